This is an optimization exercise on Yosys and OpenROAD, whose aim is small area, a short achievable clock period and few clock cycles, not a production implementation. Where RTL was checked, it was by simulation tests only, not by an equivalence proof against the original. The runs stand in the order in which they began. Some may have run side by side, so a run need not build on the results above it, and the first need not be the original design. Not every run is shown, and edits may drop behaviour that the tests do not exercise. The RTL of runs 2 to 4, 7 to 11, 13, 16 to 22, 25 to 27, 30 to 32, 34 to 36, 38 and 39 was laid out without a check of its function.

--- flow/run.sh ---
#!/bin/bash
# synth_recipe.tcl (not shown) runs the flow's synth.tcl, then flattens the netlist and writes it again
# the make line also repeats each setting of config.mk as NAME=value (left out here)
make -C /OpenROAD-flow-scripts/flow DESIGN_CONFIG=/design/flow/config.mk WORK_HOME=/design/flow/orfs CLKGATE_MAP_FILE= SYNTH_SCRIPT=/design/flow/synth_recipe.tcl finish
--- flow/config.mk ---
export PLATFORM = sky130hd
export DESIGN_NAME = Cfu
export DESIGN_NICKNAME = Cfu
export VERILOG_FILES = /design/flow/design.v
export SDC_FILE = /design/flow/constraint.sdc
export NUM_CORES = 4
export LEC_CHECK = 0
export CAP_MARGIN = 20
export CORE_MARGIN = 2
export CORE_UTILIZATION = 40
export SLEW_MARGIN = 20
--- flow/constraint.sdc ---
create_clock -name core_clock -period 13.5 [get_ports {clk}]
set_input_delay 2.7000 -clock core_clock [delete_from_list [all_inputs] [get_ports {clk}]]
set_output_delay 2.7000 -clock core_clock [all_outputs]
set_load 0.01 [all_outputs]
--- flow/design.v ---
module PE (
	in_a,
	in_b,
	out_c
);
input	[15:0] in_a;  
input	[15:0] in_b;  
output	[9:0] out_c;
wire    [7:0] psum_l0[3:0];  
wire    [8:0] psum_l1[1:0];
assign psum_l0[0] = in_a[ 3: 0] * in_b[ 3: 0];   
assign psum_l0[1] = in_a[ 7: 4] * in_b[ 7: 4];
assign psum_l0[2] = in_a[11: 8] * in_b[11: 8];
assign psum_l0[3] = in_a[15:12] * in_b[15:12];
assign psum_l1[0] = psum_l0[0] + psum_l0[1];     
assign psum_l1[1] = psum_l0[2] + psum_l0[3];
assign out_c = psum_l1[0] + psum_l1[1];          
endmodule
module Bitblade (
	mode,
	in_a,
	in_b,
    out_c
);
input	mode;
input   [63:0] in_a;
input   [63:0] in_b;
output  [17:0] out_c;
wire    [15:0] pe_in_a[3:0];
wire    [15:0] pe_in_b[3:0];
wire    [ 9:0] pe_out_c[3:0];
wire	[31:0] aw, ax, ay, az;
wire	[31:0] bw, bx, by, bz;
assign aw = {in_a[60+4-1:60], in_a[52+4-1:52], in_a[44+4-1:44], in_a[36+4-1:36]};
assign ax = {in_a[56+4-1:56], in_a[48+4-1:48], in_a[40+4-1:40], in_a[32+4-1:32]};
assign ay = {in_a[28+4-1:28], in_a[20+4-1:20], in_a[12+4-1:12], in_a[ 4+4-1: 4]};
assign az = {in_a[24+4-1:24], in_a[16+4-1:16], in_a[ 8+4-1: 8], in_a[ 0+4-1: 0]};
assign bw = {in_b[60+4-1:60], in_b[52+4-1:52], in_b[44+4-1:44], in_b[36+4-1:36]};
assign bx = {in_b[56+4-1:56], in_b[48+4-1:48], in_b[40+4-1:40], in_b[32+4-1:32]};
assign by = {in_b[28+4-1:28], in_b[20+4-1:20], in_b[12+4-1:12], in_b[ 4+4-1: 4]};
assign bz = {in_b[24+4-1:24], in_b[16+4-1:16], in_b[ 8+4-1: 8], in_b[ 0+4-1: 0]};
assign pe_in_a[0] = (mode) ? aw : ay;
assign pe_in_a[1] = (mode) ? ax : az;
assign pe_in_a[2] = ay;
assign pe_in_a[3] = az;
assign pe_in_b[0] = (mode) ? bw : by;
assign pe_in_b[1] = (mode) ? bx : by;
assign pe_in_b[2] = (mode) ? by : bz;
assign pe_in_b[3] = bz;
PE pe0( .in_a(pe_in_a[0]), .in_b(pe_in_b[0]), .out_c(pe_out_c[0]));
PE pe1( .in_a(pe_in_a[1]), .in_b(pe_in_b[1]), .out_c(pe_out_c[1]));
PE pe2( .in_a(pe_in_a[2]), .in_b(pe_in_b[2]), .out_c(pe_out_c[2]));
PE pe3( .in_a(pe_in_a[3]), .in_b(pe_in_b[3]), .out_c(pe_out_c[3]));
assign out_c = (pe_out_c[0] << (mode ? 0 : 8)) + (pe_out_c[1] << (mode ? 0 : 4)) + (pe_out_c[2] << (mode ? 0 : 4)) + (pe_out_c[3] << (mode ? 0 : 0));
endmodule
module Cfu (
  input               cmd_valid,
  output              cmd_ready,
  input      [9:0]    cmd_payload_function_id,
  input      [31:0]   cmd_payload_inputs_0,
  input      [31:0]   cmd_payload_inputs_1,
  output reg          rsp_valid,
  input               rsp_ready,
  output reg [31:0]   rsp_payload_outputs_0,
  input               reset,
  input               clk
);
wire  [2:0] opcode;
wire  is_setting_mode, is_resetting_acc, is_accumlating, is_loading_upper;
reg         mode;  
reg   [31:0] upper_bitblade_in_a;
reg   [31:0] upper_bitblade_in_b;
wire  [63:0] bitblade_in_a;
wire  [63:0] bitblade_in_b;
wire  [31:0] bitblade_out_c;
assign opcode = cmd_payload_function_id[2:0];
assign is_setting_mode =  (cmd_valid) && (opcode == 0);
assign is_resetting_acc = (cmd_valid) && (opcode == 1);
assign is_loading_upper = (cmd_valid) && (opcode == 2);
assign is_accumlating =   (cmd_valid) && (opcode == 3);
always @(posedge clk) begin
  if (reset)
    mode <= 0;  
  else if (is_setting_mode)
    mode <= cmd_payload_function_id[3];
end
assign cmd_ready = ~rsp_valid;
always @(posedge clk) begin
  if (reset)          rsp_valid <= 1'b0;
  else if (rsp_valid) rsp_valid <= ~rsp_ready;   
  else if (cmd_valid) rsp_valid <= 1'b1;         
end
always @(posedge clk) begin
  if (reset)
    rsp_payload_outputs_0 <= 32'b0;
  else if (is_resetting_acc)
    rsp_payload_outputs_0 <= 32'b0;
  else if (is_accumlating)
    rsp_payload_outputs_0 <= rsp_payload_outputs_0 + bitblade_out_c;
end
always @(posedge clk) begin
  if (reset)                  upper_bitblade_in_a <= 0;
  else if (is_loading_upper)  upper_bitblade_in_a <= cmd_payload_inputs_0;
end
always @(posedge clk) begin
  if (reset)                  upper_bitblade_in_b <= 0;
  else if (is_loading_upper)  upper_bitblade_in_b <= cmd_payload_inputs_1;
end
assign bitblade_in_a = {upper_bitblade_in_a, cmd_payload_inputs_0};
assign bitblade_in_b = {upper_bitblade_in_b, cmd_payload_inputs_1};
Bitblade bitblade(
  .mode(mode),
  .in_a(bitblade_in_a),
  .in_b(bitblade_in_b),
  .out_c(bitblade_out_c)
);
endmodule
==> impl_metrics.ini, run 1 <==
[sta]
fmax_mhz = 75.5
finalHoldViolCount = 0
setup_slack_ns = 0.258
maxSlewViolCount = 0
worst_pin_slew_ns = 1.07
setup_violations = 0
fin_worst_skew_ns = 0.00993
relSlewSlack_pct = 28.4
fin_crit_ns = 13.24
min_period_over_period_pct = 98.1

[yosys]
syn_inst = 1831
synth_warnings = 4
netlist_area_um2 = 16100
ys_seq_elements = 98
synthTopCellsByArea = fa_1 28%, ha_1 16%, dfxtp_1 12%
synth-async-reset-ratio_pct = 0
synth_nets = 2338
ys_types = 58
netlist.area_leader.share_pct = 27.7
synth_top_area_cell = fa_1
synth-seq-area-share_pct = 12.2
synth_flop_cell = dfxtp_1
syn_avg_cell_area_um2 = 8.79
synth_edf_count = 0

[clocking]
insertion_delay_ns = 0.40
clock-sinks = 98
cts_hold_buf = 0
cts_root_buf = clkbuf_16
cts_max_path_buffers = 2
h-tree-depth = 3
cts-buffers-inserted = 9
cts_tree = done
path_clk_slew_ns = 0.08

[global_route]
grt_pass1_vias = 14309
grt_pass1_wl_um = 78100
grt_overflow_total = 0
grt_usage_pct = 24.1
grt_max_degree = 81
grt_antenna_before_repair = 0

[finish]
utilization_pct = 50.7
nNetsFinal = 2609
fillCellCount = 3726
syn_to_final_growth_pct = 25.1
drive_above_1_share_pct = 17.0
antenna_cells = 0

[floorplan]
num_rows = 73
core_um2 = 39700
die_y_um = 205
die_area_um2 = 41800
start_util_pct = 40.5
design.portCount = 112
die_w_um = 205

[critical_path]
startpoint_type = primary input
max_stage_delay_ns = 0.60
worst-setup-path-type = primary input to register
cp_data_required_time_ns = 13.83
slowest_stage = fa_1
crit_fanout = 8
critPathArrivalTime_ns = 13.57
crit_top_cell = fa_1
end_kind = register

[detailed_routing]
postRouteAntennaNets = 0
dr.pass1.iters = 5
drcViolationCount = 0
wl_um = 48700
drtIter0Drc = 977
dr_total_vias = 13986
wl_per_cell_um = 18.5
viasPerCell = 5.31

[place]
hpwlAfterDp_um = 40300
dp_slack_ns = -0.665
io_buffers = 105
gp_congestion = 0.913

[status]
status = complete, no violations

[min_path]
hold_class = register to register

[job]
max-cap-violations = 0
critical path: cells and delay by family:
| kind | cells | cell delay [ns] |
|---|---|---|
| xor+xnor | 1 | 0.17 |
| compound gates | 11 | 1.90 |
| fa+ha+maj | 15 | 7.25 |
| buf+inv | 10 | 1.45 |
| simple gates | 1 | 0.08 |
metrics by stage:
stage / cells / TNS (ns) / hold slack (ns) / cell area [um^2]
after floorplan: 1831 / 0 / 0.474 / 16100
after global placement: 2602 / -6.81 / 0.468 / 19100
after global routing: 2632 / -0.202 / 0.507 / 20100
after detailed placement: 2602 / -8.24 / 0.470 / 19100
after CTS: 2618 / 0 / 0.483 / 19500
final: 2632 / 0 / 0.484 / 20100
per-layer routing:
layer | share of wire, % | vias to the layer above | track usage (%)
met5 | 0 | - | 0
met1 | 45 | 6811 | 32.7
met2 | 47 | 415 | 39.7
met3 | 5.1 | 66 | 3.53
li1 | - | 6694 | -
met4 | 2.4 | 0 | 7.45
area by class of cell:
class | count | area [um^2] | area share, %
Tap cell | 525 | 657 | 3.26
Timing Repair Buffer | 335 | 2870 | 14.3
Inverter | 310 | 1160 | 5.78
Clock buffer | 12 | 267 | 1.32
Multi-Input combinational cell | 1348 | 13200 | 65.3
Clock inverter | 4 | 57.6 | 0.286
Sequential cell | 98 | 1970 | 9.77
registers in the layout, summed over array words and instances, names as in the netlist:
signal / cells
rsp_payload_outputs_0: 32
upper_bitblade_in_a: 32
upper_bitblade_in_b: 32
mode: 1
rsp_valid: 1
cell families (layout without fill, tap and decap cells):
family | count (synthesis) | after routing | share of synthesized area, %
multiplexers | 23 | 23 | 1.48
AO/OA/AOI/OAI | 367 | 367 | 16.6
flip-flops | 98 | 98 | 12.2
XOR/XNOR | 38 | 38 | 2.16
adder cells (fa/ha/maj) | 429 | 429 | 43.8
buffers and inverters | 385 | 661 | 9.06
AND/OR/NAND/NOR | 491 | 491 | 14.7
final timing paths:
check / slack, ns / cells after the start / endpoint / from
min: 0.48 / 2 / rsp_payload_outputs_0[4]$_SDFFE_PP0P_ / rsp_payload_outputs_0[4]$_SDFFE_PP0P_
max reg2reg: 1.37 / 38 / rsp_payload_outputs_0[24]$_SDFFE_PP0P_ / mode$_SDFFE_PP0P_
min reg2reg: 0.48 / 2 / rsp_payload_outputs_0[4]$_SDFFE_PP0P_ / rsp_payload_outputs_0[4]$_SDFFE_PP0P_
max: 0.26 / 38 / rsp_payload_outputs_0[20]$_SDFFE_PP0P_ / cmd_payload_inputs_1[15]
layout by cell type, fill, tap and decap left out, drive strengths merged, types with 7 or more instances in the layout:
cell / count
buf: 230
and2: 49
nand2b: 11
ha: 206
nor2b: 78
xor2: 16
a211oi: 8
o211ai: 9
a32oi: 40
dfxtp: 98
nand4: 8
xnor2: 21
o21ai: 38
nand3: 16
fa: 223
a21oi: 126
o31ai: 10
clkdlybuf4s50: 53
a32o: 89
o21a: 9
or3: 7
dlymetal6s2s: 38
or4: 10
mux2i: 17
a21o: 8
nor3: 13
nand2: 240
inv: 311
dlygate4sd2: 10
clkbuf: 15
nor2: 41
o21bai: 7
Yosys cell counts (13+ instances only):
| master | n |
|---|---|
| o21ai_0 | 35 |
| inv_1 | 310 |
| xnor2_1 | 21 |
| a32o_1 | 89 |
| mux2i_1 | 17 |
| nor2b_1 | 78 |
| nand2_1 | 240 |
| dfxtp_1 | 98 |
| nor3_1 | 13 |
| xor2_1 | 16 |
| a32oi_1 | 40 |
| fa_1 | 223 |
| nand3_1 | 16 |
| and2_1 | 49 |
| a21oi_1 | 125 |
| clkbuf_1 | 65 |
| ha_1 | 206 |
| nor2_1 | 41 |
timing repair:
action	in CTS	in global routing
endpoints found under the setup margin	11	20
pin swaps	4	80
gates resized for setup	26	145
buffers inserted	0	14
Testbench counts, summed over its fixed seeds: cycles 4,224.
Power of run 1 is left out: the tool's default activity adds up to more than one toggle a clock period on the data nets, which glitch-free logic cannot reach.
==> run 2: changes to the inputs <==
==> flow/design.v (replaced) <==
module FA (
  input  a,
  input  b,
  input  ci,
  output s,
  output co
);
assign s  = a ^ b ^ ci;
assign co = (a & b) | (ci & (a ^ b));
endmodule
module Bitblade (
  input         sel8,    
  input         op3,     
  input  [31:0] in_a,
  input  [31:0] in_b,
  input  [31:0] acc,     
  input         ldu,     
  input  [10:0] p_g,     
  input  [31:0] acc_m,   
  output [10:0] psum,    
  output [31:0] rsp
);
wire [31:0] a8 = in_a & {32{sel8}};
wire [31:0] b8 = in_b & {32{sel8}};
wire p1;
assign p1 = ~(in_a[0] & in_b[0]);
wire p2;
assign p2 = ~(in_a[0] & in_b[4] & sel8);
wire p3;
assign p3 = ~(in_a[4] & in_b[0] & sel8);
wire p4;
assign p4 = ~(in_a[0] & in_b[1]);
wire p5;
assign p5 = ~(in_a[0] & in_b[5] & sel8);
wire p6;
assign p6 = ~(in_a[4] & in_b[1] & sel8);
wire p7;
assign p7 = ~(in_a[0] & in_b[2]);
wire p8;
assign p8 = ~(in_a[0] & in_b[6] & sel8);
wire p9;
assign p9 = ~(in_a[4] & in_b[2] & sel8);
wire p10;
assign p10 = ~(in_a[0] & in_b[3]);
wire p11;
assign p11 = ~(in_a[0] & in_b[7] & sel8);
wire p12;
assign p12 = ~(in_a[4] & in_b[3] & sel8);
wire p13;
assign p13 = ~(in_a[1] & in_b[0]);
wire p14;
assign p14 = ~(in_a[1] & in_b[4] & sel8);
wire p15;
assign p15 = ~(in_a[5] & in_b[0] & sel8);
wire p16;
assign p16 = ~(in_a[1] & in_b[1]);
wire p17;
assign p17 = ~(in_a[1] & in_b[5] & sel8);
wire p18;
assign p18 = ~(in_a[5] & in_b[1] & sel8);
wire p19;
assign p19 = ~(in_a[1] & in_b[2]);
wire p20;
assign p20 = ~(in_a[1] & in_b[6] & sel8);
wire p21;
assign p21 = ~(in_a[5] & in_b[2] & sel8);
wire p22;
assign p22 = ~(in_a[1] & in_b[3]);
wire p23;
assign p23 = ~(in_a[1] & in_b[7] & sel8);
wire p24;
assign p24 = ~(in_a[5] & in_b[3] & sel8);
wire p25;
assign p25 = ~(in_a[2] & in_b[0]);
wire p26;
assign p26 = ~(in_a[2] & in_b[4] & sel8);
wire p27;
assign p27 = ~(in_a[6] & in_b[0] & sel8);
wire p28;
assign p28 = ~(in_a[2] & in_b[1]);
wire p29;
assign p29 = ~(in_a[2] & in_b[5] & sel8);
wire p30;
assign p30 = ~(in_a[6] & in_b[1] & sel8);
wire p31;
assign p31 = ~(in_a[2] & in_b[2]);
wire p32;
assign p32 = ~(in_a[2] & in_b[6] & sel8);
wire p33;
assign p33 = ~(in_a[6] & in_b[2] & sel8);
wire p34;
assign p34 = ~(in_a[2] & in_b[3]);
wire p35;
assign p35 = ~(in_a[2] & in_b[7] & sel8);
wire p36;
assign p36 = ~(in_a[6] & in_b[3] & sel8);
wire p37;
assign p37 = ~(in_a[3] & in_b[0]);
wire p38;
assign p38 = ~(in_a[3] & in_b[4] & sel8);
wire p39;
assign p39 = ~(in_a[7] & in_b[0] & sel8);
wire p40;
assign p40 = ~(in_a[3] & in_b[1]);
wire p41;
assign p41 = ~(in_a[3] & in_b[5] & sel8);
wire p42;
assign p42 = ~(in_a[7] & in_b[1] & sel8);
wire p43;
assign p43 = ~(in_a[3] & in_b[2]);
wire p44;
assign p44 = ~(in_a[3] & in_b[6] & sel8);
wire p45;
assign p45 = ~(in_a[7] & in_b[2] & sel8);
wire p46;
assign p46 = ~(in_a[3] & in_b[3]);
wire p47;
assign p47 = ~(in_a[3] & in_b[7] & sel8);
wire p48;
assign p48 = ~(in_a[7] & in_b[3] & sel8);
wire p49;
assign p49 = ~(in_a[8] & in_b[8]);
wire p50;
assign p50 = ~(in_a[8] & in_b[12] & sel8);
wire p51;
assign p51 = ~(in_a[12] & in_b[8] & sel8);
wire p52;
assign p52 = ~(in_a[8] & in_b[9]);
wire p53;
assign p53 = ~(in_a[8] & in_b[13] & sel8);
wire p54;
assign p54 = ~(in_a[12] & in_b[9] & sel8);
wire p55;
assign p55 = ~(in_a[8] & in_b[10]);
wire p56;
assign p56 = ~(in_a[8] & in_b[14] & sel8);
wire p57;
assign p57 = ~(in_a[12] & in_b[10] & sel8);
wire p58;
assign p58 = ~(in_a[8] & in_b[11]);
wire p59;
assign p59 = ~(in_a[8] & in_b[15] & sel8);
wire p60;
assign p60 = ~(in_a[12] & in_b[11] & sel8);
wire p61;
assign p61 = ~(in_a[9] & in_b[8]);
wire p62;
assign p62 = ~(in_a[9] & in_b[12] & sel8);
wire p63;
assign p63 = ~(in_a[13] & in_b[8] & sel8);
wire p64;
assign p64 = ~(in_a[9] & in_b[9]);
wire p65;
assign p65 = ~(in_a[9] & in_b[13] & sel8);
wire p66;
assign p66 = ~(in_a[13] & in_b[9] & sel8);
wire p67;
assign p67 = ~(in_a[9] & in_b[10]);
wire p68;
assign p68 = ~(in_a[9] & in_b[14] & sel8);
wire p69;
assign p69 = ~(in_a[13] & in_b[10] & sel8);
wire p70;
assign p70 = ~(in_a[9] & in_b[11]);
wire p71;
assign p71 = ~(in_a[9] & in_b[15] & sel8);
wire p72;
assign p72 = ~(in_a[13] & in_b[11] & sel8);
wire p73;
assign p73 = ~(in_a[10] & in_b[8]);
wire p74;
assign p74 = ~(in_a[10] & in_b[12] & sel8);
wire p75;
assign p75 = ~(in_a[14] & in_b[8] & sel8);
wire p76;
assign p76 = ~(in_a[10] & in_b[9]);
wire p77;
assign p77 = ~(in_a[10] & in_b[13] & sel8);
wire p78;
assign p78 = ~(in_a[14] & in_b[9] & sel8);
wire p79;
assign p79 = ~(in_a[10] & in_b[10]);
wire p80;
assign p80 = ~(in_a[10] & in_b[14] & sel8);
wire p81;
assign p81 = ~(in_a[14] & in_b[10] & sel8);
wire p82;
assign p82 = ~(in_a[10] & in_b[11]);
wire p83;
assign p83 = ~(in_a[10] & in_b[15] & sel8);
wire p84;
assign p84 = ~(in_a[14] & in_b[11] & sel8);
wire p85;
assign p85 = ~(in_a[11] & in_b[8]);
wire p86;
assign p86 = ~(in_a[11] & in_b[12] & sel8);
wire p87;
assign p87 = ~(in_a[15] & in_b[8] & sel8);
wire p88;
assign p88 = ~(in_a[11] & in_b[9]);
wire p89;
assign p89 = ~(in_a[11] & in_b[13] & sel8);
wire p90;
assign p90 = ~(in_a[15] & in_b[9] & sel8);
wire p91;
assign p91 = ~(in_a[11] & in_b[10]);
wire p92;
assign p92 = ~(in_a[11] & in_b[14] & sel8);
wire p93;
assign p93 = ~(in_a[15] & in_b[10] & sel8);
wire p94;
assign p94 = ~(in_a[11] & in_b[11]);
wire p95;
assign p95 = ~(in_a[11] & in_b[15] & sel8);
wire p96;
assign p96 = ~(in_a[15] & in_b[11] & sel8);
wire p97;
assign p97 = ~(in_a[16] & in_b[16]);
wire p98;
assign p98 = ~(in_a[16] & in_b[20] & sel8);
wire p99;
assign p99 = ~(in_a[20] & in_b[16] & sel8);
wire p100;
assign p100 = ~(in_a[16] & in_b[17]);
wire p101;
assign p101 = ~(in_a[16] & in_b[21] & sel8);
wire p102;
assign p102 = ~(in_a[20] & in_b[17] & sel8);
wire p103;
assign p103 = ~(in_a[16] & in_b[18]);
wire p104;
assign p104 = ~(in_a[16] & in_b[22] & sel8);
wire p105;
assign p105 = ~(in_a[20] & in_b[18] & sel8);
wire p106;
assign p106 = ~(in_a[16] & in_b[19]);
wire p107;
assign p107 = ~(in_a[16] & in_b[23] & sel8);
wire p108;
assign p108 = ~(in_a[20] & in_b[19] & sel8);
wire p109;
assign p109 = ~(in_a[17] & in_b[16]);
wire p110;
assign p110 = ~(in_a[17] & in_b[20] & sel8);
wire p111;
assign p111 = ~(in_a[21] & in_b[16] & sel8);
wire p112;
assign p112 = ~(in_a[17] & in_b[17]);
wire p113;
assign p113 = ~(in_a[17] & in_b[21] & sel8);
wire p114;
assign p114 = ~(in_a[21] & in_b[17] & sel8);
wire p115;
assign p115 = ~(in_a[17] & in_b[18]);
wire p116;
assign p116 = ~(in_a[17] & in_b[22] & sel8);
wire p117;
assign p117 = ~(in_a[21] & in_b[18] & sel8);
wire p118;
assign p118 = ~(in_a[17] & in_b[19]);
wire p119;
assign p119 = ~(in_a[17] & in_b[23] & sel8);
wire p120;
assign p120 = ~(in_a[21] & in_b[19] & sel8);
wire p121;
assign p121 = ~(in_a[18] & in_b[16]);
wire p122;
assign p122 = ~(in_a[18] & in_b[20] & sel8);
wire p123;
assign p123 = ~(in_a[22] & in_b[16] & sel8);
wire p124;
assign p124 = ~(in_a[18] & in_b[17]);
wire p125;
assign p125 = ~(in_a[18] & in_b[21] & sel8);
wire p126;
assign p126 = ~(in_a[22] & in_b[17] & sel8);
wire p127;
assign p127 = ~(in_a[18] & in_b[18]);
wire p128;
assign p128 = ~(in_a[18] & in_b[22] & sel8);
wire p129;
assign p129 = ~(in_a[22] & in_b[18] & sel8);
wire p130;
assign p130 = ~(in_a[18] & in_b[19]);
wire p131;
assign p131 = ~(in_a[18] & in_b[23] & sel8);
wire p132;
assign p132 = ~(in_a[22] & in_b[19] & sel8);
wire p133;
assign p133 = ~(in_a[19] & in_b[16]);
wire p134;
assign p134 = ~(in_a[19] & in_b[20] & sel8);
wire p135;
assign p135 = ~(in_a[23] & in_b[16] & sel8);
wire p136;
assign p136 = ~(in_a[19] & in_b[17]);
wire p137;
assign p137 = ~(in_a[19] & in_b[21] & sel8);
wire p138;
assign p138 = ~(in_a[23] & in_b[17] & sel8);
wire p139;
assign p139 = ~(in_a[19] & in_b[18]);
wire p140;
assign p140 = ~(in_a[19] & in_b[22] & sel8);
wire p141;
assign p141 = ~(in_a[23] & in_b[18] & sel8);
wire p142;
assign p142 = ~(in_a[19] & in_b[19]);
wire p143;
assign p143 = ~(in_a[19] & in_b[23] & sel8);
wire p144;
assign p144 = ~(in_a[23] & in_b[19] & sel8);
wire p145;
assign p145 = ~(in_a[24] & in_b[24]);
wire p146;
assign p146 = ~(in_a[24] & in_b[28] & sel8);
wire p147;
assign p147 = ~(in_a[28] & in_b[24] & sel8);
wire p148;
assign p148 = ~(in_a[24] & in_b[25]);
wire p149;
assign p149 = ~(in_a[24] & in_b[29] & sel8);
wire p150;
assign p150 = ~(in_a[28] & in_b[25] & sel8);
wire p151;
assign p151 = ~(in_a[24] & in_b[26]);
wire p152;
assign p152 = ~(in_a[24] & in_b[30] & sel8);
wire p153;
assign p153 = ~(in_a[28] & in_b[26] & sel8);
wire p154;
assign p154 = ~(in_a[24] & in_b[27]);
wire p155;
assign p155 = ~(in_a[24] & in_b[31] & sel8);
wire p156;
assign p156 = ~(in_a[28] & in_b[27] & sel8);
wire p157;
assign p157 = ~(in_a[25] & in_b[24]);
wire p158;
assign p158 = ~(in_a[25] & in_b[28] & sel8);
wire p159;
assign p159 = ~(in_a[29] & in_b[24] & sel8);
wire p160;
assign p160 = ~(in_a[25] & in_b[25]);
wire p161;
assign p161 = ~(in_a[25] & in_b[29] & sel8);
wire p162;
assign p162 = ~(in_a[29] & in_b[25] & sel8);
wire p163;
assign p163 = ~(in_a[25] & in_b[26]);
wire p164;
assign p164 = ~(in_a[25] & in_b[30] & sel8);
wire p165;
assign p165 = ~(in_a[29] & in_b[26] & sel8);
wire p166;
assign p166 = ~(in_a[25] & in_b[27]);
wire p167;
assign p167 = ~(in_a[25] & in_b[31] & sel8);
wire p168;
assign p168 = ~(in_a[29] & in_b[27] & sel8);
wire p169;
assign p169 = ~(in_a[26] & in_b[24]);
wire p170;
assign p170 = ~(in_a[26] & in_b[28] & sel8);
wire p171;
assign p171 = ~(in_a[30] & in_b[24] & sel8);
wire p172;
assign p172 = ~(in_a[26] & in_b[25]);
wire p173;
assign p173 = ~(in_a[26] & in_b[29] & sel8);
wire p174;
assign p174 = ~(in_a[30] & in_b[25] & sel8);
wire p175;
assign p175 = ~(in_a[26] & in_b[26]);
wire p176;
assign p176 = ~(in_a[26] & in_b[30] & sel8);
wire p177;
assign p177 = ~(in_a[30] & in_b[26] & sel8);
wire p178;
assign p178 = ~(in_a[26] & in_b[27]);
wire p179;
assign p179 = ~(in_a[26] & in_b[31] & sel8);
wire p180;
assign p180 = ~(in_a[30] & in_b[27] & sel8);
wire p181;
assign p181 = ~(in_a[27] & in_b[24]);
wire p182;
assign p182 = ~(in_a[27] & in_b[28] & sel8);
wire p183;
assign p183 = ~(in_a[31] & in_b[24] & sel8);
wire p184;
assign p184 = ~(in_a[27] & in_b[25]);
wire p185;
assign p185 = ~(in_a[27] & in_b[29] & sel8);
wire p186;
assign p186 = ~(in_a[31] & in_b[25] & sel8);
wire p187;
assign p187 = ~(in_a[27] & in_b[26]);
wire p188;
assign p188 = ~(in_a[27] & in_b[30] & sel8);
wire p189;
assign p189 = ~(in_a[31] & in_b[26] & sel8);
wire p190;
assign p190 = ~(in_a[27] & in_b[27]);
wire p191;
assign p191 = ~(in_a[27] & in_b[31] & sel8);
wire p192;
assign p192 = ~(in_a[31] & in_b[27] & sel8);
wire p193;
assign p193 = ~(in_a[4] & in_b[4]);
wire p194;
assign p194 = ~(in_a[4] & in_b[5]);
wire p195;
assign p195 = ~(in_a[4] & in_b[6]);
wire p196;
assign p196 = ~(in_a[4] & in_b[7]);
wire p197;
assign p197 = ~(in_a[5] & in_b[4]);
wire p198;
assign p198 = ~(in_a[5] & in_b[5]);
wire p199;
assign p199 = ~(in_a[5] & in_b[6]);
wire p200;
assign p200 = ~(in_a[5] & in_b[7]);
wire p201;
assign p201 = ~(in_a[6] & in_b[4]);
wire p202;
assign p202 = ~(in_a[6] & in_b[5]);
wire p203;
assign p203 = ~(in_a[6] & in_b[6]);
wire p204;
assign p204 = ~(in_a[6] & in_b[7]);
wire p205;
assign p205 = ~(in_a[7] & in_b[4]);
wire p206;
assign p206 = ~(in_a[7] & in_b[5]);
wire p207;
assign p207 = ~(in_a[7] & in_b[6]);
wire p208;
assign p208 = ~(in_a[7] & in_b[7]);
wire p209;
assign p209 = ~(in_a[12] & in_b[12]);
wire p210;
assign p210 = ~(in_a[12] & in_b[13]);
wire p211;
assign p211 = ~(in_a[12] & in_b[14]);
wire p212;
assign p212 = ~(in_a[12] & in_b[15]);
wire p213;
assign p213 = ~(in_a[13] & in_b[12]);
wire p214;
assign p214 = ~(in_a[13] & in_b[13]);
wire p215;
assign p215 = ~(in_a[13] & in_b[14]);
wire p216;
assign p216 = ~(in_a[13] & in_b[15]);
wire p217;
assign p217 = ~(in_a[14] & in_b[12]);
wire p218;
assign p218 = ~(in_a[14] & in_b[13]);
wire p219;
assign p219 = ~(in_a[14] & in_b[14]);
wire p220;
assign p220 = ~(in_a[14] & in_b[15]);
wire p221;
assign p221 = ~(in_a[15] & in_b[12]);
wire p222;
assign p222 = ~(in_a[15] & in_b[13]);
wire p223;
assign p223 = ~(in_a[15] & in_b[14]);
wire p224;
assign p224 = ~(in_a[15] & in_b[15]);
wire p225;
assign p225 = ~(in_a[20] & in_b[20]);
wire p226;
assign p226 = ~(in_a[20] & in_b[21]);
wire p227;
assign p227 = ~(in_a[20] & in_b[22]);
wire p228;
assign p228 = ~(in_a[20] & in_b[23]);
wire p229;
assign p229 = ~(in_a[21] & in_b[20]);
wire p230;
assign p230 = ~(in_a[21] & in_b[21]);
wire p231;
assign p231 = ~(in_a[21] & in_b[22]);
wire p232;
assign p232 = ~(in_a[21] & in_b[23]);
wire p233;
assign p233 = ~(in_a[22] & in_b[20]);
wire p234;
assign p234 = ~(in_a[22] & in_b[21]);
wire p235;
assign p235 = ~(in_a[22] & in_b[22]);
wire p236;
assign p236 = ~(in_a[22] & in_b[23]);
wire p237;
assign p237 = ~(in_a[23] & in_b[20]);
wire p238;
assign p238 = ~(in_a[23] & in_b[21]);
wire p239;
assign p239 = ~(in_a[23] & in_b[22]);
wire p240;
assign p240 = ~(in_a[23] & in_b[23]);
wire p241;
assign p241 = ~(in_a[28] & in_b[28]);
wire p242;
assign p242 = ~(in_a[28] & in_b[29]);
wire p243;
assign p243 = ~(in_a[28] & in_b[30]);
wire p244;
assign p244 = ~(in_a[28] & in_b[31]);
wire p245;
assign p245 = ~(in_a[29] & in_b[28]);
wire p246;
assign p246 = ~(in_a[29] & in_b[29]);
wire p247;
assign p247 = ~(in_a[29] & in_b[30]);
wire p248;
assign p248 = ~(in_a[29] & in_b[31]);
wire p249;
assign p249 = ~(in_a[30] & in_b[28]);
wire p250;
assign p250 = ~(in_a[30] & in_b[29]);
wire p251;
assign p251 = ~(in_a[30] & in_b[30]);
wire p252;
assign p252 = ~(in_a[30] & in_b[31]);
wire p253;
assign p253 = ~(in_a[31] & in_b[28]);
wire p254;
assign p254 = ~(in_a[31] & in_b[29]);
wire p255;
assign p255 = ~(in_a[31] & in_b[30]);
wire p256;
assign p256 = ~(in_a[31] & in_b[31]);
wire s257;
wire c258;
FA fa258 (.a(p193), .b(p209), .ci(p225), .s(s257), .co(c258));
wire s259;
wire c260;
FA fa260 (.a(p194), .b(p197), .ci(p210), .s(s259), .co(c260));
wire s261;
wire c262;
FA fa262 (.a(p213), .b(p226), .ci(p229), .s(s261), .co(c262));
wire s263;
wire c264;
FA fa264 (.a(p242), .b(p245), .ci(c258), .s(s263), .co(c264));
wire s265;
wire c266;
assign s265 = ~(s259 ^ s261);
assign c266 = s259 | s261;
wire s267;
wire c268;
FA fa268 (.a(p195), .b(p198), .ci(p201), .s(s267), .co(c268));
wire s269;
wire c270;
FA fa270 (.a(p211), .b(p214), .ci(p217), .s(s269), .co(c270));
wire s271;
wire c272;
FA fa272 (.a(p227), .b(p230), .ci(p233), .s(s271), .co(c272));
wire s273;
wire c274;
FA fa274 (.a(p243), .b(p246), .ci(p249), .s(s273), .co(c274));
wire s275;
wire c276;
FA fa276 (.a(c260), .b(c262), .ci(s267), .s(s275), .co(c276));
wire s277;
wire c278;
FA fa278 (.a(s269), .b(s271), .ci(s273), .s(s277), .co(c278));
wire s279;
wire c280;
FA fa280 (.a(c266), .b(c264), .ci(s275), .s(s279), .co(c280));
wire s281;
wire c282;
FA fa282 (.a(p196), .b(p199), .ci(p202), .s(s281), .co(c282));
wire s283;
wire c284;
FA fa284 (.a(p205), .b(p212), .ci(p215), .s(s283), .co(c284));
wire s285;
wire c286;
FA fa286 (.a(p218), .b(p221), .ci(p228), .s(s285), .co(c286));
wire s287;
wire c288;
FA fa288 (.a(p231), .b(p234), .ci(p237), .s(s287), .co(c288));
wire s289;
wire c290;
FA fa290 (.a(p244), .b(p247), .ci(p250), .s(s289), .co(c290));
wire s291;
wire c292;
FA fa292 (.a(p253), .b(c268), .ci(c270), .s(s291), .co(c292));
wire s293;
wire c294;
FA fa294 (.a(c272), .b(c274), .ci(s281), .s(s293), .co(c294));
wire s295;
wire c296;
FA fa296 (.a(s283), .b(s285), .ci(s287), .s(s295), .co(c296));
wire s297;
wire c298;
FA fa298 (.a(s289), .b(c276), .ci(c278), .s(s297), .co(c298));
wire s299;
wire c300;
FA fa300 (.a(s291), .b(s293), .ci(s295), .s(s299), .co(c300));
wire s301;
wire c302;
FA fa302 (.a(c280), .b(s297), .ci(s299), .s(s301), .co(c302));
wire s303;
wire c304;
FA fa304 (.a(p200), .b(p203), .ci(p206), .s(s303), .co(c304));
wire s305;
wire c306;
FA fa306 (.a(p216), .b(p219), .ci(p222), .s(s305), .co(c306));
wire s307;
wire c308;
FA fa308 (.a(p232), .b(p235), .ci(p238), .s(s307), .co(c308));
wire s309;
wire c310;
FA fa310 (.a(p248), .b(p251), .ci(p254), .s(s309), .co(c310));
wire s311;
wire c312;
FA fa312 (.a(c282), .b(c284), .ci(c286), .s(s311), .co(c312));
wire s313;
wire c314;
FA fa314 (.a(c288), .b(c290), .ci(s303), .s(s313), .co(c314));
wire s315;
wire c316;
FA fa316 (.a(s305), .b(s307), .ci(s309), .s(s315), .co(c316));
wire s317;
wire c318;
FA fa318 (.a(c292), .b(c294), .ci(c296), .s(s317), .co(c318));
wire s319;
wire c320;
FA fa320 (.a(s311), .b(s313), .ci(s315), .s(s319), .co(c320));
wire s321;
wire c322;
FA fa322 (.a(c298), .b(s317), .ci(c300), .s(s321), .co(c322));
wire s323;
wire c324;
FA fa324 (.a(s319), .b(c302), .ci(s321), .s(s323), .co(c324));
wire s325;
wire c326;
FA fa326 (.a(p204), .b(p207), .ci(p220), .s(s325), .co(c326));
wire s327;
wire c328;
FA fa328 (.a(p223), .b(p236), .ci(p239), .s(s327), .co(c328));
wire s329;
wire c330;
FA fa330 (.a(p252), .b(p255), .ci(c304), .s(s329), .co(c330));
wire s331;
wire c332;
FA fa332 (.a(c306), .b(c308), .ci(c310), .s(s331), .co(c332));
wire s333;
wire c334;
FA fa334 (.a(s325), .b(s327), .ci(c312), .s(s333), .co(c334));
wire s335;
wire c336;
FA fa336 (.a(c314), .b(s329), .ci(c316), .s(s335), .co(c336));
wire s337;
wire c338;
FA fa338 (.a(s331), .b(s333), .ci(c318), .s(s337), .co(c338));
wire s339;
wire c340;
FA fa340 (.a(s335), .b(c320), .ci(s337), .s(s339), .co(c340));
wire s341;
wire c342;
FA fa342 (.a(c322), .b(s339), .ci(c324), .s(s341), .co(c342));
wire s343;
wire c344;
FA fa344 (.a(p208), .b(p224), .ci(p240), .s(s343), .co(c344));
wire s345;
wire c346;
FA fa346 (.a(p256), .b(c326), .ci(c328), .s(s345), .co(c346));
wire s347;
wire c348;
FA fa348 (.a(s343), .b(c330), .ci(c332), .s(s347), .co(c348));
wire s349;
wire c350;
FA fa350 (.a(s345), .b(c334), .ci(c336), .s(s349), .co(c350));
wire s351;
wire c352;
FA fa352 (.a(s347), .b(c338), .ci(s349), .s(s351), .co(c352));
wire s353;
wire c354;
assign s353 = ~(c340 ^ s351);
assign c354 = c340 | s351;
wire s355;
wire c356;
FA fa356 (.a(c344), .b(c346), .ci(c348), .s(s355), .co(c356));
wire s357;
wire c358;
FA fa358 (.a(c350), .b(s355), .ci(c352), .s(s357), .co(c358));
wire h359;
assign h359 = p241 | ~sel8;
wire h360;
assign h360 = p241 | sel8;
wire h361;
assign h361 = s257 | ~sel8;
wire h362;
assign h362 = s257 | sel8;
wire h363;
assign h363 = s265 | ~sel8;
wire h364;
assign h364 = s265 | sel8;
wire h365;
assign h365 = s263 | ~sel8;
wire h366;
assign h366 = s263 | sel8;
wire h367;
assign h367 = s277 | ~sel8;
wire h368;
assign h368 = s277 | sel8;
wire h369;
assign h369 = s279 | ~sel8;
wire h370;
assign h370 = s279 | sel8;
wire h371;
assign h371 = s301 | ~sel8;
wire h372;
assign h372 = s301 | sel8;
wire h373;
assign h373 = s323 | ~sel8;
wire h374;
assign h374 = s323 | sel8;
wire h375;
assign h375 = s341 | ~sel8;
wire h376;
assign h376 = s341 | sel8;
wire h377;
assign h377 = s353 | ~sel8;
wire h378;
assign h378 = s353 | sel8;
wire h379;
assign h379 = c342 | ~sel8;
wire h380;
assign h380 = c342 | sel8;
wire h381;
assign h381 = c354 | ~sel8;
wire h382;
assign h382 = c354 | sel8;
wire h383;
assign h383 = s357 | ~sel8;
wire h384;
assign h384 = s357 | sel8;
wire h385;
assign h385 = c356 | ~sel8;
wire h386;
assign h386 = c356 | sel8;
wire h387;
assign h387 = c358 | ~sel8;
wire h388;
assign h388 = c358 | sel8;
wire ag389;
assign ag389 = ~(acc[0] & ~ldu);
wire ag390;
assign ag390 = ~(acc[1] & ~ldu);
wire ag391;
assign ag391 = ~(acc[2] & ~ldu);
wire ag392;
assign ag392 = ~(acc[3] & ~ldu);
wire ag393;
assign ag393 = ~(acc[4] & ~ldu);
wire ag394;
assign ag394 = ~(acc[5] & ~ldu);
wire ag395;
assign ag395 = ~(acc[6] & ~ldu);
wire ag396;
assign ag396 = ~(acc[7] & ~ldu);
wire ag397;
assign ag397 = ~(acc[8] & ~ldu);
wire ag398;
assign ag398 = ~(acc[9] & ~ldu);
wire ag399;
assign ag399 = ~(acc[10] & ~ldu);
wire s400;
wire c401;
FA fa401 (.a(p1), .b(p49), .ci(p97), .s(s400), .co(c401));
wire s402;
wire c403;
FA fa403 (.a(p145), .b(h360), .ci(ag389), .s(s402), .co(c403));
wire s404;
wire c405;
FA fa405 (.a(~p_g[0]), .b(s400), .ci(h362), .s(s404), .co(c405));
wire s406;
wire c407;
FA fa407 (.a(p4), .b(p13), .ci(p52), .s(s406), .co(c407));
wire s408;
wire c409;
FA fa409 (.a(p61), .b(p100), .ci(p109), .s(s408), .co(c409));
wire s410;
wire c411;
FA fa411 (.a(p148), .b(p157), .ci(ag390), .s(s410), .co(c411));
wire s412;
wire c413;
FA fa413 (.a(~p_g[1]), .b(c401), .ci(s406), .s(s412), .co(c413));
wire s414;
wire c415;
FA fa415 (.a(s408), .b(c403), .ci(s410), .s(s414), .co(c415));
wire s416;
wire c417;
FA fa417 (.a(h364), .b(s412), .ci(h366), .s(s416), .co(c417));
wire s418;
wire c419;
assign s418 = ~(c405 ^ s414);
assign c419 = c405 | s414;
wire s420;
wire c421;
FA fa421 (.a(p7), .b(p16), .ci(p25), .s(s420), .co(c421));
wire s422;
wire c423;
FA fa423 (.a(p55), .b(p64), .ci(p73), .s(s422), .co(c423));
wire s424;
wire c425;
FA fa425 (.a(p103), .b(p112), .ci(p121), .s(s424), .co(c425));
wire s426;
wire c427;
FA fa427 (.a(p151), .b(p160), .ci(p169), .s(s426), .co(c427));
wire s428;
wire c429;
FA fa429 (.a(ag391), .b(~p_g[2]), .ci(c407), .s(s428), .co(c429));
wire s430;
wire c431;
FA fa431 (.a(c409), .b(s420), .ci(s422), .s(s430), .co(c431));
wire s432;
wire c433;
FA fa433 (.a(s424), .b(s426), .ci(c411), .s(s432), .co(c433));
wire s434;
wire c435;
FA fa435 (.a(c413), .b(s428), .ci(s430), .s(s434), .co(c435));
wire s436;
wire c437;
FA fa437 (.a(c415), .b(s432), .ci(h368), .s(s436), .co(c437));
wire s438;
wire c439;
FA fa439 (.a(c419), .b(c417), .ci(s434), .s(s438), .co(c439));
wire s440;
wire c441;
assign s440 = ~(h370 ^ s436);
assign c441 = h370 | s436;
wire s442;
wire c443;
FA fa443 (.a(p10), .b(p19), .ci(p28), .s(s442), .co(c443));
wire s444;
wire c445;
FA fa445 (.a(p37), .b(p58), .ci(p67), .s(s444), .co(c445));
wire s446;
wire c447;
FA fa447 (.a(p76), .b(p85), .ci(p106), .s(s446), .co(c447));
wire s448;
wire c449;
FA fa449 (.a(p115), .b(p124), .ci(p133), .s(s448), .co(c449));
wire s450;
wire c451;
FA fa451 (.a(p154), .b(p163), .ci(p172), .s(s450), .co(c451));
wire s452;
wire c453;
FA fa453 (.a(p181), .b(ag392), .ci(~p_g[3]), .s(s452), .co(c453));
wire s454;
wire c455;
FA fa455 (.a(c421), .b(c423), .ci(c425), .s(s454), .co(c455));
wire s456;
wire c457;
FA fa457 (.a(c427), .b(s442), .ci(s444), .s(s456), .co(c457));
wire s458;
wire c459;
FA fa459 (.a(s446), .b(s448), .ci(s450), .s(s458), .co(c459));
wire s460;
wire c461;
FA fa461 (.a(s452), .b(c429), .ci(c431), .s(s460), .co(c461));
wire s462;
wire c463;
FA fa463 (.a(s454), .b(c433), .ci(s456), .s(s462), .co(c463));
wire s464;
wire c465;
FA fa465 (.a(s458), .b(c435), .ci(s460), .s(s464), .co(c465));
wire s466;
wire c467;
FA fa467 (.a(s462), .b(c437), .ci(c441), .s(s466), .co(c467));
wire s468;
wire c469;
FA fa469 (.a(c439), .b(s464), .ci(h372), .s(s468), .co(c469));
wire s470;
wire c471;
FA fa471 (.a(p22), .b(p31), .ci(p40), .s(s470), .co(c471));
wire s472;
wire c473;
FA fa473 (.a(p70), .b(p79), .ci(p88), .s(s472), .co(c473));
wire s474;
wire c475;
FA fa475 (.a(p118), .b(p127), .ci(p136), .s(s474), .co(c475));
wire s476;
wire c477;
FA fa477 (.a(p166), .b(p175), .ci(p184), .s(s476), .co(c477));
wire s478;
wire c479;
FA fa479 (.a(p2), .b(p3), .ci(p50), .s(s478), .co(c479));
wire s480;
wire c481;
FA fa481 (.a(p51), .b(p98), .ci(p99), .s(s480), .co(c481));
wire s482;
wire c483;
FA fa483 (.a(p146), .b(p147), .ci(ag393), .s(s482), .co(c483));
wire s484;
wire c485;
FA fa485 (.a(~p_g[4]), .b(c443), .ci(c445), .s(s484), .co(c485));
wire s486;
wire c487;
FA fa487 (.a(c447), .b(c449), .ci(c451), .s(s486), .co(c487));
wire s488;
wire c489;
FA fa489 (.a(s470), .b(s472), .ci(s474), .s(s488), .co(c489));
wire s490;
wire c491;
FA fa491 (.a(s476), .b(s478), .ci(s480), .s(s490), .co(c491));
wire s492;
wire c493;
FA fa493 (.a(c453), .b(s482), .ci(c455), .s(s492), .co(c493));
wire s494;
wire c495;
FA fa495 (.a(c457), .b(c459), .ci(s484), .s(s494), .co(c495));
wire s496;
wire c497;
FA fa497 (.a(s486), .b(s488), .ci(s490), .s(s496), .co(c497));
wire s498;
wire c499;
FA fa499 (.a(c461), .b(s492), .ci(c463), .s(s498), .co(c499));
wire s500;
wire c501;
FA fa501 (.a(s494), .b(s496), .ci(c465), .s(s500), .co(c501));
wire s502;
wire c503;
FA fa503 (.a(s498), .b(c467), .ci(s500), .s(s502), .co(c503));
wire s504;
wire c505;
assign s504 = ~(c469 ^ h374);
assign c505 = c469 | h374;
wire s506;
wire c507;
FA fa507 (.a(p34), .b(p43), .ci(p82), .s(s506), .co(c507));
wire s508;
wire c509;
FA fa509 (.a(p91), .b(p130), .ci(p139), .s(s508), .co(c509));
wire s510;
wire c511;
FA fa511 (.a(p178), .b(p187), .ci(p5), .s(s510), .co(c511));
wire s512;
wire c513;
FA fa513 (.a(p6), .b(p14), .ci(p15), .s(s512), .co(c513));
wire s514;
wire c515;
FA fa515 (.a(p53), .b(p54), .ci(p62), .s(s514), .co(c515));
wire s516;
wire c517;
FA fa517 (.a(p63), .b(p101), .ci(p102), .s(s516), .co(c517));
wire s518;
wire c519;
FA fa519 (.a(p110), .b(p111), .ci(p149), .s(s518), .co(c519));
wire s520;
wire c521;
FA fa521 (.a(p150), .b(p158), .ci(p159), .s(s520), .co(c521));
wire s522;
wire c523;
FA fa523 (.a(ag394), .b(~p_g[5]), .ci(c471), .s(s522), .co(c523));
wire s524;
wire c525;
FA fa525 (.a(c473), .b(c475), .ci(c477), .s(s524), .co(c525));
wire s526;
wire c527;
FA fa527 (.a(c479), .b(c481), .ci(s506), .s(s526), .co(c527));
wire s528;
wire c529;
FA fa529 (.a(s508), .b(s510), .ci(s512), .s(s528), .co(c529));
wire s530;
wire c531;
FA fa531 (.a(s514), .b(s516), .ci(s518), .s(s530), .co(c531));
wire s532;
wire c533;
FA fa533 (.a(s520), .b(c483), .ci(c485), .s(s532), .co(c533));
wire s534;
wire c535;
FA fa535 (.a(c487), .b(s522), .ci(c489), .s(s534), .co(c535));
wire s536;
wire c537;
FA fa537 (.a(s524), .b(c491), .ci(s526), .s(s536), .co(c537));
wire s538;
wire c539;
FA fa539 (.a(s528), .b(s530), .ci(c493), .s(s538), .co(c539));
wire s540;
wire c541;
FA fa541 (.a(s532), .b(c495), .ci(s534), .s(s540), .co(c541));
wire s542;
wire c543;
FA fa543 (.a(c497), .b(s536), .ci(s538), .s(s542), .co(c543));
wire s544;
wire c545;
FA fa545 (.a(c499), .b(s540), .ci(s542), .s(s544), .co(c545));
wire s546;
wire c547;
FA fa547 (.a(c501), .b(s544), .ci(c503), .s(s546), .co(c547));
wire s548;
wire c549;
assign s548 = ~(c505 ^ h376);
assign c549 = c505 | h376;
wire s550;
wire c551;
FA fa551 (.a(p46), .b(p94), .ci(p142), .s(s550), .co(c551));
wire s552;
wire c553;
FA fa553 (.a(p190), .b(p8), .ci(p9), .s(s552), .co(c553));
wire s554;
wire c555;
FA fa555 (.a(p17), .b(p18), .ci(p26), .s(s554), .co(c555));
wire s556;
wire c557;
FA fa557 (.a(p27), .b(p56), .ci(p57), .s(s556), .co(c557));
wire s558;
wire c559;
FA fa559 (.a(p65), .b(p66), .ci(p74), .s(s558), .co(c559));
wire s560;
wire c561;
FA fa561 (.a(p75), .b(p104), .ci(p105), .s(s560), .co(c561));
wire s562;
wire c563;
FA fa563 (.a(p113), .b(p114), .ci(p122), .s(s562), .co(c563));
wire s564;
wire c565;
FA fa565 (.a(p123), .b(p152), .ci(p153), .s(s564), .co(c565));
wire s566;
wire c567;
FA fa567 (.a(p161), .b(p162), .ci(p170), .s(s566), .co(c567));
wire s568;
wire c569;
FA fa569 (.a(p171), .b(ag395), .ci(~p_g[6]), .s(s568), .co(c569));
wire s570;
wire c571;
FA fa571 (.a(c507), .b(c509), .ci(c511), .s(s570), .co(c571));
wire s572;
wire c573;
FA fa573 (.a(c513), .b(c515), .ci(c517), .s(s572), .co(c573));
wire s574;
wire c575;
FA fa575 (.a(c519), .b(c521), .ci(s550), .s(s574), .co(c575));
wire s576;
wire c577;
FA fa577 (.a(s552), .b(s554), .ci(s556), .s(s576), .co(c577));
wire s578;
wire c579;
FA fa579 (.a(s558), .b(s560), .ci(s562), .s(s578), .co(c579));
wire s580;
wire c581;
FA fa581 (.a(s564), .b(s566), .ci(s568), .s(s580), .co(c581));
wire s582;
wire c583;
FA fa583 (.a(c523), .b(c525), .ci(c527), .s(s582), .co(c583));
wire s584;
wire c585;
FA fa585 (.a(c529), .b(s570), .ci(c531), .s(s584), .co(c585));
wire s586;
wire c587;
FA fa587 (.a(s572), .b(s574), .ci(s576), .s(s586), .co(c587));
wire s588;
wire c589;
FA fa589 (.a(s578), .b(s580), .ci(c533), .s(s588), .co(c589));
wire s590;
wire c591;
FA fa591 (.a(c535), .b(s582), .ci(c537), .s(s590), .co(c591));
wire s592;
wire c593;
FA fa593 (.a(s584), .b(s586), .ci(c539), .s(s592), .co(c593));
wire s594;
wire c595;
FA fa595 (.a(s588), .b(c541), .ci(s590), .s(s594), .co(c595));
wire s596;
wire c597;
FA fa597 (.a(s592), .b(c543), .ci(s594), .s(s596), .co(c597));
wire s598;
wire c599;
FA fa599 (.a(c545), .b(h378), .ci(s596), .s(s598), .co(c599));
wire s600;
wire c601;
FA fa601 (.a(h380), .b(c547), .ci(c549), .s(s600), .co(c601));
wire s602;
wire c603;
FA fa603 (.a(p11), .b(p12), .ci(p20), .s(s602), .co(c603));
wire s604;
wire c605;
FA fa605 (.a(p21), .b(p29), .ci(p30), .s(s604), .co(c605));
wire s606;
wire c607;
FA fa607 (.a(p38), .b(p39), .ci(p59), .s(s606), .co(c607));
wire s608;
wire c609;
FA fa609 (.a(p60), .b(p68), .ci(p69), .s(s608), .co(c609));
wire s610;
wire c611;
FA fa611 (.a(p77), .b(p78), .ci(p86), .s(s610), .co(c611));
wire s612;
wire c613;
FA fa613 (.a(p87), .b(p107), .ci(p108), .s(s612), .co(c613));
wire s614;
wire c615;
FA fa615 (.a(p116), .b(p117), .ci(p125), .s(s614), .co(c615));
wire s616;
wire c617;
FA fa617 (.a(p126), .b(p134), .ci(p135), .s(s616), .co(c617));
wire s618;
wire c619;
FA fa619 (.a(p155), .b(p156), .ci(p164), .s(s618), .co(c619));
wire s620;
wire c621;
FA fa621 (.a(p165), .b(p173), .ci(p174), .s(s620), .co(c621));
wire s622;
wire c623;
FA fa623 (.a(p182), .b(p183), .ci(ag396), .s(s622), .co(c623));
wire s624;
wire c625;
FA fa625 (.a(~p_g[7]), .b(c551), .ci(c553), .s(s624), .co(c625));
wire s626;
wire c627;
FA fa627 (.a(c555), .b(c557), .ci(c559), .s(s626), .co(c627));
wire s628;
wire c629;
FA fa629 (.a(c561), .b(c563), .ci(c565), .s(s628), .co(c629));
wire s630;
wire c631;
FA fa631 (.a(c567), .b(s602), .ci(s604), .s(s630), .co(c631));
wire s632;
wire c633;
FA fa633 (.a(s606), .b(s608), .ci(s610), .s(s632), .co(c633));
wire s634;
wire c635;
FA fa635 (.a(s612), .b(s614), .ci(s616), .s(s634), .co(c635));
wire s636;
wire c637;
FA fa637 (.a(s618), .b(s620), .ci(c569), .s(s636), .co(c637));
wire s638;
wire c639;
FA fa639 (.a(s622), .b(c571), .ci(c573), .s(s638), .co(c639));
wire s640;
wire c641;
FA fa641 (.a(c575), .b(s624), .ci(c577), .s(s640), .co(c641));
wire s642;
wire c643;
FA fa643 (.a(c579), .b(s626), .ci(s628), .s(s642), .co(c643));
wire s644;
wire c645;
FA fa645 (.a(s630), .b(s632), .ci(s634), .s(s644), .co(c645));
wire s646;
wire c647;
FA fa647 (.a(c581), .b(s636), .ci(c583), .s(s646), .co(c647));
wire s648;
wire c649;
FA fa649 (.a(c585), .b(s638), .ci(c587), .s(s648), .co(c649));
wire s650;
wire c651;
FA fa651 (.a(s640), .b(s642), .ci(s644), .s(s650), .co(c651));
wire s652;
wire c653;
FA fa653 (.a(c589), .b(s646), .ci(c591), .s(s652), .co(c653));
wire s654;
wire c655;
FA fa655 (.a(s648), .b(c593), .ci(s650), .s(s654), .co(c655));
wire s656;
wire c657;
FA fa657 (.a(c595), .b(s652), .ci(s654), .s(s656), .co(c657));
wire s658;
wire c659;
FA fa659 (.a(h382), .b(c597), .ci(h384), .s(s658), .co(c659));
wire s660;
wire c661;
FA fa661 (.a(s656), .b(c599), .ci(s658), .s(s660), .co(c661));
wire s662;
wire c663;
FA fa663 (.a(p23), .b(p24), .ci(p32), .s(s662), .co(c663));
wire s664;
wire c665;
FA fa665 (.a(p33), .b(p41), .ci(p42), .s(s664), .co(c665));
wire s666;
wire c667;
FA fa667 (.a(p71), .b(p72), .ci(p80), .s(s666), .co(c667));
wire s668;
wire c669;
FA fa669 (.a(p81), .b(p89), .ci(p90), .s(s668), .co(c669));
wire s670;
wire c671;
FA fa671 (.a(p119), .b(p120), .ci(p128), .s(s670), .co(c671));
wire s672;
wire c673;
FA fa673 (.a(p129), .b(p137), .ci(p138), .s(s672), .co(c673));
wire s674;
wire c675;
FA fa675 (.a(p167), .b(p168), .ci(p176), .s(s674), .co(c675));
wire s676;
wire c677;
FA fa677 (.a(p177), .b(p185), .ci(p186), .s(s676), .co(c677));
wire s678;
wire c679;
FA fa679 (.a(h359), .b(ag397), .ci(~p_g[8]), .s(s678), .co(c679));
wire s680;
wire c681;
FA fa681 (.a(c603), .b(c605), .ci(c607), .s(s680), .co(c681));
wire s682;
wire c683;
FA fa683 (.a(c609), .b(c611), .ci(c613), .s(s682), .co(c683));
wire s684;
wire c685;
FA fa685 (.a(c615), .b(c617), .ci(c619), .s(s684), .co(c685));
wire s686;
wire c687;
FA fa687 (.a(c621), .b(s662), .ci(s664), .s(s686), .co(c687));
wire s688;
wire c689;
FA fa689 (.a(s666), .b(s668), .ci(s670), .s(s688), .co(c689));
wire s690;
wire c691;
FA fa691 (.a(s672), .b(s674), .ci(s676), .s(s690), .co(c691));
wire s692;
wire c693;
FA fa693 (.a(c623), .b(h361), .ci(s678), .s(s692), .co(c693));
wire s694;
wire c695;
FA fa695 (.a(c625), .b(c627), .ci(c629), .s(s694), .co(c695));
wire s696;
wire c697;
FA fa697 (.a(c631), .b(c633), .ci(c635), .s(s696), .co(c697));
wire s698;
wire c699;
FA fa699 (.a(s680), .b(s682), .ci(s684), .s(s698), .co(c699));
wire s700;
wire c701;
FA fa701 (.a(c637), .b(s686), .ci(s688), .s(s700), .co(c701));
wire s702;
wire c703;
FA fa703 (.a(s690), .b(s692), .ci(c639), .s(s702), .co(c703));
wire s704;
wire c705;
FA fa705 (.a(c641), .b(c643), .ci(s694), .s(s704), .co(c705));
wire s706;
wire c707;
FA fa707 (.a(c645), .b(s696), .ci(s698), .s(s706), .co(c707));
wire s708;
wire c709;
FA fa709 (.a(s700), .b(c647), .ci(h386), .s(s708), .co(c709));
wire s710;
wire c711;
FA fa711 (.a(s702), .b(c649), .ci(s704), .s(s710), .co(c711));
wire s712;
wire c713;
FA fa713 (.a(c651), .b(s706), .ci(c653), .s(s712), .co(c713));
wire s714;
wire c715;
FA fa715 (.a(s708), .b(s710), .ci(c655), .s(s714), .co(c715));
wire s716;
wire c717;
FA fa717 (.a(s712), .b(h388), .ci(c657), .s(s716), .co(c717));
wire s718;
wire c719;
FA fa719 (.a(s714), .b(c659), .ci(s716), .s(s718), .co(c719));
wire s720;
wire c721;
FA fa721 (.a(p35), .b(p36), .ci(p44), .s(s720), .co(c721));
wire s722;
wire c723;
FA fa723 (.a(p45), .b(p83), .ci(p84), .s(s722), .co(c723));
wire s724;
wire c725;
FA fa725 (.a(p92), .b(p93), .ci(p131), .s(s724), .co(c725));
wire s726;
wire c727;
FA fa727 (.a(p132), .b(p140), .ci(p141), .s(s726), .co(c727));
wire s728;
wire c729;
FA fa729 (.a(p179), .b(p180), .ci(p188), .s(s728), .co(c729));
wire s730;
wire c731;
FA fa731 (.a(p189), .b(ag398), .ci(~p_g[9]), .s(s730), .co(c731));
wire s732;
wire c733;
FA fa733 (.a(c663), .b(c665), .ci(c667), .s(s732), .co(c733));
wire s734;
wire c735;
FA fa735 (.a(c669), .b(c671), .ci(c673), .s(s734), .co(c735));
wire s736;
wire c737;
FA fa737 (.a(c675), .b(c677), .ci(s720), .s(s736), .co(c737));
wire s738;
wire c739;
FA fa739 (.a(s722), .b(s724), .ci(s726), .s(s738), .co(c739));
wire s740;
wire c741;
FA fa741 (.a(s728), .b(c679), .ci(s730), .s(s740), .co(c741));
wire s742;
wire c743;
FA fa743 (.a(c681), .b(c683), .ci(c685), .s(s742), .co(c743));
wire s744;
wire c745;
FA fa745 (.a(h363), .b(c687), .ci(c689), .s(s744), .co(c745));
wire s746;
wire c747;
FA fa747 (.a(c691), .b(s732), .ci(s734), .s(s746), .co(c747));
wire s748;
wire c749;
FA fa749 (.a(h365), .b(s736), .ci(s738), .s(s748), .co(c749));
wire s750;
wire c751;
FA fa751 (.a(c693), .b(s740), .ci(c695), .s(s750), .co(c751));
wire s752;
wire c753;
FA fa753 (.a(c697), .b(c699), .ci(s742), .s(s752), .co(c753));
wire s754;
wire c755;
FA fa755 (.a(c701), .b(s744), .ci(s746), .s(s754), .co(c755));
wire s756;
wire c757;
FA fa757 (.a(s748), .b(c703), .ci(s750), .s(s756), .co(c757));
wire s758;
wire c759;
FA fa759 (.a(c705), .b(c707), .ci(s752), .s(s758), .co(c759));
wire s760;
wire c761;
FA fa761 (.a(s754), .b(c709), .ci(s756), .s(s760), .co(c761));
wire s762;
wire c763;
FA fa763 (.a(c711), .b(s758), .ci(c713), .s(s762), .co(c763));
wire s764;
wire c765;
FA fa765 (.a(s760), .b(c715), .ci(s762), .s(s764), .co(c765));
wire s766;
wire c767;
assign s766 = ~(c717 ^ s764);
assign c767 = c717 | s764;
wire s768;
wire c769;
FA fa769 (.a(p47), .b(p48), .ci(p95), .s(s768), .co(c769));
wire s770;
wire c771;
FA fa771 (.a(p96), .b(p143), .ci(p144), .s(s770), .co(c771));
wire s772;
wire c773;
FA fa773 (.a(p191), .b(p192), .ci(ag399), .s(s772), .co(c773));
wire s774;
wire c775;
FA fa775 (.a(~p_g[10]), .b(c721), .ci(c723), .s(s774), .co(c775));
wire s776;
wire c777;
FA fa777 (.a(c725), .b(c727), .ci(c729), .s(s776), .co(c777));
wire s778;
wire c779;
FA fa779 (.a(s768), .b(s770), .ci(c731), .s(s778), .co(c779));
wire s780;
wire c781;
FA fa781 (.a(s772), .b(c733), .ci(c735), .s(s780), .co(c781));
wire s782;
wire c783;
FA fa783 (.a(c737), .b(c739), .ci(s774), .s(s782), .co(c783));
wire s784;
wire c785;
FA fa785 (.a(s776), .b(c741), .ci(s778), .s(s784), .co(c785));
wire s786;
wire c787;
FA fa787 (.a(h367), .b(c743), .ci(c745), .s(s786), .co(c787));
wire s788;
wire c789;
FA fa789 (.a(c747), .b(s780), .ci(c749), .s(s788), .co(c789));
wire s790;
wire c791;
FA fa791 (.a(s782), .b(h369), .ci(s784), .s(s790), .co(c791));
wire s792;
wire c793;
FA fa793 (.a(c751), .b(c753), .ci(s786), .s(s792), .co(c793));
wire s794;
wire c795;
FA fa795 (.a(c755), .b(s788), .ci(s790), .s(s794), .co(c795));
wire s796;
wire c797;
FA fa797 (.a(c757), .b(c759), .ci(s792), .s(s796), .co(c797));
wire s798;
wire c799;
FA fa799 (.a(s794), .b(c761), .ci(s796), .s(s798), .co(c799));
wire s800;
wire c801;
FA fa801 (.a(c763), .b(s798), .ci(c765), .s(s800), .co(c801));
wire s802;
wire c803;
FA fa803 (.a(~acc[11]), .b(c769), .ci(c771), .s(s802), .co(c803));
wire s804;
wire c805;
FA fa805 (.a(c773), .b(c775), .ci(c777), .s(s804), .co(c805));
wire s806;
wire c807;
FA fa807 (.a(s802), .b(c779), .ci(c781), .s(s806), .co(c807));
wire s808;
wire c809;
FA fa809 (.a(c783), .b(s804), .ci(c785), .s(s808), .co(c809));
wire s810;
wire c811;
FA fa811 (.a(c787), .b(s806), .ci(c789), .s(s810), .co(c811));
wire s812;
wire c813;
FA fa813 (.a(c791), .b(s808), .ci(h371), .s(s812), .co(c813));
wire s814;
wire c815;
FA fa815 (.a(c793), .b(s810), .ci(c795), .s(s814), .co(c815));
wire s816;
wire c817;
FA fa817 (.a(s812), .b(c797), .ci(s814), .s(s816), .co(c817));
wire s818;
wire c819;
assign s818 = ~(c799 ^ s816);
assign c819 = c799 | s816;
wire s820;
wire c821;
FA fa821 (.a(~acc[12]), .b(c803), .ci(c805), .s(s820), .co(c821));
wire s822;
wire c823;
FA fa823 (.a(c807), .b(s820), .ci(c809), .s(s822), .co(c823));
wire s824;
wire c825;
FA fa825 (.a(c811), .b(s822), .ci(c813), .s(s824), .co(c825));
wire s826;
wire c827;
FA fa827 (.a(h373), .b(c815), .ci(s824), .s(s826), .co(c827));
wire s828;
wire c829;
assign s828 = ~(c817 ^ s826);
assign c829 = c817 | s826;
wire s830;
wire c831;
FA fa831 (.a(~acc[13]), .b(c821), .ci(c823), .s(s830), .co(c831));
wire s832;
wire c833;
FA fa833 (.a(s830), .b(c825), .ci(h375), .s(s832), .co(c833));
wire s834;
wire c835;
assign s834 = ~(c827 ^ s832);
assign c835 = c827 | s832;
wire s836;
wire c837;
FA fa837 (.a(~acc[14]), .b(c831), .ci(h377), .s(s836), .co(c837));
wire s838;
wire c839;
FA fa839 (.a(h379), .b(s836), .ci(c833), .s(s838), .co(c839));
wire s840;
wire c841;
FA fa841 (.a(~acc[15]), .b(h381), .ci(h383), .s(s840), .co(c841));
wire s842;
wire c843;
assign s842 = ~(c837 ^ s840);
assign c843 = c837 | s840;
wire s844;
wire c845;
FA fa845 (.a(~acc[16]), .b(h385), .ci(h387), .s(s844), .co(c845));
wire s846;
wire c847;
assign s846 = ~(c841 ^ s844);
assign c847 = c841 | s844;
wire s848;
wire c849;
assign s848 = ~(~acc[17] ^ c845);
assign c849 = ~acc[17] | c845;
wire g850;
assign g850 = ~(s402 | s404);
wire q851;
assign q851 = s402 ^ s404;
wire g852;
assign g852 = ~(s418 | s416);
wire q853;
assign q853 = s418 ^ s416;
wire g854;
assign g854 = ~(s440 | s438);
wire q855;
assign q855 = s440 ^ s438;
wire g856;
assign g856 = ~(s466 | s468);
wire q857;
assign q857 = s466 ^ s468;
wire g858;
assign g858 = ~(s502 | s504);
wire q859;
assign q859 = s502 ^ s504;
wire g860;
assign g860 = ~(s546 | s548);
wire q861;
assign q861 = s546 ^ s548;
wire g862;
assign g862 = ~(s598 | s600);
wire q863;
assign q863 = s598 ^ s600;
wire g864;
assign g864 = ~(c601 | s660);
wire q865;
assign q865 = c601 ^ s660;
wire g866;
assign g866 = ~(c661 | s718);
wire q867;
assign q867 = c661 ^ s718;
wire g868;
assign g868 = ~(c719 | s766);
wire q869;
assign q869 = c719 ^ s766;
wire g870;
assign g870 = ~(c767 | s800);
wire q871;
assign q871 = c767 ^ s800;
wire g872;
assign g872 = ~(s818 | c801);
wire q873;
assign q873 = s818 ^ c801;
wire g874;
assign g874 = ~(c819 | s828);
wire q875;
assign q875 = c819 ^ s828;
wire g876;
assign g876 = ~(c829 | s834);
wire q877;
assign q877 = c829 ^ s834;
wire g878;
assign g878 = ~(c835 | s838);
wire q879;
assign q879 = c835 ^ s838;
wire g880;
assign g880 = ~(s842 | c839);
wire q881;
assign q881 = s842 ^ c839;
wire g882;
assign g882 = ~(s846 | c843);
wire q883;
assign q883 = s846 ^ c843;
wire g884;
assign g884 = ~(s848 | c847);
wire q885;
assign q885 = s848 ^ c847;
wire g886;
assign g886 = ~(~acc[18] | c849);
wire q887;
assign q887 = ~acc[18] ^ c849;
wire q888;
assign q888 = ~(~acc[19]);
wire q889;
assign q889 = ~(~acc[20]);
wire q890;
assign q890 = ~(~acc[21]);
wire q891;
assign q891 = ~(~acc[22]);
wire q892;
assign q892 = ~(~acc[23]);
wire q893;
assign q893 = ~(~acc[24]);
wire q894;
assign q894 = ~(~acc[25]);
wire q895;
assign q895 = ~(~acc[26]);
wire q896;
assign q896 = ~(~acc[27]);
wire q897;
assign q897 = ~(~acc[28]);
wire q898;
assign q898 = ~(~acc[29]);
wire q899;
assign q899 = ~(~acc[30]);
wire q900;
assign q900 = ~(~acc[31]);
wire [31:0] r0 = {~(~acc[31]), ~(~acc[30]), ~(~acc[29]), ~(~acc[28]), ~(~acc[27]), ~(~acc[26]), ~(~acc[25]), ~(~acc[24]), ~(~acc[23]), ~(~acc[22]), ~(~acc[21]), ~(~acc[20]), ~(~acc[19]), ~(~acc[18]), ~(s848), ~(s846), ~(s842), ~(c835), ~(c829), ~(c819), ~(s818), ~(c767), ~(c719), ~(c661), ~(c601), ~(s598), ~(s546), ~(s502), ~(s466), ~(s440), ~(s418), ~(s402)};
wire [31:0] r1 = {~(1'b1), ~(1'b1), ~(1'b1), ~(1'b1), ~(1'b1), ~(1'b1), ~(1'b1), ~(1'b1), ~(1'b1), ~(1'b1), ~(1'b1), ~(1'b1), ~(1'b1), ~(c849), ~(c847), ~(c843), ~(c839), ~(s838), ~(s834), ~(s828), ~(c801), ~(s800), ~(s766), ~(s718), ~(s660), ~(s600), ~(s548), ~(s504), ~(s468), ~(s438), ~(s416), ~(s404)};
wire [31:0] sum = r0 + r1;
wire [31:0] rspv = op3 ? sum : acc_m;
assign psum = sum[10:0];
assign rsp = rspv;
endmodule
module Cfu (
  input               cmd_valid,
  output              cmd_ready,
  input      [9:0]    cmd_payload_function_id,
  input      [31:0]   cmd_payload_inputs_0,
  input      [31:0]   cmd_payload_inputs_1,
  output              rsp_valid,
  input               rsp_ready,
  output     [31:0]   rsp_payload_outputs_0,
  input               reset,
  input               clk
);
wire [2:0] opcode = cmd_payload_function_id[2:0];
wire ld_upper = opcode[1] & ~opcode[0];
reg         mode;
reg  [31:0] acc;
reg  [10:0] ups;       
reg         pending;   
reg         nib;       
wire hold = cmd_valid && opcode == 3'd2 && !mode && !nib;
wire go   = cmd_valid && !hold;
wire op0  = go && opcode == 3'd0;
wire op1  = go && opcode == 3'd1;
wire op2  = go && opcode == 3'd2;
wire op3  = go && opcode == 3'd3;
wire [10:0] psum;
Bitblade bitblade (
  .sel8(~mode & ~nib),
  .op3(op3),
  .in_a(cmd_payload_inputs_0),
  .in_b(cmd_payload_inputs_1),
  .acc(acc),
  .ldu(ld_upper),
  .p_g(ups & {11{mode & ~ld_upper}}),
  .acc_m(acc & {32{~op1}}),
  .psum(psum),
  .rsp(rsp_payload_outputs_0)
);
assign cmd_ready = !hold;
assign rsp_valid = go | pending;
always @(posedge clk) begin
  if (reset) begin
    mode    <= 1'b0;
    acc     <= 32'd0;
    ups     <= 11'd0;
    pending <= 1'b0;
    nib     <= 1'b0;
  end else begin
    if (op0) mode <= cmd_payload_function_id[3];
    acc <= rsp_payload_outputs_0;
    if (op2) ups <= psum;
    pending <= rsp_valid & ~rsp_ready;
    nib <= hold;
  end
end
endmodule
--- a/flow/config.mk
+++ b/flow/config.mk
@@ -8,4 +8,7 @@
 export CAP_MARGIN = 20
 export CORE_MARGIN = 2
 export CORE_UTILIZATION = 40
+export SETUP_SLACK_MARGIN = 1.5
 export SLEW_MARGIN = 20
+export SYNTH_HIERARCHICAL = 1
+export SYNTH_MINIMUM_KEEP_SIZE = 0
==> run 2 against run 1 <==
Against the previous run: global-route usage decreased by 1.0 points; clock skew increased by 0.0064 ns; design area decreased by 37%; core utilization decreased by 5.1 points; via count decreased by 37%; die area decreased by 30%; non-clock buffer count decreased by 209; sequential share of layout area decreased by 2.5 points; fmax increased by 13%; critical path type is now primary input to output port; setup slack improved by 1.5 ns.
==> impl_metrics.ini, run 2 <==
[critical_path]
end_kind = output port
crit_fanout = 8
crit_chain = buf_2 > nand3_1 > fa_1 > fa_1 > fa_1 > fa_1 > fa_1 > fa_1 > fa_1 > fa_1 > inv_1 > ha_4 > nand4_1 > o211a_1 > nor4_1 > a21bo_2 > buf_4 > a2111o_1 > nand3_1 > clkdlybuf4s15_2
slowest_stage = fa_1
startpoint_type = primary input
ff2ff_setup_slack_ns = 5.88
crit_top_cell = fa_1
cp_data_required_time_ns = 10.80
max_stage_delay_ns = 0.65
critPathArrivalTime_ns = 9.06
worst-setup-path-type = primary input to output port

[finish]
nNetsFinal = 1591
drive_above_1_share_pct = 15.4
largest_reg_flops = 32
syn_to_final_growth_pct = 12.7
final_cell_mix = 246 x fa_1, 168 x nand2_1, 148 x nand3_1
reg_top3 = acc x32, ups x11
final_common_cell = fa_1
instances_no_fill = 1596
antenna_cells = 0
regMostFlops = acc

[global_route]
grt_overflow_total = 0
grt_pass1_vias = 9222
grt_antenna_before_repair = 0
grt_pass1_wl_um = 51300
grt_max_degree = 108
grt_usage_pct = 23.1

[yosys]
synth_nets = 1566
netlist_area_um2 = 11200
yosysMostFrequentCell = fa_1
synth_edf_count = 0
synth_common_cells = 264 x fa_1, 168 x nand2_1, 148 x nand3_1
synth_flop_cell = dfxtp_1
syn_inst = 1192
syn_avg_cell_area_um2 = 9.40
synth-seq-area-share_pct = 8.22
ys_types = 75
synth-async-reset-ratio_pct = 0
ys_seq_elements = 46
netlist.area_leader.share_pct = 47.2
synth_top_area_cell = fa_1
synthTopCellsByArea = fa_1 47%, dfxtp_1 8.2%, nand3_1 6.6%
synth_warnings = 7

[floorplan]
core_um2 = 27700
start_util_pct = 40.5
num_rows = 61
die_y_um = 171
design.portCount = 112
die_area_um2 = 29400
die_w_um = 171

[sta]
fin_crit_ns = 11.76
maxSlewViolCount = 0
worst_pin_slew_ns = 0.994
finalHoldViolCount = 0
rsz0062_at_grt = false
setup_violations = 0
fmax_mhz = 85.0
min_period_over_period_pct = 87.1
tns_ns = 0
setup_slack_ns = 1.74
fin_worst_skew_ns = 0.0164
relSlewSlack_pct = 33.7

[detailed_routing]
dr_total_vias = 8815
drcViolationCount = 0
drtIter0Drc = 671
wl_per_cell_um = 20.2
viasPerCell = 5.52
wl_um = 32300
postRouteAntennaNets = 0
dr.pass1.iters = 5

[place]
dp_slack_ns = 0.615
dp_cells = 1573
gp_congestion = 0.905
hpwlAfterDp_um = 26500
io_buffers = 105

[min_path]
hold_class = register to register

[clocking]
path_clk_slew_ns = 0.06
insertion_delay_ns = 0.30
cts-buffers-inserted = 5
clock-sinks = 46
cts_hold_buf = 0
cts_tree = done
h-tree-depth = 2
cts_max_path_buffers = 2
cts_root_buf = clkbuf_16

[status]
status = complete, no violations

[job]
max-cap-violations = 0
## run 2: changes by cell type in the layout (fill, tap and decap cells not counted), moves of 35 or more
cell	previous run	this run
nand3_1	16	148
dfxtp_1	97	46
a21oi_1	112	20
inv_1	309	73
nand2_1	239	168
and2_1	48	3
clkdlybuf4s50_1	53	18
ha_1	200	22
buf_4	225	20
nand2b_1	7	50
a32o_1	83	0
## run 2: what timing repair did
item	in CTS	in global routing
pin swaps	10	14
endpoints found under the hold margin	0	0
setup buffers	8	7
resized for setup	212	146
endpoints found under the setup margin	25	23
## run 2: final timing paths
path,start,to,depth (start not counted)
hold reg to reg,pending$_SDFF_PP0_,pending$_SDFF_PP0_,1
setup reg to reg,mode$_SDFFE_PP0P_,acc[26]$_SDFF_PP0_,21
setup / recovery,cmd_payload_inputs_0[12],rsp_payload_outputs_0[26],20
hold / removal,pending$_SDFF_PP0_,pending$_SDFF_PP0_,1
## run 2: layer usage
metal  vias up  GRT usage [%]  part of all wire (%)
met5         -              0                     0
met4         0           5.97                   2.9
met3        46           3.91                   6.6
met2       331           38.5                    48
met1      4533           31.3                    42
li1       3905              -                     -
## run 2: worst max-delay path, delay by kind of cell
kind | cells | cell delay [ns]
buffers and inverters | 4 | 0.67
AND/OR/NAND/NOR | 4 | 0.59
adder cells (fa/ha/maj) | 9 | 4.27
AO/OA/AOI/OAI | 3 | 0.82
## run 2: layout make-up
cell class	count	area (um^2)
fill	2698	15100
multi-input combinational	963	9860
sequential	46	921
timing repair buffer	126	895
tap	378	473
inverter	75	282
clock buffer	6	139
clock inverter	2	60.1
## run 2: Yosys stat by module, one instance, submodules excluded
module | times used | flip-flops and latches | area (um^2)
Bitblade | 1 | 0 | 4120
Cfu | 1 | 46 | 1830
FA | 263 | 0 | 20.0
## run 2: logic make-up (layout without fill, tap and decap cells)
logic type / after synthesis / count (layout) / synth area share (%)
compound gates: 98 / 98 / 6.89
mux: 26 / 26 / 2.47
flops: 46 / 46 / 8.22
simple gates: 532 / 532 / 24.4
xor+xnor: 11 / 11 / 0.860
buf+inv: 183 / 209 / 6.45
fa+ha+maj: 296 / 296 / 50.7
## run 2: metrics by stage
stage / area, um^2 / utilization [%] / hold slack (ns)
after floorplan: 11200 / - / 0.433
after global placement: 12300 / 44.5 / 0.439
after detailed placement: 12300 / 44.5 / 0.448
after CTS: 12800 / 46.3 / 0.464
after global routing: 12600 / 45.6 / 0.483
final: 12600 / 45.6 / 0.458
Power of run 2 is left out for the same reason.
==> run 3: changes to the inputs <==
==> flow/flow/run.sh (new file) <==
#!/bin/bash
# Standard layout, with the port buffers made from sky130_fd_sc_hd__buf_2 cells instead of
# the delay cells the flow picks by default.  make's output goes to
# standard.log; each tool's own log is under orfs/logs/.
set -euo pipefail
export BUFFER_PORTS_ARGS="-buffer_cell sky130_fd_sc_hd__buf_2"
bash standard.sh > standard.log 2>&1
==> flow/standard.sh (new file) <==
#!/bin/bash
# synth_recipe.tcl (not shown) runs the flow's synth.tcl, then flattens the netlist and writes it again
# the make line also repeats each setting of config.mk as NAME=value (left out here)
make -C /OpenROAD-flow-scripts/flow DESIGN_CONFIG=/design/flow/config.mk WORK_HOME=/design/flow/orfs CLKGATE_MAP_FILE= SYNTH_SCRIPT=/design/flow/synth_recipe.tcl "${@:-finish}"
--- a/flow/config.mk
+++ b/flow/config.mk
@@ -8,7 +8,7 @@
 export CAP_MARGIN = 20
 export CORE_MARGIN = 2
 export CORE_UTILIZATION = 40
-export SETUP_SLACK_MARGIN = 1.5
+export SETUP_SLACK_MARGIN = 2.5
 export SLEW_MARGIN = 20
 export SYNTH_HIERARCHICAL = 1
 export SYNTH_MINIMUM_KEEP_SIZE = 0
removed: flow/run.sh
==> run 3 against run 2 <==
Against the previous run: sequential share of layout area fell by 0.79 points; non-clock buffer count increased by 32; still clean on timing, DRC and antenna; setup slack improved by 0.47 ns; first-iteration DRC count grew 6.0%; largest cell class unchanged; synthesized cell count unchanged; core utilization increased by 5.5 points; flip-flop and latch count stayed put.
==> impl_metrics.ini, run 3 <==
[critical_path]
r2r_start = mode$_SDFFE_PP0P_
critPathLaunch = cmd_payload_inputs_0[2]
critPathArrivalTime_ns = 8.59
cp_data_required_time_ns = 10.80
crit_fanout = 8
startpoint_type = primary input
end_kind = output port
worst-setup-path-type = primary input to output port
ff2ff_setup_slack_ns = 5.94
ff2ff_path_depth = 24
rr_endpoint = acc[18]$_SDFF_PP0_

[finish]
nNetsFinal = 1623
antenna_cells = 0
largest_reg_flops = 32
regMostFlops = acc
drive_above_1_share_pct = 35.2
final_common_cell = nand2_1
final_cell_mix = 150 x nand2_1, 148 x fa_1, 116 x fa_2
reg_top3 = acc x32, ups x11
utilization_pct = 51.1
syn_to_final_growth_pct = 26.4

[place]
io_buffers = 105
hpwlAfterDp_um = 26600
gp_congestion = 0.939

[sta]
finalHoldViolCount = 0
tns_ns = 0
fmax_mhz = 88.6
worst_pin_slew_ns = 1.03
fin_worst_skew_ns = 0.00729
setup_violations = 0
min_period_over_period_pct = 83.6
relSlewSlack_pct = 31.6
maxSlewViolCount = 0
rsz0062_at_grt = true
fin_crit_ns = 11.29

[global_route]
grt_usage_pct = 24.3
grt_pass1_vias = 9662
grt_max_degree = 124
grt_antenna_before_repair = 0
grt_pass1_wl_um = 54000
grt_overflow_total = 0

[yosys]
netlist.area_leader.share_pct = 47.2
ys_types = 75
synth_common_cells = 264 x fa_1, 168 x nand2_1, 148 x nand3_1
synth_edf_count = 0
synth_top_family_by_area = adder cells
ys_seq_elements = 46
synthTopCellsByArea = fa_1 47%, dfxtp_1 8.2%, nand3_1 6.6%
synth_nets = 1566
synth_fa_ha_area_share_pct = 50.7
synth-seq-area-share_pct = 8.22
synth_flop_cell = dfxtp_1
synth-simple-area-share_pct = 24.4
netlist_area_um2 = 11200
synth_top_area_cell = fa_1
synth_xor_area_share_pct = 0.860
syn_avg_cell_area_um2 = 9.40
synthMuxAreaShare_pct = 2.47
synth-async-reset-ratio_pct = 0
synth_compound_area_share_pct = 6.89
syn_inst = 1192
synth_warnings = 7
yosysMostFrequentCell = fa_1

[floorplan]
start_util_pct = 40.5
num_rows = 61
die_y_um = 171
design.portCount = 112
die_w_um = 171
core_um2 = 27700
die_area_um2 = 29400

[clocking]
cts_root_buf = clkbuf_16
path_clk_slew_ns = 0.07
cts_max_path_buffers = 2
h-tree-depth = 2
clock-sinks = 46
cts_tree = done
cts-buffers-inserted = 5
insertion_delay_ns = 0.30

[detailed_routing]
dr.pass1.iters = 5
wl_um = 33700
postRouteAntennaNets = 0
dr_total_vias = 8995
drcViolationCount = 0
wl_per_cell_um = 20.7
drtIter0Drc = 711
viasPerCell = 5.53

[status]
status = complete, no violations

[min_path]
min_to = pending$_SDFF_PP0_
min_from = pending$_SDFF_PP0_
hold_depth = 1
hold_class = register to register

[job]
max-cap-violations = 0
[run 3: per-layer routing]
metal,track usage [%],up-vias,part of all wire [%]
met4,6.78,0,2.8
met3,2.74,56,6.7
met5,0,-,0
met2,40.4,350,48
met1,33.7,4614,42
li1,-,3975,-
[run 3: cell families (layout without fill, tap and decap cells)]
family | after synthesis | after routing
muxes | 26 | 26
AOI/OAI and AO/OA | 98 | 98
buffers and inverters | 183 | 241
xor gates and xnor gates | 11 | 11
DFF | 46 | 46
and+or+nand+nor | 532 | 532
adders and majority gates | 296 | 296
[run 3: worst max-delay path by stage]
| stage | endpoint | slack, ns | depth (start not counted) |
|---|---|---|---|
| final | rsp_payload_outputs_0[19] | 2.21 | 18 |
| after global routing | rsp_payload_outputs_0[19] | 2.06 | 20 |
| after CTS | rsp_payload_outputs_0[19] | 2.21 | 19 |
| after detailed placement | rsp_payload_outputs_0[28] | 1.50 | 21 |
| after global placement | rsp_payload_outputs_0[28] | 1.53 | 21 |
| after floorplan | rsp_payload_outputs_0[28] | 2.47 | 21 |
[run 3: final cells by class]
| cell class | count | area, um^2 |
|---|---|---|
| clock buffers | 6 | 139 |
| well taps | 378 | 473 |
| clock inverters | 2 | 12.5 |
| multi-input cells | 963 | 10700 |
| flip-flops and latches | 46 | 921 |
| fillers | 2541 | 13500 |
| repair buffers | 158 | 1640 |
| inverters | 75 | 284 |
[run 3: through the flow]
step,hold WS [ns],instance area (um^2),worst slack [ns],instances
after floorplan,0.433,11400,2.47,1192
after global placement,0.439,11900,1.53,1570
after detailed placement,0.447,11900,1.50,1570
after CTS,0.464,13700,2.21,1609
after global routing,0.490,14200,2.06,1628
final,0.458,14200,2.21,1628
[run 3: timing repair]
action	4_1_cts	5_1_grt
endpoints found under the setup margin	26	25
gates resized for setup	382	64
pin swaps	92	52
setup buffers	31	19
hold buffers	0	0
[run 3: worst max-delay path, stage by stage]
cell and delay (ns):
buf_6 0.12, nand3_2 0.09, fa_2 0.54, fa_2 0.57, fa_2 0.45, fa_2 0.58
fa_2 0.46, fa_2 0.37, fa_1 0.46, fa_1 0.51, inv_2 0.05, ha_4 0.31
nand4_1 0.24, a2111oi_4 0.38, buf_4 0.20, o31ai_4 0.06, o311ai_2 0.29, buf_2 0.19
[run 3: per-module statistics from Yosys, one instance, submodules excluded]
module,flip-flops and latches,copies in the design
Bitblade,0,1
Cfu,46,1
FA,0,263
Power of run 3 is left out for the same reason.
==> run 4: changes to the inputs <==
--- a/flow/config.mk
+++ b/flow/config.mk
@@ -8,7 +8,7 @@
 export CAP_MARGIN = 20
 export CORE_MARGIN = 2
 export CORE_UTILIZATION = 40
-export SETUP_SLACK_MARGIN = 2.5
+export SETUP_SLACK_MARGIN = 1.5
 export SLEW_MARGIN = 20
 export SYNTH_HIERARCHICAL = 1
 export SYNTH_MINIMUM_KEEP_SIZE = 0
==> run 4 against run 3 <==
Against the previous run: flip-flop and latch count stayed put; largest cell class unchanged; setup slack lost 0.47 ns; wire length is 4.7% lower; register-to-register slack about the same; critical path depth grew 3.
==> impl_metrics.ini, run 4 <==
[detailed_routing]
wl_per_cell_um = 20.3
dr_total_vias = 8714
dr.pass1.iters = 5
drtIter0Drc = 767
drcViolationCount = 0
wl_um = 32100
postRouteAntennaNets = 0
viasPerCell = 5.52

[yosys]
yosysMostFrequentCell = fa_1
syn_avg_cell_area_um2 = 9.40
synthTopCellsByArea = fa_1 47%, dfxtp_1 8.2%, nand3_1 6.6%
synth_common_cells = 264 x fa_1, 168 x nand2_1, 148 x nand3_1
synth-seq-area-share_pct = 8.22
synth_top_area_cell = fa_1
ys_types = 75
netlist_area_um2 = 11200
synth_warnings = 7
syn_inst = 1192
synth_flop_cell = dfxtp_1
synth_edf_count = 0
synth_nets = 1566
synth-async-reset-ratio_pct = 0
netlist.area_leader.share_pct = 47.2
ys_seq_elements = 46

[finish]
largest_reg_flops = 32
final_cell_mix = 263 x fa_1, 168 x nand2_1, 148 x nand3_1
instances_no_fill = 1579
nNetsFinal = 1574
drive_above_1_share_pct = 15.2
syn_to_final_growth_pct = 8.16
antenna_cells = 0
regMostFlops = acc
reg_top3 = acc x32, ups x11
final_common_cell = fa_1

[clocking]
path_clk_slew_ns = 0.06
cts_root_buf = clkbuf_16
cts_tree = done
cts-buffers-inserted = 5
h-tree-depth = 2
insertion_delay_ns = 0.30
cts_hold_buf = 0
cts_max_path_buffers = 2
clock-sinks = 46

[floorplan]
core_um2 = 27700
die_area_um2 = 29400
design.portCount = 112
die_y_um = 171
start_util_pct = 40.5
num_rows = 61
die_w_um = 171

[place]
hpwlAfterDp_um = 26400
io_buffers = 105
dp_cells = 1568
gp_congestion = 0.888

[critical_path]
worst-setup-path-type = primary input to output port
cp_data_required_time_ns = 10.80
end_kind = output port
startpoint_type = primary input
crit_fanout = 8
critPathArrivalTime_ns = 9.06

[min_path]
hold_class = register to register

[sta]
finalHoldViolCount = 0
maxSlewViolCount = 0
rsz0062_at_grt = true
setup_violations = 0
relSlewSlack_pct = 33.6
fin_worst_skew_ns = 0.00869
fmax_mhz = 85.0
worst_pin_slew_ns = 0.997
fin_crit_ns = 11.76
tns_ns = 0
min_period_over_period_pct = 87.1

[status]
status = complete, no violations

[global_route]
grt_pass1_wl_um = 51400
grt_max_degree = 162
grt_overflow_total = 0
grt_pass1_vias = 9072
grt_antenna_before_repair = 0
grt_usage_pct = 23.2

[job]
max-cap-violations = 0
-- run 4: cell counts after synthesis --
No cell type changed its count.
-- run 4: what timing repair did --
action | CTS | global route
buffers inserted | 0 | 3
pin swaps | 0 | 3
resized for setup | 2 | 28
setup endpoints to repair | 9 | 17
hold endpoints to repair | 0 | 0
-- run 4: area by class of cell --
| cell class | count | area [um^2] |
|---|---|---|
| inverters | 75 | 285 |
| well taps | 378 | 473 |
| clock inverters | 3 | 40.0 |
| flip-flops and latches | 46 | 921 |
| clock buffers | 5 | 125 |
| repair buffers | 109 | 573 |
| multi-input cells | 963 | 9700 |
| fillers | 2697 | 15600 |
-- run 4: worst paths after layout --
| path | startpoint | end | slack (ns) | cells after the start |
|---|---|---|---|---|
| worst max-delay path | cmd_payload_inputs_1[4] | rsp_payload_outputs_0[23] | 1.74 | 21 |
| worst min-delay path | pending$_SDFF_PP0_ | pending$_SDFF_PP0_ | 0.46 | 1 |
| worst max register to register | mode$_SDFFE_PP0P_ | acc[29]$_SDFF_PP0_ | 5.95 | 21 |
| worst min register to register | pending$_SDFF_PP0_ | pending$_SDFF_PP0_ | 0.46 | 1 |
-- run 4: through the flow --
step	setup WS, ns	utilization, %	instance area, um^2	hold slack (ns)
floorplan	2.17	-	11200	0.433
global placement	1.35	42.6	11800	0.439
detailed placement	1.27	42.6	11800	0.446
CTS	1.55	43.2	12000	0.462
global route	1.50	43.8	12100	0.481
finish	1.74	43.8	12100	0.459
-- run 4: worst max-delay path, stage by stage --
cell and delay (ns):
buf_2 0.22, nand2_1 0.13, fa_1 0.53, fa_1 0.58
fa_1 0.44, fa_1 0.53, nand2b_1 0.20, fa_1 0.40
fa_1 0.40, fa_1 0.41, fa_1 0.49, inv_1 0.04
ha_2 0.38, nand2_1 0.07, or3_4 0.37, a2111oi_4 0.32
buf_4 0.19, nor3_4 0.06, nor3b_2 0.17, a211oi_2 0.24
buf_2 0.17
-- run 4: Yosys stat by module, one instance, submodules excluded --
| module | flip-flops and latches | cell area, um^2 | times used | cells inside |
|---|---|---|---|---|
| Bitblade | 0 | 4120 | 1 | 747 |
| FA | 0 | 20.0 | 263 | 1 |
| Cfu | 46 | 1830 | 1 | 182 |
-- run 4: logic make-up after synthesis --
family | Yosys count | synth area share [%]
flops | 46 | 8.22
buf+inv | 183 | 6.45
compound gates | 98 | 6.89
fa+ha+maj | 296 | 50.7
mux | 26 | 2.47
simple gates | 532 | 24.4
xor+xnor | 11 | 0.860
-- run 4: routing by layer --
layer  up-vias  track usage (%)  share of wire (%)
met5         -                0                  0
met4         0             4.42                2.2
li1       3878                -                  -
met2       333             39.3                 49
met1      4454             31.5                 40
met3        49             4.28                8.1
Power of run 4 is left out for the same reason.
## Run 5: large edit since run 4, in outline
flow/design.v: 1624 -> 2035 lines; modules unchanged: 2
  INV: new, 3 lines
  NAND2: new, 3 lines, not shown
  NOR2: new, 3 lines, not shown
  XOR2: new, 3 lines
  XNOR2: new, 3 lines, not shown
  A21OI: new, 3 lines, not shown
  O21AI: new, 3 lines, not shown
  Bitblade: edited, 1558 -> 1948 lines, shown in part
==> module INV as of run 5 <==
module INV (input a, output y);
assign y = ~a;
endmodule
==> module XOR2 as of run 5 <==
module XOR2 (input a, input b, output y);
assign y = a ^ b;
endmodule
==> module Bitblade, changes in run 5, first 4 of 405 lines <==
@@ -1549,10 +1549,400 @@
 assign q899 = ~(~acc[30]);
 wire q900;
 assign q900 = ~(~acc[31]);
--- a/flow/config.mk
+++ b/flow/config.mk
@@ -8,7 +8,7 @@
 export CAP_MARGIN = 20
 export CORE_MARGIN = 2
 export CORE_UTILIZATION = 40
-export SETUP_SLACK_MARGIN = 1.5
+export SETUP_SLACK_MARGIN = 1.0
 export SLEW_MARGIN = 20
 export SYNTH_HIERARCHICAL = 1
 export SYNTH_MINIMUM_KEEP_SIZE = 0
==> run 5 against run 4 <==
Against the previous run: still clean on timing, DRC and antenna; non-clock buffer count down 1; setup slack improved by 0.025 ns; design area decreased by 4.5%; global-route usage is 0.45 points lower; via count fell by 5.1%; sequential share of layout area rose by 0.35 points; die area is 2.4% lower; flip-flop and latch count stayed put; final cell count down 3.2%; wire length fell by 4.7%; clock-buffer cell count unchanged; critical path depth up 2; critical endpoint is now rsp_payload_outputs_0[31]; largest cell class unchanged.
==> impl_metrics.ini, run 5 <==
[yosys]
ys_seq_elements = 46
syn_inst = 1183
synth_common_cells = 263 x fa_1, 186 x nand2_1, 131 x nand3_1
synth-seq-area-share_pct = 8.42
yosysMostFrequentCell = fa_1
synthTopCellsByArea = fa_1 48%, dfxtp_1 8.4%, nand2_1 6.4%
synth_edf_count = 0
synth_flop_cell = dfxtp_1
synth_top_area_cell = fa_1
synth-async-reset-ratio_pct = 0
syn_avg_cell_area_um2 = 9.24
netlist.area_leader.share_pct = 48.2
netlist_area_um2 = 10900
synth_nets = 1538
synth_warnings = 7
ys_types = 40

[clocking]
cts_root_buf = clkbuf_16
cts_max_path_buffers = 2
cts-buffers-inserted = 5
h-tree-depth = 2
clock-sinks = 46
cts_setup_buffers = 0
cts_resized = 0
cts_hold_buf = 0
insertion_delay_ns = 0.30
cts_tree = done
path_clk_slew_ns = 0.06

[finish]
nNetsFinal = 1542
largest_reg_flops = 32
ff_latch_area_um2 = 921
fillCellCount = 2709
instances_no_fill = 1529
regMostFlops = acc
drive_above_1_share_pct = 15.6
multi_input_area_um2 = 9270
reg_top3 = acc x32, ups x11
final_cell_mix = 263 x fa_1, 186 x nand2_1, 131 x nand3_1
syn_to_final_growth_pct = 5.93
antenna_cells = 0
final_common_cell = fa_1
final_area_um2 = 11600

[detailed_routing]
dr_total_vias = 8270
drcViolationCount = 0
drtIter0Drc = 499
postRouteAntennaNets = 0
wl_um = 30600
viasPerCell = 5.41
wl_per_cell_um = 20.0
dr.pass1.iters = 5

[critical_path]
r2r_start = mode$_SDFFE_PP0P_
startpoint_type = primary input
worst-setup-path-type = primary input to output port
ff2ff_path_depth = 22
end_kind = output port
critPathArrivalTime_ns = 9.04
rr_endpoint = acc[31]$_SDFF_PP0_
cp_data_required_time_ns = 10.80
crit_fanout = 17
ff2ff_setup_slack_ns = 5.61

[min_path]
hold_depth = 1
min_from = pending$_SDFF_PP0_
hold_class = register to register
min_to = pending$_SDFF_PP0_

[floorplan]
num_rows = 60
die_y_um = 169
die_area_um2 = 28700
core_um2 = 26900
die_w_um = 169
start_util_pct = 40.7
design.portCount = 112

[sta]
relSlewSlack_pct = 33.0
fin_worst_skew_ns = 0.00764
rsz0062_at_grt = false
min_period_over_period_pct = 86.9
fmax_mhz = 85.2
finalHoldViolCount = 0
tns_ns = 0
setup_violations = 0
timing.hold.ws_ns = 0.460
worst_pin_slew_ns = 1.00
maxSlewViolCount = 0
fin_crit_ns = 11.74

[place]
hpwlAfterDp_um = 26200
postPlaceCellArea_um2 = 11400
dp_cells = 1521
gp_congestion = 0.931
io_buffers = 105

[global_route]
grt_pass1_vias = 8835
grt_overflow_total = 0
grt_max_degree = 64
grt_usage_pct = 22.8
grt_pass1_wl_um = 49800
grt_antenna_before_repair = 0

[job]
max-cap-violations = 0

[status]
status = complete, no violations
==> run 5: changes by cell type in the layout (fill, tap and decap cells not counted), moves of 17 or more <==
cell,before,now
o21ai_1,4,28
a21oi_1,21,0
nand2_1,168,186
xor2_1,4,31
nor2_1,22,51
nand3_1,148,131
a21oi_2,2,36
==> run 5: kinds of logic (layout without fill, tap and decap cells) <==
family / Yosys count / in the layout / share of synthesized area [%]
XOR/XNOR: 40 / 40 / 3.20
flip-flops: 46 / 46 / 8.42
adder cells (fa/ha/maj): 277 / 277 / 49.8
multiplexers: 31 / 31 / 3.06
buffers and inverters: 181 / 186 / 6.81
AO/OA/AOI/OAI: 86 / 86 / 5.40
AND/OR/NAND/NOR: 522 / 522 / 23.3
==> run 5: cell type report <==
class,count,area share [%]
clock buffers,5,1.08
clock inverters,3,0.216
inverters,70,2.27
multi-input cells,956,80.1
flip-flops and latches,46,7.95
well taps,341,3.68
repair buffers,108,4.73
==> run 5: Yosys stat by module (local to each module, per instance) <==
module	cells inside	copies in the design	flops+latches	cell area (um^2)
XOR2	1	30	0	8.76
O21AI	1	28	0	5.00
NOR2	1	37	0	3.75
A21OI	1	36	0	8.76
INV	1	6	0	3.75
FA	1	263	0	20.0
Cfu	182	1	46	1830
NAND2	1	46	0	3.75
Bitblade	548	1	0	2730
XNOR2	1	7	0	8.76
==> run 5: worst max path at each step <==
stage	from	endpoint	slack (ns)	cells after the start
6_report	cmd_payload_function_id[0]	rsp_payload_outputs_0[31]	1.76	23
2_1_floorplan	cmd_payload_inputs_0[4]	rsp_payload_outputs_0[30]	2.26	22
5_1_grt	cmd_payload_function_id[0]	rsp_payload_outputs_0[21]	1.37	21
3_5_place_dp	cmd_payload_function_id[0]	rsp_payload_outputs_0[29]	1.80	23
4_1_cts	cmd_payload_function_id[0]	rsp_payload_outputs_0[29]	1.80	23
3_3_place_gp	cmd_payload_function_id[0]	rsp_payload_outputs_0[31]	1.82	23
==> run 5: stage by stage <==
step / utilization, % / setup WS (ns)
after floorplan: - / 2.26
after global placement: 42.5 / 1.82
after detailed placement: 42.5 / 1.80
after CTS: 43.1 / 1.80
after global routing: 43.1 / 1.37
final: 43.1 / 1.76
==> run 5: worst max-delay path, cell delays in order <==
cell and delay [ns]:
buf_2 0.10, nand2b_1 0.42, inv_1 0.29, nand2b_1 0.24, fa_1 0.44, fa_1 0.47
fa_1 0.40, fa_1 0.40, fa_1 0.51, fa_1 0.41, fa_1 0.51, fa_1 0.46
nand2_1 0.14, nand2_1 0.11, nor2_1 0.25, nand2_1 0.12, nor2_1 0.17, a21oi_2 0.08
nor2b_1 0.13, buf_4 0.22, nor2_1 0.06, a31oi_1 0.20, buf_2 0.17
==> run 5: per-layer routing <==
layer | routed length [um] | track usage, % | vias up
li1 | - | - | 3707
met5 | 0 | 0 | -
met2 | 14400 | 37.1 | 321
met3 | 2370 | 4.22 | 40
met1 | 13100 | 32.1 | 4202
met4 | 677 | 4.57 | 0
Testbench counts for the RTL of run 5, summed over its fixed seeds: cycles 2,112.
Power of run 5 is left out for the same reason.
==> run 6: changes to the inputs <==
--- a/flow/config.mk
+++ b/flow/config.mk
@@ -8,7 +8,7 @@
 export CAP_MARGIN = 20
 export CORE_MARGIN = 2
 export CORE_UTILIZATION = 40
-export SETUP_SLACK_MARGIN = 1.0
+export SETUP_SLACK_MARGIN = 1.5
 export SLEW_MARGIN = 20
 export SYNTH_HIERARCHICAL = 1
 export SYNTH_MINIMUM_KEEP_SIZE = 0
==> run 6 against run 5 <==
Against the previous run: clock-buffer cell count did not move; setup slack improved by 0.22 ns; non-clock buffer count stayed put; highest routed layer unchanged.
==> impl_metrics.ini, run 6 <==
[status]
status = complete, no violations

[finish]
antenna_cells = 0
regMostFlops = acc
nNetsFinal = 1542
fillCellCount = 2708
utilization_pct = 43.1
drive_above_1_share_pct = 15.7
largest_reg_flops = 32
final_common_cell = fa_1
syn_to_final_growth_pct = 5.95
final_cell_mix = 263 x fa_1, 186 x nand2_1, 131 x nand3_1
reg_top3 = acc x32, ups x11

[yosys]
synth_nets = 1538
synth_flop_cell = dfxtp_1
synthTopCellsByArea = fa_1 48%, dfxtp_1 8.4%, nand2_1 6.4%
synth-seq-area-share_pct = 8.42
synth_warnings = 7
netlist.area_leader.share_pct = 48.2
synth_common_cells = 263 x fa_1, 186 x nand2_1, 131 x nand3_1
netlist_area_um2 = 10900
syn_avg_cell_area_um2 = 9.24
ys_seq_elements = 46
ys_types = 40
synth_edf_count = 0
yosysMostFrequentCell = fa_1
syn_inst = 1183
synth-async-reset-ratio_pct = 0
synth_top_area_cell = fa_1

[job]
max-cap-violations = 0

[sta]
fin_worst_skew_ns = 0.00835
min_period_over_period_pct = 85.3
fmax_mhz = 86.8
tns_ns = 0
relSlewSlack_pct = 32.7
setup_slack_ns = 1.98
rsz0062_at_grt = false
finalHoldViolCount = 0
worst_pin_slew_ns = 1.01
maxSlewViolCount = 0
fin_crit_ns = 11.52
setup_violations = 0

[clocking]
clock-sinks = 46
cts_root_buf = clkbuf_16
cts_hold_buf = 0
path_clk_slew_ns = 0.06
cts_tree = done
h-tree-depth = 2
cts-buffers-inserted = 5
insertion_delay_ns = 0.30
cts_max_path_buffers = 2

[critical_path]
critPathArrivalTime_ns = 8.82
ff2ff_path_depth = 22
crit_top_cell = fa_1
crit_fanout = 17
end_kind = output port
cp_data_required_time_ns = 10.80
crit_chain = buf_2 > nand2b_2 > inv_1 > nand2b_1 > fa_1 > fa_1 > fa_1 > fa_1 > fa_1 > fa_1 > fa_1 > fa_1 > nand2_1 > nand2_1 > nor2_1 > nand2_1 > nor2_1 > a21oi_2 > nor2b_1 > buf_4 > nor2_1 > a31oi_1 > buf_2
rr_endpoint = acc[29]$_SDFF_PP0_
ff2ff_setup_slack_ns = 5.62
r2r_start = mode$_SDFFE_PP0P_
slowest_stage = fa_1
max_stage_delay_ns = 0.51
startpoint_type = primary input
cp-endpoint = rsp_payload_outputs_0[31]
critPathLaunch = cmd_payload_function_id[0]
worst-setup-path-type = primary input to output port

[detailed_routing]
dr.pass1.iters = 8
drcViolationCount = 0
dr_total_vias = 8215
postRouteAntennaNets = 0
drtIter0Drc = 487
viasPerCell = 5.37
wl_per_cell_um = 20.0
wl_um = 30600

[floorplan]
die_w_um = 169
design.portCount = 112
die_area_um2 = 28700
core_um2 = 26900
num_rows = 60
start_util_pct = 40.7
die_y_um = 169

[place]
dp_slack_ns = 1.80
gp_congestion = 0.931
hpwlAfterDp_um = 26200
io_buffers = 105

[global_route]
grt_pass1_vias = 8835
grt_antenna_before_repair = 0
grtUsageMet1_pct = 32.1
gr-usage-met3_pct = 4.22
use_met2_pct = 37.1
grt_max_degree = 64
grt_usage_pct = 22.8
grt_overflow_total = 0
gr-max-usage-layer = met2
grt_pass1_wl_um = 49800

[min_path]
hold_class = register to register
==> run 6: changes by cell type in the layout (fill, tap and decap cells not counted) <==
| cell | delta |
|---|---|
| nand2b_1 | -1 |
| nand2b_2 | +1 |
==> run 6: critical path: cells and delay by family <==
| family | cells | cell delay (ns) |
|---|---|---|
| compound gates | 2 | 0.27 |
| fa+ha+maj | 8 | 3.57 |
| simple gates | 9 | 1.45 |
| buf+inv | 4 | 0.80 |
==> run 6: modules after synthesis (local to each module, per instance) <==
module | copies in the design | flip-flops and latches | cells inside
XOR2 | 30 | 0 | 1
FA | 263 | 0 | 1
Cfu | 1 | 46 | 182
A21OI | 36 | 0 | 1
NOR2 | 37 | 0 | 1
NAND2 | 46 | 0 | 1
XNOR2 | 7 | 0 | 1
O21AI | 28 | 0 | 1
INV | 6 | 0 | 1
Bitblade | 1 | 0 | 548
==> run 6: layout make-up <==
cell class,count,area (um^2),share of cell area (%)
clock inverters,3,25.0,0.216
flip-flops and latches,46,921,7.95
multi-input cells,956,9280,80.1
clock buffers,5,125,1.08
inverters,70,263,2.27
repair buffers,108,548,4.73
well taps,341,427,3.68
==> run 6: what timing repair did <==
action	4_1_cts	5_1_grt
endpoints found under the setup margin	0	12
setup buffers	0	0
resized for setup	0	1
endpoints found under the hold margin	0	0
==> run 6: worst min path at each step <==
stage | slack, ns | startpoint | endpoint | cells after the start
2_1_floorplan | 0.43 | pending$_SDFF_PP0_ | pending$_SDFF_PP0_ | 1
3_3_place_gp | 0.44 | pending$_SDFF_PP0_ | pending$_SDFF_PP0_ | 1
3_5_place_dp | 0.45 | pending$_SDFF_PP0_ | pending$_SDFF_PP0_ | 1
4_1_cts | 0.47 | pending$_SDFF_PP0_ | pending$_SDFF_PP0_ | 1
5_1_grt | 0.50 | pending$_SDFF_PP0_ | pending$_SDFF_PP0_ | 1
6_report | 0.46 | pending$_SDFF_PP0_ | pending$_SDFF_PP0_ | 1
==> run 6: stage by stage <==
| stage | hold WS (ns) | instances | instance area (um^2) |
|---|---|---|---|
| after global routing | 0.499 | 1529 | 11600 |
| after floorplan | 0.433 | 1183 | 10900 |
| final | 0.460 | 1529 | 11600 |
| after CTS | 0.466 | 1529 | 11600 |
| after global placement | 0.439 | 1521 | 11400 |
| after detailed placement | 0.450 | 1521 | 11400 |
==> run 6: per-layer routing <==
metal,vias to the layer above,routed length (um)
li1,3710,-
met1,4174,13000
met2,293,14400
met3,38,2420
met4,0,676
met5,-,0
==> run 6: cells by family (layout without fill, tap and decap cells) <==
| family | count (synthesis) | in the layout | share of synthesized area [%] |
|---|---|---|---|
| simple gates | 522 | 522 | 23.3 |
| buf+inv | 181 | 186 | 6.81 |
| fa+ha+maj | 277 | 277 | 49.8 |
| compound gates | 86 | 86 | 5.40 |
| flops | 46 | 46 | 8.42 |
| xor+xnor | 40 | 40 | 3.20 |
| mux | 31 | 31 | 3.06 |
Power of run 6 is left out for the same reason.
==> run 7: changes to the inputs <==
--- a/flow/design.v
+++ b/flow/design.v
@@ -2002,31 +2002,33 @@
 wire op1  = go && opcode == 3'd1;
 wire op2  = go && opcode == 3'd2;
 wire op3  = go && opcode == 3'd3;
+wire use_sum = op3 && !reset;
+wire clr     = op1 || reset;
 wire [10:0] psum;
 Bitblade bitblade (
   .sel8(~mode & ~nib),
-  .op3(op3),
+  .op3(use_sum),
   .in_a(cmd_payload_inputs_0),
   .in_b(cmd_payload_inputs_1),
   .acc(acc),
   .ldu(ld_upper),
   .p_g(ups & {11{mode & ~ld_upper}}),
-  .acc_m(acc & {32{~op1}}),
+  .acc_m(acc & {32{~clr}}),
   .psum(psum),
   .rsp(rsp_payload_outputs_0)
 );
 assign cmd_ready = !hold;
 assign rsp_valid = go | pending;
+always @(posedge clk)
+  acc <= rsp_payload_outputs_0;
 always @(posedge clk) begin
   if (reset) begin
     mode    <= 1'b0;
-    acc     <= 32'd0;
     ups     <= 11'd0;
     pending <= 1'b0;
     nib     <= 1'b0;
   end else begin
     if (op0) mode <= cmd_payload_function_id[3];
-    acc <= rsp_payload_outputs_0;
     if (op2) ups <= psum;
     pending <= rsp_valid & ~rsp_ready;
     nib <= hold;
==> run 7 against run 6 <==
Against the previous run: register-to-register slack better by 0.08 ns; wire length is 1.3% lower; final cell count is 2.3% lower; critical path depth is 1 lower; global-route usage is 0.17 points lower; sequential share of layout area is 0.11 points higher; non-clock buffer count is 1 higher; via count is 1.7% lower; hold slack better by 0.012 ns; core utilization is 0.48 points higher.
==> impl_metrics.ini, run 7 <==
[critical_path]
end_kind = output port
startpoint_type = primary input
worst-setup-path-type = primary input to output port
cp_data_required_time_ns = 10.80
critPathArrivalTime_ns = 8.81
crit_fanout = 17

[job]
max-cap-violations = 0

[sta]
fin_crit_ns = 11.51
worst_pin_slew_ns = 1.02
setup_violations = 0
rsz0062_at_grt = false
maxSlewViolCount = 0
finalHoldViolCount = 0
fmax_mhz = 86.8
min_period_over_period_pct = 85.3
tns_ns = 0
relSlewSlack_pct = 31.9
fin_worst_skew_ns = 0.00443

[clocking]
cts_hold_buf = 0
path_clk_slew_ns = 0.07
cts-buffers-inserted = 5
insertion_delay_ns = 0.29
cts_max_path_buffers = 2
cts_tree = done
cts_root_buf = clkbuf_16
h-tree-depth = 2
cts_setup_buffers = 0
clock-sinks = 46

[finish]
final_area_um2 = 11400
fillCellCount = 2607
final_cell_mix = 263 x fa_1, 186 x nand2_1, 132 x nand3_1
drive_above_1_share_pct = 16.5
antenna_cells = 0
multi_input_area_um2 = 9090
ff_latch_area_um2 = 921
nNetsFinal = 1513
syn_to_final_growth_pct = 6.56
reg_top3 = acc x32, ups x11
regMostFlops = acc
final_common_cell = fa_1
largest_reg_flops = 32

[yosys]
ys_types = 41
synth-async-reset-ratio_pct = 0
netlist_area_um2 = 10700
synth_edf_count = 0
synth_warnings = 7
syn_inst = 1150
synth-seq-area-share_pct = 8.59
synth_flop_cell = dfxtp_1
ys_seq_elements = 46
synth_nets = 1505
synth_top_area_cell = fa_1
yosysMostFrequentCell = fa_1
syn_avg_cell_area_um2 = 9.32
netlist.area_leader.share_pct = 49.1
synth_common_cells = 263 x fa_1, 186 x nand2_1, 132 x nand3_1
synthTopCellsByArea = fa_1 49%, dfxtp_1 8.6%, nand2_1 6.5%

[detailed_routing]
wl_per_cell_um = 20.2
drcViolationCount = 0
postRouteAntennaNets = 0
wl_um = 30200
dr_total_vias = 8074
drtIter0Drc = 456
dr.pass1.iters = 5
viasPerCell = 5.40

[floorplan]
die_y_um = 168
design.portCount = 112
core_um2 = 26200
num_rows = 59
start_util_pct = 40.9
die_area_um2 = 28100
die_w_um = 168

[global_route]
grt_usage_pct = 22.6
grt_antenna_before_repair = 0
grt_pass1_vias = 8509
grt_pass1_wl_um = 48400
grt_max_degree = 65
grt_overflow_total = 0

[place]
postPlaceCellArea_um2 = 11200
io_buffers = 105
hpwlAfterDp_um = 26000
gp_congestion = 0.917

[min_path]
hold_class = register to register

[status]
status = complete, no violations
==> run 7: per-module statistics from Yosys (local to each module, per instance), excerpt <==
module,times used,flops+latches
XNOR2,7,0
NAND2,46,0
XOR2,30,0
O21AI,28,0
Cfu,1,46
NOR2,37,0
FA,263,0
Bitblade,1,0
A21OI,36,0
==> run 7: area by class of cell <==
class | instances | area share, %
tap | 335 | 3.67
sequential | 46 | 8.06
inverter | 71 | 2.33
multi-input combinational | 925 | 79.6
clock inverter | 3 | 0.383
clock buffer | 5 | 1.10
timing repair buffer | 109 | 4.86
==> run 7: worst max-delay path, stage by stage <==
cell      delay, ns
buf_2          0.12
nand2b_2       0.31
inv_2          0.25
nand2b_1       0.18
fa_1           0.44
fa_1           0.45
fa_1           0.40
fa_1           0.40
fa_1           0.51
fa_1           0.41
fa_1           0.51
fa_1           0.46
nor2_1         0.22
a21oi_2        0.07
o21ai_1        0.26
a21oi_2        0.07
o21ai_1        0.17
a21oi_2        0.07
nor2b_4        0.36
nor2_1         0.07
a31oi_1        0.21
buf_2          0.17
==> run 7: kinds of logic after synthesis <==
logic type	Yosys count	synth area share, %
fa+ha+maj	277	50.8
xor+xnor	40	3.27
compound gates	87	5.64
simple gates	490	21.8
mux	31	3.12
buf+inv	179	6.78
flops	46	8.59
==> run 7: metal layers <==
layer	track usage, %	part of all wire (%)
met1	32.0	44
met2	36.8	47
met3	3.57	6.6
met4	5.37	2.5
met5	0	0
==> run 7: final timing paths <==
check,start,end,slack [ns],cells after the start
max reg2reg,mode$_SDFFE_PP0P_,acc[30]$_DFF_P_,5.70,20
min,ups[9]$_SDFFE_PP0P_,ups[9]$_SDFFE_PP0P_,0.47,2
max,cmd_payload_function_id[0],rsp_payload_outputs_0[30],1.99,22
min reg2reg,ups[9]$_SDFFE_PP0P_,ups[9]$_SDFFE_PP0P_,0.47,2
==> run 7: metrics by stage <==
step           hold slack (ns)  utilization, %  cells  worst slack (ns)
6_report                 0.472            43.6   1494              1.99
5_1_grt                  0.502            43.6   1494              1.60
4_1_cts                  0.475            43.6   1494              1.73
3_5_place_dp             0.466            42.9   1486              1.44
3_3_place_gp             0.455            42.9   1486              1.44
2_1_floorplan            0.444               -   1150              2.26
==> run 7: what timing repair did <==
item                                    CTS  global route
endpoints found under the setup margin    8             8
pin swaps                                 0             0
resized for setup                         1             1
Power of run 7 is left out for the same reason.
==> run 8: too many edits to list; what changed since run 7 <==
flow/design.v: 2037 -> 2037 lines; modules unchanged: 9
  Bitblade: edited, 1948 -> 1948 lines, shown in part
==> module Bitblade, changes in run 8, first 26 of 703 lines <==
@@ -766,10 +766,10 @@
 FA fa401 (.a(p1), .b(p49), .ci(p97), .s(s400), .co(c401));
 wire s402;
 wire c403;
-FA fa403 (.a(p145), .b(h360), .ci(ag389), .s(s402), .co(c403));
+FA fa403 (.a(p145), .b(h360), .ci(s400), .s(s402), .co(c403));
 wire s404;
 wire c405;
-FA fa405 (.a(~p_g[0]), .b(s400), .ci(h362), .s(s404), .co(c405));
+FA fa405 (.a(h362), .b(ag389), .ci(~p_g[0]), .s(s404), .co(c405));
 wire s406;
 wire c407;
 FA fa407 (.a(p4), .b(p13), .ci(p52), .s(s406), .co(c407));
@@ -778,20 +778,20 @@
 FA fa409 (.a(p61), .b(p100), .ci(p109), .s(s408), .co(c409));
 wire s410;
 wire c411;
-FA fa411 (.a(p148), .b(p157), .ci(ag390), .s(s410), .co(c411));
+FA fa411 (.a(p148), .b(p157), .ci(c401), .s(s410), .co(c411));
 wire s412;
 wire c413;
-FA fa413 (.a(~p_g[1]), .b(c401), .ci(s406), .s(s412), .co(c413));
+FA fa413 (.a(s406), .b(s408), .ci(ag390), .s(s412), .co(c413));
 wire s414;
 wire c415;
-FA fa415 (.a(s408), .b(c403), .ci(s410), .s(s414), .co(c415));
==> run 8 against run 7 <==
Against the previous run: largest cell class unchanged; clock skew rose by 0.0030 ns; still clean on timing, DRC and antenna; core utilization rose by 0.18 points; critical path type unchanged; synthesized cell count did not move; wire length fell by 2.2%; fmax fell by 1.1%.
==> impl_metrics.ini, run 8 <==
[status]
status = complete, no violations

[critical_path]
end_kind = output port
cp_data_required_time_ns = 10.80
cp_num_buf_inv = 4
slowest_stage = fa_1
crit_fanout = 16
startpoint_type = primary input
cp.depth = 24
critPathLaunch = cmd_payload_inputs_0[5]
ff2ff_path_depth = 25
crit_top_cell = fa_1
crit_chain = buf_2 > nand2_1 > fa_1 > fa_1 > fa_1 > fa_1 > or2_2 > fa_1 > fa_1 > fa_1 > fa_1 > fa_1 > nand2_1 > nand2_1 > nor2_1 > nand2_1 > nor2_1 > a21oi_2 > nor2b_4 > buf_12 > buf_4 > nor2_1 > a31oi_1 > buf_2
r2r_start = mode$_SDFFE_PP0P_
cp-endpoint = rsp_payload_outputs_0[24]
rr_endpoint = acc[24]$_DFF_P_
critPathArrivalTime_ns = 8.94
worst-setup-path-type = primary input to output port
max_stage_delay_ns = 0.50
ff2ff_setup_slack_ns = 5.73
cp_top_family = adder cells

[clocking]
cts_tree = done
cts_max_path_buffers = 2
cts_hold_buf = 0
clock-sinks = 46
cts_root_buf = clkbuf_16
path_clk_slew_ns = 0.06
cts-buffers-inserted = 5
h-tree-depth = 2
insertion_delay_ns = 0.30

[detailed_routing]
wl_um = 29500
postRouteAntennaNets = 0
dr_total_vias = 8090
viasPerCell = 5.40
drtIter0Drc = 487
wl_per_cell_um = 19.7
drcViolationCount = 0
dr.pass1.iters = 5

[yosys]
ys_seq_elements = 46
synth_common_cells = 263 x fa_1, 186 x nand2_1, 132 x nand3_1
synth_warnings = 7
ys_types = 41
synth-async-reset-ratio_pct = 0
synthTopCellsByArea = fa_1 49%, dfxtp_1 8.6%, nand2_1 6.5%
synth_edf_count = 0
netlist.area_leader.share_pct = 49.1
synth_nets = 1505
syn_inst = 1150
yosysMostFrequentCell = fa_1
synth_flop_cell = dfxtp_1
synth_top_area_cell = fa_1
synth-seq-area-share_pct = 8.59
netlist_area_um2 = 10700
syn_avg_cell_area_um2 = 9.32

[sta]
fmax_mhz = 85.9
rsz0062_at_grt = false
min_period_over_period_pct = 86.2
relSlewSlack_pct = 42.0
fin_crit_ns = 11.64
setup_violations = 0
worst_pin_slew_ns = 0.869
tns_ns = 0
maxSlewViolCount = 0
timing.hold.ws_ns = 0.472
fin_worst_skew_ns = 0.00746
finalHoldViolCount = 0

[global_route]
grt_antenna_before_repair = 0
grt_pass1_vias = 8626
grt_usage_pct = 22.4
grt_pass1_wl_um = 47900
grt_overflow_total = 0
grt_max_degree = 104

[floorplan]
start_util_pct = 40.9
die_y_um = 168
design.portCount = 112
die_w_um = 168
num_rows = 59
core_um2 = 26200
die_area_um2 = 28100

[finish]
syn_to_final_growth_pct = 6.98
fillCellCount = 2594
reg_top3 = acc x32, ups x11
final_common_cell = fa_1
final_cell_mix = 263 x fa_1, 186 x nand2_1, 132 x nand3_1
largest_reg_flops = 32
nNetsFinal = 1517
regMostFlops = acc
drive_above_1_share_pct = 16.9

[job]
max-cap-violations = 0

[min_path]
hold_class = register to register

[place]
hpwlAfterDp_um = 25700
gp_congestion = 0.911
io_buffers = 105
[run 8: worst min-delay path by stage]
stage,startpoint,to,cells after the start
global placement,ups[10]$_SDFFE_PP0P_,ups[10]$_SDFFE_PP0P_,2
detailed placement,ups[2]$_SDFFE_PP0P_,ups[2]$_SDFFE_PP0P_,2
CTS,ups[2]$_SDFFE_PP0P_,ups[2]$_SDFFE_PP0P_,2
floorplan,ups[10]$_SDFFE_PP0P_,ups[10]$_SDFFE_PP0P_,2
global route,ups[7]$_SDFFE_PP0P_,ups[7]$_SDFFE_PP0P_,2
finish,ups[2]$_SDFFE_PP0P_,ups[2]$_SDFFE_PP0P_,2
[run 8: logic make-up after synthesis]
group	Yosys count	share of synthesized area, %
compound gates	87	5.64
simple gates	490	21.9
mux	31	3.12
xor+xnor	40	3.27
fa+ha+maj	277	50.7
buf+inv	179	6.78
flops	46	8.59
[run 8: timing repair]
item	in CTS	in global routing
resized for setup	1	2
buffers inserted	0	3
endpoints found under the setup margin	9	10
[run 8: layer usage]
metal / track usage, % / wire (um) / share of wire (%) / vias up
li1: - / - / - / 3635
met1: 30.7 / 12500 / 42 / 4123
met2: 37.5 / 14300 / 49 / 293
met3: 3.57 / 2000 / 6.8 / 39
met4: 5.33 / 688 / 2.3 / 0
met5: 0 / 0 / 0 / -
[run 8: metrics by stage]
stage	utilization [%]	instance area (um^2)	setup slack [ns]	cells
CTS	43.6	11400	1.54	1495
detailed placement	42.9	11300	1.24	1487
global placement	42.9	11300	1.32	1487
floorplan	-	10700	2.08	1150
finish	43.8	11500	1.86	1499
global route	43.8	11500	1.54	1498
[run 8: final cells by class]
type                    count  area [um^2]  share of cell area [%]
repair buffers            112          591                    5.15
clock inverters             3         45.0                   0.393
inverters                  72          270                    2.36
well taps                 335          419                    3.65
flip-flops and latches     46          921                    8.03
multi-input cells         925         9090                    79.3
clock buffers               5          125                    1.09
diodes                      1         2.50                  0.0218
[run 8: modules after synthesis, one instance, submodules excluded, excerpt]
module,cell area [um^2],cells,times used
O21AI,5.00,1,28
Cfu,1610,149,1
INV,3.75,1,6
XNOR2,8.76,1,7
A21OI,8.76,1,36
NOR2,3.75,1,37
[run 8: worst min-delay path, delay by kind of cell, from the launching register on]
| kind | cells | cell delay, ns |
|---|---|---|
| flip-flops | 1 | 0.31 |
| AND/OR/NAND/NOR | 1 | 0.06 |
| multiplexers | 1 | 0.05 |
Power of run 8 is left out for the same reason.
## Run 9: large edit since run 8, in outline
flow/design.v: 2037 -> 1989 lines; modules unchanged: 9
  Bitblade: edited, 1948 -> 1900 lines, shown in part
==> module Bitblade, changes in run 9, first 28 of 378 lines <==
@@ -1682,267 +1682,219 @@
 wire k966;
 NAND2 u966 (.a(k917), .b(k914), .y(k966));
 wire k967;
-A21OI u967 (.a(k920), .b(k916), .c(k919), .y(k967));
+INV u967 (.a(k901), .y(k967));
 wire k968;
-NAND2 u968 (.a(k920), .b(k917), .y(k968));
+INV u968 (.a(k902), .y(k968));
 wire k969;
-A21OI u969 (.a(k923), .b(k919), .c(k922), .y(k969));
+O21AI u969 (.a(k960), .b(k967), .c(k959), .y(k969));
 wire k970;
-NAND2 u970 (.a(k923), .b(k920), .y(k970));
+O21AI u970 (.a(k962), .b(k958), .c(k961), .y(k970));
 wire k971;
-A21OI u971 (.a(k926), .b(k922), .c(k925), .y(k971));
+O21AI u971 (.a(k964), .b(k959), .c(k963), .y(k971));
 wire k972;
-NAND2 u972 (.a(k926), .b(k923), .y(k972));
+NOR2 u972 (.a(k964), .b(k960), .y(k972));
 wire k973;
-A21OI u973 (.a(k929), .b(k925), .c(k928), .y(k973));
+O21AI u973 (.a(k966), .b(k961), .c(k965), .y(k973));
 wire k974;
-NAND2 u974 (.a(k929), .b(k926), .y(k974));
+NOR2 u974 (.a(k966), .b(k962), .y(k974));
 wire k975;
==> run 9 against run 8 <==
Against the previous run: clock skew grew 0.0041 ns; synthesized area decreased by 1.2%; critical endpoint is now rsp_payload_outputs_0[29]; core utilization down 0.39 points; clock-buffer cell count did not move; fmax increased by 0.38%; register-to-register slack gained 0.76 ns; highest routed layer is now met5.
==> impl_metrics.ini, run 9 <==
[critical_path]
crit_fanout = 17
rr_endpoint = acc[29]$_DFF_P_
r2r_start = mode$_SDFFE_PP0P_
cp_data_required_time_ns = 10.80
ff2ff_setup_slack_ns = 6.49
worst-setup-path-type = primary input to output port
critPathArrivalTime_ns = 8.89
ff2ff_path_depth = 19
end_kind = output port
critPathLaunch = cmd_payload_inputs_0[13]
startpoint_type = primary input

[place]
gp_congestion = 0.913
hpwlAfterDp_um = 24200
io_buffers = 105

[yosys]
syn_inst = 1126
synth_common_cells = 263 x fa_1, 181 x nand2_1, 132 x nand3_1
synth_flop_cell = dfxtp_1
yosysMostFrequentCell = fa_1
synth_top_area_cell = fa_1
synth_edf_count = 0
synth-async-reset-ratio_pct = 0
ys_seq_elements = 46
synthTopCellsByArea = fa_1 50%, dfxtp_1 8.7%, nand2_1 6.4%
netlist_area_um2 = 10600
synth-seq-area-share_pct = 8.70
synth_nets = 1481
netlist.area_leader.share_pct = 49.7
syn_avg_cell_area_um2 = 9.40
synth_warnings = 7
ys_types = 40

[finish]
multi_input_area_um2 = 8960
final_common_cell = fa_1
antenna_cells = 0
syn_to_final_growth_pct = 6.74
regMostFlops = acc
largest_reg_flops = 32
final_cell_mix = 263 x fa_1, 181 x nand2_1, 132 x nand3_1
drive_above_1_share_pct = 16.3
nNetsFinal = 1490
fillCellCount = 2574
ff_latch_area_um2 = 921
reg_top3 = acc x32, ups x11

[min_path]
min_from = ups[8]$_SDFFE_PP0P_
hold_depth = 2
min_to = ups[8]$_SDFFE_PP0P_
hold_class = register to register

[sta]
relSlewSlack_pct = 48.3
fin_worst_skew_ns = 0.0115
min_period_over_period_pct = 85.9
rsz0062_at_grt = false
fmax_mhz = 86.2
finalHoldViolCount = 0
tns_ns = 0
maxSlewViolCount = 0
setup_violations = 0
fin_crit_ns = 11.59
worst_pin_slew_ns = 0.774

[job]
max-cap-violations = 0

[floorplan]
die_w_um = 167
die_area_um2 = 27800
core_um2 = 26100
design.portCount = 112
start_util_pct = 40.6
num_rows = 59
die_y_um = 167

[detailed_routing]
postRouteAntennaNets = 0
viasPerCell = 5.36
dr.pass1.iters = 5
drcViolationCount = 0
wl_per_cell_um = 18.9
drtIter0Drc = 536
wl_um = 27800
dr_total_vias = 7891

[status]
status = complete, no violations

[clocking]
cts_tree = done
path_clk_slew_ns = 0.07
h-tree-depth = 2
clock-sinks = 46
insertion_delay_ns = 0.30
cts_setup_buffers = 0
cts-buffers-inserted = 5
cts_root_buf = clkbuf_16
cts_max_path_buffers = 2
cts_hold_buf = 0

[global_route]
grt_pass1_wl_um = 46300
grt_max_degree = 161
grt_pass1_vias = 8614
grt_overflow_total = 0
grt_antenna_before_repair = 2
grt_usage_pct = 21.3
==> run 9: worst max-delay path, stage by stage <==
cell	delay, ns
buf_2	0.21
nand2_1	0.12
fa_1	0.47
fa_1	0.44
fa_1	0.40
fa_1	0.43
or2_2	0.34
fa_1	0.49
fa_1	0.39
fa_1	0.45
fa_1	0.39
fa_1	0.49
nand2_1	0.14
nand2_1	0.11
o21ai_1	0.28
a21oi_2	0.08
o21ai_1	0.21
and2_4	0.28
nor2_1	0.06
a31oi_1	0.22
buf_2	0.18
==> run 9: stage by stage <==
stage / cells / hold WS (ns) / setup WS (ns) / util, % / instance area (um^2)
global route: 1471 / 0.496 / 1.55 / 43.4 / 11300
detailed placement: 1463 / 0.462 / 1.64 / 42.7 / 11100
CTS: 1471 / 0.471 / 1.63 / 43.4 / 11300
floorplan: 1126 / 0.444 / 2.12 / - / 10600
finish: 1471 / 0.470 / 1.91 / 43.4 / 11300
global placement: 1463 / 0.455 / 1.72 / 42.7 / 11100
==> run 9: modules after synthesis, one instance, submodules excluded, a selection <==
module	flip-flops and latches	copies in the design	cells	area, um^2
Cfu	46	1	149	1610
Bitblade	0	1	547	2720
NOR2	0	31	1	3.75
XOR2	0	29	1	8.76
FA	0	263	1	20.0
A21OI	0	30	1	8.76
==> run 9: worst max path at each step <==
stage | cells past startpoint | to | slack (ns)
after CTS | 21 | rsp_payload_outputs_0[29] | 1.63
final | 21 | rsp_payload_outputs_0[29] | 1.91
after detailed placement | 21 | rsp_payload_outputs_0[29] | 1.64
after floorplan | 22 | rsp_payload_outputs_0[30] | 2.12
after global placement | 21 | rsp_payload_outputs_0[29] | 1.72
after global routing | 21 | rsp_payload_outputs_0[29] | 1.55
==> run 9: kinds of logic after synthesis <==
family / share of synthesized area, %
xor+xnor: 3.31
flops: 8.70
mux: 3.16
buf+inv: 6.85
fa+ha+maj: 51.4
compound gates: 4.93
simple gates: 21.7
==> run 9: repair_timing <==
item / in CTS / in global routing
setup endpoints to repair: 0 / 9
gates resized for setup: 0 / 2
endpoints found under the hold margin: 0 / 0
==> run 9: layout make-up <==
class / count / area share [%]
clock buffer: 5 / 1.11
clock inverter: 3 / 0.399
inverter: 73 / 2.42
multi-input combinational: 901 / 79.3
sequential: 46 / 8.15
tap: 335 / 3.71
timing repair buffer: 108 / 4.96
==> run 9: per-layer routing <==
metal | up-vias | track usage (%) | routed length [um]
met5 | - | 0 | 31
met4 | 4 | 6.71 | 947
met3 | 59 | 3.68 | 1870
met2 | 276 | 34.7 | 13200
met1 | 4018 | 29.3 | 11800
li1 | 3534 | - | -
Power of run 9 is left out for the same reason.
==> run 10: too many edits to list; what changed since run 9 <==
flow/design.v: 1989 -> 1978 lines; modules unchanged: 9
  Bitblade: edited, 1900 -> 1889 lines, not shown
==> run 10 against run 9 <==
Against the previous run: fmax is essentially flat; design area shrank 1.9%; wire length grew 0.71%; critical path depth shrank 1; global-route usage grew 0.59 points; via count shrank 2.7%; still clean on timing, DRC and antenna; critical path type unchanged; clock skew shrank 0.0063 ns; critical endpoint is now rsp_payload_outputs_0[17]; non-clock buffer count is the same.
==> impl_metrics.ini, run 10 <==
[yosys]
netlist_area_um2 = 10400
synthTopCellsByArea = fa_1 50%, dfxtp_1 8.9%, nand2_1 6.4%
synth-async-reset-ratio_pct = 0
ys_types = 40
ys_seq_elements = 46
synth_common_cells = 258 x fa_1, 178 x nand2_1, 125 x nand3_1
syn_inst = 1105
synth_nets = 1450
yosysMostFrequentCell = fa_1
synth_warnings = 7
syn_avg_cell_area_um2 = 9.39
synth_flop_cell = dfxtp_1
netlist.area_leader.share_pct = 49.8
synth-seq-area-share_pct = 8.87
synth_edf_count = 0
synth_top_area_cell = fa_1

[global_route]
grt_max_degree = 161
grt_pass1_wl_um = 45000
grt_usage_pct = 21.9
grt_overflow_total = 0
grt_antenna_before_repair = 0
grt_pass1_vias = 8135

[floorplan]
die_w_um = 165
core_um2 = 25300
num_rows = 58
start_util_pct = 41.0
die_area_um2 = 27300
design.portCount = 112
die_y_um = 165

[sta]
min_period_over_period_pct = 86.0
setup_violations = 0
fmax_mhz = 86.2
tns_ns = 0
fin_crit_ns = 11.60
rsz0062_at_grt = false
worst_pin_slew_ns = 0.751
maxSlewViolCount = 0
relSlewSlack_pct = 49.8
fin_worst_skew_ns = 0.00524
finalHoldViolCount = 0
timing.hold.ws_ns = 0.471

[critical_path]
crit_fanout = 8
ff2ff_setup_slack_ns = 6.50
critPathArrivalTime_ns = 8.90
worst-setup-path-type = primary input to output port
startpoint_type = primary input
end_kind = output port
cp_data_required_time_ns = 10.80

[clocking]
cts_resized = 0
cts_setup_buffers = 0
h-tree-depth = 2
cts_hold_buf = 0
cts_tree = done
path_clk_slew_ns = 0.06
insertion_delay_ns = 0.29
clock-sinks = 46
cts_max_path_buffers = 2
cts_root_buf = clkbuf_16
cts-buffers-inserted = 5

[place]
io_buffers = 105
postPlaceCellArea_um2 = 10900
hpwlAfterDp_um = 23900
gp_congestion = 0.871

[finish]
final_cell_mix = 258 x fa_1, 178 x nand2_1, 125 x nand3_1
nNetsFinal = 1459
regMostFlops = acc
antenna_cells = 0
fillCellCount = 2436
ff_latch_area_um2 = 921
multi_input_area_um2 = 8760
reg_top3 = acc x32, ups x11
syn_to_final_growth_pct = 6.79
final_area_um2 = 11100
final_common_cell = fa_1
largest_reg_flops = 32
drive_above_1_share_pct = 16.6

[status]
status = complete, no violations

[detailed_routing]
viasPerCell = 5.31
dr.pass1.iters = 5
wl_per_cell_um = 19.4
wl_um = 28000
dr_total_vias = 7674
postRouteAntennaNets = 0
drcViolationCount = 0
drtIter0Drc = 454

[job]
max-cap-violations = 0

[min_path]
hold_class = register to register
run 10: changes by cell type in the layout (fill, tap and decap cells not counted), sizes merged, moves of 3 or more:
cell / previous run / this run
fa: 263 / 258
inv: 73 / 69
nand3: 133 / 126
xor2: 30 / 27
nand2: 181 / 178
a31oi: 9 / 16
ha: 14 / 9
run 10: path summary, 6_finish.rpt:
kind                                          startpoint                   endpoint  cells past startpoint
worst max register to register         mode$_SDFFE_PP0P_            acc[31]$_DFF_P_                     19
worst min register to register       ups[5]$_SDFFE_PP0P_        ups[5]$_SDFFE_PP0P_                      2
worst max-delay path            cmd_payload_inputs_0[13]  rsp_payload_outputs_0[17]                     20
worst min-delay path                 ups[5]$_SDFFE_PP0P_        ups[5]$_SDFFE_PP0P_                      2
run 10: Yosys stat by module (local to each module, per instance):
module | cells | area (um^2)
NOR2 | 1 | 3.75
Cfu | 149 | 1610
NAND2 | 1 | 3.75
Bitblade | 517 | 2580
FA | 1 | 20.0
XNOR2 | 1 | 8.76
O21AI | 1 | 5.00
A21OI | 1 | 8.76
INV | 1 | 3.75
XOR2 | 1 | 8.76
run 10: metrics by stage:
stage | std cells | setup WS (ns) | utilization, %
finish | 1444 | 1.90 | 43.8
global route | 1444 | 1.54 | 43.8
CTS | 1444 | 1.74 | 43.8
detailed placement | 1437 | 1.75 | 43.1
global placement | 1437 | 1.79 | 43.1
floorplan | 1105 | 2.31 | -
run 10: area by class of cell:
type / instances / area share [%]
well taps: 330 / 3.72
repair buffers: 108 / 5.06
clock inverters: 1 / 0.271
clock buffers: 6 / 1.25
multi-input cells: 884 / 79.1
flip-flops and latches: 46 / 8.31
inverters: 69 / 2.34
run 10: cells by family after synthesis:
group,share of synthesized area (%)
AND/OR/NAND/NOR,21.8
adder cells (fa/ha/maj),50.8
buffers and inverters,6.85
AO/OA/AOI/OAI,5.27
flip-flops,8.87
XOR/XNOR,3.21
multiplexers,3.22
run 10: worst max-delay path: stages:
cell,delay [ns]
buf_2,0.25
nand2_1,0.11
fa_1,0.47
fa_1,0.57
fa_1,0.44
fa_1,0.55
or2_2,0.34
fa_1,0.39
fa_1,0.43
fa_1,0.54
nor2_1,0.19
nand2_1,0.08
o21ai_1,0.47
a21oi_2,0.20
o21ai_1,0.39
inv_1,0.07
o21ai_1,0.20
xor2_1,0.10
mux2_2,0.27
buf_2,0.14
run 10: per-layer routing:
metal | up-vias | share of wire, % | track usage (%) | wire length (um)
li1 | 3480 | - | - | -
met5 | - | 0 | 0 | 0
met2 | 239 | 49 | 36.6 | 13600
met1 | 3938 | 43 | 30.8 | 12100
met3 | 17 | 6.9 | 3.87 | 1940
met4 | 0 | 1.2 | 2.96 | 335
Power of run 10 is left out for the same reason.
==> run 11: changes to the inputs <==
--- a/flow/config.mk
+++ b/flow/config.mk
@@ -8,6 +8,7 @@
 export CAP_MARGIN = 20
 export CORE_MARGIN = 2
 export CORE_UTILIZATION = 40
+export PLACE_DENSITY = 0.75
 export SETUP_SLACK_MARGIN = 1.5
 export SLEW_MARGIN = 20
 export SYNTH_HIERARCHICAL = 1
==> run 11 against run 10 <==
Against the previous run: synthesized area is the same; design area is essentially flat; die area is the same.
==> impl_metrics.ini, run 11 <==
[detailed_routing]
viasPerCell = 5.49
dr_total_vias = 7940
wl_um = 27800
drcViolationCount = 0
wl_per_cell_um = 19.2
postRouteAntennaNets = 0
drtIter0Drc = 689
dr.pass1.iters = 9

[critical_path]
crit_fanout = 17
cp_num_buf_inv = 3
startpoint_type = primary input
ff2ff_setup_slack_ns = 6.18
cp.depth = 21
r2r_start = mode$_SDFFE_PP0P_
critPathArrivalTime_ns = 8.94
ff2ff_path_depth = 19
rr_endpoint = acc[30]$_DFF_P_
crit_top_cell = fa_1
max_stage_delay_ns = 0.59
slowest_stage = fa_1
cp_top_family = adder cells
cp_data_required_time_ns = 10.80
crit_chain = buf_2 > nand2_1 > fa_1 > fa_1 > fa_1 > fa_1 > or2_2 > fa_1 > fa_1 > fa_1 > nor2_1 > nand2_1 > o21ai_1 > a21oi_2 > inv_1 > a21oi_2 > o21ai_1 > and2_2 > nor2_1 > a31oi_1 > buf_2
end_kind = output port
worst-setup-path-type = primary input to output port

[yosys]
synth_compound_area_share_pct = 5.27
synth_nets = 1450
synth_top_area_cell = fa_1
synth-async-reset-ratio_pct = 0
netlist.area_leader.share_pct = 49.8
netlist_area_um2 = 10400
synth_xor_area_share_pct = 3.21
ys_types = 40
synth_top_family_by_area = adder cells
synth_edf_count = 0
synthTopCellsByArea = fa_1 50%, dfxtp_1 8.9%, nand2_1 6.4%
synth-simple-area-share_pct = 21.8
synth-seq-area-share_pct = 8.87
synth_flop_cell = dfxtp_1
ys_seq_elements = 46
synth_warnings = 7
yosysMostFrequentCell = fa_1
synth_fa_ha_area_share_pct = 50.8
synthMuxAreaShare_pct = 3.22
syn_inst = 1105
synth_common_cells = 258 x fa_1, 178 x nand2_1, 125 x nand3_1
syn_avg_cell_area_um2 = 9.39

[sta]
min_period_over_period_pct = 86.2
fin_crit_ns = 11.64
tns_ns = 0
finalHoldViolCount = 0
relSlewSlack_pct = 29.7
fmax_mhz = 85.9
worst_pin_slew_ns = 1.05
fin_worst_skew_ns = 0.00986
maxSlewViolCount = 0
rsz0062_at_grt = false
setup_violations = 0

[global_route]
grt_pass1_wl_um = 45400
grt_overflow_total = 0
grt_max_degree = 115
grt_antenna_before_repair = 0
grt_usage_pct = 21.9
grt_pass1_vias = 8620

[min_path]
min_from = ups[10]$_SDFFE_PP0P_
hold_class = register to register
hold_depth = 2
min_to = ups[10]$_SDFFE_PP0P_

[finish]
nNetsFinal = 1460
largest_reg_flops = 32
ff_latch_area_um2 = 921
final_cell_mix = 258 x fa_1, 178 x nand2_1, 125 x nand3_1
syn_to_final_growth_pct = 6.77
reg_top3 = acc x32, ups x11
final_common_cell = fa_1
multi_input_area_um2 = 8760
drive_above_1_share_pct = 16.8
fillCellCount = 2443
regMostFlops = acc

[job]
max-cap-violations = 0

[clocking]
cts_setup_buffers = 0
cts-buffers-inserted = 5
clock-sinks = 46
insertion_delay_ns = 0.29
path_clk_slew_ns = 0.07
cts_max_path_buffers = 2
cts_root_buf = clkbuf_16
h-tree-depth = 2
cts_tree = done

[floorplan]
die_area_um2 = 27300
num_rows = 58
core_um2 = 25300
die_y_um = 165
design.portCount = 112
start_util_pct = 41.0
die_w_um = 165

[place]
io_buffers = 105
gp_congestion = 0.921
hpwlAfterDp_um = 23500

[status]
status = complete, no violations
==> run 11: cell types whose count changed in the layout (fill, tap and decap cells not counted), sizes merged <==
cell,change
diode,+1
clkinvlp,+2
clkbuf,-1
buf,+1
==> run 11: how the worst max path moves through the flow <==
stage | from | to | slack [ns]
finish | cmd_payload_inputs_1[4] | rsp_payload_outputs_0[30] | 1.86
global route | cmd_payload_inputs_1[4] | rsp_payload_outputs_0[30] | 1.54
CTS | cmd_payload_inputs_1[4] | rsp_payload_outputs_0[30] | 1.72
detailed placement | cmd_payload_inputs_1[4] | rsp_payload_outputs_0[30] | 1.73
global placement | cmd_payload_inputs_1[4] | rsp_payload_outputs_0[25] | 1.78
floorplan | cmd_payload_inputs_1[7] | rsp_payload_outputs_0[30] | 2.31
==> run 11: metal layers <==
layer | track usage, % | part of all wire [%] | routed length, um
met1 | 28.2 | 38 | 10700
met2 | 36.4 | 48 | 13400
met3 | 5.27 | 9.4 | 2600
met4 | 7.11 | 3.9 | 1080
met5 | 0 | 0 | 0
==> run 11: modules after synthesis (local to each module, per instance) <==
module / times used / cells
A21OI: 29 / 1
Bitblade: 1 / 517
Cfu: 1 / 149
FA: 258 / 1
INV: 28 / 1
NAND2: 37 / 1
NOR2: 32 / 1
O21AI: 20 / 1
XNOR2: 9 / 1
XOR2: 26 / 1
==> run 11: what timing repair did <==
item / 4_1_cts / 5_1_grt
hold buffers: 0 / 0
setup endpoints to repair: 0 / 9
resized for setup: 0 / 1
==> run 11: worst reg2reg max path: cells and delay by family (launching register included) <==
kind | cells | cell delay (ns)
DFF | 1 | 0.46
and+or+nand+nor | 5 | 1.19
AOI/OAI and AO/OA | 5 | 0.78
buffers and inverters | 1 | 0.76
adders and majority gates | 8 | 4.02
==> run 11: kinds of logic (layout without fill, tap and decap cells) <==
logic type | count (synthesis) | in the layout
and+or+nand+nor | 469 | 469
adders and majority gates | 267 | 267
buffers and inverters | 175 | 186
AOI/OAI and AO/OA | 79 | 79
DFF | 46 | 46
xor gates and xnor gates | 38 | 38
muxes | 31 | 31
other | 0 | 1
==> run 11: through the flow <==
stage / setup WS [ns] / util (%) / hold slack (ns) / cells / cell area, um^2
final: 1.86 / 43.8 / 0.476 / 1447 / 11100
after global routing: 1.54 / 43.8 / 0.497 / 1446 / 11100
after CTS: 1.72 / 43.8 / 0.478 / 1446 / 11100
after detailed placement: 1.73 / 43.1 / 0.467 / 1438 / 10900
after global placement: 1.78 / 43.1 / 0.454 / 1438 / 10900
after floorplan: 2.31 / - / 0.444 / 1105 / 10400
==> run 11: layout make-up <==
| type | count | area share [%] |
|---|---|---|
| clock buffer | 5 | 1.13 |
| antenna | 1 | 0.0226 |
| multi-input combinational | 884 | 79.1 |
| inverter | 69 | 2.34 |
| tap | 330 | 3.73 |
| sequential | 46 | 8.31 |
| clock inverter | 3 | 0.406 |
| timing repair buffer | 109 | 5.01 |
Power of run 11 is left out for the same reason.
==> run 12: changes to the inputs <==
--- a/flow/design.v
+++ b/flow/design.v
@@ -29,6 +29,15 @@
 module O21AI (input a, input b, input c, output y);
 assign y = ~((a | b) & c);
 endmodule
+module HAN (
+  input  a,
+  input  b,
+  output s,
+  output co
+);
+assign s  = ~(a ^ b);
+assign co = a | b;
+endmodule
 module Bitblade (
   input         sel8,    
   input         op3,     
@@ -37,7 +46,7 @@
   input  [31:0] acc,     
   input         ldu,     
   input  [10:0] p_g,     
-  input  [31:0] acc_m,   
+  input         keep,    
   output [10:0] psum,    
   output [31:0] rsp
 );
@@ -313,8 +322,7 @@
 FA fa136 (.a(p114), .b(p117), .ci(c130), .s(s135), .co(c136));
 wire s137;
 wire c138;
-assign s137 = ~(s131 ^ s133);
-assign c138 = s131 | s133;
+HAN ha138 (.a(s131), .b(s133), .s(s137), .co(c138));
 wire s139;
 wire c140;
 FA fa140 (.a(p67), .b(p70), .ci(p73), .s(s139), .co(c140));
@@ -446,8 +454,7 @@
 FA fa224 (.a(s219), .b(c210), .ci(s221), .s(s223), .co(c224));
 wire s225;
 wire c226;
-assign s225 = ~(c212 ^ s223);
-assign c226 = c212 | s223;
+HAN ha226 (.a(c212), .b(s223), .s(s225), .co(c226));
 wire s227;
 wire c228;
 FA fa228 (.a(c216), .b(c218), .ci(c220), .s(s227), .co(c228));
@@ -821,8 +828,7 @@
 FA fa417 (.a(h236), .b(h238), .ci(c405), .s(s416), .co(c417));
 wire s418;
 wire c419;
-assign s418 = ~(s412 ^ s414);
-assign c419 = s412 | s414;
+HAN ha419 (.a(s412), .b(s414), .s(s418), .co(c419));
 wire s420;
 wire c421;
 FA fa421 (.a(p3), .b(p6), .ci(p9), .s(s420), .co(c421));
@@ -855,8 +861,7 @@
 FA fa439 (.a(c417), .b(h242), .ci(s434), .s(s438), .co(c439));
 wire s440;
 wire c441;
-assign s440 = ~(c419 ^ s436);
-assign c441 = c419 | s436;
+HAN ha441 (.a(c419), .b(s436), .s(s440), .co(c441));
 wire s442;
 wire c443;
 FA fa443 (.a(p4), .b(p7), .ci(p10), .s(s442), .co(c443));
@@ -1327,8 +1332,7 @@
 FA fa753 (.a(s748), .b(c705), .ci(s750), .s(s752), .co(c753));
 wire s754;
 wire c755;
-assign s754 = ~(c707 ^ s752);
-assign c755 = c707 | s752;
+HAN ha755 (.a(c707), .b(s752), .s(s754), .co(c755));
 wire s756;
 wire c757;
 FA fa757 (.a(p382), .b(p383), .ci(p384), .s(s756), .co(c757));
@@ -1430,19 +1434,16 @@
 FA fa821 (.a(~acc[15]), .b(h253), .ci(h255), .s(s820), .co(c821));
 wire s822;
 wire c823;
-assign s822 = ~(c817 ^ s820);
-assign c823 = c817 | s820;
+HAN ha823 (.a(c817), .b(s820), .s(s822), .co(c823));
 wire s824;
 wire c825;
 FA fa825 (.a(~acc[16]), .b(h257), .ci(h259), .s(s824), .co(c825));
 wire s826;
 wire c827;
-assign s826 = ~(c821 ^ s824);
-assign c827 = c821 | s824;
+HAN ha827 (.a(c821), .b(s824), .s(s826), .co(c827));
 wire s828;
 wire c829;
-assign s828 = ~(~acc[17] ^ c825);
-assign c829 = ~acc[17] | c825;
+HAN ha829 (.a(~acc[17]), .b(c825), .s(s828), .co(c829));
 wire g830;
 assign g830 = ~(s402 | s404);
 wire q831;
@@ -1914,7 +1915,7 @@
 wire [18:0] lo = {k1062, k1061, k1060, k1059, k1058, k1057, k1056, k1055, k1054, k1053, k1052, k1051, k1050, k1049, k1048, k1047, k1046, k1045, S1044};
 wire [12:0] inc = acc[31:19] + 1'b1;
 wire [31:0] sum = {ck1063 ? inc : acc[31:19], lo};
-wire [31:0] rspv = {(op3 & ck1063) ? inc : acc_m[31:19], op3 ? lo : acc_m[18:0]};
+wire [31:0] rspv = {(op3 & ck1063) ? inc : acc[31:19] & {13{keep | op3}}, lo & {19{op3}} | acc[18:0] & {19{keep}}};
 assign psum = sum[10:0];
 assign rsp = rspv;
 endmodule
@@ -1954,7 +1955,7 @@
   .acc(acc),
   .ldu(ld_upper),
   .p_g(ups & {11{mode & ~ld_upper}}),
-  .acc_m(acc & {32{~clr}}),
+  .keep(~use_sum & ~clr),
   .psum(psum),
   .rsp(rsp_payload_outputs_0)
 );
--- a/flow/config.mk
+++ b/flow/config.mk
@@ -8,7 +8,6 @@
 export CAP_MARGIN = 20
 export CORE_MARGIN = 2
 export CORE_UTILIZATION = 40
-export PLACE_DENSITY = 0.75
 export SETUP_SLACK_MARGIN = 1.5
 export SLEW_MARGIN = 20
 export SYNTH_HIERARCHICAL = 1
==> run 12 against run 11 <==
Against the previous run: wire length down 1.8%; first-iteration DRC count fell by 16%; register-to-register slack improved by 0.15 ns; highest routed layer unchanged; clock skew decreased by 0.0030 ns; still clean on timing, DRC and antenna; flip-flop and latch count did not move; die area decreased by 2.5%.
==> impl_metrics.ini, run 12 <==
[detailed_routing]
postRouteAntennaNets = 0
drcViolationCount = 0
route.met2.wl_um = 13100
top_layer_used = met4
dr_total_vias = 7432
drtIter0Drc = 576
viasPerCell = 5.29
met1Wirelength_um = 11900
dr.pass1.iters = 5
wl_um = 27300
met3WireLength_um = 1820
wl_per_cell_um = 19.4

[critical_path]
end_kind = output port
crit_top_cell = fa_1
cp_top_family = adder cells
critPathLaunch = cmd_payload_inputs_0[4]
slowest_stage = fa_1
crit_fanout = 8
cp_num_buf_inv = 2
cp_data_required_time_ns = 10.80
critPathArrivalTime_ns = 8.91
startpoint_type = primary input
crit_chain = buf_2 > nand2_1 > fa_1 > fa_1 > fa_1 > fa_1 > fa_1 > fa_1 > or2_2 > fa_1 > fa_1 > nor2_1 > a21oi_2 > o21ai_1 > a21oi_2 > o21ai_2 > and4_1 > and2b_1 > nand4_1 > mux2i_2 > buf_2
r2r_start = mode$_SDFFE_PP0P_
worst-setup-path-type = primary input to output port
max_stage_delay_ns = 0.51

[clocking]
path_clk_slew_ns = 0.06
h-tree-depth = 2
clock-sinks = 46
cts_tree = done
cts_max_path_buffers = 2
insertion_delay_ns = 0.29
cts_root_buf = clkbuf_16
cts-buffers-inserted = 5

[global_route]
grt_usage_pct = 22.2
grt_pass1_wl_um = 44800
grt_max_degree = 161
grt_overflow_total = 0
grt_antenna_before_repair = 1
grt_pass1_vias = 8136

[yosys]
netlist_area_um2 = 10100
synth_warnings = 7
synth-async-reset-ratio_pct = 0
ys_types = 42
yosysMostFrequentCell = fa_1
synth-seq-area-share_pct = 9.11
synth_common_cells = 258 x fa_1, 178 x nand2_1, 130 x nand3_1
synth_nets = 1406
synthTopCellsByArea = fa_1 51%, dfxtp_1 9.1%, nand2_1 6.6%
netlist.area_leader.share_pct = 51.1
syn_avg_cell_area_um2 = 9.53
synth_top_area_cell = fa_1
synth_edf_count = 0
synth_flop_cell = dfxtp_1
syn_inst = 1061
ys_seq_elements = 46

[finish]
final_common_cell = fa_1
regMostFlops = acc
drive_above_1_share_pct = 16.1
largest_reg_flops = 32
final_cell_mix = 258 x fa_1, 178 x nand2_1, 130 x nand3_1
syn_to_final_growth_pct = 7.15
reg_top3 = acc x32, ups x11
nNetsFinal = 1418

[floorplan]
design.portCount = 112
die_w_um = 163
die_area_um2 = 26600
die_y_um = 163
num_rows = 58
start_util_pct = 40.5
core_um2 = 25000

[sta]
maxSlewViolCount = 0
setup_violations = 0
worst_pin_slew_ns = 0.790
min_period_over_period_pct = 86.0
rsz0062_at_grt = false
finalHoldViolCount = 0
relSlewSlack_pct = 47.3
fmax_mhz = 86.1
fin_worst_skew_ns = 0.00691
tns_ns = 0
fin_crit_ns = 11.61

[min_path]
hold_class = register to register
min_from = acc[31]$_DFF_P_

[job]
max-cap-violations = 0

[place]
io_buffers = 105
gp_congestion = 0.921
hpwlAfterDp_um = 23500

[status]
status = complete, no violations
-- run 12: cell types whose count changed in the layout (fill, tap and decap cells not counted), sizes merged, moves of 4 or more --
cell   delta
or2       +4
and2     -33
nand3     +4
a31oi     -9
or3       -4
nor2      -8
or4       -4
mux2     -19
mux2i     +8
inv       +5
o21ai     -5
a22o     +19
-- run 12: cell families (layout without fill, tap and decap cells) --
kind of cell               Yosys count  after routing  synth area share [%]
muxes                               20             20                  1.98
AOI/OAI and AO/OA                   84             84                  6.16
and+or+nand+nor                    433            433                  20.3
other                                0              2                     0
xor gates and xnor gates            35             35                  3.03
DFF                                 46             46                  9.11
adders and majority gates          267            267                  52.2
buffers and inverters              176            189                  7.19
-- run 12: worst register-to-register path, stage by stage, from the launching register on --
cell and delay (ns):
dfxtp_1 0.47, nor2_4 0.19, buf_12 0.42, nand3_1 0.35
fa_1 0.61, fa_1 0.45, fa_1 0.59, fa_1 0.47
fa_1 0.49, fa_1 0.42, fa_1 0.52, fa_1 0.46
nor2_1 0.22, a21oi_2 0.06, o21ai_1 0.21, a21oi_2 0.08
o21ai_2 0.22, and4_1 0.25, and2b_1 0.22, nand4_1 0.15
mux2i_2 0.23
-- run 12: layout make-up --
class                   count  area (um^2)
well taps                 330          413
inverters                  73          274
repair buffers            108          564
flip-flops and latches     46          921
clock buffers               5          125
fillers                  2490        14100
clock inverters             3         25.0
multi-input cells         839         8510
diodes                      2         5.00
-- run 12: per-layer routing --
layer,vias to the layer above,track usage (%)
met4,0,4.22
met2,281,37.0
met1,3774,31.2
met5,-,0
li1,3351,-
met3,26,3.16
-- run 12: what timing repair did --
item                                    CTS  global route
pin swaps                                 0             1
cloned                                    0             0
gates resized for setup                   1             8
setup buffers                             0             0
endpoints found under the setup margin    1             8
hold buffers                              0             0
-- run 12: worst paths after layout --
check | endpoint | slack (ns) | cells past startpoint
worst max-delay path | rsp_payload_outputs_0[27] | 1.89 | 21
worst max register to register | acc[27]$_DFF_P_ | 6.33 | 20
worst min-delay path | acc[31]$_DFF_P_ | 0.46 | 1
worst min register to register | acc[31]$_DFF_P_ | 0.46 | 1
-- run 12: stage by stage --
step | util [%] | setup slack [ns] | hold WS [ns] | instances | area, um^2
finish | 43.4 | 1.89 | 0.460 | 1406 | 10800
global route | 43.4 | 1.51 | 0.492 | 1404 | 10800
CTS | 43.2 | 1.62 | 0.464 | 1403 | 10800
detailed placement | 42.6 | 1.48 | 0.453 | 1395 | 10600
global placement | 42.6 | 1.58 | 0.445 | 1395 | 10600
floorplan | - | 2.30 | 0.444 | 1061 | 10100
-- run 12: modules after synthesis, one instance, submodules excluded --
| module | flip-flops and latches | times used |
|---|---|---|
| Cfu | 46 | 1 |
| A21OI | 0 | 29 |
| HAN | 0 | 8 |
| FA | 0 | 258 |
| NOR2 | 0 | 32 |
| NAND2 | 0 | 37 |
| Bitblade | 0 | 1 |
| INV | 0 | 28 |
| XNOR2 | 0 | 9 |
| O21AI | 0 | 20 |
| XOR2 | 0 | 26 |
Testbench counts for the RTL of run 12, summed over its fixed seeds: cycles 2,112.
Power of run 12 is left out for the same reason.
--- run 13: outline of the changes from run 12 ---
flow/design.v: 1979 -> 1953 lines; modules unchanged: 10
  Bitblade: edited, 1881 -> 1855 lines, not shown
==> run 13 against run 12 <==
Against the previous run: critical path type unchanged; first-iteration DRC count is 8.0% lower; flip-flop and latch count stayed put; synthesized cell count is 1.2% lower; fmax is 0.62% lower; critical endpoint unchanged; via count is 0.43% higher; setup slack worse by 0.072 ns; die area is 0.51% lower.
==> impl_metrics.ini, run 13 <==
[critical_path]
startpoint_type = primary input
end_kind = output port
worst-setup-path-type = primary input to output port
critPathArrivalTime_ns = 8.99
ff2ff_setup_slack_ns = 6.24
crit_fanout = 8
cp_data_required_time_ns = 10.80

[yosys]
synth-async-reset-ratio_pct = 0
synth_top_area_cell = fa_1
synth-simple-area-share_pct = 20.4
synthTopCellsByArea = fa_1 51%, dfxtp_1 9.2%, nand2_1 6.8%
synth_common_cells = 258 x fa_1, 181 x nand2_1, 130 x nand3_1
ys_types = 42
synth-seq-area-share_pct = 9.16
synth_compound_area_share_pct = 6.16
netlist.area_leader.share_pct = 51.3
synth_nets = 1393
syn_inst = 1048
synth_edf_count = 0
synth_warnings = 7
synth_xor_area_share_pct = 3.05
syn_avg_cell_area_um2 = 9.60
synthMuxAreaShare_pct = 1.99
synth_flop_cell = dfxtp_1
yosysMostFrequentCell = fa_1
synth_fa_ha_area_share_pct = 52.5
synth_top_family_by_area = adder cells
netlist_area_um2 = 10100
ys_seq_elements = 46

[clocking]
cts_root_buf = clkbuf_16
insertion_delay_ns = 0.29
cts_tree = done
cts_max_path_buffers = 2
cts_hold_buf = 0
path_clk_slew_ns = 0.06
cts-buffers-inserted = 5
clock-sinks = 46
h-tree-depth = 2

[sta]
maxSlewViolCount = 0
finalHoldViolCount = 0
relSlewSlack_pct = 32.7
tns_ns = 0
fin_worst_skew_ns = 0.00827
min_period_over_period_pct = 86.6
worst_pin_slew_ns = 1.01
rsz0062_at_grt = true
setup_violations = 0
fmax_mhz = 85.6
fin_crit_ns = 11.69

[global_route]
grt_overflow_total = 0
grt_max_degree = 161
grt_antenna_before_repair = 0
grt_pass1_wl_um = 44500
grt_pass1_vias = 7984
grt_usage_pct = 22.1

[detailed_routing]
dr_total_vias = 7464
wl_per_cell_um = 19.7
wl_um = 27400
drtIter0Drc = 530
viasPerCell = 5.36
dr.pass1.iters = 6
drcViolationCount = 0
postRouteAntennaNets = 0

[floorplan]
die_area_um2 = 26400
design.portCount = 112
die_y_um = 163
die_w_um = 163
start_util_pct = 40.3
core_um2 = 25000
num_rows = 58

[finish]
largest_reg_flops = 32
utilization_pct = 43.3
nNetsFinal = 1406
final_common_cell = fa_1
reg_top3 = acc x32, ups x11
regMostFlops = acc
syn_to_final_growth_pct = 7.46
final_cell_mix = 258 x fa_1, 181 x nand2_1, 130 x nand3_1
drive_above_1_share_pct = 15.8

[place]
hpwlAfterDp_um = 23300
gp_congestion = 0.912
io_buffers = 105

[job]
max-cap-violations = 0

[min_path]
hold_class = register to register

[status]
status = complete, no violations
## run 13: cell types whose count changed in the layout (fill, tap and decap cells not counted), moves of 2 or more
cell / change
nor2_2: -3
o21ai_1: +2
buf_4: +2
bufinv_16: +2
nand2_1: +3
inv_1: -13
## run 13: layout make-up
class                      instances  area (um^2)
clock inverter                     2         60.1
fill                            2470        14200
antenna                            1         2.50
inverter                          60          225
tap                              330          413
sequential                        46          921
timing repair buffer             109          568
clock buffer                       6          139
multi-input combinational        839         8480
## run 13: cell families (layout without fill, tap and decap cells)
kind of cell | count (synthesis) | after routing
AND/OR/NAND/NOR | 433 | 433
adder cells (fa/ha/maj) | 267 | 267
buffers and inverters | 163 | 177
AO/OA/AOI/OAI | 84 | 84
flip-flops | 46 | 46
XOR/XNOR | 35 | 35
multiplexers | 20 | 20
other | 0 | 1
## run 13: worst paths after layout
check / to / depth (start not counted) / startpoint
min: ups[10]$_SDFFE_PP0P_ / 2 / ups[10]$_SDFFE_PP0P_
max: rsp_payload_outputs_0[27] / 24 / cmd_payload_inputs_1[5]
min reg2reg: ups[10]$_SDFFE_PP0P_ / 2 / ups[10]$_SDFFE_PP0P_
max reg2reg: acc[26]$_DFF_P_ / 20 / mode$_SDFFE_PP0P_
## run 13: worst max-delay path, cell delays in order
cell and delay (ns):
buf_2 0.22, nand2_1 0.12, fa_1 0.48, fa_1 0.59, fa_1 0.52, or2_2 0.34
fa_1 0.42, fa_1 0.45, fa_1 0.43, fa_1 0.54, inv_1 0.07, nand2_1 0.09
o21ai_1 0.08, a21oi_2 0.21, inv_1 0.08, a21oi_2 0.25, inv_1 0.09, a21oi_2 0.19
o21ai_2 0.12, and4_1 0.21, and2b_1 0.22, nand4_1 0.12, mux2i_1 0.26, buf_2 0.17
## run 13: repair_timing
item / CTS / global route
endpoints found under the hold margin: 0 / 0
buffers inserted: 0 / 2
resized for setup: 0 / 3
endpoints found under the setup margin: 0 / 8
## run 13: layer usage
layer	global-route usage, %	share of wire (%)
met1	31.2	43
met2	36.4	48
met3	3.67	7.5
met4	4.22	2.1
met5	0	0
## run 13: modules after synthesis, one instance, submodules excluded
module    cells  times used  flops+latches  cell area, um^2
NOR2          1          29              0             3.75
Cfu         111           1             46             1390
XOR2          1          26              0             8.76
NAND2         1          40              0             3.75
A21OI         1          28              0             8.76
Bitblade    471           1              0             2310
XNOR2         1           9              0             8.76
HAN           5           8              0             27.5
INV           1          15              0             3.75
FA            1         258              0             20.0
O21AI         1          21              0             5.00
## run 13: stage by stage
step | hold WS (ns) | instances | instance area, um^2 | setup WS (ns)
3_5_place_dp | 0.465 | 1382 | 10600 | 1.57
5_1_grt | 0.489 | 1392 | 10800 | 1.45
3_3_place_gp | 0.445 | 1382 | 10600 | 1.66
6_report | 0.474 | 1393 | 10800 | 1.81
4_1_cts | 0.476 | 1390 | 10800 | 1.57
2_1_floorplan | 0.444 | 1048 | 10100 | 2.28
Power of run 13 is left out for the same reason.
==> run 14: changes to the inputs <==
==> flow/design.v: back to that of run 12 <==
--- a/flow/config.mk
+++ b/flow/config.mk
@@ -8,7 +8,7 @@
 export CAP_MARGIN = 20
 export CORE_MARGIN = 2
 export CORE_UTILIZATION = 40
-export SETUP_SLACK_MARGIN = 1.5
+export SETUP_SLACK_MARGIN = 2.0
 export SLEW_MARGIN = 20
 export SYNTH_HIERARCHICAL = 1
 export SYNTH_MINIMUM_KEEP_SIZE = 0
==> run 14 against run 13 <==
Against the previous run: clock skew shrank 0.0022 ns; flip-flop and latch count unchanged; non-clock buffer count is 10 higher; critical path depth shrank 3; largest cell class unchanged; global-route usage increased by 0.18 points.
==> impl_metrics.ini, run 14 <==
[yosys]
ys_types = 42
syn_inst = 1061
synth_compound_area_share_pct = 6.16
synth-simple-area-share_pct = 20.3
netlist_area_um2 = 10100
synth_common_cells = 258 x fa_1, 178 x nand2_1, 130 x nand3_1
synth_nets = 1406
synth_top_area_cell = fa_1
synth_flop_cell = dfxtp_1
synth_xor_area_share_pct = 3.03
synth_top_family_by_area = adder cells
synthMuxAreaShare_pct = 1.98
synth-async-reset-ratio_pct = 0
netlist.area_leader.share_pct = 51.1
yosysMostFrequentCell = fa_1
synth_edf_count = 0
ys_seq_elements = 46
synth-seq-area-share_pct = 9.11
synth_fa_ha_area_share_pct = 52.2
synthTopCellsByArea = fa_1 51%, dfxtp_1 9.1%, nand2_1 6.6%
syn_avg_cell_area_um2 = 9.53
synth_warnings = 7

[critical_path]
critPathArrivalTime_ns = 8.63
worst-setup-path-type = primary input to output port
startpoint_type = primary input
rr_endpoint = acc[27]$_DFF_P_
end_kind = output port
cp_data_required_time_ns = 10.80
crit_fanout = 8
ff2ff_path_depth = 21
ff2ff_setup_slack_ns = 6.35
r2r_start = mode$_SDFFE_PP0P_

[sta]
fin_crit_ns = 11.33
worst_pin_slew_ns = 0.793
setup_violations = 0
maxSlewViolCount = 0
rsz0062_at_grt = false
relSlewSlack_pct = 47.1
tns_ns = 0
fin_worst_skew_ns = 0.00605
min_period_over_period_pct = 83.9
fmax_mhz = 88.3
finalHoldViolCount = 0

[floorplan]
start_util_pct = 40.5
die_y_um = 163
die_w_um = 163
num_rows = 58
core_um2 = 25000
die_area_um2 = 26600
design.portCount = 112

[min_path]
min_to = acc[31]$_DFF_P_
hold_depth = 1
min_from = acc[31]$_DFF_P_
hold_class = register to register

[place]
io_buffers = 105
gp_congestion = 0.921
hpwlAfterDp_um = 23500

[finish]
reg_top3 = acc x32, ups x11
final_cell_mix = 229 x fa_1, 172 x nand2_1, 125 x nand3_1
syn_to_final_growth_pct = 11.1
largest_reg_flops = 32
final_common_cell = fa_1
nNetsFinal = 1429
drive_above_1_share_pct = 21.6
antenna_cells = 0
regMostFlops = acc

[detailed_routing]
dr_total_vias = 7462
drcViolationCount = 0
wl_per_cell_um = 19.5
viasPerCell = 5.27
postRouteAntennaNets = 0
drtIter0Drc = 518
wl_um = 27500
dr.pass1.iters = 6

[clocking]
cts_tree = done
insertion_delay_ns = 0.29
cts_hold_buf = 0
cts_root_buf = clkbuf_16
cts_max_path_buffers = 2
h-tree-depth = 2
clock-sinks = 46
path_clk_slew_ns = 0.06
cts-buffers-inserted = 5

[job]
max-cap-violations = 0

[global_route]
grt_pass1_vias = 8174
grt_max_degree = 161
grt_pass1_wl_um = 45000
grt_usage_pct = 22.3
grt_overflow_total = 0
grt_antenna_before_repair = 0

[status]
status = complete, no violations
## run 14: changes by cell type after synthesis, sizes merged
cell,delta
a21oi,+1
inv,+13
nand2,-3
nor2,+3
o21ai,-1
## run 14: layer usage
| layer | vias to the layer above | share of wire, % | track usage, % | wire (um) |
|---|---|---|---|---|
| li1 | 3368 | - | - | - |
| met4 | 0 | 2.1 | 4.22 | 568 |
| met1 | 3783 | 43 | 31.1 | 11700 |
| met3 | 30 | 7.2 | 3.59 | 1980 |
| met2 | 281 | 48 | 37.1 | 13300 |
| met5 | - | 0 | 0 | 0 |
## run 14: how the worst max path moves through the flow
stage / startpoint / end / slack (ns) / depth (start not counted)
after floorplan: cmd_payload_inputs_1[7] / rsp_payload_outputs_0[26] / 2.30 / 21
after global placement: cmd_payload_inputs_1[4] / rsp_payload_outputs_0[26] / 1.58 / 22
after detailed placement: cmd_payload_inputs_0[4] / rsp_payload_outputs_0[26] / 1.48 / 22
after CTS: cmd_payload_inputs_1[5] / rsp_payload_outputs_0[26] / 1.99 / 24
after global routing: cmd_payload_inputs_1[13] / rsp_payload_outputs_0[27] / 1.98 / 21
final: cmd_payload_inputs_0[9] / rsp_payload_outputs_0[27] / 2.17 / 21
## run 14: repair_timing
item	in CTS	in global routing
gates cloned	0	0
buffers inserted	4	7
resized for setup	31	95
pin swaps	4	18
setup endpoints to repair	11	13
## run 14: Yosys stat by module (local to each module, per instance), a selection
module,flops+latches,area [um^2],copies in the design
XOR2,0,8.76,26
FA,0,20.0,258
O21AI,0,5.00,20
NOR2,0,3.75,32
HAN,0,27.5,8
XNOR2,0,8.76,9
Cfu,46,1390,1
INV,0,3.75,28
NAND2,0,3.75,37
## run 14: final cells by class
cell class	count	area (um^2)
clock buffer	5	125
clock inverter	3	25.0
fill	2444	13700
inverter	73	274
multi-input combinational	839	8690
sequential	46	921
tap	330	413
timing repair buffer	119	790
## run 14: cell families (layout without fill, tap and decap cells)
family                     count (synthesis)  count (layout)
AOI/OAI and AO/OA                         84              84
buffers and inverters                    176             200
adders and majority gates                267             267
and+or+nand+nor                          433             433
muxes                                     20              20
xor gates and xnor gates                  35              35
DFF                                       46              46
## run 14: critical path: stages
cell and delay (ns):
buf_4 0.16, nand2_1 0.10, fa_1 0.48, fa_2 0.50, fa_1 0.46, fa_1 0.39, fa_1 0.41, fa_1 0.39
fa_1 0.46, fa_1 0.40, fa_2 0.59, nand2_2 0.10, a21oi_4 0.18, o21ai_2 0.08, a21oi_2 0.15, o21ai_2 0.11
and4_1 0.20, and2b_2 0.23, nand4_1 0.12, mux2i_2 0.24, buf_2 0.16
## run 14: per-stage QoR
stage               setup WS (ns)  utilization, %  std cells  hold WS (ns)  instance area (um^2)
floorplan                    2.30               -       1061         0.444                 10100
global placement             1.58            42.6       1395         0.445                 10600
detailed placement           1.48            42.6       1395         0.453                 10600
CTS                          1.99            43.7       1407         0.464                 10900
global route                 1.98            45.0       1415         0.492                 11200
finish                       2.17            45.0       1415         0.460                 11200
Testbench counts for the RTL of run 14, summed over its fixed seeds: cycles 2,112.
Power of run 14 is left out for the same reason.
==> run 15: changes to the inputs <==
--- a/flow/config.mk
+++ b/flow/config.mk
@@ -7,8 +7,9 @@
 export LEC_CHECK = 0
 export CAP_MARGIN = 20
 export CORE_MARGIN = 2
-export CORE_UTILIZATION = 40
-export SETUP_SLACK_MARGIN = 2.0
+export CORE_UTILIZATION = 60
+export PLACE_DENSITY = 0.75
+export SETUP_SLACK_MARGIN = 1.5
 export SLEW_MARGIN = 20
 export SYNTH_HIERARCHICAL = 1
 export SYNTH_MINIMUM_KEEP_SIZE = 0
==> run 15 against run 14 <==
Against the previous run: final cell count down 8.6%; design area is 5.3% lower; core utilization is 19 points higher; global-route usage rose by 9.0 points; die area fell by 33%; synthesized cell count unchanged; register-to-register slack worse by 0.73 ns; setup slack worse by 0.31 ns; critical endpoint is now rsp_payload_outputs_0[26]; flip-flop and latch count did not move; via count rose by 3.8%; clock-buffer cell count is 1 higher; clock skew rose by 0.0022 ns; still clean on timing, DRC and antenna.
==> impl_metrics.ini, run 15 <==
[critical_path]
cp_top_family = adder cells
slowest_stage = fa_1
ff2ff_setup_slack_ns = 5.62
crit_top_cell = fa_1
end_kind = output port
cp-endpoint = rsp_payload_outputs_0[26]
r2r_start = mode$_SDFFE_PP0P_
ff2ff_path_depth = 20
worst-setup-path-type = primary input to output port
startpoint_type = primary input
cp.depth = 22
cp_num_buf_inv = 3
crit_fanout = 8
critPathArrivalTime_ns = 8.94
cp_data_required_time_ns = 10.80
rr_endpoint = acc[26]$_DFF_P_
crit_chain = buf_2 > nand2_1 > fa_1 > fa_1 > fa_1 > fa_1 > or2_2 > fa_1 > fa_1 > fa_1 > nor2_1 > nand2_1 > o21ai_2 > a21oi_2 > inv_1 > a21oi_2 > o21ai_2 > nand2_2 > nor3_4 > and3_1 > mux2i_1 > buf_2
critPathLaunch = cmd_payload_inputs_0[4]
max_stage_delay_ns = 0.60

[floorplan]
die_area_um2 = 17900
die_y_um = 134
num_rows = 47
core_um2 = 16500
start_util_pct = 61.2
die_w_um = 134
design.portCount = 112

[global_route]
grt_antenna_before_repair = 0
grt_max_degree = 76
grt_overflow_total = 0
grt_usage_pct = 31.2
grt_pass1_wl_um = 42700
grt_pass1_vias = 8181

[detailed_routing]
viasPerCell = 5.99
drcViolationCount = 0
dr.pass1.iters = 5
wl_per_cell_um = 19.8
dr_total_vias = 7749
met1Wirelength_um = 10100
wl_um = 25600
met3WireLength_um = 2540
postRouteAntennaNets = 0
top_layer_used = met4
drtIter0Drc = 612
route.met2.wl_um = 12000

[finish]
syn_to_final_growth_pct = 5.28
reg_top3 = acc x32, ups x11
final_cell_mix = 258 x fa_1, 178 x nand2_1, 130 x nand3_1
fillCellCount = 1363
nNetsFinal = 1418
multi_input_area_um2 = 8480
drive_above_1_share_pct = 15.5
largest_reg_flops = 32
final_common_cell = fa_1
regMostFlops = acc
ff_latch_area_um2 = 921
antenna_cells = 0

[yosys]
yosysMostFrequentCell = fa_1
synth-async-reset-ratio_pct = 0
synth_common_cells = 258 x fa_1, 178 x nand2_1, 130 x nand3_1
synth-simple-area-share_pct = 20.3
synth-seq-area-share_pct = 9.11
synth_compound_area_share_pct = 6.16
synth_nets = 1406
netlist_area_um2 = 10100
synth_edf_count = 0
synth_top_area_cell = fa_1
synthMuxAreaShare_pct = 1.98
syn_inst = 1061
ys_seq_elements = 46
ys_types = 42
netlist.area_leader.share_pct = 51.1
syn_avg_cell_area_um2 = 9.53
synthTopCellsByArea = fa_1 51%, dfxtp_1 9.1%, nand2_1 6.6%
synth_top_family_by_area = adder cells
synth_fa_ha_area_share_pct = 52.2
synth_warnings = 7
synth_flop_cell = dfxtp_1
synth_xor_area_share_pct = 3.03

[sta]
min_period_over_period_pct = 86.2
worst_pin_slew_ns = 1.02
relSlewSlack_pct = 32.1
maxSlewViolCount = 0
finalHoldViolCount = 0
fin_crit_ns = 11.64
rsz0062_at_grt = false
tns_ns = 0
fmax_mhz = 85.9
fin_worst_skew_ns = 0.00828
setup_violations = 0

[clocking]
cts_max_path_buffers = 2
clock-sinks = 46
h-tree-depth = 2
path_clk_slew_ns = 0.06
cts_tree = done
cts_hold_buf = 0
insertion_delay_ns = 0.29
cts-buffers-inserted = 5
cts_root_buf = clkbuf_16

[place]
hpwlAfterDp_um = 22000
gp_congestion = 0.953
io_buffers = 105

[status]
status = complete, no violations

[min_path]
min_from = ups[10]$_SDFFE_PP0P_
hold_class = register to register

[job]
max-cap-violations = 0
-- run 15: worst min path at each step --
stage	end	slack (ns)	cells after the start
3_3_place_gp	acc[31]$_DFF_P_	0.44	1
5_1_grt	ups[10]$_SDFFE_PP0P_	0.49	2
2_1_floorplan	ups[10]$_SDFFE_PP0P_	0.44	2
4_1_cts	ups[10]$_SDFFE_PP0P_	0.47	2
6_report	ups[10]$_SDFFE_PP0P_	0.47	2
3_5_place_dp	ups[4]$_SDFFE_PP0P_	0.46	2
-- run 15: layout make-up --
type	count	share of cell area, %
clock buffers	6	1.21
clock inverters	2	0.129
inverters	73	2.57
multi-input cells	839	79.7
flip-flops and latches	46	8.65
well taps	220	2.59
repair buffers	108	5.15
-- run 15: per-module statistics from Yosys (local to each module, per instance) --
| module | times used | cell area, um^2 |
|---|---|---|
| HAN | 8 | 27.5 |
| O21AI | 20 | 5.00 |
| FA | 258 | 20.0 |
| XNOR2 | 9 | 8.76 |
| XOR2 | 26 | 8.76 |
| INV | 28 | 3.75 |
| NAND2 | 37 | 3.75 |
| Bitblade | 1 | 2310 |
| NOR2 | 32 | 3.75 |
| Cfu | 1 | 1390 |
| A21OI | 29 | 8.76 |
-- run 15: what timing repair did --
action                     4_1_cts  5_1_grt
buffers inserted                 0        0
setup endpoints to repair        0        8
resized for setup                0        4
-- run 15: worst reg2reg max path, cell delays in order (launching register included) --
cell     delay [ns]
dfxtp_1        0.45
nor2_4         0.79
buf_4          0.71
nand3_1        0.23
fa_1           0.54
fa_1           0.60
fa_1           0.44
fa_1           0.54
fa_1           0.46
fa_1           0.41
fa_1           0.51
fa_1           0.46
nor2_1         0.24
a21oi_2        0.07
o21ai_1        0.22
a21oi_2        0.08
o21ai_2        0.21
nand2_2        0.14
nor3_4         0.29
and3_1         0.21
mux2i_1        0.21
-- run 15: per-stage QoR --
stage / util [%] / setup WS [ns] / hold WS (ns) / area (um^2) / std cells
6_report: 64.4 / 1.86 / 0.470 / 10600 / 1294
5_1_grt: 64.4 / 1.54 / 0.495 / 10600 / 1294
4_1_cts: 64.3 / 1.54 / 0.472 / 10600 / 1294
3_5_place_dp: 63.5 / 1.52 / 0.459 / 10500 / 1286
3_3_place_gp: 63.5 / 1.66 / 0.441 / 10500 / 1286
2_1_floorplan: - / 2.30 / 0.444 / 10100 / 1061
-- run 15: layer usage --
| metal | vias up | GRT usage, % |
|---|---|---|
| li1 | 3349 | - |
| met1 | 3895 | 44.2 |
| met2 | 430 | 49.1 |
| met3 | 75 | 6.01 |
| met4 | 0 | 10.9 |
| met5 | - | 0 |
-- run 15: logic make-up after synthesis --
family,Yosys count
adders and majority gates,267
buffers and inverters,176
DFF,46
muxes,20
AOI/OAI and AO/OA,84
xor gates and xnor gates,35
and+or+nand+nor,433
Power of run 15 is left out for the same reason.
--- run 16: outline of the changes from run 15 ---
flow/design.v: 1979 -> 1994 lines; modules unchanged: 10
  HAP: new, 9 lines
  MUX2: new, 3 lines
  Bitblade: edited, 1881 -> 1884 lines, not shown
==> module HAP as of run 16 <==
module HAP (
  input  a,
  input  b,
  output s,
  output co
);
assign s  = a ^ b;
assign co = a & b;
endmodule
==> module MUX2 as of run 16 <==
module MUX2 (input a, input b, input c, output y);
assign y = c ? a : b;
endmodule
--- a/flow/config.mk
+++ b/flow/config.mk
@@ -7,8 +7,7 @@
 export LEC_CHECK = 0
 export CAP_MARGIN = 20
 export CORE_MARGIN = 2
-export CORE_UTILIZATION = 60
-export PLACE_DENSITY = 0.75
+export CORE_UTILIZATION = 40
 export SETUP_SLACK_MARGIN = 1.5
 export SLEW_MARGIN = 20
 export SYNTH_HIERARCHICAL = 1
==> run 16 against run 15 <==
Against the previous run: design area grew 4.8%; critical path depth is 5 lower; final cell count increased by 9.7%; flip-flop and latch count stayed put; non-clock buffer count is the same; synthesized cell count down 0.28%; critical endpoint is now rsp_payload_outputs_0[20]; largest cell class unchanged.
==> impl_metrics.ini, run 16 <==
[sta]
setup_violations = 0
rsz0062_at_grt = false
worst_pin_slew_ns = 1.01
relSlewSlack_pct = 32.8
fin_worst_skew_ns = 0.00716
fin_crit_ns = 11.70
min_period_over_period_pct = 86.7
fmax_mhz = 85.4
maxSlewViolCount = 0
finalHoldViolCount = 0
tns_ns = 0

[clocking]
cts_max_path_buffers = 2
insertion_delay_ns = 0.30
cts_hold_buf = 0
cts_resized = 0
cts_root_buf = clkbuf_16
cts-buffers-inserted = 5
cts_tree = done
h-tree-depth = 2
path_clk_slew_ns = 0.08
cts_setup_buffers = 0
clock-sinks = 46

[min_path]
hold_depth = 2
hold_class = register to register

[yosys]
ys_seq_elements = 46
syn_inst = 1058
synth_flop_cell = dfxtp_1
synth-seq-area-share_pct = 8.79
synth_common_cells = 258 x fa_1, 131 x nand2_1, 126 x nand3_1
synth_edf_count = 0
ys_types = 47
synth_top_area_cell = fa_1
synth-async-reset-ratio_pct = 0
synth_warnings = 7
synthTopCellsByArea = fa_1 49%, dfxtp_1 8.8%, nand3_1 6.0%
netlist.area_leader.share_pct = 49.3
syn_avg_cell_area_um2 = 9.90
yosysMostFrequentCell = fa_1
synth_nets = 1403
netlist_area_um2 = 10500

[detailed_routing]
top_layer_used = met4
postRouteAntennaNets = 0
met3WireLength_um = 2100
drtIter0Drc = 572
dr_total_vias = 7779
route.met2.wl_um = 13800
dr.pass1.iters = 6
wl_per_cell_um = 20.3
met1Wirelength_um = 11900
drcViolationCount = 0
viasPerCell = 5.48
wl_um = 28700

[critical_path]
critPathArrivalTime_ns = 9.00
startpoint_type = primary input
crit_fanout = 13
cp_data_required_time_ns = 10.80
ff2ff_path_depth = 17
end_kind = output port
worst-setup-path-type = primary input to output port

[global_route]
grt_usage_pct = 21.7
grt_antenna_before_repair = 0
grt_overflow_total = 0
grt_pass1_vias = 8292
grt_max_degree = 161
grt_pass1_wl_um = 46400

[finish]
drive_above_1_share_pct = 15.5
syn_to_final_growth_pct = 6.50
ff_latch_area_um2 = 921
final_cell_mix = 258 x fa_1, 131 x nand2_1, 126 x nand3_1
regMostFlops = acc
final_common_cell = fa_1
multi_input_area_um2 = 8880
reg_top3 = acc x32, ups x11
antenna_cells = 0
nNetsFinal = 1428
largest_reg_flops = 32
fillCellCount = 2502

[floorplan]
core_um2 = 25900
die_w_um = 166
die_y_um = 166
start_util_pct = 40.4
num_rows = 59
design.portCount = 112
die_area_um2 = 27500

[place]
io_buffers = 105
gp_congestion = 0.914
hpwlAfterDp_um = 24000

[job]
max-cap-violations = 0

[status]
status = complete, no violations
run 16: changes by cell type after synthesis, moves of 13 or more:
cell      before  now
and2_1         1   72
buf_4         11   26
clkbuf_1      74   47
inv_1         73   59
mux2_4         0   13
nand2_1      178  131
or2_2         14    0
run 16: cell families after synthesis:
group / after synthesis / share of synthesized area [%]
AOI/OAI and AO/OA: 91 / 6.39
xor gates and xnor gates: 35 / 2.93
adders and majority gates: 267 / 50.4
buffers and inverters: 149 / 6.53
DFF: 46 / 8.79
muxes: 32 / 3.69
and+or+nand+nor: 438 / 21.3
run 16: area by class of cell:
cell class	instances	share of cell area, %
repair buffers	108	5.02
flip-flops and latches	46	8.25
well taps	335	3.76
clock inverters	3	0.236
inverters	59	1.98
multi-input cells	863	79.6
clock buffers	5	1.12
run 16: final timing paths:
check	startpoint	endpoint	slack (ns)
worst min register to register	ups[4]$_SDFFE_PP0P_	ups[4]$_SDFFE_PP0P_	0.47
worst max register to register	mode$_SDFFE_PP0P_	acc[20]$_DFF_P_	6.12
worst max-delay path	cmd_payload_inputs_1[11]	rsp_payload_outputs_0[20]	1.80
worst min-delay path	ups[4]$_SDFFE_PP0P_	ups[4]$_SDFFE_PP0P_	0.47
run 16: per-stage QoR:
stage               util, %  hold slack (ns)  setup slack (ns)  instances  area [um^2]
floorplan                 -            0.444              1.95       1058        10500
global placement       42.5            0.455              1.80       1411        11000
detailed placement     42.5            0.463              1.80       1411        11000
CTS                    43.1            0.476              1.77       1419        11200
global route           43.1            0.498              1.55       1419        11200
finish                 43.1            0.470              1.80       1419        11200
run 16: per-module statistics from Yosys, one instance, submodules excluded, excerpt:
module    flops+latches  cells inside
Bitblade              0           476
HAN                   0             5
FA                    0             1
MUX2                  0             1
HAP                   0             1
A21OI                 0             1
XNOR2                 0             1
XOR2                  0             1
INV                   0             1
NAND2                 0             1
run 16: worst max-delay path: stages:
cell     delay [ns]
buf_2          0.24
nand3_1        0.15
fa_1           0.61
fa_1           0.46
fa_1           0.51
fa_1           0.54
fa_1           0.46
fa_1           0.41
fa_1           0.52
fa_1           0.46
nor2_1         0.22
a21oi_2        0.07
o21ai_1        0.26
a21oi_2        0.09
o21ai_2        0.80
mux2_4         0.36
buf_2          0.14
run 16: per-layer routing:
metal,global-route usage (%),vias to the layer above
met1,30.1,3985
met3,3.50,56
met5,0,-
li1,-,3428
met2,35.5,310
met4,5.94,0
Power of run 16 is left out for the same reason.
==> run 17: changes to the inputs <==
--- a/flow/design.v
+++ b/flow/design.v
@@ -193,133 +193,133 @@
 wire p64;
 assign p64 = ~(in_a[27] & in_b[27]);
 wire p65;
-assign p65 = in_a[4] & in_b[4];
+assign p65 = ~(in_a[4] & in_b[4]);
 wire p66;
-assign p66 = in_a[4] & in_b[5];
+assign p66 = ~(in_a[4] & in_b[5]);
 wire p67;
-assign p67 = in_a[4] & in_b[6];
+assign p67 = ~(in_a[4] & in_b[6]);
 wire p68;
-assign p68 = in_a[4] & in_b[7];
+assign p68 = ~(in_a[4] & in_b[7]);
 wire p69;
-assign p69 = in_a[5] & in_b[4];
+assign p69 = ~(in_a[5] & in_b[4]);
 wire p70;
-assign p70 = in_a[5] & in_b[5];
+assign p70 = ~(in_a[5] & in_b[5]);
 wire p71;
-assign p71 = in_a[5] & in_b[6];
+assign p71 = ~(in_a[5] & in_b[6]);
 wire p72;
-assign p72 = in_a[5] & in_b[7];
+assign p72 = ~(in_a[5] & in_b[7]);
 wire p73;
-assign p73 = in_a[6] & in_b[4];
+assign p73 = ~(in_a[6] & in_b[4]);
 wire p74;
-assign p74 = in_a[6] & in_b[5];
+assign p74 = ~(in_a[6] & in_b[5]);
 wire p75;
-assign p75 = in_a[6] & in_b[6];
+assign p75 = ~(in_a[6] & in_b[6]);
 wire p76;
-assign p76 = in_a[6] & in_b[7];
+assign p76 = ~(in_a[6] & in_b[7]);
 wire p77;
-assign p77 = in_a[7] & in_b[4];
+assign p77 = ~(in_a[7] & in_b[4]);
 wire p78;
-assign p78 = in_a[7] & in_b[5];
+assign p78 = ~(in_a[7] & in_b[5]);
 wire p79;
-assign p79 = in_a[7] & in_b[6];
+assign p79 = ~(in_a[7] & in_b[6]);
 wire p80;
-assign p80 = in_a[7] & in_b[7];
+assign p80 = ~(in_a[7] & in_b[7]);
 wire p81;
-assign p81 = in_a[12] & in_b[12];
+assign p81 = ~(in_a[12] & in_b[12]);
 wire p82;
-assign p82 = in_a[12] & in_b[13];
+assign p82 = ~(in_a[12] & in_b[13]);
 wire p83;
-assign p83 = in_a[12] & in_b[14];
+assign p83 = ~(in_a[12] & in_b[14]);
 wire p84;
-assign p84 = in_a[12] & in_b[15];
+assign p84 = ~(in_a[12] & in_b[15]);
 wire p85;
-assign p85 = in_a[13] & in_b[12];
+assign p85 = ~(in_a[13] & in_b[12]);
 wire p86;
-assign p86 = in_a[13] & in_b[13];
+assign p86 = ~(in_a[13] & in_b[13]);
 wire p87;
-assign p87 = in_a[13] & in_b[14];
+assign p87 = ~(in_a[13] & in_b[14]);
 wire p88;
-assign p88 = in_a[13] & in_b[15];
+assign p88 = ~(in_a[13] & in_b[15]);
 wire p89;
-assign p89 = in_a[14] & in_b[12];
+assign p89 = ~(in_a[14] & in_b[12]);
 wire p90;
-assign p90 = in_a[14] & in_b[13];
+assign p90 = ~(in_a[14] & in_b[13]);
 wire p91;
-assign p91 = in_a[14] & in_b[14];
+assign p91 = ~(in_a[14] & in_b[14]);
 wire p92;
-assign p92 = in_a[14] & in_b[15];
+assign p92 = ~(in_a[14] & in_b[15]);
 wire p93;
-assign p93 = in_a[15] & in_b[12];
+assign p93 = ~(in_a[15] & in_b[12]);
 wire p94;
-assign p94 = in_a[15] & in_b[13];
+assign p94 = ~(in_a[15] & in_b[13]);
 wire p95;
-assign p95 = in_a[15] & in_b[14];
+assign p95 = ~(in_a[15] & in_b[14]);
 wire p96;
-assign p96 = in_a[15] & in_b[15];
+assign p96 = ~(in_a[15] & in_b[15]);
 wire p97;
-assign p97 = in_a[20] & in_b[20];
+assign p97 = ~(in_a[20] & in_b[20]);
 wire p98;
-assign p98 = in_a[20] & in_b[21];
+assign p98 = ~(in_a[20] & in_b[21]);
 wire p99;
-assign p99 = in_a[20] & in_b[22];
+assign p99 = ~(in_a[20] & in_b[22]);
 wire p100;
-assign p100 = in_a[20] & in_b[23];
+assign p100 = ~(in_a[20] & in_b[23]);
 wire p101;
-assign p101 = in_a[21] & in_b[20];
+assign p101 = ~(in_a[21] & in_b[20]);
 wire p102;
-assign p102 = in_a[21] & in_b[21];
+assign p102 = ~(in_a[21] & in_b[21]);
 wire p103;
-assign p103 = in_a[21] & in_b[22];
+assign p103 = ~(in_a[21] & in_b[22]);
 wire p104;
-assign p104 = in_a[21] & in_b[23];
+assign p104 = ~(in_a[21] & in_b[23]);
 wire p105;
-assign p105 = in_a[22] & in_b[20];
+assign p105 = ~(in_a[22] & in_b[20]);
 wire p106;
-assign p106 = in_a[22] & in_b[21];
+assign p106 = ~(in_a[22] & in_b[21]);
 wire p107;
-assign p107 = in_a[22] & in_b[22];
+assign p107 = ~(in_a[22] & in_b[22]);
 wire p108;
-assign p108 = in_a[22] & in_b[23];
+assign p108 = ~(in_a[22] & in_b[23]);
 wire p109;
-assign p109 = in_a[23] & in_b[20];
+assign p109 = ~(in_a[23] & in_b[20]);
 wire p110;
-assign p110 = in_a[23] & in_b[21];
+assign p110 = ~(in_a[23] & in_b[21]);
 wire p111;
-assign p111 = in_a[23] & in_b[22];
+assign p111 = ~(in_a[23] & in_b[22]);
 wire p112;
-assign p112 = in_a[23] & in_b[23];
+assign p112 = ~(in_a[23] & in_b[23]);
 wire p113;
-assign p113 = in_a[28] & in_b[28];
+assign p113 = ~(in_a[28] & in_b[28]);
 wire p114;
-assign p114 = in_a[28] & in_b[29];
+assign p114 = ~(in_a[28] & in_b[29]);
 wire p115;
-assign p115 = in_a[28] & in_b[30];
+assign p115 = ~(in_a[28] & in_b[30]);
 wire p116;
-assign p116 = in_a[28] & in_b[31];
+assign p116 = ~(in_a[28] & in_b[31]);
 wire p117;
-assign p117 = in_a[29] & in_b[28];
+assign p117 = ~(in_a[29] & in_b[28]);
 wire p118;
-assign p118 = in_a[29] & in_b[29];
+assign p118 = ~(in_a[29] & in_b[29]);
 wire p119;
-assign p119 = in_a[29] & in_b[30];
+assign p119 = ~(in_a[29] & in_b[30]);
 wire p120;
-assign p120 = in_a[29] & in_b[31];
+assign p120 = ~(in_a[29] & in_b[31]);
 wire p121;
-assign p121 = in_a[30] & in_b[28];
+assign p121 = ~(in_a[30] & in_b[28]);
 wire p122;
-assign p122 = in_a[30] & in_b[29];
+assign p122 = ~(in_a[30] & in_b[29]);
 wire p123;
-assign p123 = in_a[30] & in_b[30];
+assign p123 = ~(in_a[30] & in_b[30]);
 wire p124;
-assign p124 = in_a[30] & in_b[31];
+assign p124 = ~(in_a[30] & in_b[31]);
 wire p125;
-assign p125 = in_a[31] & in_b[28];
+assign p125 = ~(in_a[31] & in_b[28]);
 wire p126;
-assign p126 = in_a[31] & in_b[29];
+assign p126 = ~(in_a[31] & in_b[29]);
 wire p127;
-assign p127 = in_a[31] & in_b[30];
+assign p127 = ~(in_a[31] & in_b[30]);
 wire p128;
-assign p128 = in_a[31] & in_b[31];
+assign p128 = ~(in_a[31] & in_b[31]);
 wire s129;
 wire c130;
 FA fa130 (.a(p65), .b(p81), .ci(p97), .s(s129), .co(c130));
@@ -334,7 +334,7 @@
 FA fa136 (.a(p114), .b(p117), .ci(c130), .s(s135), .co(c136));
 wire s137;
 wire c138;
-HAP ha138 (.a(s131), .b(s133), .s(s137), .co(c138));
+HAN ha138 (.a(s131), .b(s133), .s(s137), .co(c138));
 wire s139;
 wire c140;
 FA fa140 (.a(p67), .b(p70), .ci(p73), .s(s139), .co(c140));
@@ -442,13 +442,13 @@
 FA fa208 (.a(c186), .b(s201), .ci(c188), .s(s207), .co(c208));
 wire s209;
 wire c210;
-FA fa210 (.a(s203), .b(c190), .ci(s205), .s(s209), .co(c210));
+FA fa210 (.a(s203), .b(s205), .ci(c190), .s(s209), .co(c210));
 wire s211;
 wire c212;
-FA fa212 (.a(c192), .b(s207), .ci(c194), .s(s211), .co(c212));
+FA fa212 (.a(s207), .b(c192), .ci(s209), .s(s211), .co(c212));
 wire s213;
 wire c214;
-FA fa214 (.a(s209), .b(c196), .ci(s211), .s(s213), .co(c214));
+FA fa214 (.a(c194), .b(s211), .ci(c196), .s(s213), .co(c214));
 wire s215;
 wire c216;
 FA fa216 (.a(p80), .b(p96), .ci(p112), .s(s215), .co(c216));
@@ -466,7 +466,7 @@
 FA fa224 (.a(s219), .b(c210), .ci(s221), .s(s223), .co(c224));
 wire s225;
 wire c226;
-HAP ha226 (.a(c212), .b(s223), .s(s225), .co(c226));
+HAN ha226 (.a(c212), .b(s223), .s(s225), .co(c226));
 wire s227;
 wire c228;
 FA fa228 (.a(c216), .b(c218), .ci(c220), .s(s227), .co(c228));
@@ -474,65 +474,65 @@
 wire c230;
 FA fa230 (.a(c222), .b(s227), .ci(c224), .s(s229), .co(c230));
 wire h231;
-assign h231 = ~(p113 & sel8);
+assign h231 = p113 | ~sel8;
 wire h232;
-assign h232 = ~(p113 & ~sel8);
+assign h232 = p113 | sel8;
 wire h233;
-assign h233 = ~(s129 & sel8);
+assign h233 = s129 | ~sel8;
 wire h234;
-assign h234 = ~(s129 & ~sel8);
+assign h234 = s129 | sel8;
 wire h235;
-assign h235 = ~(s137 & sel8);
+assign h235 = s137 | ~sel8;
 wire h236;
-assign h236 = ~(s137 & ~sel8);
+assign h236 = s137 | sel8;
 wire h237;
-assign h237 = ~(s135 & sel8);
+assign h237 = s135 | ~sel8;
 wire h238;
-assign h238 = ~(s135 & ~sel8);
+assign h238 = s135 | sel8;
 wire h239;
-assign h239 = ~(s149 & sel8);
+assign h239 = s149 | ~sel8;
 wire h240;
-assign h240 = ~(s149 & ~sel8);
+assign h240 = s149 | sel8;
 wire h241;
-assign h241 = ~(s151 & sel8);
+assign h241 = s151 | ~sel8;
 wire h242;
-assign h242 = ~(s151 & ~sel8);
+assign h242 = s151 | sel8;
 wire h243;
-assign h243 = ~(s173 & sel8);
+assign h243 = s173 | ~sel8;
 wire h244;
-assign h244 = ~(s173 & ~sel8);
+assign h244 = s173 | sel8;
 wire h245;
-assign h245 = ~(s195 & sel8);
+assign h245 = s195 | ~sel8;
 wire h246;
-assign h246 = ~(s195 & ~sel8);
+assign h246 = s195 | sel8;
 wire h247;
-assign h247 = ~(s213 & sel8);
+assign h247 = s213 | ~sel8;
 wire h248;
-assign h248 = ~(s213 & ~sel8);
+assign h248 = s213 | sel8;
 wire h249;
-assign h249 = ~(s225 & sel8);
+assign h249 = s225 | ~sel8;
 wire h250;
-assign h250 = ~(s225 & ~sel8);
+assign h250 = s225 | sel8;
 wire h251;
-assign h251 = ~(c214 & sel8);
+assign h251 = c214 | ~sel8;
 wire h252;
-assign h252 = ~(c214 & ~sel8);
+assign h252 = c214 | sel8;
 wire h253;
-assign h253 = ~(c226 & sel8);
+assign h253 = c226 | ~sel8;
 wire h254;
-assign h254 = ~(c226 & ~sel8);
+assign h254 = c226 | sel8;
 wire h255;
-assign h255 = ~(s229 & sel8);
+assign h255 = s229 | ~sel8;
 wire h256;
-assign h256 = ~(s229 & ~sel8);
+assign h256 = s229 | sel8;
 wire h257;
-assign h257 = ~(c228 & sel8);
+assign h257 = c228 | ~sel8;
 wire h258;
-assign h258 = ~(c228 & ~sel8);
+assign h258 = c228 | sel8;
 wire h259;
-assign h259 = ~(c230 & sel8);
+assign h259 = c230 | ~sel8;
 wire h260;
-assign h260 = ~(c230 & ~sel8);
+assign h260 = c230 | sel8;
 wire m261;
 assign m261 = ~(in_a[28] & in_b[24] & sel8 | p_g[4]);
 wire m262;
@@ -870,7 +870,7 @@
 FA fa437 (.a(h240), .b(s432), .ci(c415), .s(s436), .co(c437));
 wire s438;
 wire c439;
-FA fa439 (.a(c417), .b(s434), .ci(h242), .s(s438), .co(c439));
+FA fa439 (.a(c417), .b(h242), .ci(s434), .s(s438), .co(c439));
 wire s440;
 wire c441;
 HAN ha441 (.a(c419), .b(s436), .s(s440), .co(c441));
@@ -966,7 +966,7 @@
 FA fa501 (.a(s496), .b(c465), .ci(s498), .s(s500), .co(c501));
 wire s502;
 wire c503;
-FA fa503 (.a(c467), .b(c469), .ci(s500), .s(s502), .co(c503));
+FA fa503 (.a(c467), .b(c469), .ci(h246), .s(s502), .co(c503));
 wire s504;
 wire c505;
 FA fa505 (.a(p12), .b(p15), .ci(p28), .s(s504), .co(c505));
@@ -1029,7 +1029,7 @@
 FA fa543 (.a(s538), .b(c501), .ci(s540), .s(s542), .co(c543));
 wire s544;
 wire c545;
-FA fa545 (.a(c503), .b(s542), .ci(h248), .s(s544), .co(c545));
+FA fa545 (.a(c503), .b(h248), .ci(s542), .s(s544), .co(c545));
 wire s546;
 wire c547;
 FA fa547 (.a(p16), .b(p32), .ci(p48), .s(s546), .co(c547));
@@ -1104,7 +1104,7 @@
 FA fa593 (.a(s588), .b(h250), .ci(s590), .s(s592), .co(c593));
 wire s594;
 wire c595;
-FA fa595 (.a(c543), .b(h252), .ci(s592), .s(s594), .co(c595));
+FA fa595 (.a(h252), .b(c543), .ci(s592), .s(s594), .co(c595));
 wire s596;
 wire c597;
 FA fa597 (.a(p313), .b(p314), .ci(p315), .s(s596), .co(c597));
@@ -1260,10 +1260,10 @@
 FA fa697 (.a(c637), .b(s686), .ci(s688), .s(s696), .co(c697));
 wire s698;
 wire c699;
-FA fa699 (.a(s690), .b(c639), .ci(s692), .s(s698), .co(c699));
+FA fa699 (.a(s690), .b(c639), .ci(h258), .s(s698), .co(c699));
 wire s700;
 wire c701;
-FA fa701 (.a(h258), .b(c641), .ci(s694), .s(s700), .co(c701));
+FA fa701 (.a(s692), .b(c641), .ci(s694), .s(s700), .co(c701));
 wire s702;
 wire c703;
 FA fa703 (.a(c643), .b(s696), .ci(c645), .s(s702), .co(c703));
@@ -1311,7 +1311,7 @@
 FA fa731 (.a(c671), .b(c673), .ci(c675), .s(s730), .co(c731));
 wire s732;
 wire c733;
-FA fa733 (.a(c677), .b(c679), .ci(h235), .s(s732), .co(c733));
+FA fa733 (.a(h235), .b(c677), .ci(c679), .s(s732), .co(c733));
 wire s734;
 wire c735;
 FA fa735 (.a(c681), .b(s720), .ci(s722), .s(s734), .co(c735));
@@ -1368,7 +1368,7 @@
 FA fa769 (.a(c725), .b(c727), .ci(s760), .s(s768), .co(c769));
 wire s770;
 wire c771;
-FA fa771 (.a(s762), .b(c729), .ci(h239), .s(s770), .co(c771));
+FA fa771 (.a(s762), .b(h239), .ci(c729), .s(s770), .co(c771));
 wire s772;
 wire c773;
 FA fa773 (.a(s764), .b(c731), .ci(c733), .s(s772), .co(c773));
@@ -1473,9 +1473,9 @@
 wire q837;
 assign q837 = s466 ^ s468;
 wire g838;
-assign g838 = ~(h246 | s502);
+assign g838 = ~(s500 | s502);
 wire q839;
-assign q839 = h246 ^ s502;
+assign q839 = s500 ^ s502;
 wire q840;
 assign q840 = ~(s544);
 wire g841;
@@ -1579,11 +1579,11 @@
 wire k890;
 XOR2 u890 (.a(s466), .b(s468), .y(k890));
 wire k891;
-NOR2 u891 (.a(h246), .b(s502), .y(k891));
+NOR2 u891 (.a(s500), .b(s502), .y(k891));
 wire k892;
-NAND2 u892 (.a(h246), .b(s502), .y(k892));
+NAND2 u892 (.a(s500), .b(s502), .y(k892));
 wire k893;
-XOR2 u893 (.a(h246), .b(s502), .y(k893));
+XOR2 u893 (.a(s500), .b(s502), .y(k893));
 wire k894;
 INV u894 (.a(s544), .y(k894));
 wire k895;
==> run 17 against run 16 <==
Against the previous run: still clean on timing, DRC and antenna; fmax increased by 1.5%; setup slack improved by 0.17 ns; clock-buffer cell count unchanged; sequential share of layout area increased by 0.056 points; synthesized cell count increased by 2.8%; critical path depth increased by 1; synthesized area increased by 0.19%; register-to-register slack got worse by 0.07 ns; flip-flop and latch count unchanged; critical path type unchanged.
==> impl_metrics.ini, run 17 <==
[status]
status = complete, no violations

[critical_path]
critPathArrivalTime_ns = 8.84
slowest_stage = o21ai_4
cp_num_buf_inv = 2
max_stage_delay_ns = 0.55
cp_data_required_time_ns = 10.80
startpoint_type = primary input
worst-setup-path-type = primary input to output port
cp_top_family = adder cells
end_kind = output port
crit_fanout = 13
crit_top_cell = fa_1
crit_chain = buf_2 > nand2_1 > fa_1 > fa_1 > fa_1 > fa_1 > fa_1 > fa_1 > or2_2 > fa_1 > fa_1 > nor2_1 > a21oi_2 > o21ai_1 > a21oi_2 > o21ai_4 > mux2_4 > buf_2

[place]
io_buffers = 105
gp_congestion = 0.882
hpwlAfterDp_um = 23900
dp_slack_ns = 1.68

[finish]
final_cell_mix = 258 x fa_1, 173 x nand2_1, 126 x nand3_1
reg_top3 = acc x32, ups x11
drive_above_1_share_pct = 17.1
regMostFlops = acc
nNetsFinal = 1430
final_common_cell = fa_1
syn_to_final_growth_pct = 5.58
largest_reg_flops = 32

[sta]
setup_slack_ns = 1.96
maxSlewViolCount = 0
worst_pin_slew_ns = 0.787
min_period_over_period_pct = 85.5
setup_violations = 0
fin_crit_ns = 11.54
finalHoldViolCount = 0
rsz0062_at_grt = false
relSlewSlack_pct = 47.5
fmax_mhz = 86.7
fin_worst_skew_ns = 0.0126
tns_ns = 0

[yosys]
syn_inst = 1088
synth_top_area_cell = fa_1
synth-seq-area-share_pct = 8.77
netlist.area_leader.share_pct = 49.2
synth_common_cells = 258 x fa_1, 173 x nand2_1, 126 x nand3_1
yosysMostFrequentCell = fa_1
synth_flop_cell = dfxtp_1
ys_seq_elements = 46
ys_types = 47
synth_nets = 1433
netlist_area_um2 = 10500
synthTopCellsByArea = fa_1 49%, dfxtp_1 8.8%, nand2_1 6.2%
synth_edf_count = 0
synth-async-reset-ratio_pct = 0
syn_avg_cell_area_um2 = 9.65
synth_warnings = 7

[detailed_routing]
dr_total_vias = 7674
wl_per_cell_um = 19.7
drcViolationCount = 0
drtIter0Drc = 678
viasPerCell = 5.40
dr.pass1.iters = 5
wl_um = 28000
postRouteAntennaNets = 0

[global_route]
grtUsageMet1_pct = 30.0
grt_overflow_total = 0
use_met2_pct = 36.0
grt_max_degree = 145
grt_antenna_before_repair = 0
gr-usage-met3_pct = 4.03
grt_usage_pct = 21.5
grt_pass1_wl_um = 46400
grt_pass1_vias = 8420
gr-max-usage-layer = met2

[clocking]
cts_resized = 0
cts-buffers-inserted = 5
clock-sinks = 46
cts_setup_buffers = 0
h-tree-depth = 2
cts_tree = done
cts_max_path_buffers = 2
path_clk_slew_ns = 0.08
cts_root_buf = clkbuf_16
cts_hold_buf = 0
insertion_delay_ns = 0.29

[floorplan]
die_area_um2 = 27600
design.portCount = 112
die_y_um = 166
core_um2 = 25900
num_rows = 59
start_util_pct = 40.5
die_w_um = 166

[job]
max-cap-violations = 0

[min_path]
hold_class = register to register
==> run 17: cell count changes after synthesis, sizes merged, moves of 3 or more <==
| cell | previous run | this run |
|---|---|---|
| and2 | 72 | 13 |
| buf | 43 | 46 |
| clkbuf | 47 | 72 |
| inv | 59 | 64 |
| mux2i | 18 | 14 |
| nand2 | 131 | 173 |
| or2 | 1 | 15 |
==> run 17: layer usage <==
metal | share of wire, % | routed length (um) | vias up
li1 | - | - | 3431
met2 | 48 | 13400 | 327
met5 | 0 | 0 | -
met3 | 8.1 | 2260 | 26
met1 | 43 | 12000 | 3890
met4 | 1.3 | 360 | 0
==> run 17: cells by family after synthesis <==
logic type / share of synthesized area [%]
buffers and inverters: 7.70
flip-flops: 8.77
adder cells (fa/ha/maj): 50.3
AND/OR/NAND/NOR: 20.2
XOR/XNOR: 2.92
AO/OA/AOI/OAI: 6.62
multiplexers: 3.52
==> run 17: layout make-up <==
type / instances / area [um^2]
repair buffers: 108 / 561
diodes: 1 / 2.50
clock inverters: 3 / 26.3
multi-input cells: 860 / 8790
flip-flops and latches: 46 / 921
fillers: 2546 / 14800
well taps: 335 / 419
inverters: 64 / 240
clock buffers: 5 / 125
==> run 17: worst min-delay path, cell delays in order (launching register included) <==
cell and delay [ns]:
dfxtp_1 0.31, nand2b_1 0.06, mux2i_1 0.06
==> run 17: final timing paths <==
check	cells after the start	to	slack (ns)	start
max	18	rsp_payload_outputs_0[22]	1.96	cmd_payload_inputs_0[4]
min	2	ups[4]$_SDFFE_PP0P_	0.47	ups[4]$_SDFFE_PP0P_
max reg2reg	17	acc[22]$_DFF_P_	6.05	mode$_SDFFE_PP0P_
min reg2reg	2	ups[4]$_SDFFE_PP0P_	0.47	ups[4]$_SDFFE_PP0P_
==> run 17: per-module statistics from Yosys, one instance, submodules excluded, excerpt <==
module	cell area, um^2	flops+latches	cells inside
Cfu	1390	46	111
FA	20.0	0	1
MUX2	15.0	0	1
A21OI	8.76	0	1
O21AI	5.00	0	1
NOR2	3.75	0	1
INV	3.75	0	1
NAND2	3.75	0	1
==> run 17: through the flow <==
| step | util, % | hold slack [ns] | instances | cell area, um^2 |
|---|---|---|---|---|
| after global placement | 42.1 | 0.455 | 1413 | 10900 |
| final | 42.8 | 0.473 | 1422 | 11100 |
| after CTS | 42.7 | 0.475 | 1421 | 11100 |
| after global routing | 42.8 | 0.496 | 1421 | 11100 |
| after detailed placement | 42.1 | 0.458 | 1413 | 10900 |
| after floorplan | - | 0.444 | 1088 | 10500 |
Power of run 17 is left out for the same reason.
==> run 18: changes to the inputs <==
--- a/flow/design.v
+++ b/flow/design.v
@@ -29,14 +29,8 @@
 module O21AI (input a, input b, input c, output y);
 assign y = ~((a | b) & c);
 endmodule
-module HAN (
-  input  a,
-  input  b,
-  output s,
-  output co
-);
-assign s  = ~(a ^ b);
-assign co = a | b;
+module OR2 (input a, input b, output y);
+assign y = a | b;
 endmodule
 module HAP (
   input  a,
@@ -334,7 +328,8 @@
 FA fa136 (.a(p114), .b(p117), .ci(c130), .s(s135), .co(c136));
 wire s137;
 wire c138;
-HAN ha138 (.a(s131), .b(s133), .s(s137), .co(c138));
+XNOR2 hx138 (.a(s131), .b(s133), .y(s137));
+OR2 ho138 (.a(s131), .b(s133), .y(c138));
 wire s139;
 wire c140;
 FA fa140 (.a(p67), .b(p70), .ci(p73), .s(s139), .co(c140));
@@ -466,7 +461,8 @@
 FA fa224 (.a(s219), .b(c210), .ci(s221), .s(s223), .co(c224));
 wire s225;
 wire c226;
-HAN ha226 (.a(c212), .b(s223), .s(s225), .co(c226));
+XNOR2 hx226 (.a(c212), .b(s223), .y(s225));
+OR2 ho226 (.a(c212), .b(s223), .y(c226));
 wire s227;
 wire c228;
 FA fa228 (.a(c216), .b(c218), .ci(c220), .s(s227), .co(c228));
@@ -840,7 +836,8 @@
 FA fa417 (.a(h236), .b(h238), .ci(c405), .s(s416), .co(c417));
 wire s418;
 wire c419;
-HAN ha419 (.a(s412), .b(s414), .s(s418), .co(c419));
+XNOR2 hx419 (.a(s412), .b(s414), .y(s418));
+OR2 ho419 (.a(s412), .b(s414), .y(c419));
 wire s420;
 wire c421;
 FA fa421 (.a(p3), .b(p6), .ci(p9), .s(s420), .co(c421));
@@ -873,7 +870,8 @@
 FA fa439 (.a(c417), .b(h242), .ci(s434), .s(s438), .co(c439));
 wire s440;
 wire c441;
-HAN ha441 (.a(c419), .b(s436), .s(s440), .co(c441));
+XNOR2 hx441 (.a(c419), .b(s436), .y(s440));
+OR2 ho441 (.a(c419), .b(s436), .y(c441));
 wire s442;
 wire c443;
 FA fa443 (.a(p4), .b(p7), .ci(p10), .s(s442), .co(c443));
@@ -1344,7 +1342,8 @@
 FA fa753 (.a(s748), .b(c705), .ci(s750), .s(s752), .co(c753));
 wire s754;
 wire c755;
-HAN ha755 (.a(c707), .b(s752), .s(s754), .co(c755));
+XNOR2 hx755 (.a(c707), .b(s752), .y(s754));
+OR2 ho755 (.a(c707), .b(s752), .y(c755));
 wire s756;
 wire c757;
 FA fa757 (.a(p382), .b(p383), .ci(p384), .s(s756), .co(c757));
@@ -1446,16 +1445,19 @@
 FA fa821 (.a(~acc[15]), .b(h253), .ci(h255), .s(s820), .co(c821));
 wire s822;
 wire c823;
-HAN ha823 (.a(c817), .b(s820), .s(s822), .co(c823));
+XNOR2 hx823 (.a(c817), .b(s820), .y(s822));
+OR2 ho823 (.a(c817), .b(s820), .y(c823));
 wire s824;
 wire c825;
 FA fa825 (.a(~acc[16]), .b(h257), .ci(h259), .s(s824), .co(c825));
 wire s826;
 wire c827;
-HAN ha827 (.a(c821), .b(s824), .s(s826), .co(c827));
+XNOR2 hx827 (.a(c821), .b(s824), .y(s826));
+OR2 ho827 (.a(c821), .b(s824), .y(c827));
 wire s828;
 wire c829;
-HAN ha829 (.a(~acc[17]), .b(c825), .s(s828), .co(c829));
+XNOR2 hx829 (.a(~acc[17]), .b(c825), .y(s828));
+OR2 ho829 (.a(~acc[17]), .b(c825), .y(c829));
 wire g830;
 assign g830 = ~(s402 | s404);
 wire q831;
@@ -1904,32 +1906,36 @@
 wire [12:0] hi1 = op3 ? inc : acc[31:19] & {13{keep}};
 wire [12:0] hi0 = acc[31:19] & {13{keep | op3}};
 wire k1051;
-MUX2 u1051 (.a(hi1[0]), .b(hi0[0]), .c(ck1050), .y(k1051));
+O21AI u1051 (.a(k1023), .b(k1007), .c(k1022), .y(k1051));
 wire k1052;
-MUX2 u1052 (.a(hi1[1]), .b(hi0[1]), .c(ck1050), .y(k1052));
+O21AI u1052 (.a(k1023), .b(k1007), .c(k1022), .y(k1052));
 wire k1053;
-MUX2 u1053 (.a(hi1[2]), .b(hi0[2]), .c(ck1050), .y(k1053));
+MUX2 u1053 (.a(hi1[0]), .b(hi0[0]), .c(k1030), .y(k1053));
 wire k1054;
-MUX2 u1054 (.a(hi1[3]), .b(hi0[3]), .c(ck1050), .y(k1054));
+MUX2 u1054 (.a(hi1[1]), .b(hi0[1]), .c(k1030), .y(k1054));
 wire k1055;
-MUX2 u1055 (.a(hi1[4]), .b(hi0[4]), .c(ck1050), .y(k1055));
+MUX2 u1055 (.a(hi1[2]), .b(hi0[2]), .c(k1030), .y(k1055));
 wire k1056;
-MUX2 u1056 (.a(hi1[5]), .b(hi0[5]), .c(ck1050), .y(k1056));
+MUX2 u1056 (.a(hi1[3]), .b(hi0[3]), .c(k1030), .y(k1056));
 wire k1057;
-MUX2 u1057 (.a(hi1[6]), .b(hi0[6]), .c(ck1050), .y(k1057));
+MUX2 u1057 (.a(hi1[4]), .b(hi0[4]), .c(k1030), .y(k1057));
 wire k1058;
-MUX2 u1058 (.a(hi1[7]), .b(hi0[7]), .c(ck1050), .y(k1058));
+MUX2 u1058 (.a(hi1[5]), .b(hi0[5]), .c(k1051), .y(k1058));
 wire k1059;
-MUX2 u1059 (.a(hi1[8]), .b(hi0[8]), .c(ck1050), .y(k1059));
+MUX2 u1059 (.a(hi1[6]), .b(hi0[6]), .c(k1051), .y(k1059));
 wire k1060;
-MUX2 u1060 (.a(hi1[9]), .b(hi0[9]), .c(ck1050), .y(k1060));
+MUX2 u1060 (.a(hi1[7]), .b(hi0[7]), .c(k1051), .y(k1060));
 wire k1061;
-MUX2 u1061 (.a(hi1[10]), .b(hi0[10]), .c(ck1050), .y(k1061));
+MUX2 u1061 (.a(hi1[8]), .b(hi0[8]), .c(k1051), .y(k1061));
 wire k1062;
-MUX2 u1062 (.a(hi1[11]), .b(hi0[11]), .c(ck1050), .y(k1062));
+MUX2 u1062 (.a(hi1[9]), .b(hi0[9]), .c(k1052), .y(k1062));
 wire k1063;
-MUX2 u1063 (.a(hi1[12]), .b(hi0[12]), .c(ck1050), .y(k1063));
-wire [12:0] hi = {k1063, k1062, k1061, k1060, k1059, k1058, k1057, k1056, k1055, k1054, k1053, k1052, k1051};
+MUX2 u1063 (.a(hi1[10]), .b(hi0[10]), .c(k1052), .y(k1063));
+wire k1064;
+MUX2 u1064 (.a(hi1[11]), .b(hi0[11]), .c(k1052), .y(k1064));
+wire k1065;
+MUX2 u1065 (.a(hi1[12]), .b(hi0[12]), .c(k1052), .y(k1065));
+wire [12:0] hi = {k1065, k1064, k1063, k1062, k1061, k1060, k1059, k1058, k1057, k1056, k1055, k1054, k1053};
 wire [31:0] rspv = {hi, lo & {19{op3}} | acc[18:0] & {19{keep}}};
 assign psum = sum[10:0];
 assign rsp = rspv;
==> run 18 against run 17 <==
Against the previous run: still clean; critical path depth up 3; flip-flop and latch count unchanged; clock skew down 0.0062 ns; design area down 0.51%; synthesized area down 0.86%; critical endpoint is now rsp_payload_outputs_0[21]; highest routed layer unchanged.
==> impl_metrics.ini, run 18 <==
[place]
io_buffers = 105
postPlaceCellArea_um2 = 10800
hpwlAfterDp_um = 23700
dp_slack_ns = 1.94
gp_congestion = 0.902
dp_cells = 1391

[yosys]
synth-async-reset-ratio_pct = 0
syn_avg_cell_area_um2 = 9.76
netlist.area_leader.share_pct = 49.6
synth_warnings = 7
synth_nets = 1403
synth_flop_cell = dfxtp_1
netlist_area_um2 = 10400
synth_top_area_cell = fa_1
ys_types = 47
synthTopCellsByArea = fa_1 50%, dfxtp_1 8.8%, nand2_1 6.2%
yosysMostFrequentCell = fa_1
syn_inst = 1066
ys_seq_elements = 46
synth_edf_count = 0
synth-seq-area-share_pct = 8.85
synth_common_cells = 258 x fa_1, 173 x nand2_1, 126 x nand3_1

[finish]
nNetsFinal = 1400
final_area_um2 = 11000
regMostFlops = acc
largest_reg_flops = 32
drive_above_1_share_pct = 17.4
final_cell_mix = 258 x fa_1, 173 x nand2_1, 126 x nand3_1
fillCellCount = 2531
instances_no_fill = 1399
reg_top3 = acc x32, ups x11
antenna_cells = 0
final_common_cell = fa_1
syn_to_final_growth_pct = 5.95

[global_route]
grt_pass1_vias = 7985
grt_max_degree = 141
grt_pass1_wl_um = 44700
grt_overflow_total = 0
grt_usage_pct = 21.8
grt_antenna_before_repair = 0

[clocking]
cts_setup_buffers = 0
insertion_delay_ns = 0.30
cts_max_path_buffers = 2
clock-sinks = 46
path_clk_slew_ns = 0.06
h-tree-depth = 2
cts_resized = 0
cts_tree = done
cts_hold_buf = 0
cts_root_buf = clkbuf_16
cts-buffers-inserted = 5

[sta]
fmax_mhz = 86.6
worst_pin_slew_ns = 0.757
fin_crit_ns = 11.55
maxSlewViolCount = 0
min_period_over_period_pct = 85.6
finalHoldViolCount = 0
relSlewSlack_pct = 49.5
setup_violations = 0
fin_worst_skew_ns = 0.00646
tns_ns = 0
setup_slack_ns = 1.95
rsz0062_at_grt = false

[critical_path]
cp_num_buf_inv = 5
max_stage_delay_ns = 0.57
cp_data_required_time_ns = 10.80
rr_endpoint = acc[19]$_DFF_P_
crit_fanout = 8
crit_chain = buf_2 > nand2_1 > fa_1 > fa_1 > fa_1 > fa_1 > or2_2 > fa_1 > fa_1 > fa_1 > inv_1 > nand2_1 > nor2_1 > a21oi_2 > inv_1 > a21oi_2 > inv_1 > a21oi_2 > o21ai_1 > mux2_4 > buf_2
end_kind = output port
worst-setup-path-type = primary input to output port
ff2ff_path_depth = 18
cp_top_family = adder cells
critPathLaunch = cmd_payload_inputs_1[4]
r2r_start = mode$_SDFFE_PP0P_
ff2ff_setup_slack_ns = 6.01
critPathArrivalTime_ns = 8.85
cp.depth = 21
crit_top_cell = fa_1
slowest_stage = fa_1
startpoint_type = primary input

[floorplan]
num_rows = 59
die_w_um = 165
die_area_um2 = 27300
start_util_pct = 40.4
die_y_um = 165
core_um2 = 25800
design.portCount = 112

[status]
status = complete, no violations

[job]
max-cap-violations = 0

[detailed_routing]
dr_total_vias = 7607
drtIter0Drc = 549
dr.pass1.iters = 5
drcViolationCount = 0
postRouteAntennaNets = 0
viasPerCell = 5.44
wl_um = 28000
wl_per_cell_um = 20.0

[min_path]
min_to = ups[4]$_SDFFE_PP0P_
hold_class = register to register
hold_depth = 2
min_from = ups[4]$_SDFFE_PP0P_
## run 18: changes by cell type in the layout (fill, tap and decap cells not counted), moves of 2 or more
cell and delta:
inv_6 -3, bufinv_16 +2, inv_1 -32, or2_1 +8, ha_1 -8, o21ai_1 +3
xnor2_1 +8
## run 18: stage by stage
step | hold WS (ns) | utilization [%]
floorplan | 0.444 | -
global placement | 0.454 | 42.0
detailed placement | 0.465 | 42.0
CTS | 0.476 | 42.8
global route | 0.491 | 42.8
finish | 0.471 | 42.8
## run 18: per-module statistics from Yosys (local to each module, per instance), a selection
| module | cell area [um^2] | cells inside | flops+latches | copies in the design |
|---|---|---|---|---|
| NAND2 | 3.75 | 1 | 0 | 40 |
| MUX2 | 15.0 | 1 | 0 | 13 |
| FA | 20.0 | 1 | 0 | 258 |
| O21AI | 5.00 | 1 | 0 | 23 |
| XOR2 | 8.76 | 1 | 0 | 26 |
| Bitblade | 2550 | 498 | 0 | 1 |
| OR2 | 6.26 | 1 | 0 | 8 |
| INV | 3.75 | 1 | 0 | 15 |
| NOR2 | 3.75 | 1 | 0 | 29 |
| Cfu | 1390 | 111 | 46 | 1 |
| A21OI | 8.76 | 1 | 0 | 28 |
## run 18: kinds of logic (layout without fill, tap and decap cells)
logic type / after synthesis / after routing / synth area share, %
buffers and inverters: 150 / 148 / 6.61
muxes: 30 / 30 / 3.55
and+or+nand+nor: 442 / 442 / 20.8
AOI/OAI and AO/OA: 96 / 96 / 6.77
xor gates and xnor gates: 43 / 43 / 3.62
adders and majority gates: 259 / 259 / 49.8
DFF: 46 / 46 / 8.85
## run 18: how the worst max path moves through the flow
stage and end:
2_1_floorplan rsp_payload_outputs_0[19], 3_3_place_gp rsp_payload_outputs_0[20], 3_5_place_dp rsp_payload_outputs_0[19], 4_1_cts rsp_payload_outputs_0[19], 5_1_grt rsp_payload_outputs_0[19], 6_report rsp_payload_outputs_0[21]
## run 18: layer usage
metal / track usage (%) / vias to the layer above / wire length, um
li1: - / 3380 / -
met1: 30.7 / 3883 / 12000
met2: 35.8 / 327 / 13500
met3: 4.37 / 17 / 2270
met4: 2.90 / 0 / 267
met5: 0 / - / 0
## run 18: tightest hold or removal path: cells and delay by family, from the launching register on
| kind | cells | cell delay, ns |
|---|---|---|
| DFF | 1 | 0.31 |
| and+or+nand+nor | 1 | 0.06 |
| muxes | 1 | 0.06 |
## run 18: layout make-up
cell class | count | area (um^2) | share of cell area [%]
multi-input combinational | 870 | 8810 | 79.9
sequential | 46 | 921 | 8.35
timing repair buffer | 108 | 561 | 5.08
tap | 335 | 419 | 3.80
clock buffer | 6 | 139 | 1.26
inverter | 32 | 120 | 1.09
clock inverter | 2 | 60.1 | 0.545
Power of run 18 is left out for the same reason.
==> run 19: changes to the inputs <==
--- a/flow/design.v
+++ b/flow/design.v
@@ -1903,40 +1903,7 @@
 wire [18:0] lo = {k1049, k1048, k1047, k1046, k1045, k1044, k1043, k1042, k1041, k1040, k1039, k1038, k1037, k1036, k1035, k1034, k1033, k1032, S1031};
 wire [12:0] inc = acc[31:19] + 1'b1;
 wire [31:0] sum = {ck1050 ? inc : acc[31:19], lo};
-wire [12:0] hi1 = op3 ? inc : acc[31:19] & {13{keep}};
-wire [12:0] hi0 = acc[31:19] & {13{keep | op3}};
-wire k1051;
-O21AI u1051 (.a(k1023), .b(k1007), .c(k1022), .y(k1051));
-wire k1052;
-O21AI u1052 (.a(k1023), .b(k1007), .c(k1022), .y(k1052));
-wire k1053;
-MUX2 u1053 (.a(hi1[0]), .b(hi0[0]), .c(k1030), .y(k1053));
-wire k1054;
-MUX2 u1054 (.a(hi1[1]), .b(hi0[1]), .c(k1030), .y(k1054));
-wire k1055;
-MUX2 u1055 (.a(hi1[2]), .b(hi0[2]), .c(k1030), .y(k1055));
-wire k1056;
-MUX2 u1056 (.a(hi1[3]), .b(hi0[3]), .c(k1030), .y(k1056));
-wire k1057;
-MUX2 u1057 (.a(hi1[4]), .b(hi0[4]), .c(k1030), .y(k1057));
-wire k1058;
-MUX2 u1058 (.a(hi1[5]), .b(hi0[5]), .c(k1051), .y(k1058));
-wire k1059;
-MUX2 u1059 (.a(hi1[6]), .b(hi0[6]), .c(k1051), .y(k1059));
-wire k1060;
-MUX2 u1060 (.a(hi1[7]), .b(hi0[7]), .c(k1051), .y(k1060));
-wire k1061;
-MUX2 u1061 (.a(hi1[8]), .b(hi0[8]), .c(k1051), .y(k1061));
-wire k1062;
-MUX2 u1062 (.a(hi1[9]), .b(hi0[9]), .c(k1052), .y(k1062));
-wire k1063;
-MUX2 u1063 (.a(hi1[10]), .b(hi0[10]), .c(k1052), .y(k1063));
-wire k1064;
-MUX2 u1064 (.a(hi1[11]), .b(hi0[11]), .c(k1052), .y(k1064));
-wire k1065;
-MUX2 u1065 (.a(hi1[12]), .b(hi0[12]), .c(k1052), .y(k1065));
-wire [12:0] hi = {k1065, k1064, k1063, k1062, k1061, k1060, k1059, k1058, k1057, k1056, k1055, k1054, k1053};
-wire [31:0] rspv = {hi, lo & {19{op3}} | acc[18:0] & {19{keep}}};
+wire [31:0] rspv = {(op3 & ck1050) ? inc : acc[31:19] & {13{keep | op3}}, lo & {19{op3}} | acc[18:0] & {19{keep}}};
 assign psum = sum[10:0];
 assign rsp = rspv;
 endmodule
==> run 19 against run 18 <==
Against the previous run: still clean; global-route usage up 0.31 points; synthesized area down 4.3%; clock skew up 0.0031 ns; die area down 4.2%; wire length down 2.6%; largest cell class unchanged.
==> impl_metrics.ini, run 19 <==
[status]
status = complete, no violations

[clocking]
cts_hold_buf = 0
insertion_delay_ns = 0.29
cts_tree = done
cts_max_path_buffers = 2
path_clk_slew_ns = 0.06
cts_root_buf = clkbuf_16
h-tree-depth = 2
clock-sinks = 46
cts-buffers-inserted = 5

[sta]
fmax_mhz = 85.8
fin_crit_ns = 11.66
min_period_over_period_pct = 86.3
rsz0062_at_grt = false
finalHoldViolCount = 0
fin_worst_skew_ns = 0.00955
maxSlewViolCount = 0
worst_pin_slew_ns = 0.805
relSlewSlack_pct = 46.3
setup_violations = 0
tns_ns = 0

[yosys]
ys_types = 42
synth-seq-area-share_pct = 9.25
ys_seq_elements = 46
synth-async-reset-ratio_pct = 0
synth_common_cells = 258 x fa_1, 181 x nand2_1, 130 x nand3_1
synth_warnings = 7
syn_inst = 1024
synthTopCellsByArea = fa_1 52%, dfxtp_1 9.2%, nand2_1 6.8%
synth_flop_cell = dfxtp_1
yosysMostFrequentCell = fa_1
synth_top_area_cell = fa_1
synth_edf_count = 0
netlist_area_um2 = 9960
syn_avg_cell_area_um2 = 9.72
netlist.area_leader.share_pct = 51.9
synth_nets = 1361

[detailed_routing]
wl_um = 27300
dr.pass1.iters = 5
drcViolationCount = 0
viasPerCell = 5.38
postRouteAntennaNets = 0
dr_total_vias = 7339
wl_per_cell_um = 20.0
drtIter0Drc = 560

[finish]
nNetsFinal = 1375
reg_top3 = acc x32, ups x11
utilization_pct = 43.8
final_area_um2 = 10700
syn_to_final_growth_pct = 7.39
regMostFlops = acc
final_common_cell = fa_1
largest_reg_flops = 32
final_cell_mix = 258 x fa_1, 181 x nand2_1, 130 x nand3_1
drive_above_1_share_pct = 16.2
instances_no_fill = 1363

[place]
postPlaceCellArea_um2 = 10500
hpwlAfterDp_um = 23400
io_buffers = 105
gp_congestion = 0.907
dp_cells = 1353

[floorplan]
die_area_um2 = 26200
die_y_um = 162
start_util_pct = 40.8
design.portCount = 112
die_w_um = 162
num_rows = 57
core_um2 = 24400

[critical_path]
ff2ff_setup_slack_ns = 6.28
critPathArrivalTime_ns = 8.96
worst-setup-path-type = primary input to output port
startpoint_type = primary input
cp_data_required_time_ns = 10.80
crit_fanout = 8
end_kind = output port

[min_path]
hold_class = register to register

[job]
max-cap-violations = 0

[global_route]
grt_usage_pct = 22.1
grt_pass1_wl_um = 43900
grt_pass1_vias = 7804
grt_antenna_before_repair = 0
grt_overflow_total = 0
grt_max_degree = 161
-- run 19: cell types whose count changed in the layout (fill, tap and decap cells not counted), moves of 4 or more --
cell	previous run	this run
and2_1	11	1
a21oi_1	4	0
nand2_1	173	181
mux2i_1	14	20
nand3_1	126	130
inv_1	32	28
mux2_4	13	0
-- run 19: final timing paths --
check,from,endpoint,cells after the start
setup / recovery,cmd_payload_inputs_1[29],rsp_payload_outputs_0[27],20
hold / removal,acc[31]$_DFF_P_,acc[31]$_DFF_P_,1
setup reg to reg,mode$_SDFFE_PP0P_,acc[27]$_DFF_P_,21
hold reg to reg,acc[31]$_DFF_P_,acc[31]$_DFF_P_,1
-- run 19: what timing repair did --
action,CTS,global route
setup endpoints to repair,0,8
gates resized for setup,0,5
buffers inserted,0,2
-- run 19: layout make-up --
cell class                      instances  area, um^2
Clock buffer                            6         139
Clock inverter                          1        30.0
Inverter                               28         105
Antenna cell                            1        2.50
Multi-Input combinational cell        847        8520
Tap cell                              324         405
Sequential cell                        46         921
Fill cell                            2421       13700
Timing Repair Buffer                  110         576
-- run 19: metrics by stage --
| stage | hold slack, ns | setup slack [ns] |
|---|---|---|
| floorplan | 0.444 | 2.28 |
| global placement | 0.443 | 1.72 |
| detailed placement | 0.448 | 1.65 |
| CTS | 0.458 | 1.63 |
| global route | 0.465 | 1.52 |
| finish | 0.457 | 1.84 |
-- run 19: logic make-up (layout without fill, tap and decap cells) --
logic type / after synthesis / in the layout / synth area share [%]
mux: 20 / 20 / 2.01
xor+xnor: 43 / 43 / 3.78
other cells: 0 / 1 / 0
buf+inv: 131 / 145 / 5.60
compound gates: 84 / 84 / 6.22
flops: 46 / 46 / 9.25
fa+ha+maj: 259 / 259 / 52.0
simple gates: 441 / 441 / 21.1
-- run 19: modules after synthesis (local to each module, per instance) --
module	area [um^2]	cells inside	times used
A21OI	8.76	1	28
Bitblade	2310	471	1
Cfu	1390	111	1
FA	20.0	1	258
INV	3.75	1	15
NAND2	3.75	1	40
NOR2	3.75	1	29
O21AI	5.00	1	21
OR2	6.26	1	8
XNOR2	8.76	1	17
XOR2	8.76	1	26
-- run 19: layer usage --
layer	share of wire [%]	up-vias	track usage, %	wire (um)
met5	0	-	0	0
met4	2.3	0	4.83	635
met3	7.2	34	4.11	1970
met2	47	275	36.0	12900
met1	43	3754	31.0	11800
li1	-	3276	-	-
-- run 19: worst max-delay path: stages --
cell and delay, ns:
buf_2 0.22, nand3_1 0.15, fa_1 0.52, fa_1 0.52, fa_1 0.52, fa_1 0.56
fa_1 0.45, fa_1 0.43, fa_1 0.53, fa_1 0.46, nor2_1 0.23, a21oi_2 0.07
o21ai_1 0.26, a21oi_2 0.09, o21ai_2 0.22, and4_1 0.24, and2b_1 0.21, nand4_1 0.13
mux2i_1 0.23, buf_2 0.17
Power of run 19 is left out for the same reason.
## Run 20: large edit since run 19, in outline
flow/design.v: 1967 -> 1994 lines; modules unchanged: 12
  Bitblade: edited, 1863 -> 1890 lines, shown in part
==> module Bitblade, changes in run 20, first 29 of 387 lines <==
@@ -1627,237 +1627,264 @@
 wire k936;
 NAND2 u936 (.a(k889), .b(k886), .y(k936));
 wire k937;
-A21OI u937 (.a(k892), .b(k888), .c(k891), .y(k937));
+INV u937 (.a(k879), .y(k937));
 wire k938;
-NAND2 u938 (.a(k892), .b(k889), .y(k938));
+INV u938 (.a(k880), .y(k938));
 wire k939;
-NAND2 u939 (.a(k894), .b(k891), .y(k939));
+O21AI u939 (.a(k934), .b(k937), .c(k933), .y(k939));
 wire k940;
-NAND2 u940 (.a(k894), .b(k892), .y(k940));
+O21AI u940 (.a(k936), .b(k932), .c(k935), .y(k940));
 wire k941;
-INV u941 (.a(k879), .y(k941));
+A21OI u941 (.a(k892), .b(k940), .c(k891), .y(k941));
 wire k942;
-INV u942 (.a(k880), .y(k942));
+NAND2 u942 (.a(k894), .b(k891), .y(k942));
 wire k943;
-O21AI u943 (.a(k934), .b(k941), .c(k933), .y(k943));
+NAND2 u943 (.a(k894), .b(k892), .y(k943));
 wire k944;
-O21AI u944 (.a(k936), .b(k932), .c(k935), .y(k944));
+INV u944 (.a(k895), .y(k944));
 wire k945;
-O21AI u945 (.a(k938), .b(k933), .c(k937), .y(k945));
==> run 20 against run 19 <==
Against the previous run: die area increased by 4.2%; non-clock buffer count shrank 1; core utilization down 0.62 points; via count up 3.3%; critical path depth is 2 lower; still clean on timing, DRC and antenna; clock skew grew 0.0027 ns; flip-flop and latch count unchanged; sequential share of layout area down 0.20 points; hold slack better by 0.014 ns; final cell count up 2.1%; critical endpoint is now rsp_payload_outputs_0[19]; setup slack better by 0.10 ns.
==> impl_metrics.ini, run 20 <==
[status]
status = complete, no violations

[yosys]
synth_nets = 1400
ys_types = 47
ys_seq_elements = 46
synth-async-reset-ratio_pct = 0
synth_top_area_cell = fa_1
netlist.area_leader.share_pct = 49.7
synthTopCellsByArea = fa_1 50%, dfxtp_1 8.9%, nand2_1 6.3%
synth_warnings = 7
synth-seq-area-share_pct = 8.86
syn_avg_cell_area_um2 = 9.77
netlist_area_um2 = 10400
syn_inst = 1063
synth_flop_cell = dfxtp_1
synth_common_cells = 258 x fa_1, 175 x nand2_1, 126 x nand3_1
synth_edf_count = 0
yosysMostFrequentCell = fa_1

[floorplan]
die_w_um = 165
design.portCount = 112
start_util_pct = 41.0
die_y_um = 165
die_area_um2 = 27300
core_um2 = 25300
num_rows = 58

[clocking]
cts_tree = done
cts_root_buf = clkbuf_16
cts_setup_buffers = 0
insertion_delay_ns = 0.29
clock-sinks = 46
cts_resized = 0
cts_hold_buf = 0
cts-buffers-inserted = 5
path_clk_slew_ns = 0.07
h-tree-depth = 2
cts_max_path_buffers = 2

[finish]
final_common_cell = fa_1
nNetsFinal = 1398
antenna_cells = 0
syn_to_final_growth_pct = 5.37
regMostFlops = acc
reg_top3 = acc x32, ups x11
final_cell_mix = 258 x fa_1, 175 x nand2_1, 126 x nand3_1
largest_reg_flops = 32
final_area_um2 = 10900
drive_above_1_share_pct = 17.3
ff_latch_area_um2 = 921
multi_input_area_um2 = 8810
fillCellCount = 2457

[critical_path]
crit_top_cell = fa_1
crit_chain = buf_2 > nand2_1 > fa_1 > fa_1 > fa_1 > fa_1 > fa_1 > fa_1 > or2_2 > fa_1 > fa_1 > nor2_1 > a21oi_2 > o21ai_1 > a21oi_2 > o21ai_1 > mux2_4 > buf_2
ff2ff_path_depth = 19
critPathArrivalTime_ns = 8.85
worst-setup-path-type = primary input to output port
startpoint_type = primary input
end_kind = output port
cp_data_required_time_ns = 10.80
slowest_stage = o21ai_1
max_stage_delay_ns = 0.59
crit_fanout = 8

[global_route]
grt_antenna_before_repair = 0
grt_usage_pct = 21.6
grt_pass1_vias = 8024
grt_pass1_wl_um = 44500
grt_overflow_total = 0
grt_max_degree = 95

[detailed_routing]
dr.pass1.iters = 5
met3WireLength_um = 2220
viasPerCell = 5.45
top_layer_used = met4
met1Wirelength_um = 12300
wl_um = 27700
route.met2.wl_um = 12900
dr_total_vias = 7581
drcViolationCount = 0
drtIter0Drc = 516
wl_per_cell_um = 19.9
postRouteAntennaNets = 0

[place]
hpwlAfterDp_um = 23700
gp_congestion = 0.895
io_buffers = 105
postPlaceCellArea_um2 = 10800

[sta]
relSlewSlack_pct = 38.6
fin_crit_ns = 11.55
finalHoldViolCount = 0
fmax_mhz = 86.6
worst_pin_slew_ns = 0.922
tns_ns = 0
fin_worst_skew_ns = 0.0122
maxSlewViolCount = 0
rsz0062_at_grt = false
min_period_over_period_pct = 85.6
setup_violations = 0

[min_path]
hold_class = register to register
hold_depth = 2

[job]
max-cap-violations = 0
-- run 20: cell types whose count changed after synthesis, moves of 4 or more --
cell | before | now
buf_4 | 11 | 24
mux2_4 | 0 | 13
and2_1 | 1 | 11
clkbuf_1 | 76 | 70
mux2i_1 | 20 | 14
nand2_1 | 181 | 175
buf_1 | 1 | 6
a21oi_1 | 1 | 5
nand3_1 | 130 | 126
-- run 20: worst max-delay path, delay by kind of cell --
family / cells / cell delay [ns]
adders and majority gates: 8 / 3.69
AOI/OAI and AO/OA: 4 / 1.04
and+or+nand+nor: 3 / 0.69
muxes: 1 / 0.37
buffers and inverters: 2 / 0.35
-- run 20: logic make-up (layout without fill, tap and decap cells) --
logic type,count (synthesis),in the layout,share of synthesized area (%)
muxes,30,30,3.55
adders and majority gates,259,259,49.8
buffers and inverters,144,143,6.41
and+or+nand+nor,444,444,21.0
xor gates and xnor gates,43,43,3.63
DFF,46,46,8.86
AOI/OAI and AO/OA,97,97,6.76
-- run 20: layout make-up --
class,count,share of cell area [%]
clock buffer,5,1.14
clock inverter,3,0.217
inverter,26,0.892
multi-input combinational,873,80.5
sequential,46,8.41
tap,330,3.77
timing repair buffer,109,5.07
-- run 20: worst paths after layout --
| path | startpoint | to | slack (ns) |
|---|---|---|---|
| max | cmd_payload_inputs_0[4] | rsp_payload_outputs_0[19] | 1.95 |
| min reg2reg | ups[10]$_SDFFE_PP0P_ | ups[10]$_SDFFE_PP0P_ | 0.47 |
| max reg2reg | mode$_SDFFE_PP0P_ | acc[19]$_DFF_P_ | 5.68 |
| min | ups[10]$_SDFFE_PP0P_ | ups[10]$_SDFFE_PP0P_ | 0.47 |
-- run 20: modules after synthesis, one instance, submodules excluded, a selection --
module,flops+latches,times used
MUX2,0,13
XNOR2,0,14
Bitblade,0,1
NOR2,0,29
Cfu,46,1
A21OI,0,26
FA,0,258
O21AI,0,26
INV,0,9
-- run 20: stage by stage --
step	std cells	setup slack (ns)	utilization, %	hold WS, ns
floorplan	1063	2.46	-	0.444
global placement	1384	1.96	42.6	0.455
detailed placement	1384	1.94	42.6	0.461
CTS	1392	1.93	43.2	0.473
global route	1392	1.63	43.2	0.496
finish	1392	1.95	43.2	0.471
-- run 20: metal layers --
| metal | track usage (%) | vias up |
|---|---|---|
| li1 | - | 3390 |
| met1 | 31.0 | 3903 |
| met2 | 35.2 | 274 |
| met3 | 4.32 | 14 |
| met4 | 2.41 | 0 |
| met5 | 0 | - |
Power of run 20 is left out for the same reason.
## Run 21: large edit since run 20, in outline
flow/design.v: 1994 -> 2032 lines; modules unchanged: 12
  Bitblade: edited, 1890 -> 1928 lines, shown in part
==> module Bitblade, changes in run 21, first 29 of 436 lines <==
@@ -1627,263 +1627,301 @@
 wire k936;
 NAND2 u936 (.a(k889), .b(k886), .y(k936));
 wire k937;
-INV u937 (.a(k879), .y(k937));
+A21OI u937 (.a(k892), .b(k888), .c(k891), .y(k937));
 wire k938;
-INV u938 (.a(k880), .y(k938));
+NAND2 u938 (.a(k892), .b(k889), .y(k938));
 wire k939;
-O21AI u939 (.a(k934), .b(k937), .c(k933), .y(k939));
+NAND2 u939 (.a(k894), .b(k891), .y(k939));
 wire k940;
-O21AI u940 (.a(k936), .b(k932), .c(k935), .y(k940));
+NAND2 u940 (.a(k894), .b(k892), .y(k940));
 wire k941;
-A21OI u941 (.a(k892), .b(k940), .c(k891), .y(k941));
+INV u941 (.a(k895), .y(k941));
 wire k942;
-NAND2 u942 (.a(k894), .b(k891), .y(k942));
+NAND2 u942 (.a(k896), .b(k894), .y(k942));
 wire k943;
-NAND2 u943 (.a(k894), .b(k892), .y(k943));
+A21OI u943 (.a(k899), .b(k895), .c(k898), .y(k943));
 wire k944;
-INV u944 (.a(k895), .y(k944));
+NAND2 u944 (.a(k899), .b(k896), .y(k944));
 wire k945;
-NAND2 u945 (.a(k896), .b(k894), .y(k945));
==> run 21 against run 20 <==
Against the previous run: die area up 1.1%; final cell count up 1.7%; wire length up 5.9%; global-route usage up 0.59 points; register-to-register slack better by 0.16 ns; first-iteration DRC count up 6.2%; flip-flop and latch count unchanged.
==> impl_metrics.ini, run 21 <==
[status]
status = complete, no violations

[clocking]
cts-buffers-inserted = 5
cts_resized = 0
cts_max_path_buffers = 2
cts_root_buf = clkbuf_16
cts_tree = done
clock-sinks = 46
insertion_delay_ns = 0.30
h-tree-depth = 2
path_clk_slew_ns = 0.07
cts_hold_buf = 0
cts_setup_buffers = 0

[global_route]
use_met2_pct = 36.1
gr-max-usage-layer = met2
grt_max_degree = 107
grt_pass1_wl_um = 47700
grtUsageMet1_pct = 31.8
grt_pass1_vias = 8369
grt_antenna_before_repair = 0
gr-usage-met3_pct = 4.00
grt_overflow_total = 0
grt_usage_pct = 22.2

[yosys]
synth_nets = 1419
synthTopCellsByArea = fa_1 49%, dfxtp_1 8.8%, nand2_1 6.4%
synth-seq-area-share_pct = 8.77
synth-async-reset-ratio_pct = 0
synth_xor_area_share_pct = 3.59
synth_top_area_cell = fa_1
synth_flop_cell = dfxtp_1
synth_warnings = 7
ys_types = 47
synth_compound_area_share_pct = 7.45
synth_common_cells = 258 x fa_1, 179 x nand2_1, 126 x nand3_1
ys_seq_elements = 46
syn_avg_cell_area_um2 = 9.71
synthMuxAreaShare_pct = 3.51
synth_top_family_by_area = adder cells
synth_edf_count = 0
synth-simple-area-share_pct = 21.1
netlist.area_leader.share_pct = 49.2
syn_inst = 1082
yosysMostFrequentCell = fa_1
synth_fa_ha_area_share_pct = 49.3
netlist_area_um2 = 10500

[sta]
setup_violations = 0
rsz0062_at_grt = false
relSlewSlack_pct = 36.9
worst_pin_slew_ns = 0.947
fin_worst_skew_ns = 0.0107
fmax_mhz = 87.2
timing.hold.ws_ns = 0.472
maxSlewViolCount = 0
min_period_over_period_pct = 84.9
fin_crit_ns = 11.46
tns_ns = 0
finalHoldViolCount = 0

[floorplan]
die_y_um = 166
die_w_um = 166
core_um2 = 25900
design.portCount = 112
start_util_pct = 40.5
die_area_um2 = 27600
num_rows = 59

[place]
gp_congestion = 0.904
postPlaceCellArea_um2 = 10900
hpwlAfterDp_um = 25100
io_buffers = 105

[finish]
regMostFlops = acc
antenna_cells = 0
final_area_um2 = 11100
final_common_cell = fa_1
fillCellCount = 2559
nNetsFinal = 1417
utilization_pct = 42.7
reg_top3 = acc x32, ups x11
final_cell_mix = 258 x fa_1, 179 x nand2_1, 126 x nand3_1
syn_to_final_growth_pct = 5.37
drive_above_1_share_pct = 17.8
largest_reg_flops = 32

[detailed_routing]
drtIter0Drc = 548
postRouteAntennaNets = 0
viasPerCell = 5.54
dr.pass1.iters = 5
dr_total_vias = 7838
drcViolationCount = 0
wl_um = 29300
wl_per_cell_um = 20.7

[job]
max-cap-violations = 0

[critical_path]
crit_chain = buf_2 > nand2_1 > fa_1 > fa_1 > fa_1 > fa_1 > fa_1 > fa_1 > or2_2 > fa_1 > fa_1 > nor2_1 > a21oi_2 > o21ai_1 > a21oi_2 > o21ai_1 > a21oi_2 > mux2_4 > buf_2
ff2ff_setup_slack_ns = 5.84
crit_top_cell = fa_1
critPathArrivalTime_ns = 8.76
max_stage_delay_ns = 0.52
startpoint_type = primary input
slowest_stage = fa_1
crit_fanout = 8
end_kind = output port
cp_data_required_time_ns = 10.80
worst-setup-path-type = primary input to output port

[min_path]
hold_class = register to register
-- run 21: cells by family after synthesis --
family / after synthesis
AND/OR/NAND/NOR: 454
adder cells (fa/ha/maj): 259
buffers and inverters: 143
AO/OA/AOI/OAI: 107
flip-flops: 46
XOR/XNOR: 43
multiplexers: 30
-- run 21: metal layers --
metal | wire length [um] | vias to the layer above
li1 | - | 3454
met1 | 12700 | 4012
met2 | 13800 | 341
met3 | 2420 | 31
met4 | 459 | 0
met5 | 0 | -
-- run 21: final timing paths --
path | from | cells past startpoint | endpoint
worst max-delay path | cmd_payload_inputs_0[4] | 19 | rsp_payload_outputs_0[21]
worst min-delay path | ups[5]$_SDFFE_PP0P_ | 2 | ups[5]$_SDFFE_PP0P_
worst max register to register | mode$_SDFFE_PP0P_ | 18 | acc[20]$_DFF_P_
worst min register to register | ups[5]$_SDFFE_PP0P_ | 2 | ups[5]$_SDFFE_PP0P_
-- run 21: per-module statistics from Yosys (local to each module, per instance) --
module    area, um^2  cells inside
A21OI           8.76             1
INV             3.75             1
O21AI           5.00             1
OR2             6.26             1
NOR2            3.75             1
NAND2           3.75             1
Cfu             1390           111
MUX2            15.0             1
XNOR2           8.76             1
Bitblade        2550           498
FA              20.0             1
XOR2            8.76             1
-- run 21: final cells by class --
type	instances	area, um^2	share of cell area (%)
multi-input combinational	893	8930	80.7
sequential	46	921	8.32
timing repair buffer	109	556	5.02
tap	335	419	3.79
clock buffer	5	125	1.13
inverter	25	93.8	0.848
clock inverter	3	23.8	0.215
-- run 21: critical path: cells and delay by family --
kind / cells / cell delay [ns]
buffers and inverters: 2 / 0.36
AO/OA/AOI/OAI: 5 / 0.92
AND/OR/NAND/NOR: 3 / 0.67
adder cells (fa/ha/maj): 8 / 3.73
multiplexers: 1 / 0.37
-- run 21: stage by stage --
| stage | setup WS, ns | std cells |
|---|---|---|
| after floorplan | 2.49 | 1082 |
| after global placement | 2.07 | 1408 |
| final | 2.04 | 1416 |
| after detailed placement | 2.02 | 1408 |
| after CTS | 2.01 | 1416 |
| after global routing | 1.76 | 1416 |
Power of run 21 is left out for the same reason.
## Run 22: large edit since run 21, in outline
flow/design.v: 2032 -> 1943 lines; modules unchanged: 10
  Bitblade: edited, 1928 -> 1851 lines, shown in part
  removed: HAP, MUX2
==> module Bitblade, changes in run 22, first 28 of 404 lines <==
@@ -1635,294 +1635,217 @@
 wire k940;
 NAND2 u940 (.a(k894), .b(k892), .y(k940));
 wire k941;
-INV u941 (.a(k895), .y(k941));
+INV u941 (.a(k879), .y(k941));
 wire k942;
-NAND2 u942 (.a(k896), .b(k894), .y(k942));
+INV u942 (.a(k880), .y(k942));
 wire k943;
-A21OI u943 (.a(k899), .b(k895), .c(k898), .y(k943));
+O21AI u943 (.a(k934), .b(k941), .c(k933), .y(k943));
 wire k944;
-NAND2 u944 (.a(k899), .b(k896), .y(k944));
+O21AI u944 (.a(k936), .b(k932), .c(k935), .y(k944));
 wire k945;
-A21OI u945 (.a(k902), .b(k898), .c(k901), .y(k945));
+O21AI u945 (.a(k938), .b(k933), .c(k937), .y(k945));
 wire k946;
-NAND2 u946 (.a(k902), .b(k899), .y(k946));
+NOR2 u946 (.a(k938), .b(k934), .y(k946));
 wire k947;
-A21OI u947 (.a(k905), .b(k901), .c(k904), .y(k947));
+O21AI u947 (.a(k940), .b(k935), .c(k939), .y(k947));
 wire k948;
-NAND2 u948 (.a(k905), .b(k902), .y(k948));
+NOR2 u948 (.a(k940), .b(k936), .y(k948));
 wire k949;
==> run 22 against run 21 <==
Against the previous run: still clean; flip-flop and latch count unchanged; via count shrank 6.0%; hold slack worse by 0.021 ns; clock-buffer cell count grew 1; first-iteration DRC count up 5.1%; global-route usage down 0.11 points; design area decreased by 3.5%; clock skew up 0.0023 ns; critical path type unchanged; highest routed layer unchanged.
==> impl_metrics.ini, run 22 <==
[status]
status = complete, no violations

[yosys]
netlist_area_um2 = 9970
synth-async-reset-ratio_pct = 0
syn_avg_cell_area_um2 = 9.78
synth_common_cells = 258 x fa_1, 181 x nand2_1, 127 x nand3_1
synthTopCellsByArea = fa_1 52%, dfxtp_1 9.2%, nand2_1 6.8%
synth_nets = 1356
yosysMostFrequentCell = fa_1
synth-seq-area-share_pct = 9.24
synth_warnings = 7
synth_edf_count = 0
ys_types = 44
syn_inst = 1019
synth_flop_cell = dfxtp_1
synth_top_area_cell = fa_1
ys_seq_elements = 46
netlist.area_leader.share_pct = 51.8

[sta]
setup_violations = 0
setup_slack_ns = 1.75
tns_ns = 0
fin_crit_ns = 11.75
relSlewSlack_pct = 29.7
fmax_mhz = 85.1
worst_pin_slew_ns = 1.05
fin_worst_skew_ns = 0.0130
min_period_over_period_pct = 87.0
maxSlewViolCount = 0
finalHoldViolCount = 0
rsz0062_at_grt = true

[min_path]
min_to = acc[31]$_DFF_P_
hold_class = register to register
hold_depth = 1
min_from = acc[31]$_DFF_P_

[critical_path]
r2r_start = mode$_SDFFE_PP0P_
worst-setup-path-type = primary input to output port
cp_top_family = adder cells
critPathArrivalTime_ns = 9.05
rr_endpoint = acc[27]$_DFF_P_
slowest_stage = fa_1
max_stage_delay_ns = 0.59
crit_fanout = 8
startpoint_type = primary input
cp_data_required_time_ns = 10.80
cp_num_buf_inv = 2
end_kind = output port
ff2ff_path_depth = 21
crit_top_cell = fa_1
ff2ff_setup_slack_ns = 6.09
crit_chain = buf_2 > nand3_1 > fa_1 > fa_1 > fa_1 > fa_1 > fa_1 > fa_1 > fa_1 > fa_1 > nor2_1 > a21oi_2 > o21ai_1 > a21oi_2 > o21ai_1 > nand3_2 > nor3_4 > and4_1 > mux2i_1 > buf_2

[floorplan]
die_area_um2 = 26200
num_rows = 57
die_y_um = 162
die_w_um = 162
core_um2 = 24400
start_util_pct = 40.9
design.portCount = 112

[place]
dp_slack_ns = 1.72
io_buffers = 105
gp_congestion = 0.908
hpwlAfterDp_um = 23300

[global_route]
grt_overflow_total = 0
grt_max_degree = 121
grt_pass1_wl_um = 44200
grt_usage_pct = 22.1
grt_pass1_vias = 7948
grt_antenna_before_repair = 2

[clocking]
path_clk_slew_ns = 0.06
insertion_delay_ns = 0.30
clock-sinks = 46
cts_hold_buf = 0
cts-buffers-inserted = 5
h-tree-depth = 2
cts_max_path_buffers = 2
cts_tree = done
cts_root_buf = clkbuf_16

[job]
max-cap-violations = 0

[finish]
final_cell_mix = 258 x fa_1, 181 x nand2_1, 126 x nand3_1
syn_to_final_growth_pct = 7.14
nNetsFinal = 1368
final_common_cell = fa_1
reg_top3 = acc x32, ups x11
regMostFlops = acc
drive_above_1_share_pct = 16.3
largest_reg_flops = 32

[detailed_routing]
wl_um = 27400
dr_total_vias = 7368
wl_per_cell_um = 20.2
drtIter0Drc = 576
drcViolationCount = 0
viasPerCell = 5.43
dr.pass1.iters = 5
postRouteAntennaNets = 0
## run 22: cell types whose count changed after synthesis, moves of 4 or more
cell	previous run	this run
nor2_1	39	32
a21oi_2	34	27
o21ai_1	28	23
mux2_4	13	0
and2_1	11	1
buf_4	24	11
mux2i_1	14	21
a21oi_1	5	1
## run 22: cell type report
cell class	count	area [um^2]
clock inverter	2	37.5
sequential	46	921
fill	2405	13700
multi-input combinational	846	8530
tap	324	405
inverter	24	90.1
timing repair buffer	108	568
clock buffer	6	129
antenna	2	5.00
## run 22: modules after synthesis (local to each module, per instance)
module	flip-flops and latches	cell area [um^2]	cells inside	times used
Bitblade	0	2350	472	1
Cfu	46	1390	111	1
FA	0	20.0	1	258
A21OI	0	8.76	1	27
XNOR2	0	8.76	1	16
XOR2	0	8.76	1	27
OR2	0	6.26	1	8
O21AI	0	5.00	1	22
INV	0	3.75	1	9
NAND2	0	3.75	1	40
NOR2	0	3.75	1	29
## run 22: worst max-delay path by stage
stage	from	end	slack [ns]	cells after the start
after floorplan	cmd_payload_inputs_0[21]	rsp_payload_outputs_0[27]	2.35	20
after global placement	cmd_payload_inputs_0[4]	rsp_payload_outputs_0[27]	1.76	21
after detailed placement	cmd_payload_inputs_0[13]	rsp_payload_outputs_0[27]	1.72	21
after CTS	cmd_payload_inputs_0[13]	rsp_payload_outputs_0[27]	1.71	21
after global routing	cmd_payload_inputs_0[4]	rsp_payload_outputs_0[26]	1.47	24
final	cmd_payload_inputs_1[29]	rsp_payload_outputs_0[27]	1.75	20
## run 22: routing by layer
metal  share of wire, %  GRT usage (%)  wire length [um]  up-vias
met5                  0              0                 0        -
met4                1.8           3.86               483        0
met3                8.5           4.67              2320       28
met2                 49           36.7             13400      283
met1                 41           30.4             11200     3788
li1                   -              -                 -     3269
## run 22: kinds of logic (layout without fill, tap and decap cells)
group | Yosys count | after routing | synth area share (%)
AND/OR/NAND/NOR | 440 | 440 | 21.3
adder cells (fa/ha/maj) | 259 | 259 | 51.9
buffers and inverters | 127 | 140 | 5.48
AO/OA/AOI/OAI | 83 | 83 | 6.12
flip-flops | 46 | 46 | 9.24
XOR/XNOR | 43 | 43 | 3.78
multiplexers | 21 | 21 | 2.11
other | 0 | 2 | 0
## run 22: worst reg2reg max path: stages (launching register included)
cell     delay (ns)
dfxtp_1        0.48
nor2_4         0.16
buf_4          0.32
buf_16         0.35
nand3_1        0.20
fa_1           0.53
fa_1           0.60
fa_1           0.46
fa_1           0.56
fa_1           0.46
fa_1           0.42
fa_1           0.52
fa_1           0.46
nor2_1         0.24
a21oi_2        0.06
o21ai_1        0.26
a21oi_2        0.08
o21ai_1        0.27
nand3_2        0.17
nor3_4         0.30
and4_1         0.24
mux2i_1        0.21
## run 22: per-stage QoR
stage / util [%] / cell area, um^2 / std cells / hold slack (ns)
after detailed placement: 42.9 / 10500 / 1347 / 0.449
after floorplan: - / 9970 / 1019 / 0.444
final: 43.8 / 10700 / 1358 / 0.451
after CTS: 43.6 / 10600 / 1355 / 0.458
after global placement: 42.9 / 10500 / 1347 / 0.440
after global routing: 43.8 / 10700 / 1356 / 0.497
## run 22: what timing repair did
action | in CTS | in global routing
setup buffers | 0 | 0
setup endpoints to repair | 0 | 4
gates resized for setup | 0 | 3
Power of run 22 is left out for the same reason.
==> run 23: changes to the inputs <==
--- a/flow/design.v
+++ b/flow/design.v
@@ -1661,225 +1661,231 @@
 wire k936;
 NAND2 u936 (.a(k889), .b(k886), .y(k936));
 wire k937;
-A21OI u937 (.a(k892), .b(k888), .c(k891), .y(k937));
+INV u937 (.a(k879), .y(k937));
 wire k938;
-NAND2 u938 (.a(k892), .b(k889), .y(k938));
+INV u938 (.a(k880), .y(k938));
 wire k939;
-NAND2 u939 (.a(k894), .b(k891), .y(k939));
+O21AI u939 (.a(k934), .b(k937), .c(k933), .y(k939));
 wire k940;
-NAND2 u940 (.a(k894), .b(k892), .y(k940));
+O21AI u940 (.a(k936), .b(k932), .c(k935), .y(k940));
 wire k941;
-INV u941 (.a(k879), .y(k941));
+A21OI u941 (.a(k892), .b(k940), .c(k891), .y(k941));
 wire k942;
-INV u942 (.a(k880), .y(k942));
+NAND2 u942 (.a(k894), .b(k891), .y(k942));
 wire k943;
-O21AI u943 (.a(k934), .b(k941), .c(k933), .y(k943));
+NAND2 u943 (.a(k894), .b(k892), .y(k943));
 wire k944;
-O21AI u944 (.a(k936), .b(k932), .c(k935), .y(k944));
+INV u944 (.a(k895), .y(k944));
 wire k945;
-O21AI u945 (.a(k938), .b(k933), .c(k937), .y(k945));
+NAND2 u945 (.a(k896), .b(k894), .y(k945));
 wire k946;
-NOR2 u946 (.a(k938), .b(k934), .y(k946));
+A21OI u946 (.a(k899), .b(k895), .c(k898), .y(k946));
 wire k947;
-O21AI u947 (.a(k940), .b(k935), .c(k939), .y(k947));
+NAND2 u947 (.a(k899), .b(k896), .y(k947));
 wire k948;
-NOR2 u948 (.a(k940), .b(k936), .y(k948));
+A21OI u948 (.a(k902), .b(k898), .c(k901), .y(k948));
 wire k949;
-A21OI u949 (.a(k946), .b(k879), .c(k945), .y(k949));
+NAND2 u949 (.a(k902), .b(k899), .y(k949));
 wire k950;
-INV u950 (.a(k932), .y(k950));
+A21OI u950 (.a(k905), .b(k901), .c(k904), .y(k950));
 wire k951;
-A21OI u951 (.a(k948), .b(k950), .c(k947), .y(k951));
+NAND2 u951 (.a(k905), .b(k902), .y(k951));
 wire k952;
-INV u952 (.a(k951), .y(k952));
+A21OI u952 (.a(k908), .b(k904), .c(k907), .y(k952));
 wire k953;
-A21OI u953 (.a(k896), .b(k952), .c(k895), .y(k953));
+NAND2 u953 (.a(k908), .b(k905), .y(k953));
 wire k954;
-A21OI u954 (.a(k899), .b(k895), .c(k898), .y(k954));
+A21OI u954 (.a(k911), .b(k907), .c(k910), .y(k954));
 wire k955;
-NAND2 u955 (.a(k899), .b(k896), .y(k955));
+NAND2 u955 (.a(k911), .b(k908), .y(k955));
 wire k956;
-A21OI u956 (.a(k902), .b(k898), .c(k901), .y(k956));
+A21OI u956 (.a(k914), .b(k910), .c(k913), .y(k956));
 wire k957;
-NAND2 u957 (.a(k902), .b(k899), .y(k957));
+NAND2 u957 (.a(k914), .b(k911), .y(k957));
 wire k958;
-A21OI u958 (.a(k905), .b(k901), .c(k904), .y(k958));
+A21OI u958 (.a(k917), .b(k913), .c(k916), .y(k958));
 wire k959;
-NAND2 u959 (.a(k905), .b(k902), .y(k959));
+NAND2 u959 (.a(k917), .b(k914), .y(k959));
 wire k960;
-A21OI u960 (.a(k908), .b(k904), .c(k907), .y(k960));
+NAND2 u960 (.a(k919), .b(k916), .y(k960));
 wire k961;
-NAND2 u961 (.a(k908), .b(k905), .y(k961));
+NAND2 u961 (.a(k919), .b(k917), .y(k961));
 wire k962;
-A21OI u962 (.a(k911), .b(k907), .c(k910), .y(k962));
+INV u962 (.a(k920), .y(k962));
 wire k963;
-NAND2 u963 (.a(k911), .b(k908), .y(k963));
+NAND2 u963 (.a(k921), .b(k919), .y(k963));
 wire k964;
-A21OI u964 (.a(k914), .b(k910), .c(k913), .y(k964));
+A21OI u964 (.a(k924), .b(k920), .c(k923), .y(k964));
 wire k965;
-NAND2 u965 (.a(k914), .b(k911), .y(k965));
+NAND2 u965 (.a(k924), .b(k921), .y(k965));
 wire k966;
-A21OI u966 (.a(k917), .b(k913), .c(k916), .y(k966));
+A21OI u966 (.a(k927), .b(k923), .c(k926), .y(k966));
 wire k967;
-NAND2 u967 (.a(k917), .b(k914), .y(k967));
+NAND2 u967 (.a(k927), .b(k924), .y(k967));
 wire k968;
-NAND2 u968 (.a(k919), .b(k916), .y(k968));
+A21OI u968 (.a(k930), .b(k926), .c(k929), .y(k968));
 wire k969;
-NAND2 u969 (.a(k919), .b(k917), .y(k969));
+NAND2 u969 (.a(k930), .b(k927), .y(k969));
 wire k970;
-INV u970 (.a(k920), .y(k970));
+INV u970 (.a(k940), .y(k970));
 wire k971;
-NAND2 u971 (.a(k921), .b(k919), .y(k971));
+O21AI u971 (.a(k943), .b(k970), .c(k942), .y(k971));
 wire k972;
-A21OI u972 (.a(k924), .b(k920), .c(k923), .y(k972));
+O21AI u972 (.a(k945), .b(k941), .c(k944), .y(k972));
 wire k973;
-NAND2 u973 (.a(k924), .b(k921), .y(k973));
+O21AI u973 (.a(k947), .b(k942), .c(k946), .y(k973));
 wire k974;
-A21OI u974 (.a(k927), .b(k923), .c(k926), .y(k974));
+NOR2 u974 (.a(k947), .b(k943), .y(k974));
 wire k975;
-NAND2 u975 (.a(k927), .b(k924), .y(k975));
+O21AI u975 (.a(k949), .b(k944), .c(k948), .y(k975));
 wire k976;
-A21OI u976 (.a(k930), .b(k926), .c(k929), .y(k976));
+NOR2 u976 (.a(k949), .b(k945), .y(k976));
 wire k977;
-NAND2 u977 (.a(k930), .b(k927), .y(k977));
+O21AI u977 (.a(k951), .b(k946), .c(k950), .y(k977));
 wire k978;
-O21AI u978 (.a(k955), .b(k951), .c(k954), .y(k978));
+NOR2 u978 (.a(k951), .b(k947), .y(k978));
 wire k979;
-O21AI u979 (.a(k957), .b(k953), .c(k956), .y(k979));
+O21AI u979 (.a(k953), .b(k948), .c(k952), .y(k979));
 wire k980;
-O21AI u980 (.a(k959), .b(k954), .c(k958), .y(k980));
+NOR2 u980 (.a(k953), .b(k949), .y(k980));
 wire k981;
-NOR2 u981 (.a(k959), .b(k955), .y(k981));
+O21AI u981 (.a(k955), .b(k950), .c(k954), .y(k981));
 wire k982;
-O21AI u982 (.a(k961), .b(k956), .c(k960), .y(k982));
+NOR2 u982 (.a(k955), .b(k951), .y(k982));
 wire k983;
-NOR2 u983 (.a(k961), .b(k957), .y(k983));
+O21AI u983 (.a(k957), .b(k952), .c(k956), .y(k983));
 wire k984;
-O21AI u984 (.a(k963), .b(k958), .c(k962), .y(k984));
+NOR2 u984 (.a(k957), .b(k953), .y(k984));
 wire k985;
-NOR2 u985 (.a(k963), .b(k959), .y(k985));
+O21AI u985 (.a(k959), .b(k954), .c(k958), .y(k985));
 wire k986;
-O21AI u986 (.a(k965), .b(k960), .c(k964), .y(k986));
+NOR2 u986 (.a(k959), .b(k955), .y(k986));
 wire k987;
-NOR2 u987 (.a(k965), .b(k961), .y(k987));
+O21AI u987 (.a(k961), .b(k956), .c(k960), .y(k987));
 wire k988;
-O21AI u988 (.a(k967), .b(k962), .c(k966), .y(k988));
+NOR2 u988 (.a(k961), .b(k957), .y(k988));
 wire k989;
-NOR2 u989 (.a(k967), .b(k963), .y(k989));
+O21AI u989 (.a(k963), .b(k958), .c(k962), .y(k989));
 wire k990;
-O21AI u990 (.a(k969), .b(k964), .c(k968), .y(k990));
+NOR2 u990 (.a(k963), .b(k959), .y(k990));
 wire k991;
-NOR2 u991 (.a(k969), .b(k965), .y(k991));
+O21AI u991 (.a(k965), .b(k960), .c(k964), .y(k991));
 wire k992;
-O21AI u992 (.a(k971), .b(k966), .c(k970), .y(k992));
+NOR2 u992 (.a(k965), .b(k961), .y(k992));
 wire k993;
-NOR2 u993 (.a(k971), .b(k967), .y(k993));
+O21AI u993 (.a(k967), .b(k962), .c(k966), .y(k993));
 wire k994;
-O21AI u994 (.a(k973), .b(k968), .c(k972), .y(k994));
+NOR2 u994 (.a(k967), .b(k963), .y(k994));
 wire k995;
-NOR2 u995 (.a(k973), .b(k969), .y(k995));
+O21AI u995 (.a(k969), .b(k964), .c(k968), .y(k995));
 wire k996;
-O21AI u996 (.a(k975), .b(k970), .c(k974), .y(k996));
+NOR2 u996 (.a(k969), .b(k965), .y(k996));
 wire k997;
-NOR2 u997 (.a(k975), .b(k971), .y(k997));
+A21OI u997 (.a(k974), .b(k940), .c(k973), .y(k997));
 wire k998;
-O21AI u998 (.a(k977), .b(k972), .c(k976), .y(k998));
+INV u998 (.a(k941), .y(k998));
 wire k999;
-NOR2 u999 (.a(k977), .b(k973), .y(k999));
+A21OI u999 (.a(k976), .b(k998), .c(k975), .y(k999));
 wire k1000;
-A21OI u1000 (.a(k981), .b(k952), .c(k980), .y(k1000));
+A21OI u1000 (.a(k978), .b(k971), .c(k977), .y(k1000));
 wire k1001;
-INV u1001 (.a(k953), .y(k1001));
+A21OI u1001 (.a(k980), .b(k972), .c(k979), .y(k1001));
 wire k1002;
-A21OI u1002 (.a(k983), .b(k1001), .c(k982), .y(k1002));
+A21OI u1002 (.a(k982), .b(k973), .c(k981), .y(k1002));
 wire k1003;
-A21OI u1003 (.a(k985), .b(k978), .c(k984), .y(k1003));
+NAND2 u1003 (.a(k982), .b(k974), .y(k1003));
 wire k1004;
-A21OI u1004 (.a(k987), .b(k979), .c(k986), .y(k1004));
+A21OI u1004 (.a(k984), .b(k975), .c(k983), .y(k1004));
 wire k1005;
-A21OI u1005 (.a(k989), .b(k980), .c(k988), .y(k1005));
+NAND2 u1005 (.a(k984), .b(k976), .y(k1005));
 wire k1006;
-NAND2 u1006 (.a(k989), .b(k981), .y(k1006));
+A21OI u1006 (.a(k986), .b(k977), .c(k985), .y(k1006));
 wire k1007;
-A21OI u1007 (.a(k991), .b(k982), .c(k990), .y(k1007));
+NAND2 u1007 (.a(k986), .b(k978), .y(k1007));
 wire k1008;
-NAND2 u1008 (.a(k991), .b(k983), .y(k1008));
+A21OI u1008 (.a(k988), .b(k979), .c(k987), .y(k1008));
 wire k1009;
-A21OI u1009 (.a(k993), .b(k984), .c(k992), .y(k1009));
+NAND2 u1009 (.a(k988), .b(k980), .y(k1009));
 wire k1010;
-NAND2 u1010 (.a(k993), .b(k985), .y(k1010));
+A21OI u1010 (.a(k990), .b(k981), .c(k989), .y(k1010));
 wire k1011;
-A21OI u1011 (.a(k995), .b(k986), .c(k994), .y(k1011));
+NAND2 u1011 (.a(k990), .b(k982), .y(k1011));
 wire k1012;
-NAND2 u1012 (.a(k995), .b(k987), .y(k1012));
+A21OI u1012 (.a(k992), .b(k983), .c(k991), .y(k1012));
 wire k1013;
-A21OI u1013 (.a(k997), .b(k988), .c(k996), .y(k1013));
+NAND2 u1013 (.a(k992), .b(k984), .y(k1013));
 wire k1014;
-NAND2 u1014 (.a(k997), .b(k989), .y(k1014));
+A21OI u1014 (.a(k994), .b(k985), .c(k993), .y(k1014));
 wire k1015;
-A21OI u1015 (.a(k999), .b(k990), .c(k998), .y(k1015));
+NAND2 u1015 (.a(k994), .b(k986), .y(k1015));
 wire k1016;
-NAND2 u1016 (.a(k999), .b(k991), .y(k1016));
+A21OI u1016 (.a(k996), .b(k987), .c(k995), .y(k1016));
 wire k1017;
-O21AI u1017 (.a(k1006), .b(k951), .c(k1005), .y(k1017));
+NAND2 u1017 (.a(k996), .b(k988), .y(k1017));
 wire k1018;
-O21AI u1018 (.a(k1008), .b(k953), .c(k1007), .y(k1018));
+O21AI u1018 (.a(k1003), .b(k970), .c(k1002), .y(k1018));
 wire k1019;
-INV u1019 (.a(k978), .y(k1019));
+O21AI u1019 (.a(k1005), .b(k941), .c(k1004), .y(k1019));
 wire k1020;
-O21AI u1020 (.a(k1010), .b(k1019), .c(k1009), .y(k1020));
+INV u1020 (.a(k971), .y(k1020));
 wire k1021;
-INV u1021 (.a(k979), .y(k1021));
+O21AI u1021 (.a(k1007), .b(k1020), .c(k1006), .y(k1021));
 wire k1022;
-O21AI u1022 (.a(k1012), .b(k1021), .c(k1011), .y(k1022));
+INV u1022 (.a(k972), .y(k1022));
 wire k1023;
-O21AI u1023 (.a(k1014), .b(k1000), .c(k1013), .y(k1023));
+O21AI u1023 (.a(k1009), .b(k1022), .c(k1008), .y(k1023));
 wire k1024;
-O21AI u1024 (.a(k1016), .b(k1002), .c(k1015), .y(k1024));
-wire S1025;
-assign S1025 = k881;
+O21AI u1024 (.a(k1011), .b(k997), .c(k1010), .y(k1024));
+wire k1025;
+O21AI u1025 (.a(k1013), .b(k999), .c(k1012), .y(k1025));
 wire k1026;
-XOR2 u1026 (.a(k884), .b(k879), .y(k1026));
+O21AI u1026 (.a(k1015), .b(k1000), .c(k1014), .y(k1026));
 wire k1027;
-XNOR2 u1027 (.a(k887), .b(k932), .y(k1027));
-wire k1028;
-XOR2 u1028 (.a(k890), .b(k943), .y(k1028));
+O21AI u1027 (.a(k1017), .b(k1001), .c(k1016), .y(k1027));
+wire S1028;
+assign S1028 = k881;
 wire k1029;
-XOR2 u1029 (.a(k893), .b(k944), .y(k1029));
+XOR2 u1029 (.a(k884), .b(k879), .y(k1029));
 wire k1030;
-XNOR2 u1030 (.a(k894), .b(k949), .y(k1030));
+XNOR2 u1030 (.a(k887), .b(k932), .y(k1030));
 wire k1031;
-XNOR2 u1031 (.a(k897), .b(k951), .y(k1031));
+XOR2 u1031 (.a(k890), .b(k939), .y(k1031));
 wire k1032;
-XNOR2 u1032 (.a(k900), .b(k953), .y(k1032));
+XOR2 u1032 (.a(k893), .b(k940), .y(k1032));
 wire k1033;
-XOR2 u1033 (.a(k903), .b(k978), .y(k1033));
+XNOR2 u1033 (.a(k894), .b(k941), .y(k1033));
 wire k1034;
-XOR2 u1034 (.a(k906), .b(k979), .y(k1034));
+XOR2 u1034 (.a(k897), .b(k971), .y(k1034));
 wire k1035;
-XNOR2 u1035 (.a(k909), .b(k1000), .y(k1035));
+XOR2 u1035 (.a(k900), .b(k972), .y(k1035));
 wire k1036;
-XNOR2 u1036 (.a(k912), .b(k1002), .y(k1036));
+XNOR2 u1036 (.a(k903), .b(k997), .y(k1036));
 wire k1037;
-XNOR2 u1037 (.a(k915), .b(k1003), .y(k1037));
+XNOR2 u1037 (.a(k906), .b(k999), .y(k1037));
 wire k1038;
-XNOR2 u1038 (.a(k918), .b(k1004), .y(k1038));
+XNOR2 u1038 (.a(k909), .b(k1000), .y(k1038));
 wire k1039;
-XOR2 u1039 (.a(k919), .b(k1017), .y(k1039));
+XNOR2 u1039 (.a(k912), .b(k1001), .y(k1039));
 wire k1040;
-XOR2 u1040 (.a(k922), .b(k1018), .y(k1040));
+XOR2 u1040 (.a(k915), .b(k1018), .y(k1040));
 wire k1041;
-XOR2 u1041 (.a(k925), .b(k1020), .y(k1041));
+XOR2 u1041 (.a(k918), .b(k1019), .y(k1041));
 wire k1042;
-XOR2 u1042 (.a(k928), .b(k1022), .y(k1042));
+XOR2 u1042 (.a(k919), .b(k1021), .y(k1042));
 wire k1043;
-XOR2 u1043 (.a(k931), .b(k1023), .y(k1043));
-wire ck1044;
-assign ck1044 = k1024;
-wire [18:0] lo = {k1043, k1042, k1041, k1040, k1039, k1038, k1037, k1036, k1035, k1034, k1033, k1032, k1031, k1030, k1029, k1028, k1027, k1026, S1025};
+XOR2 u1043 (.a(k922), .b(k1023), .y(k1043));
+wire k1044;
+XOR2 u1044 (.a(k925), .b(k1024), .y(k1044));
+wire k1045;
+XOR2 u1045 (.a(k928), .b(k1025), .y(k1045));
+wire k1046;
+XOR2 u1046 (.a(k931), .b(k1026), .y(k1046));
+wire ck1047;
+assign ck1047 = k1027;
+wire [18:0] lo = {k1046, k1045, k1044, k1043, k1042, k1041, k1040, k1039, k1038, k1037, k1036, k1035, k1034, k1033, k1032, k1031, k1030, k1029, S1028};
 wire [12:0] inc = acc[31:19] + 1'b1;
-wire [31:0] sum = {ck1044 ? inc : acc[31:19], lo};
-wire [31:0] rspv = {(op3 & ck1044) ? inc : acc[31:19] & {13{keep | op3}}, lo & {19{op3}} | acc[18:0] & {19{keep}}};
+wire [31:0] sum = {ck1047 ? inc : acc[31:19], lo};
+wire [31:0] rspv = {(op3 & ck1047) ? inc : acc[31:19] & {13{keep | op3}}, lo & {19{op3}} | acc[18:0] & {19{keep}}};
 assign psum = sum[10:0];
 assign rsp = rspv;
 endmodule
==> run 23 against run 22 <==
Against the previous run: still clean on timing, DRC and antenna; via count barely moved; critical path depth rose by 1; core utilization fell by 0.072 points; final cell count did not move; first-iteration DRC count fell by 14%; hold slack improved by 0.0023 ns; clock-buffer cell count did not move; fmax rose by 0.97%; wire length fell by 0.93%; largest cell class unchanged.
==> impl_metrics.ini, run 23 <==
[sta]
min_period_over_period_pct = 86.2
setup_violations = 0
worst_pin_slew_ns = 1.09
maxSlewViolCount = 0
tns_ns = 0
rsz0062_at_grt = false
fin_crit_ns = 11.64
fin_worst_skew_ns = 0.00835
finalHoldViolCount = 0
relSlewSlack_pct = 27.3
fmax_mhz = 85.9

[min_path]
hold_class = register to register
min_from = acc[31]$_DFF_P_
min_to = acc[31]$_DFF_P_
hold_depth = 1

[floorplan]
design.portCount = 112
die_area_um2 = 26200
core_um2 = 24400
die_y_um = 162
die_w_um = 162
num_rows = 57
start_util_pct = 40.9

[yosys]
synth_top_area_cell = fa_1
yosysMostFrequentCell = fa_1
synth_warnings = 7
synth-seq-area-share_pct = 9.23
synth_edf_count = 0
synth_flop_cell = dfxtp_1
synth_common_cells = 258 x fa_1, 183 x nand2_1, 127 x nand3_1
synth_nets = 1359
syn_avg_cell_area_um2 = 9.76
netlist.area_leader.share_pct = 51.8
synth-async-reset-ratio_pct = 0
netlist_area_um2 = 9980
ys_seq_elements = 46
ys_types = 44
synthTopCellsByArea = fa_1 52%, dfxtp_1 9.2%, nand2_1 6.9%
syn_inst = 1022

[global_route]
grt_pass1_wl_um = 44500
grt_max_degree = 143
grt_antenna_before_repair = 0
grt_overflow_total = 0
grt_usage_pct = 22.1
grt_pass1_vias = 7890

[place]
gp_congestion = 0.894
hpwlAfterDp_um = 23400
io_buffers = 105

[finish]
reg_top3 = acc x32, ups x11
syn_to_final_growth_pct = 6.87
drive_above_1_share_pct = 16.2
nNetsFinal = 1370
largest_reg_flops = 32
antenna_cells = 0
final_cell_mix = 258 x fa_1, 183 x nand2_1, 127 x nand3_1
final_common_cell = fa_1
regMostFlops = acc

[detailed_routing]
dr.pass1.iters = 4
viasPerCell = 5.42
dr_total_vias = 7361
postRouteAntennaNets = 0
wl_per_cell_um = 20.0
wl_um = 27200
drtIter0Drc = 493
drcViolationCount = 0

[status]
status = complete, no violations

[critical_path]
crit_fanout = 8
rr_endpoint = acc[27]$_DFF_P_
critPathArrivalTime_ns = 8.94
end_kind = output port
worst-setup-path-type = primary input to output port
cp_data_required_time_ns = 10.80
ff2ff_setup_slack_ns = 6.02
r2r_start = mode$_SDFFE_PP0P_
ff2ff_path_depth = 20
startpoint_type = primary input

[clocking]
h-tree-depth = 2
cts_max_path_buffers = 2
cts-buffers-inserted = 5
cts_tree = done
path_clk_slew_ns = 0.06
clock-sinks = 46
cts_root_buf = clkbuf_16
insertion_delay_ns = 0.29
cts_setup_buffers = 0

[job]
max-cap-violations = 0
[run 23: cell types whose count changed after synthesis, sizes merged]
cell / delta
a21oi: -1
xor2: +2
o21ai: +2
xnor2: -2
nand2: +2
[run 23: per-module statistics from Yosys (local to each module, per instance)]
module | area, um^2 | cells
O21AI | 5.00 | 1
XOR2 | 8.76 | 1
A21OI | 8.76 | 1
NOR2 | 3.75 | 1
Cfu | 1390 | 111
Bitblade | 2350 | 472
XNOR2 | 8.76 | 1
NAND2 | 3.75 | 1
FA | 20.0 | 1
OR2 | 6.26 | 1
INV | 3.75 | 1
[run 23: cell type report]
type	instances	area, um^2
timing repair buffer	107	553
clock buffer	6	129
fill	2447	13700
tap	324	405
multi-input combinational	849	8530
clock inverter	2	37.5
sequential	46	921
inverter	24	90.1
[run 23: how the worst max path moves through the flow]
stage	start	to	slack, ns	depth (start not counted)
2_1_floorplan	cmd_payload_inputs_0[21]	rsp_payload_outputs_0[27]	2.34	20
4_1_cts	cmd_payload_inputs_0[4]	rsp_payload_outputs_0[27]	1.69	21
3_5_place_dp	cmd_payload_inputs_0[4]	rsp_payload_outputs_0[27]	1.70	21
5_1_grt	cmd_payload_inputs_0[4]	rsp_payload_outputs_0[27]	1.50	21
3_3_place_gp	cmd_payload_inputs_0[4]	rsp_payload_outputs_0[27]	1.77	21
6_report	cmd_payload_inputs_0[4]	rsp_payload_outputs_0[27]	1.86	21
[run 23: per-stage QoR]
stage | utilization [%] | setup slack [ns] | cells | instance area [um^2] | hold slack (ns)
final | 43.7 | 1.86 | 1358 | 10700 | 0.453
after global routing | 43.7 | 1.50 | 1358 | 10700 | 0.484
after CTS | 43.7 | 1.69 | 1358 | 10700 | 0.461
after detailed placement | 43.0 | 1.70 | 1350 | 10500 | 0.452
after global placement | 43.0 | 1.77 | 1350 | 10500 | 0.442
after floorplan | - | 2.34 | 1022 | 9980 | 0.444
[run 23: what timing repair did]
item	CTS	global route
endpoints found under the setup margin	0	5
gates resized for setup	0	3
hold buffers	0	0
[run 23: cell families after synthesis]
kind of cell,count (synthesis),share of synthesized area (%)
compound gates,84,6.13
buf+inv,127,5.48
xor+xnor,43,3.77
fa+ha+maj,259,51.9
mux,21,2.11
simple gates,442,21.4
flops,46,9.23
[run 23: worst max-delay path, stage by stage]
cell	delay [ns]
buf_2	0.21
nand2_1	0.11
fa_1	0.47
fa_1	0.45
fa_1	0.47
fa_1	0.45
fa_1	0.43
fa_1	0.48
or2_2	0.34
fa_1	0.51
fa_1	0.47
nor2_2	0.19
a21oi_2	0.09
o21ai_1	0.24
a21oi_2	0.08
o21ai_2	0.20
nand3_1	0.18
nor3_4	0.22
and4_1	0.24
mux2i_1	0.21
buf_2	0.16
[run 23: routing by layer]
layer / wire, um / track usage (%)
met3: 1940 / 3.19
met5: 0 / 0
met1: 11700 / 31.9
met4: 365 / 2.70
met2: 13100 / 36.6
Testbench counts for the RTL of run 23, summed over its fixed seeds: cycles 2,112.
Power of run 23 is left out for the same reason.
==> run 24: changes to the inputs <==
--- a/flow/config.mk
+++ b/flow/config.mk
@@ -8,7 +8,7 @@
 export CAP_MARGIN = 20
 export CORE_MARGIN = 2
 export CORE_UTILIZATION = 40
-export SETUP_SLACK_MARGIN = 1.5
+export SETUP_SLACK_MARGIN = 1.75
 export SLEW_MARGIN = 20
 export SYNTH_HIERARCHICAL = 1
 export SYNTH_MINIMUM_KEEP_SIZE = 0
==> run 24 against run 23 <==
Against the previous run: still clean on timing, DRC and antenna; non-clock buffer count increased by 1; synthesized cell count unchanged; first-iteration DRC count is 5.1% lower; register-to-register slack about the same; via count is 0.11% lower; wire length is 0.33% higher; core utilization increased by 0.49 points; largest cell class unchanged.
==> impl_metrics.ini, run 24 <==
[yosys]
netlist_area_um2 = 9980
synth_common_cells = 258 x fa_1, 183 x nand2_1, 127 x nand3_1
synth-seq-area-share_pct = 9.23
synth_edf_count = 0
syn_inst = 1022
ys_seq_elements = 46
synth_flop_cell = dfxtp_1
synthTopCellsByArea = fa_1 52%, dfxtp_1 9.2%, nand2_1 6.9%
yosysMostFrequentCell = fa_1
netlist.area_leader.share_pct = 51.8
synth_top_area_cell = fa_1
syn_avg_cell_area_um2 = 9.76
ys_types = 44
synth_warnings = 7
synth_nets = 1359
synth-async-reset-ratio_pct = 0

[clocking]
cts_max_path_buffers = 2
path_clk_slew_ns = 0.06
h-tree-depth = 2
cts-buffers-inserted = 5
cts_tree = done
cts_hold_buf = 0
clock-sinks = 46
cts_root_buf = clkbuf_16
insertion_delay_ns = 0.29

[sta]
tns_ns = 0
worst_pin_slew_ns = 1.06
relSlewSlack_pct = 29.1
setup_violations = 0
fmax_mhz = 87.1
rsz0062_at_grt = false
timing.hold.ws_ns = 0.453
finalHoldViolCount = 0
maxSlewViolCount = 0
min_period_over_period_pct = 85.1
fin_crit_ns = 11.48
fin_worst_skew_ns = 0.00841

[critical_path]
critPathLaunch = cmd_payload_inputs_0[28]
startpoint_type = primary input
worst-setup-path-type = primary input to output port
cp_data_required_time_ns = 10.80
crit_chain = buf_2 > nand2_1 > fa_1 > fa_1 > fa_1 > fa_1 > fa_1 > fa_1 > or2_2 > fa_1 > fa_2 > nor2_4 > a21oi_2 > o21ai_2 > a21oi_2 > o21ai_2 > nand3_2 > nor3_4 > and4_1 > mux2i_1 > buf_2
crit_fanout = 9
ff2ff_path_depth = 21
crit_top_cell = fa_1
ff2ff_setup_slack_ns = 6.02
r2r_start = mode$_SDFFE_PP0P_
rr_endpoint = acc[27]$_DFF_P_
cp-endpoint = rsp_payload_outputs_0[27]
critPathArrivalTime_ns = 8.78
end_kind = output port
max_stage_delay_ns = 0.51
slowest_stage = fa_1

[finish]
instances_no_fill = 1359
antenna_cells = 0
final_common_cell = fa_1
largest_reg_flops = 32
syn_to_final_growth_pct = 8.06
reg_top3 = acc x32, ups x11
regMostFlops = acc
final_cell_mix = 255 x fa_1, 180 x nand2_1, 126 x nand3_1
nNetsFinal = 1371
final_area_um2 = 10800
drive_above_1_share_pct = 17.5

[detailed_routing]
drtIter0Drc = 468
viasPerCell = 5.41
wl_um = 27300
dr_total_vias = 7353
postRouteAntennaNets = 0
dr.pass1.iters = 5
drcViolationCount = 0
wl_per_cell_um = 20.1

[global_route]
grt_max_degree = 143
grt_usage_pct = 22.1
grt_pass1_vias = 7891
grt_pass1_wl_um = 44500
grt_overflow_total = 0
grt_antenna_before_repair = 0

[place]
dp_cells = 1350
postPlaceCellArea_um2 = 10500
hpwlAfterDp_um = 23400
io_buffers = 105
gp_congestion = 0.894

[min_path]
min_from = acc[31]$_DFF_P_
hold_class = register to register

[floorplan]
num_rows = 57
die_w_um = 162
start_util_pct = 40.9
core_um2 = 24400
design.portCount = 112
die_y_um = 162
die_area_um2 = 26200

[status]
status = complete, no violations

[job]
max-cap-violations = 0
-- run 24: cell count changes in the layout (fill, tap and decap cells not counted), sizes merged --
cell	change
clkbuf	+25
buf	-24
-- run 24: Yosys stat by module, one instance, submodules excluded --
module / flip-flops and latches / area [um^2] / cells inside / times used
Cfu: 46 / 1390 / 111 / 1
NOR2: 0 / 3.75 / 1 / 29
FA: 0 / 20.0 / 1 / 258
Bitblade: 0 / 2350 / 472 / 1
O21AI: 0 / 5.00 / 1 / 24
OR2: 0 / 6.26 / 1 / 8
NAND2: 0 / 3.75 / 1 / 42
XNOR2: 0 / 8.76 / 1 / 14
A21OI: 0 / 8.76 / 1 / 26
INV: 0 / 3.75 / 1 / 9
XOR2: 0 / 8.76 / 1 / 29
-- run 24: metal layers --
layer  GRT usage, %  routed length (um)  vias to the layer above  share of wire (%)
met4           2.70                 421                        0                1.5
met1           32.0               11800                     3789                 43
met5              0                   0                        -                  0
met3           3.19                1990                       29                7.3
met2           36.6               13100                      271                 48
li1               -                   -                     3264                  -
-- run 24: how the worst min path moves through the flow --
stage / endpoint / slack, ns / cells after the start
floorplan: ups[10]$_SDFFE_PP0P_ / 0.44 / 2
global placement: acc[31]$_DFF_P_ / 0.44 / 1
detailed placement: acc[31]$_DFF_P_ / 0.45 / 1
CTS: acc[31]$_DFF_P_ / 0.46 / 1
global route: ups[7]$_SDFFE_PP0P_ / 0.48 / 2
finish: acc[31]$_DFF_P_ / 0.45 / 1
-- run 24: what timing repair did --
item / in CTS / in global routing
pin swaps: 0 / 6
setup buffers: 0 / 1
resized for setup: 1 / 41
hold endpoints to repair: 0 / 0
endpoints found under the setup margin: 1 / 8
-- run 24: area by class of cell --
class / count / area, um^2
clock buffer: 6 / 129
clock inverter: 2 / 37.5
fill: 2433 / 13600
inverter: 24 / 90.1
multi-input combinational: 849 / 8580
sequential: 46 / 921
tap: 324 / 405
timing repair buffer: 108 / 623
-- run 24: worst max-delay path: cells and delay by family --
| kind | cells | cell delay (ns) |
|---|---|---|
| AND/OR/NAND/NOR | 6 | 1.22 |
| multiplexers | 1 | 0.22 |
| adder cells (fa/ha/maj) | 8 | 3.68 |
| AO/OA/AOI/OAI | 4 | 0.54 |
| buffers and inverters | 2 | 0.40 |
-- run 24: cell families after synthesis --
group | synth area share, %
buffers and inverters | 5.48
flip-flops | 9.23
AO/OA/AOI/OAI | 6.13
XOR/XNOR | 3.77
adder cells (fa/ha/maj) | 51.9
multiplexers | 2.11
AND/OR/NAND/NOR | 21.4
-- run 24: per-stage QoR --
| stage | worst slack, ns | util [%] |
|---|---|---|
| after global routing | 1.73 | 44.2 |
| after CTS | 1.76 | 43.7 |
| after global placement | 1.77 | 43.0 |
| after floorplan | 2.34 | - |
| after detailed placement | 1.70 | 43.0 |
| final | 2.02 | 44.2 |
Power of run 24 is left out for the same reason.
==> run 25: changes to the inputs <==
--- a/flow/design.v
+++ b/flow/design.v
@@ -32,6 +32,9 @@
 module OR2 (input a, input b, output y);
 assign y = a | b;
 endmodule
+module INCR #(parameter W = 13) (input [W-1:0] a, output [W-1:0] y);
+assign y = a + 1'b1;
+endmodule
 module Bitblade (
   input         sel8,    
   input         op3,     
@@ -1883,9 +1886,12 @@
 wire ck1047;
 assign ck1047 = k1027;
 wire [18:0] lo = {k1046, k1045, k1044, k1043, k1042, k1041, k1040, k1039, k1038, k1037, k1036, k1035, k1034, k1033, k1032, k1031, k1030, k1029, S1028};
-wire [12:0] inc = acc[31:19] + 1'b1;
+wire [12:0] inc;
+INCR #(.W(13)) uinc (.a(acc[31:19]), .y(inc));
 wire [31:0] sum = {ck1047 ? inc : acc[31:19], lo};
-wire [31:0] rspv = {(op3 & ck1047) ? inc : acc[31:19] & {13{keep | op3}}, lo & {19{op3}} | acc[18:0] & {19{keep}}};
+wire [12:0] hi1 = op3 ? inc : acc[31:19] & {13{keep}};
+wire [12:0] hi0 = acc[31:19] & {13{keep | op3}};
+wire [31:0] rspv = {ck1047 ? hi1 : hi0, lo & {19{op3}} | acc[18:0] & {19{keep}}};
 assign psum = sum[10:0];
 assign rsp = rspv;
 endmodule
--- a/flow/config.mk
+++ b/flow/config.mk
@@ -8,7 +8,7 @@
 export CAP_MARGIN = 20
 export CORE_MARGIN = 2
 export CORE_UTILIZATION = 40
-export SETUP_SLACK_MARGIN = 1.75
+export SETUP_SLACK_MARGIN = 1.5
 export SLEW_MARGIN = 20
 export SYNTH_HIERARCHICAL = 1
 export SYNTH_MINIMUM_KEEP_SIZE = 0
==> run 25 against run 24 <==
Against the previous run: still clean on timing, DRC and antenna; wire length increased by 0.52%; register-to-register slack improved by 0.16 ns; non-clock buffer count increased by 1; core utilization decreased by 0.96 points; clock skew increased by 0.0019 ns; setup slack got worse by 0.14 ns; synthesized cell count increased by 1.4%; hold slack improved by 0.015 ns; final cell count increased by 1.3%; global-route usage decreased by 0.33 points; flip-flop and latch count unchanged; critical endpoint is now rsp_payload_outputs_0[30].
==> impl_metrics.ini, run 25 <==
[yosys]
synth_flop_cell = dfxtp_1
synth_warnings = 7
synthTopCellsByArea = fa_1 51%, dfxtp_1 9.0%, nand2_1 6.3%
synth-async-reset-ratio_pct = 0
syn_inst = 1036
netlist_area_um2 = 10200
ys_types = 41
yosysMostFrequentCell = fa_1
synth-seq-area-share_pct = 9.03
ys_seq_elements = 46
netlist.area_leader.share_pct = 50.6
syn_avg_cell_area_um2 = 9.85
synth_nets = 1373
synth_common_cells = 258 x fa_1, 171 x nand2_1, 125 x nand3_1
synth_top_area_cell = fa_1
synth_edf_count = 0

[detailed_routing]
viasPerCell = 5.42
drcViolationCount = 0
met1Wirelength_um = 12000
wl_um = 27400
dr.pass1.iters = 5
drtIter0Drc = 622
top_layer_used = met4
wl_per_cell_um = 19.9
met3WireLength_um = 2170
dr_total_vias = 7469
route.met2.wl_um = 12900
postRouteAntennaNets = 0

[min_path]
hold_depth = 2
hold_class = register to register
min_from = ups[0]$_SDFFE_PP0P_
min_to = ups[0]$_SDFFE_PP0P_

[clocking]
clock-sinks = 46
cts-buffers-inserted = 5
insertion_delay_ns = 0.29
cts_setup_buffers = 0
path_clk_slew_ns = 0.07
cts_hold_buf = 0
cts_resized = 0
cts_root_buf = clkbuf_16
cts_max_path_buffers = 2
h-tree-depth = 2
cts_tree = done

[finish]
nNetsFinal = 1383
syn_to_final_growth_pct = 6.44
final_cell_mix = 258 x fa_1, 171 x nand2_1, 125 x nand3_1
antenna_cells = 0
regMostFlops = acc
final_common_cell = fa_1
drive_above_1_share_pct = 16.9
largest_reg_flops = 32
reg_top3 = acc x32, ups x11
instances_no_fill = 1377

[sta]
setup_violations = 0
fmax_mhz = 86.1
tns_ns = 0
setup_slack_ns = 1.88
maxSlewViolCount = 0
worst_pin_slew_ns = 0.773
min_period_over_period_pct = 86.1
relSlewSlack_pct = 48.5
rsz0062_at_grt = false
fin_worst_skew_ns = 0.0103
fin_crit_ns = 11.62
finalHoldViolCount = 0

[critical_path]
critPathArrivalTime_ns = 8.92
ff2ff_path_depth = 19
crit_fanout = 13
startpoint_type = primary input
worst-setup-path-type = primary input to output port
cp_data_required_time_ns = 10.80
r2r_start = mode$_SDFFE_PP0P_
rr_endpoint = acc[30]$_DFF_P_
ff2ff_setup_slack_ns = 6.18
critPathLaunch = cmd_payload_inputs_0[4]
end_kind = output port

[place]
io_buffers = 105
dp_cells = 1369
dp_slack_ns = 1.84
hpwlAfterDp_um = 23500
gp_congestion = 0.897

[floorplan]
die_w_um = 164
die_area_um2 = 26800
start_util_pct = 40.6
design.portCount = 112
core_um2 = 25100
num_rows = 58
die_y_um = 164

[global_route]
grt_pass1_vias = 7842
grt_max_degree = 159
grt_antenna_before_repair = 0
grt_usage_pct = 21.8
grt_pass1_wl_um = 44200
grt_overflow_total = 0

[job]
max-cap-violations = 0

[status]
status = complete, no violations
run 25: per-module statistics from Yosys, one instance, submodules excluded, excerpt:
module / cell area (um^2) / cells inside / flip-flops and latches / times used
XNOR2: 8.76 / 1 / 0 / 14
OR2: 6.26 / 1 / 0 / 8
NAND2: 3.75 / 1 / 0 / 42
FA: 20.0 / 1 / 0 / 258
NOR2: 3.75 / 1 / 0 / 29
O21AI: 5.00 / 1 / 0 / 24
Bitblade: 2360 / 455 / 0 / 1
run 25: cell type report:
cell class / count / area [um^2]
Multi-Input combinational cell: 860 / 8720
Fill cell: 2548 / 14200
Clock inverter: 3 / 23.8
Tap cell: 330 / 413
Sequential cell: 46 / 921
Inverter: 24 / 90.1
Timing Repair Buffer: 109 / 568
Clock buffer: 5 / 125
run 25: worst max-delay path, stage by stage:
cell and delay [ns]:
buf_2 0.20, nand2_1 0.11, fa_1 0.47, fa_1 0.45, fa_1 0.47, fa_1 0.45
fa_1 0.41, fa_1 0.47, or2_2 0.35, fa_1 0.51, fa_1 0.46, nor2_1 0.22
a21oi_2 0.10, o21ai_1 0.27, a21oi_2 0.08, o21ai_1 0.17, buf_4 0.27, mux2_2 0.37
a22o_1 0.24, buf_2 0.14
run 25: worst max-delay path by stage:
stage	endpoint	slack, ns	cells past startpoint
after detailed placement	rsp_payload_outputs_0[30]	1.84	20
after global routing	rsp_payload_outputs_0[30]	1.59	20
after CTS	rsp_payload_outputs_0[30]	1.84	20
after floorplan	rsp_payload_outputs_0[20]	2.37	19
final	rsp_payload_outputs_0[30]	1.88	20
after global placement	rsp_payload_outputs_0[30]	1.88	20
run 25: kinds of logic (layout without fill, tap and decap cells):
| kind of cell | Yosys count | after routing | share of synthesized area [%] |
|---|---|---|---|
| compound gates | 92 | 92 | 6.79 |
| buf+inv | 130 | 141 | 5.60 |
| xor+xnor | 54 | 54 | 4.64 |
| mux | 25 | 25 | 2.98 |
| simple gates | 430 | 430 | 20.2 |
| flops | 46 | 46 | 9.03 |
| fa+ha+maj | 259 | 259 | 50.7 |
run 25: metal layers:
metal / vias up / GRT usage (%)
met5: - / 0
met4: 0 / 2.83
met3: 22 / 3.61
met2: 310 / 35.0
met1: 3802 / 32.0
li1: 3335 / -
run 25: metrics by stage:
step                utilization (%)  instance area [um^2]  hold slack, ns
floorplan                         -                 10200           0.444
global placement               42.7                 10700           0.455
detailed placement             42.7                 10700           0.458
CTS                            43.2                 10900           0.475
global route                   43.2                 10900           0.490
finish                         43.2                 10900           0.468
Power of run 25 is left out for the same reason.
--- run 26: outline of the changes from run 25 ---
flow/design.v: 1955 -> 1921 lines; modules unchanged: 10
  HAP: new, 9 lines
  Bitblade: edited, 1860 -> 1820 lines, shown in part
  removed: INCR
==> module HAP as of run 26 <==
module HAP (
  input  a,
  input  b,
  output s,
  output co
);
assign s  = a ^ b;
assign co = a & b;
endmodule
==> module Bitblade, changes in run 26, first 34 of 2035 lines <==
@@ -453,46 +453,46 @@
 assign h244 = s173 | sel8;
 wire h245;
 assign h245 = s195 | ~sel8;
-wire h246;
-assign h246 = s195 | sel8;
+wire m246;
+assign m246 = sel8 ? ~(in_a[28] & in_b[24]) : s195;
 wire h247;
 assign h247 = s213 | ~sel8;
-wire h248;
-assign h248 = s213 | sel8;
+wire m248;
+assign m248 = sel8 ? ~(in_a[29] & in_b[24]) : s213;
 wire h249;
 assign h249 = s225 | ~sel8;
-wire h250;
-assign h250 = s225 | sel8;
+wire m250;
+assign m250 = sel8 ? ~(in_a[30] & in_b[24]) : s225;
 wire h251;
 assign h251 = c214 | ~sel8;
-wire h252;
-assign h252 = c214 | sel8;
+wire m252;
+assign m252 = sel8 ? ~(in_a[26] & in_b[28]) : c214;
 wire h253;
 assign h253 = c226 | ~sel8;
-wire h254;
-assign h254 = c226 | sel8;
+wire m254;
+assign m254 = sel8 ? ~(in_a[31] & in_b[24]) : c226;
 wire h255;
 assign h255 = s229 | ~sel8;
==> run 26 against run 25 <==
Against the previous run: non-clock buffer count increased by 4; synthesized cell count is 2.0% lower; via count is 0.25% lower; critical path depth unchanged; critical path type unchanged; highest routed layer unchanged.
==> impl_metrics.ini, run 26 <==
[floorplan]
core_um2 = 24300
design.portCount = 112
start_util_pct = 40.7
num_rows = 57
die_area_um2 = 26000
die_y_um = 161
die_w_um = 161

[critical_path]
worst-setup-path-type = primary input to output port
startpoint_type = primary input
ff2ff_setup_slack_ns = 5.99
crit_chain = buf_2 > nand2_1 > fa_1 > fa_1 > fa_1 > fa_1 > fa_1 > fa_1 > fa_1 > fa_1 > fa_2 > inv_1 > nand2_1 > nor2_2 > a21oi_2 > o21ai_4 > nand4_4 > o311ai_1 > o41ai_2 > buf_2
cp_num_buf_inv = 3
cp_top_family = adder cells
ff2ff_path_depth = 20
max_stage_delay_ns = 0.53
critPathLaunch = cmd_payload_inputs_0[26]
slowest_stage = fa_1
crit_top_cell = fa_1
cp_data_required_time_ns = 10.80
critPathArrivalTime_ns = 9.07
rr_endpoint = acc[26]$_DFF_P_
crit_fanout = 8
r2r_start = mode$_SDFFE_PP0P_
end_kind = output port
cp-endpoint = rsp_payload_outputs_0[26]
cp.depth = 20

[sta]
fmax_mhz = 85.0
tns_ns = 0
min_period_over_period_pct = 87.2
rsz0062_at_grt = true
relSlewSlack_pct = 35.9
fin_crit_ns = 11.77
fin_worst_skew_ns = 0.00432
worst_pin_slew_ns = 0.962
maxSlewViolCount = 0
finalHoldViolCount = 0
setup_violations = 0

[finish]
fillCellCount = 2352
regMostFlops = acc
nNetsFinal = 1360
multi_input_area_um2 = 8490
reg_top3 = acc x32, ups x11
final_common_cell = fa_1
largest_reg_flops = 32
syn_to_final_growth_pct = 7.91
ff_latch_area_um2 = 921
final_cell_mix = 247 x fa_1, 174 x nand2_1, 117 x nand3_1
drive_above_1_share_pct = 17.4

[yosys]
ys_seq_elements = 46
synth_fa_ha_area_share_pct = 50.9
synth_xor_area_share_pct = 3.98
synth_compound_area_share_pct = 7.56
synth_top_family_by_area = adder cells
synth-simple-area-share_pct = 20.9
synth_flop_cell = dfxtp_1
synth-async-reset-ratio_pct = 0
synth_common_cells = 251 x fa_1, 174 x nand2_1, 117 x nand3_1
ys_types = 46
syn_avg_cell_area_um2 = 9.75
synth_nets = 1345
synthMuxAreaShare_pct = 1.63
netlist.area_leader.share_pct = 50.8
synthTopCellsByArea = fa_1 51%, dfxtp_1 9.3%, nand2_1 6.6%
syn_inst = 1015
synth-seq-area-share_pct = 9.30
synth_edf_count = 0
yosysMostFrequentCell = fa_1
synth_top_area_cell = fa_1
netlist_area_um2 = 9900
synth_warnings = 7

[clocking]
cts_max_path_buffers = 2
h-tree-depth = 2
clock-sinks = 46
cts_tree = done
cts-buffers-inserted = 5
cts_root_buf = clkbuf_16
insertion_delay_ns = 0.29
path_clk_slew_ns = 0.06

[place]
io_buffers = 105
hpwlAfterDp_um = 23500
gp_congestion = 0.933

[detailed_routing]
drcViolationCount = 0
wl_per_cell_um = 20.4
drtIter0Drc = 557
dr_total_vias = 7450
wl_um = 27600
viasPerCell = 5.49
postRouteAntennaNets = 0
dr.pass1.iters = 5

[global_route]
grt_antenna_before_repair = 0
grt_max_degree = 101
grt_usage_pct = 22.5
grt_pass1_wl_um = 44600
grt_overflow_total = 0
grt_pass1_vias = 7829

[min_path]
hold_depth = 2
hold_class = register to register

[job]
max-cap-violations = 0

[status]
status = complete, no violations
[run 26: cell types whose count changed in the layout (fill, tap and decap cells not counted), sizes merged, moves of 5 or more]
cell	previous run	this run
nor2	35	41
fa	258	251
mux2	13	1
nand3	125	119
a31oi	7	15
or2	22	17
xor2	34	29
a22o	33	22
[run 26: cell type report]
cell class                 instances  share of cell area, %
antenna                            1                 0.0234
clock buffer                       6                   1.21
clock inverter                     2                  0.351
tap                              324                   3.79
inverter                          27                  0.949
multi-input combinational        837                   79.5
sequential                        46                   8.62
timing repair buffer             113                   5.55
[run 26: Yosys stat by module (local to each module, per instance), a selection]
module,copies in the design,cells,cell area (um^2)
A21OI,25,1,8.76
Cfu,1,111,1390
OR2,10,1,6.26
NAND2,41,1,3.75
O21AI,22,1,5.00
Bitblade,1,471,2400
INV,11,1,3.75
[run 26: logic make-up after synthesis]
| logic type | Yosys count |
|---|---|
| AOI/OAI and AO/OA | 101 |
| and+or+nand+nor | 423 |
| muxes | 16 |
| DFF | 46 |
| adders and majority gates | 252 |
| buffers and inverters | 132 |
| xor gates and xnor gates | 45 |
[run 26: worst min-delay path by stage]
| stage | from | end | slack [ns] |
|---|---|---|---|
| 2_1_floorplan | ups[10]$_SDFFE_PP0P_ | ups[10]$_SDFFE_PP0P_ | 0.44 |
| 6_report | ups[1]$_SDFFE_PP0P_ | ups[1]$_SDFFE_PP0P_ | 0.47 |
| 4_1_cts | ups[4]$_SDFFE_PP0P_ | ups[4]$_SDFFE_PP0P_ | 0.47 |
| 3_3_place_gp | acc[31]$_DFF_P_ | acc[31]$_DFF_P_ | 0.45 |
| 3_5_place_dp | acc[31]$_DFF_P_ | acc[31]$_DFF_P_ | 0.46 |
| 5_1_grt | ups[9]$_SDFFE_PP0P_ | ups[9]$_SDFFE_PP0P_ | 0.49 |
[run 26: layer usage]
metal / track usage (%) / vias up / part of all wire [%]
li1: - / 3297 / -
met1: 32.3 / 3832 / 43
met2: 36.8 / 293 / 48
met3: 3.52 / 28 / 7.3
met4: 3.57 / 0 / 1.4
met5: 0 / - / 0
[run 26: metrics by stage]
stage          cells  util, %  instance area, um^2  hold slack [ns]  setup WS, ns
5_1_grt         1355     43.9                10700            0.488          1.48
3_3_place_gp    1343     42.8                10400            0.445          1.32
4_1_cts         1351     43.5                10600            0.474          1.52
3_5_place_dp    1343     42.8                10400            0.461          1.26
2_1_floorplan   1015        -                 9900            0.444          1.89
6_report        1356     43.9                10700            0.472          1.73
[run 26: what timing repair did]
action | in CTS | in global routing
endpoints found under the setup margin | 8 | 12
hold buffers | 0 | 0
pin swaps | 0 | 3
gates cloned | 0 | 0
setup buffers | 0 | 4
gates resized for setup | 2 | 18
endpoints found under the hold margin | 0 | 0
[run 26: worst reg2reg max path: cells and delay by family, from the launching register on]
kind                     cells  cell delay [ns]
flip-flops                   1             0.47
AND/OR/NAND/NOR              6             1.23
adder cells (fa/ha/maj)      9             3.99
buffers and inverters        2             0.88
AO/OA/AOI/OAI                3             0.81
Power of run 26 is left out for the same reason.
## Run 27: large edit since run 26, in outline
flow/design.v: 1921 -> 1956 lines; modules unchanged: 11
  Bitblade: edited, 1820 -> 1855 lines, not shown
==> run 27 against run 26 <==
Against the previous run: fmax is 0.86% higher; core utilization up 0.061 points; still clean; clock-buffer cell count unchanged; die area increased by 0.47%.
==> impl_metrics.ini, run 27 <==
[sta]
tns_ns = 0
relSlewSlack_pct = 35.6
setup_violations = 0
min_period_over_period_pct = 86.4
worst_pin_slew_ns = 0.966
maxSlewViolCount = 0
timing.hold.ws_ns = 0.471
fin_worst_skew_ns = 0.0105
finalHoldViolCount = 0
fmax_mhz = 85.7
fin_crit_ns = 11.67
rsz0062_at_grt = false

[yosys]
synth-async-reset-ratio_pct = 0
netlist_area_um2 = 9950
ys_types = 41
netlist.area_leader.share_pct = 51.9
synth_flop_cell = dfxtp_1
synth_edf_count = 0
ys_seq_elements = 46
synth_nets = 1329
synthTopCellsByArea = fa_1 52%, dfxtp_1 9.3%, nand3_1 6.5%
synth_top_area_cell = fa_1
yosysMostFrequentCell = fa_1
synth_warnings = 7
syn_avg_cell_area_um2 = 10.0
syn_inst = 990
synth-seq-area-share_pct = 9.26
synth_common_cells = 258 x fa_1, 134 x nand2_1, 130 x nand3_1

[critical_path]
critPathArrivalTime_ns = 8.97
r2r_start = mode$_SDFFE_PP0P_
end_kind = output port
ff2ff_setup_slack_ns = 5.95
rr_endpoint = acc[26]$_DFF_P_
critPathLaunch = cmd_payload_inputs_1[20]
crit_fanout = 8
cp_data_required_time_ns = 10.80
worst-setup-path-type = primary input to output port
ff2ff_path_depth = 20
startpoint_type = primary input

[finish]
drive_above_1_share_pct = 14.6
fillCellCount = 2382
ff_latch_area_um2 = 921
syn_to_final_growth_pct = 7.86
antenna_cells = 0
multi_input_area_um2 = 8620
largest_reg_flops = 32
final_area_um2 = 10700
final_common_cell = fa_1
reg_top3 = acc x32, ups x11
regMostFlops = acc
final_cell_mix = 258 x fa_1, 134 x nand2_1, 130 x nand3_1
nNetsFinal = 1371

[clocking]
path_clk_slew_ns = 0.07
cts-buffers-inserted = 5
cts_max_path_buffers = 2
cts_setup_buffers = 0
clock-sinks = 46
cts_root_buf = clkbuf_16
h-tree-depth = 2
cts_tree = done
insertion_delay_ns = 0.29

[detailed_routing]
drcViolationCount = 0
met1Wirelength_um = 11500
met3WireLength_um = 2320
wl_per_cell_um = 20.6
postRouteAntennaNets = 0
wl_um = 28000
dr.pass1.iters = 8
dr_total_vias = 7366
route.met2.wl_um = 13600
viasPerCell = 5.43
drtIter0Drc = 517
top_layer_used = met5

[global_route]
grt_pass1_wl_um = 44900
grt_max_degree = 107
grt_pass1_vias = 7889
grt_antenna_before_repair = 1
grt_overflow_total = 0
grt_usage_pct = 22.7

[place]
gp_congestion = 0.923
postPlaceCellArea_um2 = 10600
hpwlAfterDp_um = 23600
io_buffers = 105

[min_path]
min_to = acc[31]$_DFF_P_
min_from = acc[31]$_DFF_P_
hold_class = register to register
hold_depth = 1

[status]
status = complete, no violations

[floorplan]
num_rows = 57
start_util_pct = 40.8
core_um2 = 24400
die_area_um2 = 26100
die_w_um = 162
die_y_um = 162
design.portCount = 112

[job]
max-cap-violations = 0
## run 27: cells by family (layout without fill, tap and decap cells)
kind of cell / after synthesis / count (layout) / synth area share, %
buffers and inverters: 96 / 139 / 4.28
xor gates and xnor gates: 41 / 41 / 3.61
AOI/OAI and AO/OA: 85 / 85 / 6.20
muxes: 20 / 20 / 2.01
DFF: 46 / 46 / 9.26
and+or+nand+nor: 441 / 441 / 22.3
adders and majority gates: 261 / 261 / 52.3
## run 27: Yosys stat by module (local to each module, per instance), a selection
module | cells | flip-flops and latches | times used | cell area [um^2]
XOR2 | 1 | 0 | 29 | 8.76
XNOR2 | 1 | 0 | 12 | 8.76
A21OI | 1 | 0 | 26 | 8.76
INV | 1 | 0 | 9 | 3.75
NOR2 | 1 | 0 | 29 | 3.75
NAND2 | 1 | 0 | 42 | 3.75
O21AI | 1 | 0 | 24 | 5.00
OR2 | 1 | 0 | 6 | 6.26
FA | 1 | 0 | 258 | 20.0
Bitblade | 442 | 0 | 1 | 2320
Cfu | 111 | 46 | 1 | 1390
## run 27: metal layers
metal,global-route usage [%],vias up
met5,0,-
met4,3.74,4
met3,4.62,40
met2,37.8,309
met1,31.4,3740
li1,-,3273
## run 27: worst max-delay path by stage
stage / to / depth (start not counted)
3_3_place_gp: rsp_payload_outputs_0[26] / 21
4_1_cts: rsp_payload_outputs_0[26] / 20
2_1_floorplan: rsp_payload_outputs_0[26] / 20
3_5_place_dp: rsp_payload_outputs_0[26] / 20
6_report: rsp_payload_outputs_0[26] / 20
5_1_grt: rsp_payload_outputs_0[27] / 20
## run 27: what timing repair did
item / CTS / global route
setup endpoints to repair: 0 / 8
gates resized for setup: 0 / 3
hold buffers: 0 / 0
## run 27: stage by stage
stage / std cells / util [%] / setup slack [ns]
floorplan: 990 / - / 2.31
global placement: 1349 / 43.4 / 1.71
detailed placement: 1349 / 43.4 / 1.63
CTS: 1357 / 43.9 / 1.63
global route: 1357 / 44.0 / 1.52
finish: 1357 / 44.0 / 1.83
## run 27: final cells by class
type,instances,area share [%]
clock buffers,6,1.20
well taps,324,3.78
clock inverters,2,0.128
flip-flops and latches,46,8.58
multi-input cells,848,80.4
repair buffers,109,5.18
inverters,22,0.770
## run 27: critical path, cell delays in order
cell and delay [ns]:
buf_2 0.25, nand3_1 0.15, fa_1 0.51, fa_1 0.47
fa_1 0.52, fa_1 0.60, fa_1 0.46, fa_1 0.42
fa_1 0.52, fa_1 0.49, nor2_2 0.19, a21oi_2 0.06
o21ai_1 0.25, a21oi_2 0.08, o21ai_2 0.26, nand2_2 0.15
nor3_4 0.27, and3_1 0.21, mux2i_1 0.23, buf_2 0.17
Power of run 27 is left out for the same reason.
==> run 28: changes to the inputs <==
==> flow/design.v: back to that of run 23 <==
--- a/flow/config.mk
+++ b/flow/config.mk
@@ -5,10 +5,10 @@
 export SDC_FILE = /design/flow/constraint.sdc
 export NUM_CORES = 4
 export LEC_CHECK = 0
-export CAP_MARGIN = 20
+export CAP_MARGIN = 5
 export CORE_MARGIN = 2
 export CORE_UTILIZATION = 40
 export SETUP_SLACK_MARGIN = 1.5
-export SLEW_MARGIN = 20
+export SLEW_MARGIN = 5
 export SYNTH_HIERARCHICAL = 1
 export SYNTH_MINIMUM_KEEP_SIZE = 0
==> run 28 against run 27 <==
Against the previous run: non-clock buffer count fell by 2; largest cell class unchanged; still clean on timing, DRC and antenna; first-iteration DRC count shrank 4.6%; wire length down 2.8%.
==> impl_metrics.ini, run 28 <==
[critical_path]
end_kind = output port
critPathLaunch = cmd_payload_inputs_0[4]
rr_endpoint = acc[27]$_DFF_P_
r2r_start = mode$_SDFFE_PP0P_
worst-setup-path-type = primary input to output port
crit_fanout = 8
cp_data_required_time_ns = 10.80
critPathArrivalTime_ns = 8.94
ff2ff_path_depth = 20
startpoint_type = primary input
ff2ff_setup_slack_ns = 6.02

[yosys]
synth_flop_cell = dfxtp_1
synth_common_cells = 258 x fa_1, 183 x nand2_1, 127 x nand3_1
netlist.area_leader.share_pct = 51.8
ys_types = 44
synth_warnings = 7
netlist_area_um2 = 9980
syn_avg_cell_area_um2 = 9.76
synth-async-reset-ratio_pct = 0
synth_top_area_cell = fa_1
syn_inst = 1022
synth_edf_count = 0
ys_seq_elements = 46
synth_nets = 1359
synthTopCellsByArea = fa_1 52%, dfxtp_1 9.2%, nand2_1 6.9%
yosysMostFrequentCell = fa_1
synth-seq-area-share_pct = 9.23

[finish]
reg_top3 = acc x32, ups x11
final_area_um2 = 10700
regMostFlops = acc
drive_above_1_share_pct = 16.2
final_common_cell = fa_1
antenna_cells = 0
largest_reg_flops = 32
syn_to_final_growth_pct = 6.87
final_cell_mix = 258 x fa_1, 183 x nand2_1, 127 x nand3_1
instances_no_fill = 1358
nNetsFinal = 1370

[sta]
worst_pin_slew_ns = 1.09
maxSlewViolCount = 0
fin_crit_ns = 11.64
relSlewSlack_pct = 27.3
min_period_over_period_pct = 86.2
setup_violations = 0
rsz0062_at_grt = false
timing.hold.ws_ns = 0.453
fin_worst_skew_ns = 0.00835
finalHoldViolCount = 0
tns_ns = 0
fmax_mhz = 85.9

[detailed_routing]
wl_um = 27200
drcViolationCount = 0
dr_total_vias = 7361
dr.pass1.iters = 4
postRouteAntennaNets = 0
wl_per_cell_um = 20.0
viasPerCell = 5.42
drtIter0Drc = 493

[global_route]
grt_overflow_total = 0
grt_pass1_wl_um = 44500
grt_antenna_before_repair = 0
grt_pass1_vias = 7890
grt_usage_pct = 22.1
grt_max_degree = 143

[clocking]
h-tree-depth = 2
path_clk_slew_ns = 0.06
cts_max_path_buffers = 2
cts_root_buf = clkbuf_16
cts_tree = done
cts-buffers-inserted = 5
insertion_delay_ns = 0.29
cts_setup_buffers = 0
clock-sinks = 46

[min_path]
min_to = acc[31]$_DFF_P_
min_from = acc[31]$_DFF_P_
hold_class = register to register
hold_depth = 1

[place]
io_buffers = 105
gp_congestion = 0.894
postPlaceCellArea_um2 = 10500
hpwlAfterDp_um = 23400
dp_cells = 1350

[floorplan]
core_um2 = 24400
die_area_um2 = 26200
num_rows = 57
design.portCount = 112
die_y_um = 162
start_util_pct = 40.9
die_w_um = 162

[status]
status = complete, no violations

[job]
max-cap-violations = 0
[run 28: cell type report]
type	count	area, um^2
Timing Repair Buffer	107	553
Multi-Input combinational cell	849	8530
Clock inverter	2	37.5
Clock buffer	6	129
Fill cell	2447	13700
Inverter	24	90.1
Sequential cell	46	921
Tap cell	324	405
[run 28: stage by stage]
stage	setup WS [ns]	utilization, %
2_1_floorplan	2.34	-
3_3_place_gp	1.77	43.0
3_5_place_dp	1.70	43.0
4_1_cts	1.69	43.7
5_1_grt	1.50	43.7
6_report	1.86	43.7
[run 28: repair_timing]
item / 4_1_cts / 5_1_grt
hold buffers: 0 / 0
setup endpoints to repair: 0 / 5
resized for setup: 0 / 3
[run 28: worst max path at each step]
stage	cells after the start	endpoint
after global routing	21	rsp_payload_outputs_0[27]
after floorplan	20	rsp_payload_outputs_0[27]
after global placement	21	rsp_payload_outputs_0[27]
final	21	rsp_payload_outputs_0[27]
after CTS	21	rsp_payload_outputs_0[27]
after detailed placement	21	rsp_payload_outputs_0[27]
[run 28: per-module statistics from Yosys, one instance, submodules excluded]
module,area (um^2),flops+latches,times used
Bitblade,2350,0,1
Cfu,1390,46,1
FA,20.0,0,258
A21OI,8.76,0,26
XNOR2,8.76,0,14
XOR2,8.76,0,29
OR2,6.26,0,8
O21AI,5.00,0,24
INV,3.75,0,9
NAND2,3.75,0,42
NOR2,3.75,0,29
[run 28: layer usage]
metal,GRT usage (%),vias up,wire (um)
li1,-,3264,-
met1,31.9,3799,11700
met2,36.6,275,13100
met3,3.19,23,1940
met4,2.70,0,365
met5,0,-,0
[run 28: cells by family after synthesis]
group	count (synthesis)	share of synthesized area, %
xor gates and xnor gates	43	3.77
and+or+nand+nor	442	21.4
AOI/OAI and AO/OA	84	6.13
muxes	21	2.11
DFF	46	9.23
buffers and inverters	127	5.48
adders and majority gates	259	51.9
[run 28: critical path: stages]
cell and delay (ns):
buf_2 0.21, nand2_1 0.11, fa_1 0.47, fa_1 0.45, fa_1 0.47, fa_1 0.45, fa_1 0.43, fa_1 0.48
or2_2 0.34, fa_1 0.51, fa_1 0.47, nor2_2 0.19, a21oi_2 0.09, o21ai_1 0.24, a21oi_2 0.08, o21ai_2 0.20
nand3_1 0.18, nor3_4 0.22, and4_1 0.24, mux2i_1 0.21, buf_2 0.16
Testbench counts for the RTL of run 28, summed over its fixed seeds: cycles 2,112.
Power of run 28 is left out for the same reason.
==> run 29: changes to the inputs <==
==> flow/config.mk (replaced) <==
export PLATFORM = sky130hd
export DESIGN_NAME = Cfu
export DESIGN_NICKNAME = Cfu
export VERILOG_FILES = /design/flow/design.v
export SDC_FILE = /design/flow/constraint.sdc
export NUM_CORES = 4
export LEC_CHECK = 0
export CAP_MARGIN = 20
export CORE_MARGIN = 2
export CORE_UTILIZATION = 40
export SETUP_SLACK_MARGIN = 1.25
export SLEW_MARGIN = 20
export SYNTH_HIERARCHICAL = 1
export SYNTH_MINIMUM_KEEP_SIZE = 0
==> run 29 against run 28 <==
Against the previous run: flip-flop and latch count stayed put; critical path type unchanged; clock skew hardly changed; first-iteration DRC count is 1.4% higher; critical endpoint unchanged; core utilization hardly changed.
==> impl_metrics.ini, run 29 <==
[critical_path]
crit_chain = buf_2 > nand2_1 > fa_1 > fa_1 > fa_1 > fa_1 > fa_1 > fa_1 > or2_2 > fa_1 > fa_1 > nor2_1 > a21oi_2 > o21ai_1 > a21oi_2 > o21ai_1 > nand3_1 > nor3_4 > and4_1 > mux2i_1 > buf_2
worst-setup-path-type = primary input to output port
slowest_stage = fa_1
end_kind = output port
rr_endpoint = acc[27]$_DFF_P_
startpoint_type = primary input
ff2ff_setup_slack_ns = 5.90
max_stage_delay_ns = 0.53
crit_top_cell = fa_1
cp_data_required_time_ns = 10.80
r2r_start = mode$_SDFFE_PP0P_
crit_fanout = 8
ff2ff_path_depth = 20
critPathArrivalTime_ns = 9.04

[clocking]
cts_setup_buffers = 0
cts_hold_buf = 0
cts-buffers-inserted = 5
cts_max_path_buffers = 2
path_clk_slew_ns = 0.06
cts_resized = 0
h-tree-depth = 2
cts_tree = done
clock-sinks = 46
insertion_delay_ns = 0.29
cts_root_buf = clkbuf_16

[min_path]
min_from = acc[31]$_DFF_P_
hold_depth = 1
hold_class = register to register
min_to = acc[31]$_DFF_P_

[yosys]
synth_edf_count = 0
syn_avg_cell_area_um2 = 9.76
ys_types = 44
synth_warnings = 7
synth-seq-area-share_pct = 9.23
synthTopCellsByArea = fa_1 52%, dfxtp_1 9.2%, nand2_1 6.9%
synth_common_cells = 258 x fa_1, 183 x nand2_1, 127 x nand3_1
syn_inst = 1022
synth_nets = 1359
synth_flop_cell = dfxtp_1
ys_seq_elements = 46
netlist.area_leader.share_pct = 51.8
netlist_area_um2 = 9980
yosysMostFrequentCell = fa_1
synth-async-reset-ratio_pct = 0
synth_top_area_cell = fa_1

[sta]
relSlewSlack_pct = 28.5
fmax_mhz = 85.2
worst_pin_slew_ns = 1.07
setup_slack_ns = 1.76
fin_crit_ns = 11.74
min_period_over_period_pct = 87.0
tns_ns = 0
setup_violations = 0
fin_worst_skew_ns = 0.00842
finalHoldViolCount = 0
rsz0062_at_grt = false
maxSlewViolCount = 0

[global_route]
grt_pass1_vias = 7890
grt_usage_pct = 22.1
grt_overflow_total = 0
grt_pass1_wl_um = 44500
grt_max_degree = 143
grt_antenna_before_repair = 0

[finish]
nNetsFinal = 1370
reg_top3 = acc x32, ups x11
final_area_um2 = 10700
syn_to_final_growth_pct = 6.78
drive_above_1_share_pct = 15.9
final_cell_mix = 258 x fa_1, 183 x nand2_1, 127 x nand3_1
antenna_cells = 0
regMostFlops = acc
final_common_cell = fa_1
fillCellCount = 2448
largest_reg_flops = 32
utilization_pct = 43.7

[floorplan]
die_y_um = 162
num_rows = 57
die_area_um2 = 26200
design.portCount = 112
start_util_pct = 40.9
die_w_um = 162
core_um2 = 24400

[detailed_routing]
drtIter0Drc = 500
dr_total_vias = 7351
top_layer_used = met4
viasPerCell = 5.41
wl_per_cell_um = 20.0
route.met2.wl_um = 13100
drcViolationCount = 0
met3WireLength_um = 1940
dr.pass1.iters = 5
wl_um = 27100
met1Wirelength_um = 11700
postRouteAntennaNets = 0

[place]
postPlaceCellArea_um2 = 10500
dp_slack_ns = 1.70
gp_congestion = 0.894
io_buffers = 105
hpwlAfterDp_um = 23400

[status]
status = complete, no violations

[job]
max-cap-violations = 0
-- run 29: critical path: cells and delay by family --
| family | cells | cell delay [ns] |
|---|---|---|
| fa+ha+maj | 8 | 3.69 |
| simple gates | 6 | 1.34 |
| compound gates | 4 | 0.68 |
| buf+inv | 2 | 0.41 |
| mux | 1 | 0.21 |
-- run 29: final cells by class --
| type | instances | area [um^2] | area share (%) |
|---|---|---|---|
| multi-input cells | 849 | 8520 | 80.0 |
| flip-flops and latches | 46 | 921 | 8.64 |
| repair buffers | 107 | 553 | 5.19 |
| well taps | 324 | 405 | 3.80 |
| clock buffers | 6 | 129 | 1.21 |
| inverters | 24 | 90.1 | 0.845 |
| clock inverters | 2 | 37.5 | 0.352 |
-- run 29: per-stage QoR --
step	hold WS, ns	instances
4_1_cts	0.461	1358
6_report	0.453	1358
5_1_grt	0.484	1358
3_3_place_gp	0.442	1350
2_1_floorplan	0.444	1022
3_5_place_dp	0.452	1350
-- run 29: how the worst max path moves through the flow --
stage	end	slack, ns	startpoint	depth (start not counted)
2_1_floorplan	rsp_payload_outputs_0[27]	2.34	cmd_payload_inputs_0[21]	20
3_3_place_gp	rsp_payload_outputs_0[27]	1.77	cmd_payload_inputs_0[4]	21
3_5_place_dp	rsp_payload_outputs_0[27]	1.70	cmd_payload_inputs_0[4]	21
4_1_cts	rsp_payload_outputs_0[27]	1.69	cmd_payload_inputs_0[4]	21
5_1_grt	rsp_payload_outputs_0[27]	1.34	cmd_payload_inputs_0[4]	21
6_report	rsp_payload_outputs_0[27]	1.76	cmd_payload_inputs_0[13]	21
-- run 29: logic make-up after synthesis --
| kind of cell | share of synthesized area [%] |
|---|---|
| AND/OR/NAND/NOR | 21.4 |
| adder cells (fa/ha/maj) | 51.9 |
| buffers and inverters | 5.48 |
| AO/OA/AOI/OAI | 6.13 |
| flip-flops | 9.23 |
| XOR/XNOR | 3.77 |
| multiplexers | 2.11 |
-- run 29: metal layers --
| metal | GRT usage, % | vias up |
|---|---|---|
| met5 | 0 | - |
| met4 | 2.70 | 0 |
| met3 | 3.19 | 21 |
| met2 | 36.6 | 281 |
| met1 | 31.9 | 3783 |
| li1 | - | 3266 |
-- run 29: modules after synthesis, one instance, submodules excluded, a selection --
module / cells inside / flip-flops and latches / cell area [um^2]
Bitblade: 472 / 0 / 2350
FA: 1 / 0 / 20.0
XOR2: 1 / 0 / 8.76
O21AI: 1 / 0 / 5.00
NOR2: 1 / 0 / 3.75
INV: 1 / 0 / 3.75
Power of run 29 is left out for the same reason.
==> run 30: changes to the inputs <==
--- a/flow/design.v
+++ b/flow/design.v
@@ -32,6 +32,16 @@
 module OR2 (input a, input b, output y);
 assign y = a | b;
 endmodule
+module HISEL #(parameter W = 13) (
+  input  [W-1:0] a,
+  input          op3,
+  input          keep,
+  output [W-1:0] h1,
+  output [W-1:0] h0
+);
+assign h1 = op3 ? a + 1'b1 : a & {W{keep}};
+assign h0 = a & {W{keep | op3}};
+endmodule
 module Bitblade (
   input         sel8,    
   input         op3,     
@@ -1885,7 +1895,9 @@
 wire [18:0] lo = {k1046, k1045, k1044, k1043, k1042, k1041, k1040, k1039, k1038, k1037, k1036, k1035, k1034, k1033, k1032, k1031, k1030, k1029, S1028};
 wire [12:0] inc = acc[31:19] + 1'b1;
 wire [31:0] sum = {ck1047 ? inc : acc[31:19], lo};
-wire [31:0] rspv = {(op3 & ck1047) ? inc : acc[31:19] & {13{keep | op3}}, lo & {19{op3}} | acc[18:0] & {19{keep}}};
+wire [12:0] hi1, hi0;
+HISEL #(.W(13)) uhi (.a(acc[31:19]), .op3(op3), .keep(keep), .h1(hi1), .h0(hi0));
+wire [31:0] rspv = {ck1047 ? hi1 : hi0, lo & {19{op3}} | acc[18:0] & {19{keep}}};
 assign psum = sum[10:0];
 assign rsp = rspv;
 endmodule
--- a/flow/config.mk
+++ b/flow/config.mk
@@ -8,7 +8,7 @@
 export CAP_MARGIN = 20
 export CORE_MARGIN = 2
 export CORE_UTILIZATION = 40
-export SETUP_SLACK_MARGIN = 1.25
+export SETUP_SLACK_MARGIN = 1.5
 export SLEW_MARGIN = 20
 export SYNTH_HIERARCHICAL = 1
 export SYNTH_MINIMUM_KEEP_SIZE = 0
==> run 30 against run 29 <==
Against the previous run: synthesized cell count is 2.8% higher; die area grew 2.6%; first-iteration DRC count increased by 7.4%.
==> impl_metrics.ini, run 30 <==
[detailed_routing]
dr_total_vias = 7588
wl_um = 27800
drcViolationCount = 0
viasPerCell = 5.45
postRouteAntennaNets = 0
dr.pass1.iters = 5
drtIter0Drc = 537
wl_per_cell_um = 20.0

[finish]
final_cell_mix = 258 x fa_1, 176 x nand2_1, 126 x nand3_1
ff_latch_area_um2 = 921
fillCellCount = 2485
syn_to_final_growth_pct = 6.39
final_common_cell = fa_1
instances_no_fill = 1392
multi_input_area_um2 = 8740
reg_top3 = acc x32, ups x11
antenna_cells = 0
drive_above_1_share_pct = 17.1
largest_reg_flops = 32
regMostFlops = acc
nNetsFinal = 1398

[critical_path]
ff2ff_path_depth = 18
rr_endpoint = acc[26]$_DFF_P_
ff2ff_setup_slack_ns = 6.54
critPathLaunch = cmd_payload_inputs_0[5]
r2r_start = mode$_SDFFE_PP0P_
startpoint_type = primary input
cp_data_required_time_ns = 10.80
crit_top_cell = fa_1
crit_chain = buf_2 > nand2_1 > fa_1 > fa_1 > fa_1 > fa_1 > fa_1 > fa_1 > or2_2 > fa_1 > fa_1 > nor2_1 > a21oi_2 > o21ai_1 > a21oi_2 > o21ai_1 > buf_4 > mux2_2 > buf_2
crit_fanout = 13
end_kind = output port
critPathArrivalTime_ns = 8.69
worst-setup-path-type = primary input to output port
slowest_stage = fa_1
max_stage_delay_ns = 0.53

[clocking]
cts-buffers-inserted = 5
clock-sinks = 46
h-tree-depth = 2
cts_resized = 0
cts_setup_buffers = 0
insertion_delay_ns = 0.30
cts_max_path_buffers = 2
cts_hold_buf = 0
cts_root_buf = clkbuf_16
cts_tree = done
path_clk_slew_ns = 0.06

[min_path]
hold_depth = 2
min_from = ups[9]$_SDFFE_PP0P_
min_to = ups[9]$_SDFFE_PP0P_
hold_class = register to register

[floorplan]
start_util_pct = 40.7
die_y_um = 164
die_w_um = 164
core_um2 = 25200
design.portCount = 112
num_rows = 58
die_area_um2 = 26900

[place]
gp_congestion = 0.898
hpwlAfterDp_um = 23800
dp_cells = 1384
io_buffers = 105

[job]
max-cap-violations = 0

[yosys]
ys_types = 47
synth_top_area_cell = fa_1
ys_seq_elements = 46
synth_edf_count = 0
synth_flop_cell = dfxtp_1
synth_warnings = 7
netlist.area_leader.share_pct = 50.4
synth_nets = 1388
synth-seq-area-share_pct = 8.99
synth_common_cells = 258 x fa_1, 176 x nand2_1, 126 x nand3_1
syn_avg_cell_area_um2 = 9.75
synthTopCellsByArea = fa_1 50%, dfxtp_1 9.0%, nand2_1 6.4%
netlist_area_um2 = 10200
synth-async-reset-ratio_pct = 0
syn_inst = 1051
yosysMostFrequentCell = fa_1

[sta]
worst_pin_slew_ns = 0.801
tns_ns = 0
rsz0062_at_grt = false
finalHoldViolCount = 0
fmax_mhz = 87.8
min_period_over_period_pct = 84.3
fin_crit_ns = 11.39
relSlewSlack_pct = 46.6
fin_worst_skew_ns = 0.0129
setup_violations = 0
maxSlewViolCount = 0

[global_route]
grt_pass1_wl_um = 45100
grt_max_degree = 161
grt_usage_pct = 22.2
grt_overflow_total = 0
grt_antenna_before_repair = 0
grt_pass1_vias = 8135

[status]
status = complete, no violations
[run 30: stage by stage]
step | hold slack [ns] | instance area [um^2] | setup WS, ns | util (%)
2_1_floorplan | 0.444 | 10200 | 2.54 | -
3_3_place_gp | 0.455 | 10700 | 2.08 | 42.7
3_5_place_dp | 0.459 | 10700 | 2.06 | 42.7
4_1_cts | 0.479 | 10900 | 2.06 | 43.3
5_1_grt | 0.494 | 10900 | 1.88 | 43.3
6_report | 0.471 | 10900 | 2.11 | 43.3
[run 30: layout make-up]
| cell class | instances | area share, % |
|---|---|---|
| repair buffers | 109 | 5.21 |
| clock buffers | 5 | 1.15 |
| inverters | 27 | 0.930 |
| flip-flops and latches | 46 | 8.45 |
| multi-input cells | 872 | 80.2 |
| clock inverters | 3 | 0.264 |
| well taps | 330 | 3.79 |
[run 30: worst max path at each step]
stage | end | slack [ns]
2_1_floorplan | rsp_payload_outputs_0[21] | 2.54
3_3_place_gp | rsp_payload_outputs_0[22] | 2.08
3_5_place_dp | rsp_payload_outputs_0[26] | 2.06
4_1_cts | rsp_payload_outputs_0[26] | 2.06
5_1_grt | rsp_payload_outputs_0[20] | 1.88
6_report | rsp_payload_outputs_0[26] | 2.11
[run 30: modules after synthesis (local to each module, per instance), excerpt]
module / flip-flops and latches / copies in the design / cells / area [um^2]
NAND2: 0 / 42 / 1 / 3.75
Cfu: 46 / 1 / 111 / 1390
NOR2: 0 / 29 / 1 / 3.75
FA: 0 / 258 / 1 / 20.0
INV: 0 / 9 / 1 / 3.75
OR2: 0 / 8 / 1 / 6.26
O21AI: 0 / 24 / 1 / 5.00
A21OI: 0 / 26 / 1 / 8.76
Bitblade: 0 / 1 / 438 / 2190
XNOR2: 0 / 14 / 1 / 8.76
XOR2: 0 / 29 / 1 / 8.76
[run 30: cell families (layout without fill, tap and decap cells)]
| logic type | count (synthesis) | count (layout) | synth area share (%) |
|---|---|---|---|
| simple gates | 446 | 446 | 21.2 |
| flops | 46 | 46 | 8.99 |
| mux | 31 | 31 | 3.22 |
| xor+xnor | 43 | 43 | 3.68 |
| buf+inv | 133 | 144 | 5.77 |
| fa+ha+maj | 259 | 259 | 50.5 |
| compound gates | 93 | 93 | 6.58 |
[run 30: worst max-delay path: cells and delay by family]
family                     cells  cell delay (ns)
and+or+nand+nor                3             0.68
muxes                          1             0.38
AOI/OAI and AO/OA              4             0.60
buffers and inverters          3             0.62
adders and majority gates      8             3.70
[run 30: metal layers]
layer  up-vias  global-route usage (%)  routed length, um
li1       3380                       -                  -
met1      3849                    30.5              11800
met2       318                    36.4              13200
met5         -                       0                  0
met4         0                    3.87                577
met3        41                    5.35               2230
Power of run 30 is left out for the same reason.
==> run 31: changes to the inputs <==
--- a/flow/design.v
+++ b/flow/design.v
@@ -1663,241 +1663,179 @@
 wire k932;
 A21OI u932 (.a(k883), .b(k879), .c(k882), .y(k932));
 wire k933;
-A21OI u933 (.a(k886), .b(k882), .c(k885), .y(k933));
+A21OI u933 (.a(k889), .b(k885), .c(k888), .y(k933));
 wire k934;
-NAND2 u934 (.a(k886), .b(k883), .y(k934));
+NAND2 u934 (.a(k889), .b(k886), .y(k934));
 wire k935;
-A21OI u935 (.a(k889), .b(k885), .c(k888), .y(k935));
+INV u935 (.a(k932), .y(k935));
 wire k936;
-NAND2 u936 (.a(k889), .b(k886), .y(k936));
+A21OI u936 (.a(k886), .b(k935), .c(k885), .y(k936));
 wire k937;
-INV u937 (.a(k879), .y(k937));
+O21AI u937 (.a(k934), .b(k932), .c(k933), .y(k937));
 wire k938;
-INV u938 (.a(k880), .y(k938));
+A21OI u938 (.a(k892), .b(k937), .c(k891), .y(k938));
 wire k939;
-O21AI u939 (.a(k934), .b(k937), .c(k933), .y(k939));
+INV u939 (.a(k895), .y(k939));
 wire k940;
-O21AI u940 (.a(k936), .b(k932), .c(k935), .y(k940));
+NAND2 u940 (.a(k896), .b(k894), .y(k940));
 wire k941;
-A21OI u941 (.a(k892), .b(k940), .c(k891), .y(k941));
+A21OI u941 (.a(k902), .b(k898), .c(k901), .y(k941));
 wire k942;
-NAND2 u942 (.a(k894), .b(k891), .y(k942));
+NAND2 u942 (.a(k902), .b(k899), .y(k942));
 wire k943;
-NAND2 u943 (.a(k894), .b(k892), .y(k943));
+A21OI u943 (.a(k908), .b(k904), .c(k907), .y(k943));
 wire k944;
-INV u944 (.a(k895), .y(k944));
+NAND2 u944 (.a(k908), .b(k905), .y(k944));
 wire k945;
-NAND2 u945 (.a(k896), .b(k894), .y(k945));
+A21OI u945 (.a(k914), .b(k910), .c(k913), .y(k945));
 wire k946;
-A21OI u946 (.a(k899), .b(k895), .c(k898), .y(k946));
+NAND2 u946 (.a(k914), .b(k911), .y(k946));
 wire k947;
-NAND2 u947 (.a(k899), .b(k896), .y(k947));
+NAND2 u947 (.a(k919), .b(k916), .y(k947));
 wire k948;
-A21OI u948 (.a(k902), .b(k898), .c(k901), .y(k948));
+NAND2 u948 (.a(k919), .b(k917), .y(k948));
 wire k949;
-NAND2 u949 (.a(k902), .b(k899), .y(k949));
+A21OI u949 (.a(k924), .b(k920), .c(k923), .y(k949));
 wire k950;
-A21OI u950 (.a(k905), .b(k901), .c(k904), .y(k950));
+NAND2 u950 (.a(k924), .b(k921), .y(k950));
 wire k951;
-NAND2 u951 (.a(k905), .b(k902), .y(k951));
+A21OI u951 (.a(k930), .b(k926), .c(k929), .y(k951));
 wire k952;
-A21OI u952 (.a(k908), .b(k904), .c(k907), .y(k952));
+NAND2 u952 (.a(k930), .b(k927), .y(k952));
 wire k953;
-NAND2 u953 (.a(k908), .b(k905), .y(k953));
+INV u953 (.a(k938), .y(k953));
 wire k954;
-A21OI u954 (.a(k911), .b(k907), .c(k910), .y(k954));
+NAND2 u954 (.a(k894), .b(k953), .y(k954));
 wire k955;
-NAND2 u955 (.a(k911), .b(k908), .y(k955));
+O21AI u955 (.a(k940), .b(k938), .c(k939), .y(k955));
 wire k956;
-A21OI u956 (.a(k914), .b(k910), .c(k913), .y(k956));
+INV u956 (.a(k941), .y(k956));
 wire k957;
-NAND2 u957 (.a(k914), .b(k911), .y(k957));
+INV u957 (.a(k942), .y(k957));
 wire k958;
-A21OI u958 (.a(k917), .b(k913), .c(k916), .y(k958));
+A21OI u958 (.a(k905), .b(k956), .c(k904), .y(k958));
 wire k959;
-NAND2 u959 (.a(k917), .b(k914), .y(k959));
+NAND2 u959 (.a(k905), .b(k957), .y(k959));
 wire k960;
-NAND2 u960 (.a(k919), .b(k916), .y(k960));
+O21AI u960 (.a(k944), .b(k941), .c(k943), .y(k960));
 wire k961;
-NAND2 u961 (.a(k919), .b(k917), .y(k961));
+NOR2 u961 (.a(k944), .b(k942), .y(k961));
 wire k962;
-INV u962 (.a(k920), .y(k962));
+INV u962 (.a(k945), .y(k962));
 wire k963;
-NAND2 u963 (.a(k921), .b(k919), .y(k963));
+INV u963 (.a(k946), .y(k963));
 wire k964;
-A21OI u964 (.a(k924), .b(k920), .c(k923), .y(k964));
+A21OI u964 (.a(k917), .b(k962), .c(k916), .y(k964));
 wire k965;
-NAND2 u965 (.a(k924), .b(k921), .y(k965));
+NAND2 u965 (.a(k917), .b(k963), .y(k965));
 wire k966;
-A21OI u966 (.a(k927), .b(k923), .c(k926), .y(k966));
+O21AI u966 (.a(k948), .b(k945), .c(k947), .y(k966));
 wire k967;
-NAND2 u967 (.a(k927), .b(k924), .y(k967));
+NOR2 u967 (.a(k948), .b(k946), .y(k967));
 wire k968;
-A21OI u968 (.a(k930), .b(k926), .c(k929), .y(k968));
+INV u968 (.a(k949), .y(k968));
 wire k969;
-NAND2 u969 (.a(k930), .b(k927), .y(k969));
+INV u969 (.a(k950), .y(k969));
 wire k970;
-INV u970 (.a(k940), .y(k970));
+A21OI u970 (.a(k927), .b(k968), .c(k926), .y(k970));
 wire k971;
-O21AI u971 (.a(k943), .b(k970), .c(k942), .y(k971));
+NAND2 u971 (.a(k927), .b(k969), .y(k971));
 wire k972;
-O21AI u972 (.a(k945), .b(k941), .c(k944), .y(k972));
+O21AI u972 (.a(k952), .b(k949), .c(k951), .y(k972));
 wire k973;
-O21AI u973 (.a(k947), .b(k942), .c(k946), .y(k973));
+NOR2 u973 (.a(k952), .b(k950), .y(k973));
 wire k974;
-NOR2 u974 (.a(k947), .b(k943), .y(k974));
+A21OI u974 (.a(k899), .b(k955), .c(k898), .y(k974));
 wire k975;
-O21AI u975 (.a(k949), .b(k944), .c(k948), .y(k975));
+INV u975 (.a(k955), .y(k975));
 wire k976;
-NOR2 u976 (.a(k949), .b(k945), .y(k976));
+O21AI u976 (.a(k942), .b(k975), .c(k941), .y(k976));
 wire k977;
-O21AI u977 (.a(k951), .b(k946), .c(k950), .y(k977));
+O21AI u977 (.a(k959), .b(k975), .c(k958), .y(k977));
 wire k978;
-NOR2 u978 (.a(k951), .b(k947), .y(k978));
+A21OI u978 (.a(k961), .b(k955), .c(k960), .y(k978));
 wire k979;
-O21AI u979 (.a(k953), .b(k948), .c(k952), .y(k979));
+A21OI u979 (.a(k921), .b(k966), .c(k920), .y(k979));
 wire k980;
-NOR2 u980 (.a(k953), .b(k949), .y(k980));
+NAND2 u980 (.a(k921), .b(k967), .y(k980));
 wire k981;
-O21AI u981 (.a(k955), .b(k950), .c(k954), .y(k981));
+INV u981 (.a(k966), .y(k981));
 wire k982;
-NOR2 u982 (.a(k955), .b(k951), .y(k982));
+INV u982 (.a(k967), .y(k982));
 wire k983;
-O21AI u983 (.a(k957), .b(k952), .c(k956), .y(k983));
+O21AI u983 (.a(k950), .b(k981), .c(k949), .y(k983));
 wire k984;
-NOR2 u984 (.a(k957), .b(k953), .y(k984));
+NOR2 u984 (.a(k950), .b(k982), .y(k984));
 wire k985;
-O21AI u985 (.a(k959), .b(k954), .c(k958), .y(k985));
+O21AI u985 (.a(k971), .b(k981), .c(k970), .y(k985));
 wire k986;
-NOR2 u986 (.a(k959), .b(k955), .y(k986));
+NOR2 u986 (.a(k971), .b(k982), .y(k986));
 wire k987;
-O21AI u987 (.a(k961), .b(k956), .c(k960), .y(k987));
+A21OI u987 (.a(k973), .b(k966), .c(k972), .y(k987));
 wire k988;
-NOR2 u988 (.a(k961), .b(k957), .y(k988));
+NAND2 u988 (.a(k973), .b(k967), .y(k988));
 wire k989;
-O21AI u989 (.a(k963), .b(k958), .c(k962), .y(k989));
+INV u989 (.a(k978), .y(k989));
 wire k990;
-NOR2 u990 (.a(k963), .b(k959), .y(k990));
+A21OI u990 (.a(k911), .b(k989), .c(k910), .y(k990));
 wire k991;
-O21AI u991 (.a(k965), .b(k960), .c(k964), .y(k991));
+O21AI u991 (.a(k946), .b(k978), .c(k945), .y(k991));
 wire k992;
-NOR2 u992 (.a(k965), .b(k961), .y(k992));
+O21AI u992 (.a(k965), .b(k978), .c(k964), .y(k992));
 wire k993;
-O21AI u993 (.a(k967), .b(k962), .c(k966), .y(k993));
+A21OI u993 (.a(k967), .b(k989), .c(k966), .y(k993));
 wire k994;
-NOR2 u994 (.a(k967), .b(k963), .y(k994));
+O21AI u994 (.a(k980), .b(k978), .c(k979), .y(k994));
 wire k995;
-O21AI u995 (.a(k969), .b(k964), .c(k968), .y(k995));
+A21OI u995 (.a(k984), .b(k989), .c(k983), .y(k995));
 wire k996;
-NOR2 u996 (.a(k969), .b(k965), .y(k996));
+A21OI u996 (.a(k986), .b(k989), .c(k985), .y(k996));
 wire k997;
-A21OI u997 (.a(k974), .b(k940), .c(k973), .y(k997));
-wire k998;
-INV u998 (.a(k941), .y(k998));
+O21AI u997 (.a(k988), .b(k978), .c(k987), .y(k997));
+wire S998;
+assign S998 = k881;
 wire k999;
-A21OI u999 (.a(k976), .b(k998), .c(k975), .y(k999));
+XOR2 u999 (.a(k884), .b(k879), .y(k999));
 wire k1000;
-A21OI u1000 (.a(k978), .b(k971), .c(k977), .y(k1000));
+XNOR2 u1000 (.a(k887), .b(k932), .y(k1000));
 wire k1001;
-A21OI u1001 (.a(k980), .b(k972), .c(k979), .y(k1001));
+XNOR2 u1001 (.a(k890), .b(k936), .y(k1001));
 wire k1002;
-A21OI u1002 (.a(k982), .b(k973), .c(k981), .y(k1002));
+XOR2 u1002 (.a(k893), .b(k937), .y(k1002));
 wire k1003;
-NAND2 u1003 (.a(k982), .b(k974), .y(k1003));
+XNOR2 u1003 (.a(k894), .b(k938), .y(k1003));
 wire k1004;
-A21OI u1004 (.a(k984), .b(k975), .c(k983), .y(k1004));
+XNOR2 u1004 (.a(k897), .b(k954), .y(k1004));
 wire k1005;
-NAND2 u1005 (.a(k984), .b(k976), .y(k1005));
+XOR2 u1005 (.a(k900), .b(k955), .y(k1005));
 wire k1006;
-A21OI u1006 (.a(k986), .b(k977), .c(k985), .y(k1006));
+XNOR2 u1006 (.a(k903), .b(k974), .y(k1006));
 wire k1007;
-NAND2 u1007 (.a(k986), .b(k978), .y(k1007));
+XOR2 u1007 (.a(k906), .b(k976), .y(k1007));
 wire k1008;
-A21OI u1008 (.a(k988), .b(k979), .c(k987), .y(k1008));
+XOR2 u1008 (.a(k909), .b(k977), .y(k1008));
 wire k1009;
-NAND2 u1009 (.a(k988), .b(k980), .y(k1009));
+XNOR2 u1009 (.a(k912), .b(k978), .y(k1009));
 wire k1010;
-A21OI u1010 (.a(k990), .b(k981), .c(k989), .y(k1010));
+XNOR2 u1010 (.a(k915), .b(k990), .y(k1010));
 wire k1011;
-NAND2 u1011 (.a(k990), .b(k982), .y(k1011));
+XOR2 u1011 (.a(k918), .b(k991), .y(k1011));
 wire k1012;
-A21OI u1012 (.a(k992), .b(k983), .c(k991), .y(k1012));
+XOR2 u1012 (.a(k919), .b(k992), .y(k1012));
 wire k1013;
-NAND2 u1013 (.a(k992), .b(k984), .y(k1013));
+XNOR2 u1013 (.a(k922), .b(k993), .y(k1013));
 wire k1014;
-A21OI u1014 (.a(k994), .b(k985), .c(k993), .y(k1014));
+XOR2 u1014 (.a(k925), .b(k994), .y(k1014));
 wire k1015;
-NAND2 u1015 (.a(k994), .b(k986), .y(k1015));
+XNOR2 u1015 (.a(k928), .b(k995), .y(k1015));
 wire k1016;
-A21OI u1016 (.a(k996), .b(k987), .c(k995), .y(k1016));
-wire k1017;
-NAND2 u1017 (.a(k996), .b(k988), .y(k1017));
-wire k1018;
-O21AI u1018 (.a(k1003), .b(k970), .c(k1002), .y(k1018));
-wire k1019;
-O21AI u1019 (.a(k1005), .b(k941), .c(k1004), .y(k1019));
-wire k1020;
-INV u1020 (.a(k971), .y(k1020));
-wire k1021;
-O21AI u1021 (.a(k1007), .b(k1020), .c(k1006), .y(k1021));
-wire k1022;
-INV u1022 (.a(k972), .y(k1022));
-wire k1023;
-O21AI u1023 (.a(k1009), .b(k1022), .c(k1008), .y(k1023));
-wire k1024;
-O21AI u1024 (.a(k1011), .b(k997), .c(k1010), .y(k1024));
-wire k1025;
-O21AI u1025 (.a(k1013), .b(k999), .c(k1012), .y(k1025));
-wire k1026;
-O21AI u1026 (.a(k1015), .b(k1000), .c(k1014), .y(k1026));
-wire k1027;
-O21AI u1027 (.a(k1017), .b(k1001), .c(k1016), .y(k1027));
-wire S1028;
-assign S1028 = k881;
-wire k1029;
-XOR2 u1029 (.a(k884), .b(k879), .y(k1029));
-wire k1030;
-XNOR2 u1030 (.a(k887), .b(k932), .y(k1030));
-wire k1031;
-XOR2 u1031 (.a(k890), .b(k939), .y(k1031));
-wire k1032;
-XOR2 u1032 (.a(k893), .b(k940), .y(k1032));
-wire k1033;
-XNOR2 u1033 (.a(k894), .b(k941), .y(k1033));
-wire k1034;
-XOR2 u1034 (.a(k897), .b(k971), .y(k1034));
-wire k1035;
-XOR2 u1035 (.a(k900), .b(k972), .y(k1035));
-wire k1036;
-XNOR2 u1036 (.a(k903), .b(k997), .y(k1036));
-wire k1037;
-XNOR2 u1037 (.a(k906), .b(k999), .y(k1037));
-wire k1038;
-XNOR2 u1038 (.a(k909), .b(k1000), .y(k1038));
-wire k1039;
-XNOR2 u1039 (.a(k912), .b(k1001), .y(k1039));
-wire k1040;
-XOR2 u1040 (.a(k915), .b(k1018), .y(k1040));
-wire k1041;
-XOR2 u1041 (.a(k918), .b(k1019), .y(k1041));
-wire k1042;
-XOR2 u1042 (.a(k919), .b(k1021), .y(k1042));
-wire k1043;
-XOR2 u1043 (.a(k922), .b(k1023), .y(k1043));
-wire k1044;
-XOR2 u1044 (.a(k925), .b(k1024), .y(k1044));
-wire k1045;
-XOR2 u1045 (.a(k928), .b(k1025), .y(k1045));
-wire k1046;
-XOR2 u1046 (.a(k931), .b(k1026), .y(k1046));
-wire ck1047;
-assign ck1047 = k1027;
-wire [18:0] lo = {k1046, k1045, k1044, k1043, k1042, k1041, k1040, k1039, k1038, k1037, k1036, k1035, k1034, k1033, k1032, k1031, k1030, k1029, S1028};
+XNOR2 u1016 (.a(k931), .b(k996), .y(k1016));
+wire ck1017;
+assign ck1017 = k997;
+wire [18:0] lo = {k1016, k1015, k1014, k1013, k1012, k1011, k1010, k1009, k1008, k1007, k1006, k1005, k1004, k1003, k1002, k1001, k1000, k999, S998};
 wire [12:0] inc = acc[31:19] + 1'b1;
-wire [31:0] sum = {ck1047 ? inc : acc[31:19], lo};
-wire [12:0] hi1, hi0;
-HISEL #(.W(13)) uhi (.a(acc[31:19]), .op3(op3), .keep(keep), .h1(hi1), .h0(hi0));
-wire [31:0] rspv = {ck1047 ? hi1 : hi0, lo & {19{op3}} | acc[18:0] & {19{keep}}};
+wire [31:0] sum = {ck1017 ? inc : acc[31:19], lo};
+wire [31:0] rspv = {(op3 & ck1017) ? inc : acc[31:19] & {13{keep | op3}}, lo & {19{op3}} | acc[18:0] & {19{keep}}};
 assign psum = sum[10:0];
 assign rsp = rspv;
 endmodule
==> run 31 against run 30 <==
Against the previous run: still clean on timing, DRC and antenna; hold slack got worse by 0.018 ns; synthesized cell count fell by 5.6%; global-route usage fell by 0.27 points; design area fell by 3.8%; via count fell by 5.6%; synthesized area fell by 4.4%; final cell count fell by 4.5%; register-to-register slack got worse by 0.35 ns; critical path type unchanged; critical endpoint unchanged; largest cell class unchanged.
==> impl_metrics.ini, run 31 <==
[clocking]
h-tree-depth = 2
clock-sinks = 46
cts_max_path_buffers = 2
path_clk_slew_ns = 0.06
cts_root_buf = clkbuf_16
cts_hold_buf = 0
cts_tree = done
insertion_delay_ns = 0.29
cts-buffers-inserted = 5

[status]
status = complete, no violations

[yosys]
netlist_area_um2 = 9790
netlist.area_leader.share_pct = 52.8
synth_warnings = 7
yosysMostFrequentCell = fa_1
synth_edf_count = 0
syn_inst = 992
synth-async-reset-ratio_pct = 0
synth_top_area_cell = fa_1
ys_types = 42
synth-seq-area-share_pct = 9.41
synth_common_cells = 258 x fa_1, 172 x nand2_1, 130 x nand3_1
synthTopCellsByArea = fa_1 53%, dfxtp_1 9.4%, nand3_1 6.6%
ys_seq_elements = 46
synth_nets = 1329
syn_avg_cell_area_um2 = 9.87
synth_flop_cell = dfxtp_1

[sta]
worst_pin_slew_ns = 1.09
maxSlewViolCount = 0
fin_crit_ns = 11.63
setup_violations = 0
relSlewSlack_pct = 27.1
rsz0062_at_grt = false
fin_worst_skew_ns = 0.00999
finalHoldViolCount = 0
tns_ns = 0
fmax_mhz = 86.0
min_period_over_period_pct = 86.2

[place]
hpwlAfterDp_um = 22600
gp_congestion = 0.888
io_buffers = 105
dp_cells = 1320

[finish]
antenna_cells = 0
syn_to_final_growth_pct = 7.07
instances_no_fill = 1329
final_cell_mix = 258 x fa_1, 172 x nand2_1, 130 x nand3_1
largest_reg_flops = 32
final_common_cell = fa_1
reg_top3 = acc x32, ups x11
regMostFlops = acc
nNetsFinal = 1341
drive_above_1_share_pct = 16.0
utilization_pct = 43.3

[floorplan]
num_rows = 57
start_util_pct = 40.5
die_area_um2 = 25700
core_um2 = 24200
die_w_um = 160
die_y_um = 160
design.portCount = 112

[critical_path]
crit_fanout = 8
end_kind = output port
worst-setup-path-type = primary input to output port
startpoint_type = primary input
ff2ff_setup_slack_ns = 6.19
cp_data_required_time_ns = 10.80
critPathArrivalTime_ns = 8.93

[detailed_routing]
dr_total_vias = 7163
drcViolationCount = 0
dr.pass1.iters = 8
drtIter0Drc = 525
postRouteAntennaNets = 0
viasPerCell = 5.39
wl_um = 26400
wl_per_cell_um = 19.8

[global_route]
grt_overflow_total = 0
grt_max_degree = 123
grt_pass1_vias = 7828
grt_usage_pct = 21.9
grt_antenna_before_repair = 0
grt_pass1_wl_um = 43500

[min_path]
hold_class = register to register

[job]
max-cap-violations = 0
## run 31: cell count changes after synthesis, sizes merged, moves of 5 or more
cell and change:
a21oi -10, and2 -9, buf -13, clkbuf +10, mux2 -16, mux2i +5, nor2 -11, o21ai -10
## run 31: Yosys stat by module, one instance, submodules excluded
module / cells / cell area (um^2) / copies in the design / flops+latches
Bitblade: 471 / 2310 / 1 / 0
FA: 1 / 20.0 / 258 / 0
XOR2: 1 / 8.76 / 25 / 0
A21OI: 1 / 8.76 / 20 / 0
OR2: 1 / 6.26 / 8 / 0
O21AI: 1 / 5.00 / 13 / 0
XNOR2: 1 / 8.76 / 18 / 0
INV: 1 / 3.75 / 15 / 0
NAND2: 1 / 3.75 / 31 / 0
Cfu: 111 / 1390 / 1 / 46
NOR2: 1 / 3.75 / 22 / 0
## run 31: critical path: stages
cell	delay, ns
buf_2	0.20
nand3_1	0.15
fa_1	0.57
fa_1	0.55
fa_1	0.47
fa_1	0.45
fa_1	0.49
fa_1	0.55
fa_1	0.44
fa_1	0.46
nand2_1	0.12
nand2_1	0.10
nor2_1	0.28
nand2_1	0.11
o21ai_2	0.24
nand2_2	0.16
nor3_4	0.27
and3_1	0.20
mux2i_1	0.24
buf_2	0.17
## run 31: through the flow
step | area (um^2) | worst slack [ns] | hold slack (ns)
floorplan | 9790 | 2.28 | 0.444
global placement | 10300 | 1.64 | 0.442
detailed placement | 10300 | 1.56 | 0.447
CTS | 10400 | 1.54 | 0.457
global route | 10500 | 1.52 | 0.496
finish | 10500 | 1.87 | 0.453
## run 31: per-layer routing
metal  global-route usage [%]  part of all wire (%)  up-vias
li1                         -                     -     3163
met1                     29.9                    42     3668
met2                     36.0                    47      302
met3                     4.98                   8.3       30
met4                     4.91                   2.4        0
met5                        0                     0        -
## run 31: cells by family after synthesis
group	after synthesis	share of synthesized area (%)
AO/OA/AOI/OAI	68	5.20
XOR/XNOR	43	3.85
adder cells (fa/ha/maj)	259	52.9
buffers and inverters	131	5.70
flip-flops	46	9.41
multiplexers	20	2.05
AND/OR/NAND/NOR	425	20.9
## run 31: layout make-up
cell class	count	area [um^2]
clock buffers	6	139
clock inverters	2	12.5
fillers	2395	13700
inverters	28	105
multi-input cells	815	8350
flip-flops and latches	46	921
well taps	324	405
repair buffers	108	552
## run 31: what timing repair did
item,4_1_cts,5_1_grt
resized for setup,0,5
buffers inserted,0,1
endpoints found under the setup margin,0,8
## run 31: worst paths after layout
kind / startpoint / endpoint / cells past startpoint
max: cmd_payload_inputs_1[29] / rsp_payload_outputs_0[26] / 20
max reg2reg: mode$_SDFFE_PP0P_ / acc[26]$_DFF_P_ / 21
min: acc[31]$_DFF_P_ / acc[31]$_DFF_P_ / 1
min reg2reg: acc[31]$_DFF_P_ / acc[31]$_DFF_P_ / 1
Power of run 31 is left out for the same reason.
==> run 32: changes to the inputs <==
--- a/flow/design.v
+++ b/flow/design.v
@@ -1835,7 +1835,9 @@
 wire [18:0] lo = {k1016, k1015, k1014, k1013, k1012, k1011, k1010, k1009, k1008, k1007, k1006, k1005, k1004, k1003, k1002, k1001, k1000, k999, S998};
 wire [12:0] inc = acc[31:19] + 1'b1;
 wire [31:0] sum = {ck1017 ? inc : acc[31:19], lo};
-wire [31:0] rspv = {(op3 & ck1017) ? inc : acc[31:19] & {13{keep | op3}}, lo & {19{op3}} | acc[18:0] & {19{keep}}};
+wire [12:0] hi1, hi0;
+HISEL #(.W(13)) uhi (.a(acc[31:19]), .op3(op3), .keep(keep), .h1(hi1), .h0(hi0));
+wire [31:0] rspv = {ck1017 ? hi1 : hi0, lo & {19{op3}} | acc[18:0] & {19{keep}}};
 assign psum = sum[10:0];
 assign rsp = rspv;
 endmodule
==> run 32 against run 31 <==
Against the previous run: sequential share of layout area is 0.23 points lower; global-route usage is 0.33 points lower; non-clock buffer count is 2 higher; clock skew is 0.0062 ns lower; synthesized cell count is 3.0% higher; still clean on timing, DRC and antenna; first-iteration DRC count is 9.0% lower.
==> impl_metrics.ini, run 32 <==
[floorplan]
die_area_um2 = 26500
die_w_um = 163
core_um2 = 25000
num_rows = 58
design.portCount = 112
start_util_pct = 40.4
die_y_um = 163

[finish]
fillCellCount = 2449
multi_input_area_um2 = 8570
nNetsFinal = 1370
largest_reg_flops = 32
antenna_cells = 0
final_common_cell = fa_1
regMostFlops = acc
reg_top3 = acc x32, ups x11
final_cell_mix = 258 x fa_1, 165 x nand2_1, 126 x nand3_1
utilization_pct = 43.1
ff_latch_area_um2 = 921
drive_above_1_share_pct = 17.1
instances_no_fill = 1364
syn_to_final_growth_pct = 6.60

[clocking]
cts_root_buf = clkbuf_16
path_clk_slew_ns = 0.07
cts_hold_buf = 0
cts_setup_buffers = 0
cts_tree = done
cts_max_path_buffers = 2
cts_resized = 0
cts-buffers-inserted = 5
clock-sinks = 46
h-tree-depth = 2
insertion_delay_ns = 0.29

[sta]
timing.hold.ws_ns = 0.468
fin_crit_ns = 11.37
relSlewSlack_pct = 32.7
setup_violations = 0
fin_worst_skew_ns = 0.00375
fmax_mhz = 88.0
min_period_over_period_pct = 84.2
tns_ns = 0
finalHoldViolCount = 0
worst_pin_slew_ns = 1.01
rsz0062_at_grt = false
maxSlewViolCount = 0

[yosys]
ys_types = 47
synthTopCellsByArea = fa_1 51%, dfxtp_1 9.1%, nand3_1 6.2%
synth_top_area_cell = fa_1
synth_edf_count = 0
synth_common_cells = 258 x fa_1, 165 x nand2_1, 126 x nand3_1
synth-seq-area-share_pct = 9.13
synth_warnings = 7
ys_seq_elements = 46
synth_nets = 1359
synth_flop_cell = dfxtp_1
netlist.area_leader.share_pct = 51.2
synth-async-reset-ratio_pct = 0
yosysMostFrequentCell = fa_1
netlist_area_um2 = 10100
syn_avg_cell_area_um2 = 9.87
syn_inst = 1022

[detailed_routing]
wl_per_cell_um = 19.4
drtIter0Drc = 478
wl_um = 26500
dr.pass1.iters = 5
postRouteAntennaNets = 0
drcViolationCount = 0
dr_total_vias = 7425
viasPerCell = 5.44

[critical_path]
worst-setup-path-type = primary input to output port
cp_data_required_time_ns = 10.80
ff2ff_path_depth = 19
critPathArrivalTime_ns = 8.67
end_kind = output port
cp-endpoint = rsp_payload_outputs_0[21]
crit_fanout = 13
r2r_start = mode$_SDFFE_PP0P_
critPathLaunch = cmd_payload_inputs_1[4]
rr_endpoint = acc[15]$_DFF_P_
ff2ff_setup_slack_ns = 6.24
startpoint_type = primary input

[place]
io_buffers = 105
dp_cells = 1356
gp_congestion = 0.926
hpwlAfterDp_um = 22700

[global_route]
grt_antenna_before_repair = 0
grt_max_degree = 107
grt_pass1_wl_um = 43700
grt_usage_pct = 21.6
grt_overflow_total = 0
grt_pass1_vias = 7989

[job]
max-cap-violations = 0

[min_path]
hold_class = register to register

[status]
status = complete, no violations
==> run 32: layer usage <==
metal / GRT usage (%) / share of wire (%) / vias to the layer above
li1: - / - / 3277
met1: 30.1 / 42 / 3825
met2: 35.7 / 48 / 291
met3: 3.49 / 7.6 / 32
met4: 4.87 / 2.3 / 0
met5: 0 / 0 / -
==> run 32: worst max-delay path, stage by stage <==
cell     delay [ns]
buf_2          0.21
nand3_1        0.14
fa_1           0.50
fa_1           0.46
fa_1           0.42
fa_1           0.47
fa_1           0.44
fa_1           0.39
fa_1           0.46
fa_1           0.40
fa_1           0.43
nor2_1         0.23
a21oi_2        0.11
o21ai_1        0.36
a21oi_2        0.08
o21ai_1        0.09
buf_4          0.24
mux2_2         0.38
buf_2          0.14
==> run 32: area by class of cell <==
class,count,area share (%)
clock buffer,5,1.16
inverter,33,1.15
multi-input combinational,837,79.6
clock inverter,3,0.419
tap,330,3.84
timing repair buffer,110,5.23
sequential,46,8.56
==> run 32: metrics by stage <==
stage | setup WS, ns | cell area, um^2
global placement | 2.11 | 10600
CTS | 2.12 | 10800
detailed placement | 2.12 | 10600
finish | 2.13 | 10800
floorplan | 2.55 | 10100
global route | 1.83 | 10800
==> run 32: logic make-up after synthesis <==
| kind of cell | count (synthesis) | synth area share, % |
|---|---|---|
| AND/OR/NAND/NOR | 428 | 20.9 |
| adder cells (fa/ha/maj) | 259 | 51.3 |
| buffers and inverters | 139 | 6.08 |
| AO/OA/AOI/OAI | 76 | 5.62 |
| flip-flops | 46 | 9.13 |
| XOR/XNOR | 43 | 3.73 |
| multiplexers | 31 | 3.27 |
==> run 32: worst min-delay path by stage <==
stage / cells after the start / to / startpoint / slack, ns
6_report: 2 / ups[1]$_SDFFE_PP0P_ / ups[1]$_SDFFE_PP0P_ / 0.47
5_1_grt: 2 / ups[1]$_SDFFE_PP0P_ / ups[1]$_SDFFE_PP0P_ / 0.49
4_1_cts: 2 / ups[1]$_SDFFE_PP0P_ / ups[1]$_SDFFE_PP0P_ / 0.47
3_5_place_dp: 2 / ups[6]$_SDFFE_PP0P_ / ups[6]$_SDFFE_PP0P_ / 0.46
3_3_place_gp: 2 / ups[10]$_SDFFE_PP0P_ / ups[10]$_SDFFE_PP0P_ / 0.46
2_1_floorplan: 2 / ups[10]$_SDFFE_PP0P_ / ups[10]$_SDFFE_PP0P_ / 0.44
==> run 32: modules after synthesis, one instance, submodules excluded, a selection <==
| module | copies in the design | flops+latches | cell area [um^2] | cells |
|---|---|---|---|---|
| Bitblade | 1 | 0 | 2190 | 438 |
| Cfu | 1 | 46 | 1390 | 111 |
| FA | 258 | 0 | 20.0 | 1 |
| A21OI | 20 | 0 | 8.76 | 1 |
| XNOR2 | 18 | 0 | 8.76 | 1 |
| XOR2 | 25 | 0 | 8.76 | 1 |
| OR2 | 8 | 0 | 6.26 | 1 |
| O21AI | 13 | 0 | 5.00 | 1 |
| INV | 15 | 0 | 3.75 | 1 |
| NAND2 | 31 | 0 | 3.75 | 1 |
| NOR2 | 22 | 0 | 3.75 | 1 |
Power of run 32 is left out for the same reason.
==> run 33: changes to the inputs <==
--- a/flow/design.v
+++ b/flow/design.v
@@ -32,16 +32,6 @@
 module OR2 (input a, input b, output y);
 assign y = a | b;
 endmodule
-module HISEL #(parameter W = 13) (
-  input  [W-1:0] a,
-  input          op3,
-  input          keep,
-  output [W-1:0] h1,
-  output [W-1:0] h0
-);
-assign h1 = op3 ? a + 1'b1 : a & {W{keep}};
-assign h0 = a & {W{keep | op3}};
-endmodule
 module Bitblade (
   input         sel8,    
   input         op3,     
@@ -1835,9 +1825,7 @@
 wire [18:0] lo = {k1016, k1015, k1014, k1013, k1012, k1011, k1010, k1009, k1008, k1007, k1006, k1005, k1004, k1003, k1002, k1001, k1000, k999, S998};
 wire [12:0] inc = acc[31:19] + 1'b1;
 wire [31:0] sum = {ck1017 ? inc : acc[31:19], lo};
-wire [12:0] hi1, hi0;
-HISEL #(.W(13)) uhi (.a(acc[31:19]), .op3(op3), .keep(keep), .h1(hi1), .h0(hi0));
-wire [31:0] rspv = {ck1017 ? hi1 : hi0, lo & {19{op3}} | acc[18:0] & {19{keep}}};
+wire [31:0] rspv = {(op3 & ck1017) ? inc : acc[31:19] & {13{keep | op3}}, lo & {19{op3}} | acc[18:0] & {19{keep}}};
 assign psum = sum[10:0];
 assign rsp = rspv;
 endmodule
==> run 33 against run 32 <==
Against the previous run: synthesized cell count shrank 2.8%; critical path depth grew 2; synthesized area shrank 2.6%; flip-flop and latch count is the same; first-iteration DRC count shrank 0.42%; design area shrank 2.3%; register-to-register slack lost 0.49 ns.
==> impl_metrics.ini, run 33 <==
[floorplan]
die_w_um = 161
start_util_pct = 40.5
core_um2 = 24200
die_area_um2 = 25800
num_rows = 57
design.portCount = 112
die_y_um = 161

[yosys]
synth_warnings = 7
synth_nets = 1330
synth-seq-area-share_pct = 9.37
netlist.area_leader.share_pct = 52.6
yosysMostFrequentCell = fa_1
syn_avg_cell_area_um2 = 9.89
synth_top_area_cell = fa_1
syn_inst = 993
ys_types = 44
synth_flop_cell = dfxtp_1
synth_common_cells = 258 x fa_1, 172 x nand2_1, 127 x nand3_1
synthTopCellsByArea = fa_1 53%, dfxtp_1 9.4%, nand2_1 6.6%
synth_edf_count = 0
synth-async-reset-ratio_pct = 0
ys_seq_elements = 46
netlist_area_um2 = 9830

[finish]
drive_above_1_share_pct = 16.4
reg_top3 = acc x32, ups x11
nNetsFinal = 1344
final_cell_mix = 258 x fa_1, 172 x nand2_1, 126 x nand3_1
syn_to_final_growth_pct = 6.95
regMostFlops = acc
final_common_cell = fa_1
largest_reg_flops = 32
antenna_cells = 0

[detailed_routing]
wl_um = 26300
drtIter0Drc = 476
wl_per_cell_um = 19.8
viasPerCell = 5.38
dr_total_vias = 7163
postRouteAntennaNets = 0
drcViolationCount = 0
dr.pass1.iters = 6

[sta]
finalHoldViolCount = 0
setup_violations = 0
maxSlewViolCount = 0
fin_crit_ns = 11.60
fmax_mhz = 86.2
fin_worst_skew_ns = 0.00866
min_period_over_period_pct = 86.0
worst_pin_slew_ns = 1.02
relSlewSlack_pct = 32.2
rsz0062_at_grt = false
tns_ns = 0

[clocking]
h-tree-depth = 2
insertion_delay_ns = 0.29
cts-buffers-inserted = 5
cts_max_path_buffers = 2
cts_root_buf = clkbuf_16
cts_tree = done
cts_hold_buf = 0
path_clk_slew_ns = 0.06
clock-sinks = 46

[min_path]
min_to = acc[31]$_DFF_P_
hold_class = register to register
hold_depth = 1
min_from = acc[31]$_DFF_P_

[critical_path]
rr_endpoint = acc[27]$_DFF_P_
worst-setup-path-type = primary input to output port
end_kind = output port
ff2ff_path_depth = 21
startpoint_type = primary input
crit_top_cell = fa_1
slowest_stage = fa_1
cp_num_buf_inv = 2
crit_fanout = 8
cp_top_family = adder cells
crit_chain = buf_2 > nand2_1 > fa_1 > fa_1 > fa_1 > fa_1 > fa_1 > fa_1 > or2_2 > fa_1 > fa_1 > nor2_2 > a21oi_2 > o21ai_1 > a21oi_2 > o21ai_2 > nand3_2 > nor3_4 > and4_1 > mux2i_1 > buf_2
ff2ff_setup_slack_ns = 5.75
r2r_start = mode$_SDFFE_PP0P_
max_stage_delay_ns = 0.51
cp_data_required_time_ns = 10.80
critPathArrivalTime_ns = 8.90

[global_route]
grt_usage_pct = 21.6
grt_overflow_total = 0
grt_antenna_before_repair = 2
grt_pass1_wl_um = 42900
grt_max_degree = 103
grt_pass1_vias = 7773

[place]
gp_congestion = 0.935
io_buffers = 105
hpwlAfterDp_um = 22400

[job]
max-cap-violations = 0

[status]
status = complete, no violations
## run 33: cell count changes in the layout (fill, tap and decap cells not counted), sizes merged, moves of 3 or more
cell / previous run / this run
mux2: 16 / 0
and2: 10 / 1
nand2: 165 / 174
mux2i: 15 / 21
a21oi: 25 / 21
nand4: 5 / 1
nor2: 30 / 26
inv: 33 / 30
## run 33: cells by family after synthesis
group / synth area share (%)
and+or+nand+nor: 21.0
adders and majority gates: 52.7
buffers and inverters: 5.79
AOI/OAI and AO/OA: 5.13
DFF: 9.37
xor gates and xnor gates: 3.83
muxes: 2.14
## run 33: layer usage
layer / part of all wire [%] / vias up / GRT usage (%)
met5: 0.10 / - / 0
met4: 2.3 / 4 / 4.34
met3: 7.9 / 36 / 4.57
met2: 49 / 277 / 36.3
met1: 41 / 3689 / 29.2
li1: - / 3157 / -
## run 33: how the worst max path moves through the flow
stage                                   startpoint                        end  slack, ns  cells past startpoint
after global routing       cmd_payload_inputs_0[4]  rsp_payload_outputs_0[27]       1.52                     21
final                      cmd_payload_inputs_0[4]  rsp_payload_outputs_0[27]       1.90                     21
after CTS                 cmd_payload_inputs_0[12]  rsp_payload_outputs_0[27]       1.69                     21
after floorplan            cmd_payload_inputs_0[9]  rsp_payload_outputs_0[27]       2.33                     20
after global placement    cmd_payload_inputs_0[12]  rsp_payload_outputs_0[27]       1.76                     21
after detailed placement  cmd_payload_inputs_0[12]  rsp_payload_outputs_0[27]       1.69                     21
## run 33: stage by stage
step                setup slack (ns)  cell area, um^2  hold slack, ns  utilization (%)  instances
CTS                             1.69            10500           0.454             43.1       1328
finish                          1.90            10500           0.451             43.3       1331
floorplan                       2.33             9830           0.444                -        993
detailed placement              1.69            10300           0.444             42.6       1321
global placement                1.76            10300           0.442             42.6       1321
global route                    1.52            10500           0.474             43.3       1331
## run 33: layout make-up
cell class                      count  area (um^2)
Fill cell                        2411        13700
Clock inverter                      1         7.51
Timing Repair Buffer              110          563
Tap cell                          324          405
Sequential cell                    46          921
Clock buffer                        6          129
Multi-Input combinational cell    814         8370
Inverter                           30          113
## run 33: worst reg2reg max path, delay by kind of cell (launching register included)
family	cells	cell delay (ns)
AO/OA/AOI/OAI	4	0.57
adder cells (fa/ha/maj)	9	3.96
buffers and inverters	1	0.80
flip-flops	1	0.46
multiplexers	1	0.21
AND/OR/NAND/NOR	6	1.67
## run 33: Yosys stat by module (local to each module, per instance)
| module | flip-flops and latches | cell area [um^2] | times used | cells inside |
|---|---|---|---|---|
| Cfu | 46 | 1390 | 1 | 111 |
| OR2 | 0 | 6.26 | 8 | 1 |
| INV | 0 | 3.75 | 15 | 1 |
| O21AI | 0 | 5.00 | 13 | 1 |
| NOR2 | 0 | 3.75 | 22 | 1 |
| Bitblade | 0 | 2350 | 1 | 472 |
| FA | 0 | 20.0 | 258 | 1 |
| NAND2 | 0 | 3.75 | 31 | 1 |
| A21OI | 0 | 8.76 | 20 | 1 |
| XOR2 | 0 | 8.76 | 25 | 1 |
| XNOR2 | 0 | 8.76 | 18 | 1 |
## run 33: repair_timing
| item | 4_1_cts | 5_1_grt |
|---|---|---|
| endpoints found under the setup margin | 0 | 6 |
| resized for setup | 0 | 5 |
| buffers inserted | 0 | 3 |
Testbench counts for the RTL of run 33, summed over its fixed seeds: cycles 2,112.
Power of run 33 is left out for the same reason.
==> run 34: changes to the inputs <==
--- a/flow/design.v
+++ b/flow/design.v
@@ -32,6 +32,16 @@
 module OR2 (input a, input b, output y);
 assign y = a | b;
 endmodule
+module HISEL #(parameter W = 13) (
+  input  [W-1:0] a,
+  input          op3,
+  input          keep,
+  output [W-1:0] h1,
+  output [W-1:0] h0
+);
+assign h1 = op3 ? a + 1'b1 : a & {W{keep}};
+assign h0 = a & {W{keep | op3}};
+endmodule
 module Bitblade (
   input         sel8,    
   input         op3,     
@@ -1657,175 +1667,157 @@
 wire k934;
 NAND2 u934 (.a(k889), .b(k886), .y(k934));
 wire k935;
-INV u935 (.a(k932), .y(k935));
+NAND2 u935 (.a(k894), .b(k891), .y(k935));
 wire k936;
-A21OI u936 (.a(k886), .b(k935), .c(k885), .y(k936));
+NAND2 u936 (.a(k894), .b(k892), .y(k936));
 wire k937;
-O21AI u937 (.a(k934), .b(k932), .c(k933), .y(k937));
+INV u937 (.a(k932), .y(k937));
 wire k938;
-A21OI u938 (.a(k892), .b(k937), .c(k891), .y(k938));
+A21OI u938 (.a(k886), .b(k937), .c(k885), .y(k938));
 wire k939;
-INV u939 (.a(k895), .y(k939));
+O21AI u939 (.a(k934), .b(k932), .c(k933), .y(k939));
 wire k940;
-NAND2 u940 (.a(k896), .b(k894), .y(k940));
+A21OI u940 (.a(k892), .b(k939), .c(k891), .y(k940));
 wire k941;
-A21OI u941 (.a(k902), .b(k898), .c(k901), .y(k941));
+INV u941 (.a(k939), .y(k941));
 wire k942;
-NAND2 u942 (.a(k902), .b(k899), .y(k942));
+O21AI u942 (.a(k936), .b(k941), .c(k935), .y(k942));
 wire k943;
-A21OI u943 (.a(k908), .b(k904), .c(k907), .y(k943));
+A21OI u943 (.a(k896), .b(k942), .c(k895), .y(k943));
 wire k944;
-NAND2 u944 (.a(k908), .b(k905), .y(k944));
+A21OI u944 (.a(k902), .b(k898), .c(k901), .y(k944));
 wire k945;
-A21OI u945 (.a(k914), .b(k910), .c(k913), .y(k945));
+NAND2 u945 (.a(k902), .b(k899), .y(k945));
 wire k946;
-NAND2 u946 (.a(k914), .b(k911), .y(k946));
+A21OI u946 (.a(k908), .b(k904), .c(k907), .y(k946));
 wire k947;
-NAND2 u947 (.a(k919), .b(k916), .y(k947));
+NAND2 u947 (.a(k908), .b(k905), .y(k947));
 wire k948;
-NAND2 u948 (.a(k919), .b(k917), .y(k948));
+A21OI u948 (.a(k914), .b(k910), .c(k913), .y(k948));
 wire k949;
-A21OI u949 (.a(k924), .b(k920), .c(k923), .y(k949));
+NAND2 u949 (.a(k914), .b(k911), .y(k949));
 wire k950;
-NAND2 u950 (.a(k924), .b(k921), .y(k950));
+NAND2 u950 (.a(k919), .b(k916), .y(k950));
 wire k951;
-A21OI u951 (.a(k930), .b(k926), .c(k929), .y(k951));
+NAND2 u951 (.a(k919), .b(k917), .y(k951));
 wire k952;
-NAND2 u952 (.a(k930), .b(k927), .y(k952));
+A21OI u952 (.a(k924), .b(k920), .c(k923), .y(k952));
 wire k953;
-INV u953 (.a(k938), .y(k953));
+NAND2 u953 (.a(k924), .b(k921), .y(k953));
 wire k954;
-NAND2 u954 (.a(k894), .b(k953), .y(k954));
+A21OI u954 (.a(k930), .b(k926), .c(k929), .y(k954));
 wire k955;
-O21AI u955 (.a(k940), .b(k938), .c(k939), .y(k955));
+NAND2 u955 (.a(k930), .b(k927), .y(k955));
 wire k956;
-INV u956 (.a(k941), .y(k956));
+INV u956 (.a(k943), .y(k956));
 wire k957;
-INV u957 (.a(k942), .y(k957));
+A21OI u957 (.a(k899), .b(k956), .c(k898), .y(k957));
 wire k958;
-A21OI u958 (.a(k905), .b(k956), .c(k904), .y(k958));
+O21AI u958 (.a(k945), .b(k943), .c(k944), .y(k958));
 wire k959;
-NAND2 u959 (.a(k905), .b(k957), .y(k959));
+INV u959 (.a(k946), .y(k959));
 wire k960;
-O21AI u960 (.a(k944), .b(k941), .c(k943), .y(k960));
+INV u960 (.a(k947), .y(k960));
 wire k961;
-NOR2 u961 (.a(k944), .b(k942), .y(k961));
+A21OI u961 (.a(k911), .b(k959), .c(k910), .y(k961));
 wire k962;
-INV u962 (.a(k945), .y(k962));
+NAND2 u962 (.a(k911), .b(k960), .y(k962));
 wire k963;
-INV u963 (.a(k946), .y(k963));
+O21AI u963 (.a(k949), .b(k946), .c(k948), .y(k963));
 wire k964;
-A21OI u964 (.a(k917), .b(k962), .c(k916), .y(k964));
+NOR2 u964 (.a(k949), .b(k947), .y(k964));
 wire k965;
-NAND2 u965 (.a(k917), .b(k963), .y(k965));
+INV u965 (.a(k950), .y(k965));
 wire k966;
-O21AI u966 (.a(k948), .b(k945), .c(k947), .y(k966));
+INV u966 (.a(k951), .y(k966));
 wire k967;
-NOR2 u967 (.a(k948), .b(k946), .y(k967));
+A21OI u967 (.a(k921), .b(k965), .c(k920), .y(k967));
 wire k968;
-INV u968 (.a(k949), .y(k968));
+NAND2 u968 (.a(k921), .b(k966), .y(k968));
 wire k969;
-INV u969 (.a(k950), .y(k969));
+O21AI u969 (.a(k953), .b(k950), .c(k952), .y(k969));
 wire k970;
-A21OI u970 (.a(k927), .b(k968), .c(k926), .y(k970));
+NOR2 u970 (.a(k953), .b(k951), .y(k970));
 wire k971;
-NAND2 u971 (.a(k927), .b(k969), .y(k971));
+A21OI u971 (.a(k905), .b(k958), .c(k904), .y(k971));
 wire k972;
-O21AI u972 (.a(k952), .b(k949), .c(k951), .y(k972));
+INV u972 (.a(k958), .y(k972));
 wire k973;
-NOR2 u973 (.a(k952), .b(k950), .y(k973));
+O21AI u973 (.a(k947), .b(k972), .c(k946), .y(k973));
 wire k974;
-A21OI u974 (.a(k899), .b(k955), .c(k898), .y(k974));
+O21AI u974 (.a(k962), .b(k972), .c(k961), .y(k974));
 wire k975;
-INV u975 (.a(k955), .y(k975));
+A21OI u975 (.a(k964), .b(k958), .c(k963), .y(k975));
 wire k976;
-O21AI u976 (.a(k942), .b(k975), .c(k941), .y(k976));
+A21OI u976 (.a(k927), .b(k969), .c(k926), .y(k976));
 wire k977;
-O21AI u977 (.a(k959), .b(k975), .c(k958), .y(k977));
+NAND2 u977 (.a(k927), .b(k970), .y(k977));
 wire k978;
-A21OI u978 (.a(k961), .b(k955), .c(k960), .y(k978));
+INV u978 (.a(k969), .y(k978));
 wire k979;
-A21OI u979 (.a(k921), .b(k966), .c(k920), .y(k979));
+INV u979 (.a(k970), .y(k979));
 wire k980;
-NAND2 u980 (.a(k921), .b(k967), .y(k980));
+O21AI u980 (.a(k955), .b(k978), .c(k954), .y(k980));
 wire k981;
-INV u981 (.a(k966), .y(k981));
+NOR2 u981 (.a(k955), .b(k979), .y(k981));
 wire k982;
-INV u982 (.a(k967), .y(k982));
+INV u982 (.a(k975), .y(k982));
 wire k983;
-O21AI u983 (.a(k950), .b(k981), .c(k949), .y(k983));
+A21OI u983 (.a(k917), .b(k982), .c(k916), .y(k983));
 wire k984;
-NOR2 u984 (.a(k950), .b(k982), .y(k984));
+O21AI u984 (.a(k951), .b(k975), .c(k950), .y(k984));
 wire k985;
-O21AI u985 (.a(k971), .b(k981), .c(k970), .y(k985));
+O21AI u985 (.a(k968), .b(k975), .c(k967), .y(k985));
 wire k986;
-NOR2 u986 (.a(k971), .b(k982), .y(k986));
+A21OI u986 (.a(k970), .b(k982), .c(k969), .y(k986));
 wire k987;
-A21OI u987 (.a(k973), .b(k966), .c(k972), .y(k987));
+O21AI u987 (.a(k977), .b(k975), .c(k976), .y(k987));
 wire k988;
-NAND2 u988 (.a(k973), .b(k967), .y(k988));
-wire k989;
-INV u989 (.a(k978), .y(k989));
+A21OI u988 (.a(k981), .b(k982), .c(k980), .y(k988));
+wire S989;
+assign S989 = k881;
 wire k990;
-A21OI u990 (.a(k911), .b(k989), .c(k910), .y(k990));
+XOR2 u990 (.a(k884), .b(k879), .y(k990));
 wire k991;
-O21AI u991 (.a(k946), .b(k978), .c(k945), .y(k991));
+XNOR2 u991 (.a(k887), .b(k932), .y(k991));
 wire k992;
-O21AI u992 (.a(k965), .b(k978), .c(k964), .y(k992));
+XNOR2 u992 (.a(k890), .b(k938), .y(k992));
 wire k993;
-A21OI u993 (.a(k967), .b(k989), .c(k966), .y(k993));
+XOR2 u993 (.a(k893), .b(k939), .y(k993));
 wire k994;
-O21AI u994 (.a(k980), .b(k978), .c(k979), .y(k994));
+XNOR2 u994 (.a(k894), .b(k940), .y(k994));
 wire k995;
-A21OI u995 (.a(k984), .b(k989), .c(k983), .y(k995));
+XOR2 u995 (.a(k897), .b(k942), .y(k995));
 wire k996;
-A21OI u996 (.a(k986), .b(k989), .c(k985), .y(k996));
+XNOR2 u996 (.a(k900), .b(k943), .y(k996));
 wire k997;
-O21AI u997 (.a(k988), .b(k978), .c(k987), .y(k997));
-wire S998;
-assign S998 = k881;
+XNOR2 u997 (.a(k903), .b(k957), .y(k997));
+wire k998;
+XOR2 u998 (.a(k906), .b(k958), .y(k998));
 wire k999;
-XOR2 u999 (.a(k884), .b(k879), .y(k999));
+XNOR2 u999 (.a(k909), .b(k971), .y(k999));
 wire k1000;
-XNOR2 u1000 (.a(k887), .b(k932), .y(k1000));
+XOR2 u1000 (.a(k912), .b(k973), .y(k1000));
 wire k1001;
-XNOR2 u1001 (.a(k890), .b(k936), .y(k1001));
+XOR2 u1001 (.a(k915), .b(k974), .y(k1001));
 wire k1002;
-XOR2 u1002 (.a(k893), .b(k937), .y(k1002));
+XNOR2 u1002 (.a(k918), .b(k975), .y(k1002));
 wire k1003;
-XNOR2 u1003 (.a(k894), .b(k938), .y(k1003));
+XNOR2 u1003 (.a(k919), .b(k983), .y(k1003));
 wire k1004;
-XNOR2 u1004 (.a(k897), .b(k954), .y(k1004));
+XOR2 u1004 (.a(k922), .b(k984), .y(k1004));
 wire k1005;
-XOR2 u1005 (.a(k900), .b(k955), .y(k1005));
+XOR2 u1005 (.a(k925), .b(k985), .y(k1005));
 wire k1006;
-XNOR2 u1006 (.a(k903), .b(k974), .y(k1006));
+XNOR2 u1006 (.a(k928), .b(k986), .y(k1006));
 wire k1007;
-XOR2 u1007 (.a(k906), .b(k976), .y(k1007));
-wire k1008;
-XOR2 u1008 (.a(k909), .b(k977), .y(k1008));
-wire k1009;
-XNOR2 u1009 (.a(k912), .b(k978), .y(k1009));
-wire k1010;
-XNOR2 u1010 (.a(k915), .b(k990), .y(k1010));
-wire k1011;
-XOR2 u1011 (.a(k918), .b(k991), .y(k1011));
-wire k1012;
-XOR2 u1012 (.a(k919), .b(k992), .y(k1012));
-wire k1013;
-XNOR2 u1013 (.a(k922), .b(k993), .y(k1013));
-wire k1014;
-XOR2 u1014 (.a(k925), .b(k994), .y(k1014));
-wire k1015;
-XNOR2 u1015 (.a(k928), .b(k995), .y(k1015));
-wire k1016;
-XNOR2 u1016 (.a(k931), .b(k996), .y(k1016));
-wire ck1017;
-assign ck1017 = k997;
-wire [18:0] lo = {k1016, k1015, k1014, k1013, k1012, k1011, k1010, k1009, k1008, k1007, k1006, k1005, k1004, k1003, k1002, k1001, k1000, k999, S998};
+XOR2 u1007 (.a(k931), .b(k987), .y(k1007));
+wire ck1008;
+assign ck1008 = ~k988;
+wire [18:0] lo = {k1007, k1006, k1005, k1004, k1003, k1002, k1001, k1000, k999, k998, k997, k996, k995, k994, k993, k992, k991, k990, S989};
 wire [12:0] inc = acc[31:19] + 1'b1;
-wire [31:0] sum = {ck1017 ? inc : acc[31:19], lo};
-wire [31:0] rspv = {(op3 & ck1017) ? inc : acc[31:19] & {13{keep | op3}}, lo & {19{op3}} | acc[18:0] & {19{keep}}};
+wire [31:0] sum = {ck1008 ? inc : acc[31:19], lo};
+wire [31:0] rspv = {(op3 & ck1008) ? inc : acc[31:19] & {13{keep | op3}}, lo & {19{op3}} | acc[18:0] & {19{keep}}};
 assign psum = sum[10:0];
 assign rsp = rspv;
 endmodule
==> run 34 against run 33 <==
Against the previous run: flip-flop and latch count unchanged; first-iteration DRC count up 29%; via count down 0.89%.
==> impl_metrics.ini, run 34 <==
[status]
status = complete, no violations

[critical_path]
cp_num_buf_inv = 3
crit_top_cell = fa_1
slowest_stage = fa_1
worst-setup-path-type = primary input to output port
crit_chain = buf_2 > nand3_1 > fa_1 > fa_1 > fa_1 > fa_1 > fa_1 > fa_1 > fa_1 > fa_1 > nand2_1 > a21oi_2 > o21ai_4 > a21oi_2 > inv_1 > a21oi_2 > nand2b_4 > nor3_4 > and4_1 > mux2i_1 > buf_2
startpoint_type = primary input
crit_fanout = 8
critPathArrivalTime_ns = 8.94
end_kind = output port
cp_data_required_time_ns = 10.80
ff2ff_setup_slack_ns = 6.28
max_stage_delay_ns = 0.58
cp_top_family = adder cells

[global_route]
grt_usage_pct = 21.4
grt_pass1_wl_um = 42500
grt_antenna_before_repair = 0
grt_overflow_total = 0
grt_pass1_vias = 7733
grt_max_degree = 161

[sta]
tns_ns = 0
fin_worst_skew_ns = 0.00691
maxSlewViolCount = 0
fin_crit_ns = 11.64
finalHoldViolCount = 0
rsz0062_at_grt = false
fmax_mhz = 85.9
worst_pin_slew_ns = 0.990
setup_violations = 0
min_period_over_period_pct = 86.3
relSlewSlack_pct = 34.0

[floorplan]
num_rows = 57
die_area_um2 = 25700
die_y_um = 160
die_w_um = 160
design.portCount = 112
core_um2 = 24200
start_util_pct = 40.5

[place]
gp_congestion = 0.881
io_buffers = 105
postPlaceCellArea_um2 = 10300
hpwlAfterDp_um = 22200
dp_cells = 1314

[finish]
largest_reg_flops = 32
fillCellCount = 2341
nNetsFinal = 1334
instances_no_fill = 1321
final_cell_mix = 258 x fa_1, 171 x nand2_1, 128 x nand3_1
final_common_cell = fa_1
drive_above_1_share_pct = 15.9
antenna_cells = 0
syn_to_final_growth_pct = 7.12
regMostFlops = acc
utilization_pct = 43.3
ff_latch_area_um2 = 921
final_area_um2 = 10500
multi_input_area_um2 = 8330
reg_top3 = acc x32, ups x11

[yosys]
synth_warnings = 7
ys_types = 45
synth_nets = 1323
syn_inst = 986
synth_top_area_cell = fa_1
synth-seq-area-share_pct = 9.41
synthTopCellsByArea = fa_1 53%, dfxtp_1 9.4%, nand2_1 6.6%
yosysMostFrequentCell = fa_1
syn_avg_cell_area_um2 = 9.92
synth-async-reset-ratio_pct = 0
synth_edf_count = 0
ys_seq_elements = 46
synth_common_cells = 258 x fa_1, 171 x nand2_1, 128 x nand3_1
synth_flop_cell = dfxtp_1
netlist.area_leader.share_pct = 52.8
netlist_area_um2 = 9780

[clocking]
path_clk_slew_ns = 0.06
cts_hold_buf = 0
insertion_delay_ns = 0.29
h-tree-depth = 2
cts_max_path_buffers = 2
cts_tree = done
cts_root_buf = clkbuf_16
clock-sinks = 46
cts_setup_buffers = 0
cts-buffers-inserted = 5

[min_path]
hold_class = register to register

[detailed_routing]
wl_per_cell_um = 19.6
viasPerCell = 5.37
dr.pass1.iters = 5
postRouteAntennaNets = 0
dr_total_vias = 7099
wl_um = 25900
drcViolationCount = 0
drtIter0Drc = 616

[job]
max-cap-violations = 0
==> run 34: cell count changes after synthesis, moves of 2 or more <==
cell      delta
inv_1        -3
o21ai_0      +3
o21ai_1      -3
buf_1        -2
clkbuf_1     +2
mux2i_1      -2
==> run 34: final cells by class <==
cell class                      count  share of cell area (%)
Inverter                           27                   0.967
Clock buffer                        6                    1.33
Sequential cell                    46                    8.79
Tap cell                          324                    3.87
Multi-Input combinational cell    810                    79.5
Clock inverter                      1                   0.287
Timing Repair Buffer              107                    5.28
==> run 34: worst paths after layout <==
| path | start | endpoint | cells after the start |
|---|---|---|---|
| worst max-delay path | cmd_payload_inputs_1[29] | rsp_payload_outputs_0[27] | 21 |
| worst min-delay path | acc[31]$_DFF_P_ | acc[31]$_DFF_P_ | 1 |
| worst max register to register | mode$_SDFFE_PP0P_ | acc[27]$_DFF_P_ | 22 |
| worst min register to register | acc[31]$_DFF_P_ | acc[31]$_DFF_P_ | 1 |
==> run 34: worst register-to-register path, delay by kind of cell (launching register included) <==
family / cells / cell delay [ns]
and+or+nand+nor: 6 / 1.10
buffers and inverters: 2 / 0.61
AOI/OAI and AO/OA: 4 / 0.72
DFF: 1 / 0.47
muxes: 1 / 0.17
adders and majority gates: 9 / 4.08
==> run 34: routing by layer <==
| layer | up-vias | GRT usage [%] | part of all wire [%] |
|---|---|---|---|
| met5 | - | 0 | 0 |
| met3 | 22 | 4.42 | 8.7 |
| met2 | 308 | 36.0 | 49 |
| li1 | 3138 | - | - |
| met4 | 0 | 3.69 | 1.6 |
| met1 | 3631 | 29.3 | 41 |
==> run 34: timing repair <==
action | 4_1_cts | 5_1_grt
endpoints found under the hold margin | 0 | 0
endpoints found under the setup margin | 0 | 8
gates resized for setup | 0 | 3
==> run 34: metrics by stage <==
step           setup slack (ns)  hold slack, ns
5_1_grt                    1.51           0.486
3_5_place_dp               1.57           0.448
6_report                   1.86           0.450
3_3_place_gp               1.64           0.440
2_1_floorplan              2.25           0.444
4_1_cts                    1.56           0.458
==> run 34: logic make-up after synthesis <==
logic type / after synthesis / share of synthesized area, %
flip-flops: 46 / 9.41
buffers and inverters: 130 / 5.70
AO/OA/AOI/OAI: 66 / 5.09
AND/OR/NAND/NOR: 423 / 21.1
adder cells (fa/ha/maj): 259 / 52.9
multiplexers: 19 / 1.94
XOR/XNOR: 43 / 3.85
==> run 34: Yosys stat by module (local to each module, per instance) <==
| module | area [um^2] | flops+latches |
|---|---|---|
| Bitblade | 2350 | 0 |
| OR2 | 6.26 | 0 |
| O21AI | 5.00 | 0 |
| NOR2 | 3.75 | 0 |
| XOR2 | 8.76 | 0 |
| A21OI | 8.76 | 0 |
| XNOR2 | 8.76 | 0 |
| Cfu | 1390 | 46 |
| INV | 3.75 | 0 |
| NAND2 | 3.75 | 0 |
| FA | 20.0 | 0 |
Power of run 34 is left out for the same reason.
==> run 35: changes to the inputs <==
==> flow/design.v: back to that of run 31 <==
--- a/flow/config.mk
+++ b/flow/config.mk
@@ -8,6 +8,8 @@
 export CAP_MARGIN = 20
 export CORE_MARGIN = 2
 export CORE_UTILIZATION = 40
+export CTS_BUF_LIST = sky130_fd_sc_hd__clkbuf_2 sky130_fd_sc_hd__clkbuf_4 sky130_fd_sc_hd__clkbuf_8
+export CTS_CLUSTER_SIZE = 30
 export SETUP_SLACK_MARGIN = 1.5
 export SLEW_MARGIN = 20
 export SYNTH_HIERARCHICAL = 1
==> run 35 against run 34 <==
Against the previous run: non-clock buffer count is 1 higher; register-to-register slack worse by 0.10 ns; flip-flop and latch count stayed put; die area hardly changed; setup slack better by 0.012 ns; final cell count is 0.61% higher; sequential share of layout area hardly changed; hold slack better by 0.0062 ns; largest cell class unchanged.
==> impl_metrics.ini, run 35 <==
[sta]
finalHoldViolCount = 0
min_period_over_period_pct = 86.2
fin_worst_skew_ns = 0.0103
setup_slack_ns = 1.87
setup_violations = 0
relSlewSlack_pct = 27.3
fmax_mhz = 86.0
fin_crit_ns = 11.63
worst_pin_slew_ns = 1.09
maxSlewViolCount = 0
rsz0062_at_grt = false
tns_ns = 0

[min_path]
min_from = acc[31]$_DFF_P_
min_to = acc[31]$_DFF_P_
hold_class = register to register
hold_depth = 1

[critical_path]
crit_top_cell = fa_1
crit_chain = buf_2 > nand3_1 > fa_1 > fa_1 > fa_1 > fa_1 > fa_1 > fa_1 > fa_1 > fa_1 > nand2_1 > nand2_1 > nor2_1 > nand2_1 > o21ai_2 > nand2_2 > nor3_4 > and3_1 > mux2i_1 > buf_2
rr_endpoint = acc[26]$_DFF_P_
critPathArrivalTime_ns = 8.93
ff2ff_setup_slack_ns = 6.18
worst-setup-path-type = primary input to output port
ff2ff_path_depth = 21
end_kind = output port
crit_fanout = 8
startpoint_type = primary input
cp_data_required_time_ns = 10.80
r2r_start = mode$_SDFFE_PP0P_
slowest_stage = fa_1
max_stage_delay_ns = 0.57

[yosys]
netlist_area_um2 = 9790
synth_edf_count = 0
synth_top_area_cell = fa_1
synth_flop_cell = dfxtp_1
yosysMostFrequentCell = fa_1
syn_avg_cell_area_um2 = 9.87
synth_warnings = 7
synth_nets = 1329
synth_common_cells = 258 x fa_1, 172 x nand2_1, 130 x nand3_1
ys_seq_elements = 46
synth-seq-area-share_pct = 9.41
netlist.area_leader.share_pct = 52.8
synth-async-reset-ratio_pct = 0
syn_inst = 992
ys_types = 42
synthTopCellsByArea = fa_1 53%, dfxtp_1 9.4%, nand3_1 6.6%

[floorplan]
start_util_pct = 40.5
design.portCount = 112
die_w_um = 160
num_rows = 57
core_um2 = 24200
die_y_um = 160
die_area_um2 = 25700

[detailed_routing]
dr.pass1.iters = 6
drtIter0Drc = 522
viasPerCell = 5.37
drcViolationCount = 0
wl_per_cell_um = 19.8
postRouteAntennaNets = 0
dr_total_vias = 7139
wl_um = 26300

[clocking]
clock-sinks = 46
cts_max_path_buffers = 2
insertion_delay_ns = 0.31
path_clk_slew_ns = 0.08
cts_hold_buf = 0
h-tree-depth = 2
cts_root_buf = clkbuf_8
cts_tree = done
cts-buffers-inserted = 5

[finish]
antenna_cells = 0
utilization_pct = 43.1
syn_to_final_growth_pct = 6.49
regMostFlops = acc
nNetsFinal = 1341
reg_top3 = acc x32, ups x11
drive_above_1_share_pct = 16.0
instances_no_fill = 1329
final_cell_mix = 258 x fa_1, 172 x nand2_1, 130 x nand3_1
final_common_cell = fa_1
largest_reg_flops = 32

[global_route]
grt_usage_pct = 21.9
grt_max_degree = 123
grt_overflow_total = 0
grt_pass1_wl_um = 43500
grt_pass1_vias = 7831
grt_antenna_before_repair = 0

[job]
max-cap-violations = 0

[place]
io_buffers = 105
hpwlAfterDp_um = 22600
gp_congestion = 0.888
dp_slack_ns = 1.56
dp_cells = 1320

[status]
status = complete, no violations
==> run 35: cell types whose count changed in the layout (fill, tap and decap cells not counted), moves of 2 or more <==
| cell | change |
|---|---|
| clkbuf_8 | +5 |
| clkbuf_16 | -5 |
| o21ai_1 | +3 |
| nand3_1 | +2 |
| o21ai_0 | -4 |
| o21ai_2 | +3 |
==> run 35: worst max-delay path: cells and delay by family <==
kind	cells	cell delay, ns
adder cells (fa/ha/maj)	8	3.98
AND/OR/NAND/NOR	8	1.38
buffers and inverters	2	0.38
AO/OA/AOI/OAI	1	0.24
multiplexers	1	0.24
==> run 35: how the worst max path moves through the flow <==
stage	startpoint	endpoint	slack [ns]	cells past startpoint
2_1_floorplan	cmd_payload_inputs_1[11]	rsp_payload_outputs_0[26]	2.28	20
5_1_grt	cmd_payload_inputs_0[5]	rsp_payload_outputs_0[27]	1.52	21
3_5_place_dp	cmd_payload_inputs_0[0]	rsp_payload_outputs_0[26]	1.56	21
4_1_cts	cmd_payload_inputs_0[0]	rsp_payload_outputs_0[26]	1.54	21
6_report	cmd_payload_inputs_1[29]	rsp_payload_outputs_0[26]	1.87	20
3_3_place_gp	cmd_payload_inputs_1[0]	rsp_payload_outputs_0[26]	1.64	21
==> run 35: kinds of logic (layout without fill, tap and decap cells) <==
family	Yosys count	in the layout	share of synthesized area (%)
flip-flops	46	46	9.41
buffers and inverters	131	144	5.70
adder cells (fa/ha/maj)	259	259	52.9
XOR/XNOR	43	43	3.85
AO/OA/AOI/OAI	68	68	5.20
multiplexers	20	20	2.05
AND/OR/NAND/NOR	425	425	20.9
==> run 35: area by class of cell <==
| class | count | area (um^2) |
|---|---|---|
| sequential | 46 | 921 |
| timing repair buffer | 108 | 552 |
| tap | 324 | 405 |
| fill | 2399 | 13800 |
| clock inverter | 2 | 12.5 |
| clock buffer | 6 | 82.6 |
| inverter | 28 | 105 |
| multi-input combinational | 815 | 8350 |
==> run 35: modules after synthesis (local to each module, per instance) <==
module | flip-flops and latches | copies in the design | area (um^2)
O21AI | 0 | 13 | 5.00
Cfu | 46 | 1 | 1390
NAND2 | 0 | 31 | 3.75
NOR2 | 0 | 22 | 3.75
Bitblade | 0 | 1 | 2310
A21OI | 0 | 20 | 8.76
INV | 0 | 15 | 3.75
XOR2 | 0 | 25 | 8.76
FA | 0 | 258 | 20.0
OR2 | 0 | 8 | 6.26
XNOR2 | 0 | 18 | 8.76
==> run 35: repair_timing <==
action	CTS	global route
resized for setup	0	5
buffers inserted	0	1
endpoints found under the hold margin	0	0
setup endpoints to repair	0	8
==> run 35: metal layers <==
layer | up-vias | share of wire (%) | global-route usage, %
li1 | 3158 | - | -
met1 | 3641 | 42 | 29.9
met2 | 308 | 47 | 36.0
met3 | 32 | 8.5 | 4.98
met4 | 0 | 2.5 | 4.79
met5 | - | 0 | 0
==> run 35: stage by stage <==
step / cell area [um^2] / hold slack (ns)
2_1_floorplan: 9790 / 0.444
3_5_place_dp: 10300 / 0.447
4_1_cts: 10400 / 0.461
6_report: 10400 / 0.457
3_3_place_gp: 10300 / 0.442
5_1_grt: 10400 / 0.501
Power of run 35 is left out for the same reason.
==> run 36: changes to the inputs <==
--- a/flow/config.mk
+++ b/flow/config.mk
@@ -8,8 +8,9 @@
 export CAP_MARGIN = 20
 export CORE_MARGIN = 2
 export CORE_UTILIZATION = 40
-export CTS_BUF_LIST = sky130_fd_sc_hd__clkbuf_2 sky130_fd_sc_hd__clkbuf_4 sky130_fd_sc_hd__clkbuf_8
-export CTS_CLUSTER_SIZE = 30
+export CTS_BUF_LIST = sky130_fd_sc_hd__clkbuf_4 sky130_fd_sc_hd__clkbuf_8
+export CTS_CLUSTER_DIAMETER = 300
+export CTS_CLUSTER_SIZE = 50
 export SETUP_SLACK_MARGIN = 1.5
 export SLEW_MARGIN = 20
 export SYNTH_HIERARCHICAL = 1
==> run 36 against run 35 <==
Against the previous run: clock skew stayed put; critical path depth unchanged; synthesized cell count did not move; wire length is the same; die area unchanged; sequential share of layout area stayed put; flip-flop and latch count did not move; fmax is the same; still clean; clock-buffer cell count did not move.
==> impl_metrics.ini, run 36 <==
[status]
status = complete, no violations

[floorplan]
core_um2 = 24200
num_rows = 57
design.portCount = 112
die_y_um = 160
die_area_um2 = 25700
die_w_um = 160
start_util_pct = 40.5

[yosys]
synth_nets = 1329
ys_seq_elements = 46
synth_flop_cell = dfxtp_1
syn_inst = 992
synth_edf_count = 0
synth-async-reset-ratio_pct = 0
netlist.area_leader.share_pct = 52.8
syn_avg_cell_area_um2 = 9.87
synth-seq-area-share_pct = 9.41
synth_warnings = 7
netlist_area_um2 = 9790
synth_top_area_cell = fa_1
ys_types = 42
yosysMostFrequentCell = fa_1
synthTopCellsByArea = fa_1 53%, dfxtp_1 9.4%, nand3_1 6.6%
synth_common_cells = 258 x fa_1, 172 x nand2_1, 130 x nand3_1

[sta]
fin_crit_ns = 11.63
relSlewSlack_pct = 27.3
fin_worst_skew_ns = 0.0103
maxSlewViolCount = 0
worst_pin_slew_ns = 1.09
setup_violations = 0
fmax_mhz = 86.0
tns_ns = 0
finalHoldViolCount = 0
rsz0062_at_grt = false
min_period_over_period_pct = 86.2

[global_route]
grt_antenna_before_repair = 0
grt_max_degree = 123
grt_usage_pct = 21.9
grt_pass1_wl_um = 43500
grt_overflow_total = 0
grt_pass1_vias = 7831

[clocking]
h-tree-depth = 2
cts-buffers-inserted = 5
insertion_delay_ns = 0.31
cts_max_path_buffers = 2
cts_hold_buf = 0
cts_tree = done
cts_root_buf = clkbuf_8
path_clk_slew_ns = 0.08
clock-sinks = 46

[finish]
final_cell_mix = 258 x fa_1, 172 x nand2_1, 130 x nand3_1
antenna_cells = 0
reg_top3 = acc x32, ups x11
largest_reg_flops = 32
nNetsFinal = 1341
syn_to_final_growth_pct = 6.49
regMostFlops = acc
final_common_cell = fa_1
drive_above_1_share_pct = 16.0

[critical_path]
worst-setup-path-type = primary input to output port
crit_top_cell = fa_1
cp_top_family = adder cells
startpoint_type = primary input
max_stage_delay_ns = 0.57
cp_data_required_time_ns = 10.80
critPathArrivalTime_ns = 8.93
slowest_stage = fa_1
crit_chain = buf_2 > nand3_1 > fa_1 > fa_1 > fa_1 > fa_1 > fa_1 > fa_1 > fa_1 > fa_1 > nand2_1 > nand2_1 > nor2_1 > nand2_1 > o21ai_2 > nand2_2 > nor3_4 > and3_1 > mux2i_1 > buf_2
cp.depth = 20
crit_fanout = 8
cp_num_buf_inv = 2
end_kind = output port
ff2ff_path_depth = 21

[detailed_routing]
drcViolationCount = 0
postRouteAntennaNets = 0
drtIter0Drc = 522
viasPerCell = 5.37
dr_total_vias = 7139
wl_um = 26300
dr.pass1.iters = 6
wl_per_cell_um = 19.8

[place]
hpwlAfterDp_um = 22600
gp_congestion = 0.888
io_buffers = 105

[min_path]
hold_depth = 1
hold_class = register to register

[job]
max-cap-violations = 0
run 36: metal layers:
metal | routed length, um | vias up | part of all wire [%] | GRT usage [%]
met1 | 11000 | 3641 | 42 | 29.9
met3 | 2240 | 32 | 8.5 | 4.98
met4 | 649 | 0 | 2.5 | 4.79
met5 | 0 | - | 0 | 0
met2 | 12400 | 308 | 47 | 36.0
li1 | - | 3158 | - | -
run 36: per-stage QoR:
| stage | utilization, % | instances | worst slack [ns] | cell area (um^2) | hold WS (ns) |
|---|---|---|---|---|---|
| after detailed placement | 42.6 | 1320 | 1.56 | 10300 | 0.447 |
| after CTS | 43.0 | 1328 | 1.54 | 10400 | 0.461 |
| after floorplan | - | 992 | 2.28 | 9790 | 0.444 |
| after global routing | 43.1 | 1329 | 1.52 | 10400 | 0.501 |
| after global placement | 42.6 | 1320 | 1.64 | 10300 | 0.442 |
| final | 43.1 | 1329 | 1.87 | 10400 | 0.457 |
run 36: per-module statistics from Yosys (local to each module, per instance), excerpt:
module    times used  area (um^2)
XOR2              25         8.76
O21AI             13         5.00
Bitblade           1         2310
FA               258         20.0
OR2                8         6.26
A21OI             20         8.76
run 36: kinds of logic after synthesis:
kind of cell | Yosys count | share of synthesized area, %
adder cells (fa/ha/maj) | 259 | 52.9
flip-flops | 46 | 9.41
AO/OA/AOI/OAI | 68 | 5.20
buffers and inverters | 131 | 5.70
XOR/XNOR | 43 | 3.85
multiplexers | 20 | 2.05
AND/OR/NAND/NOR | 425 | 20.9
run 36: worst paths after layout:
| check | from | end | slack (ns) |
|---|---|---|---|
| hold reg to reg | acc[31]$_DFF_P_ | acc[31]$_DFF_P_ | 0.46 |
| setup reg to reg | mode$_SDFFE_PP0P_ | acc[26]$_DFF_P_ | 6.18 |
| setup / recovery | cmd_payload_inputs_1[29] | rsp_payload_outputs_0[26] | 1.87 |
| hold / removal | acc[31]$_DFF_P_ | acc[31]$_DFF_P_ | 0.46 |
run 36: what timing repair did:
action	4_1_cts	5_1_grt
buffers inserted	0	1
setup endpoints to repair	0	8
gates resized for setup	0	5
run 36: layout make-up:
type	count	area [um^2]
fillers	2399	13800
clock inverters	2	12.5
inverters	28	105
flip-flops and latches	46	921
clock buffers	6	82.6
well taps	324	405
multi-input cells	815	8350
repair buffers	108	552
run 36: worst reg2reg max path, cell delays in order, from the launching register on:
cell     delay (ns)
dfxtp_1        0.47
nor2_4         0.17
buf_6          0.58
nand3_1        0.32
fa_1           0.51
fa_1           0.48
fa_1           0.50
fa_1           0.43
fa_1           0.39
fa_1           0.46
fa_1           0.40
fa_1           0.41
fa_1           0.43
inv_1          0.11
nand2_1        0.09
nor2_1         0.26
nand2_1        0.11
o21ai_2        0.24
nand2_2        0.16
nor3_4         0.27
and3_1         0.20
mux2i_1        0.24
Power of run 36 is left out for the same reason.
==> run 37: changes to the inputs <==
--- a/flow/design.v
+++ b/flow/design.v
@@ -32,16 +32,6 @@
 module OR2 (input a, input b, output y);
 assign y = a | b;
 endmodule
-module HISEL #(parameter W = 13) (
-  input  [W-1:0] a,
-  input          op3,
-  input          keep,
-  output [W-1:0] h1,
-  output [W-1:0] h0
-);
-assign h1 = op3 ? a + 1'b1 : a & {W{keep}};
-assign h0 = a & {W{keep | op3}};
-endmodule
 module Bitblade (
   input         sel8,    
   input         op3,     
--- a/flow/config.mk
+++ b/flow/config.mk
@@ -8,9 +8,8 @@
 export CAP_MARGIN = 20
 export CORE_MARGIN = 2
 export CORE_UTILIZATION = 40
-export CTS_BUF_LIST = sky130_fd_sc_hd__clkbuf_4 sky130_fd_sc_hd__clkbuf_8
-export CTS_CLUSTER_DIAMETER = 300
-export CTS_CLUSTER_SIZE = 50
+export CTS_BUF_LIST = sky130_fd_sc_hd__clkbuf_2 sky130_fd_sc_hd__clkbuf_4 sky130_fd_sc_hd__clkbuf_8
+export CTS_CLUSTER_SIZE = 30
 export SETUP_SLACK_MARGIN = 1.5
 export SLEW_MARGIN = 20
 export SYNTH_HIERARCHICAL = 1
==> run 37 against run 36 <==
Against the previous run: hold slack worse by 0.0015 ns; via count rose by 0.11%; fmax grew 0.25%; register-to-register slack worse by 0.41 ns; global-route usage shrank 0.32 points; die area is 0.37% higher; sequential share of layout area is essentially flat; critical path type unchanged; critical endpoint is now rsp_payload_outputs_0[27].
==> impl_metrics.ini, run 37 <==
[finish]
regMostFlops = acc
drive_above_1_share_pct = 16.5
reg_top3 = acc x32, ups x11
antenna_cells = 0
final_cell_mix = 258 x fa_1, 172 x nand2_1, 126 x nand3_1
instances_no_fill = 1331
multi_input_area_um2 = 8370
syn_to_final_growth_pct = 6.42
fillCellCount = 2411
final_common_cell = fa_1
nNetsFinal = 1344
ff_latch_area_um2 = 921
largest_reg_flops = 32

[critical_path]
cp_top_family = adder cells
crit_fanout = 8
ff2ff_setup_slack_ns = 5.77
startpoint_type = primary input
cp_num_buf_inv = 2
critPathArrivalTime_ns = 8.90
worst-setup-path-type = primary input to output port
critPathLaunch = cmd_payload_inputs_0[12]
crit_chain = buf_2 > nand3_1 > fa_1 > fa_1 > fa_1 > fa_1 > fa_1 > fa_1 > fa_1 > fa_1 > fa_1 > nor2_1 > a21oi_2 > o21ai_2 > a21oi_2 > o21ai_2 > nand3_2 > nor3_4 > and4_1 > mux2i_1 > buf_2
r2r_start = mode$_SDFFE_PP0P_
cp_data_required_time_ns = 10.80
crit_top_cell = fa_1
slowest_stage = fa_1
end_kind = output port
max_stage_delay_ns = 0.48

[clocking]
cts_tree = done
path_clk_slew_ns = 0.08
h-tree-depth = 2
clock-sinks = 46
insertion_delay_ns = 0.30
cts_root_buf = clkbuf_8
cts_max_path_buffers = 2
cts-buffers-inserted = 5
cts_hold_buf = 0

[yosys]
synth-async-reset-ratio_pct = 0
netlist.area_leader.share_pct = 52.6
yosysMostFrequentCell = fa_1
ys_seq_elements = 46
synth_common_cells = 258 x fa_1, 172 x nand2_1, 127 x nand3_1
syn_avg_cell_area_um2 = 9.89
syn_inst = 993
synth_warnings = 7
synth_nets = 1330
synth_edf_count = 0
synth_top_area_cell = fa_1
synth-seq-area-share_pct = 9.37
ys_types = 44
synthTopCellsByArea = fa_1 53%, dfxtp_1 9.4%, nand2_1 6.6%
netlist_area_um2 = 9830
synth_flop_cell = dfxtp_1

[sta]
finalHoldViolCount = 0
fin_worst_skew_ns = 0.0125
maxSlewViolCount = 0
setup_violations = 0
min_period_over_period_pct = 85.9
fin_crit_ns = 11.60
rsz0062_at_grt = false
worst_pin_slew_ns = 1.03
fmax_mhz = 86.2
relSlewSlack_pct = 31.2
setup_slack_ns = 1.90
timing.hold.ws_ns = 0.455
tns_ns = 0

[floorplan]
die_y_um = 161
die_w_um = 161
die_area_um2 = 25800
num_rows = 57
design.portCount = 112
start_util_pct = 40.5
core_um2 = 24200

[global_route]
grt_overflow_total = 0
grt_antenna_before_repair = 2
grt_max_degree = 103
grt_usage_pct = 21.6
grt_pass1_wl_um = 42900
grt_pass1_vias = 7771

[place]
dp_cells = 1321
io_buffers = 105
dp_slack_ns = 1.69
gp_congestion = 0.935
hpwlAfterDp_um = 22400

[detailed_routing]
postRouteAntennaNets = 0
wl_um = 26400
drtIter0Drc = 478
viasPerCell = 5.37
drcViolationCount = 0
dr.pass1.iters = 5
dr_total_vias = 7147
wl_per_cell_um = 19.8

[min_path]
min_from = acc[31]$_DFF_P_
hold_class = register to register

[job]
max-cap-violations = 0

[status]
status = complete, no violations
run 37: cell count changes in the layout (fill, tap and decap cells not counted), moves of 2 or more:
cell	before	now
nand3_1	130	126
inv_1	28	30
buf_4	2	5
nand3_2	0	2
o21ai_1	13	11
run 37: cell type report:
class,count,area share [%]
timing repair buffer,110,5.38
clock buffer,6,0.730
tap,324,3.88
sequential,46,8.81
multi-input combinational,814,80.1
inverter,30,1.08
clock inverter,1,0.0718
run 37: cell families (layout without fill, tap and decap cells):
group                      Yosys count  count (layout)  synth area share [%]
and+or+nand+nor                    424             424                  21.0
muxes                               21              21                  2.14
AOI/OAI and AO/OA                   67              67                  5.13
buffers and inverters              133             147                  5.79
adders and majority gates          259             259                  52.7
xor gates and xnor gates            43              43                  3.83
DFF                                 46              46                  9.37
run 37: path summary, 6_finish.rpt:
check                              endpoint  depth (start not counted)
setup reg to reg            acc[27]$_DFF_P_                         21
setup / recovery  rsp_payload_outputs_0[27]                         21
hold / removal              acc[31]$_DFF_P_                          1
hold reg to reg             acc[31]$_DFF_P_                          1
run 37: metrics by stage:
step	area (um^2)	util (%)
2_1_floorplan	9830	-
3_3_place_gp	10300	42.6
3_5_place_dp	10300	42.6
4_1_cts	10400	42.9
5_1_grt	10500	43.1
6_report	10500	43.1
run 37: worst register-to-register path: cells and delay by family (launching register included):
kind | cells | cell delay [ns]
adders and majority gates | 9 | 3.96
and+or+nand+nor | 6 | 1.67
buffers and inverters | 1 | 0.79
AOI/OAI and AO/OA | 4 | 0.57
DFF | 1 | 0.47
muxes | 1 | 0.21
run 37: Yosys stat by module, one instance, submodules excluded:
module	cell area (um^2)	cells
FA	20.0	1
O21AI	5.00	1
Cfu	1390	111
Bitblade	2350	472
NOR2	3.75	1
A21OI	8.76	1
XNOR2	8.76	1
INV	3.75	1
NAND2	3.75	1
XOR2	8.76	1
OR2	6.26	1
run 37: what timing repair did:
item	in CTS	in global routing
setup endpoints to repair	0	6
setup buffers	0	3
gates resized for setup	0	5
run 37: routing by layer:
layer  global-route usage, %  vias up  wire (um)
met5                       0        -         27
met4                    4.34        4        601
met3                    4.57       34       2190
met2                    36.3      279      12900
met1                    29.2     3673      10600
li1                        -     3157          -
Testbench counts for the RTL of run 37, summed over its fixed seeds: cycles 2,112.
Power of run 37 is left out for the same reason.
==> run 38: changes to the inputs <==
--- a/flow/design.v
+++ b/flow/design.v
@@ -1846,6 +1846,7 @@
 reg         mode;
 reg  [31:0] acc;
 reg  [10:0] ups;       
+reg         ups_set;   
 reg         pending;   
 reg         nib;       
 wire hold = cmd_valid && opcode == 3'd2 && !mode && !nib;
@@ -1864,7 +1865,7 @@
   .in_b(cmd_payload_inputs_1),
   .acc(acc),
   .ldu(ld_upper),
-  .p_g(ups & {11{mode & ~ld_upper}}),
+  .p_g(ups & {11{mode & ups_set & ~ld_upper}}),
   .keep(~use_sum & ~clr),
   .psum(psum),
   .rsp(rsp_payload_outputs_0)
@@ -1873,15 +1874,17 @@
 assign rsp_valid = go | pending;
 always @(posedge clk)
   acc <= rsp_payload_outputs_0;
+always @(posedge clk)
+  if (op2) ups <= psum;
 always @(posedge clk) begin
   if (reset) begin
     mode    <= 1'b0;
-    ups     <= 11'd0;
+    ups_set <= 1'b0;
     pending <= 1'b0;
     nib     <= 1'b0;
   end else begin
     if (op0) mode <= cmd_payload_function_id[3];
-    if (op2) ups <= psum;
+    if (op2) ups_set <= 1'b1;
     pending <= rsp_valid & ~rsp_ready;
     nib <= hold;
   end
==> run 38 against run 37 <==
Against the previous run: still clean on timing, DRC and antenna; global-route usage increased by 0.073 points; core utilization grew 0.20 points; sequential share of layout area increased by 1.2 points; hold slack better by 0.0040 ns; setup slack worse by 0.027 ns; critical path depth unchanged; non-clock buffer count grew 2; wire length is 1.7% lower; fmax is 0.23% lower; design area increased by 0.18%; via count shrank 1.4%; critical path type unchanged.
==> impl_metrics.ini, run 38 <==
[yosys]
netlist_area_um2 = 9800
syn_inst = 963
ys_seq_elements = 47
synth_flop_cell = dfxtp_1
synth-simple-area-share_pct = 20.7
synth-async-reset-ratio_pct = 0
synth_xor_area_share_pct = 3.84
synthTopCellsByArea = fa_1 53%, dfxtp_1 7.4%, nand2_1 6.7%
synth_top_family_by_area = adder cells
synthMuxAreaShare_pct = 1.02
yosysMostFrequentCell = fa_1
synth_fa_ha_area_share_pct = 52.8
synth_common_cells = 258 x fa_1, 174 x nand2_1, 127 x nand3_1
ys_types = 46
netlist.area_leader.share_pct = 52.7
synth_edf_count = 11
synth_compound_area_share_pct = 5.21
synth_top_area_cell = fa_1
synth-seq-area-share_pct = 10.7
synth_warnings = 7
synth_nets = 1300
syn_avg_cell_area_um2 = 10.2

[critical_path]
end_kind = output port
cp_num_buf_inv = 2
rr_endpoint = acc[27]$_DFF_P_
cp.depth = 21
crit_chain = buf_2 > nand2_1 > fa_1 > fa_1 > fa_1 > fa_1 > fa_1 > fa_1 > or2_2 > fa_1 > fa_1 > nor2_2 > a21oi_2 > o21ai_1 > a21oi_2 > o21ai_1 > nand3_1 > nor3_4 > and4_1 > mux2i_1 > buf_2
cp-endpoint = rsp_payload_outputs_0[27]
ff2ff_setup_slack_ns = 5.78
r2r_start = mode$_SDFFE_PP0P_
critPathLaunch = cmd_payload_inputs_0[13]
cp_data_required_time_ns = 10.80
critPathArrivalTime_ns = 8.93
ff2ff_path_depth = 20
crit_top_cell = fa_1
startpoint_type = primary input
worst-setup-path-type = primary input to output port
cp_top_family = adder cells
slowest_stage = fa_1
crit_fanout = 8
max_stage_delay_ns = 0.53

[detailed_routing]
wl_um = 25900
postRouteAntennaNets = 0
drtIter0Drc = 524
viasPerCell = 5.39
dr.pass1.iters = 5
drcViolationCount = 0
wl_per_cell_um = 19.8
dr_total_vias = 7047

[sta]
finalHoldViolCount = 0
fmax_mhz = 86.0
fin_worst_skew_ns = 0.0124
fin_crit_ns = 11.63
setup_slack_ns = 1.87
maxSlewViolCount = 0
rsz0062_at_grt = false
setup_violations = 0
worst_pin_slew_ns = 0.950
min_period_over_period_pct = 86.1
tns_ns = 0
relSlewSlack_pct = 36.5

[finish]
nNetsFinal = 1319
final_common_cell = fa_1
fillCellCount = 2363
reg_top3 = acc x32, ups x11
drive_above_1_share_pct = 18.0
regMostFlops = acc
final_area_um2 = 10500
syn_to_final_growth_pct = 6.92
final_cell_mix = 258 x fa_1, 174 x nand2_1, 127 x nand3_1
antenna_cells = 0
largest_reg_flops = 32

[global_route]
grt_usage_pct = 21.7
use_met2_pct = 36.7
grt_pass1_vias = 7705
grt_overflow_total = 0
grt_antenna_before_repair = 0
grt_pass1_wl_um = 42700
gr-max-usage-layer = met2
gr-usage-met3_pct = 4.75
grtUsageMet1_pct = 28.9
grt_max_degree = 68

[clocking]
cts-buffers-inserted = 5
cts_max_path_buffers = 2
cts_tree = done
clock-sinks = 47
cts_root_buf = clkbuf_8
h-tree-depth = 2
path_clk_slew_ns = 0.08
insertion_delay_ns = 0.31

[place]
hpwlAfterDp_um = 22400
dp_slack_ns = 1.76
postPlaceCellArea_um2 = 10300
gp_congestion = 0.907
io_buffers = 105

[floorplan]
die_y_um = 161
die_area_um2 = 25800
design.portCount = 112
num_rows = 57
start_util_pct = 40.5
die_w_um = 161
core_um2 = 24200

[job]
max-cap-violations = 0

[min_path]
hold_class = register to register

[status]
status = complete, no violations
[run 38: final cells by class]
class                      count  area [um^2]  area share (%)
clock buffer                   7         83.8           0.800
clock inverter                 1         30.0           0.287
inverter                      29          109            1.04
multi-input combinational    787         8220            78.5
sequential                    47         1050            10.0
tap                          324          405            3.87
timing repair buffer         112          578            5.52
[run 38: worst min path at each step]
stage / start / end / slack (ns) / cells after the start
after detailed placement: acc[31]$_DFF_P_ / acc[31]$_DFF_P_ / 0.45 / 1
after global routing: acc[31]$_DFF_P_ / acc[31]$_DFF_P_ / 0.50 / 1
final: acc[31]$_DFF_P_ / acc[31]$_DFF_P_ / 0.46 / 1
after floorplan: nib$_SDFF_PP0_ / nib$_SDFF_PP0_ / 0.42 / 1
after global placement: acc[31]$_DFF_P_ / acc[31]$_DFF_P_ / 0.44 / 1
after CTS: acc[31]$_DFF_P_ / acc[31]$_DFF_P_ / 0.46 / 1
[run 38: cell families (layout without fill, tap and decap cells)]
family	count (synthesis)	in the layout
flops	47	47
mux	10	10
compound gates	67	67
simple gates	408	408
fa+ha+maj	259	259
buf+inv	129	149
xor+xnor	43	43
[run 38: metrics by stage]
step	hold WS (ns)	utilization [%]	std cells
after CTS	0.464	43.2	1304
after global placement	0.440	42.7	1296
after global routing	0.497	43.3	1307
after detailed placement	0.452	42.7	1296
after floorplan	0.421	-	963
final	0.459	43.3	1307
[run 38: what timing repair did]
item / CTS / global route
setup buffers: 0 / 2
hold endpoints to repair: 0 / 0
endpoints found under the setup margin: 0 / 2
hold buffers: 0 / 0
gates resized for setup: 0 / 4
[run 38: metal layers]
| layer | up-vias | routed length, um |
|---|---|---|
| met1 | 3643 | 10400 |
| met5 | - | 0 |
| li1 | 3095 | - |
| met2 | 277 | 12700 |
| met4 | 0 | 558 |
| met3 | 32 | 2190 |
[run 38: worst reg2reg max path: cells and delay by family (launching register included)]
family / cells / cell delay [ns]
buf+inv: 1 / 0.66
mux: 1 / 0.23
fa+ha+maj: 8 / 3.88
compound gates: 4 / 0.60
flops: 1 / 0.39
simple gates: 6 / 1.87
[run 38: per-module statistics from Yosys, one instance, submodules excluded]
module | cell area, um^2 | times used | cells
Bitblade | 2350 | 1 | 472
Cfu | 1360 | 1 | 81
FA | 20.0 | 258 | 1
A21OI | 8.76 | 20 | 1
XNOR2 | 8.76 | 18 | 1
XOR2 | 8.76 | 25 | 1
OR2 | 6.26 | 8 | 1
O21AI | 5.00 | 13 | 1
INV | 3.75 | 15 | 1
NAND2 | 3.75 | 31 | 1
NOR2 | 3.75 | 22 | 1
Power of run 38 is left out for the same reason.
## Run 39: large edit since run 38, in outline
flow/design.v: 1892 -> 1896 lines; modules unchanged: 9
  HAP: new, 9 lines
  Bitblade: edited, 1797 -> 1795 lines, not shown
  Cfu: edited, 61 -> 58 lines, not shown
==> module HAP as of run 39 <==
module HAP (
  input  a,
  input  b,
  output s,
  output co
);
assign s  = a ^ b;
assign co = a & b;
endmodule
==> run 39 against run 38 <==
Against the previous run: core utilization increased by 0.51 points; fmax decreased by 0.52%; non-clock buffer count decreased by 4; register-to-register slack about the same; hold slack improved by 0.0090 ns; flip-flop and latch count decreased by 1; design area increased by 1.2%; still clean on timing, DRC and antenna; clock skew increased by 0.0035 ns.
==> impl_metrics.ini, run 39 <==
[finish]
drive_above_1_share_pct = 14.5
largest_reg_flops = 32
antenna_cells = 0
nNetsFinal = 1341
reg_top3 = acc x32, ups x11
fillCellCount = 2321
final_common_cell = fa_1
final_cell_mix = 258 x fa_1, 130 x nand3_1, 123 x nand2_1
syn_to_final_growth_pct = 8.20
regMostFlops = acc
instances_no_fill = 1327

[global_route]
grt_overflow_total = 0
grt_max_degree = 98
grt_antenna_before_repair = 0
grt_pass1_wl_um = 44300
grt_usage_pct = 22.4
grt_pass1_vias = 8026

[clocking]
cts_max_path_buffers = 2
cts-buffers-inserted = 5
clock-sinks = 46
path_clk_slew_ns = 0.08
cts_tree = done
cts_root_buf = clkbuf_8
h-tree-depth = 2
insertion_delay_ns = 0.31
cts_hold_buf = 0

[detailed_routing]
dr.pass1.iters = 7
wl_um = 27100
drcViolationCount = 0
dr_total_vias = 7224
wl_per_cell_um = 20.4
postRouteAntennaNets = 0
viasPerCell = 5.44
drtIter0Drc = 518

[critical_path]
crit_top_cell = fa_1
r2r_start = mode$_SDFFE_PP0P_
slowest_stage = fa_1
crit_fanout = 8
ff2ff_setup_slack_ns = 5.77
crit_chain = buf_2 > and2_1 > fa_1 > fa_1 > fa_1 > fa_1 > fa_1 > fa_1 > nand2b_1 > fa_1 > fa_1 > nor2_1 > a21oi_2 > o21ai_1 > a21oi_4 > o21ai_1 > and4_1 > and2b_1 > nand4_1 > mux2i_1 > buf_2
end_kind = output port
startpoint_type = primary input
worst-setup-path-type = primary input to output port
critPathArrivalTime_ns = 8.99
max_stage_delay_ns = 0.54
critPathLaunch = cmd_payload_inputs_0[5]
cp_data_required_time_ns = 10.80

[min_path]
hold_class = register to register
min_from = acc[31]$_DFF_P_

[yosys]
syn_avg_cell_area_um2 = 10.2
synth_flop_cell = dfxtp_1
netlist_area_um2 = 9800
synth_common_cells = 258 x fa_1, 130 x nand3_1, 123 x nand2_1
ys_seq_elements = 46
synth_top_area_cell = fa_1
synth_nets = 1300
synth-seq-area-share_pct = 9.40
yosysMostFrequentCell = fa_1
synth-async-reset-ratio_pct = 0
synth_warnings = 7
syn_inst = 961
synth_edf_count = 0
ys_types = 41
netlist.area_leader.share_pct = 52.7
synthTopCellsByArea = fa_1 53%, dfxtp_1 9.4%, nand3_1 6.6%

[floorplan]
num_rows = 57
core_um2 = 24200
die_w_um = 160
die_y_um = 160
design.portCount = 112
start_util_pct = 40.5
die_area_um2 = 25800

[place]
dp_slack_ns = 1.64
dp_cells = 1318
gp_congestion = 0.908
hpwlAfterDp_um = 22800
io_buffers = 105

[sta]
fin_worst_skew_ns = 0.0159
fmax_mhz = 85.5
relSlewSlack_pct = 30.2
finalHoldViolCount = 0
min_period_over_period_pct = 86.6
setup_violations = 0
fin_crit_ns = 11.69
worst_pin_slew_ns = 1.04
maxSlewViolCount = 0
setup_slack_ns = 1.81
rsz0062_at_grt = false
tns_ns = 0

[job]
max-cap-violations = 0

[status]
status = complete, no violations
[run 39: cell types whose count changed after synthesis, moves of 3 or more]
cell / delta
and2_1: +64
buf_1: -3
and3_1: +11
nor3b_2: -9
or2_2: -14
nand2b_1: +19
nor3b_1: -3
mux2i_1: +10
clkbuf_1: -18
buf_2: -5
dfxtp_1: +10
edfxtp_1: -11
nand2_1: -51
nand3_1: +3
[run 39: final timing paths]
path	cells past startpoint	to
worst max-delay path	21	rsp_payload_outputs_0[27]
worst min-delay path	1	acc[31]$_DFF_P_
worst max register to register	20	acc[27]$_DFF_P_
worst min register to register	1	acc[31]$_DFF_P_
[run 39: per-stage QoR]
step	util, %	cell area, um^2	hold WS [ns]
4_1_cts	43.7	10600	0.469
6_report	43.8	10600	0.468
5_1_grt	43.8	10600	0.487
3_5_place_dp	43.1	10400	0.458
2_1_floorplan	-	9800	0.444
3_3_place_gp	43.1	10400	0.443
[run 39: cells by family (layout without fill, tap and decap cells)]
family          after synthesis  in the layout  synth area share, %
xor+xnor                     41             41                 3.67
fa+ha+maj                   261            261                 53.1
flops                        46             46                 9.40
buf+inv                     102            144                 4.57
simple gates                423            423                 22.0
mux                          20             20                 2.04
compound gates               68             68                 5.20
[run 39: routing by layer]
| metal | vias up | track usage, % | part of all wire, % | wire length [um] |
|---|---|---|---|---|
| met4 | 0 | 5.69 | 2.8 | 773 |
| li1 | 3147 | - | - | - |
| met5 | - | 0 | 0 | 0 |
| met1 | 3742 | 30.2 | 41 | 11100 |
| met3 | 49 | 3.31 | 6.7 | 1830 |
| met2 | 286 | 38.3 | 49 | 13400 |
[run 39: area by class of cell]
| cell class | instances | area, um^2 | share of cell area [%] |
|---|---|---|---|
| inverters | 28 | 105 | 0.992 |
| repair buffers | 108 | 561 | 5.29 |
| well taps | 324 | 405 | 3.82 |
| multi-input cells | 813 | 8460 | 79.9 |
| clock inverters | 2 | 60.1 | 0.567 |
| flip-flops and latches | 46 | 921 | 8.69 |
| clock buffers | 6 | 82.6 | 0.779 |
[run 39: worst max-delay path: cells and delay by family]
family	cells	cell delay (ns)
compound gates	4	0.76
fa+ha+maj	8	3.76
buf+inv	2	0.33
mux	1	0.21
simple gates	6	1.21
[run 39: modules after synthesis (local to each module, per instance), excerpt]
module,times used,flip-flops and latches
Bitblade,1,0
Cfu,1,46
OR2,6,0
A21OI,20,0
NAND2,31,0
NOR2,22,0
XOR2,25,0
[run 39: timing repair]
action                                  in CTS  in global routing
endpoints found under the setup margin       0                  8
setup buffers                                0                  1
gates resized for setup                      0                  4
Power of run 39 is left out for the same reason.

-- port drivers added, routing unchanged --
The flow's constraints put no driver on any port. The routed layouts listed below were extracted and timed again, unchanged, in two steps.
Step 1 sets driving cells, clkbuf_16 on the clock port and buf_2 on the other inputs (assumed; they add their load-dependent delay and slew).
Step 2 adds t to the input delays and takes it off the output delays; t is the mean of the earliest and latest rising clock arrival at the registers after step 1. Input paths then give back, and output paths get back, about the clock's delay inside the block.
Three values: no drivers, after step 1, after step 2; two values: the first two.
run | t (ns) | setup slack, ns | worst hold slack (ns) | latest minus earliest clock arrival (ns) | worst slew at a driven data input, ns
run 1 | 0.449 | 0.258 / 0.284 / -0.165 | 0.484 / 0.484 / 0.484 | 0.013 / 0.012 | 0.06
run 2 | 0.329 | 1.742 / 1.722 / 1.722 | 0.458 / 0.458 / 0.458 | 0.016 / 0.016 | 0.04
run 3 | 0.330 | 2.213 / 2.156 / 2.156 | 0.458 / 0.458 / 0.458 | 0.007 / 0.008 | 0.07
run 4 | 0.331 | 1.740 / 1.715 / 1.715 | 0.459 / 0.459 / 0.459 | 0.009 / 0.009 | 0.03
run 5 | 0.330 | 1.764 / 1.743 / 1.743 | 0.460 / 0.460 / 0.460 | 0.008 / 0.008 | 0.04
run 6 | 0.330 | 1.985 / 1.966 / 1.966 | 0.460 / 0.460 / 0.460 | 0.008 / 0.009 | 0.04
run 7 | 0.328 | 1.985 / 1.964 / 1.964 | 0.472 / 0.472 / 0.472 | 0.005 / 0.005 | 0.05
run 8 | 0.335 | 1.861 / 1.841 / 1.841 | 0.472 / 0.472 / 0.472 | 0.007 / 0.007 | 0.04
run 9 | 0.327 | 1.905 / 1.876 / 1.876 | 0.470 / 0.470 / 0.470 | 0.011 / 0.012 | 0.04
run 10 | 0.325 | 1.897 / 1.861 / 1.861 | 0.471 / 0.471 / 0.471 | 0.006 / 0.005 | 0.04
run 11 | 0.316 | 1.859 / 1.829 / 1.829 | 0.476 / 0.476 / 0.476 | 0.010 / 0.009 | 0.03
run 12 | 0.321 | 1.886 / 1.864 / 1.864 | 0.460 / 0.460 / 0.460 | 0.006 / 0.007 | 0.03
run 13 | 0.319 | 1.814 / 1.785 / 1.785 | 0.474 / 0.474 / 0.474 | 0.008 / 0.008 | 0.04
run 14 | 0.321 | 2.170 / 2.145 / 2.145 | 0.460 / 0.460 / 0.460 | 0.006 / 0.006 | 0.04
run 15 | 0.322 | 1.857 / 1.836 / 1.836 | 0.470 / 0.470 / 0.470 | 0.009 / 0.008 | 0.04
run 16 | 0.328 | 1.795 / 1.775 / 1.775 | 0.470 / 0.470 / 0.470 | 0.007 / 0.007 | 0.04
run 17 | 0.320 | 1.964 / 1.941 / 1.941 | 0.473 / 0.473 / 0.473 | 0.012 / 0.012 | 0.03
run 18 | 0.328 | 1.947 / 1.926 / 1.926 | 0.471 / 0.471 / 0.471 | 0.006 / 0.006 | 0.04
run 19 | 0.317 | 1.843 / 1.821 / 1.821 | 0.457 / 0.457 / 0.457 | 0.009 / 0.010 | 0.03
run 20 | 0.321 | 1.947 / 1.926 / 1.926 | 0.471 / 0.471 / 0.471 | 0.012 / 0.012 | 0.03
run 21 | 0.328 | 2.036 / 2.016 / 2.016 | 0.472 / 0.472 / 0.472 | 0.011 / 0.011 | 0.04
run 22 | 0.327 | 1.750 / 1.729 / 1.729 | 0.451 / 0.451 / 0.451 | 0.013 / 0.014 | 0.03
run 23 | 0.320 | 1.862 / 1.842 / 1.842 | 0.453 / 0.453 / 0.453 | 0.008 / 0.009 | 0.04
run 24 | 0.320 | 2.017 / 1.997 / 1.997 | 0.453 / 0.453 / 0.453 | 0.008 / 0.009 | 0.03
run 25 | 0.322 | 1.881 / 1.860 / 1.860 | 0.468 / 0.468 / 0.468 | 0.010 / 0.010 | 0.04
run 26 | 0.325 | 1.734 / 1.707 / 1.707 | 0.472 / 0.472 / 0.472 | 0.004 / 0.004 | 0.04
run 27 | 0.319 | 1.834 / 1.811 / 1.811 | 0.471 / 0.471 / 0.471 | 0.010 / 0.010 | 0.04
run 28 | 0.320 | 1.862 / 1.842 / 1.842 | 0.453 / 0.453 / 0.453 | 0.008 / 0.009 | 0.04
run 29 | 0.320 | 1.758 / 1.737 / 1.737 | 0.453 / 0.453 / 0.453 | 0.009 / 0.009 | 0.04
run 30 | 0.329 | 2.115 / 2.094 / 2.094 | 0.471 / 0.471 / 0.471 | 0.013 / 0.012 | 0.05
run 31 | 0.319 | 1.867 / 1.843 / 1.843 | 0.453 / 0.453 / 0.453 | 0.010 / 0.010 | 0.03
run 32 | 0.326 | 2.134 / 2.111 / 2.111 | 0.468 / 0.468 / 0.468 | 0.004 / 0.004 | 0.03
run 33 | 0.317 | 1.896 / 1.874 / 1.874 | 0.451 / 0.451 / 0.451 | 0.009 / 0.009 | 0.03
run 34 | 0.319 | 1.856 / 1.835 / 1.835 | 0.450 / 0.450 / 0.450 | 0.007 / 0.007 | 0.04
run 35 | 0.331 | 1.868 / 1.844 / 1.844 | 0.457 / 0.457 / 0.457 | 0.011 / 0.011 | 0.03
run 36 | 0.331 | 1.868 / 1.844 / 1.844 | 0.457 / 0.457 / 0.457 | 0.011 / 0.011 | 0.03
run 37 | 0.325 | 1.897 / 1.872 / 1.872 | 0.455 / 0.455 / 0.455 | 0.012 / 0.013 | 0.03
run 38 | 0.335 | 1.870 / 1.847 / 1.847 | 0.459 / 0.459 / 0.459 | 0.012 / 0.012 | 0.03
run 39 | 0.332 | 1.809 / 1.790 / 1.790 | 0.468 / 0.468 / 0.468 | 0.016 / 0.016 | 0.05
With both steps, setup timing fails in run 1, where it was met with ideal ports. For run 1, which loses most, drivers alone change the setup slack by +0.026 ns; drivers and shift together by -0.423 ns.
